Context: an optimization exercise on an open-source flow, tuned for small area, a short achievable clock period and few clock cycles per item. The choices shown serve that exercise and are no tape-out recipe.
At most, simulation tests tie the RTL to the original design; equivalence was not proved.
Runs are listed by start time; runs that overlapped did not see each other's results, and the first one shown may already differ from the original design.
The series may have gaps, and a smaller design here may also do less where the tests do not look.
Function not checked in runs 1, 3 to 10, 13, 14, 17, 21, 24, 31 and 34: the RTL went through the layout flow alone.
No activity file was given, so power comes from the tool's default toggle rates.

==> flow/design.v <==
module Processor(clk , rst , imem_addr , imem_data , IR , Loaded , Stored , Out , valid) ;
	input clk ;  
	input rst ;  
	input [15:0] imem_data ;  
	output [15:0] imem_addr ;  
	output reg valid ;  
	output reg [15:0] Out , Stored , Loaded ;  
	output reg [15:0] IR ;  
	reg RegWr , MemRd , MemWr ;  
	reg [2:0] ALUOP ;  
	reg [3:0] source1 , source2 ;  
    reg [3:0] destination ;  
	reg [3:0] opcode ;  
   	reg [15:0] source1Content , source2Content ;  
	reg [15:0] destinationContent ;  
	reg [15:0] pc ;	 
	reg [2:0] state ;  
	reg [15:0] AluOut ;	 
    reg [15:0] registers [15:0] ;
	reg [15:0] DataMemory [15:0] ;
	assign imem_addr = pc ;
	always @ (posedge clk) 	begin
		valid = 0 ;
		if (rst) begin
		    registers[0]  = 16'h0010;
		    registers[1]  = 16'h0020;
		    registers[2]  = 16'h0030;
		    registers[3]  = 16'h00AA;
		    registers[4]  = 16'h1C3A;
		    registers[5]  = 16'h0001;
		    registers[6]  = 16'h22E0;
		    registers[7]  = 16'h1C86;
		    registers[8]  = 16'h22DA;
		    registers[9]  = 16'h0414;
		    registers[10] = 16'h1A32;
		    registers[11] = 16'h0102;
		    registers[12] = 16'h1CBA;
		    registers[13] = 16'h0CDE;
		    registers[14] = 16'h3994;
		    registers[15] = 16'h1984;
			pc = 0 ;
			state = 0 ;
			IR = 0 ;
			Out = 0 ;
			Loaded = 0 ;
			Stored = 0 ;
			DataMemory[0] = 16'h0001 ;
			DataMemory[1] = 16'h0020 ;
			DataMemory[2] = 16'h0000 ;
			DataMemory[3] = 16'h00AA ;
			DataMemory[4] = 16'h1C3A ;
			DataMemory[5] = 16'h0000 ;
			DataMemory[6] = 16'h0000 ; 
			DataMemory[7] = 16'h0000 ;
			DataMemory[8] = 16'h22DA ;
			DataMemory[9] = 16'h0000 ;
			DataMemory[10] = 16'h1A32 ;
			DataMemory[11] = 16'h0102 ;
			DataMemory[12] = 16'h000 ;
			DataMemory[13] = 16'h0CDE ;
			DataMemory[14] = 16'h0000 ;
			DataMemory[15] = 16'h1984 ;
		end
		else
		case (state)
			3'b000: begin   
				IR = imem_data ;
				pc = pc + 1 ;  
				state = 3'b001 ;  
			end
			3'b001: begin  
				{opcode , destination , source1 , source2} = IR ;
				case (opcode)  
					4'b0000: begin RegWr = 1 ; MemRd=0 ; MemWr=0 ; ALUOP=0 ; end
					4'b0001: begin RegWr=1 ; MemRd=0 ; MemWr=0 ; ALUOP=1 ;	end
					4'b0010: begin RegWr=1 ; MemRd=0 ; MemWr=0 ; ALUOP=2 ; end
					4'b0011: begin RegWr=1 ; MemRd=0 ; MemWr=0 ; ALUOP=3 ; end
					4'b0100: begin RegWr=1 ; MemRd=0 ; MemWr=0 ; ALUOP=4 ; end
					4'b0101: begin RegWr=1 ; MemRd=1 ; MemWr=0 ; ALUOP=0 ; end  
					4'b0110: begin RegWr=0 ; MemRd=0 ; MemWr=1 ; ALUOP=0 ; end  
					default: begin RegWr=1 ; MemRd=0 ; MemWr=0 ; ALUOP=0 ; end   
				endcase
				state = 3'b010 ;  
			end
			3'b010: begin  
				case ({RegWr , MemRd , MemWr , ALUOP}) 
					6'b100000: begin  
							 source1Content = registers[source1] ;
							 source2Content = registers[source2] ;
							 AluOut = source1Content + source2Content ;
							 state = 3'b011 ;  
					end
					6'b100001: begin   
							source1Content = registers[source1] ;
							source2Content = registers[source2] ;
							AluOut = source1Content - source2Content ;
							state = 3'b011 ;    
					end
					6'b100010: begin    
						source1Content = registers[source1] ;
						source2Content = registers[source2] ;
						AluOut = source1Content & source2Content ;
						state = 3'b011 ;		 
					end
					6'b100011: begin 	  
						source1Content = registers[source1] ;
						source2Content = registers[source2] ;
						AluOut = source1Content | source2Content ;
						state = 3'b011 ;  
					end	
					6'b100100: begin  
						source1Content = registers[source1] ;
						source2Content = registers[source2] ;
						AluOut = source1Content ^ source2Content ;
						state = 3'b011 ;  
					end	
					6'b110000: begin
						source1Content = registers[source1] ;
						state = 3'b100 ;  
					end	
					6'b001000: begin  
						source1Content = registers[source1] ;
						state = 3'b101 ;  
					end
					default: begin  
							 state = 3'b000 ;
					end
				endcase
			end
			3'b011: begin  
					registers[destination] = AluOut ;  
					Out = AluOut ;
					valid = 1 ;
					state = 3'b000 ;   
			end
			3'b100: begin  
						registers[destination] = DataMemory[source1Content[3:0]] ;  
						Loaded = DataMemory[source1Content[3:0]] ;  
						Out = DataMemory[source1Content[3:0]] ;
						valid = 1 ;
						state = 3'b000 ;  
			end
			3'b101: begin  
				DataMemory[source1Content[3:0]] = registers[destination] ;  
				Stored = registers[destination] ;  
				Out = registers[destination] ;
				valid = 1 ;
				state = 3'b000 ;  
			end
			default: begin  
				 state = 3'b000 ;
			end
		endcase
	end
endmodule
==> flow/run.sh <==
#!/bin/bash
# synth_recipe.tcl (not shown) runs the flow's synth.tcl, then flattens the netlist and writes it again
# the make line also repeats each setting of config.mk as NAME=value (left out here)
make -C /OpenROAD-flow-scripts/flow DESIGN_CONFIG=/design/flow/config.mk WORK_HOME=/design/flow/orfs CLKGATE_MAP_FILE= SYNTH_SCRIPT=/design/flow/synth_recipe.tcl finish
==> flow/config.mk <==
export PLATFORM = sky130hd
export DESIGN_NAME = Processor
export DESIGN_NICKNAME = Processor
export VERILOG_FILES = /design/flow/design.v
export SDC_FILE = /design/flow/constraint.sdc
export NUM_CORES = 4
export LEC_CHECK = 0
export CAP_MARGIN = 20
export CORE_MARGIN = 2
export CORE_UTILIZATION = 45
export SLEW_MARGIN = 20
==> flow/constraint.sdc <==
create_clock -name core_clock -period 6.0 [get_ports {clk}]
set_input_delay 1.2000 -clock core_clock [delete_from_list [all_inputs] [get_ports {clk}]]
set_output_delay 1.2000 -clock core_clock [all_outputs]
set_load 0.01 [all_outputs]
==> qor.txt, run 1 <==
Leak Pwr: 12.34 nW
Starting Density: 45.38%
Crit-path cells: buf_4 > buf_4 > nand2b_1 > o21ai_0 > a21oi_1 > a311oi_1 > a21oi_1 > buf_4 > inv_1 > ha_1 > nor2b_1 > a21oi_1 > xnor2_1 > ha_1 > a21boi_0 > o21ai_1 > a21oi_1 > o31a_1 > o311a_1 > o311a_1 > o21a_1 > o31ai_1
Floorplan row count: 96
HP Class: flop to flop
CP startpoint kind: flop
IO Port Bufs: 98
Wirelength, routed: 146000 µm
Post-synth ARST share: 0%
Vias in the first global route: 28630
CP most frequent cell: a21oi_1
Cell with the most instances after synthesis: nand2_1
CP max-delay cell: edfxtp_1
Clock sinks: 634
Setup Skew: 0.03389 ns
Layout cells sized above 1: 10.28%
Post-synth cell types: 87
Number of enable flip-flop cells after synthesis: 38
Area leader, netlist: dfxtp_1
Pre-CTS setup slack: 0.4220 ns
Final worst setup slack: 0.3231 ns
Core area: 68470 µm²
Post-DRT Antenna Nets: 0
Drt via density: 6.630
Total GRT Usage: 40.13%
Final hold vios: 0
Synth top area share: 38.40%
Cts hold-fix bufs: 0
CTS root buffer: clkbuf_16
HPWL Detailed: 100500 µm
CP Capture Type: flop
Clock Path Buffers: 3
Min Tclk post-route: 5.677 ns
Setup Crit Path Kind: flop to flop
Hold depth: 2
Worst R2R End: AluOut[14]$_DFFE_PP_
Ranking of synthesized cells by area: dfxtp_1 (38%), nand2_1 (8.3%), a22oi_1 (6.4%)
Die area: 71170 µm²
Hold EP: Stored[13]$_SDFFE_PP0P_
Max_cap viols: 0
Post-layout util: 52.45%
DIE WIDTH: 266.8 µm
Critical path arrival: 6.13 ns
Max VDD drop: 0.0002228 V
Hold Path Origin: Stored[13]$_SDFFE_PP0P_
Antenna violations before repair: 5
R2r setup slk: 0.32 ns
Synthesized area: 31070 µm²
Top FF cell, synth: dfxtp_1
Cts bufs inserted: 72
Clock latency on the worst-skew pair: 0.66 ns
Yosys warning count: 3
Fin. max-slew vios: 0
Sum of negative setup slack: 0 ns
Post-synth net total: 3899
CTS tree: done
GRT Residual Overflow: 0
Top post-synthesis cells by count: nand2_1 (683), dfxtp_1 (596), nor2_1 (412)
Setup bufs post-CTS: 0
Fin crit share: 94.62%
DR pass1 iterations: 9
Synthesis-to-finish area growth: 15.58%
Max-Slew Margin vs Limit: 12.57%
Critical path peak fanout: 19
Status: complete, no violations
Max stage delay on crit path: 0.74 ns
Seq/Total Area, Yosys: 42.07%
#FFs+latches synth: 634
I/O pin count: 99
First-pass GRT wire length: 208500 µm
Via count: 31700
Post-CTS resize count: 0
Unrepaired setup endpoints after global routing: false
DRT iter0 DRCs: 5055
CTS clk-pin slew, worst paths: 0.07 ns
Synth Instances: 3829
Top delay family on crit path: compound AO/OA/AOI/OAI gates
Wirelength per Cell: 30.53 µm
Worst Path Buf+Inv: 4
Pwr/cell area: 279.2 nW/µm²
Avg Inst Size Synth: 8.115 µm²
Fin nets: 3913
Worst EP required: 6.46 ns
Gp weighted congestion: 1.045
Die height: 266.8 µm
Worst slew pin tran: 1.307 ns
CTS HTree Levels: 3
Largest net degree at the start of global routing: 218
R2r worst-path depth: 22
DRC: 0
Final Setup Violations: 0
Worst r2r src: source2[2]$_DFFE_PP_
Fmax: 0.1762 GHz
Antenna Cells: 0
kinds of logic (layout without fill, tap and decap cells):
family	Yosys count	after routing	synth area share [%]
compound gates	1219	1219	27.41
xor+xnor	36	36	1.015
fa+ha+maj	52	52	2.118
buf+inv	389	459	5.178
flops	634	634	42.07
mux	61	61	2.219
simple gates	1438	1438	19.99
area by class of cell:
| cell class | count | area [µm²] |
|---|---|---|
| clock buffers | 102 | 2076 |
| well taps | 882 | 1104 |
| clock inverters | 28 | 434.2 |
| flip-flops and latches | 634 | 13070 |
| repair buffers | 273 | 2375 |
| multi-input cells | 2806 | 16640 |
| fillers | 6590 | 32550 |
| inverters | 56 | 210.2 |
per-stage QoR:
| stage | hold WS [ns] | cell area (µm²) | std cells | total power, mW |
|---|---|---|---|---|
| detailed placement | 0.4439 | 33380 | 4651 | 5.403 |
| CTS | 0.4517 | 35890 | 4781 | 10.02 |
| floorplan | 0.4332 | 31070 | 3829 | 5.009 |
| finish | 0.4514 | 35910 | 4781 | 10.03 |
| global placement | 0.4389 | 33380 | 4651 | 5.409 |
| global route | 0.4684 | 35910 | 4781 | 10.28 |
tightest hold or removal path, stage by stage (launching register included):
cell	delay [ns]
dfxtp_1	0.30
nand2_1	0.05
a21oi_1	0.05
per-layer routing:
| metal | vias to the layer above | wire length [µm] | track usage (%) |
|---|---|---|---|
| li1 | 13900 | - | - |
| met1 | 15110 | 60710 | 55.80 |
| met2 | 2166 | 59980 | 57.85 |
| met3 | 514 | 17360 | 11.00 |
| met4 | 8 | 7842 | 17.61 |
| met5 | - | 57 | 0 |
sequential cells by signal, summed over array words and instances (netlist names), 16 cells and up:
name,flops
DataMemory,256
pc,16
IR,16
Out,16
AluOut,16
Loaded,16
registers,256
Stored,16
placed cells by master (no fill, tap or decap), types with 37 or more instances in the layout:
| cell type | count |
|---|---|
| edfxtp_1 | 38 |
| o21ai_0 | 46 |
| nor2_1 | 404 |
| a22o_1 | 44 |
| a21oi_1 | 386 |
| nand2_1 | 683 |
| a211oi_1 | 195 |
| buf_4 | 169 |
| nand3b_1 | 40 |
| nand3_1 | 75 |
| clkbuf_16 | 73 |
| nand4_1 | 58 |
| mux2i_1 | 37 |
| a22oi_1 | 266 |
| clkdlybuf4s50_1 | 97 |
| inv_1 | 54 |
| a211o_1 | 75 |
| ha_1 | 51 |
| a221oi_1 | 48 |
| dfxtp_1 | 596 |
worst max-delay path by stage:
stage | to | from | depth (start not counted)
floorplan | AluOut[14]$_DFFE_PP_ | source2[1]$_DFFE_PP_ | 22
global placement | AluOut[14]$_DFFE_PP_ | source2[1]$_DFFE_PP_ | 20
detailed placement | AluOut[14]$_DFFE_PP_ | source2[1]$_DFFE_PP_ | 20
CTS | AluOut[14]$_DFFE_PP_ | source2[1]$_DFFE_PP_ | 20
global route | AluOut[14]$_DFFE_PP_ | source2[2]$_DFFE_PP_ | 22
finish | AluOut[14]$_DFFE_PP_ | source2[2]$_DFFE_PP_ | 22
power by group:
group / switching, mW / internal (mW) / total, mW
registers: 0.0486 / 4.30 / 4.35
clock network: 1.95 / 2.71 / 4.67
logic: 0.678 / 0.334 / 1.01
total: 2.68 / 7.35 / 10.0
==> run 2, diff against run 1 <==
==> flow/design.v (replaced) <==
module Processor(clk , rst , imem_addr , imem_data , IR , Loaded , Stored , Out , valid) ;
	input clk ;
	input rst ;
	input [15:0] imem_data ;
	output [15:0] imem_addr ;
	output reg valid ;
	output reg [15:0] Out , Stored , Loaded ;
	output reg [15:0] IR ;
	localparam [255:0] RINIT = {
		16'h1984, 16'h3994, 16'h0CDE, 16'h1CBA, 16'h0102, 16'h1A32, 16'h0414, 16'h22DA,
		16'h1C86, 16'h22E0, 16'h0001, 16'h1C3A, 16'h00AA, 16'h0030, 16'h0020, 16'h0010 } ;
	localparam [255:0] MINIT = {
		16'h1984, 16'h0000, 16'h0CDE, 16'h0000, 16'h0102, 16'h1A32, 16'h0000, 16'h22DA,
		16'h0000, 16'h0000, 16'h0000, 16'h1C3A, 16'h00AA, 16'h0000, 16'h0020, 16'h0001 } ;
	reg [15:0] pc ;
	assign imem_addr = pc ;
	reg [255:0] rf ;    
	reg [255:0] dm ;    
	reg [15:0] IRd ;
	reg vd ;
	always @(posedge clk) begin
		IRd <= imem_data ;
		if (rst) begin
			pc <= 16'd0 ;
			vd <= 1'b0 ;
		end else begin
			pc <= pc + 16'd1 ;
			vd <= 1'b1 ;
		end
	end
	wire [3:0] d_op  = IRd[15:12] ;
	wire [3:0] d_rd  = IRd[11:8] ;
	wire [3:0] d_rs1 = IRd[7:4] ;
	wire [3:0] d_rs2 = IRd[3:0] ;
	wire d_store = (d_op == 4'd6) ;
	wire [3:0] d_rb = d_store ? d_rd : d_rs2 ;
	reg [15:0] A , B ;
	reg [15:0] IRe ;
	reg ve ;
	reg fa , fb ;         
	wire e_wr ;           
	always @(posedge clk) begin
		A <= rf[{d_rs1, 4'b0} +: 16] ;
		B <= rf[{d_rb, 4'b0} +: 16] ;
		IRe <= IRd ;
		fa <= e_wr && (IRe[11:8] == d_rs1) ;
		fb <= e_wr && (IRe[11:8] == d_rb) ;
		ve <= vd && !rst ;
	end
	wire [3:0] e_op = IRe[15:12] ;
	wire [3:0] e_rd = IRe[11:8] ;
	wire e_sub   = (e_op == 4'd1) ;
	wire e_and   = (e_op == 4'd2) ;
	wire e_or    = (e_op == 4'd3) ;
	wire e_xor   = (e_op == 4'd4) ;
	wire e_load  = (e_op == 4'd5) ;
	wire e_store = (e_op == 4'd6) ;
	assign e_wr = ve && !e_store ;
	wire [15:0] a = fa ? Out : A ;
	wire [15:0] b = fb ? Out : B ;
	wire [15:0] sum = a + (e_sub ? ~b : b) + {15'd0, e_sub} ;
	wire [15:0] mrd = dm[{a[3:0], 4'b0} +: 16] ;
	reg [15:0] res ;
	always @* begin
		if (e_load) res = mrd ;
		else if (e_store) res = b ;
		else if (e_and) res = a & b ;
		else if (e_or) res = a | b ;
		else if (e_xor) res = a ^ b ;
		else res = sum ;
	end
	integer i ;
	always @(posedge clk) begin
		if (rst) begin
			rf <= RINIT ;
			dm <= MINIT ;
			valid <= 1'b0 ;
			Loaded <= 16'd0 ;
			Stored <= 16'd0 ;
		end else begin
			valid <= ve ;
			for (i = 0 ; i < 16 ; i = i + 1) begin
				if (e_wr && e_rd == i) rf[16*i +: 16] <= res ;
				if (ve && e_store && a[3:0] == i) dm[16*i +: 16] <= b ;
			end
			if (ve && e_load) Loaded <= res ;
			if (ve && e_store) Stored <= b ;
		end
		IR <= IRe ;
		Out <= res ;
	end
endmodule
==> run 2 against run 1 <==
Fmax grew 24%. Final area shrank 4.7%. Clock power fell by 2%. Sequential power grew 6.9%. Register-to-register slack better by 1.1 ns. Utilization down 0.58 points. Critical path type unchanged. Largest cell class unchanged. Largest power group is now registers.
==> qor.txt, run 2 <==
Critical path arrival: 5.04 ns
Dpl cells: 3843
Final hold vios: 0
Setup Crit Path Kind: flop to flop
DRC: 0
Avg Inst Size Synth: 9.713 µm²
Wirelength, routed: 96500 µm
Sequential Power Share: 43.0%
Seq/Total Area, Yosys: 44.05%
CP max-delay cell: dfxtp_1
Clock power frac: 42.2%
Antenna violations before repair: 2
Top delay family on crit path: compound AO/OA/AOI/OAI gates
Die height: 262.4 µm
CTS clk-pin slew, worst paths: 0.06 ns
Max stage delay on crit path: 0.79 ns
I/O pin count: 99
Worst EP required: 6.46 ns
Post-DRT Antenna Nets: 0
Most common cell after layout, fill and taps aside: dfxtp_1
DP Area: 31770 µm²
CTS tree: done
Clock latency on the worst-skew pair: 0.63 ns
Wirelength per Cell: 24.29 µm
Max_cap viols: 0
Clock Path Buffers: 3
Unrepaired setup endpoints after global routing: false
Layout cells sized above 1: 15.06%
CP startpoint kind: flop
R2r worst-path depth: 12
Cell with the most instances after synthesis: dfxtp_1
#FFs+latches synth: 661
Yosys warning count: 1
Cts hold-fix bufs: 0
Drt via density: 6.211
Antenna Cells: 0
Fin nets: 3121
CP Capture Type: flop
Sum of negative setup slack: 0 ns
Synthesized area: 30040 µm²
Register area: 13240 µm²
Area leader, netlist: dfxtp_1
Net Switching: 3.000 mW
Synthesis-to-finish area growth: 13.93%
GRT Residual Overflow: 0
R2r setup slk: 1.42 ns
Most frequent cells in the layout: dfxtp_1 (659), nor2_1 (388), a211oi_1 (323), nand2_1 (283), mux4_2 (186)
Starting Density: 45.53%
CTS root buffer: clkbuf_16
Comb pwr share: 14.8%
Via count: 24670
Fmax: 0.2183 GHz
Top post-synthesis cells by count: dfxtp_1 (661), nor2_1 (408), a211oi_1 (323)
Synth Instances: 3093
Max VDD drop: 0.0001824 V
Die area: 68840 µm²
CP most frequent cell: a21oi_1
Ranking of synthesized cells by area: dfxtp_1 (44%), mux4_2 (14%), a211oi_1 (8.1%)
Core area: 65980 µm²
Worst R2R End: rf[237]$_SDFFE_PP1P_
Fin crit share: 76.33%
Final instance area: 34230 µm²
Floorplan row count: 94
Fin. max-slew vios: 0
Post-synth cell types: 70
Top FF cell, synth: dfxtp_1
DR pass1 iterations: 5
First-pass GRT wire length: 147700 µm
Post-CTS resize count: 0
Worst slew pin tran: 1.051 ns
DIE WIDTH: 262.4 µm
Post-synth ARST share: 0%
Switching part of the total: 27.74%
Vias in the first global route: 24180
Number of enable flip-flop cells after synthesis: 0
Critical path peak fanout: 21
Leak Pwr: 12.02 nW
Gp weighted congestion: 0.9081
Setup Skew: 0.02639 ns
Max-Slew Margin vs Limit: 28.44%
Clock sinks: 661
Post-synth net total: 3161
Cts bufs inserted: 72
Largest net degree at the start of global routing: 158
Final Setup Violations: 0
Synth top area share: 44.05%
IO Port Bufs: 98
Total GRT Usage: 27.68%
Min Tclk post-route: 4.580 ns
Multi-input logic area: 15570 µm²
Worst Path Buf+Inv: 2
Hold depth: 0
Setup bufs post-CTS: 0
Worst r2r src: fb$_DFF_P_
Crit-path cells: buf_12 > mux2i_2 > buf_4 > xnor2_1 > ha_1 > a21oi_1 > nor2_1 > a2111oi_0 > o21ai_1 > or4_1 > a31oi_2 > a21oi_1
Status: complete, no violations
Pint: 7.814 mW
HP Class: flop to flop
Layout Cells excl Fill: 3972
CTS HTree Levels: 3
Hold Path Origin: IRe[3]$_DFF_P_
Hold_ws: 0.3243 ns
Hold EP: IR[3]$_DFF_P_
# fillers: 5852
HPWL Detailed: 61860 µm
Pwr/cell area: 316.0 nW/µm²
DRT iter0 DRCs: 2295
run 2: metal layers:
metal	vias to the layer above	global-route usage [%]	part of all wire [%]
li1	11200	-	-
met1	12130	34.85	40
met2	1051	44.59	46
met3	287	5.875	7.3
met4	2	15.08	5.8
met5	-	0	0.0093
run 2: worst max-delay path by stage:
stage | from | end | cells after the start
floorplan | fb$_DFF_P_ | Out[13]$_DFF_P_ | 15
global placement | fb$_DFF_P_ | rf[61]$_SDFFE_PP0P_ | 12
detailed placement | fb$_DFF_P_ | rf[189]$_SDFFE_PP0P_ | 12
CTS | fb$_DFF_P_ | rf[237]$_SDFFE_PP1P_ | 12
global route | fb$_DFF_P_ | rf[237]$_SDFFE_PP1P_ | 12
finish | fb$_DFF_P_ | rf[237]$_SDFFE_PP1P_ | 12
run 2: per-stage QoR:
stage	total power, mW	utilization [%]	worst slack [ns]
after floorplan	5.723	-	1.756
after global placement	6.302	48.15	1.568
after detailed placement	6.323	48.15	1.427
after CTS	10.87	51.87	1.413
after global routing	11.18	51.87	1.029
final	10.81	51.87	1.420
run 2: worst reg2reg max path, stage by stage (launching register included):
cell	delay, ns
dfxtp_1	0.79
buf_12	0.26
mux2i_2	0.22
buf_4	0.29
xnor2_1	0.14
ha_1	0.25
a21oi_1	0.27
nor2_1	0.08
a2111oi_0	0.47
o21ai_1	0.23
or4_1	0.53
a31oi_2	0.72
a21oi_1	0.17
run 2: area by class of cell:
cell class	instances	share of cell area, %
sequential	661	38.68
inverter	54	0.6068
multi-input combinational	2081	45.49
clock inverter	16	0.6032
clock buffer	113	6.576
tap	864	3.158
timing repair buffer	183	4.891
run 2: cells by family (layout without fill, tap and decap cells):
group                      count (synthesis)  after routing  share of synthesized area (%)
DFF                                      661            661                          44.05
buffers and inverters                    351            366                          4.869
muxes                                    284            284                          17.38
and+or+nand+nor                          884            884                          12.35
adders and majority gates                 50             50                          2.107
xor gates and xnor gates                  44             44                          1.283
AOI/OAI and AO/OA                        819            819                          17.96
run 2: power groups by stage:
stage                     clock [mW]  combinational, mW  sequential, mW
after floorplan                    0               1.05            4.67
after global placement             0               1.55            4.75
after detailed placement           0               1.57            4.75
after CTS                       4.64               1.58            4.65
after global routing            4.81               1.71            4.66
final                           4.56               1.60            4.65
Testbench counts for the RTL of run 2, summed over its fixed seeds: cycles 3,216, instrs 3,200.
==> run 3, diff against run 2 <==
--- a/flow/design.v
+++ b/flow/design.v
@@ -70,9 +70,23 @@
 		else res = sum ;
 	end
-	integer i ;
+	wire [15:0] rf_wd_0 = res & {16{~rst}} ;    
+	wire [15:0] rf_wd_1 = res | {16{rst}} ;     
+	wire [15:0] dm_wd_0 = b & {16{~rst}} ;
+	wire [15:0] dm_wd_1 = b | {16{rst}} ;
+	genvar gi , gj ;
+	generate
+		for (gi = 0 ; gi < 16 ; gi = gi + 1) begin : row
+			wire rf_en = rst | (e_wr && e_rd == gi) ;
+			wire dm_en = rst | (ve && e_store && a[3:0] == gi) ;
+			for (gj = 0 ; gj < 16 ; gj = gj + 1) begin : col
+				always @(posedge clk) begin
+					if (rf_en) rf[16*gi + gj] <= RINIT[16*gi + gj] ? rf_wd_1[gj] : rf_wd_0[gj] ;
+					if (dm_en) dm[16*gi + gj] <= MINIT[16*gi + gj] ? dm_wd_1[gj] : dm_wd_0[gj] ;
+				end
+			end
+		end
+	endgenerate
 	always @(posedge clk) begin
 		if (rst) begin
-			rf <= RINIT ;
-			dm <= MINIT ;
 			valid <= 1'b0 ;
 			Loaded <= 16'd0 ;
@@ -80,8 +94,4 @@
 		end else begin
 			valid <= ve ;
-			for (i = 0 ; i < 16 ; i = i + 1) begin
-				if (e_wr && e_rd == i) rf[16*i +: 16] <= res ;
-				if (ve && e_store && a[3:0] == i) dm[16*i +: 16] <= b ;
-			end
 			if (ve && e_load) Loaded <= res ;
 			if (ve && e_store) Stored <= b ;
--- a/flow/config.mk
+++ b/flow/config.mk
@@ -8,4 +8,5 @@
 export CAP_MARGIN = 20
 export CORE_MARGIN = 2
-export CORE_UTILIZATION = 45
+export CORE_UTILIZATION = 50
+export SETUP_SLACK_MARGIN = 3.2
 export SLEW_MARGIN = 20
==> run 3 against run 2 <==
Still clean. Synthesized cell count shrank 39%. Die area shrank 13%. Register-to-register slack gained 1.3 ns. Sequential share of layout area grew 11 points. Wire length shrank 6.4%. Critical path depth grew 2. Combinational power grew to 3.1 times the previous value. Clock-buffer cell count shrank 8. First-iteration DRC count shrank 5.1%. Setup slack gained 1.3 ns. Largest cell class is now registers. Highest routed layer is now met4.
==> qor.txt, run 3 <==
Status: complete, no violations
DR WL met2: 44760 µm
Clock latency on the worst-skew pair: 0.62 ns
DRT iter0 DRCs: 2178
Via count: 19140
Routed length on met1: 35600 µm
Synthesis-to-finish area growth: 27.48%
Top FF cell, synth: edfxtp_1
CTS HTree Levels: 3
Synthesized area: 28950 µm²
Vias in the first global route: 18640
Antenna violations before repair: 0
Cts hold-fix bufs: 0
Avg Inst Size Synth: 15.28 µm²
Antenna Cells: 0
Fmax: 0.3067 GHz
# fillers: 4109
#FFs+latches synth: 661
Sum of negative setup slack: 0 ns
Worst slew pin tran: 1.162 ns
Cts bufs inserted: 69
GRT Residual Overflow: 0
Final Setup Violations: 0
Most frequent cells in the layout: edfxtp_1 (512), mux4_2 (178), buf_4 (178), nand2_1 (176), dfxtp_1 (124)
Setup Crit Path Kind: flop to flop
Wirelength, routed: 90300 µm
IO Port Bufs: 98
Worst EP required: 6.37 ns
Multi-input logic area: 11490 µm²
Seq/Total Area, Yosys: 63.42%
Top routing layer in use: met4
Max-Slew Margin vs Limit: 22.26%
Yosys warning count: 1
Post-synth ARST share: 0%
Post-DRT Antenna Nets: 0
Post-synth net total: 1963
Clock Path Buffers: 3
Final hold vios: 0
Ranking of synthesized cells by area: edfxtp_1 (53%), mux4_2 (14%), dfxtp_1 (10%)
Number of enable flip-flop cells after synthesis: 512
Top post-synthesis cells by count: edfxtp_1 (512), nand2_1 (180), mux4_2 (178)
Fin nets: 2268
Most common cell after layout, fill and taps aside: edfxtp_1
Max VDD drop: 0.0002484 V
Critical path peak fanout: 7
Gp weighted congestion: 0.8726
Die height: 244.6 µm
Worst r2r src: IRe[14]$_DFF_P_
Die area: 59840 µm²
Critical path arrival: 3.63 ns
Setup Skew: 0.02494 ns
Synth top area share: 53.11%
DR pass1 iterations: 7
Cell with the most instances after synthesis: edfxtp_1
Wirelength per Cell: 29.88 µm
Core area: 57480 µm²
DRC: 0
Fin. max-slew vios: 0
CP Capture Type: flop
Starting Density: 50.37%
First-pass GRT wire length: 128500 µm
Unrepaired setup endpoints after global routing: true
Area leader, netlist: edfxtp_1
Post-layout util: 64.21%
I/O pin count: 99
CTS tree: done
HPWL Detailed: 52750 µm
Crit path launch: IRe[14]$_DFF_P_
Clock sinks: 661
Synth Instances: 1895
Max_cap viols: 0
CP startpoint kind: flop
Post-synth cell types: 77
Hold Path Origin: IRe[7]$_DFF_P_
Met3 WL: 7069 µm
CTS root buffer: clkbuf_16
CTS clk-pin slew, worst paths: 0.06 ns
Layout cells sized above 1: 33.10%
DIE WIDTH: 244.6 µm
Total GRT Usage: 29.70%
Leak Pwr: 13.39 nW
Largest net degree at the start of global routing: 46
Register area: 18410 µm²
Pwr/cell area: 426.4 nW/µm²
Min Tclk post-route: 3.260 ns
Fin crit share: 54.34%
HP Class: flop to flop
Floorplan row count: 88
Drt via density: 6.333
==> run 3: cell types whose count changed in the layout (fill, tap and decap cells not counted), moves of 35 or more <==
cell	previous run	this run
buf_4	81	178
nand3_1	57	12
o21ai_0	119	22
a211oi_1	323	32
edfxtp_1	0	512
nor3_1	44	9
a21oi_1	185	28
nand2_1	283	176
dfxtp_1	659	124
nor2_1	388	79
==> run 3: power breakdown <==
part	internal, mW	switching, mW	total, mW
sequential	6.05	0.487	6.54
combinational	2.34	2.61	4.96
clock	2.47	1.77	4.24
==> run 3: cell families (layout without fill, tap and decap cells) <==
group,count (synthesis),in the layout,synth area share (%)
multiplexers,300,301,18.16
AND/OR/NAND/NOR,409,411,6.531
AO/OA/AOI/OAI,272,275,6.259
adder cells (fa/ha/maj),50,50,2.187
XOR/XNOR,36,36,1.089
flip-flops,661,661,63.42
buffers and inverters,167,523,2.360
==> run 3: timing repair <==
item / 4_1_cts / 5_1_grt
pin swaps: 62 / 55
cloned: 9 / 9
setup endpoints to repair: 831 / 460
resized for setup: 195 / 71
setup buffers: 111 / 72
hold endpoints to repair: 0 / 0
==> run 3: area by class of cell <==
cell class	count	area share, %
Sequential cell	661	49.90
Multi-Input combinational cell	1073	31.14
Timing Repair Buffer	348	9.656
Clock buffer	105	5.489
Tap cell	765	2.594
Inverter	45	0.5967
Clock inverter	23	0.5662
Timing Repair inverter	2	0.06103
==> run 3: worst paths after layout <==
path	end	cells past startpoint	slack [ns]
setup / recovery	rf[168]$_DFFE_PP_	14	2.74
hold / removal	IR[7]$_DFF_P_	0	0.32
setup reg to reg	rf[168]$_DFFE_PP_	14	2.74
hold reg to reg	IR[7]$_DFF_P_	0	0.32
==> run 3: critical path, stage by stage, from the launching register on <==
cell and delay, ns:
dfxtp_4 0.36, nor4b_4 0.29, buf_4 0.17, buf_12 0.13
buf_4 0.12, xnor2_2 0.12, ha_4 0.25, nor2b_4 0.13
o31a_1 0.31, o211a_1 0.24, o211ai_1 0.25, a31o_2 0.27
a21oi_4 0.09, buf_4 0.17, buf_12 0.12
==> run 3: through the flow <==
step	setup WS (ns)	std cells	hold WS [ns]	instance area (µm²)	power [mW]
floorplan	2.796	1895	0.3096	29500	8.954
global placement	1.902	2692	0.3099	31490	10.16
detailed placement	1.694	2693	0.3121	31500	10.25
CTS	2.803	2941	0.3279	35750	15.28
global route	2.675	3022	0.3329	36900	16.30
finish	2.740	3022	0.3234	36900	15.73
==> run 3: per-layer routing <==
metal | up-vias | track usage, %
li1 | 8067 | -
met1 | 9894 | 40.40
met2 | 1005 | 49.50
met3 | 171 | 4.253
met4 | 0 | 9.918
met5 | - | 0
==> run 4, diff against run 3 <==
--- a/flow/config.mk
+++ b/flow/config.mk
@@ -6,7 +6,8 @@
 export NUM_CORES = 4
 export LEC_CHECK = 0
+export ABC_CLOCK_PERIOD_IN_PS = 2300
 export CAP_MARGIN = 20
 export CORE_MARGIN = 2
 export CORE_UTILIZATION = 50
-export SETUP_SLACK_MARGIN = 3.2
+export SETUP_SLACK_MARGIN = 3.7
 export SLEW_MARGIN = 20
==> run 4 against run 3 <==
Fmax about the same. Area after synthesis unchanged. Utilization rose by 2.6 points. Clock-buffer cell count down 5. Critical path depth shrank 2. Largest cell class unchanged. Largest power group unchanged.
==> qor.txt, run 4 <==
Status: complete, no violations
Pwr/cell area: 417.7 nW/µm²
Worst slew pin tran: 0.8726 ns
Synth Area in Compound Gates: 6.259%
Most frequent cells in the layout: edfxtp_1 (512), mux4_2 (178), buf_4 (174), nand2_1 (161), dfxtp_1 (79)
Seq/Total Area, Yosys: 63.42%
Min Tclk post-route: 3.263 ns
# fillers: 3995
Critical path arrival: 3.60 ns
CTS root buffer: clkbuf_16
Mux cell area share after synthesis: 18.16%
Antenna violations before repair: 0
Drt via density: 6.302
Unrepaired setup endpoints after global routing: true
Wirelength, routed: 91160 µm
Floorplan row count: 88
CTS tree: done
Cts bufs inserted: 69
Wirelength per Cell: 29.64 µm
Cell with the most instances after synthesis: edfxtp_1
#FFs+latches synth: 661
HPWL Detailed: 51040 µm
Fin. max-slew vios: 0
Worst EP required: 6.34 ns
Via count: 19390
GRT met3 Usage: 5.456%
Avg Inst Size Synth: 15.28 µm²
Largest net degree at the start of global routing: 51
CTS HTree Levels: 3
Critical path peak fanout: 5
Dpl cells: 2680
Yosys warning count: 1
Final Setup Violations: 0
Global Route met1 Usage: 40.93%
Gp weighted congestion: 0.8930
Cts hold-fix bufs: 0
Setup Crit Path Kind: flop to flop
Max-Slew Margin vs Limit: 41.70%
Fin crit share: 54.38%
Vias in the first global route: 19000
Post-synth ARST share: 0%
Area leader, netlist: edfxtp_1
Met2 GRT Util: 49.87%
Max VDD drop: 0.0002913 V
GRT Residual Overflow: 0
Sum of negative setup slack: 0 ns
I/O pin count: 99
Core area: 57480 µm²
Ranking of synthesized cells by area: edfxtp_1 (53%), mux4_2 (14%), dfxtp_1 (10%)
Largest family of logic cells by synthesized area: multiplexers
DRC: 0
Final instance area: 38400 µm²
Fin nets: 2323
DP Area: 31700 µm²
Final hold vios: 0
Leak Pwr: 14.04 nW
Post-DRT Antenna Nets: 0
Layout Cells excl Fill: 3076
Starting Density: 50.37%
DR pass1 iterations: 7
Die area: 59840 µm²
Total GRT Usage: 30.37%
Clock sinks: 661
Setup Skew: 0.03173 ns
Grt peak-use layer: met2
Register area: 18530 µm²
Synth Area in XOR/XNOR: 1.089%
Top FF cell, synth: edfxtp_1
Number of enable flip-flop cells after synthesis: 512
HP Class: flop to flop
Fmax: 0.3065 GHz
CP startpoint kind: flop
Clock latency on the worst-skew pair: 0.62 ns
Max_cap viols: 0
CTS clk-pin slew, worst paths: 0.06 ns
Synth top area share: 53.11%
Synth Instances: 1895
DRT iter0 DRCs: 1914
Layout cells sized above 1: 44.05%
Post-synthesis adder-cell area fraction: 2.187%
Post-synth cell types: 77
Multi-input logic area: 12010 µm²
CP Capture Type: flop
Post-synthesis simple-gate area fraction: 6.531%
Most common cell after layout, fill and taps aside: edfxtp_1
Synthesis-to-finish area growth: 32.65%
Top post-synthesis cells by count: edfxtp_1 (512), nand2_1 (180), mux4_2 (178)
DIE WIDTH: 244.6 µm
Clock Path Buffers: 3
Synthesized area: 28950 µm²
Post-synth net total: 1963
Die height: 244.6 µm
IO Port Bufs: 98
First-pass GRT wire length: 130800 µm
Antenna Cells: 0
Post-layout util: 66.81%
run 4: metal layers:
metal | up-vias | part of all wire (%) | routed length, µm
met3 | 195 | 8.3 | 7598
met5 | - | 0 | 0
li1 | 8177 | - | -
met4 | 0 | 3.5 | 3150
met2 | 1047 | 49 | 44350
met1 | 9966 | 40 | 36070
run 4: logic make-up (layout without fill, tap and decap cells):
family                     after synthesis  in the layout
buffers and inverters                  167            579
AOI/OAI and AO/OA                      272            275
adders and majority gates               50             50
xor gates and xnor gates                36             36
DFF                                    661            661
muxes                                  300            300
and+or+nand+nor                        409            410
run 4: worst paths after layout:
path,to,cells after the start,startpoint,slack (ns)
worst max-delay path,rf[214]$_DFFE_PP_,12,IRe[13]$_DFF_P_,2.74
worst max register to register,rf[214]$_DFFE_PP_,12,IRe[13]$_DFF_P_,2.74
worst min register to register,IR[3]$_DFF_P_,0,IRe[3]$_DFF_P_,0.32
worst min-delay path,IR[3]$_DFF_P_,0,IRe[3]$_DFF_P_,0.32
run 4: power by group:
group          internal, mW  leakage, nW  switching (mW)
clock                  2.38         1.06            1.75
combinational          2.62         6.65            2.79
sequential             6.06         6.33           0.432
run 4: repair_timing:
action	CTS	global route
endpoints found under the setup margin	995	719
pin swaps	92	51
gates resized for setup	703	97
cloned	17	4
buffers inserted	200	48
run 4: critical path, cell delays in order, from the launching register on:
cell       delay (ns)
dfxtp_4          0.36
nor4b_4          0.27
buf_4            0.19
clkbuf_16        0.17
xnor2_4          0.13
ha_4             0.24
nor2b_4          0.14
o31a_1           0.33
buf_4            0.17
or3_4            0.39
a31oi_4          0.21
o21ai_4          0.13
or2_1            0.27
run 4: area by class of cell:
type                            count  share of cell area (%)
Clock buffer                      100                   5.044
Clock inverter                     27                  0.5996
Inverter                           45                  0.6028
Multi-Input combinational cell   1071                   31.27
Sequential cell                   661                   48.26
Tap cell                          765                   2.493
Timing Repair Buffer              405                   11.70
Timing Repair inverter              2                 0.03910
run 4: per-stage QoR:
stage               hold WS, ns  power [mW]  setup slack [ns]
floorplan                0.3096       9.028             2.931
global placement         0.3105       10.18             1.960
detailed placement       0.3121       10.27             1.917
CTS                      0.3252       15.56             2.761
global route             0.3302       16.60             2.697
finish                   0.3235       16.04             2.737
==> run 5, diff against run 4 <==
==> flow/design.v (replaced) <==
module Processor(clk , rst , imem_addr , imem_data , IR , Loaded , Stored , Out , valid) ;
	input clk ;
	input rst ;
	input [15:0] imem_data ;
	output [15:0] imem_addr ;
	output reg valid ;
	output reg [15:0] Out , Stored , Loaded ;
	output reg [15:0] IR ;
	localparam [255:0] RINIT = {
		16'h1984, 16'h3994, 16'h0CDE, 16'h1CBA, 16'h0102, 16'h1A32, 16'h0414, 16'h22DA,
		16'h1C86, 16'h22E0, 16'h0001, 16'h1C3A, 16'h00AA, 16'h0030, 16'h0020, 16'h0010 } ;
	localparam [255:0] MINIT = {
		16'h1984, 16'h0000, 16'h0CDE, 16'h0000, 16'h0102, 16'h1A32, 16'h0000, 16'h22DA,
		16'h0000, 16'h0000, 16'h0000, 16'h1C3A, 16'h00AA, 16'h0000, 16'h0020, 16'h0001 } ;
	reg [15:0] pc ;
	assign imem_addr = pc ;
	reg [255:0] rf ;    
	reg [255:0] dm ;    
	reg rst_q ;
	reg [15:0] IRd ;
	reg vd ;
	always @(posedge clk) begin
		IRd <= imem_data ;
		rst_q <= rst ;
		if (rst) begin
			pc <= 16'd0 ;
			vd <= 1'b0 ;
		end else begin
			pc <= pc + 16'd1 ;
			vd <= 1'b1 ;
		end
	end
	wire [3:0] d_op  = IRd[15:12] ;
	wire [3:0] d_rd  = IRd[11:8] ;
	wire [3:0] d_rs1 = IRd[7:4] ;
	wire [3:0] d_rs2 = IRd[3:0] ;
	wire d_sub   = (d_op == 4'd1) ;
	wire d_and   = (d_op == 4'd2) ;
	wire d_or    = (d_op == 4'd3) ;
	wire d_xor   = (d_op == 4'd4) ;
	wire d_load  = (d_op == 4'd5) ;
	wire d_store = (d_op == 4'd6) ;
	wire d_sum   = !(d_and || d_or || d_xor || d_load || d_store) ;
	wire [3:0] d_rb = d_store ? d_rd : d_rs2 ;
	reg [15:0] A , Bx ;   
	reg [15:0] IRe ;
	reg ve ;
	reg c_sub , c_and , c_or , c_xor , c_ld , c_st , c_sum ;
	reg fa ;              
	reg fbp , fbn ;       
	reg ww ;              
	reg [3:0] wrd ;
	wire e_wr = ve && !c_st ;    
	wire [15:0] rfa = (ww && wrd == d_rs1) ? Out : rf[{d_rs1, 4'b0} +: 16] ;
	wire [15:0] rfb = (ww && wrd == d_rb) ? Out : rf[{d_rb, 4'b0} +: 16] ;
	wire fwa = e_wr && (IRe[11:8] == d_rs1) ;
	wire fwb = e_wr && (IRe[11:8] == d_rb) ;
	always @(posedge clk) begin
		A <= rfa ;
		Bx <= d_sub ? ~rfb : rfb ;
		IRe <= IRd ;
		fa <= fwa ;
		fbp <= fwb && !d_sub ;
		fbn <= fwb && d_sub ;
		c_sub <= d_sub ;
		c_and <= d_and ;
		c_or <= d_or ;
		c_xor <= d_xor ;
		c_sum <= d_sum ;
		c_ld <= d_load && vd && !rst ;
		c_st <= d_store && vd && !rst ;
		ve <= vd && !rst ;
	end
	wire [15:0] a = fa ? Out : A ;
	wire [15:0] b = fbp ? Out : (fbn ? ~Out : Bx) ;    
	wire [15:0] sum = a + b + {15'd0, c_sub} ;
	wire [15:0] mrd = dm[{a[3:0], 4'b0} +: 16] ;
	wire [15:0] res = ({16{c_sum}} & sum) | ({16{c_and}} & (a & b)) | ({16{c_or}} & (a | b)) |
	                  ({16{c_xor}} & (a ^ b)) | ({16{c_ld}} & mrd) | ({16{c_st}} & b) ;
	wire [15:0] rf_wd_0 = Out & {16{~rst_q}} ;    
	wire [15:0] rf_wd_1 = Out | {16{rst_q}} ;     
	wire [15:0] dm_wd_0 = b & {16{~rst_q}} ;
	wire [15:0] dm_wd_1 = b | {16{rst_q}} ;
	genvar gi , gj ;
	generate
		for (gi = 0 ; gi < 16 ; gi = gi + 1) begin : row
			wire rf_en = rst_q | (ww && wrd == gi) ;
			wire dm_en = rst_q | (c_st && a[3:0] == gi) ;
			for (gj = 0 ; gj < 16 ; gj = gj + 1) begin : col
				always @(posedge clk) begin
					if (rf_en) rf[16*gi + gj] <= RINIT[16*gi + gj] ? rf_wd_1[gj] : rf_wd_0[gj] ;
					if (dm_en) dm[16*gi + gj] <= MINIT[16*gi + gj] ? dm_wd_1[gj] : dm_wd_0[gj] ;
				end
			end
		end
	endgenerate
	always @(posedge clk) begin
		if (rst) begin
			valid <= 1'b0 ;
			ww <= 1'b0 ;
		end else begin
			valid <= ve ;
			ww <= e_wr ;
		end
		if (rst_q) begin
			Loaded <= 16'd0 ;
			Stored <= 16'd0 ;
		end else begin
			if (c_ld) Loaded <= res ;
			if (c_st) Stored <= b ;
		end
		wrd <= IRe[11:8] ;
		IR <= IRe ;
		Out <= res ;
	end
endmodule
--- a/flow/config.mk
+++ b/flow/config.mk
@@ -6,8 +6,8 @@
 export NUM_CORES = 4
 export LEC_CHECK = 0
-export ABC_CLOCK_PERIOD_IN_PS = 2300
+export ABC_CLOCK_PERIOD_IN_PS = 2000
 export CAP_MARGIN = 20
 export CORE_MARGIN = 2
 export CORE_UTILIZATION = 50
-export SETUP_SLACK_MARGIN = 3.7
+export SETUP_SLACK_MARGIN = 3.9
 export SLEW_MARGIN = 20
==> run 5 against run 4 <==
Cell count increased by 4.8%. Sequential power decreased by 3%. Critical path type unchanged. Fmax increased by 7.0%. Highest routed layer unchanged. Non-clock buffer count increased by 9. Clock skew decreased by 0.010 ns. Global-route usage increased by 2.4 points.
==> qor.txt, run 5 <==
Status: complete, no violations
Top post-synthesis cells by count: edfxtp_1 (512), nand2_1 (247), dfxtp_1 (159)
DR pass1 iterations: 9
DRT iter0 DRCs: 2893
Synthesis-to-finish area growth: 32.79%
Clock Path Buffers: 3
Post-DRT Antenna Nets: 0
Fin. max-slew vios: 0
CTS tree: done
CTS root buffer: clkbuf_16
CP most frequent cell: ha_4
# fillers: 4010
Gp weighted congestion: 0.8775
Critical path peak fanout: 6
HP Class: flop to flop
Final instance area: 38960 µm²
Pwr/cell area: 391.0 nW/µm²
CP Capture Type: flop
Via count: 20770
Starting Density: 50.76%
Antenna Cells: 0
Fin crit share: 50.84%
Antenna violations before repair: 1
Die area: 60630 µm²
Pre-CTS setup slack: 2.170 ns
Most frequent cells in the layout: edfxtp_1 (512), nand2_1 (238), buf_4 (175), mux4_2 (154), buf_6 (123)
Leak Pwr: 14.34 nW
Critical path arrival: 3.54 ns
Cell with the most instances after synthesis: edfxtp_1
Area leader, netlist: edfxtp_1
DIE WIDTH: 246.2 µm
Clock latency on the worst-skew pair: 0.62 ns
I/O pin count: 99
Top delay family on crit path: compound AO/OA/AOI/OAI gates
Final Setup Violations: 0
Min Tclk post-route: 3.050 ns
Setup Skew: 0.02141 ns
IO Port Bufs: 98
CTS HTree Levels: 3
Synthesized area: 29340 µm²
Final hold vios: 0
Final worst setup slack: 2.950 ns
Max-Slew Margin vs Limit: 26.24%
Fmax: 0.3278 GHz
PnR Total Power: 15.23 mW
Ranking of synthesized cells by area: edfxtp_1 (52%), mux4_2 (12%), dfxtp_1 (11%)
Max_cap viols: 0
Most common cell after layout, fill and taps aside: edfxtp_1
Post-synth cell types: 69
Top FF cell, synth: edfxtp_1
Hold_ws: 0.3219 ns
DP Area: 31710 µm²
Max VDD drop: 0.0002488 V
First-pass GRT wire length: 140500 µm
Unrepaired setup endpoints after global routing: true
Die height: 246.2 µm
Seq/Total Area, Yosys: 63.25%
Sum of negative setup slack: 0 ns
Worst EP required: 6.49 ns
Worst Path Buf+Inv: 2
Hold Path Origin: IRe[14]$_DFF_P_
Core area: 57810 µm²
Synth Instances: 2038
Largest net degree at the start of global routing: 65
Cts bufs inserted: 72
Drt via density: 6.442
Layout Cells excl Fill: 3224
CTS clk-pin slew, worst paths: 0.06 ns
Post-layout util: 67.40%
Max stage delay on crit path: 0.48 ns
Crit path launch: fbn$_DFF_P_
Vias in the first global route: 20210
Total GRT Usage: 32.73%
Avg Inst Size Synth: 14.40 µm²
Floorplan row count: 88
GRT Residual Overflow: 0
Post-synth ARST share: 0%
Post-synth net total: 2089
Yosys warning count: 1
Setup Crit Path Kind: flop to flop
Number of enable flip-flop cells after synthesis: 512
Wirelength, routed: 100200 µm
Worst r2r src: fbn$_DFF_P_
Worst slew pin tran: 1.091 ns
Layout cells sized above 1: 41.68%
CP startpoint kind: flop
Dpl cells: 2819
Wirelength per Cell: 31.08 µm
Crit-path cells: buf_12 > mux2i_4 > nor2b_4 > a21o_4 > ha_4 > ha_4 > inv_4 > a221o_2 > a211oi_2 > mux2i_1 > a311o_1 > o31a_1
#FFs+latches synth: 671
Clock sinks: 671
Fin nets: 2453
DRC: 0
CP max-delay cell: a221o_2
HPWL Detailed: 54460 µm
Synth top area share: 52.40%
[run 5: changes by cell type after synthesis, sizes merged, moves of 21 or more]
cell,change
a211oi,-28
and2,-21
inv,+30
mux2,+22
mux2i,-28
mux4,-24
nand2,+67
nand3,+37
nor2,+35
o21ai,-34
[run 5: repair_timing]
| action | in CTS | in global routing |
|---|---|---|
| endpoints found under the setup margin | 1025 | 435 |
| buffers inserted | 176 | 59 |
| endpoints found under the hold margin | 0 | 0 |
| hold buffers | 0 | 0 |
| cloned | 29 | 10 |
| resized for setup | 759 | 124 |
| pin swaps | 72 | 54 |
[run 5: path summary, 6_finish.rpt]
kind	end	slack [ns]	cells after the start
max reg2reg	Loaded[13]$_SDFFE_PP0P_	2.95	12
max	Loaded[13]$_SDFFE_PP0P_	2.95	12
min	IR[14]$_DFF_P_	0.32	0
min reg2reg	IR[14]$_DFF_P_	0.32	0
[run 5: logic make-up (layout without fill, tap and decap cells)]
| logic type | after synthesis | in the layout | synth area share [%] |
|---|---|---|---|
| flip-flops | 671 | 671 | 63.25 |
| AND/OR/NAND/NOR | 532 | 532 | 8.090 |
| AO/OA/AOI/OAI | 275 | 275 | 6.648 |
| multiplexers | 270 | 276 | 16.07 |
| buffers and inverters | 206 | 621 | 3.007 |
| XOR/XNOR | 51 | 51 | 1.522 |
| adder cells (fa/ha/maj) | 33 | 33 | 1.407 |
[run 5: cell type report]
cell class | instances | area (µm²) | share of cell area (%)
multi-input combinational | 1167 | 11640 | 29.89
clock inverter | 41 | 370.4 | 0.9506
tap | 765 | 957.2 | 2.457
clock buffer | 90 | 1973 | 5.065
sequential | 671 | 18740 | 48.11
inverter | 75 | 330.3 | 0.8479
timing repair buffer | 414 | 4936 | 12.67
timing repair inverter | 1 | 5.005 | 0.01285
[run 5: layer usage]
layer | wire, µm | GRT usage (%) | vias up
met5 | 0 | 0 | -
met4 | 4189 | 13.60 | 0
met2 | 45360 | 49.08 | 1286
met3 | 11390 | 7.582 | 244
li1 | - | - | 8577
met1 | 39260 | 46.18 | 10660
[run 5: worst reg2reg max path: stages, from the launching register on]
cell      delay (ns)
dfxtp_4         0.37
buf_12          0.14
mux2i_4         0.18
nor2b_4         0.14
a21o_4          0.21
ha_4            0.29
ha_4            0.18
inv_4           0.05
a221o_2         0.48
a211oi_2        0.26
mux2i_1         0.11
a311o_1         0.29
o31a_1          0.24
[run 5: where the power goes]
group / internal [mW] / leakage, nW / switching, mW
sequential: 5.90 / 6.43 / 0.415
combinational: 1.99 / 6.77 / 2.48
clock: 2.60 / 1.14 / 1.84
total: 10.5 / 14.3 / 4.74
==> run 6, diff against run 5 <==
--- a/flow/config.mk
+++ b/flow/config.mk
@@ -6,8 +6,8 @@
 export NUM_CORES = 4
 export LEC_CHECK = 0
-export ABC_CLOCK_PERIOD_IN_PS = 2000
+export ABC_CLOCK_PERIOD_IN_PS = 2500
 export CAP_MARGIN = 20
 export CORE_MARGIN = 2
 export CORE_UTILIZATION = 50
-export SETUP_SLACK_MARGIN = 3.9
+export SETUP_SLACK_MARGIN = 3.5
 export SLEW_MARGIN = 20
==> run 6 against run 5 <==
Fmax rose by 2.0%. Synthesized cell count unchanged. Area after synthesis unchanged. Critical path depth up 3. Combinational power is 6.0% lower. Die area unchanged. Setup slack better by 0.061 ns. Clock-buffer cell count rose by 19. Register-to-register slack improved by 0.06 ns. Via count shrank 4.4%. Clock power decreased by 4%. Largest power group unchanged.
==> qor.txt, run 6 <==
Status: complete, no violations
Switching part of the total: 30.97%
Clock Path Buffers: 3
Max-Slew Margin vs Limit: 18.00%
Avg Inst Size Synth: 14.40 µm²
Final worst setup slack: 3.010 ns
DRT iter0 DRCs: 2544
Cts bufs inserted: 73
Starting Density: 50.76%
DP Area: 31640 µm²
DR pass1 iterations: 8
Layout Cells excl Fill: 3120
Post-DRT Antenna Nets: 0
Cts hold-fix bufs: 0
Fmax: 0.3345 GHz
Drt via density: 6.363
Top post-synthesis cells by count: edfxtp_1 (512), nand2_1 (247), dfxtp_1 (159)
Comb pwr share: 28.5%
Grt peak-use layer: met2
GRT Residual Overflow: 0
Total GRT Usage: 30.76%
Most frequent cells in the layout: edfxtp_1 (512), nand2_1 (239), mux4_2 (152), buf_4 (141), dfxtp_1 (123)
Post-synth ARST share: 0%
Synth Instances: 2038
Min Tclk post-route: 2.990 ns
Net Switching: 4.565 mW
Final hold vios: 0
Die area: 60630 µm²
Fin. max-slew vios: 0
Post-synth cell types: 69
Global Route met1 Usage: 43.82%
Dpl cells: 2829
I/O pin count: 99
Floorplan row count: 88
Fin crit share: 49.83%
Pwr/cell area: 401.5 nW/µm²
GRT met3 Usage: 6.797%
Ranking of synthesized cells by area: edfxtp_1 (52%), mux4_2 (12%), dfxtp_1 (11%)
Clock latency on the worst-skew pair: 0.62 ns
Top FF cell, synth: edfxtp_1
Seq/Total Area, Yosys: 63.25%
CTS clk-pin slew, worst paths: 0.06 ns
Critical path arrival: 3.50 ns
Largest net degree at the start of global routing: 64
HPWL Detailed: 55350 µm
Pre-CTS setup slack: 2.060 ns
Gp weighted congestion: 0.8894
CP startpoint kind: flop
Most common cell after layout, fill and taps aside: edfxtp_1
Sequential Power Share: 42.7%
Number of enable flip-flop cells after synthesis: 512
HP Class: flop to flop
Yosys warning count: 1
Post-synth net total: 2089
IO Port Bufs: 98
Synthesis-to-finish area growth: 25.12%
Clock power frac: 28.8%
Met2 GRT Util: 46.93%
Cell with the most instances after synthesis: edfxtp_1
Final instance area: 36710 µm²
Synthesized area: 29340 µm²
Unrepaired setup endpoints after global routing: true
Pint: 10.18 mW
CTS HTree Levels: 3
Max_cap viols: 0
Via count: 19850
CP Capture Type: flop
Vias in the first global route: 19540
Max VDD drop: 0.0002076 V
Wirelength, routed: 93400 µm
Synth top area share: 52.40%
Layout cells sized above 1: 31.48%
CTS tree: done
Setup Crit Path Kind: flop to flop
#FFs+latches synth: 671
Setup Skew: 0.02400 ns
DRC: 0
Worst EP required: 6.51 ns
Die height: 246.2 µm
Sum of negative setup slack: 0 ns
Hold_ws: 0.3257 ns
Area leader, netlist: edfxtp_1
Wirelength per Cell: 29.94 µm
Worst slew pin tran: 1.228 ns
Antenna violations before repair: 0
CTS root buffer: clkbuf_16
Clock sinks: 671
Critical path peak fanout: 7
Leak Pwr: 13.42 nW
DIE WIDTH: 246.2 µm
Final Setup Violations: 0
Core area: 57810 µm²
First-pass GRT wire length: 133300 µm
Fin nets: 2345
-- run 6: cell counts after synthesis --
No cell type changed its count.
-- run 6: timing repair --
action / 4_1_cts / 5_1_grt
setup buffers: 99 / 42
pin swaps: 65 / 67
gates resized for setup: 347 / 103
setup endpoints to repair: 602 / 210
cloned: 10 / 3
-- run 6: power groups by stage --
stage | sequential [mW] | clock, mW | combinational, mW
after floorplan | 6.20 | 0 | 2.23
after global placement | 6.37 | 0 | 3.26
after detailed placement | 6.40 | 0 | 3.29
after CTS | 6.28 | 4.31 | 3.87
after global routing | 6.35 | 4.50 | 4.43
final | 6.30 | 4.25 | 4.20
-- run 6: cells by family after synthesis --
family | synth area share, %
DFF | 63.25
and+or+nand+nor | 8.090
AOI/OAI and AO/OA | 6.648
muxes | 16.07
buffers and inverters | 3.007
xor gates and xnor gates | 1.522
adders and majority gates | 1.407
-- run 6: through the flow --
step / total power [mW] / util, %
after global placement: 9.629 / 54.71
after global routing: 15.28 / 63.50
after floorplan: 8.432 / -
after detailed placement: 9.691 / 54.73
final: 14.74 / 63.51
after CTS: 14.46 / 61.93
-- run 6: final cells by class --
type	instances	area, µm²
timing repair buffer	310	3207
clock buffer	109	2098
antenna	1	2.502
fill	4222	21100
timing repair inverter	1	5.005
multi-input combinational	1162	11310
sequential	671	18660
inverter	75	317.8
clock inverter	26	148.9
tap	765	957.2
-- run 6: worst max-delay path, cell delays in order, from the launching register on --
cell and delay (ns):
dfxtp_4 0.39, buf_12 0.15, mux2i_4 0.23, nor2b_4 0.19, a21o_4 0.11, ha_4 0.20
ha_4 0.16, inv_2 0.06, buf_6 0.09, o21ai_4 0.05, ha_4 0.20, nor2_4 0.10
o221ai_4 0.12, a221oi_2 0.30, mux2_4 0.34, a211oi_2 0.18
-- run 6: final timing paths --
| path | startpoint | to | slack [ns] | cells past startpoint |
|---|---|---|---|---|
| worst max-delay path | fbn$_DFF_P_ | Loaded[12]$_SDFFE_PP0P_ | 3.01 | 15 |
| worst min-delay path | IRe[6]$_DFF_P_ | IR[6]$_DFF_P_ | 0.33 | 0 |
| worst max register to register | fbn$_DFF_P_ | Loaded[12]$_SDFFE_PP0P_ | 3.01 | 15 |
| worst min register to register | IRe[6]$_DFF_P_ | IR[6]$_DFF_P_ | 0.33 | 0 |
-- run 6: layer usage --
metal	wire length, µm	share of wire [%]
met2	42640	46
met1	37560	40
met5	0	0
met4	3100	3.3
met3	10110	11
==> run 7, diff against run 6 <==
--- a/flow/design.v
+++ b/flow/design.v
@@ -47,20 +47,19 @@
 	reg ve ;
 	reg c_sub , c_and , c_or , c_xor , c_ld , c_st , c_sum ;
-	reg fa ;              
-	reg fbp , fbn ;       
 	reg ww ;              
 	reg [3:0] wrd ;
+	wire [15:0] res ;     
+	reg [3:0] Am ;        
 	wire e_wr = ve && !c_st ;    
+	wire fwa = e_wr && (IRe[11:8] == d_rs1) ;
+	wire fwb = e_wr && (IRe[11:8] == d_rb) ;
 	wire [15:0] rfa = (ww && wrd == d_rs1) ? Out : rf[{d_rs1, 4'b0} +: 16] ;
 	wire [15:0] rfb = (ww && wrd == d_rb) ? Out : rf[{d_rb, 4'b0} +: 16] ;
-	wire fwa = e_wr && (IRe[11:8] == d_rs1) ;
-	wire fwb = e_wr && (IRe[11:8] == d_rb) ;
+	wire [15:0] opb = fwb ? res : rfb ;
 	always @(posedge clk) begin
-		A <= rfa ;
-		Bx <= d_sub ? ~rfb : rfb ;
+		A <= fwa ? res : rfa ;
+		if (d_load || d_store) Am <= fwa ? res[3:0] : rfa[3:0] ;
+		Bx <= d_sub ? ~opb : opb ;
 		IRe <= IRd ;
-		fa <= fwa ;
-		fbp <= fwb && !d_sub ;
-		fbn <= fwb && d_sub ;
 		c_sub <= d_sub ;
 		c_and <= d_and ;
@@ -72,19 +71,17 @@
 		ve <= vd && !rst ;
 	end
-	wire [15:0] a = fa ? Out : A ;
-	wire [15:0] b = fbp ? Out : (fbn ? ~Out : Bx) ;    
-	wire [15:0] sum = a + b + {15'd0, c_sub} ;
-	wire [15:0] mrd = dm[{a[3:0], 4'b0} +: 16] ;
-	wire [15:0] res = ({16{c_sum}} & sum) | ({16{c_and}} & (a & b)) | ({16{c_or}} & (a | b)) |
-	                  ({16{c_xor}} & (a ^ b)) | ({16{c_ld}} & mrd) | ({16{c_st}} & b) ;
+	wire [15:0] sum = A + Bx + {15'd0, c_sub} ;
+	wire [15:0] mrd = dm[{Am, 4'b0} +: 16] ;
+	assign res = ({16{c_sum}} & sum) | ({16{c_and}} & (A & Bx)) | ({16{c_or}} & (A | Bx)) |
+	             ({16{c_xor}} & (A ^ Bx)) | ({16{c_ld}} & mrd) | ({16{c_st}} & Bx) ;
 	wire [15:0] rf_wd_0 = Out & {16{~rst_q}} ;    
 	wire [15:0] rf_wd_1 = Out | {16{rst_q}} ;     
-	wire [15:0] dm_wd_0 = b & {16{~rst_q}} ;
-	wire [15:0] dm_wd_1 = b | {16{rst_q}} ;
+	wire [15:0] dm_wd_0 = Bx & {16{~rst_q}} ;
+	wire [15:0] dm_wd_1 = Bx | {16{rst_q}} ;
 	genvar gi , gj ;
 	generate
 		for (gi = 0 ; gi < 16 ; gi = gi + 1) begin : row
 			wire rf_en = rst_q | (ww && wrd == gi) ;
-			wire dm_en = rst_q | (c_st && a[3:0] == gi) ;
+			wire dm_en = rst_q | (c_st && Am == gi) ;
 			for (gj = 0 ; gj < 16 ; gj = gj + 1) begin : col
 				always @(posedge clk) begin
@@ -107,6 +104,6 @@
 			Stored <= 16'd0 ;
 		end else begin
-			if (c_ld) Loaded <= res ;
-			if (c_st) Stored <= b ;
+			if (c_ld) Loaded <= mrd ;
+			if (c_st) Stored <= Bx ;
 		end
 		wrd <= IRe[11:8] ;
--- a/flow/config.mk
+++ b/flow/config.mk
@@ -6,5 +6,4 @@
 export NUM_CORES = 4
 export LEC_CHECK = 0
-export ABC_CLOCK_PERIOD_IN_PS = 2500
 export CAP_MARGIN = 20
 export CORE_MARGIN = 2
==> run 7 against run 6 <==
Worst hold slack got worse by 0.012 ns. Largest cell class unchanged. Critical path depth fell by 5. Sequential power rose by 1%. Non-clock buffer count fell by 58. Largest power group unchanged. Clock-buffer cell count fell by 8. Fmax rose by 4.1%.
==> qor.txt, run 7 <==
Floorplan row count: 88
Cell with the most instances after synthesis: edfxtp_1
DR pass1 iterations: 6
Fmax: 0.3484 GHz
Synthesized area: 29090 µm²
Post-synth ARST share: 0%
Min Tclk post-route: 2.871 ns
Net Switching: 3.765 mW
Clock sinks: 672
Worst slew pin tran: 1.117 ns
Leak Pwr: 13.18 nW
Wirelength, routed: 86110 µm
Clock power frac: 32.6%
Area leader, netlist: edfxtp_1
Post-DRT Antenna Nets: 0
DIE WIDTH: 245.2 µm
DRC: 0
Top FF cell, synth: edfxtp_1
Synth Instances: 1913
Dpl cells: 2705
GRT Residual Overflow: 0
Number of enable flip-flop cells after synthesis: 516
Die height: 245.2 µm
Pint: 9.862 mW
Critical path arrival: 3.37 ns
Clock latency on the worst-skew pair: 0.62 ns
CP Capture Type: flop
Die area: 60120 µm²
Sum of negative setup slack: 0 ns
Fin. max-slew vios: 0
Fin nets: 2175
Antenna violations before repair: 3
Max_cap viols: 0
Gp weighted congestion: 0.8558
Critical path peak fanout: 13
Wirelength per Cell: 29.24 µm
Cts bufs inserted: 72
CP startpoint kind: flop
Final hold vios: 0
Switching part of the total: 27.63%
#FFs+latches synth: 672
Comb pwr share: 20.6%
HP Class: flop to flop
Layout cells sized above 1: 30.15%
Total GRT Usage: 29.00%
Vias in the first global route: 18430
Drt via density: 6.261
Unrepaired setup endpoints after global routing: true
Avg Inst Size Synth: 15.21 µm²
Sequential Power Share: 46.8%
Synth top area share: 53.27%
CTS HTree Levels: 3
Ranking of synthesized cells by area: edfxtp_1 (53%), mux4_2 (13%), dfxtp_1 (11%)
Pwr/cell area: 381.9 nW/µm²
Seq/Total Area, Yosys: 64.00%
Max-Slew Margin vs Limit: 25.25%
Setup Skew: 0.02331 ns
Fin crit share: 47.84%
Post-synth cell types: 80
Status: complete, no violations
Largest net degree at the start of global routing: 50
First-pass GRT wire length: 125000 µm
Layout Cells excl Fill: 2945
Core area: 57590 µm²
DRT iter0 DRCs: 2029
Yosys warning count: 1
Most common cell after layout, fill and taps aside: edfxtp_1
Clock Path Buffers: 3
Starting Density: 50.51%
Top post-synthesis cells by count: edfxtp_1 (516), nand2_1 (191), mux4_2 (168)
IO Port Bufs: 98
CTS root buffer: clkbuf_16
I/O pin count: 99
PnR Total Power: 13.63 mW
Final Setup Violations: 0
Setup Crit Path Kind: flop to flop
Post-synth net total: 1966
Max VDD drop: 0.0003536 V
Via count: 18440
Synthesis-to-finish area growth: 22.66%
Most frequent cells in the layout: edfxtp_1 (516), nand2_1 (176), mux4_2 (168), mux2i_1 (117), dfxtp_1 (107)
Worst EP required: 6.50 ns
HPWL Detailed: 50890 µm
CTS clk-pin slew, worst paths: 0.06 ns
CTS tree: done
==> run 7: final timing paths <==
| path | from | endpoint | slack [ns] | cells after the start |
|---|---|---|---|---|
| worst max-delay path | IRd[12]$_DFF_P_ | Bx[5]$_DFF_P_ | 3.13 | 10 |
| worst min-delay path | IRe[7]$_DFF_P_ | IR[7]$_DFF_P_ | 0.31 | 0 |
| worst max register to register | IRd[12]$_DFF_P_ | Bx[5]$_DFF_P_ | 3.13 | 10 |
| worst min register to register | IRe[7]$_DFF_P_ | IR[7]$_DFF_P_ | 0.31 | 0 |
==> run 7: layout make-up <==
cell class                      count  area (µm²)
Fill cell                        4319       21900
Sequential cell                   672       18750
Multi-Input combinational cell   1074       10710
Timing Repair Buffer              252        2699
Clock buffer                      101        2087
Tap cell                          765       957.2
Clock inverter                     30       276.5
Inverter                           50       200.2
Antenna cell                        1       2.502
==> run 7: critical path, stage by stage, from the launching register on <==
cell and delay (ns):
dfxtp_4 0.40, nand4bb_4 0.16, buf_12 0.17, mux2i_4 0.43
buf_4 0.37, nor2_1 0.16, a32oi_1 0.20, a31oi_1 0.15
a21o_1 0.20, a22o_1 0.17, a221o_1 0.34
==> run 7: cells by family after synthesis <==
group	count (synthesis)	share of synthesized area [%]
and+or+nand+nor	441	7.002
xor gates and xnor gates	49	1.475
DFF	672	64.00
AOI/OAI and AO/OA	250	5.979
buffers and inverters	168	2.387
adders and majority gates	35	1.557
muxes	298	17.60
==> run 7: through the flow <==
| step | hold slack, ns | instance area [µm²] | worst slack [ns] | util, % |
|---|---|---|---|---|
| after global routing | 0.3104 | 35680 | 3.049 | 61.96 |
| final | 0.3132 | 35680 | 3.129 | 61.96 |
| after floorplan | 0.3096 | 29290 | 3.300 | - |
| after CTS | 0.3084 | 35230 | 3.156 | 61.19 |
| after detailed placement | 0.3121 | 31210 | 2.309 | 54.20 |
| after global placement | 0.3120 | 31200 | 2.273 | 54.18 |
==> run 7: layer usage <==
layer	vias up	share of wire, %	track usage (%)	wire [µm]
li1	7826	-	-	-
met4	0	4.6	12.20	3977
met1	9494	38	36.80	32700
met5	-	0	0	0
met3	232	7.5	5.259	6440
met2	887	50	49.13	42990
==> run 7: power by group through the flow <==
| stage | logic, mW | registers [mW] | clock network, mW |
|---|---|---|---|
| 5_1_grt | 2.99 | 6.43 | 4.69 |
| 4_1_cts | 2.64 | 6.36 | 4.51 |
| 2_1_floorplan | 1.54 | 6.22 | 0 |
| 6_report | 2.81 | 6.37 | 4.44 |
| 3_3_place_gp | 2.22 | 6.41 | 0 |
| 3_5_place_dp | 2.26 | 6.44 | 0 |
==> run 7: timing repair <==
action                                  4_1_cts  5_1_grt
endpoints found under the setup margin      408      155
buffers inserted                             72       23
pin swaps                                    38       25
resized for setup                           316       88
hold buffers                                  0        0
cloned                                       13        0
==> run 8, diff against run 7 <==
--- a/flow/config.mk
+++ b/flow/config.mk
@@ -8,5 +8,6 @@
 export CAP_MARGIN = 20
 export CORE_MARGIN = 2
-export CORE_UTILIZATION = 50
-export SETUP_SLACK_MARGIN = 3.5
+export CORE_UTILIZATION = 55
+export SETUP_SLACK_MARGIN = 3.8
 export SLEW_MARGIN = 20
+export TNS_END_PERCENT = 100
==> run 8 against run 7 <==
Still clean. Setup slack improved by 0.015 ns. Die area decreased by 8.9%. Clock skew decreased by 0.0014 ns. Sequential power decreased by 0.6%. Combinational power increased by 9.3%. Via count increased by 3.9%. Cell count increased by 1.5%. Wire length increased by 3.5%. Clock power increased by 2%. Sequential cell count unchanged. Synthesized cell count unchanged. Area after synthesis unchanged. Critical path type unchanged. Largest power group unchanged. Highest routed layer is now met5.
==> qor.txt, run 8 <==
Status: complete, no violations
Worst EP required: 6.53 ns
Fin nets: 2297
Switching part of the total: 27.41%
Post-synth ARST share: 0%
Via count: 19160
Synth Area in XOR/XNOR: 1.475%
DRC: 0
IO Port Bufs: 98
Antenna Cells: 0
Setup Skew: 0.02192 ns
Cell with the most instances after synthesis: edfxtp_1
Most frequent cells in the layout: edfxtp_1 (516), nand2_1 (175), mux4_2 (168), buf_4 (161), mux2i_1 (115)
Worst slew pin tran: 1.087 ns
Drt via density: 6.408
Setup Crit Path Kind: flop to flop
Clock Path Buffers: 3
Pwr/cell area: 371.1 nW/µm²
Most common cell after layout, fill and taps aside: edfxtp_1
Core area: 52450 µm²
#FFs+latches synth: 672
Max VDD drop: 0.0002614 V
Ranking of synthesized cells by area: edfxtp_1 (53%), mux4_2 (13%), dfxtp_1 (11%)
Die area: 54740 µm²
Final hold vios: 0
Mux cell area share after synthesis: 17.60%
CP Capture Type: flop
Cts bufs inserted: 72
Seq/Total Area, Yosys: 64.00%
R2r worst-path depth: 11
Gp weighted congestion: 0.8249
HP Class: flop to flop
Floorplan row count: 84
Pint: 10.13 mW
DIE WIDTH: 234.0 µm
Comb pwr share: 22.0%
Wirelength, routed: 89140 µm
Fin. max-slew vios: 0
CTS root buffer: clkbuf_16
DR pass1 iterations: 5
Die height: 234.0 µm
Vias in the first global route: 18800
Post-synth net total: 1966
Layout cells sized above 1: 40.27%
PnR Total Power: 13.95 mW
Hold depth: 0
DP Area: 31250 µm²
Max-Slew Margin vs Limit: 27.38%
Fmax: 0.3502 GHz
Area leader, netlist: edfxtp_1
Post-synthesis adder-cell area fraction: 1.557%
CTS tree: done
Total GRT Usage: 32.74%
I/O pin count: 99
Antenna violations before repair: 1
HPWL Detailed: 48300 µm
Sequential Power Share: 45.4%
Yosys warning count: 1
Top post-synthesis cells by count: edfxtp_1 (516), nand2_1 (191), mux4_2 (168)
Min Tclk post-route: 2.855 ns
Top FF cell, synth: edfxtp_1
Wirelength per Cell: 29.81 µm
CP startpoint kind: flop
Synthesis-to-finish area growth: 29.29%
Critical path peak fanout: 3
Largest family of logic cells by synthesized area: multiplexers
Clock latency on the worst-skew pair: 0.61 ns
Unrepaired setup endpoints after global routing: true
Synth top area share: 53.27%
Avg Inst Size Synth: 15.21 µm²
Synthesized area: 29090 µm²
Max_cap viols: 0
Starting Density: 55.47%
DRT iter0 DRCs: 1983
Number of enable flip-flop cells after synthesis: 516
Synth Area in Compound Gates: 5.979%
Critical path arrival: 3.39 ns
CTS clk-pin slew, worst paths: 0.06 ns
First-pass GRT wire length: 127400 µm
GRT Residual Overflow: 0
Post-DRT Antenna Nets: 0
Leak Pwr: 14.08 nW
CTS HTree Levels: 3
Clock sinks: 672
Post-synth cell types: 80
Synth Instances: 1913
Largest net degree at the start of global routing: 54
Final Setup Violations: 0
Clock power frac: 32.6%
Net Switching: 3.825 mW
Sum of negative setup slack: 0 ns
Final instance area: 37610 µm²
Post-synthesis simple-gate area fraction: 7.002%
Fin crit share: 47.59%
## run 8: cell counts after synthesis
No cell type changed its count.
## run 8: layer usage
metal	track usage, %	part of all wire, %	vias to the layer above
met3	5.873	8.8	257
li1	-	-	8107
met4	14.16	4.7	2
met1	42.22	37	9746
met5	0	0.013	-
met2	54.84	50	1048
## run 8: logic make-up (layout without fill, tap and decap cells)
family,count (synthesis),after routing
flops,672,672
simple gates,441,445
mux,298,304
compound gates,250,250
buf+inv,168,547
xor+xnor,49,49
fa+ha+maj,35,35
## run 8: cell type report
type                    count  area (µm²)
clock inverters            34       381.6
fillers                  3367       14840
inverters                  50       197.7
repair buffers            365        4151
multi-input cells        1083       11120
clock buffers              98        2057
flip-flops and latches    672       18840
well taps                 688       860.8
## run 8: worst paths after layout
check,from,end,slack (ns)
max,Bx[0]$_DFF_P_,Bx[14]$_DFF_P_,3.14
min,IRe[3]$_DFF_P_,IR[3]$_DFF_P_,0.33
max reg2reg,Bx[0]$_DFF_P_,Bx[14]$_DFF_P_,3.14
min reg2reg,IRe[3]$_DFF_P_,IR[3]$_DFF_P_,0.33
## run 8: timing repair
item                       4_1_cts  5_1_grt
gates resized for setup        679       83
setup endpoints to repair      518      347
cloned                          24        2
pin swaps                       56       34
hold endpoints to repair         0        0
setup buffers                  147       62
hold buffers                     0        0
## run 8: stage by stage
step / std cells / hold WS (ns) / setup WS (ns) / utilization, %
floorplan: 1913 / 0.3096 / 3.300 / -
CTS: 2926 / 0.3244 / 3.136 / 69.90
global placement: 2621 / 0.3115 / 2.125 / 59.53
finish: 2990 / 0.3254 / 3.145 / 71.71
global route: 2990 / 0.3302 / 3.016 / 71.71
detailed placement: 2623 / 0.3121 / 2.059 / 59.58
## run 8: power by group through the flow
stage	Combinational, mW	Sequential [mW]	Clock, mW
floorplan	1.60	6.22	0
global placement	2.27	6.40	0
detailed placement	2.31	6.43	0
CTS	2.85	6.32	4.59
global route	3.25	6.39	4.80
finish	3.07	6.33	4.55
## run 8: critical path, cell delays in order (launching register included)
cell and delay, ns:
dfxtp_4 0.36, fa_2 0.41, inv_2 0.08, fa_2 0.21, nor2b_2 0.06, o2111ai_2 0.20
nand3_2 0.17, a311o_1 0.35, o31a_1 0.26, o311a_4 0.38, mux2i_1 0.16, xor2_1 0.15
==> run 9, diff against run 8 <==
--- a/flow/design.v
+++ b/flow/design.v
@@ -19,7 +19,11 @@
 	reg rst_q ;
 	reg [15:0] IRd ;
+	reg [3:0] d_rb ;      
+	reg d_sub ;
 	reg vd ;
 	always @(posedge clk) begin
 		IRd <= imem_data ;
+		d_rb <= (imem_data[15:12] == 4'd6) ? imem_data[11:8] : imem_data[3:0] ;
+		d_sub <= (imem_data[15:12] == 4'd1) ;
 		rst_q <= rst ;
 		if (rst) begin
@@ -32,8 +36,5 @@
 	end
 	wire [3:0] d_op  = IRd[15:12] ;
-	wire [3:0] d_rd  = IRd[11:8] ;
 	wire [3:0] d_rs1 = IRd[7:4] ;
-	wire [3:0] d_rs2 = IRd[3:0] ;
-	wire d_sub   = (d_op == 4'd1) ;
 	wire d_and   = (d_op == 4'd2) ;
 	wire d_or    = (d_op == 4'd3) ;
@@ -42,5 +43,4 @@
 	wire d_store = (d_op == 4'd6) ;
 	wire d_sum   = !(d_and || d_or || d_xor || d_load || d_store) ;
-	wire [3:0] d_rb = d_store ? d_rd : d_rs2 ;
 	reg [15:0] A , Bx ;   
 	reg [15:0] IRe ;
@@ -71,7 +71,7 @@
 		ve <= vd && !rst ;
 	end
-	wire [15:0] sum = A + Bx + {15'd0, c_sub} ;
+	wire [16:0] sum = {A, 1'b1} + {Bx, c_sub} ;    
 	wire [15:0] mrd = dm[{Am, 4'b0} +: 16] ;
-	assign res = ({16{c_sum}} & sum) | ({16{c_and}} & (A & Bx)) | ({16{c_or}} & (A | Bx)) |
+	assign res = ({16{c_sum}} & sum[16:1]) | ({16{c_and}} & (A & Bx)) | ({16{c_or}} & (A | Bx)) |
 	             ({16{c_xor}} & (A ^ Bx)) | ({16{c_ld}} & mrd) | ({16{c_st}} & Bx) ;
 	wire [15:0] rf_wd_0 = Out & {16{~rst_q}} ;    
--- a/flow/config.mk
+++ b/flow/config.mk
@@ -8,6 +8,7 @@
 export CAP_MARGIN = 20
 export CORE_MARGIN = 2
-export CORE_UTILIZATION = 55
-export SETUP_SLACK_MARGIN = 3.8
+export CORE_UTILIZATION = 50
+export CTS_CLUSTER_DIAMETER = 60
+export CTS_CLUSTER_SIZE = 30
+export SETUP_SLACK_MARGIN = 3.7
 export SLEW_MARGIN = 20
-export TNS_END_PERCENT = 100
==> run 9 against run 8 <==
Final area down 8.1%. Wire length down 12%. Worst hold slack better by 0.0026 ns. Largest power group unchanged. Setup slack better by 0.32 ns. Clock skew down 0.00079 ns. Register-to-register slack better by 0.32 ns.
==> qor.txt, run 9 <==
Yosys warning count: 1
Most common cell after layout, fill and taps aside: edfxtp_1
Switching part of the total: 28.94%
Max-Slew Margin vs Limit: 29.45%
Cts bufs inserted: 47
Clock latency on the worst-skew pair: 0.61 ns
Largest net degree at the start of global routing: 49
CTS clk-pin slew, worst paths: 0.08 ns
Layout cells sized above 1: 35.56%
Total GRT Usage: 26.54%
Fin nets: 2067
Pwr/cell area: 357.6 nW/µm²
Leak Pwr: 12.42 nW
Drt via density: 6.157
HPWL Detailed: 46180 µm
Fin crit share: 42.33%
Seq/Total Area, Yosys: 64.89%
Min Tclk post-route: 2.540 ns
Unrepaired setup endpoints after global routing: true
Antenna violations before repair: 0
Wirelength per Cell: 27.90 µm
Starting Density: 50.28%
Post-synth ARST share: 0%
Avg Inst Size Synth: 15.91 µm²
Critical path arrival: 3.02 ns
HP Class: flop to flop
First-pass GRT wire length: 115300 µm
Pint: 8.778 mW
Max VDD drop: 0.0003691 V
CP Capture Type: flop
Ranking of synthesized cells by area: edfxtp_1 (54%), mux4_2 (14%), dfxtp_1 (11%)
Sequential Power Share: 51.4%
Clock Path Buffers: 3
Post-synth net total: 1865
CTS tree: done
DR pass1 iterations: 6
Setup Crit Path Kind: flop to flop
CP startpoint kind: flop
Final Setup Violations: 0
Critical path peak fanout: 8
Gp weighted congestion: 0.9052
Fmax: 0.3937 GHz
Most frequent cells in the layout: edfxtp_1 (516), mux4_2 (180), buf_4 (116), nand2_1 (102), mux2i_1 (85)
Worst EP required: 6.48 ns
Synthesized area: 28840 µm²
Floorplan row count: 88
Via count: 17350
Vias in the first global route: 17260
Fin. max-slew vios: 0
I/O pin count: 99
Final instance area: 34550 µm²
Final hold vios: 0
#FFs+latches synth: 677
DRC: 0
Cell with the most instances after synthesis: edfxtp_1
GRT Residual Overflow: 0
Clock sinks: 677
Dpl cells: 2606
Comb pwr share: 21.2%
CTS HTree Levels: 2
Post-DRT Antenna Nets: 0
Area leader, netlist: edfxtp_1
DP Area: 30700 µm²
Net Switching: 3.575 mW
Status: complete, no violations
# fillers: 4301
Top FF cell, synth: edfxtp_1
DRT iter0 DRCs: 1720
Layout Cells excl Fill: 2818
Number of enable flip-flop cells after synthesis: 516
Synthesis-to-finish area growth: 19.78%
Wirelength, routed: 78630 µm
Setup Skew: 0.02113 ns
Sum of negative setup slack: 0 ns
Synth Instances: 1813
Die area: 59620 µm²
Max_cap viols: 0
IO Port Bufs: 98
Post-synth cell types: 69
CTS root buffer: clkbuf_16
Core area: 57370 µm²
Antenna Cells: 0
DIE WIDTH: 244.2 µm
Top post-synthesis cells by count: edfxtp_1 (516), mux4_2 (180), dfxtp_1 (161)
Worst slew pin tran: 1.056 ns
Cts hold-fix bufs: 0
Synth top area share: 53.72%
Die height: 244.2 µm
Clock power frac: 27.4%
==> run 9: metrics by stage <==
| step | setup WS [ns] | hold WS [ns] | total power, mW | utilization [%] |
|---|---|---|---|---|
| 3_3_place_gp | 2.639 | 0.3110 | 8.528 | 53.51 |
| 6_report | 3.460 | 0.3281 | 12.35 | 60.23 |
| 3_5_place_dp | 2.601 | 0.3121 | 8.591 | 53.51 |
| 2_1_floorplan | 3.715 | 0.3096 | 7.763 | - |
| 4_1_cts | 3.475 | 0.3279 | 12.30 | 59.45 |
| 5_1_grt | 3.347 | 0.3371 | 12.85 | 60.23 |
==> run 9: routing by layer <==
metal  global-route usage, %  wire length (µm)
met1                   35.71             31420
met4                   7.640              2227
met3                   4.104              5418
met2                   45.02             39560
met5                       0                 0
==> run 9: cell type report <==
cell class              count  area, µm²  share of cell area (%)
clock buffers              52       1247                   3.611
inverters                  55      212.7                  0.6157
clock inverters            35      365.4                   1.058
multi-input cells         966      10030                   29.04
well taps                 765      957.2                   2.771
repair buffers            268       2814                   8.145
flip-flops and latches    677      18920                   54.76
==> run 9: path summary, 6_finish.rpt <==
kind	from	endpoint	slack, ns	cells past startpoint
min	IRe[5]$_DFF_P_	IR[5]$_DFF_P_	0.33	0
min reg2reg	IRe[5]$_DFF_P_	IR[5]$_DFF_P_	0.33	0
max reg2reg	Am[0]$_DFFE_PP_	Bx[15]$_DFF_P_	3.46	10
max	Am[0]$_DFFE_PP_	Bx[15]$_DFF_P_	3.46	10
==> run 9: timing repair <==
item | in CTS | in global routing
pin swaps | 29 | 10
gates cloned | 7 | 0
buffers inserted | 95 | 23
endpoints found under the setup margin | 513 | 168
resized for setup | 610 | 60
==> run 9: power by group through the flow <==
stage	Clock, mW	Combinational [mW]	Sequential, mW
floorplan	0	1.51	6.26
global placement	0	2.09	6.44
detailed placement	0	2.13	6.46
CTS	3.45	2.51	6.35
global route	3.62	2.82	6.42
finish	3.39	2.62	6.35
==> run 9: logic make-up after synthesis <==
kind of cell               Yosys count  synth area share [%]
buffers and inverters              170                 2.681
and+or+nand+nor                    331                 5.579
AOI/OAI and AO/OA                  274                 6.372
xor gates and xnor gates            50                 1.518
muxes                              277                 17.46
adders and majority gates           34                 1.501
DFF                                677                 64.89
==> run 9: critical path, stage by stage (launching register included) <==
cell and delay [ns]:
edfxtp_1 0.42, buf_12 0.19, buf_12 0.12, buf_16 0.13
mux4_2 0.49, a22o_1 0.24, a31oi_4 0.22, o2111a_1 0.23
o211ai_2 0.13, a21oi_2 0.16, xnor2_1 0.07
==> run 10, diff against run 9 <==
--- a/flow/config.mk
+++ b/flow/config.mk
@@ -9,6 +9,4 @@
 export CORE_MARGIN = 2
 export CORE_UTILIZATION = 50
-export CTS_CLUSTER_DIAMETER = 60
-export CTS_CLUSTER_SIZE = 30
-export SETUP_SLACK_MARGIN = 3.7
+export SETUP_SLACK_MARGIN = 3.5
 export SLEW_MARGIN = 20
==> run 10 against run 9 <==
Worst hold slack got worse by 0.0055 ns. Non-clock buffer count down 74. Setup slack better by 0.026 ns. Global-route usage fell by 0.51 points. Still clean on timing, DRC and antenna. Sequential share of layout area up 0.43 points. Sequential power about the same. Critical path depth shrank 2.
==> qor.txt, run 10 <==
Status: complete, no violations
Min Tclk post-route: 2.514 ns
Pwr/cell area: 383.0 nW/µm²
GRT Residual Overflow: 0
Clock power frac: 33.0%
Dpl cells: 2604
HPWL Detailed: 46270 µm
Core area: 57370 µm²
Top FF cell, synth: edfxtp_1
Max stage delay on crit path: 0.59 ns
Most frequent cells in the layout: edfxtp_1 (516), mux4_2 (180), dfxtp_1 (109), nand2_1 (103), mux2i_1 (88)
Area leader, netlist: edfxtp_1
Synthesis-to-finish area growth: 18.38%
Floorplan row count: 88
Total GRT Usage: 26.03%
Sequential Power Share: 48.8%
Post-synthesis simple-gate area fraction: 5.578%
Comb pwr share: 18.2%
DP Area: 30690 µm²
Number of enable flip-flop cells after synthesis: 516
CTS clk-pin slew, worst paths: 0.06 ns
DR pass1 iterations: 5
Synth Area in XOR/XNOR: 1.518%
Starting Density: 50.28%
Max_cap viols: 0
Final hold vios: 0
First-pass GRT wire length: 113300 µm
Unrepaired setup endpoints after global routing: true
Largest net degree at the start of global routing: 57
Ranking of synthesized cells by area: edfxtp_1 (54%), mux4_2 (14%), dfxtp_1 (11%)
CP Capture Type: flop
Via count: 17070
Final Setup Violations: 0
DRC: 0
CP max-delay cell: edfxtp_1
CTS tree: done
Sum of negative setup slack: 0 ns
Post-synth cell types: 69
Fmax: 0.3978 GHz
Die area: 59620 µm²
Layout Cells excl Fill: 2787
Critical path peak fanout: 11
Synth top area share: 53.72%
Largest family of logic cells by synthesized area: multiplexers
Cts bufs inserted: 71
Clock Path Buffers: 3
Fin. max-slew vios: 0
Avg Inst Size Synth: 15.91 µm²
Max-Slew Margin vs Limit: 30.14%
Final instance area: 34150 µm²
Synthesized area: 28840 µm²
Most common cell after layout, fill and taps aside: edfxtp_1
Worst EP required: 6.47 ns
Antenna violations before repair: 0
Antenna Cells: 0
Leak Pwr: 12.25 nW
DRT iter0 DRCs: 1544
Clock latency on the worst-skew pair: 0.62 ns
Top post-synthesis cells by count: edfxtp_1 (516), mux4_2 (180), dfxtp_1 (161)
I/O pin count: 99
# fillers: 4318
Post-synth ARST share: 0%
#FFs+latches synth: 677
Synth Area in Compound Gates: 6.372%
Max VDD drop: 0.0002852 V
Pint: 9.587 mW
Post-DRT Antenna Nets: 0
HP Class: flop to flop
CTS root buffer: clkbuf_16
Clock sinks: 677
Seq/Total Area, Yosys: 64.89%
Worst slew pin tran: 1.044 ns
Net Switching: 3.491 mW
Switching part of the total: 26.69%
CP startpoint kind: flop
Fin nets: 2017
Crit-path cells: and3b_1 > a22o_1 > a31oi_4 > o2111ai_2 > a31o_1 > buf_4 > nor2_1 > a21oi_1
Wirelength per Cell: 27.63 µm
Die height: 244.2 µm
Mux cell area share after synthesis: 17.46%
Synth Instances: 1813
Yosys warning count: 1
Post-synth net total: 1865
Drt via density: 6.123
Vias in the first global route: 17440
IO Port Bufs: 98
Post-layout util: 59.52%
Wirelength, routed: 77010 µm
DIE WIDTH: 244.2 µm
Layout cells sized above 1: 27.15%
Gp weighted congestion: 0.9656
CTS HTree Levels: 3
Fin crit share: 41.90%
Cell with the most instances after synthesis: edfxtp_1
Post-synthesis adder-cell area fraction: 1.501%
Setup Skew: 0.02304 ns
Setup Crit Path Kind: flop to flop
Critical path arrival: 2.99 ns
## run 10: cell counts after synthesis
Identical to the previous run, type by type.
## run 10: layer usage
layer / up-vias / GRT usage (%) / share of wire (%)
met2: 764 / 44.28 / 50
met1: 8758 / 33.92 / 39
met3: 136 / 4.785 / 8.0
met5: - / 0 / 0
li1: 7407 / - / -
met4: 0 / 8.590 / 2.6
## run 10: worst paths after layout
| path | startpoint | end | slack, ns | cells after the start |
|---|---|---|---|---|
| setup reg to reg | Am[2]$_DFFE_PP_ | A[9]$_DFF_P_ | 3.49 | 8 |
| hold / removal | IRd[3]$_DFF_P_ | IRe[3]$_DFF_P_ | 0.32 | 0 |
| setup / recovery | Am[2]$_DFFE_PP_ | A[9]$_DFF_P_ | 3.49 | 8 |
| hold reg to reg | IRd[3]$_DFF_P_ | IRe[3]$_DFF_P_ | 0.32 | 0 |
## run 10: power by group through the flow
stage	Combinational (mW)	Sequential [mW]	Clock, mW
2_1_floorplan	1.50	6.26	0
3_3_place_gp	2.10	6.43	0
3_5_place_dp	2.14	6.46	0
4_1_cts	2.24	6.38	4.40
5_1_grt	2.55	6.46	4.58
6_report	2.37	6.38	4.32
## run 10: timing repair
action                     4_1_cts  5_1_grt
gates resized for setup        237       67
pin swaps                        7       15
cloned                           3        2
buffers inserted                24       24
setup endpoints to repair      341       67
hold buffers                     0        0
## run 10: critical path: cells and delay by family (launching register included)
family,cells,cell delay [ns]
simple gates,2,0.61
flops,1,0.59
compound gates,5,1.02
buf+inv,1,0.14
## run 10: logic make-up (layout without fill, tap and decap cells)
family	count (synthesis)	after routing
AOI/OAI and AO/OA	274	274
buffers and inverters	170	379
xor gates and xnor gates	50	50
muxes	277	277
DFF	677	677
adders and majority gates	34	34
and+or+nand+nor	331	331
## run 10: cell type report
cell class / instances / area, µm² / share of cell area [%]
clock buffer: 103 / 2039 / 5.973
clock inverter: 27 / 242.7 / 0.7109
inverter: 55 / 207.7 / 0.6083
multi-input combinational: 966 / 9869 / 28.90
sequential: 677 / 18850 / 55.19
tap: 765 / 957.2 / 2.803
timing repair buffer: 194 / 1983 / 5.808
## run 10: per-stage QoR
step | setup slack (ns) | power, mW | hold slack [ns]
after floorplan | 3.403 | 7.761 | 0.3096
after global routing | 3.399 | 13.59 | 0.3314
after CTS | 3.441 | 13.02 | 0.3201
after global placement | 2.693 | 8.530 | 0.3102
final | 3.486 | 13.08 | 0.3226
after detailed placement | 2.701 | 8.597 | 0.3121
==> run 11, diff against run 10 <==
--- a/flow/design.v
+++ b/flow/design.v
@@ -50,5 +50,6 @@
 	reg [3:0] wrd ;
 	wire [15:0] res ;     
-	reg [3:0] Am ;        
+	reg [15:0] Am ;       
+	reg [15:0] wen ;      
 	wire e_wr = ve && !c_st ;    
 	wire fwa = e_wr && (IRe[11:8] == d_rs1) ;
@@ -59,5 +60,6 @@
 	always @(posedge clk) begin
 		A <= fwa ? res : rfa ;
-		if (d_load || d_store) Am <= fwa ? res[3:0] : rfa[3:0] ;
+		Am <= 16'd1 << (fwa ? res[3:0] : rfa[3:0]) ;
+		wen <= {16{rst}} | ({16{e_wr}} & (16'd1 << IRe[11:8])) ;
 		Bx <= d_sub ? ~opb : opb ;
 		IRe <= IRd ;
@@ -72,5 +74,10 @@
 	end
 	wire [16:0] sum = {A, 1'b1} + {Bx, c_sub} ;    
-	wire [15:0] mrd = dm[{Am, 4'b0} +: 16] ;
+	reg [15:0] mrd ;
+	integer k ;
+	always @* begin
+		mrd = 16'd0 ;
+		for (k = 0 ; k < 16 ; k = k + 1) mrd = mrd | ({16{Am[k]}} & dm[16*k +: 16]) ;
+	end
 	assign res = ({16{c_sum}} & sum[16:1]) | ({16{c_and}} & (A & Bx)) | ({16{c_or}} & (A | Bx)) |
 	             ({16{c_xor}} & (A ^ Bx)) | ({16{c_ld}} & mrd) | ({16{c_st}} & Bx) ;
@@ -82,6 +89,6 @@
 	generate
 		for (gi = 0 ; gi < 16 ; gi = gi + 1) begin : row
-			wire rf_en = rst_q | (ww && wrd == gi) ;
-			wire dm_en = rst_q | (c_st && Am == gi) ;
+			wire rf_en = wen[gi] ;
+			wire dm_en = rst_q | (c_st && Am[gi]) ;
 			for (gj = 0 ; gj < 16 ; gj = gj + 1) begin : col
 				always @(posedge clk) begin
--- a/flow/config.mk
+++ b/flow/config.mk
@@ -9,4 +9,5 @@
 export CORE_MARGIN = 2
 export CORE_UTILIZATION = 50
-export SETUP_SLACK_MARGIN = 3.5
+export SETUP_SLACK_MARGIN = 3.8
 export SLEW_MARGIN = 20
+export TNS_END_PERCENT = 20
==> run 11 against run 10 <==
Still clean on timing, DRC and antenna. Final area increased by 2.9%. Global-route usage is 1.5 points higher. Power increased by 13%. Clock power up 6.3%. Sequential power increased by 4.9%. Critical path depth is 1 higher. Via count grew 2.9%. Clock skew shrank 0.0074 ns. Fmax rose by 0.69%. Register-to-register slack improved by 0.02 ns. Critical path type unchanged. Critical endpoint is now Bx[10]$_DFF_P_. Largest power group unchanged.
==> qor.txt, run 11 <==
Total GRT Usage: 27.49%
Max-Slew Margin vs Limit: 20.32%
#FFs+latches synth: 705
HPWL Detailed: 46380 µm
Largest net degree at the start of global routing: 52
Leak Pwr: 12.76 nW
# fillers: 4219
IO Port Bufs: 98
CTS root buffer: clkbuf_16
Pwr/cell area: 421.5 nW/µm²
CP Capture Type: flop
Worst r2r src: A[0]$_DFF_P_
Fin crit share: 41.61%
Starting Density: 50.24%
Clock latency on the worst-skew pair: 0.61 ns
Fin nets: 2068
Antenna violations before repair: 0
Antenna Cells: 0
Die area: 59580 µm²
Unrepaired setup endpoints after global routing: true
Cell with the most instances after synthesis: edfxtp_1
Most frequent cells in the layout: edfxtp_1 (512), mux4_2 (158), dfxtp_1 (140), buf_4 (107), nand2_1 (92)
Top FF cell, synth: edfxtp_1
Die height: 244.1 µm
Comb pwr share: 23.9%
DIE WIDTH: 244.1 µm
Hold Path Origin: IRe[12]$_DFF_P_
HP Class: flop to flop
Status: complete, no violations
Clock sinks: 705
Net Switching: 4.196 mW
Wirelength, routed: 81280 µm
Setup Skew: 0.01560 ns
Hold depth: 0
Synth Instances: 1811
Drt via density: 6.187
Final hold vios: 0
PnR Total Power: 14.82 mW
Most common cell after layout, fill and taps aside: edfxtp_1
Max stage delay on crit path: 0.36 ns
Yosys warning count: 1
Gp weighted congestion: 0.8670
Max VDD drop: 0.0002850 V
Clock Path Buffers: 3
Synth top area share: 53.34%
Max_cap viols: 0
Min Tclk post-route: 2.496 ns
Critical path arrival: 3.03 ns
GRT Residual Overflow: 0
Worst EP required: 6.54 ns
CTS clk-pin slew, worst paths: 0.06 ns
Switching part of the total: 28.32%
Area leader, netlist: edfxtp_1
Vias in the first global route: 17710
Hold EP: IR[12]$_DFF_P_
Worst Path Buf+Inv: 1
DR pass1 iterations: 5
R2r worst-path depth: 9
Top post-synthesis cells by count: edfxtp_1 (512), dfxtp_1 (193), mux4_2 (158)
DRC: 0
Via count: 17560
I/O pin count: 99
Ranking of synthesized cells by area: edfxtp_1 (53%), dfxtp_1 (13%), mux4_2 (12%)
Final Setup Violations: 0
Wirelength per Cell: 28.63 µm
Clock power frac: 31.0%
Crit-path cells: inv_2 > ha_4 > a211oi_4 > o211ai_1 > and2_4 > or3_1 > a311o_1 > o21ai_1 > xnor2_1
Synthesis-to-finish area growth: 21.96%
Multi-input logic area: 9495 µm²
Met3 WL: 5470 µm
Routed length on met1: 32180 µm
Seq/Total Area, Yosys: 66.75%
Cts bufs inserted: 73
Worst R2R End: Bx[10]$_DFF_P_
Sum of negative setup slack: 0 ns
Floorplan row count: 88
Number of enable flip-flop cells after synthesis: 512
Sequential Power Share: 45.2%
Setup Crit Path Kind: flop to flop
Core area: 57370 µm²
Fmax: 0.4006 GHz
Post-synth net total: 1863
Post-synth cell types: 72
Post-DRT Antenna Nets: 0
Critical path peak fanout: 3
Top delay family on crit path: compound AO/OA/AOI/OAI gates
Register area: 19390 µm²
Fin. max-slew vios: 0
Pint: 10.62 mW
CP max-delay cell: dfxtp_2
DRT iter0 DRCs: 1828
DR WL met2: 40960 µm
First-pass GRT wire length: 118400 µm
Synthesized area: 28820 µm²
Layout cells sized above 1: 30.52%
Avg Inst Size Synth: 15.91 µm²
Top routing layer in use: met4
Worst slew pin tran: 1.195 ns
CP startpoint kind: flop
CTS HTree Levels: 3
Post-synth ARST share: 0%
CTS tree: done
R2r setup slk: 3.50 ns
run 11: worst max path at each step:
stage	endpoint	slack [ns]	cells past startpoint	startpoint
finish	Bx[10]$_DFF_P_	3.50	9	A[0]$_DFF_P_
global route	Bx[13]$_DFF_P_	3.43	9	Bx[3]$_DFF_P_
CTS	Out[14]	3.46	1	Out[14]$_DFF_P_
detailed placement	Am[2]$_SDFF_PP0_	2.80	7	IRd[5]$_DFF_P_
global placement	Bx[1]$_DFF_P_	2.82	7	d_rb[0]$_DFF_P_
floorplan	Bx[13]$_DFF_P_	3.56	10	Bx[4]$_DFF_P_
run 11: cell type report:
cell class | instances | share of cell area [%]
inverter | 46 | 0.5304
tap | 765 | 2.723
multi-input combinational | 938 | 27.01
timing repair buffer | 252 | 7.628
sequential | 705 | 55.17
clock buffer | 106 | 6.161
clock inverter | 27 | 0.7760
run 11: kinds of logic (layout without fill, tap and decap cells):
group | after synthesis | after routing | share of synthesized area (%)
muxes | 202 | 202 | 13.90
xor gates and xnor gates | 53 | 53 | 1.611
AOI/OAI and AO/OA | 305 | 305 | 7.884
DFF | 705 | 705 | 66.75
buffers and inverters | 168 | 431 | 2.396
adders and majority gates | 34 | 34 | 1.502
and+or+nand+nor | 344 | 344 | 5.961
run 11: through the flow:
stage | area [µm²] | instances | util, % | hold slack [ns] | worst slack (ns)
final | 35150 | 2839 | 61.28 | 0.3251 | 3.504
after global routing | 35150 | 2839 | 61.28 | 0.3286 | 3.434
after CTS | 34710 | 2819 | 60.52 | 0.3251 | 3.463
after detailed placement | 30710 | 2600 | 53.54 | 0.3121 | 2.796
after global placement | 30710 | 2600 | 53.54 | 0.3098 | 2.822
after floorplan | 28950 | 1811 | - | 0.3096 | 3.562
run 11: repair_timing:
action | CTS | global route
endpoints found under the setup margin | 248 | 190
buffers inserted | 76 | 20
cloned | 10 | 0
resized for setup | 289 | 103
pin swaps | 55 | 19
hold buffers | 0 | 0
run 11: metal layers:
metal / vias to the layer above / global-route usage, %
met5: - / 0
met4: 0 / 9.415
met1: 9159 / 35.98
met2: 665 / 47.02
met3: 166 / 4.258
li1: 7574 / -
run 11: power by group through the flow:
stage	clock network, mW	logic [mW]	registers (mW)
after floorplan	0	1.79	6.56
after global placement	0	2.59	6.75
after detailed placement	0	2.62	6.78
after CTS	4.66	3.25	6.68
after global routing	4.85	3.75	6.77
final	4.59	3.53	6.69
Testbench counts for the RTL of run 11, summed over its fixed seeds: cycles 3,216, instrs 3,200.
==> run 12, diff against run 11 <==
--- a/flow/config.mk
+++ b/flow/config.mk
@@ -9,5 +9,4 @@
 export CORE_MARGIN = 2
 export CORE_UTILIZATION = 50
-export SETUP_SLACK_MARGIN = 3.8
+export SETUP_SLACK_MARGIN = 3.6
 export SLEW_MARGIN = 20
-export TNS_END_PERCENT = 20
==> run 12 against run 11 <==
Cell count is 0.85% lower. Area after synthesis stayed put. Fmax is 2.7% lower. Critical path type unchanged. Global-route usage is 0.14 points lower.
==> qor.txt, run 12 <==
Status: complete, no violations
Worst r2r src: Bx[6]$_DFF_P_
Unrepaired setup endpoints after global routing: true
Synthesis-to-finish area growth: 18.55%
Number of enable flip-flop cells after synthesis: 512
Setup Crit Path Kind: flop to flop
Clock Path Buffers: 3
First-pass GRT wire length: 118100 µm
R2r setup slk: 3.43 ns
Cell with the most instances after synthesis: edfxtp_1
Leak Pwr: 12.22 nW
CP max-delay cell: or4_4
Hold_ws: 0.3218 ns
Fin nets: 2045
Pwr/cell area: 418.2 nW/µm²
Layout Cells excl Fill: 2815
Post-synth net total: 1863
# fillers: 4377
Max-Slew Margin vs Limit: 19.61%
Seq/Total Area, Yosys: 66.75%
Fmax: 0.3898 GHz
HP Class: flop to flop
Hold depth: 0
Avg Inst Size Synth: 15.91 µm²
Critical path arrival: 3.06 ns
DR pass1 iterations: 5
Clock latency on the worst-skew pair: 0.62 ns
Most frequent cells in the layout: edfxtp_1 (512), mux4_2 (158), dfxtp_1 (117), buf_4 (106), nand2_1 (95)
Die area: 59580 µm²
Sum of negative setup slack: 0 ns
CTS HTree Levels: 3
Most common cell after layout, fill and taps aside: edfxtp_1
CP most frequent cell: or4_4
PnR Total Power: 14.29 mW
IO Port Bufs: 98
CTS root buffer: clkbuf_16
Total GRT Usage: 27.35%
GRT Residual Overflow: 0
Gp weighted congestion: 0.8605
Post-synth ARST share: 0%
Top post-synthesis cells by count: edfxtp_1 (512), dfxtp_1 (193), mux4_2 (158)
Pre-CTS setup slack: 2.593 ns
Crit-path cells: inv_1 > ha_4 > nand4_1 > or4_4 > and3_4 > or4_4 > buf_4 > nor2_4 > a21oi_1
Final worst setup slack: 3.435 ns
Final Setup Violations: 0
Clock sinks: 705
Hold EP: IR[13]$_DFF_P_
Post-synth cell types: 72
Fin crit share: 42.75%
Hold Path Origin: IRe[13]$_DFF_P_
CTS tree: done
Critical path peak fanout: 4
Synthesized area: 28820 µm²
Starting Density: 50.24%
DP Area: 30700 µm²
DRT iter0 DRCs: 1662
Max stage delay on crit path: 0.53 ns
Vias in the first global route: 17670
Final hold vios: 0
Register area: 19420 µm²
Max_cap viols: 0
Layout cells sized above 1: 31.87%
Post-layout util: 59.56%
Post-DRT Antenna Nets: 0
DIE WIDTH: 244.1 µm
Core area: 57370 µm²
I/O pin count: 99
CP startpoint kind: flop
Min Tclk post-route: 2.565 ns
R2r worst-path depth: 9
Fin. max-slew vios: 0
Wirelength, routed: 80820 µm
Ranking of synthesized cells by area: edfxtp_1 (53%), dfxtp_1 (13%), mux4_2 (12%)
Top FF cell, synth: edfxtp_1
Die height: 244.1 µm
Worst EP required: 6.49 ns
Worst slew pin tran: 1.206 ns
Area leader, netlist: edfxtp_1
CTS clk-pin slew, worst paths: 0.06 ns
#FFs+latches synth: 705
Final instance area: 34170 µm²
Drt via density: 6.135
Multi-input logic area: 9365 µm²
Synth Instances: 1811
Antenna violations before repair: 3
Cts bufs inserted: 73
Wirelength per Cell: 28.71 µm
Max VDD drop: 0.0002979 V
HPWL Detailed: 47300 µm
Worst R2R End: A[13]$_DFF_P_
Largest net degree at the start of global routing: 58
Yosys warning count: 1
Via count: 17270
DRC: 0
CP Capture Type: flop
Synth top area share: 53.34%
Setup Skew: 0.01908 ns
Dpl cells: 2601
Floorplan row count: 88
## run 12: cell counts after synthesis
Identical to the previous run, type by type.
## run 12: worst max path at each step
stage / from / to / slack (ns) / depth (start not counted)
floorplan: Bx[4]$_DFF_P_ / Bx[13]$_DFF_P_ / 3.56 / 10
global placement: IRd[5]$_DFF_P_ / Am[0]$_SDFF_PP0_ / 2.66 / 7
detailed placement: IRd[6]$_DFF_P_ / Am[2]$_SDFF_PP0_ / 2.59 / 8
CTS: Bx[3]$_DFF_P_ / Bx[13]$_DFF_P_ / 3.43 / 9
global route: Bx[3]$_DFF_P_ / Bx[10]$_DFF_P_ / 3.36 / 9
finish: Bx[6]$_DFF_P_ / A[13]$_DFF_P_ / 3.43 / 9
## run 12: repair_timing
action | 4_1_cts | 5_1_grt
setup endpoints to repair | 158 | 123
buffers inserted | 54 | 25
hold buffers | 0 | 0
gates cloned | 1 | 2
gates resized for setup | 428 | 74
pin swaps | 28 | 24
## run 12: layout make-up
type                    instances  share of cell area, %
diodes                          1               0.007324
clock inverters                35                 0.9082
multi-input cells             939                  27.41
flip-flops and latches        705                  56.84
clock buffers                  96                  5.790
well taps                     765                  2.801
repair buffers                228                  5.691
inverters                      46                 0.5493
## run 12: logic make-up after synthesis
kind of cell | count (synthesis) | share of synthesized area [%]
compound gates | 305 | 7.884
xor+xnor | 53 | 1.611
fa+ha+maj | 34 | 1.502
buf+inv | 168 | 2.396
flops | 705 | 66.75
mux | 202 | 13.90
simple gates | 344 | 5.961
## run 12: worst max-delay path: cells and delay by family (launching register included)
family / cells / cell delay, ns
AO/OA/AOI/OAI: 1 / 0.04
adder cells (fa/ha/maj): 1 / 0.31
buffers and inverters: 2 / 0.31
flip-flops: 1 / 0.40
AND/OR/NAND/NOR: 5 / 1.37
## run 12: routing by layer
metal	GRT usage, %	up-vias	part of all wire, %
met5	0	-	0
met4	7.676	0	2.4
met3	3.797	114	7.2
met2	47.64	729	51
met1	36.05	8895	39
li1	-	7532	-
## run 12: power by group
group | internal [mW] | total (mW) | switching, mW
Combinational | 1.45 | 3.25 | 1.80
Clock | 2.51 | 4.36 | 1.86
Sequential | 6.23 | 6.68 | 0.448
Total | 10.2 | 14.3 | 4.10
==> run 13, diff against run 12 <==
--- a/flow/design.v
+++ b/flow/design.v
@@ -57,10 +57,10 @@
 	wire [15:0] rfa = (ww && wrd == d_rs1) ? Out : rf[{d_rs1, 4'b0} +: 16] ;
 	wire [15:0] rfb = (ww && wrd == d_rb) ? Out : rf[{d_rb, 4'b0} +: 16] ;
-	wire [15:0] opb = fwb ? res : rfb ;
+	wire [15:0] nA , nBx , nAm ;
 	always @(posedge clk) begin
-		A <= fwa ? res : rfa ;
-		Am <= 16'd1 << (fwa ? res[3:0] : rfa[3:0]) ;
+		A <= nA ;
+		Am <= nAm ;
 		wen <= {16{rst}} | ({16{e_wr}} & (16'd1 << IRe[11:8])) ;
-		Bx <= d_sub ? ~opb : opb ;
+		Bx <= nBx ;
 		IRe <= IRd ;
 		c_sub <= d_sub ;
@@ -73,13 +73,8 @@
 		ve <= vd && !rst ;
 	end
-	wire [16:0] sum = {A, 1'b1} + {Bx, c_sub} ;    
-	reg [15:0] mrd ;
-	integer k ;
-	always @* begin
-		mrd = 16'd0 ;
-		for (k = 0 ; k < 16 ; k = k + 1) mrd = mrd | ({16{Am[k]}} & dm[16*k +: 16]) ;
-	end
-	assign res = ({16{c_sum}} & sum[16:1]) | ({16{c_and}} & (A & Bx)) | ({16{c_or}} & (A | Bx)) |
-	             ({16{c_xor}} & (A ^ Bx)) | ({16{c_ld}} & mrd) | ({16{c_st}} & Bx) ;
+	wire [15:0] mrd ;
+	Alu alu (.A(A), .Bx(Bx), .Am(Am), .dm(dm), .c_sub(c_sub), .c_sum(c_sum), .c_and(c_and), .c_or(c_or),
+	         .c_xor(c_xor), .c_ld(c_ld), .c_st(c_st), .rfa(rfa), .rfb(rfb), .fwa(fwa), .fwb(fwb), .d_sub(d_sub),
+	         .mrd(mrd), .res(res), .nA(nA), .nBx(nBx), .nAm(nAm)) ;
 	wire [15:0] rf_wd_0 = Out & {16{~rst_q}} ;    
 	wire [15:0] rf_wd_1 = Out | {16{rst_q}} ;     
@@ -119,2 +114,22 @@
 	end
 endmodule
+module Alu(A , Bx , Am , dm , c_sub , c_sum , c_and , c_or , c_xor , c_ld , c_st , rfa , rfb , fwa , fwb , d_sub ,
+           mrd , res , nA , nBx , nAm) ;
+	input [15:0] A , Bx , Am , rfa , rfb ;
+	input [255:0] dm ;
+	input c_sub , c_sum , c_and , c_or , c_xor , c_ld , c_st , fwa , fwb , d_sub ;
+	output reg [15:0] mrd ;
+	output [15:0] res , nA , nBx , nAm ;
+	integer k ;
+	always @* begin
+		mrd = 16'd0 ;
+		for (k = 0 ; k < 16 ; k = k + 1) mrd = mrd | ({16{Am[k]}} & dm[16*k +: 16]) ;
+	end
+	wire [16:0] sum = {A, 1'b1} + {Bx, c_sub} ;    
+	assign res = ({16{c_sum}} & sum[16:1]) | ({16{c_and}} & (A & Bx)) | ({16{c_or}} & (A | Bx)) |
+	             ({16{c_xor}} & (A ^ Bx)) | ({16{c_ld}} & mrd) | ({16{c_st}} & Bx) ;
+	assign nA = fwa ? res : rfa ;
+	assign nAm = 16'd1 << nA[3:0] ;
+	wire [15:0] opb = fwb ? res : rfb ;
+	assign nBx = d_sub ? ~opb : opb ;
+endmodule
--- a/flow/config.mk
+++ b/flow/config.mk
@@ -8,5 +8,9 @@
 export CAP_MARGIN = 20
 export CORE_MARGIN = 2
-export CORE_UTILIZATION = 50
-export SETUP_SLACK_MARGIN = 3.6
+export CORE_UTILIZATION = 65
+export CTS_CLUSTER_DIAMETER = 80
+export CTS_CLUSTER_SIZE = 25
+export SETUP_SLACK_MARGIN = 3.7
 export SLEW_MARGIN = 20
+export SYNTH_HIERARCHICAL = 1
+export SYNTH_MINIMUM_KEEP_SIZE = 0
==> run 13 against run 12 <==
Still clean. Power down 9.8%. Synthesized cell count up 2.2%. Die area down 21%. Sequential cell count unchanged. Register-to-register slack worse by 0.06 ns. Via count up 4.1%.
==> qor.txt, run 13 <==
Max-Slew Margin vs Limit: 25.66%
Pwr/cell area: 379.2 nW/µm²
Final worst setup slack: 3.374 ns
Top post-synthesis cells by count: edfxtp_1 (512), dfxtp_1 (193), mux2i_1 (135)
Synth Instances: 1850
Post-DRT Antenna Nets: 0
Cts bufs inserted: 36
Number of enable flip-flop cells after synthesis: 512
Avg Inst Size Synth: 15.91 µm²
GRT Residual Overflow: 0
PnR Total Power: 12.89 mW
Clock latency on the worst-skew pair: 0.59 ns
CP startpoint kind: flop
HP Class: flop to flop
Critical path peak fanout: 9
DR pass1 iterations: 5
Via count: 17980
I/O pin count: 99
DR WL met2: 39950 µm
Fin crit share: 43.77%
Setup Crit Path Kind: flop to flop
Post-synth cell types: 72
Cell with the most instances after synthesis: edfxtp_1
DIE WIDTH: 216.8 µm
Drt via density: 6.785
Largest net degree at the start of global routing: 60
Most frequent cells in the layout: edfxtp_1 (512), mux4_2 (128), buf_4 (124), mux2i_1 (121), dfxtp_1 (95)
Total GRT Usage: 32.97%
CTS root buffer: clkbuf_16
Most common cell after layout, fill and taps aside: edfxtp_1
Ranking of synthesized cells by area: edfxtp_1 (52%), dfxtp_1 (13%), mux4_2 (9.8%)
Antenna violations before repair: 1
Min Tclk post-route: 2.626 ns
Worst slew pin tran: 1.115 ns
Floorplan row count: 77
Post-synth net total: 1902
Fin nets: 2087
IO Port Bufs: 98
CTS tree: done
Vias in the first global route: 17790
Clock Path Buffers: 3
Max_cap viols: 0
Worst EP required: 6.48 ns
Status: complete, no violations
Critical path arrival: 3.11 ns
Post-synth ARST share: 0%
Final Setup Violations: 0
DRC: 0
Layout cells sized above 1: 34.22%
Post-layout util: 76.55%
Gp weighted congestion: 0.9217
Final hold vios: 0
Die height: 216.8 µm
Max VDD drop: 0.0002769 V
HPWL Detailed: 42680 µm
Top FF cell, synth: edfxtp_1
Met3 WL: 7013 µm
Wirelength per Cell: 29.34 µm
Yosys warning count: 8
Unrepaired setup endpoints after global routing: true
CTS clk-pin slew, worst paths: 0.10 ns
Sum of negative setup slack: 0 ns
Cts hold-fix bufs: 0
DRT iter0 DRCs: 1696
Seq/Total Area, Yosys: 65.37%
Top routing layer in use: met4
CP Capture Type: flop
Fmax: 0.3808 GHz
Core area: 44410 µm²
Pre-CTS setup slack: 2.769 ns
#FFs+latches synth: 705
Starting Density: 66.26%
Synth top area share: 52.24%
Synthesis-to-finish area growth: 15.53%
Clock sinks: 705
Routed length on met1: 27680 µm
Leak Pwr: 12.48 nW
CTS HTree Levels: 2
Area leader, netlist: edfxtp_1
Die area: 46990 µm²
Fin. max-slew vios: 0
First-pass GRT wire length: 112500 µm
Synthesized area: 29430 µm²
Setup Skew: 0.02797 ns
Wirelength, routed: 77750 µm
-- run 13: final cells by class --
type	count	area, µm²
Sequential cell	705	19470
Fill cell	2584	10420
Multi-Input combinational cell	970	9986
Timing Repair Buffer	265	2502
Clock buffer	51	991.0
Tap cell	592	740.7
Inverter	57	221.5
Clock inverter	9	88.84
Antenna cell	1	2.502
-- run 13: kinds of logic (layout without fill, tap and decap cells) --
logic type / count (synthesis) / in the layout / share of synthesized area (%)
fa+ha+maj: 34 / 34 / 1.471
mux: 308 / 308 / 16.16
xor+xnor: 45 / 45 / 1.339
buf+inv: 175 / 382 / 2.653
other cells: 0 / 1 / 0
compound gates: 283 / 283 / 7.551
flops: 705 / 705 / 65.37
simple gates: 300 / 300 / 5.455
-- run 13: worst max-delay path: stages, from the launching register on --
cell     delay [ns]
dfxtp_4        0.38
buf_12         0.15
mux4_2         0.51
mux2i_1        0.21
mux2i_2        0.16
mux2_2         0.29
mux2_4         0.35
buf_4          0.16
nor4_2         0.30
-- run 13: final timing paths --
kind              slack (ns)  cells after the start            from        endpoint
hold / removal          0.33                      0  IRd[1]$_DFF_P_  IRe[1]$_DFF_P_
setup / recovery        3.37                      8  IRd[4]$_DFF_P_   Am[4]$_DFF_P_
hold reg to reg         0.33                      0  IRd[1]$_DFF_P_  IRe[1]$_DFF_P_
setup reg to reg        3.37                      8  IRd[4]$_DFF_P_   Am[4]$_DFF_P_
-- run 13: what timing repair did --
item / 4_1_cts / 5_1_grt
setup endpoints to repair: 188 / 324
gates resized for setup: 554 / 65
hold endpoints to repair: 0 / 0
setup buffers: 87 / 22
cloned: 6 / 7
pin swaps: 32 / 18
-- run 13: power by group --
| group | leakage [nW] | switching [mW] | internal, mW |
|---|---|---|---|
| Combinational | 5.20 | 1.91 | 1.59 |
| Sequential | 6.75 | 0.456 | 6.23 |
| Clock | 0.528 | 1.52 | 1.19 |
-- run 13: metrics by stage --
stage / hold slack, ns / instance area [µm²] / instances
global route: 0.3338 / 34000 / 2650
CTS: 0.3295 / 33400 / 2620
finish: 0.3330 / 34000 / 2650
detailed placement: 0.3121 / 31070 / 2467
floorplan: 0.3096 / 29580 / 1850
global placement: 0.3113 / 31040 / 2466
-- run 13: Yosys stat by module, one instance, submodules excluded --
module     cell area (µm²)  cells  flip-flops and latches  times used
Alu                   3814    546                       0           1
Processor            25620   1304                     705           1
-- run 13: metal layers --
layer	track usage [%]	up-vias
li1	-	7645
met1	42.08	9110
met2	57.43	1015
met3	5.507	209
met4	12.01	0
met5	0	-
==> run 14, diff against run 13 <==
--- a/flow/config.mk
+++ b/flow/config.mk
@@ -9,6 +9,4 @@
 export CORE_MARGIN = 2
 export CORE_UTILIZATION = 65
-export CTS_CLUSTER_DIAMETER = 80
-export CTS_CLUSTER_SIZE = 25
 export SETUP_SLACK_MARGIN = 3.7
 export SLEW_MARGIN = 20
==> run 14 against run 13 <==
Cell count up 3.3%. Critical path depth increased by 4. Via count grew 3.4%. Critical endpoint is now Bx[12]$_DFF_P_. Highest routed layer unchanged.
==> qor.txt, run 14 <==
Fmax: 0.3878 GHz
IO Port Bufs: 98
Pwr/cell area: 413.2 nW/µm²
Most common cell after layout, fill and taps aside: edfxtp_1
Worst slew pin tran: 1.167 ns
Worst Path Buf+Inv: 4
CTS HTree Levels: 3
Largest family of logic cells by synthesized area: multiplexers
Antenna violations before repair: 1
Avg Inst Size Synth: 15.91 µm²
Post-synth net total: 1902
Total GRT Usage: 34.05%
Fin crit share: 42.97%
Layout Cells excl Fill: 2737
Synth top area share: 52.24%
Clock latency on the worst-skew pair: 0.62 ns
Ranking of synthesized cells by area: edfxtp_1 (52%), dfxtp_1 (13%), mux4_2 (9.8%)
Seq/Total Area, Yosys: 65.37%
Top post-synthesis cells by count: edfxtp_1 (512), dfxtp_1 (193), mux2i_1 (135)
Dpl cells: 2467
Die height: 216.8 µm
Via count: 18600
Yosys warning count: 8
Synthesis-to-finish area growth: 21.22%
CP max-delay cell: o211ai_1
Top delay family on crit path: compound AO/OA/AOI/OAI gates
Unrepaired setup endpoints after global routing: true
Vias in the first global route: 18420
DRC: 0
HP Class: flop to flop
First-pass GRT wire length: 115700 µm
CTS tree: done
I/O pin count: 99
Fin nets: 2141
GRT Residual Overflow: 0
DR pass1 iterations: 6
Setup Skew: 0.02512 ns
Crit-path cells: buf_6 > buf_6 > ha_4 > a21oi_4 > o211ai_1 > buf_4 > o211ai_1 > buf_4 > a31oi_2 > o211ai_1 > mux2i_1 > xnor2_1
Post-synth cell types: 72
Max VDD drop: 0.0004979 V
Status: complete, no violations
Leak Pwr: 13.25 nW
Min Tclk post-route: 2.578 ns
CP most frequent cell: o211ai_1
Synth Area in Compound Gates: 7.551%
Cts bufs inserted: 69
Final hold vios: 0
HPWL Detailed: 42680 µm
DRT iter0 DRCs: 2020
Critical path peak fanout: 4
Die area: 46990 µm²
CP startpoint kind: flop
CTS clk-pin slew, worst paths: 0.06 ns
CTS root buffer: clkbuf_16
Antenna Cells: 0
Layout cells sized above 1: 36.32%
Wirelength, routed: 82570 µm
Largest net degree at the start of global routing: 60
Final Setup Violations: 0
DIE WIDTH: 216.8 µm
Synth Area in XOR/XNOR: 1.339%
Post-synthesis simple-gate area fraction: 5.455%
Critical path arrival: 3.07 ns
Floorplan row count: 77
Worst EP required: 6.49 ns
Max stage delay on crit path: 0.38 ns
Synth Instances: 1850
Top FF cell, synth: edfxtp_1
Cts hold-fix bufs: 0
Wirelength per Cell: 30.17 µm
Drt via density: 6.795
Starting Density: 66.26%
Max-Slew Margin vs Limit: 22.21%
Synthesized area: 29430 µm²
CP Capture Type: flop
Post-synth ARST share: 0%
Max_cap viols: 0
Gp weighted congestion: 0.9217
Most frequent cells in the layout: edfxtp_1 (512), buf_4 (130), mux4_2 (128), mux2i_1 (117), dfxtp_1 (105)
Clock sinks: 705
Area leader, netlist: edfxtp_1
Post-DRT Antenna Nets: 0
Fin. max-slew vios: 0
Post-synthesis adder-cell area fraction: 1.471%
Setup Crit Path Kind: flop to flop
Core area: 44410 µm²
#FFs+latches synth: 705
Mux cell area share after synthesis: 16.16%
Cell with the most instances after synthesis: edfxtp_1
Clock Path Buffers: 3
DP Area: 31070 µm²
Sum of negative setup slack: 0 ns
Final instance area: 35670 µm²
Number of enable flip-flop cells after synthesis: 512
## run 14: changes by cell type in the layout (fill, tap and decap cells not counted), sizes merged
cell / previous run / this run
clkinv: 6 / 28
clkbuf: 57 / 95
mux2i: 136 / 137
buf: 240 / 258
clkinvlp: 0 / 2
clkdlybuf4s15: 0 / 1
diode: 1 / 0
bufinv: 0 / 3
inv: 60 / 63
## run 14: layout make-up
class                   count  area, µm²
clock inverters            39      287.8
clock buffers              88       1966
fillers                  2319       8740
inverters                  57      221.5
multi-input cells         971      10140
well taps                 592      740.7
repair buffers            285       2863
flip-flops and latches    705      19450
## run 14: where the power goes
| group | internal (mW) | leakage [nW] | switching, mW |
|---|---|---|---|
| Sequential | 6.24 | 6.74 | 0.471 |
| Clock | 2.46 | 1.12 | 1.84 |
| Combinational | 1.70 | 5.38 | 2.03 |
## run 14: final timing paths
kind	cells past startpoint	start	slack [ns]	endpoint
worst max-delay path	12	Bx[0]$_DFF_P_	3.42	Bx[12]$_DFF_P_
worst min-delay path	0	IRd[1]$_DFF_P_	0.33	IRe[1]$_DFF_P_
worst max register to register	12	Bx[0]$_DFF_P_	3.42	Bx[12]$_DFF_P_
worst min register to register	0	IRd[1]$_DFF_P_	0.33	IRe[1]$_DFF_P_
## run 14: what timing repair did
item,4_1_cts,5_1_grt
buffers inserted,88,39
gates resized for setup,551,110
endpoints found under the setup margin,193,335
gates cloned,8,8
hold endpoints to repair,0,0
pin swaps,41,38
## run 14: routing by layer
layer / track usage [%] / vias to the layer above / part of all wire [%]
met4: 13.81 / 0 / 4.5
met1: 43.08 / 9399 / 35
li1: - / 7776 / -
met3: 5.926 / 254 / 9.3
met2: 58.86 / 1169 / 51
met5: 0 / - / 0
## run 14: per-module statistics from Yosys (local to each module, per instance)
| module | area [µm²] | flops+latches | cells |
|---|---|---|---|
| Processor | 25620 | 705 | 1304 |
| Alu | 3814 | 0 | 546 |
## run 14: cell families (layout without fill, tap and decap cells)
| group | count (synthesis) | after routing |
|---|---|---|
| muxes | 308 | 309 |
| AOI/OAI and AO/OA | 283 | 283 |
| xor gates and xnor gates | 45 | 45 |
| DFF | 705 | 705 |
| buffers and inverters | 175 | 469 |
| and+or+nand+nor | 300 | 300 |
| adders and majority gates | 34 | 34 |
## run 14: metrics by stage
step / utilization [%] / worst slack (ns) / hold WS (ns) / total power, mW
floorplan: - / 3.701 / 0.3096 / 8.441
global placement: 69.90 / 2.833 / 0.3113 / 9.384
detailed placement: 69.96 / 2.769 / 0.3121 / 9.492
CTS: 78.15 / 3.547 / 0.3261 / 14.30
global route: 80.32 / 3.358 / 0.3310 / 15.21
finish: 80.32 / 3.422 / 0.3268 / 14.74
==> run 15, diff against run 14 <==
--- a/flow/design.v
+++ b/flow/design.v
@@ -57,10 +57,10 @@
 	wire [15:0] rfa = (ww && wrd == d_rs1) ? Out : rf[{d_rs1, 4'b0} +: 16] ;
 	wire [15:0] rfb = (ww && wrd == d_rb) ? Out : rf[{d_rb, 4'b0} +: 16] ;
-	wire [15:0] nA , nBx , nAm ;
+	wire [15:0] opb = fwb ? res : rfb ;
 	always @(posedge clk) begin
-		A <= nA ;
-		Am <= nAm ;
+		A <= fwa ? res : rfa ;
+		Am <= 16'd1 << (fwa ? res[3:0] : rfa[3:0]) ;
 		wen <= {16{rst}} | ({16{e_wr}} & (16'd1 << IRe[11:8])) ;
-		Bx <= nBx ;
+		Bx <= d_sub ? ~opb : opb ;
 		IRe <= IRd ;
 		c_sub <= d_sub ;
@@ -73,8 +73,13 @@
 		ve <= vd && !rst ;
 	end
-	wire [15:0] mrd ;
-	Alu alu (.A(A), .Bx(Bx), .Am(Am), .dm(dm), .c_sub(c_sub), .c_sum(c_sum), .c_and(c_and), .c_or(c_or),
-	         .c_xor(c_xor), .c_ld(c_ld), .c_st(c_st), .rfa(rfa), .rfb(rfb), .fwa(fwa), .fwb(fwb), .d_sub(d_sub),
-	         .mrd(mrd), .res(res), .nA(nA), .nBx(nBx), .nAm(nAm)) ;
+	wire [16:0] sum = {A, 1'b1} + {Bx, c_sub} ;    
+	reg [15:0] mrd ;
+	integer k ;
+	always @* begin
+		mrd = 16'd0 ;
+		for (k = 0 ; k < 16 ; k = k + 1) mrd = mrd | ({16{Am[k]}} & dm[16*k +: 16]) ;
+	end
+	assign res = ({16{c_sum}} & sum[16:1]) | ({16{c_and}} & (A & Bx)) | ({16{c_or}} & (A | Bx)) |
+	             ({16{c_xor}} & (A ^ Bx)) | ({16{c_ld}} & mrd) | ({16{c_st}} & Bx) ;
 	wire [15:0] rf_wd_0 = Out & {16{~rst_q}} ;    
 	wire [15:0] rf_wd_1 = Out | {16{rst_q}} ;     
@@ -114,22 +119,2 @@
 	end
 endmodule
-module Alu(A , Bx , Am , dm , c_sub , c_sum , c_and , c_or , c_xor , c_ld , c_st , rfa , rfb , fwa , fwb , d_sub ,
-           mrd , res , nA , nBx , nAm) ;
-	input [15:0] A , Bx , Am , rfa , rfb ;
-	input [255:0] dm ;
-	input c_sub , c_sum , c_and , c_or , c_xor , c_ld , c_st , fwa , fwb , d_sub ;
-	output reg [15:0] mrd ;
-	output [15:0] res , nA , nBx , nAm ;
-	integer k ;
-	always @* begin
-		mrd = 16'd0 ;
-		for (k = 0 ; k < 16 ; k = k + 1) mrd = mrd | ({16{Am[k]}} & dm[16*k +: 16]) ;
-	end
-	wire [16:0] sum = {A, 1'b1} + {Bx, c_sub} ;    
-	assign res = ({16{c_sum}} & sum[16:1]) | ({16{c_and}} & (A & Bx)) | ({16{c_or}} & (A | Bx)) |
-	             ({16{c_xor}} & (A ^ Bx)) | ({16{c_ld}} & mrd) | ({16{c_st}} & Bx) ;
-	assign nA = fwa ? res : rfa ;
-	assign nAm = 16'd1 << nA[3:0] ;
-	wire [15:0] opb = fwb ? res : rfb ;
-	assign nBx = d_sub ? ~opb : opb ;
-endmodule
--- a/flow/config.mk
+++ b/flow/config.mk
@@ -11,4 +11,2 @@
 export SETUP_SLACK_MARGIN = 3.7
 export SLEW_MARGIN = 20
-export SYNTH_HIERARCHICAL = 1
-export SYNTH_MINIMUM_KEEP_SIZE = 0
==> run 15 against run 14 <==
Sequential share of layout area up 2.1 points. Final area down 3.7%. Critical path depth down 4. Highest routed layer unchanged. Cell count down 3.2%. Fmax up 0.47%. Non-clock buffer count down 41. Setup slack better by 0.012 ns. Clock power down 2%. Sequential cell count unchanged. First-iteration DRC count up 1.3%.
==> qor.txt, run 15 <==
Min Tclk post-route: 2.566 ns
Via count: 17910
Yosys warning count: 1
HP Class: flop to flop
Layout cells sized above 1: 34.99%
Number of enable flip-flop cells after synthesis: 512
Max VDD drop: 0.0003232 V
# fillers: 2543
CP startpoint kind: flop
Seq/Total Area, Yosys: 66.75%
Pwr/cell area: 418.2 nW/µm²
Net Switching: 4.149 mW
Synth top area share: 53.34%
Max-Slew Margin vs Limit: 20.14%
Ranking of synthesized cells by area: edfxtp_1 (53%), dfxtp_1 (13%), mux4_2 (12%)
Unrepaired setup endpoints after global routing: true
Comb pwr share: 23.7%
Most common cell after layout, fill and taps aside: edfxtp_1
CTS tree: done
Clock sinks: 705
Synthesis-to-finish area growth: 19.15%
Drt via density: 6.757
Area leader, netlist: edfxtp_1
Hold_ws: 0.3235 ns
CTS HTree Levels: 3
Final hold vios: 0
DR pass1 iterations: 5
Fin nets: 2057
Wirelength per Cell: 29.88 µm
Setup Skew: 0.01974 ns
Antenna Cells: 0
DP Area: 30410 µm²
DRT iter0 DRCs: 2047
Fin crit share: 42.77%
Multi-input logic area: 9532 µm²
Wirelength, routed: 79180 µm
Switching part of the total: 28.89%
Fmax: 0.3896 GHz
CTS root buffer: clkbuf_16
Register area: 19450 µm²
Sequential Power Share: 47.1%
Post-synth net total: 1863
Sum of negative setup slack: 0 ns
Die height: 214.6 µm
Floorplan row count: 77
Pre-CTS setup slack: 2.736 ns
Cts bufs inserted: 69
Max_cap viols: 0
Post-DRT Antenna Nets: 0
Clock Path Buffers: 3
Synthesized area: 28820 µm²
Clock latency on the worst-skew pair: 0.62 ns
Most frequent cells in the layout: edfxtp_1 (512), mux4_2 (158), buf_4 (109), dfxtp_1 (100), nand2_1 (92)
Leak Pwr: 12.41 nW
Top FF cell, synth: edfxtp_1
Worst r2r src: Bx[5]$_DFF_P_
Status: complete, no violations
Fin. max-slew vios: 0
GRT Residual Overflow: 0
#FFs+latches synth: 705
Cell with the most instances after synthesis: edfxtp_1
Vias in the first global route: 17940
Critical path peak fanout: 8
Pint: 10.21 mW
Antenna violations before repair: 0
Final Setup Violations: 0
Starting Density: 65.46%
Dpl cells: 2415
CP Capture Type: flop
Worst EP required: 6.46 ns
Total GRT Usage: 34.61%
Synth Instances: 1811
Final worst setup slack: 3.434 ns
Post-synth cell types: 72
Clock power frac: 29.2%
Final instance area: 34340 µm²
Core area: 44030 µm²
Critical path arrival: 3.02 ns
Gp weighted congestion: 0.9102
DIE WIDTH: 214.6 µm
Post-synth ARST share: 0%
Worst slew pin tran: 1.198 ns
First-pass GRT wire length: 115900 µm
IO Port Bufs: 98
Top post-synthesis cells by count: edfxtp_1 (512), dfxtp_1 (193), mux4_2 (158)
CTS clk-pin slew, worst paths: 0.07 ns
Largest net degree at the start of global routing: 67
Setup Crit Path Kind: flop to flop
Avg Inst Size Synth: 15.91 µm²
Layout Cells excl Fill: 2650
HPWL Detailed: 43870 µm
I/O pin count: 99
DRC: 0
Crit path launch: Bx[5]$_DFF_P_
Die area: 46040 µm²
Hold Path Origin: IRe[2]$_DFF_P_
==> run 15: final cells by class <==
type	instances	area share (%)
clock buffers	94	5.669
clock inverters	30	0.6704
inverters	46	0.5429
multi-input cells	939	27.76
flip-flops and latches	705	56.64
well taps	592	2.157
repair buffers	244	6.562
==> run 15: layer usage <==
metal	GRT usage, %	part of all wire (%)
met1	43.74	35
met2	58.38	50
met3	6.879	10
met4	16.09	4.7
met5	0	0
==> run 15: power by group through the flow <==
| stage | clock network [mW] | registers [mW] | logic (mW) |
|---|---|---|---|
| 2_1_floorplan | 0 | 6.56 | 1.79 |
| 3_3_place_gp | 0 | 6.77 | 2.48 |
| 3_5_place_dp | 0 | 6.82 | 2.52 |
| 4_1_cts | 4.22 | 6.73 | 3.07 |
| 5_1_grt | 4.40 | 6.83 | 3.59 |
| 6_report | 4.20 | 6.77 | 3.40 |
==> run 15: timing repair <==
item,CTS,global route
setup endpoints to repair,161,154
gates resized for setup,544,72
pin swaps,41,25
buffers inserted,79,22
hold buffers,0,0
cloned,9,1
==> run 15: critical path: stages, from the launching register on <==
cell        delay, ns
dfxtp_2          0.37
inv_1            0.09
ha_4             0.33
clkinvlp_4       0.12
or4_4            0.56
and3_4           0.16
or4_4            0.52
o22ai_4          0.17
xnor2_1          0.08
==> run 15: kinds of logic after synthesis <==
logic type	count (synthesis)	synth area share [%]
mux	202	13.90
simple gates	344	5.961
xor+xnor	53	1.611
buf+inv	168	2.396
flops	705	66.75
compound gates	305	7.884
fa+ha+maj	34	1.502
==> run 15: worst paths after layout <==
kind	end	slack, ns	cells after the start
max	Bx[13]$_DFF_P_	3.43	8
min	IR[2]$_DFF_P_	0.32	0
max reg2reg	Bx[13]$_DFF_P_	3.43	8
min reg2reg	IR[2]$_DFF_P_	0.32	0
==> run 15: through the flow <==
stage / util [%] / power (mW)
final: 78.00 / 14.36
after CTS: 76.85 / 14.02
after floorplan: - / 8.348
after global placement: 69.07 / 9.244
after global routing: 78.00 / 14.82
after detailed placement: 69.08 / 9.342
Testbench counts for the RTL of run 15, summed over its fixed seeds: cycles 3,216, instrs 3,200.
==> run 16, diff against run 15 <==
--- a/flow/config.mk
+++ b/flow/config.mk
@@ -9,4 +9,6 @@
 export CORE_MARGIN = 2
 export CORE_UTILIZATION = 65
+export CTS_CLUSTER_DIAMETER = 70
+export CTS_CLUSTER_SIZE = 20
 export SETUP_SLACK_MARGIN = 3.7
 export SLEW_MARGIN = 20
==> run 16 against run 15 <==
Clock skew up 0.010 ns. Clock power decreased by about 30%. Wire length down 3.6%. Critical path depth is 1 higher. Die area unchanged. Final area is 2.4% lower. Worst hold slack worse by 0.013 ns. Area after synthesis stayed put. Global-route usage down 1.7 points. Clock-buffer cell count fell by 24. Combinational power down 3%. Largest power group unchanged.
==> qor.txt, run 16 <==
Status: complete, no violations
Max VDD drop: 0.0003108 V
Pint: 9.189 mW
Cell with the most instances after synthesis: edfxtp_1
Synthesized area: 28820 µm²
I/O pin count: 99
Crit-path cells: inv_2 > ha_4 > and3_4 > a221oi_4 > or4_4 > and3_4 > or4_4 > o22ai_2 > xnor2_1
Gp weighted congestion: 0.9102
HP Class: flop to flop
Layout Cells excl Fill: 2616
Setup Skew: 0.02973 ns
Wirelength per Cell: 29.18 µm
Post-synth net total: 1863
Top post-synthesis cells by count: edfxtp_1 (512), dfxtp_1 (193), mux4_2 (158)
First-pass GRT wire length: 111100 µm
Critical path peak fanout: 5
Avg Inst Size Synth: 15.91 µm²
CP startpoint kind: flop
Final Setup Violations: 0
Leak Pwr: 12.02 nW
Max_cap viols: 0
Comb pwr share: 25.4%
Yosys warning count: 1
DIE WIDTH: 214.6 µm
Min Tclk post-route: 2.549 ns
Most frequent cells in the layout: edfxtp_1 (512), mux4_2 (158), buf_4 (114), dfxtp_1 (95), nand2_1 (92)
Fin. max-slew vios: 0
Fmax: 0.3924 GHz
Top FF cell, synth: edfxtp_1
Sequential Power Share: 51.9%
Fin crit share: 42.48%
Starting Density: 65.46%
Layout cells sized above 1: 33.42%
Area leader, netlist: edfxtp_1
Worst slew pin tran: 1.183 ns
Post-synth cell types: 72
Ranking of synthesized cells by area: edfxtp_1 (53%), dfxtp_1 (13%), mux4_2 (12%)
Critical path arrival: 3.00 ns
Largest net degree at the start of global routing: 67
Worst EP required: 6.45 ns
Floorplan row count: 77
Seq/Total Area, Yosys: 66.75%
Switching part of the total: 29.21%
Vias in the first global route: 17350
CP max-delay cell: or4_4
Fin nets: 2041
Setup Crit Path Kind: flop to flop
Max stage delay on crit path: 0.52 ns
PnR Total Power: 12.98 mW
Core area: 44030 µm²
Sum of negative setup slack: 0 ns
Dpl cells: 2415
Post-DRT Antenna Nets: 0
Number of enable flip-flop cells after synthesis: 512
CTS tree: done
Clock latency on the worst-skew pair: 0.61 ns
CTS HTree Levels: 2
Via count: 17620
Clock sinks: 705
CTS root buffer: clkbuf_16
Pwr/cell area: 387.2 nW/µm²
DRT iter0 DRCs: 2083
Total GRT Usage: 32.89%
Net Switching: 3.791 mW
Die height: 214.6 µm
Final hold vios: 0
GRT Residual Overflow: 0
IO Port Bufs: 98
Die area: 46040 µm²
Clock Path Buffers: 3
Post-synth ARST share: 0%
Clock power frac: 22.7%
Cts hold-fix bufs: 0
DR pass1 iterations: 6
Synth top area share: 53.34%
Hold_ws: 0.3106 ns
Antenna violations before repair: 0
HPWL Detailed: 43870 µm
Synth Instances: 1811
Final worst setup slack: 3.451 ns
Unrepaired setup endpoints after global routing: true
Max-Slew Margin vs Limit: 21.10%
Cts bufs inserted: 42
Drt via density: 6.737
#FFs+latches synth: 705
Pre-CTS setup slack: 2.736 ns
Synthesis-to-finish area growth: 16.30%
DRC: 0
Most common cell after layout, fill and taps aside: edfxtp_1
CP Capture Type: flop
# fillers: 2669
Wirelength, routed: 76340 µm
CTS clk-pin slew, worst paths: 0.08 ns
[run 16: worst max-delay path: cells and delay by family, from the launching register on]
| family | cells | cell delay, ns |
|---|---|---|
| simple gates | 4 | 1.32 |
| buf+inv | 1 | 0.07 |
| compound gates | 2 | 0.25 |
| xor+xnor | 1 | 0.08 |
| flops | 1 | 0.41 |
| fa+ha+maj | 1 | 0.27 |
[run 16: timing repair]
| item | 4_1_cts | 5_1_grt |
|---|---|---|
| gates cloned | 5 | 6 |
| pin swaps | 32 | 25 |
| resized for setup | 531 | 74 |
| buffers inserted | 76 | 35 |
| endpoints found under the setup margin | 164 | 143 |
[run 16: final timing paths]
kind | end | cells past startpoint | slack [ns] | start
worst max-delay path | Bx[13]$_DFF_P_ | 9 | 3.45 | Bx[4]$_DFF_P_
worst min-delay path | IRe[3]$_DFF_P_ | 0 | 0.31 | IRd[3]$_DFF_P_
worst max register to register | Bx[13]$_DFF_P_ | 9 | 3.45 | Bx[4]$_DFF_P_
worst min register to register | IRe[3]$_DFF_P_ | 0 | 0.31 | IRd[3]$_DFF_P_
[run 16: kinds of logic (layout without fill, tap and decap cells)]
group	count (synthesis)	in the layout	synth area share (%)
compound gates	305	305	7.884
mux	202	202	13.90
simple gates	344	345	5.961
other cells	0	1	0
flops	705	705	66.75
xor+xnor	53	53	1.611
buf+inv	168	379	2.396
fa+ha+maj	34	34	1.502
[run 16: per-stage QoR]
step,area [µm²],utilization [%]
final,33520,76.13
after global routing,33520,76.13
after CTS,32750,74.38
after detailed placement,30410,69.08
after global placement,30410,69.07
after floorplan,28930,-
[run 16: per-layer routing]
layer	wire length, µm	share of wire, %	track usage (%)
met3	7754	10	5.475
met5	0	0	0
met4	3002	3.9	11.81
met2	38500	50	55.95
met1	27090	35	43.40
[run 16: final cells by class]
type / instances / area [µm²] / area share [%]
Sequential cell: 705 / 19450 / 58.04
Multi-Input combinational cell: 939 / 9435 / 28.15
Timing Repair Buffer: 255 / 2432 / 7.256
Clock buffer: 70 / 1199 / 3.576
Tap cell: 592 / 740.7 / 2.210
Inverter: 46 / 185.2 / 0.5524
Clock inverter: 8 / 71.32 / 0.2128
Antenna cell: 1 / 2.502 / 0.007465
[run 16: power groups by stage]
stage | Combinational, mW | Clock, mW | Sequential [mW]
after global routing | 3.49 | 3.15 | 6.80
after global placement | 2.48 | 0 | 6.77
after floorplan | 1.79 | 0 | 6.56
after detailed placement | 2.52 | 0 | 6.82
after CTS | 2.96 | 2.98 | 6.71
final | 3.30 | 2.94 | 6.74
==> run 17, diff against run 16 <==
--- a/flow/design.v
+++ b/flow/design.v
@@ -57,10 +57,10 @@
 	wire [15:0] rfa = (ww && wrd == d_rs1) ? Out : rf[{d_rs1, 4'b0} +: 16] ;
 	wire [15:0] rfb = (ww && wrd == d_rb) ? Out : rf[{d_rb, 4'b0} +: 16] ;
-	wire [15:0] opb = fwb ? res : rfb ;
+	wire [15:0] nA , nBx ;
 	always @(posedge clk) begin
-		A <= fwa ? res : rfa ;
-		Am <= 16'd1 << (fwa ? res[3:0] : rfa[3:0]) ;
+		A <= nA ;
+		Am <= 16'd1 << nA[3:0] ;
 		wen <= {16{rst}} | ({16{e_wr}} & (16'd1 << IRe[11:8])) ;
-		Bx <= d_sub ? ~opb : opb ;
+		Bx <= nBx ;
 		IRe <= IRd ;
 		c_sub <= d_sub ;
@@ -73,5 +73,4 @@
 		ve <= vd && !rst ;
 	end
-	wire [16:0] sum = {A, 1'b1} + {Bx, c_sub} ;    
 	reg [15:0] mrd ;
 	integer k ;
@@ -80,6 +79,7 @@
 		for (k = 0 ; k < 16 ; k = k + 1) mrd = mrd | ({16{Am[k]}} & dm[16*k +: 16]) ;
 	end
-	assign res = ({16{c_sum}} & sum[16:1]) | ({16{c_and}} & (A & Bx)) | ({16{c_or}} & (A | Bx)) |
-	             ({16{c_xor}} & (A ^ Bx)) | ({16{c_ld}} & mrd) | ({16{c_st}} & Bx) ;
+	Alu alu (.A(A), .Bx(Bx), .c_sub(c_sub), .c_sum(c_sum), .c_and(c_and), .c_or(c_or), .c_xor(c_xor),
+	         .c_ld(c_ld), .c_st(c_st), .mrd(mrd), .rfa(rfa), .rfb(rfb), .fwa(fwa), .fwb(fwb), .d_sub(d_sub),
+	         .res(res), .nA(nA), .nBx(nBx)) ;
 	wire [15:0] rf_wd_0 = Out & {16{~rst_q}} ;    
 	wire [15:0] rf_wd_1 = Out | {16{rst_q}} ;     
@@ -119,2 +119,14 @@
 	end
 endmodule
+module Alu(A , Bx , c_sub , c_sum , c_and , c_or , c_xor , c_ld , c_st , mrd , rfa , rfb , fwa , fwb , d_sub ,
+           res , nA , nBx) ;
+	input [15:0] A , Bx , mrd , rfa , rfb ;
+	input c_sub , c_sum , c_and , c_or , c_xor , c_ld , c_st , fwa , fwb , d_sub ;
+	output [15:0] res , nA , nBx ;
+	wire [16:0] sum = {A, 1'b1} + {Bx, c_sub} ;    
+	assign res = ({16{c_sum}} & sum[16:1]) | ({16{c_and}} & (A & Bx)) | ({16{c_or}} & (A | Bx)) |
+	             ({16{c_xor}} & (A ^ Bx)) | ({16{c_ld}} & mrd) | ({16{c_st}} & Bx) ;
+	assign nA = fwa ? res : rfa ;
+	wire [15:0] opb = fwb ? res : rfb ;
+	assign nBx = d_sub ? ~opb : opb ;
+endmodule
--- a/flow/config.mk
+++ b/flow/config.mk
@@ -13,2 +13,4 @@
 export SETUP_SLACK_MARGIN = 3.7
 export SLEW_MARGIN = 20
+export SYNTH_HIERARCHICAL = 1
+export SYNTH_MINIMUM_KEEP_SIZE = 0
==> run 17 against run 16 <==
Area after synthesis rose by 2.2%. Synthesized cell count rose by 6.7%. Clock power rose by 4%. Sequential power rose by 0.9%. Cell count rose by 6.9%. Global-route usage rose by 2.4 points. Critical endpoint is now Am[8]$_SDFF_PN0_. Worst hold slack improved by 0.015 ns. Register-to-register slack got worse by 0.14 ns. Setup slack got worse by 0.14 ns. Die area rose by 2.2%. Still clean on timing, DRC and antenna.
==> qor.txt, run 17 <==
Leak Pwr: 13.38 nW
Setup Crit Path Kind: flop to flop
Fin. max-slew vios: 0
DRT iter0 DRCs: 2439
Die area: 47060 µm²
Fin nets: 2221
I/O pin count: 99
Min Tclk post-route: 2.692 ns
#FFs+latches synth: 705
Clock Path Buffers: 3
Post-synth ARST share: 0%
Clock sinks: 705
Post-synth net total: 1984
CTS root buffer: clkbuf_16
Post-synth cell types: 65
Area leader, netlist: edfxtp_1
Max VDD drop: 0.0002401 V
Top post-synthesis cells by count: edfxtp_1 (512), dfxtp_1 (193), a22oi_1 (137)
Unrepaired setup endpoints after global routing: true
Antenna Cells: 0
Drt via density: 6.710
Sum of negative setup slack: 0 ns
Synthesis-to-finish area growth: 21.20%
Gp weighted congestion: 0.8767
IO Port Bufs: 98
Multi-input logic area: 10630 µm²
Floorplan row count: 78
Antenna violations before repair: 4
Post-DRT Antenna Nets: 0
Crit-path cells: buf_4 > clkbuf_16 > a22oi_1 > nand2_1 > nor4_4 > buf_4 > inv_2 > a221oi_2 > o311a_1 > buf_6 > a21oi_4 > buf_6 > nor3_1
DR pass1 iterations: 5
First-pass GRT wire length: 120400 µm
Most common cell after layout, fill and taps aside: edfxtp_1
Register area: 19480 µm²
CP startpoint kind: flop
Top FF cell, synth: edfxtp_1
PnR Total Power: 14.08 mW
Clock latency on the worst-skew pair: 0.62 ns
Worst slew pin tran: 1.239 ns
Worst EP required: 6.52 ns
Fin crit share: 44.87%
HPWL Detailed: 46990 µm
# fillers: 2470
Final hold vios: 0
Die height: 216.9 µm
Synth top area share: 52.17%
Vias in the first global route: 18600
GRT met3 Usage: 5.437%
Number of enable flip-flop cells after synthesis: 512
Critical path arrival: 3.21 ns
Cell with the most instances after synthesis: edfxtp_1
Max stage delay on crit path: 0.36 ns
HP Class: flop to flop
Wirelength per Cell: 30.32 µm
Layout cells sized above 1: 40.03%
Largest net degree at the start of global routing: 61
Synthesized area: 29470 µm²
Starting Density: 65.36%
DRC: 0
Seq/Total Area, Yosys: 65.28%
CP Capture Type: flop
GRT Residual Overflow: 0
CTS tree: done
Wirelength, routed: 84770 µm
CTS clk-pin slew, worst paths: 0.08 ns
Critical path peak fanout: 6
Grt peak-use layer: met2
Pwr/cell area: 394.2 nW/µm²
Yosys warning count: 7
Cts bufs inserted: 43
CP max-delay cell: dfxtp_4
Fmax: 0.3714 GHz
Global Route met1 Usage: 46.85%
Avg Inst Size Synth: 15.25 µm²
Most frequent cells in the layout: edfxtp_1 (512), buf_4 (131), mux4_2 (128), mux2i_1 (107), nand2_1 (100)
Max_cap viols: 0
Setup Skew: 0.02874 ns
Final Setup Violations: 0
Met2 GRT Util: 57.28%
DIE WIDTH: 216.9 µm
Core area: 45090 µm²
Total GRT Usage: 35.33%
Max-Slew Margin vs Limit: 17.42%
Synth Instances: 1932
Via count: 18760
CTS HTree Levels: 2
Ranking of synthesized cells by area: edfxtp_1 (52%), dfxtp_1 (13%), mux4_2 (9.8%)
Status: complete, no violations
Cts hold-fix bufs: 0
## run 17: cell count changes after synthesis, moves of 16 or more
cell      previous run  this run
a221oi_1            51         3
a22o_1              43         1
a22oi_1             50       137
inv_1               45        64
mux2_2               5        42
mux2i_1             39       118
mux4_2             158       128
nand2_1             95       122
nor2b_1             26        42
nor4_1               2        23
## run 17: area by class of cell
cell class                 instances  area share, %
sequential                       705          54.55
clock inverter                    11         0.3328
inverter                          65         0.6831
multi-input combinational       1037          29.76
tap                              600          2.102
timing repair buffer             317          9.248
clock buffer                      61          3.321
## run 17: worst paths after layout
path / start / to / slack [ns] / cells after the start
worst max register to register: Am[14]$_SDFF_PN0_ / Am[8]$_SDFF_PN0_ / 3.31 / 13
worst min-delay path: IRe[7]$_DFF_P_ / IR[7]$_DFF_P_ / 0.33 / 0
worst max-delay path: Am[14]$_SDFF_PN0_ / Am[8]$_SDFF_PN0_ / 3.31 / 13
worst min register to register: IRe[7]$_DFF_P_ / IR[7]$_DFF_P_ / 0.33 / 0
## run 17: logic make-up after synthesis
family	after synthesis	synth area share, %
buffers and inverters	190	2.815
XOR/XNOR	53	1.575
adder cells (fa/ha/maj)	34	1.469
flip-flops	705	65.28
AND/OR/NAND/NOR	357	5.825
AO/OA/AOI/OAI	304	7.587
multiplexers	289	15.45
## run 17: per-layer routing
metal | vias up | routed length [µm] | part of all wire (%)
met1 | 9452 | 30800 | 36
met5 | - | 34 | 0.040
li1 | 7899 | - | -
met3 | 251 | 8056 | 9.5
met2 | 1152 | 41030 | 48
met4 | 6 | 4836 | 5.7
## run 17: repair_timing
item	in CTS	in global routing
pin swaps	75	52
endpoints found under the setup margin	145	160
buffers inserted	122	30
resized for setup	702	124
gates cloned	9	4
## run 17: critical path, delay by kind of cell, from the launching register on
kind	cells	cell delay, ns
compound gates	4	0.82
simple gates	3	0.57
buf+inv	6	0.85
flops	1	0.36
## run 17: Yosys stat by module, one instance, submodules excluded
module / flops+latches / times used / cell area, µm²
Alu: 0 / 1 / 2315
Processor: 705 / 1 / 27150
## run 17: report_power, final
part	internal [mW]	switching [mW]
sequential	6.25	0.547
clock	1.45	1.61
combinational	1.96	2.26
total	9.66	4.42
## run 17: per-stage QoR
stage | std cells | hold WS, ns | setup slack [ns] | cell area (µm²) | utilization [%]
after floorplan | 1932 | 0.3096 | 3.677 | 29700 | -
after global placement | 2559 | 0.3101 | 2.637 | 31130 | 69.05
after detailed placement | 2559 | 0.3121 | 2.647 | 31140 | 69.08
after CTS | 2762 | 0.3247 | 3.438 | 34810 | 77.21
after global routing | 2796 | 0.3316 | 3.256 | 35720 | 79.22
final | 2796 | 0.3261 | 3.308 | 35720 | 79.22
==> run 18, diff against run 17 <==
--- a/flow/design.v
+++ b/flow/design.v
@@ -21,4 +21,5 @@
 	reg [3:0] d_rb ;      
 	reg d_sub ;
+	reg [15:0] ra_oh , rb_oh ;    
 	reg vd ;
 	always @(posedge clk) begin
@@ -26,4 +27,6 @@
 		d_rb <= (imem_data[15:12] == 4'd6) ? imem_data[11:8] : imem_data[3:0] ;
 		d_sub <= (imem_data[15:12] == 4'd1) ;
+		ra_oh <= 16'd1 << imem_data[7:4] ;
+		rb_oh <= 16'd1 << ((imem_data[15:12] == 4'd6) ? imem_data[11:8] : imem_data[3:0]) ;
 		rst_q <= rst ;
 		if (rst) begin
@@ -55,12 +58,22 @@
 	wire fwa = e_wr && (IRe[11:8] == d_rs1) ;
 	wire fwb = e_wr && (IRe[11:8] == d_rb) ;
-	wire [15:0] rfa = (ww && wrd == d_rs1) ? Out : rf[{d_rs1, 4'b0} +: 16] ;
-	wire [15:0] rfb = (ww && wrd == d_rb) ? Out : rf[{d_rb, 4'b0} +: 16] ;
-	wire [15:0] nA , nBx ;
+	reg [15:0] rda , rdb ;
+	integer k ;
+	always @* begin
+		rda = 16'd0 ;
+		rdb = 16'd0 ;
+		for (k = 0 ; k < 16 ; k = k + 1) begin
+			rda = rda | ({16{ra_oh[k]}} & rf[16*k +: 16]) ;
+			rdb = rdb | ({16{rb_oh[k]}} & rf[16*k +: 16]) ;
+		end
+	end
+	wire [15:0] rfa = (ww && wrd == d_rs1) ? Out : rda ;
+	wire [15:0] rfb = (ww && wrd == d_rb) ? Out : rdb ;
+	wire [15:0] opb = fwb ? res : rfb ;
 	always @(posedge clk) begin
-		A <= nA ;
-		Am <= 16'd1 << nA[3:0] ;
+		A <= fwa ? res : rfa ;
+		Am <= 16'd1 << (fwa ? res[3:0] : rfa[3:0]) ;
 		wen <= {16{rst}} | ({16{e_wr}} & (16'd1 << IRe[11:8])) ;
-		Bx <= nBx ;
+		Bx <= d_sub ? ~opb : opb ;
 		IRe <= IRd ;
 		c_sub <= d_sub ;
@@ -73,13 +86,13 @@
 		ve <= vd && !rst ;
 	end
+	wire [16:0] sum = {A, 1'b1} + {Bx, c_sub} ;    
 	reg [15:0] mrd ;
-	integer k ;
+	integer m ;
 	always @* begin
 		mrd = 16'd0 ;
-		for (k = 0 ; k < 16 ; k = k + 1) mrd = mrd | ({16{Am[k]}} & dm[16*k +: 16]) ;
+		for (m = 0 ; m < 16 ; m = m + 1) mrd = mrd | ({16{Am[m]}} & dm[16*m +: 16]) ;
 	end
-	Alu alu (.A(A), .Bx(Bx), .c_sub(c_sub), .c_sum(c_sum), .c_and(c_and), .c_or(c_or), .c_xor(c_xor),
-	         .c_ld(c_ld), .c_st(c_st), .mrd(mrd), .rfa(rfa), .rfb(rfb), .fwa(fwa), .fwb(fwb), .d_sub(d_sub),
-	         .res(res), .nA(nA), .nBx(nBx)) ;
+	assign res = ({16{c_sum}} & sum[16:1]) | ({16{c_and}} & (A & Bx)) | ({16{c_or}} & (A | Bx)) |
+	             ({16{c_xor}} & (A ^ Bx)) | ({16{c_ld}} & mrd) | ({16{c_st}} & Bx) ;
 	wire [15:0] rf_wd_0 = Out & {16{~rst_q}} ;    
 	wire [15:0] rf_wd_1 = Out | {16{rst_q}} ;     
@@ -119,14 +132,2 @@
 	end
 endmodule
-module Alu(A , Bx , c_sub , c_sum , c_and , c_or , c_xor , c_ld , c_st , mrd , rfa , rfb , fwa , fwb , d_sub ,
-           res , nA , nBx) ;
-	input [15:0] A , Bx , mrd , rfa , rfb ;
-	input c_sub , c_sum , c_and , c_or , c_xor , c_ld , c_st , fwa , fwb , d_sub ;
-	output [15:0] res , nA , nBx ;
-	wire [16:0] sum = {A, 1'b1} + {Bx, c_sub} ;    
-	assign res = ({16{c_sum}} & sum[16:1]) | ({16{c_and}} & (A & Bx)) | ({16{c_or}} & (A | Bx)) |
-	             ({16{c_xor}} & (A ^ Bx)) | ({16{c_ld}} & mrd) | ({16{c_st}} & Bx) ;
-	assign nA = fwa ? res : rfa ;
-	wire [15:0] opb = fwb ? res : rfb ;
-	assign nBx = d_sub ? ~opb : opb ;
-endmodule
--- a/flow/config.mk
+++ b/flow/config.mk
@@ -11,6 +11,5 @@
 export CTS_CLUSTER_DIAMETER = 70
 export CTS_CLUSTER_SIZE = 20
-export SETUP_SLACK_MARGIN = 3.7
+export SETUP_SLACK_MARGIN = 3.85
 export SLEW_MARGIN = 20
-export SYNTH_HIERARCHICAL = 1
-export SYNTH_MINIMUM_KEEP_SIZE = 0
+export TNS_END_PERCENT = 30
==> run 18 against run 17 <==
Still clean. Cell count is 3.3% higher. Critical path depth fell by 4. Setup slack better by 0.24 ns. Non-clock buffer count shrank 69. Wire length rose by 6.3%. Largest cell class unchanged.
==> qor.txt, run 18 <==
Min Tclk post-route: 2.451 ns
CP startpoint kind: flop
Yosys warning count: 1
Leak Pwr: 12.09 nW
Fin crit share: 40.85%
Clock power frac: 23.5%
HPWL Detailed: 51210 µm
Critical path arrival: 2.98 ns
IO Port Bufs: 98
Drt via density: 7.075
Post-synthesis adder-cell area fraction: 1.500%
Sum of negative setup slack: 0 ns
DRT iter0 DRCs: 2954
Synth Area in XOR/XNOR: 1.548%
Fmax: 0.4080 GHz
Area leader, netlist: edfxtp_1
Worst Path Buf+Inv: 1
Clock sinks: 737
PnR Total Power: 12.79 mW
DR pass1 iterations: 9
Synth Instances: 2131
GRT Residual Overflow: 0
Pint: 9.010 mW
Max_cap viols: 0
Hold_ws: 0.3225 ns
Net Switching: 3.778 mW
Worst R2R End: Bx[15]$_DFF_P_
Final worst setup slack: 3.549 ns
Hold depth: 0
Gp weighted congestion: 0.9326
Antenna Cells: 0
Worst EP required: 6.52 ns
HP Class: flop to flop
Top delay family on crit path: compound AO/OA/AOI/OAI gates
CP most frequent cell: o211ai_1
Total GRT Usage: 39.02%
Top FF cell, synth: edfxtp_1
Vias in the first global route: 20210
Wirelength per Cell: 31.20 µm
I/O pin count: 99
Cts bufs inserted: 43
Most common cell after layout, fill and taps aside: edfxtp_1
Hold Path Origin: IRe[4]$_DFF_P_
Die area: 46090 µm²
Synth Area in Compound Gates: 15.71%
Max VDD drop: 0.0003130 V
Seq/Total Area, Yosys: 68.90%
DRC: 0
Max stage delay on crit path: 0.41 ns
Post-synth ARST share: 0%
Comb pwr share: 22.5%
CTS clk-pin slew, worst paths: 0.08 ns
Clock Path Buffers: 3
Synthesized area: 28850 µm²
Fin nets: 2321
Ranking of synthesized cells by area: edfxtp_1 (53%), dfxtp_1 (16%), a22oi_1 (5.2%)
Floorplan row count: 77
Largest family of logic cells by synthesized area: compound AO/OA/AOI/OAI gates
Crit-path cells: fa_2 > a21oi_2 > o211ai_1 > buf_4 > a221oi_4 > nand4b_1 > o211ai_1 > o21ai_1 > xnor2_1
Cts hold-fix bufs: 0
CP Capture Type: flop
Starting Density: 65.53%
Max-Slew Margin vs Limit: 18.18%
Die height: 214.7 µm
Wirelength, routed: 90110 µm
CP max-delay cell: fa_2
R2r setup slk: 3.55 ns
Setup Crit Path Kind: flop to flop
Number of enable flip-flop cells after synthesis: 512
Avg Inst Size Synth: 13.54 µm²
#FFs+latches synth: 737
Worst r2r src: Bx[0]$_DFF_P_
Sequential Power Share: 54.1%
Critical path peak fanout: 4
CTS tree: done
Layout cells sized above 1: 25.09%
Status: complete, no violations
Fin. max-slew vios: 0
Hold EP: IR[4]$_DFF_P_
DIE WIDTH: 214.7 µm
Worst slew pin tran: 1.226 ns
Synth top area share: 53.29%
Cell with the most instances after synthesis: edfxtp_1
CTS root buffer: clkbuf_16
Via count: 20430
Pre-CTS setup slack: 3.075 ns
Post-synth cell types: 69
Mux cell area share after synthesis: 1.167%
DR WL met2: 42500 µm
Routed length on met1: 30460 µm
Final Setup Violations: 0
CTS HTree Levels: 2
Core area: 44030 µm²
Clock latency on the worst-skew pair: 0.60 ns
Switching part of the total: 29.54%
Top routing layer in use: met4
Most frequent cells in the layout: edfxtp_1 (512), a22oi_1 (201), nor2_1 (135), buf_4 (128), dfxtp_1 (112)
Setup Skew: 0.02172 ns
Unrepaired setup endpoints after global routing: true
Post-DRT Antenna Nets: 0
Post-synth net total: 2183
Top post-synthesis cells by count: edfxtp_1 (512), dfxtp_1 (225), a22oi_1 (201)
Pwr/cell area: 381.6 nW/µm²
Antenna violations before repair: 0
First-pass GRT wire length: 131400 µm
Met3 WL: 11470 µm
Largest net degree at the start of global routing: 72
Post-synthesis simple-gate area fraction: 8.313%
R2r worst-path depth: 9
Synthesis-to-finish area growth: 16.16%
Final hold vios: 0
-- run 18: cell types whose count changed after synthesis, sizes merged, moves of 33 or more --
cell | before | now
mux4 | 128 | 0
a221oi | 3 | 105
mux2i | 118 | 22
a22o | 1 | 96
a22oi | 137 | 201
nor2 | 86 | 142
clkbuf | 74 | 120
nand3 | 12 | 58
mux2 | 43 | 10
-- run 18: layer usage --
| metal | GRT usage, % | vias up |
|---|---|---|
| met2 | 63.41 | 1610 |
| met4 | 21.27 | 0 |
| li1 | - | 8510 |
| met1 | 48.34 | 9906 |
| met3 | 9.816 | 406 |
| met5 | 0 | - |
-- run 18: worst max path at each step --
stage | from | end | depth (start not counted)
after floorplan | Bx[13]$_DFF_P_ | A[14]$_DFF_P_ | 10
after global placement | rst | vd$_DFF_P_ | 2
after detailed placement | imem_data[15] | rb_oh[1]$_SDFF_PP0_ | 5
after CTS | Out[3]$_DFF_P_ | Out[3] | 1
after global routing | Bx[0]$_DFF_P_ | Bx[11]$_DFF_P_ | 9
final | Bx[0]$_DFF_P_ | Bx[15]$_DFF_P_ | 9
-- run 18: repair_timing --
item	in CTS	in global routing
gates resized for setup	700	43
endpoints found under the setup margin	410	524
gates cloned	2	0
buffers inserted	90	13
hold endpoints to repair	0	0
pin swaps	43	23
-- run 18: final cells by class --
type	instances	area, µm²
Fill cell	2772	10510
Clock inverter	3	23.77
Sequential cell	737	20120
Inverter	52	207.7
Multi-Input combinational cell	1187	8901
Clock buffer	69	1226
Tap cell	592	740.7
Timing Repair Buffer	248	2292
-- run 18: power by group through the flow --
stage	combinational [mW]	sequential (mW)	clock [mW]
floorplan	1.33	6.77	0
global placement	2.02	6.96	0
detailed placement	2.07	6.98	0
CTS	2.65	6.88	3.01
global route	3.04	6.97	3.19
finish	2.87	6.92	3.00
-- run 18: logic make-up after synthesis --
group           count (synthesis)
compound gates                587
xor+xnor                       51
fa+ha+maj                      34
buf+inv                       209
flops                         737
mux                            32
simple gates                  481
-- run 18: stage by stage --
stage	instances	util, %	area [µm²]
final	2888	76.12	33510
after global routing	2888	76.12	33510
after CTS	2874	75.53	33260
after detailed placement	2710	68.83	30310
after global placement	2710	68.83	30310
after floorplan	2131	-	28860
Testbench counts for the RTL of run 18, summed over its fixed seeds: cycles 3,216, instrs 3,200.
==> run 19, diff against run 18 <==
--- a/flow/config.mk
+++ b/flow/config.mk
@@ -11,5 +11,4 @@
 export CTS_CLUSTER_DIAMETER = 70
 export CTS_CLUSTER_SIZE = 20
-export SETUP_SLACK_MARGIN = 3.85
+export SETUP_SLACK_MARGIN = 3.7
 export SLEW_MARGIN = 20
-export TNS_END_PERCENT = 30
==> run 19 against run 18 <==
Highest routed layer unchanged. Die area did not move. Critical endpoint unchanged. Sequential share of layout area rose by 1.5 points. Area after synthesis did not move. Largest power group unchanged. Still clean.
==> qor.txt, run 19 <==
Crit-path cells: fa_2 > a21oi_2 > o211ai_1 > buf_4 > a2111oi_2 > nor3_1 > o211ai_1 > buf_4 > o21ai_2 > xnor2_1
Cell with the most instances after synthesis: edfxtp_1
Worst Path Buf+Inv: 2
Worst R2R End: Bx[15]$_DFF_P_
Synthesized area: 28850 µm²
Synthesis-to-finish area growth: 13.40%
Worst r2r src: Bx[0]$_DFF_P_
Worst slew pin tran: 1.238 ns
CP startpoint kind: flop
Max stage delay on crit path: 0.42 ns
Most frequent cells in the layout: edfxtp_1 (512), a22oi_1 (201), nor2_1 (135), dfxtp_1 (110), a22o_1 (96)
CP max-delay cell: fa_2
Register area: 20130 µm²
Starting Density: 65.53%
Gp weighted congestion: 0.9394
Setup Crit Path Kind: flop to flop
Clock Path Buffers: 3
HPWL Detailed: 50430 µm
Wirelength, routed: 87190 µm
Top delay family on crit path: compound AO/OA/AOI/OAI gates
I/O pin count: 99
Cts hold-fix bufs: 0
IO Port Bufs: 98
DR pass1 iterations: 6
Max_cap viols: 0
GRT Residual Overflow: 0
Hold EP: IR[13]$_DFF_P_
Area leader, netlist: edfxtp_1
Grt peak-use layer: met2
#FFs+latches synth: 737
Critical path peak fanout: 4
Core area: 44030 µm²
Pwr/cell area: 385.6 nW/µm²
Hold depth: 0
Max VDD drop: 0.0003341 V
Comb pwr share: 21.0%
HP Class: flop to flop
Vias in the first global route: 19660
Post-synth ARST share: 0%
Die area: 46090 µm²
Fin nets: 2271
Critical path arrival: 2.88 ns
Ranking of synthesized cells by area: edfxtp_1 (53%), dfxtp_1 (16%), a22oi_1 (5.2%)
CTS tree: done
Most common cell after layout, fill and taps aside: edfxtp_1
Clock latency on the worst-skew pair: 0.61 ns
Layout Cells excl Fill: 2845
Number of enable flip-flop cells after synthesis: 512
Floorplan row count: 77
Avg Inst Size Synth: 13.54 µm²
Post-DRT Antenna Nets: 0
Global Route met1 Usage: 47.61%
Fmax: 0.4184 GHz
Pint: 8.903 mW
Antenna violations before repair: 1
DRT iter0 DRCs: 2987
Worst EP required: 6.49 ns
Post-synth cell types: 69
CTS root buffer: clkbuf_16
Status: complete, no violations
Top FF cell, synth: edfxtp_1
# fillers: 2868
DRC: 0
Synth Instances: 2131
Met2 GRT Util: 60.84%
CTS clk-pin slew, worst paths: 0.08 ns
Wirelength per Cell: 30.65 µm
Yosys warning count: 1
Hold Path Origin: IRe[13]$_DFF_P_
Post-synth net total: 2183
Total GRT Usage: 37.34%
Final Setup Violations: 0
Top post-synthesis cells by count: edfxtp_1 (512), dfxtp_1 (225), a22oi_1 (201)
R2r worst-path depth: 10
Seq/Total Area, Yosys: 68.90%
Dpl cells: 2701
Final hold vios: 0
Net Switching: 3.713 mW
Max-Slew Margin vs Limit: 17.37%
First-pass GRT wire length: 126200 µm
Largest net degree at the start of global routing: 67
Cts bufs inserted: 43
Multi-input logic area: 8788 µm²
Antenna Cells: 0
Clock sinks: 737
Via count: 19990
Die height: 214.7 µm
Setup Skew: 0.02046 ns
Synth top area share: 53.29%
R2r setup slk: 3.61 ns
Min Tclk post-route: 2.390 ns
Leak Pwr: 11.72 nW
CTS HTree Levels: 2
Switching part of the total: 29.43%
Fin crit share: 39.83%
DIE WIDTH: 214.7 µm
Clock power frac: 24.0%
CP Capture Type: flop
Fin. max-slew vios: 0
Unrepaired setup endpoints after global routing: true
Layout cells sized above 1: 22.50%
Sequential Power Share: 54.9%
Drt via density: 7.028
GRT met3 Usage: 8.270%
Sum of negative setup slack: 0 ns
-- run 19: cell counts after synthesis --
Identical to the previous run, type by type.
-- run 19: layout make-up --
type,instances,share of cell area [%]
clock buffers,74,3.775
clock inverters,5,0.09561
inverters,52,0.6272
multi-input cells,1187,26.86
flip-flops and latches,737,61.54
well taps,592,2.264
repair buffers,198,4.841
-- run 19: metrics by stage --
step / hold slack (ns) / instance area (µm²) / setup WS (ns) / utilization (%) / power (mW)
after floorplan: 0.3096 / 28860 / 3.710 / - / 8.100
after global placement: 0.3107 / 30240 / 3.135 / 68.68 / 8.972
after detailed placement: 0.3128 / 30240 / 3.079 / 68.68 / 9.030
after CTS: 0.3258 / 32160 / 3.610 / 73.05 / 12.29
after global routing: 0.3311 / 32720 / 3.561 / 74.31 / 13.03
final: 0.3263 / 32720 / 3.610 / 74.31 / 12.62
-- run 19: timing repair --
item	CTS	global route
resized for setup	563	97
pin swaps	22	23
setup buffers	45	18
endpoints found under the setup margin	137	126
gates cloned	1	1
-- run 19: power groups by stage --
| stage | Sequential, mW | Combinational (mW) | Clock (mW) |
|---|---|---|---|
| finish | 6.93 | 2.66 | 3.03 |
| global route | 6.98 | 2.81 | 3.23 |
| CTS | 6.89 | 2.36 | 3.04 |
| detailed placement | 6.99 | 2.04 | 0 |
| global placement | 6.97 | 2.00 | 0 |
| floorplan | 6.77 | 1.33 | 0 |
-- run 19: worst max path at each step --
stage,endpoint,start,cells past startpoint
after global placement,vd$_DFF_P_,rst,2
after floorplan,A[14]$_DFF_P_,Bx[13]$_DFF_P_,10
final,Bx[15]$_DFF_P_,Bx[0]$_DFF_P_,10
after CTS,Out[14],Out[14]$_DFF_P_,1
after global routing,A[14]$_DFF_P_,Bx[1]$_DFF_P_,9
after detailed placement,wen[11]$_DFF_P_,rst,3
-- run 19: logic make-up after synthesis --
kind of cell | count (synthesis) | share of synthesized area (%)
xor+xnor | 51 | 1.548
simple gates | 481 | 8.313
flops | 737 | 68.90
compound gates | 587 | 15.71
mux | 32 | 1.167
fa+ha+maj | 34 | 1.500
buf+inv | 209 | 2.866
-- run 19: layer usage --
| metal | share of wire (%) | vias to the layer above | wire length (µm) |
|---|---|---|---|
| met5 | 0 | - | 0 |
| met4 | 6.3 | 0 | 5450 |
| met3 | 12 | 389 | 10550 |
| met2 | 46 | 1502 | 40540 |
| met1 | 35 | 9688 | 30650 |
| li1 | - | 8415 | - |
==> run 20, diff against run 19 <==
--- a/flow/config.mk
+++ b/flow/config.mk
@@ -8,5 +8,5 @@
 export CAP_MARGIN = 20
 export CORE_MARGIN = 2
-export CORE_UTILIZATION = 65
+export CORE_UTILIZATION = 72
 export CTS_CLUSTER_DIAMETER = 70
 export CTS_CLUSTER_SIZE = 20
==> run 20 against run 19 <==
Now fails the layout checks on capacitance limit, slew limit. Synthesized cell count unchanged. Clock power up 3%. Cell count shrank 2.5%. Via count increased by 3.8%. Area after synthesis unchanged. Fmax shrank 0.73%. Global-route usage grew 5.4 points. Die area fell by 9.5%. First-iteration DRC count grew 29%. Critical path type unchanged.
==> qor.txt, run 20 <==
First-pass GRT wire length: 128400 µm
Fin. max-slew vios: 16
Floorplan row count: 73
CP Capture Type: flop
Wirelength per Cell: 32.62 µm
Vias in the first global route: 20410
Max_cap viols: 1
Final Setup Violations: 0
Leak Pwr: 11.75 nW
Final hold vios: 0
SO Faults: capacitance limit, slew limit
Post-synth net total: 2183
Synth top area share: 53.29%
Min Tclk post-route: 2.407 ns
Layout cells sized above 1: 22.91%
# fillers: 2059
Cts hold-fix bufs: 0
Most frequent cells in the layout: edfxtp_1 (512), a22oi_1 (201), nor2_1 (136), dfxtp_1 (99), a22o_1 (96)
Worst EP required: 6.50 ns
CTS HTree Levels: 2
Status: finished with violations
Die height: 204.2 µm
HPWL Detailed: 50970 µm
Gp weighted congestion: 0.9422
Max-Slew Margin vs Limit: -14.55%
Top post-synthesis cells by count: edfxtp_1 (512), dfxtp_1 (225), a22oi_1 (201)
Worst slew pin tran: 1.712 ns
Yosys warning count: 1
Post-synth ARST share: 0%
Starting Density: 72.79%
R2r setup slk: 3.59 ns
Synthesis-to-finish area growth: 13.45%
Fin nets: 2272
Clock latency on the worst-skew pair: 0.64 ns
Critical path arrival: 2.91 ns
Die area: 41690 µm²
Number of enable flip-flop cells after synthesis: 512
Via count: 20750
Unrepaired setup endpoints after global routing: true
Clock Path Buffers: 3
#FFs+latches synth: 737
DIE WIDTH: 204.2 µm
Register area: 20170 µm²
DR pass1 iterations: 9
Core area: 39640 µm²
Cts bufs inserted: 44
CTS clk-pin slew, worst paths: 0.09 ns
Fin crit share: 40.12%
Drt via density: 7.481
Multi-input logic area: 8768 µm²
Cell with the most instances after synthesis: edfxtp_1
Antenna violations before repair: 3
HP Class: flop to flop
Pwr/cell area: 388.6 nW/µm²
CTS root buffer: clkbuf_16
Setup Skew: 0.04282 ns
Synth Instances: 2131
Post-synth cell types: 69
Ranking of synthesized cells by area: edfxtp_1 (53%), dfxtp_1 (16%), a22oi_1 (5.2%)
I/O pin count: 99
DRC: 0
Fmax: 0.4154 GHz
Area leader, netlist: edfxtp_1
Setup Crit Path Kind: flop to flop
Clock sinks: 737
Max VDD drop: 0.0003082 V
CTS tree: done
IO Port Bufs: 98
Largest net degree at the start of global routing: 52
Synthesized area: 28850 µm²
Wirelength, routed: 90480 µm
Total GRT Usage: 42.73%
Post-layout util: 82.58%
Sum of negative setup slack: 0 ns
DRT iter0 DRCs: 3859
Most common cell after layout, fill and taps aside: edfxtp_1
Critical path peak fanout: 4
GRT Residual Overflow: 0
Post-DRT Antenna Nets: 0
Top FF cell, synth: edfxtp_1
Seq/Total Area, Yosys: 68.90%
Avg Inst Size Synth: 13.54 µm²
CP startpoint kind: flop
[run 20: cell families after synthesis]
group | after synthesis | share of synthesized area (%)
and+or+nand+nor | 481 | 8.313
muxes | 32 | 1.167
DFF | 737 | 68.90
buffers and inverters | 209 | 2.866
xor gates and xnor gates | 51 | 1.548
AOI/OAI and AO/OA | 587 | 15.71
adders and majority gates | 34 | 1.500
[run 20: power by group]
group | internal [mW] | switching (mW) | total, mW
Sequential | 6.40 | 0.600 | 7.00
Combinational | 1.07 | 1.54 | 2.61
Clock | 1.43 | 1.67 | 3.11
Total | 8.90 | 3.82 | 12.7
[run 20: critical path, stage by stage (launching register included)]
cell and delay [ns]:
dfxtp_4 0.37, fa_2 0.38, a21oi_2 0.18, o211ai_1 0.26, a2111oi_2 0.45, nor3_1 0.09, o211ai_1 0.31, o21ai_1 0.14
xnor2_1 0.13
[run 20: area by class of cell]
class / count / area share, %
clock inverters: 9 / 0.3325
clock buffers: 65 / 3.604
diodes: 1 / 0.007645
inverters: 52 / 0.6230
multi-input cells: 1187 / 26.79
repair buffers: 198 / 5.030
flip-flops and latches: 737 / 61.61
well taps: 525 / 2.007
[run 20: per-stage QoR]
step	std cells	cell area, µm²	power [mW]	setup WS (ns)	hold WS [ns]
2_1_floorplan	2131	28860	8.100	3.710	0.3096
3_3_place_gp	2628	30110	8.925	3.152	0.3098
3_5_place_dp	2628	30110	9.021	3.085	0.3128
4_1_cts	2752	32100	12.32	3.634	0.3253
5_1_grt	2773	32730	13.05	3.522	0.3356
6_report	2774	32730	12.72	3.593	0.3226
[run 20: layer usage]
layer  global-route usage (%)  routed length (µm)
met1                    52.42               28490
met2                    68.17               40980
met3                    12.85               13760
met4                    23.96                7107
met5                        0                 139
[run 20: timing repair]
action / CTS / global route
resized for setup: 573 / 102
gates cloned: 1 / 1
pin swaps: 20 / 29
setup buffers: 49 / 20
endpoints found under the setup margin: 231 / 100
endpoints found under the hold margin: 0 / 0
[run 20: final timing paths]
check            startpoint        endpoint  depth (start not counted)
max           Bx[0]$_DFF_P_  Bx[15]$_DFF_P_                          8
max reg2reg   Bx[0]$_DFF_P_  Bx[15]$_DFF_P_                          8
min          IRd[9]$_DFF_P_  IRe[9]$_DFF_P_                          0
min reg2reg  IRd[9]$_DFF_P_  IRe[9]$_DFF_P_                          0
==> run 21, diff against run 20 <==
--- a/flow/design.v
+++ b/flow/design.v
@@ -19,5 +19,5 @@
 	reg rst_q ;
 	reg [15:0] IRd ;
-	reg [3:0] d_rb ;      
+	reg [3:0] d_rb ;              
 	reg d_sub ;
 	reg [15:0] ra_oh , rb_oh ;    
@@ -50,12 +50,11 @@
 	reg ve ;
 	reg c_sub , c_and , c_or , c_xor , c_ld , c_st , c_sum ;
-	reg ww ;              
-	reg [3:0] wrd ;
-	wire [15:0] res ;     
-	reg [15:0] Am ;       
+	reg fa , fb ;         
+	reg [15:0] sumR , othR ;
+	reg sW , wW , ldW , stW , vW ;
+	reg [3:0] rdW ;
+	reg [15:0] IRw ;
 	reg [15:0] wen ;      
-	wire e_wr = ve && !c_st ;    
-	wire fwa = e_wr && (IRe[11:8] == d_rs1) ;
-	wire fwb = e_wr && (IRe[11:8] == d_rb) ;
+	wire [15:0] wv = sW ? sumR : othR ;    
 	reg [15:0] rda , rdb ;
 	integer k ;
@@ -68,12 +67,12 @@
 		end
 	end
-	wire [15:0] rfa = (ww && wrd == d_rs1) ? Out : rda ;
-	wire [15:0] rfb = (ww && wrd == d_rb) ? Out : rdb ;
-	wire [15:0] opb = fwb ? res : rfb ;
+	wire [15:0] rfa = (wW && rdW == d_rs1) ? wv : rda ;
+	wire [15:0] rfb = (wW && rdW == d_rb) ? wv : rdb ;
+	wire e_wr = ve && !c_st ;    
 	always @(posedge clk) begin
-		A <= fwa ? res : rfa ;
-		Am <= 16'd1 << (fwa ? res[3:0] : rfa[3:0]) ;
-		wen <= {16{rst}} | ({16{e_wr}} & (16'd1 << IRe[11:8])) ;
-		Bx <= d_sub ? ~opb : opb ;
+		A <= rfa ;
+		Bx <= d_sub ? ~rfb : rfb ;
+		fa <= e_wr && (IRe[11:8] == d_rs1) ;
+		fb <= e_wr && (IRe[11:8] == d_rb) ;
 		IRe <= IRd ;
 		c_sub <= d_sub ;
@@ -86,22 +85,44 @@
 		ve <= vd && !rst ;
 	end
-	wire [16:0] sum = {A, 1'b1} + {Bx, c_sub} ;    
+	wire [15:0] a = fa ? wv : A ;
+	wire [15:0] b = fb ? (wv ^ {16{c_sub}}) : Bx ;    
+	wire [16:0] sum = {a, 1'b1} + {b, c_sub} ;        
+	wire [15:0] am = 16'd1 << a[3:0] ;                
 	reg [15:0] mrd ;
 	integer m ;
 	always @* begin
 		mrd = 16'd0 ;
-		for (m = 0 ; m < 16 ; m = m + 1) mrd = mrd | ({16{Am[m]}} & dm[16*m +: 16]) ;
+		for (m = 0 ; m < 16 ; m = m + 1) mrd = mrd | ({16{am[m]}} & dm[16*m +: 16]) ;
 	end
-	assign res = ({16{c_sum}} & sum[16:1]) | ({16{c_and}} & (A & Bx)) | ({16{c_or}} & (A | Bx)) |
-	             ({16{c_xor}} & (A ^ Bx)) | ({16{c_ld}} & mrd) | ({16{c_st}} & Bx) ;
-	wire [15:0] rf_wd_0 = Out & {16{~rst_q}} ;    
-	wire [15:0] rf_wd_1 = Out | {16{rst_q}} ;     
-	wire [15:0] dm_wd_0 = Bx & {16{~rst_q}} ;
-	wire [15:0] dm_wd_1 = Bx | {16{rst_q}} ;
+	wire [15:0] oth = ({16{c_and}} & (a & b)) | ({16{c_or}} & (a | b)) | ({16{c_xor}} & (a ^ b)) |
+	                  ({16{c_ld}} & mrd) | ({16{c_st}} & b) ;
+	always @(posedge clk) begin
+		sumR <= sum[16:1] ;
+		othR <= oth ;
+		sW <= c_sum ;
+		rdW <= IRe[11:8] ;
+		IRw <= IRe ;
+		wen <= {16{rst}} | ({16{e_wr}} & (16'd1 << IRe[11:8])) ;
+		if (rst) begin
+			wW <= 1'b0 ;
+			ldW <= 1'b0 ;
+			stW <= 1'b0 ;
+			vW <= 1'b0 ;
+		end else begin
+			wW <= e_wr ;
+			ldW <= c_ld ;
+			stW <= c_st ;
+			vW <= ve ;
+		end
+	end
+	wire [15:0] rf_wd_0 = wv & {16{~rst_q}} ;    
+	wire [15:0] rf_wd_1 = wv | {16{rst_q}} ;     
+	wire [15:0] dm_wd_0 = b & {16{~rst_q}} ;
+	wire [15:0] dm_wd_1 = b | {16{rst_q}} ;
 	genvar gi , gj ;
 	generate
 		for (gi = 0 ; gi < 16 ; gi = gi + 1) begin : row
 			wire rf_en = wen[gi] ;
-			wire dm_en = rst_q | (c_st && Am[gi]) ;
+			wire dm_en = rst_q | (c_st && am[gi]) ;
 			for (gj = 0 ; gj < 16 ; gj = gj + 1) begin : col
 				always @(posedge clk) begin
@@ -113,21 +134,17 @@
 	endgenerate
 	always @(posedge clk) begin
-		if (rst) begin
+		if (rst)
 			valid <= 1'b0 ;
-			ww <= 1'b0 ;
-		end else begin
-			valid <= ve ;
-			ww <= e_wr ;
-		end
+		else
+			valid <= vW ;
 		if (rst_q) begin
 			Loaded <= 16'd0 ;
 			Stored <= 16'd0 ;
 		end else begin
-			if (c_ld) Loaded <= mrd ;
-			if (c_st) Stored <= Bx ;
+			if (ldW) Loaded <= othR ;
+			if (stW) Stored <= othR ;
 		end
-		wrd <= IRe[11:8] ;
-		IR <= IRe ;
-		Out <= res ;
+		IR <= IRw ;
+		Out <= wv ;
 	end
 endmodule
--- a/flow/config.mk
+++ b/flow/config.mk
@@ -8,5 +8,5 @@
 export CAP_MARGIN = 20
 export CORE_MARGIN = 2
-export CORE_UTILIZATION = 72
+export CORE_UTILIZATION = 65
 export CTS_CLUSTER_DIAMETER = 70
 export CTS_CLUSTER_SIZE = 20
==> run 21 against run 20 <==
Now clean on timing, DRC and antenna. Setup slack got worse by 0.85 ns. Cell count rose by 16%. Power grew 16%. Worst hold slack improved by 0.00076 ns. Wire length is 32% higher. Area after synthesis up 5.6%. Largest cell class unchanged.
==> qor.txt, run 21 <==
Status: complete, no violations
Switching part of the total: 33.40%
Met3 WL: 20450 µm
Final Setup Violations: 0
Antenna violations before repair: 7
Post-synth net total: 2330
Gp weighted congestion: 1.006
Sequential Power Share: 48.4%
Layout cells sized above 1: 29.91%
DR pass1 iterations: 11
Clock sinks: 775
Starting Density: 65.60%
PnR Total Power: 14.71 mW
CTS HTree Levels: 2
Core area: 46460 µm²
Leak Pwr: 14.12 nW
Top post-synthesis cells by count: edfxtp_1 (512), dfxtp_1 (263), a22oi_1 (185)
Routed length on met1: 37280 µm
Cell with the most instances after synthesis: edfxtp_1
Post-synth cell types: 78
CP startpoint kind: flop
Clock Path Buffers: 3
DRT iter0 DRCs: 5171
Most frequent cells in the layout: edfxtp_1 (512), dfxtp_1 (181), a22oi_1 (173), buf_4 (171), nor2_1 (122)
Wirelength, routed: 119800 µm
CTS clk-pin slew, worst paths: 0.08 ns
Pint: 9.796 mW
Post-synthesis simple-gate area fraction: 7.924%
DIE WIDTH: 220.5 µm
Cts hold-fix bufs: 0
Setup Crit Path Kind: flop to flop
Die area: 48630 µm²
Area leader, netlist: edfxtp_1
Synth Area in Compound Gates: 13.80%
HPWL Detailed: 61820 µm
Yosys warning count: 1
Total GRT Usage: 46.51%
Pwr/cell area: 386.8 nW/µm²
Die height: 220.5 µm
Vias in the first global route: 22680
Synth top area share: 50.45%
Multi-input logic area: 10650 µm²
Clock power frac: 22.6%
Fin. max-slew vios: 0
Layout Cells excl Fill: 3211
CTS tree: done
Worst slew pin tran: 1.317 ns
Post-synthesis adder-cell area fraction: 1.421%
Sum of negative setup slack: 0 ns
Dpl cells: 2870
Floorplan row count: 79
Wirelength per Cell: 37.29 µm
CP Capture Type: flop
Setup Skew: 0.06296 ns
R2r worst-path depth: 10
Clock latency on the worst-skew pair: 0.69 ns
GRT Residual Overflow: 0
Cts bufs inserted: 46
Most common cell after layout, fill and taps aside: edfxtp_1
I/O pin count: 99
Final worst setup slack: 2.738 ns
Max VDD drop: 0.0003524 V
Synth Instances: 2278
Final hold vios: 0
Largest net degree at the start of global routing: 81
Post-layout util: 81.87%
DP Area: 32100 µm²
Unrepaired setup endpoints after global routing: true
Via count: 24370
Mux cell area share after synthesis: 3.917%
Synthesized area: 30470 µm²
Ranking of synthesized cells by area: edfxtp_1 (50%), dfxtp_1 (17%), a22oi_1 (4.6%)
Fmax: 0.3065 GHz
Synthesis-to-finish area growth: 24.80%
Largest family of logic cells by synthesized area: compound AO/OA/AOI/OAI gates
Post-synth ARST share: 0%
Critical path peak fanout: 26
Hold_ws: 0.3233 ns
DRC: 0
Comb pwr share: 29.0%
Fin crit share: 54.37%
Hold depth: 0
Worst EP required: 6.47 ns
Pre-CTS setup slack: 1.768 ns
Post-DRT Antenna Nets: 0
#FFs+latches synth: 775
IO Port Bufs: 98
HP Class: flop to flop
Net Switching: 4.913 mW
Avg Inst Size Synth: 13.38 µm²
First-pass GRT wire length: 158200 µm
Fin nets: 2616
Top FF cell, synth: edfxtp_1
Seq/Total Area, Yosys: 67.73%
Drt via density: 7.589
# fillers: 2336
Min Tclk post-route: 3.262 ns
Critical path arrival: 3.74 ns
Final instance area: 38030 µm²
DR WL met2: 49930 µm
Register area: 20760 µm²
Max-Slew Margin vs Limit: 12.07%
Top routing layer in use: met5
Number of enable flip-flop cells after synthesis: 512
Synth Area in XOR/XNOR: 2.098%
Max_cap viols: 0
CTS root buffer: clkbuf_16
[run 21: changes by cell type after synthesis, moves of 19 or more]
cell      previous run  this run
nand2_1             90       112
nand4_1             39        17
dfxtp_1            225       263
nor2b_1             27         8
or2_2               34         3
xor2_1              17        43
nor3_1              27        59
o22ai_1              0        19
a22o_1              96        69
nand3_1             57        89
a21oi_1             47        66
mux2i_1             22        90
a221oi_1            96        63
[run 21: final cells by class]
type | count | share of cell area (%)
clock inverter | 8 | 0.2204
antenna | 6 | 0.03948
timing repair inverter | 7 | 0.2763
multi-input combinational | 1292 | 28.00
timing repair buffer | 378 | 10.61
tap | 607 | 1.997
inverter | 64 | 0.8192
clock buffer | 74 | 3.441
sequential | 775 | 54.60
[run 21: logic make-up (layout without fill, tap and decap cells)]
| family | after synthesis | after routing |
|---|---|---|
| compound gates | 555 | 558 |
| xor+xnor | 73 | 73 |
| fa+ha+maj | 34 | 34 |
| buf+inv | 214 | 531 |
| flops | 775 | 775 |
| mux | 110 | 110 |
| other cells | 0 | 6 |
| simple gates | 517 | 517 |
[run 21: power groups by stage]
| stage | clock, mW | combinational (mW) | sequential (mW) |
|---|---|---|---|
| after floorplan | 0 | 1.66 | 6.96 |
| after global placement | 0 | 2.48 | 7.12 |
| after detailed placement | 0 | 2.54 | 7.14 |
| after CTS | 3.26 | 3.38 | 7.03 |
| after global routing | 3.48 | 4.31 | 7.14 |
| final | 3.33 | 4.26 | 7.12 |
[run 21: final timing paths]
path,start,endpoint,slack [ns]
worst max register to register,fa$_DFF_P_,othR[15]$_DFF_P_,2.74
worst max-delay path,fa$_DFF_P_,othR[15]$_DFF_P_,2.74
worst min register to register,IRw[6]$_DFF_P_,IR[6]$_DFF_P_,0.32
worst min-delay path,IRw[6]$_DFF_P_,IR[6]$_DFF_P_,0.32
[run 21: metal layers]
layer,track usage (%),up-vias
met5,1.111,-
met4,30.40,12
met3,20.30,947
met2,67.59,2769
met1,56.64,11350
li1,-,9292
[run 21: what timing repair did]
action                     in CTS  in global routing
resized for setup             682                195
setup endpoints to repair     729                433
gates cloned                   15                  0
pin swaps                      67                 65
hold endpoints to repair        0                  0
buffers inserted              163                 74
[run 21: worst max-delay path: stages (launching register included)]
cell and delay [ns]:
dfxtp_4 0.44, buf_8 0.21, nor2_2 0.33, a21o_4 0.22, buf_6 0.13, buf_4 0.23
inv_12 0.13, nand2_1 0.19, o21ai_1 0.16, nor4_4 0.79, o221ai_1 0.25
==> run 22, diff against run 21 <==
==> flow/design.v: back to that of run 18 <==
--- a/flow/config.mk
+++ b/flow/config.mk
@@ -9,6 +9,6 @@
 export CORE_MARGIN = 2
 export CORE_UTILIZATION = 65
-export CTS_CLUSTER_DIAMETER = 70
-export CTS_CLUSTER_SIZE = 20
+export CTS_CLUSTER_DIAMETER = 60
+export CTS_CLUSTER_SIZE = 16
 export SETUP_SLACK_MARGIN = 3.7
 export SLEW_MARGIN = 20
==> run 22 against run 21 <==
Sequential power fell by 3%. Cell count down 11%. Synthesized cell count shrank 6.5%. Critical path type is now flop to primary output. Utilization down 6.4 points. Wire length decreased by 27%. Worst hold slack worse by 0.0050 ns. Still clean on timing, DRC and antenna.
==> qor.txt, run 22 <==
Max_cap viols: 0
DRC: 0
Setup Crit Path Kind: flop to primary output
Synth top area share: 53.29%
Antenna violations before repair: 1
Most common cell after layout, fill and taps aside: edfxtp_1
Largest net degree at the start of global routing: 67
Ranking of synthesized cells by area: edfxtp_1 (53%), dfxtp_1 (16%), a22oi_1 (5.2%)
R2r setup slk: 3.63 ns
Hold EP: IR[7]$_DFF_P_
CTS HTree Levels: 2
Yosys warning count: 1
Clock Path Buffers: 3
Floorplan row count: 77
GRT Residual Overflow: 0
I/O pin count: 99
Core area: 44030 µm²
Min Tclk post-route: 2.381 ns
Worst EP required: 4.80 ns
Status: complete, no violations
Post-synth ARST share: 0%
CTS clk-pin slew, worst paths: 0.08 ns
Total GRT Usage: 37.47%
Unrepaired setup endpoints after global routing: true
Fmax: 0.4200 GHz
Fin. max-slew vios: 0
Post-synth net total: 2183
Starting Density: 65.53%
Die height: 214.7 µm
Worst Path Buf+Inv: 1
Setup Skew: 0.02615 ns
Pwr/cell area: 393.6 nW/µm²
Worst slew pin tran: 1.227 ns
Top post-synthesis cells by count: edfxtp_1 (512), dfxtp_1 (225), a22oi_1 (201)
Drt via density: 6.999
CP Capture Type: primary output
Most frequent cells in the layout: edfxtp_1 (512), a22oi_1 (201), nor2_1 (135), dfxtp_1 (106), a22o_1 (96)
Crit path launch: Out[14]$_DFF_P_
Number of enable flip-flop cells after synthesis: 512
Top FF cell, synth: edfxtp_1
Synthesized area: 28850 µm²
Top delay family on crit path: flip-flops
Crit-path cells: buf_6
IO Port Bufs: 98
Gp weighted congestion: 0.9394
DR pass1 iterations: 8
Critical path peak fanout: 4
Cts hold-fix bufs: 0
CTS tree: done
Fin nets: 2282
Cell with the most instances after synthesis: edfxtp_1
DIE WIDTH: 214.7 µm
Seq/Total Area, Yosys: 68.90%
Synthesis-to-finish area growth: 15.15%
Wirelength, routed: 87260 µm
Clock latency on the worst-skew pair: 0.63 ns
Cts bufs inserted: 53
HPWL Detailed: 50430 µm
Leak Pwr: 11.89 nW
CP startpoint kind: flop
Max VDD drop: 0.0003276 V
Post-synth cell types: 69
Clock sinks: 737
Avg Inst Size Synth: 13.54 µm²
Synth Instances: 2131
Hold depth: 0
Max-Slew Margin vs Limit: 18.08%
Hold Path Origin: IRe[7]$_DFF_P_
Die area: 46090 µm²
Critical Path Stages: 1
Dpl cells: 2701
Sum of negative setup slack: 0 ns
Critical path arrival: 1.18 ns
Hold_ws: 0.3184 ns
HP Class: flop to flop
Final hold vios: 0
# fillers: 2801
CP max-delay cell: dfxtp_4
Layout cells sized above 1: 23.30%
First-pass GRT wire length: 126600 µm
Post-DRT Antenna Nets: 0
Antenna Cells: 0
Worst R2R End: A[14]$_DFF_P_
Max stage delay on crit path: 0.42 ns
Area leader, netlist: edfxtp_1
#FFs+latches synth: 737
DRT iter0 DRCs: 2839
Vias in the first global route: 19800
Wirelength per Cell: 30.44 µm
Fin crit share: 39.69%
R2r worst-path depth: 10
Layout Cells excl Fill: 2867
Worst r2r src: Bx[1]$_DFF_P_
CTS root buffer: clkbuf_16
Final Setup Violations: 0
Via count: 20070
[run 22: changes by cell type in the layout (fill, tap and decap cells not counted), sizes merged, moves of 19 or more]
cell and change:
dfxtp -38, nand3 -30, or2 +33, nor2b +19
a22o +27, nor3 -32, o22ai -19, nand2 -22
mux2i -72, a221oi +40, buf -178, nand4 +22
xor2 -26
[run 22: what timing repair did]
action                     4_1_cts  5_1_grt
setup endpoints to repair      138      120
resized for setup              578      112
buffers inserted                44       20
pin swaps                       25       27
cloned                           2        0
[run 22: per-layer routing]
metal	up-vias	GRT usage (%)	part of all wire, %
li1	8459	-	-
met1	9761	47.13	35
met2	1493	60.82	47
met3	352	9.106	12
met4	0	19.38	5.7
met5	-	0	0
[run 22: kinds of logic after synthesis]
| group | count (synthesis) | share of synthesized area [%] |
|---|---|---|
| AO/OA/AOI/OAI | 587 | 15.71 |
| XOR/XNOR | 51 | 1.548 |
| adder cells (fa/ha/maj) | 34 | 1.500 |
| buffers and inverters | 209 | 2.866 |
| flip-flops | 737 | 68.90 |
| multiplexers | 32 | 1.167 |
| AND/OR/NAND/NOR | 481 | 8.313 |
[run 22: worst max path at each step]
stage | to
finish | Out[14]
global route | A[14]$_DFF_P_
CTS | Out[14]
detailed placement | wen[11]$_DFF_P_
global placement | vd$_DFF_P_
floorplan | A[14]$_DFF_P_
[run 22: power breakdown]
part | internal (mW) | total [mW] | leakage [nW] | switching [mW]
clock | 1.79 | 3.49 | 0.780 | 1.70
sequential | 6.41 | 6.94 | 7.03 | 0.534
combinational | 1.08 | 2.65 | 4.08 | 1.57
[run 22: area by class of cell]
class	count	area [µm²]	share of cell area [%]
flip-flops and latches	737	20150	60.64
clock buffers	92	1514	4.557
multi-input cells	1187	8770	26.40
well taps	592	740.7	2.230
inverters	52	203.9	0.6139
repair buffers	199	1739	5.235
clock inverters	8	107.6	0.3239
[run 22: per-stage QoR]
stage	util, %	total power, mW	area, µm²	setup WS (ns)
after floorplan	-	8.100	28860	3.710
after global placement	68.68	8.972	30240	3.135
after detailed placement	68.68	9.030	30240	3.079
after CTS	74.12	12.75	32640	3.608
after global routing	75.46	13.50	33220	3.571
final	75.46	13.08	33220	3.619
Testbench counts for the RTL of run 22, summed over its fixed seeds: cycles 3,216, instrs 3,200.
==> run 23, diff against run 22 <==
--- a/flow/config.mk
+++ b/flow/config.mk
@@ -9,6 +9,6 @@
 export CORE_MARGIN = 2
 export CORE_UTILIZATION = 65
-export CTS_CLUSTER_DIAMETER = 60
-export CTS_CLUSTER_SIZE = 16
-export SETUP_SLACK_MARGIN = 3.7
+export CTS_CLUSTER_DIAMETER = 70
+export CTS_CLUSTER_SIZE = 20
+export SETUP_SLACK_MARGIN = 3.6
 export SLEW_MARGIN = 20
==> run 23 against run 22 <==
Still clean. Power down 5.4%. Utilization down 2.0 points. Fmax down 1.5%. Synthesized cell count unchanged. Clock power down 12%. Sequential share of layout area up 1.4 points. Critical path type is now flop to flop. Largest cell class unchanged.
==> qor.txt, run 23 <==
Synthesis-to-finish area growth: 12.03%
Avg Inst Size Synth: 13.54 µm²
Number of enable flip-flop cells after synthesis: 512
First-pass GRT wire length: 126800 µm
Min Tclk post-route: 2.416 ns
Max_cap viols: 0
Drt via density: 7.100
CTS HTree Levels: 2
Worst slew pin tran: 1.215 ns
Post-layout util: 73.42%
Post-DRT Antenna Nets: 0
Wirelength, routed: 88000 µm
CTS tree: done
R2r setup slk: 3.58 ns
Setup Skew: 0.03064 ns
Most common cell after layout, fill and taps aside: edfxtp_1
Total GRT Usage: 37.71%
Clock Path Buffers: 3
HP Class: flop to flop
Gp weighted congestion: 0.9202
Die area: 46090 µm²
I/O pin count: 99
Post-synth net total: 2183
Clock sinks: 737
Largest net degree at the start of global routing: 80
PnR Total Power: 12.37 mW
#FFs+latches synth: 737
Worst EP required: 6.53 ns
IO Port Bufs: 98
CP Capture Type: flop
Post-synth cell types: 69
Critical path arrival: 2.95 ns
Core area: 44030 µm²
Sum of negative setup slack: 0 ns
Cell with the most instances after synthesis: edfxtp_1
DIE WIDTH: 214.7 µm
DR pass1 iterations: 7
Layout cells sized above 1: 19.68%
Pwr/cell area: 382.8 nW/µm²
Fmax: 0.4138 GHz
Synth top area share: 53.29%
Post-synth ARST share: 0%
Top FF cell, synth: edfxtp_1
Fin crit share: 40.27%
Final hold vios: 0
Starting Density: 65.53%
Max-Slew Margin vs Limit: 18.87%
Synthesized area: 28850 µm²
HPWL Detailed: 51020 µm
Max VDD drop: 0.0003374 V
Ranking of synthesized cells by area: edfxtp_1 (53%), dfxtp_1 (16%), a22oi_1 (5.2%)
Vias in the first global route: 19540
Fin nets: 2255
Floorplan row count: 77
Wirelength per Cell: 31.16 µm
Cts bufs inserted: 44
Area leader, netlist: edfxtp_1
Yosys warning count: 1
Hold depth: 0
Setup Crit Path Kind: flop to flop
Hold_ws: 0.3219 ns
GRT Residual Overflow: 0
Final Setup Violations: 0
Leak Pwr: 11.47 nW
R2r worst-path depth: 9
CTS root buffer: clkbuf_16
Synth Instances: 2131
Top post-synthesis cells by count: edfxtp_1 (512), dfxtp_1 (225), a22oi_1 (201)
DRC: 0
Status: complete, no violations
DP Area: 30300 µm²
Unrepaired setup endpoints after global routing: true
CTS clk-pin slew, worst paths: 0.09 ns
Die height: 214.7 µm
Most frequent cells in the layout: edfxtp_1 (512), a22oi_1 (201), nor2_1 (136), dfxtp_1 (131), a22o_1 (96)
Fin. max-slew vios: 0
Antenna violations before repair: 2
CP startpoint kind: flop
DRT iter0 DRCs: 2864
Via count: 20050
Seq/Total Area, Yosys: 68.90%
Clock latency on the worst-skew pair: 0.61 ns
Final instance area: 32320 µm²
Critical path peak fanout: 5
[run 23: path summary, 6_finish.rpt]
check,startpoint,endpoint
worst max-delay path,Bx[3]$_DFF_P_,Bx[9]$_DFF_P_
worst min-delay path,IRe[6]$_DFF_P_,IR[6]$_DFF_P_
worst max register to register,Bx[3]$_DFF_P_,Bx[9]$_DFF_P_
worst min register to register,IRe[6]$_DFF_P_,IR[6]$_DFF_P_
[run 23: metrics by stage]
step | cells | worst slack [ns]
after detailed placement | 2711 | 2.993
after global routing | 2824 | 3.521
after CTS | 2809 | 3.473
after global placement | 2711 | 3.030
final | 2824 | 3.584
after floorplan | 2131 | 3.615
[run 23: timing repair]
item	CTS	global route
buffers inserted	23	13
pin swaps	13	19
hold buffers	0	0
endpoints found under the setup margin	127	71
resized for setup	367	97
gates cloned	1	0
[run 23: layout make-up]
class                           count  area (µm²)
Fill cell                        2851       11700
Clock inverter                      9       98.84
Multi-Input combinational cell   1186        8534
Antenna cell                        1       2.502
Timing Repair Buffer              182        1481
Sequential cell                   737       20060
Tap cell                          592       740.7
Clock buffer                       65        1201
Inverter                           52       201.4
[run 23: cell families (layout without fill, tap and decap cells)]
| kind of cell | Yosys count | in the layout | share of synthesized area, % |
|---|---|---|---|
| compound gates | 587 | 587 | 15.71 |
| flops | 737 | 737 | 68.90 |
| simple gates | 481 | 482 | 8.313 |
| mux | 32 | 32 | 1.167 |
| buf+inv | 209 | 308 | 2.866 |
| other cells | 0 | 1 | 0 |
| xor+xnor | 51 | 51 | 1.548 |
| fa+ha+maj | 34 | 34 | 1.500 |
[run 23: per-layer routing]
layer	share of wire [%]	up-vias	track usage, %
met3	13	378	7.972
met5	0	-	0
li1	-	8379	-
met4	6.1	0	19.72
met2	47	1612	61.28
met1	35	9680	48.14
[run 23: worst max-delay path, stage by stage, from the launching register on]
cell	delay, ns
dfxtp_4	0.39
inv_2	0.06
ha_4	0.31
nand2_1	0.08
o211ai_1	0.49
a21oi_2	0.21
xnor2_1	0.18
a211o_1	0.33
o21ai_2	0.16
xnor2_1	0.12
[run 23: power by group]
part | switching [mW] | internal (mW) | leakage (nW)
Combinational | 1.47 | 0.904 | 3.82
Clock | 1.61 | 1.45 | 0.629
Sequential | 0.534 | 6.41 | 7.02
==> run 24, diff against run 23 <==
--- a/flow/design.v
+++ b/flow/design.v
@@ -47,4 +47,6 @@
 	wire d_sum   = !(d_and || d_or || d_xor || d_load || d_store) ;
 	reg [15:0] A , Bx ;   
+	reg [15:0] As , Bs ;  
+	reg sa , sb ;         
 	reg [15:0] IRe ;
 	reg ve ;
@@ -53,4 +55,7 @@
 	reg [3:0] wrd ;
 	wire [15:0] res ;     
+	wire [15:0] rest ;    
+	wire [15:0] a , b ;   
+	wire [16:0] sum ;
 	reg [15:0] Am ;       
 	reg [15:0] wen ;      
@@ -70,10 +75,14 @@
 	wire [15:0] rfa = (ww && wrd == d_rs1) ? Out : rda ;
 	wire [15:0] rfb = (ww && wrd == d_rb) ? Out : rdb ;
-	wire [15:0] opb = fwb ? res : rfb ;
+	wire [15:0] opb = fwb ? rest : rfb ;
 	always @(posedge clk) begin
-		A <= fwa ? res : rfa ;
+		A <= fwa ? rest : rfa ;
+		As <= sum[16:1] ;
+		sa <= fwa && c_sum ;
+		Bs <= sum[16:1] ^ {16{d_sub}} ;
+		sb <= fwb && c_sum ;
 		Am <= 16'd1 << (fwa ? res[3:0] : rfa[3:0]) ;
 		wen <= {16{rst}} | ({16{e_wr}} & (16'd1 << IRe[11:8])) ;
-		Bx <= d_sub ? ~opb : opb ;
+		Bx <= opb ^ {16{d_sub}} ;
 		IRe <= IRd ;
 		c_sub <= d_sub ;
@@ -86,5 +95,7 @@
 		ve <= vd && !rst ;
 	end
-	wire [16:0] sum = {A, 1'b1} + {Bx, c_sub} ;    
+	assign a = sa ? As : A ;
+	assign b = sb ? Bs : Bx ;
+	assign sum = {a, 1'b1} + {b, c_sub} ;    
 	reg [15:0] mrd ;
 	integer m ;
@@ -93,10 +104,11 @@
 		for (m = 0 ; m < 16 ; m = m + 1) mrd = mrd | ({16{Am[m]}} & dm[16*m +: 16]) ;
 	end
-	assign res = ({16{c_sum}} & sum[16:1]) | ({16{c_and}} & (A & Bx)) | ({16{c_or}} & (A | Bx)) |
-	             ({16{c_xor}} & (A ^ Bx)) | ({16{c_ld}} & mrd) | ({16{c_st}} & Bx) ;
+	assign rest = ({16{c_and}} & (a & b)) | ({16{c_or}} & (a | b)) |
+	              ({16{c_xor}} & (a ^ b)) | ({16{c_ld}} & mrd) | ({16{c_st}} & b) ;
+	assign res = c_sum ? sum[16:1] : rest ;
 	wire [15:0] rf_wd_0 = Out & {16{~rst_q}} ;    
 	wire [15:0] rf_wd_1 = Out | {16{rst_q}} ;     
-	wire [15:0] dm_wd_0 = Bx & {16{~rst_q}} ;
-	wire [15:0] dm_wd_1 = Bx | {16{rst_q}} ;
+	wire [15:0] dm_wd_0 = b & {16{~rst_q}} ;
+	wire [15:0] dm_wd_1 = b | {16{rst_q}} ;
 	genvar gi , gj ;
 	generate
@@ -125,5 +137,5 @@
 		end else begin
 			if (c_ld) Loaded <= mrd ;
-			if (c_st) Stored <= Bx ;
+			if (c_st) Stored <= b ;
 		end
 		wrd <= IRe[11:8] ;
--- a/flow/config.mk
+++ b/flow/config.mk
@@ -11,4 +11,4 @@
 export CTS_CLUSTER_DIAMETER = 70
 export CTS_CLUSTER_SIZE = 20
-export SETUP_SLACK_MARGIN = 3.6
+export SETUP_SLACK_MARGIN = 3.7
 export SLEW_MARGIN = 20
==> run 24 against run 23 <==
Die area increased by 4.3%. Power grew 12%. First-iteration DRC count up 19%. Sequential power grew 5.5%. Non-clock buffer count is 90 higher. Wire length is 9.9% higher.
==> qor.txt, run 24 <==
Status: complete, no violations
Clock latency on the worst-skew pair: 0.61 ns
Top post-synthesis cells by count: edfxtp_1 (512), dfxtp_1 (259), a221oi_1 (161)
Number of enable flip-flop cells after synthesis: 512
Wirelength, routed: 96740 µm
Post-synth ARST share: 0%
Hold depth: 0
Drt via density: 7.159
HPWL Detailed: 57110 µm
DR WL met2: 45540 µm
CP startpoint kind: flop
Gp weighted congestion: 0.9235
Worst R2R End: Am[4]$_SDFF_PP0_
CP Capture Type: flop
Die area: 48060 µm²
IO Port Bufs: 98
CTS HTree Levels: 2
Cts bufs inserted: 46
Avg Inst Size Synth: 14.19 µm²
DRC: 0
Worst r2r src: sb$_DFF_P_
Critical Path Stages: 11
Post-DRT Antenna Nets: 0
#FFs+latches synth: 771
Ranking of synthesized cells by area: edfxtp_1 (51%), dfxtp_1 (17%), a221oi_1 (4.7%)
Core area: 45580 µm²
Starting Density: 66.06%
Top delay family on crit path: compound AO/OA/AOI/OAI gates
Crit-path cells: buf_4 > buf_4 > mux2i_4 > ha_4 > nand2_1 > o21ai_0 > a221oi_2 > o211ai_1 > a31o_4 > buf_12 > nor4_4
CTS clk-pin slew, worst paths: 0.09 ns
Setup Skew: 0.02388 ns
Floorplan row count: 78
DR pass1 iterations: 13
CP max-delay cell: dfxtp_4
Routed length on met1: 33320 µm
Min Tclk post-route: 2.799 ns
Final worst setup slack: 3.201 ns
CTS tree: done
Pre-CTS setup slack: 2.391 ns
Synthesis-to-finish area growth: 17.44%
Antenna violations before repair: 1
Final hold vios: 0
Leak Pwr: 12.95 nW
Worst EP required: 6.51 ns
Fmax: 0.3573 GHz
Fin. max-slew vios: 0
Critical path peak fanout: 6
Cts hold-fix bufs: 0
Top routing layer in use: met4
Area leader, netlist: edfxtp_1
Pwr/cell area: 391.6 nW/µm²
Setup Crit Path Kind: flop to flop
R2r worst-path depth: 11
GRT Residual Overflow: 0
Worst slew pin tran: 1.282 ns
Max-Slew Margin vs Limit: 14.40%
Post-synth cell types: 69
Via count: 20910
Sum of negative setup slack: 0 ns
Synth top area share: 51.07%
Most frequent cells in the layout: edfxtp_1 (512), dfxtp_1 (163), a22o_1 (160), a221oi_1 (160), buf_4 (148)
Layout cells sized above 1: 27.51%
Synthesized area: 30110 µm²
Critical Path End: Am[4]$_SDFF_PP0_
R2r setup slk: 3.20 ns
Crit path launch: sb$_DFF_P_
Synth Instances: 2121
DRT iter0 DRCs: 3399
Clock sinks: 771
Die height: 219.2 µm
Largest net degree at the start of global routing: 65
Top FF cell, synth: edfxtp_1
Worst Path Buf+Inv: 3
Hold_ws: 0.3239 ns
Yosys warning count: 1
Unrepaired setup endpoints after global routing: true
Critical path arrival: 3.31 ns
Total GRT Usage: 39.84%
Wirelength per Cell: 33.12 µm
Final Setup Violations: 0
First-pass GRT wire length: 135800 µm
Max stage delay on crit path: 0.42 ns
Max_cap viols: 0
Fin crit share: 46.65%
CTS root buffer: clkbuf_16
CP most frequent cell: buf_4
Clock Path Buffers: 3
Vias in the first global route: 20250
Seq/Total Area, Yosys: 68.29%
Max VDD drop: 0.0002913 V
HP Class: flop to flop
Fin nets: 2337
I/O pin count: 99
Met3 WL: 11540 µm
Post-synth net total: 2173
Cell with the most instances after synthesis: edfxtp_1
DIE WIDTH: 219.2 µm
Most common cell after layout, fill and taps aside: edfxtp_1
[run 24: worst min path at each step]
stage	end	from	slack [ns]
after floorplan	IR[0]$_DFF_P_	IRe[0]$_DFF_P_	0.31
after global placement	IR[13]$_DFF_P_	IRe[13]$_DFF_P_	0.31
after detailed placement	IR[12]$_DFF_P_	IRe[12]$_DFF_P_	0.31
after CTS	IR[3]$_DFF_P_	IRe[3]$_DFF_P_	0.33
after global routing	IRe[9]$_DFF_P_	IRd[9]$_DFF_P_	0.34
final	IR[0]$_DFF_P_	IRe[0]$_DFF_P_	0.32
[run 24: cell families after synthesis]
logic type      count (synthesis)  synth area share (%)
xor+xnor                       73                 2.174
compound gates                559                 15.53
simple gates                  384                 6.467
mux                            91                 3.296
buf+inv                       209                 2.809
fa+ha+maj                      34                 1.438
flops                         771                 68.29
[run 24: through the flow]
stage	instances	cell area, µm²	total power, mW	util (%)
2_1_floorplan	2121	30330	8.687	-
3_3_place_gp	2717	31770	9.650	69.71
3_5_place_dp	2717	31770	9.746	69.71
4_1_cts	2886	34480	13.40	75.64
5_1_grt	2919	35350	14.23	77.57
6_report	2921	35360	13.85	77.58
[run 24: final cells by class]
| type | instances | area (µm²) |
|---|---|---|
| Clock buffer | 76 | 1338 |
| Sequential cell | 771 | 20760 |
| Inverter | 53 | 202.7 |
| Timing Repair Buffer | 272 | 2354 |
| Fill cell | 2598 | 10220 |
| Antenna cell | 2 | 5.005 |
| Clock inverter | 6 | 66.31 |
| Multi-Input combinational cell | 1141 | 9882 |
| Tap cell | 600 | 750.7 |
[run 24: per-layer routing]
layer,global-route usage (%),up-vias
li1,-,8628
met1,50.99,10280
met2,64.63,1624
met3,8.371,385
met4,20.63,0
met5,0,-
[run 24: timing repair]
action                                  4_1_cts  5_1_grt
pin swaps                                    25       35
setup buffers                                87       33
endpoints found under the setup margin      422      161
resized for setup                           605      132
[run 24: power by group]
part | internal, mW | leakage (nW) | switching (mW)
Combinational | 1.38 | 4.96 | 1.88
Sequential | 6.73 | 7.31 | 0.599
Clock | 1.55 | 0.674 | 1.72
==> run 25, diff against run 24 <==
--- a/flow/design.v
+++ b/flow/design.v
@@ -47,6 +47,4 @@
 	wire d_sum   = !(d_and || d_or || d_xor || d_load || d_store) ;
 	reg [15:0] A , Bx ;   
-	reg [15:0] As , Bs ;  
-	reg sa , sb ;         
 	reg [15:0] IRe ;
 	reg ve ;
@@ -55,7 +53,4 @@
 	reg [3:0] wrd ;
 	wire [15:0] res ;     
-	wire [15:0] rest ;    
-	wire [15:0] a , b ;   
-	wire [16:0] sum ;
 	reg [15:0] Am ;       
 	reg [15:0] wen ;      
@@ -75,14 +70,10 @@
 	wire [15:0] rfa = (ww && wrd == d_rs1) ? Out : rda ;
 	wire [15:0] rfb = (ww && wrd == d_rb) ? Out : rdb ;
-	wire [15:0] opb = fwb ? rest : rfb ;
+	wire [15:0] opb = fwb ? res : rfb ;
 	always @(posedge clk) begin
-		A <= fwa ? rest : rfa ;
-		As <= sum[16:1] ;
-		sa <= fwa && c_sum ;
-		Bs <= sum[16:1] ^ {16{d_sub}} ;
-		sb <= fwb && c_sum ;
+		A <= fwa ? res : rfa ;
 		Am <= 16'd1 << (fwa ? res[3:0] : rfa[3:0]) ;
 		wen <= {16{rst}} | ({16{e_wr}} & (16'd1 << IRe[11:8])) ;
-		Bx <= opb ^ {16{d_sub}} ;
+		Bx <= d_sub ? ~opb : opb ;
 		IRe <= IRd ;
 		c_sub <= d_sub ;
@@ -95,7 +86,5 @@
 		ve <= vd && !rst ;
 	end
-	assign a = sa ? As : A ;
-	assign b = sb ? Bs : Bx ;
-	assign sum = {a, 1'b1} + {b, c_sub} ;    
+	wire [16:0] sum = {A, 1'b1} + {Bx, c_sub} ;    
 	reg [15:0] mrd ;
 	integer m ;
@@ -104,11 +93,10 @@
 		for (m = 0 ; m < 16 ; m = m + 1) mrd = mrd | ({16{Am[m]}} & dm[16*m +: 16]) ;
 	end
-	assign rest = ({16{c_and}} & (a & b)) | ({16{c_or}} & (a | b)) |
-	              ({16{c_xor}} & (a ^ b)) | ({16{c_ld}} & mrd) | ({16{c_st}} & b) ;
-	assign res = c_sum ? sum[16:1] : rest ;
+	assign res = ({16{c_sum}} & sum[16:1]) | ({16{c_and}} & (A & Bx)) | ({16{c_or}} & (A | Bx)) |
+	             ({16{c_xor}} & (A ^ Bx)) | ({16{c_ld}} & mrd) | ({16{c_st}} & Bx) ;
 	wire [15:0] rf_wd_0 = Out & {16{~rst_q}} ;    
 	wire [15:0] rf_wd_1 = Out | {16{rst_q}} ;     
-	wire [15:0] dm_wd_0 = b & {16{~rst_q}} ;
-	wire [15:0] dm_wd_1 = b | {16{rst_q}} ;
+	wire [15:0] dm_wd_0 = Bx & {16{~rst_q}} ;
+	wire [15:0] dm_wd_1 = Bx | {16{rst_q}} ;
 	genvar gi , gj ;
 	generate
@@ -137,5 +125,5 @@
 		end else begin
 			if (c_ld) Loaded <= mrd ;
-			if (c_st) Stored <= b ;
+			if (c_st) Stored <= Bx ;
 		end
 		wrd <= IRe[11:8] ;
--- a/flow/config.mk
+++ b/flow/config.mk
@@ -13,2 +13,3 @@
 export SETUP_SLACK_MARGIN = 3.7
 export SLEW_MARGIN = 20
+export TNS_END_PERCENT = 5
==> run 25 against run 24 <==
Highest routed layer unchanged. Largest power group unchanged. Sequential share of layout area rose by 3.3 points. Still clean on timing, DRC and antenna. Worst hold slack improved by 0.0031 ns. Power decreased by 10%. Clock power shrank 7.1%. Area after synthesis down 4.2%. Critical endpoint is now A[14]$_DFF_P_. Final area decreased by 8.5%. Setup slack better by 0.37 ns.
==> qor.txt, run 25 <==
CP most frequent cell: o211ai_1
Drt via density: 7.049
DRT iter0 DRCs: 3122
Clock latency on the worst-skew pair: 0.61 ns
Min Tclk post-route: 2.425 ns
Net Switching: 3.650 mW
I/O pin count: 99
Post-synth cell types: 69
Synthesized area: 28850 µm²
Most frequent cells in the layout: edfxtp_1 (512), a22oi_1 (201), dfxtp_1 (139), nor2_1 (137), a22o_1 (96)
Synth Instances: 2131
First-pass GRT wire length: 125500 µm
Setup Skew: 0.01687 ns
DIE WIDTH: 214.7 µm
Comb pwr share: 19.9%
DR pass1 iterations: 8
Floorplan row count: 77
Global Route met1 Usage: 47.68%
Total GRT Usage: 37.15%
Avg Inst Size Synth: 13.54 µm²
Top FF cell, synth: edfxtp_1
DRC: 0
Antenna violations before repair: 1
Worst Path Buf+Inv: 1
PnR Total Power: 12.42 mW
Setup Crit Path Kind: flop to flop
Fin crit share: 40.42%
Unrepaired setup endpoints after global routing: true
Wirelength per Cell: 30.58 µm
Post-synth ARST share: 0%
Sequential Power Share: 55.7%
Post-DRT Antenna Nets: 0
HPWL Detailed: 50430 µm
GRT met3 Usage: 7.943%
Fmax: 0.4124 GHz
Met2 GRT Util: 60.61%
CTS tree: done
HP Class: flop to flop
Hold Path Origin: IRe[13]$_DFF_P_
CTS root buffer: clkbuf_16
Grt peak-use layer: met2
Fin nets: 2248
Top post-synthesis cells by count: edfxtp_1 (512), dfxtp_1 (225), a22oi_1 (201)
Largest net degree at the start of global routing: 67
Post-synth net total: 2183
Layout cells sized above 1: 18.12%
Switching part of the total: 29.38%
Leak Pwr: 11.43 nW
Clock Path Buffers: 3
Synthesis-to-finish area growth: 12.09%
CP Capture Type: flop
Antenna Cells: 0
Top delay family on crit path: compound AO/OA/AOI/OAI gates
Worst r2r src: Bx[1]$_DFF_P_
Synth top area share: 53.29%
Max-Slew Margin vs Limit: 14.73%
Most common cell after layout, fill and taps aside: edfxtp_1
CTS HTree Levels: 2
Number of enable flip-flop cells after synthesis: 512
IO Port Bufs: 98
Yosys warning count: 1
Core area: 44030 µm²
Fin. max-slew vios: 0
Cts bufs inserted: 43
Critical path arrival: 2.94 ns
Worst EP required: 6.51 ns
Clock power frac: 24.4%
Cell with the most instances after synthesis: edfxtp_1
CP startpoint kind: flop
Wirelength, routed: 86290 µm
GRT Residual Overflow: 0
CP max-delay cell: o211ai_1
Area leader, netlist: edfxtp_1
Starting Density: 65.53%
Die height: 214.7 µm
Clock sinks: 737
Pwr/cell area: 384.2 nW/µm²
CTS clk-pin slew, worst paths: 0.09 ns
Critical path peak fanout: 5
Pint: 8.774 mW
Gp weighted congestion: 0.9394
Seq/Total Area, Yosys: 68.90%
Via count: 19890
Sum of negative setup slack: 0 ns
Max stage delay on crit path: 0.40 ns
Vias in the first global route: 19570
Crit path launch: Bx[1]$_DFF_P_
Status: complete, no violations
Die area: 46090 µm²
Final hold vios: 0
Ranking of synthesized cells by area: edfxtp_1 (53%), dfxtp_1 (16%), a22oi_1 (5.2%)
Worst slew pin tran: 1.277 ns
Crit-path cells: inv_2 > ha_4 > o211ai_1 > o21ai_4 > o211ai_1 > nand2_1 > or3_1 > a31o_1 > a21o_1
#FFs+latches synth: 737
Max_cap viols: 0
Final Setup Violations: 0
Max VDD drop: 0.0003311 V
==> run 25: path summary, 6_finish.rpt <==
| path | slack [ns] | end | cells past startpoint |
|---|---|---|---|
| min reg2reg | 0.33 | IR[13]$_DFF_P_ | 0 |
| max | 3.57 | A[14]$_DFF_P_ | 9 |
| max reg2reg | 3.57 | A[14]$_DFF_P_ | 9 |
| min | 0.33 | IR[13]$_DFF_P_ | 0 |
==> run 25: power groups by stage <==
stage / Clock [mW] / Sequential, mW / Combinational, mW
2_1_floorplan: 0 / 6.77 / 1.33
3_3_place_gp: 0 / 6.97 / 2.00
3_5_place_dp: 0 / 6.99 / 2.04
4_1_cts: 3.04 / 6.89 / 2.26
5_1_grt: 3.24 / 6.98 / 2.63
6_report: 3.03 / 6.92 / 2.47
==> run 25: cells by family after synthesis <==
family / synth area share [%]
buf+inv: 2.866
mux: 1.167
xor+xnor: 1.548
flops: 68.90
compound gates: 15.71
simple gates: 8.313
fa+ha+maj: 1.500
==> run 25: routing by layer <==
layer  vias to the layer above  wire (µm)
met5                         -          0
met4                         0       5162
met3                       385      10820
met2                      1532      40160
met1                      9600      30150
li1                       8375          -
==> run 25: layout make-up <==
cell class                 instances  area [µm²]
multi-input combinational       1186        8569
sequential                       737       20050
fill                            2961       11690
timing repair buffer             176        1515
clock buffer                      74        1235
clock inverter                     5       31.28
inverter                          52       197.7
tap                              592       740.7
==> run 25: through the flow <==
stage	instance area [µm²]	hold WS [ns]	utilization [%]	cells	setup slack (ns)
global route	32340	0.3314	73.45	2822	3.487
CTS	32050	0.3258	72.80	2817	3.607
detailed placement	30240	0.3128	68.68	2701	3.079
finish	32340	0.3270	73.45	2822	3.575
global placement	30240	0.3107	68.68	2701	3.135
floorplan	28860	0.3096	-	2131	3.710
==> run 25: repair_timing <==
item / in CTS / in global routing
setup endpoints to repair: 137 / 179
pin swaps: 16 / 19
gates cloned: 1 / 0
hold buffers: 0 / 0
resized for setup: 399 / 51
buffers inserted: 36 / 4
Testbench counts for the RTL of run 25, summed over its fixed seeds: cycles 3,216, instrs 3,200.
==> run 26, diff against run 25 <==
--- a/flow/config.mk
+++ b/flow/config.mk
@@ -11,5 +11,5 @@
 export CTS_CLUSTER_DIAMETER = 70
 export CTS_CLUSTER_SIZE = 20
-export SETUP_SLACK_MARGIN = 3.7
+export SETUP_SLACK_MARGIN = 3.75
 export SLEW_MARGIN = 20
-export TNS_END_PERCENT = 5
+export TNS_END_PERCENT = 10
==> run 26 against run 25 <==
Sequential share of layout area shrank 1.9 points. Still clean on timing, DRC and antenna. Utilization up 2.5 points. Combinational power grew 18%. Register-to-register slack worse by 0.05 ns. Global-route usage up 0.97 points. Clock-buffer cell count fell by 5.
==> qor.txt, run 26 <==
Hold_ws: 0.3247 ns
Number of enable flip-flop cells after synthesis: 512
Top post-synthesis cells by count: edfxtp_1 (512), dfxtp_1 (225), a22oi_1 (201)
Cts bufs inserted: 43
Via count: 20290
Largest net degree at the start of global routing: 72
# fillers: 2770
DR pass1 iterations: 6
Starting Density: 65.53%
Antenna violations before repair: 2
Synthesis-to-finish area growth: 15.91%
Most common cell after layout, fill and taps aside: edfxtp_1
Ranking of synthesized cells by area: edfxtp_1 (53%), dfxtp_1 (16%), a22oi_1 (5.2%)
Fmax: 0.4044 GHz
Status: complete, no violations
Crit-path cells: a21o_1
Unrepaired setup endpoints after global routing: true
R2r worst-path depth: 1
CTS root buffer: clkbuf_16
Post-synth net total: 2183
Worst R2R End: dm[232]$_DFFE_PP_
Leak Pwr: 11.89 nW
IO Port Bufs: 98
Drt via density: 7.073
Worst slew pin tran: 1.296 ns
CP startpoint kind: flop
Die height: 214.7 µm
Dpl cells: 2710
Fin nets: 2302
Max_cap viols: 0
Cell with the most instances after synthesis: edfxtp_1
Hold Path Origin: IRe[4]$_DFF_P_
Total GRT Usage: 38.12%
Min Tclk post-route: 2.473 ns
HPWL Detailed: 51210 µm
Pwr/cell area: 383.4 nW/µm²
Post-synth ARST share: 0%
Seq/Total Area, Yosys: 68.90%
Synthesized area: 28850 µm²
Clock latency on the worst-skew pair: 0.60 ns
Critical path peak fanout: 71
Area leader, netlist: edfxtp_1
CP Capture Type: flop
Vias in the first global route: 19730
Max VDD drop: 0.0003079 V
Max-Slew Margin vs Limit: 13.57%
Most frequent cells in the layout: edfxtp_1 (512), a22oi_1 (200), nor2_1 (135), dfxtp_1 (132), buf_4 (109)
DP Area: 30310 µm²
Gp weighted congestion: 0.9326
Core area: 44030 µm²
Synth Instances: 2131
CTS HTree Levels: 2
Setup Crit Path Kind: flop to flop
Synth top area share: 53.29%
CTS clk-pin slew, worst paths: 0.08 ns
Post-DRT Antenna Nets: 0
Wirelength, routed: 89670 µm
Clock Path Buffers: 3
R2r setup slk: 3.53 ns
DIE WIDTH: 214.7 µm
DRT iter0 DRCs: 2924
Setup Skew: 0.01742 ns
CTS tree: done
I/O pin count: 99
Top FF cell, synth: edfxtp_1
Die area: 46090 µm²
DRC: 0
CP max-delay cell: a21o_1
Sum of negative setup slack: 0 ns
Final Setup Violations: 0
Hold EP: IR[4]$_DFF_P_
Layout Cells excl Fill: 2869
GRT Residual Overflow: 0
Critical path arrival: 2.68 ns
First-pass GRT wire length: 128400 µm
Post-layout util: 75.96%
Worst r2r src: rst_q$_DFF_P_
Worst Path Buf+Inv: 0
Antenna Cells: 0
Yosys warning count: 1
Max stage delay on crit path: 1.03 ns
Layout cells sized above 1: 22.79%
Hold depth: 0
Worst EP required: 6.20 ns
Cts hold-fix bufs: 0
Wirelength per Cell: 31.26 µm
#FFs+latches synth: 737
Fin crit share: 41.22%
Fin. max-slew vios: 0
Clock sinks: 737
Top delay family on crit path: compound AO/OA/AOI/OAI gates
Final instance area: 33440 µm²
HP Class: flop to flop
Final hold vios: 0
Floorplan row count: 77
Post-synth cell types: 69
Avg Inst Size Synth: 13.54 µm²
[run 26: cell counts after synthesis]
Identical to the previous run, type by type.
[run 26: cell type report]
class                           count  area, µm²  area share [%]
Sequential cell                   737      20100           60.09
Inverter                           52      207.7          0.6211
Clock buffer                       69       1226           3.667
Clock inverter                      3      23.77         0.07109
Timing Repair Buffer              229       2123           6.349
Tap cell                          592      740.7           2.215
Multi-Input combinational cell   1187       9025           26.99
[run 26: worst max-delay path by stage]
stage	from	endpoint	cells past startpoint
6_report	rst_q$_DFF_P_	dm[232]$_DFFE_PP_	1
5_1_grt	Bx[0]$_DFF_P_	Bx[15]$_DFF_P_	9
4_1_cts	pc[12]$_SDFF_PP0_	imem_addr[12]	1
3_5_place_dp	imem_data[15]	rb_oh[1]$_SDFF_PP0_	5
3_3_place_gp	rst	vd$_DFF_P_	2
2_1_floorplan	Bx[13]$_DFF_P_	A[14]$_DFF_P_	10
[run 26: kinds of logic (layout without fill, tap and decap cells)]
logic type / count (synthesis) / after routing / share of synthesized area (%)
flip-flops: 737 / 737 / 68.90
AO/OA/AOI/OAI: 587 / 587 / 15.71
AND/OR/NAND/NOR: 481 / 483 / 8.313
buffers and inverters: 209 / 353 / 2.866
XOR/XNOR: 51 / 51 / 1.548
adder cells (fa/ha/maj): 34 / 34 / 1.500
multiplexers: 32 / 32 / 1.167
[run 26: through the flow]
step / power (mW) / setup WS [ns]
after floorplan: 8.100 / 3.710
after global placement: 8.983 / 3.131
after detailed placement: 9.048 / 3.075
after CTS: 12.20 / 3.610
after global routing: 13.24 / 3.505
final: 12.82 / 3.527
[run 26: routing by layer]
layer	share of wire, %	GRT usage (%)
met3	12	8.752
met2	47	61.74
met1	35	48.05
met4	6.7	20.63
met5	0	0
[run 26: timing repair]
action / CTS / global route
buffers inserted: 35 / 50
setup endpoints to repair: 228 / 391
pin swaps: 12 / 62
cloned: 1 / 1
gates resized for setup: 397 / 197
[run 26: where the power goes]
| part | internal (mW) | switching [mW] |
|---|---|---|
| Clock | 1.41 | 1.58 |
| Combinational | 1.21 | 1.70 |
| Sequential | 6.41 | 0.512 |
==> run 27, diff against run 26 <==
--- a/flow/config.mk
+++ b/flow/config.mk
@@ -9,7 +9,7 @@
 export CORE_MARGIN = 2
 export CORE_UTILIZATION = 65
-export CTS_CLUSTER_DIAMETER = 70
-export CTS_CLUSTER_SIZE = 20
-export SETUP_SLACK_MARGIN = 3.75
+export CTS_BUF_LIST = sky130_fd_sc_hd__clkbuf_8 sky130_fd_sc_hd__clkbuf_16
+export CTS_CLUSTER_DIAMETER = 60
+export CTS_CLUSTER_SIZE = 16
+export SETUP_SLACK_MARGIN = 3.7
 export SLEW_MARGIN = 20
-export TNS_END_PERCENT = 10
==> run 27 against run 26 <==
Still clean. Power rose by 1.9%. Sequential share of layout area rose by 0.37 points. Setup slack improved by 0.096 ns. Critical path depth did not move. Utilization fell by 0.27 points. Register-to-register slack improved by 0.10 ns. Sequential cell count did not move. Global-route usage fell by 0.65 points. Largest cell class unchanged. Largest power group unchanged. Highest routed layer is now met5.
==> qor.txt, run 27 <==
Status: complete, no violations
Top post-synthesis cells by count: edfxtp_1 (512), dfxtp_1 (225), a22oi_1 (201)
Cell with the most instances after synthesis: edfxtp_1
Layout cells sized above 1: 23.66%
Largest net degree at the start of global routing: 67
Clock sinks: 737
Cts hold-fix bufs: 0
Cts bufs inserted: 53
Seq/Total Area, Yosys: 68.90%
Setup Skew: 0.02178 ns
Gp weighted congestion: 0.9394
Top delay family on crit path: flip-flops
DR pass1 iterations: 9
Core area: 44030 µm²
CP Capture Type: primary output
Critical path arrival: 1.18 ns
HP Class: flop to flop
Post-synth net total: 2183
Post-synth ARST share: 0%
Wirelength, routed: 87890 µm
Vias in the first global route: 19800
Die height: 214.7 µm
DRT iter0 DRCs: 2787
Max_cap viols: 0
Antenna Cells: 0
Post-synth cell types: 69
CTS root buffer: clkbuf_16
Post-layout util: 75.69%
CTS clk-pin slew, worst paths: 0.08 ns
CP startpoint kind: flop
Pwr/cell area: 391.9 nW/µm²
GRT Residual Overflow: 0
GRT met3 Usage: 8.950%
DP Area: 30240 µm²
CP max-delay cell: dfxtp_4
Post-DRT Antenna Nets: 0
Clock power frac: 26.3%
Area leader, netlist: edfxtp_1
#FFs+latches synth: 737
Yosys warning count: 1
First-pass GRT wire length: 126600 µm
Synth Instances: 2131
Worst Path Buf+Inv: 1
CTS tree: done
Wirelength per Cell: 30.66 µm
Antenna violations before repair: 1
Most common cell after layout, fill and taps aside: edfxtp_1
Final instance area: 33320 µm²
I/O pin count: 99
Synthesized area: 28850 µm²
Comb pwr share: 20.5%
DIE WIDTH: 214.7 µm
Via count: 20200
Global Route met1 Usage: 47.23%
Fin nets: 2281
Met2 GRT Util: 60.83%
Final hold vios: 0
Ranking of synthesized cells by area: edfxtp_1 (53%), dfxtp_1 (16%), a22oi_1 (5.2%)
PnR Total Power: 13.06 mW
Max stage delay on crit path: 0.42 ns
Synthesis-to-finish area growth: 15.50%
Fmax: 0.4207 GHz
Sum of negative setup slack: 0 ns
Final Setup Violations: 0
Clock Path Buffers: 3
Unrepaired setup endpoints after global routing: true
Avg Inst Size Synth: 13.54 µm²
Max-Slew Margin vs Limit: 16.72%
Leak Pwr: 12.07 nW
Fin crit share: 39.62%
Crit-path cells: buf_6
Floorplan row count: 77
Max VDD drop: 0.0003287 V
IO Port Bufs: 98
DRC: 0
Pint: 9.233 mW
Critical path peak fanout: 4
Die area: 46090 µm²
Number of enable flip-flop cells after synthesis: 512
Grt peak-use layer: met2
Fin. max-slew vios: 0
# fillers: 2797
Sequential Power Share: 53.2%
Most frequent cells in the layout: edfxtp_1 (512), a22oi_1 (201), nor2_1 (134), dfxtp_1 (106), a22o_1 (96)
Top FF cell, synth: edfxtp_1
Total GRT Usage: 37.47%
Synth top area share: 53.29%
Net Switching: 3.826 mW
Starting Density: 65.53%
CTS HTree Levels: 2
Worst slew pin tran: 1.248 ns
Min Tclk post-route: 2.377 ns
Setup Crit Path Kind: flop to primary output
HPWL Detailed: 50430 µm
Drt via density: 7.050
Worst EP required: 4.80 ns
Clock latency on the worst-skew pair: 0.63 ns
Switching part of the total: 29.30%
## run 27: cells by family after synthesis
| family | Yosys count | share of synthesized area (%) |
|---|---|---|
| XOR/XNOR | 51 | 1.548 |
| buffers and inverters | 209 | 2.866 |
| AO/OA/AOI/OAI | 587 | 15.71 |
| adder cells (fa/ha/maj) | 34 | 1.500 |
| multiplexers | 32 | 1.167 |
| flip-flops | 737 | 68.90 |
| AND/OR/NAND/NOR | 481 | 8.313 |
## run 27: worst paths after layout
path,from,to,slack [ns],cells after the start
hold / removal,IRd[0]$_DFF_P_,IRe[0]$_DFF_P_,0.32,0
hold reg to reg,IRd[0]$_DFF_P_,IRe[0]$_DFF_P_,0.32,0
setup / recovery,Out[14]$_DFF_P_,Out[14],3.62,1
setup reg to reg,Bx[1]$_DFF_P_,A[14]$_DFF_P_,3.63,10
## run 27: power groups by stage
| stage | clock network, mW | logic [mW] | registers [mW] |
|---|---|---|---|
| finish | 3.43 | 2.68 | 6.95 |
| global route | 3.65 | 2.83 | 7.00 |
| global placement | 0 | 2.00 | 6.97 |
| floorplan | 0 | 1.33 | 6.77 |
| detailed placement | 0 | 2.04 | 6.99 |
| CTS | 3.44 | 2.35 | 6.90 |
## run 27: layout make-up
| type | count | area (µm²) | share of cell area, % |
|---|---|---|---|
| flip-flops and latches | 737 | 20150 | 60.46 |
| clock inverters | 44 | 242.7 | 0.7284 |
| repair buffers | 198 | 1779 | 5.339 |
| clock buffers | 56 | 1379 | 4.138 |
| well taps | 592 | 740.7 | 2.223 |
| inverters | 52 | 203.9 | 0.6120 |
| multi-input cells | 1187 | 8831 | 26.50 |
## run 27: routing by layer
metal	wire length, µm	vias to the layer above
met5	32	-
met4	5268	2
met3	10980	387
met2	40870	1541
met1	30730	9812
li1	-	8462
## run 27: what timing repair did
action | 4_1_cts | 5_1_grt
endpoints found under the setup margin | 138 | 122
setup buffers | 44 | 18
cloned | 2 | 0
pin swaps | 25 | 36
gates resized for setup | 578 | 129
## run 27: stage by stage
step / hold slack, ns / cells / setup WS [ns]
3_5_place_dp: 0.3128 / 2701 / 3.079
5_1_grt: 0.3218 / 2866 / 3.570
4_1_cts: 0.3137 / 2847 / 3.608
2_1_floorplan: 0.3096 / 2131 / 3.710
3_3_place_gp: 0.3107 / 2701 / 3.135
6_report: 0.3237 / 2866 / 3.623
==> run 28, diff against run 27 <==
--- a/flow/config.mk
+++ b/flow/config.mk
@@ -9,7 +9,7 @@
 export CORE_MARGIN = 2
 export CORE_UTILIZATION = 65
-export CTS_BUF_LIST = sky130_fd_sc_hd__clkbuf_8 sky130_fd_sc_hd__clkbuf_16
-export CTS_CLUSTER_DIAMETER = 60
-export CTS_CLUSTER_SIZE = 16
+export CTS_BUF_LIST = sky130_fd_sc_hd__clkbuf_8
+export CTS_CLUSTER_DIAMETER = 50
+export CTS_CLUSTER_SIZE = 12
 export SETUP_SLACK_MARGIN = 3.7
 export SLEW_MARGIN = 20
==> run 28 against run 27 <==
Critical path type unchanged. Sequential cell count unchanged. Setup slack worse by 0.068 ns. Sequential share of layout area up 0.29 points. Worst hold slack worse by 0.011 ns. Synthesized cell count unchanged. Still clean on timing, DRC and antenna. Clock-buffer cell count up 23. Utilization down 0.41 points. Clock skew up 0.023 ns. Largest power group unchanged. Area after synthesis unchanged. Clock power down 14%. Fmax down 2.8%.
==> qor.txt, run 28 <==
Status: complete, no violations
Worst Path Buf+Inv: 1
Sum of negative setup slack: 0 ns
CTS clk-pin slew, worst paths: 0.09 ns
Synth Instances: 2131
Starting Density: 65.53%
Clock latency on the worst-skew pair: 0.69 ns
Routed length on met1: 30580 µm
Met3 WL: 11170 µm
Cell with the most instances after synthesis: edfxtp_1
Unrepaired setup endpoints after global routing: true
Ranking of synthesized cells by area: edfxtp_1 (53%), dfxtp_1 (16%), a22oi_1 (5.2%)
I/O pin count: 99
Number of enable flip-flop cells after synthesis: 512
Gp weighted congestion: 0.9394
Critical path peak fanout: 4
Synthesized area: 28850 µm²
DP Area: 30240 µm²
# fillers: 2825
Synthesis-to-finish area growth: 14.87%
First-pass GRT wire length: 126300 µm
Pwr/cell area: 379.0 nW/µm²
Antenna violations before repair: 1
DIE WIDTH: 214.7 µm
Pre-CTS setup slack: 3.079 ns
Drt via density: 6.971
GRT Residual Overflow: 0
CTS root buffer: clkbuf_8
Wirelength, routed: 87880 µm
DRT iter0 DRCs: 2919
Seq/Total Area, Yosys: 68.90%
Die area: 46090 µm²
Top FF cell, synth: edfxtp_1
Vias in the first global route: 19830
Clock Path Buffers: 3
Via count: 20280
DR pass1 iterations: 7
Wirelength per Cell: 30.21 µm
Most common cell after layout, fill and taps aside: edfxtp_1
Fmax: 0.4089 GHz
Max-Slew Margin vs Limit: 17.77%
Final worst setup slack: 3.555 ns
Crit-path cells: buf_6
Worst EP required: 4.80 ns
CTS tree: done
CTS HTree Levels: 3
Final Setup Violations: 0
Final hold vios: 0
Post-synth ARST share: 0%
Synth top area share: 53.29%
Leak Pwr: 12.06 nW
Fin. max-slew vios: 0
Fin nets: 2314
CP startpoint kind: flop
#FFs+latches synth: 737
Critical path arrival: 1.25 ns
Top routing layer in use: met4
Post-layout util: 75.27%
Post-synth cell types: 69
CP Capture Type: primary output
Layout cells sized above 1: 24.21%
Area leader, netlist: edfxtp_1
Fin crit share: 40.76%
Core area: 44030 µm²
Floorplan row count: 77
Post-synth net total: 2183
DR WL met2: 41050 µm
Max_cap viols: 0
Post-DRT Antenna Nets: 0
Worst slew pin tran: 1.232 ns
Final instance area: 33140 µm²
Max stage delay on crit path: 0.42 ns
HP Class: flop to flop
Multi-input logic area: 8786 µm²
Largest net degree at the start of global routing: 67
Antenna Cells: 0
Top delay family on crit path: flip-flops
Register area: 20130 µm²
CP max-delay cell: dfxtp_4
PnR Total Power: 12.56 mW
DRC: 0
HPWL Detailed: 50430 µm
Yosys warning count: 1
Total GRT Usage: 37.46%
IO Port Bufs: 98
Clock sinks: 737
Max VDD drop: 0.0003544 V
Top post-synthesis cells by count: edfxtp_1 (512), dfxtp_1 (225), a22oi_1 (201)
Setup Skew: 0.04493 ns
Most frequent cells in the layout: edfxtp_1 (512), a22oi_1 (201), nor2_1 (136), dfxtp_1 (106), buf_4 (98)
Die height: 214.7 µm
Cts bufs inserted: 72
Min Tclk post-route: 2.445 ns
Avg Inst Size Synth: 13.54 µm²
Setup Crit Path Kind: flop to primary output
==> run 28: timing repair <==
action                     in CTS  in global routing
setup buffers                  43                 34
pin swaps                      22                 39
hold buffers                    0                  0
gates cloned                    1                  1
setup endpoints to repair     138                157
gates resized for setup       597                110
==> run 28: area by class of cell <==
cell class	count	share of cell area, %
Sequential cell	737	60.75
Multi-Input combinational cell	1187	26.51
Timing Repair Buffer	212	5.923
Clock buffer	79	3.281
Tap cell	592	2.235
Clock inverter	50	0.6871
Inverter	52	0.6154
==> run 28: power breakdown <==
group / internal, mW / total, mW / switching [mW] / leakage, nW
sequential: 6.40 / 6.93 / 0.531 / 7.03
clock: 1.26 / 2.94 / 1.68 / 0.830
combinational: 1.11 / 2.69 / 1.58 / 4.19
==> run 28: worst paths after layout <==
| check | startpoint | to | slack, ns | depth (start not counted) |
|---|---|---|---|---|
| worst max-delay path | Out[14]$_DFF_P_ | Out[14] | 3.55 | 1 |
| worst min-delay path | IRe[7]$_DFF_P_ | IR[7]$_DFF_P_ | 0.31 | 0 |
| worst max register to register | Bx[1]$_DFF_P_ | A[14]$_DFF_P_ | 3.61 | 9 |
| worst min register to register | IRe[7]$_DFF_P_ | IR[7]$_DFF_P_ | 0.31 | 0 |
==> run 28: logic make-up after synthesis <==
kind of cell,after synthesis,share of synthesized area [%]
flops,737,68.90
fa+ha+maj,34,1.500
simple gates,481,8.313
xor+xnor,51,1.548
buf+inv,209,2.866
compound gates,587,15.71
mux,32,1.167
==> run 28: per-stage QoR <==
stage                     cells  hold slack (ns)
after floorplan            2131           0.3096
after detailed placement   2701           0.3128
final                      2909           0.3128
after CTS                  2874           0.3177
after global placement     2701           0.3107
after global routing       2909           0.3310
==> run 28: layer usage <==
layer | GRT usage, % | vias to the layer above
li1 | - | 8505
met3 | 8.071 | 356
met4 | 19.70 | 0
met2 | 60.66 | 1633
met1 | 47.84 | 9786
met5 | 0 | -
==> run 29, diff against run 28 <==
--- a/flow/config.mk
+++ b/flow/config.mk
@@ -9,7 +9,6 @@
 export CORE_MARGIN = 2
 export CORE_UTILIZATION = 65
-export CTS_BUF_LIST = sky130_fd_sc_hd__clkbuf_8
-export CTS_CLUSTER_DIAMETER = 50
-export CTS_CLUSTER_SIZE = 12
+export CTS_CLUSTER_DIAMETER = 70
+export CTS_CLUSTER_SIZE = 30
 export SETUP_SLACK_MARGIN = 3.7
 export SLEW_MARGIN = 20
==> run 29 against run 28 <==
Critical path type is now flop to flop. Clock-buffer cell count fell by 37. Setup slack gained 0.018 ns. Utilization down 0.50 points. Register-to-register slack got worse by 0.04 ns. Largest cell class unchanged. Clock skew down 0.024 ns. Fmax is 0.75% higher. Non-clock buffer count decreased by 2. Largest power group unchanged. Sequential cell count unchanged. Highest routed layer unchanged.
==> qor.txt, run 29 <==
Post-synthesis simple-gate area fraction: 8.313%
Clock latency on the worst-skew pair: 0.60 ns
Vias in the first global route: 19620
Synthesized area: 28850 µm²
DRT iter0 DRCs: 2720
DRC: 0
Most common cell after layout, fill and taps aside: edfxtp_1
Unrepaired setup endpoints after global routing: true
Top FF cell, synth: edfxtp_1
I/O pin count: 99
Die height: 214.7 µm
Fmax: 0.4120 GHz
First-pass GRT wire length: 126300 µm
Post-synth cell types: 69
Post-synth net total: 2183
DIE WIDTH: 214.7 µm
CTS root buffer: clkbuf_16
Largest family of logic cells by synthesized area: compound AO/OA/AOI/OAI gates
CTS clk-pin slew, worst paths: 0.10 ns
Largest net degree at the start of global routing: 67
Area leader, netlist: edfxtp_1
Post-DRT Antenna Nets: 0
Cts bufs inserted: 37
Die area: 46090 µm²
Post-synth ARST share: 0%
CP max-delay cell: fa_2
Top delay family on crit path: compound AO/OA/AOI/OAI gates
Number of enable flip-flop cells after synthesis: 512
CTS tree: done
Fin crit share: 40.45%
Critical path peak fanout: 4
Synth Area in XOR/XNOR: 1.548%
Most frequent cells in the layout: edfxtp_1 (512), a22oi_1 (199), nor2_1 (132), dfxtp_1 (107), buf_4 (100)
Worst slew pin tran: 1.214 ns
Clock Path Buffers: 3
Clock sinks: 737
Leak Pwr: 11.82 nW
Synthesis-to-finish area growth: 14.10%
Synth top area share: 53.29%
Floorplan row count: 77
Pwr/cell area: 385.3 nW/µm²
Wirelength, routed: 87610 µm
Fin. max-slew vios: 0
Sum of negative setup slack: 0 ns
Total GRT Usage: 37.37%
Avg Inst Size Synth: 13.54 µm²
Ranking of synthesized cells by area: edfxtp_1 (53%), dfxtp_1 (16%), a22oi_1 (5.2%)
Layout cells sized above 1: 23.81%
Post-synthesis adder-cell area fraction: 1.500%
Drt via density: 7.040
Status: complete, no violations
Wirelength per Cell: 30.82 µm
Seq/Total Area, Yosys: 68.90%
GRT Residual Overflow: 0
Synth Area in Compound Gates: 15.71%
Max_cap viols: 0
CP startpoint kind: flop
Max VDD drop: 0.0003868 V
Max stage delay on crit path: 0.37 ns
Antenna violations before repair: 1
Antenna Cells: 0
Mux cell area share after synthesis: 1.167%
Starting Density: 65.53%
Cell with the most instances after synthesis: edfxtp_1
Max-Slew Margin vs Limit: 18.97%
Via count: 20020
Crit-path cells: buf_4 > fa_2 > a21oi_2 > o211ai_1 > buf_4 > a2111oi_4 > nor3_1 > o211ai_1 > buf_4 > o21ai_2 > xnor2_1
Cts hold-fix bufs: 0
Min Tclk post-route: 2.427 ns
#FFs+latches synth: 737
Final hold vios: 0
Setup Crit Path Kind: flop to flop
Gp weighted congestion: 0.9394
Top post-synthesis cells by count: edfxtp_1 (512), dfxtp_1 (225), a22oi_1 (201)
IO Port Bufs: 98
DR pass1 iterations: 6
HPWL Detailed: 50430 µm
Fin nets: 2277
Post-layout util: 74.77%
CP Capture Type: flop
HP Class: flop to flop
Worst Path Buf+Inv: 3
Critical path arrival: 2.90 ns
CP most frequent cell: buf_4
Setup Skew: 0.02124 ns
CTS HTree Levels: 2
Worst EP required: 6.47 ns
Core area: 44030 µm²
Final Setup Violations: 0
Yosys warning count: 1
Synth Instances: 2131
run 29: area by class of cell:
| type | instances | area, µm² |
|---|---|---|
| multi-input cells | 1187 | 8792 |
| clock inverters | 23 | 324.1 |
| clock buffers | 42 | 965.9 |
| flip-flops and latches | 737 | 20140 |
| repair buffers | 210 | 1753 |
| fillers | 2815 | 11110 |
| well taps | 592 | 740.7 |
| inverters | 52 | 202.7 |
run 29: where the power goes:
| part | switching [mW] | internal [mW] | total [mW] | leakage [nW] |
|---|---|---|---|---|
| logic | 1.58 | 1.10 | 2.69 | 4.16 |
| clock network | 1.72 | 1.34 | 3.06 | 0.623 |
| registers | 0.528 | 6.40 | 6.93 | 7.03 |
run 29: per-stage QoR:
| stage | setup slack, ns | hold WS, ns | instance area, µm² | std cells | power [mW] |
|---|---|---|---|---|---|
| after global routing | 3.515 | 0.3420 | 32920 | 2843 | 13.09 |
| after global placement | 3.135 | 0.3107 | 30240 | 2701 | 8.972 |
| after floorplan | 3.710 | 0.3096 | 28860 | 2131 | 8.100 |
| after detailed placement | 3.079 | 0.3128 | 30240 | 2701 | 9.030 |
| after CTS | 3.620 | 0.3372 | 32210 | 2816 | 12.32 |
| final | 3.573 | 0.3332 | 32920 | 2843 | 12.68 |
run 29: cells by family after synthesis:
logic type               after synthesis
flip-flops                           737
AO/OA/AOI/OAI                        587
AND/OR/NAND/NOR                      481
buffers and inverters                209
XOR/XNOR                              51
adder cells (fa/ha/maj)               34
multiplexers                          32
run 29: routing by layer:
metal / up-vias / GRT usage [%] / routed length, µm
met2: 1501 / 61.34 / 41040
li1: 8425 / - / -
met1: 9728 / 47.48 / 30710
met5: - / 0 / 0
met3: 362 / 8.199 / 10770
met4: 0 / 18.22 / 5090
run 29: path summary, 6_finish.rpt:
check / from / end / slack [ns] / cells past startpoint
worst min register to register: IRd[3]$_DFF_P_ / IRe[3]$_DFF_P_ / 0.33 / 0
worst max-delay path: A[0]$_DFF_P_ / Bx[15]$_DFF_P_ / 3.57 / 11
worst min-delay path: IRd[3]$_DFF_P_ / IRe[3]$_DFF_P_ / 0.33 / 0
worst max register to register: A[0]$_DFF_P_ / Bx[15]$_DFF_P_ / 3.57 / 11
run 29: worst register-to-register path: cells and delay by family (launching register included):
| family | cells | cell delay, ns |
|---|---|---|
| AO/OA/AOI/OAI | 5 | 0.89 |
| buffers and inverters | 3 | 0.49 |
| adder cells (fa/ha/maj) | 1 | 0.37 |
| flip-flops | 1 | 0.35 |
| XOR/XNOR | 1 | 0.12 |
| AND/OR/NAND/NOR | 1 | 0.08 |
run 29: timing repair:
action | CTS | global route
pin swaps | 24 | 34
setup buffers | 48 | 26
cloned | 2 | 0
endpoints found under the setup margin | 137 | 93
resized for setup | 563 | 114
==> run 30, diff against run 29 <==
--- a/flow/config.mk
+++ b/flow/config.mk
@@ -9,6 +9,6 @@
 export CORE_MARGIN = 2
 export CORE_UTILIZATION = 65
-export CTS_CLUSTER_DIAMETER = 70
-export CTS_CLUSTER_SIZE = 30
+export CTS_CLUSTER_DIAMETER = 80
+export CTS_CLUSTER_SIZE = 25
 export SETUP_SLACK_MARGIN = 3.7
 export SLEW_MARGIN = 20
==> run 30 against run 29 <==
Cell count down 0.46%. Setup slack improved by 0.024 ns. Die area did not move. Largest cell class unchanged. Global-route usage barely moved. Synthesized cell count stayed put. Wire length decreased by 0.70%. Via count down 0.36%. Worst hold slack got worse by 0.017 ns. Critical path depth decreased by 2. Sequential share of layout area grew 0.80 points.
==> qor.txt, run 30 <==
Yosys warning count: 1
Fin crit share: 40.06%
Synth Area in Compound Gates: 15.71%
Final hold vios: 0
I/O pin count: 99
Clock power frac: 22.2%
CTS tree: done
Unrepaired setup endpoints after global routing: true
Setup Skew: 0.02457 ns
Die area: 46090 µm²
Most frequent cells in the layout: edfxtp_1 (512), a22oi_1 (201), nor2_1 (133), dfxtp_1 (111), a22o_1 (96)
HP Class: flop to flop
CP Capture Type: flop
Cts hold-fix bufs: 0
Synthesized area: 28850 µm²
Top post-synthesis cells by count: edfxtp_1 (512), dfxtp_1 (225), a22oi_1 (201)
Most common cell after layout, fill and taps aside: edfxtp_1
Synthesis-to-finish area growth: 12.57%
Final Setup Violations: 0
Leak Pwr: 11.63 nW
Post-synthesis adder-cell area fraction: 1.500%
GRT Residual Overflow: 0
Critical path peak fanout: 5
Hold Path Origin: IRd[2]$_DFF_P_
Pint: 8.655 mW
CTS clk-pin slew, worst paths: 0.10 ns
Synth Instances: 2131
IO Port Bufs: 98
Post-synthesis simple-gate area fraction: 8.313%
DR pass1 iterations: 7
Via count: 19940
Mux cell area share after synthesis: 1.167%
Area leader, netlist: edfxtp_1
Seq/Total Area, Yosys: 68.90%
Starting Density: 65.53%
Ranking of synthesized cells by area: edfxtp_1 (53%), dfxtp_1 (16%), a22oi_1 (5.2%)
# fillers: 2890
Comb pwr share: 21.4%
Drt via density: 7.047
Synth top area share: 53.29%
Largest net degree at the start of global routing: 67
Crit path launch: Bx[1]$_DFF_P_
CP most frequent cell: o211ai_1
Worst EP required: 6.49 ns
Max_cap viols: 0
#FFs+latches synth: 737
Fin. max-slew vios: 0
Worst Path Buf+Inv: 1
Sequential Power Share: 56.4%
Sum of negative setup slack: 0 ns
Top delay family on crit path: compound AO/OA/AOI/OAI gates
First-pass GRT wire length: 126100 µm
Critical path arrival: 2.90 ns
Post-synth ARST share: 0%
CP max-delay cell: dfxtp_4
Floorplan row count: 77
Pwr/cell area: 378.4 nW/µm²
Dpl cells: 2701
Antenna violations before repair: 1
PnR Total Power: 12.29 mW
Min Tclk post-route: 2.403 ns
CTS root buffer: clkbuf_16
Synth Area in XOR/XNOR: 1.548%
Net Switching: 3.634 mW
HPWL Detailed: 50430 µm
DRC: 0
Wirelength, routed: 87000 µm
Cell with the most instances after synthesis: edfxtp_1
Clock Path Buffers: 3
Fin nets: 2269
Clock latency on the worst-skew pair: 0.59 ns
Max-Slew Margin vs Limit: 17.20%
Gp weighted congestion: 0.9394
Cts bufs inserted: 36
Worst slew pin tran: 1.240 ns
Crit-path cells: inv_4 > ha_4 > o211ai_1 > o21ai_4 > o211ai_1 > nand2_1 > or3_1 > a31o_1 > a21o_1
Core area: 44030 µm²
Layout Cells excl Fill: 2830
Vias in the first global route: 19430
Die height: 214.7 µm
Top FF cell, synth: edfxtp_1
Post-synth cell types: 69
Layout cells sized above 1: 22.65%
DIE WIDTH: 214.7 µm
Clock sinks: 737
DRT iter0 DRCs: 2821
Worst r2r src: Bx[1]$_DFF_P_
Status: complete, no violations
Post-DRT Antenna Nets: 0
Fmax: 0.4161 GHz
Antenna Cells: 0
Total GRT Usage: 37.36%
Setup Crit Path Kind: flop to flop
Max stage delay on crit path: 0.39 ns
Wirelength per Cell: 30.74 µm
Switching part of the total: 29.57%
Max VDD drop: 0.0003906 V
Largest family of logic cells by synthesized area: compound AO/OA/AOI/OAI gates
Number of enable flip-flop cells after synthesis: 512
CP startpoint kind: flop
Avg Inst Size Synth: 13.54 µm²
CTS HTree Levels: 2
Post-synth net total: 2183
run 30: changes by cell type in the layout (fill, tap and decap cells not counted), sizes merged:
| cell | previous run | this run |
|---|---|---|
| inv | 59 | 52 |
| clkinvlp | 2 | 1 |
| bufinv | 2 | 0 |
| clkdlybuf4s50 | 15 | 14 |
| clkbuf | 42 | 55 |
| dlymetal6s2s | 1 | 2 |
| buf | 193 | 186 |
| clkinv | 12 | 3 |
run 30: final timing paths:
path	to	slack [ns]	depth (start not counted)
max reg2reg	A[14]$_DFF_P_	3.60	9
min reg2reg	IRe[2]$_DFF_P_	0.32	0
min	IRe[2]$_DFF_P_	0.32	0
max	A[14]$_DFF_P_	3.60	9
run 30: routing by layer:
metal  routed length [µm]  track usage [%]  part of all wire [%]
met2                40360            60.95                    46
met4                 5288            17.69                   6.1
met1                30690            48.59                    35
met5                    0                0                     0
met3                10660            7.376                    12
run 30: cell type report:
cell class / count / area (µm²) / area share (%)
Timing Repair Buffer: 203 / 1603 / 4.935
Inverter: 52 / 205.2 / 0.6318
Tap cell: 592 / 740.7 / 2.281
Multi-Input combinational cell: 1187 / 8752 / 26.95
Clock inverter: 4 / 42.54 / 0.1310
Sequential cell: 737 / 20130 / 61.98
Clock buffer: 55 / 1003 / 3.090
run 30: kinds of logic after synthesis:
family	count (synthesis)
flip-flops	737
AO/OA/AOI/OAI	587
AND/OR/NAND/NOR	481
buffers and inverters	209
XOR/XNOR	51
adder cells (fa/ha/maj)	34
multiplexers	32
run 30: timing repair:
| item | in CTS | in global routing |
|---|---|---|
| resized for setup | 553 | 104 |
| setup buffers | 45 | 23 |
| gates cloned | 2 | 0 |
| setup endpoints to repair | 138 | 108 |
| pin swaps | 20 | 27 |
run 30: worst reg2reg max path, cell delays in order, from the launching register on:
cell and delay [ns]:
dfxtp_4 0.39, inv_4 0.04, ha_4 0.22, o211ai_1 0.37
o21ai_4 0.12, o211ai_1 0.30, nand2_1 0.14, or3_1 0.33
a31o_1 0.24, a21o_1 0.16
run 30: metrics by stage:
step	area, µm²	utilization [%]	setup WS [ns]	hold slack (ns)
detailed placement	30240	68.68	3.079	0.3128
finish	32480	73.77	3.597	0.3161
floorplan	28860	-	3.710	0.3096
CTS	31900	72.45	3.627	0.3208
global placement	30240	68.68	3.135	0.3107
global route	32480	73.77	3.539	0.3193
run 30: power groups by stage:
stage / Sequential [mW] / Combinational [mW] / Clock (mW)
after CTS: 6.89 / 2.33 / 2.74
after global routing: 6.98 / 2.79 / 2.93
after global placement: 6.97 / 2.00 / 0
after floorplan: 6.77 / 1.33 / 0
after detailed placement: 6.99 / 2.04 / 0
final: 6.93 / 2.63 / 2.73
==> run 31, diff against run 30 <==
--- a/flow/design.v
+++ b/flow/design.v
@@ -53,4 +53,6 @@
 	reg [3:0] wrd ;
 	wire [15:0] res ;     
+	wire [15:0] rest ;
+	wire [16:0] sum = {A, 1'b1} + {Bx, c_sub} ;    
 	reg [15:0] Am ;       
 	reg [15:0] wen ;      
@@ -70,10 +72,13 @@
 	wire [15:0] rfa = (ww && wrd == d_rs1) ? Out : rda ;
 	wire [15:0] rfb = (ww && wrd == d_rb) ? Out : rdb ;
-	wire [15:0] opb = fwb ? res : rfb ;
+	wire fsa = fwa && c_sum ;
+	wire fsb = fwb && c_sum ;
+	wire [15:0] nA = fsa ? sum[16:1] : (fwa ? rest : rfa) ;
+	wire [15:0] opb = fwb ? rest : rfb ;
 	always @(posedge clk) begin
-		A <= fwa ? res : rfa ;
-		Am <= 16'd1 << (fwa ? res[3:0] : rfa[3:0]) ;
+		A <= nA ;
+		Am <= 16'd1 << nA[3:0] ;
 		wen <= {16{rst}} | ({16{e_wr}} & (16'd1 << IRe[11:8])) ;
-		Bx <= d_sub ? ~opb : opb ;
+		Bx <= fsb ? (sum[16:1] ^ {16{d_sub}}) : (opb ^ {16{d_sub}}) ;
 		IRe <= IRd ;
 		c_sub <= d_sub ;
@@ -86,5 +91,4 @@
 		ve <= vd && !rst ;
 	end
-	wire [16:0] sum = {A, 1'b1} + {Bx, c_sub} ;    
 	reg [15:0] mrd ;
 	integer m ;
@@ -93,6 +97,7 @@
 		for (m = 0 ; m < 16 ; m = m + 1) mrd = mrd | ({16{Am[m]}} & dm[16*m +: 16]) ;
 	end
-	assign res = ({16{c_sum}} & sum[16:1]) | ({16{c_and}} & (A & Bx)) | ({16{c_or}} & (A | Bx)) |
-	             ({16{c_xor}} & (A ^ Bx)) | ({16{c_ld}} & mrd) | ({16{c_st}} & Bx) ;
+	assign rest = ({16{c_and}} & (A & Bx)) | ({16{c_or}} & (A | Bx)) |
+	              ({16{c_xor}} & (A ^ Bx)) | ({16{c_ld}} & mrd) | ({16{c_st}} & Bx) ;
+	assign res = c_sum ? sum[16:1] : rest ;
 	wire [15:0] rf_wd_0 = Out & {16{~rst_q}} ;    
 	wire [15:0] rf_wd_1 = Out | {16{rst_q}} ;     
--- a/flow/config.mk
+++ b/flow/config.mk
@@ -9,6 +9,6 @@
 export CORE_MARGIN = 2
 export CORE_UTILIZATION = 65
-export CTS_CLUSTER_DIAMETER = 80
-export CTS_CLUSTER_SIZE = 25
+export CTS_CLUSTER_DIAMETER = 70
+export CTS_CLUSTER_SIZE = 20
 export SETUP_SLACK_MARGIN = 3.7
 export SLEW_MARGIN = 20
==> run 31 against run 30 <==
Wire length up 4.1%. Highest routed layer unchanged. Combinational power is essentially flat. Sequential share of layout area down 1.3 points. Clock-buffer cell count increased by 11. Clock skew down 0.0018 ns.
==> qor.txt, run 31 <==
Status: complete, no violations
CTS tree: done
Starting Density: 65.41%
Via count: 20550
Leak Pwr: 12.06 nW
Synthesized area: 28740 µm²
Top FF cell, synth: edfxtp_1
Final hold vios: 0
DR pass1 iterations: 6
CTS HTree Levels: 2
Post-DRT Antenna Nets: 0
Worst r2r src: Am[14]$_SDFF_PN0_
Comb pwr share: 20.5%
Setup Skew: 0.02273 ns
Switching part of the total: 28.93%
Post-layout util: 75.42%
R2r worst-path depth: 10
Layout cells sized above 1: 24.08%
Seq/Total Area, Yosys: 69.18%
Yosys warning count: 1
Crit-path cells: buf_2 > a22o_1 > a221oi_1 > nand3_1 > o21ai_2 > a32oi_1 > nand2_2 > o21ai_4 > buf_4 > nor4b_4
Max VDD drop: 0.0003430 V
Hold depth: 0
Worst slew pin tran: 1.162 ns
Synthesis-to-finish area growth: 15.31%
Cts bufs inserted: 44
HPWL Detailed: 51440 µm
Critical path arrival: 3.02 ns
CTS clk-pin slew, worst paths: 0.09 ns
Floorplan row count: 77
Min Tclk post-route: 2.532 ns
Number of enable flip-flop cells after synthesis: 512
Hold Path Origin: IRd[0]$_DFF_P_
Max stage delay on crit path: 0.38 ns
Hold EP: IRe[0]$_DFF_P_
Dpl cells: 2701
GRT Residual Overflow: 0
Clock latency on the worst-skew pair: 0.60 ns
Fin nets: 2329
IO Port Bufs: 98
Fmax: 0.3949 GHz
Core area: 43930 µm²
Fin. max-slew vios: 0
Largest net degree at the start of global routing: 67
Clock Path Buffers: 3
Most frequent cells in the layout: edfxtp_1 (512), a22oi_1 (187), buf_4 (155), nor2_1 (134), dfxtp_1 (122)
#FFs+latches synth: 737
Drt via density: 7.091
CTS root buffer: clkbuf_16
Max_cap viols: 0
Die height: 214.3 µm
DRC: 0
Critical path peak fanout: 8
Pwr/cell area: 383.0 nW/µm²
Net Switching: 3.671 mW
Sum of negative setup slack: 0 ns
# fillers: 2821
CP startpoint kind: flop
Post-synth ARST share: 0%
Synth top area share: 53.51%
Gp weighted congestion: 0.9047
Synth Instances: 2111
Fin crit share: 42.20%
DIE WIDTH: 214.3 µm
CP Capture Type: flop
Antenna violations before repair: 1
Wirelength per Cell: 31.24 µm
Layout Cells excl Fill: 2898
Post-synth cell types: 69
R2r setup slk: 3.47 ns
Unrepaired setup endpoints after global routing: true
Final Setup Violations: 0
DRT iter0 DRCs: 3159
Area leader, netlist: edfxtp_1
Pint: 9.020 mW
Vias in the first global route: 19960
Ranking of synthesized cells by area: edfxtp_1 (54%), dfxtp_1 (16%), a22oi_1 (4.9%)
Post-synth net total: 2163
Cell with the most instances after synthesis: edfxtp_1
Max-Slew Margin vs Limit: 22.57%
Setup Crit Path Kind: flop to flop
Clock power frac: 25.0%
Sequential Power Share: 54.5%
Wirelength, routed: 90540 µm
CP max-delay cell: dfxtp_4
I/O pin count: 99
HP Class: flop to flop
Clock sinks: 737
Worst R2R End: Am[13]$_SDFF_PN0_
Avg Inst Size Synth: 13.61 µm²
Most common cell after layout, fill and taps aside: edfxtp_1
Worst EP required: 6.49 ns
Die area: 45910 µm²
Total GRT Usage: 38.50%
First-pass GRT wire length: 129200 µm
Top post-synthesis cells by count: edfxtp_1 (512), dfxtp_1 (225), a22oi_1 (188)
[run 31: metal layers]
| metal | track usage, % | vias up | share of wire (%) |
|---|---|---|---|
| met1 | 48.47 | 9957 | 34 |
| met4 | 18.75 | 0 | 6.5 |
| met5 | 0 | - | 0 |
| met2 | 63.39 | 1622 | 47 |
| li1 | - | 8532 | - |
| met3 | 9.050 | 438 | 13 |
[run 31: layout make-up]
cell class              count  area, µm²  area share (%)
flip-flops and latches    737      20100           60.67
multi-input cells        1172       8600           25.95
repair buffers            272       2135           6.442
clock buffers              66       1236           3.731
well taps                 592      740.7           2.236
inverters                  50      201.4          0.6080
clock inverters             8      117.6          0.3550
diodes                      1      2.502        0.007553
[run 31: metrics by stage]
| stage | area [µm²] | hold WS [ns] | total power, mW | worst slack, ns |
|---|---|---|---|---|
| 2_1_floorplan | 28800 | 0.3096 | 7.978 | 3.650 |
| 3_3_place_gp | 30330 | 0.3101 | 8.799 | 3.003 |
| 3_5_place_dp | 30330 | 0.3138 | 8.864 | 2.910 |
| 4_1_cts | 32580 | 0.3277 | 12.35 | 3.532 |
| 6_report | 33130 | 0.3268 | 12.69 | 3.468 |
| 5_1_grt | 33130 | 0.3347 | 13.09 | 3.379 |
[run 31: cells by family after synthesis]
kind of cell / Yosys count / synth area share, %
xor gates and xnor gates: 51 / 1.554
and+or+nand+nor: 453 / 8.112
AOI/OAI and AO/OA: 610 / 15.96
adders and majority gates: 34 / 1.507
DFF: 737 / 69.18
muxes: 23 / 0.9100
buffers and inverters: 203 / 2.778
[run 31: what timing repair did]
item	4_1_cts	5_1_grt
endpoints found under the setup margin	295	87
resized for setup	560	70
pin swaps	40	40
hold buffers	0	0
cloned	0	3
hold endpoints to repair	0	0
setup buffers	86	33
[run 31: worst max-delay path by stage]
stage,to,slack [ns],from
2_1_floorplan,rb_oh[8]$_SDFF_PN0_,3.65,imem_data[15]
3_3_place_gp,Am[6]$_SDFF_PP0_,3.00,Am[7]$_SDFF_PP0_
3_5_place_dp,rb_oh[15]$_SDFF_PN0_,2.91,imem_data[15]
4_1_cts,Bx[12]$_DFF_P_,3.53,Bx[0]$_DFF_P_
5_1_grt,Bx[9]$_DFF_P_,3.38,Bx[0]$_DFF_P_
6_report,Am[13]$_SDFF_PN0_,3.47,Am[14]$_SDFF_PN0_
[run 31: worst max-delay path, delay by kind of cell (launching register included)]
family / cells / cell delay, ns
simple gates: 3 / 0.57
compound gates: 5 / 1.12
flops: 1 / 0.38
buf+inv: 2 / 0.36
[run 31: power by group through the flow]
stage / clock (mW) / combinational (mW) / sequential [mW]
2_1_floorplan: 0 / 1.23 / 6.74
6_report: 3.17 / 2.60 / 6.92
5_1_grt: 3.37 / 2.75 / 6.97
3_5_place_dp: 0 / 1.85 / 7.01
3_3_place_gp: 0 / 1.80 / 6.99
4_1_cts: 3.18 / 2.28 / 6.89
==> run 32, diff against run 31 <==
--- a/flow/design.v
+++ b/flow/design.v
@@ -53,6 +53,4 @@
 	reg [3:0] wrd ;
 	wire [15:0] res ;     
-	wire [15:0] rest ;
-	wire [16:0] sum = {A, 1'b1} + {Bx, c_sub} ;    
 	reg [15:0] Am ;       
 	reg [15:0] wen ;      
@@ -72,13 +70,10 @@
 	wire [15:0] rfa = (ww && wrd == d_rs1) ? Out : rda ;
 	wire [15:0] rfb = (ww && wrd == d_rb) ? Out : rdb ;
-	wire fsa = fwa && c_sum ;
-	wire fsb = fwb && c_sum ;
-	wire [15:0] nA = fsa ? sum[16:1] : (fwa ? rest : rfa) ;
-	wire [15:0] opb = fwb ? rest : rfb ;
+	wire [15:0] opb = fwb ? res : rfb ;
 	always @(posedge clk) begin
-		A <= nA ;
-		Am <= 16'd1 << nA[3:0] ;
+		A <= fwa ? res : rfa ;
+		Am <= 16'd1 << (fwa ? res[3:0] : rfa[3:0]) ;
 		wen <= {16{rst}} | ({16{e_wr}} & (16'd1 << IRe[11:8])) ;
-		Bx <= fsb ? (sum[16:1] ^ {16{d_sub}}) : (opb ^ {16{d_sub}}) ;
+		Bx <= d_sub ? ~opb : opb ;
 		IRe <= IRd ;
 		c_sub <= d_sub ;
@@ -91,4 +86,5 @@
 		ve <= vd && !rst ;
 	end
+	wire [16:0] sum = {A, 1'b1} + {Bx, c_sub} ;    
 	reg [15:0] mrd ;
 	integer m ;
@@ -97,7 +93,6 @@
 		for (m = 0 ; m < 16 ; m = m + 1) mrd = mrd | ({16{Am[m]}} & dm[16*m +: 16]) ;
 	end
-	assign rest = ({16{c_and}} & (A & Bx)) | ({16{c_or}} & (A | Bx)) |
-	              ({16{c_xor}} & (A ^ Bx)) | ({16{c_ld}} & mrd) | ({16{c_st}} & Bx) ;
-	assign res = c_sum ? sum[16:1] : rest ;
+	assign res = ({16{c_sum}} & sum[16:1]) | ({16{c_and}} & (A & Bx)) | ({16{c_or}} & (A | Bx)) |
+	             ({16{c_xor}} & (A ^ Bx)) | ({16{c_ld}} & mrd) | ({16{c_st}} & Bx) ;
 	wire [15:0] rf_wd_0 = Out & {16{~rst_q}} ;    
 	wire [15:0] rf_wd_1 = Out | {16{rst_q}} ;     
--- a/flow/config.mk
+++ b/flow/config.mk
@@ -11,4 +11,5 @@
 export CTS_CLUSTER_DIAMETER = 70
 export CTS_CLUSTER_SIZE = 20
+export GPL_ROUTABILITY_DRIVEN = 0
 export SETUP_SLACK_MARGIN = 3.7
 export SLEW_MARGIN = 20
==> run 32 against run 31 <==
First-iteration DRC count is 4.2% lower. Power is 1.2% lower. Die area is 0.40% higher. Register-to-register slack better by 0.19 ns. Clock power is 3% lower. Sequential cell count stayed put. Area after synthesis is 0.41% higher. Wire length is 2.8% lower. Largest power group unchanged. Highest routed layer unchanged.
==> qor.txt, run 32 <==
Top FF cell, synth: edfxtp_1
Max_cap viols: 0
Largest net degree at the start of global routing: 72
I/O pin count: 99
Die area: 46090 µm²
CTS tree: done
Ranking of synthesized cells by area: edfxtp_1 (53%), dfxtp_1 (16%), a22oi_1 (5.2%)
PnR Total Power: 12.54 mW
Clock latency on the worst-skew pair: 0.61 ns
Layout cells sized above 1: 22.39%
CTS root buffer: clkbuf_16
Total GRT Usage: 37.76%
CTS HTree Levels: 2
Hold depth: 0
CP Capture Type: flop
Fin crit share: 38.95%
Layout Cells excl Fill: 2847
IO Port Bufs: 98
Floorplan row count: 77
R2r worst-path depth: 8
Cts bufs inserted: 44
CP startpoint kind: flop
DRT iter0 DRCs: 3027
Synth Instances: 2131
Cell with the most instances after synthesis: edfxtp_1
HPWL Detailed: 50710 µm
Post-synth ARST share: 0%
Die height: 214.7 µm
Area leader, netlist: edfxtp_1
#FFs+latches synth: 737
Max VDD drop: 0.0002571 V
Number of enable flip-flop cells after synthesis: 512
Wirelength, routed: 87990 µm
Critical path peak fanout: 17
DR pass1 iterations: 6
Min Tclk post-route: 2.337 ns
Most frequent cells in the layout: edfxtp_1 (512), a22oi_1 (201), nor2_1 (135), dfxtp_1 (117), a22o_1 (96)
Unrepaired setup endpoints after global routing: true
Antenna Cells: 0
Synthesis-to-finish area growth: 13.30%
Drt via density: 7.068
Antenna violations before repair: 3
Top post-synthesis cells by count: edfxtp_1 (512), dfxtp_1 (225), a22oi_1 (201)
Sum of negative setup slack: 0 ns
Dpl cells: 2707
DIE WIDTH: 214.7 µm
Fin. max-slew vios: 0
DRC: 0
Final instance area: 32690 µm²
Via count: 20120
Setup Skew: 0.02346 ns
Synthesized area: 28850 µm²
Avg Inst Size Synth: 13.54 µm²
HP Class: flop to flop
Pre-CTS setup slack: 3.067 ns
Fin nets: 2274
Cts hold-fix bufs: 0
Worst EP required: 6.51 ns
Fmax: 0.4279 GHz
Post-DRT Antenna Nets: 0
DP Area: 30290 µm²
Worst slew pin tran: 1.209 ns
Most common cell after layout, fill and taps aside: edfxtp_1
CTS clk-pin slew, worst paths: 0.08 ns
Vias in the first global route: 19700
Leak Pwr: 11.73 nW
Clock sinks: 737
Critical path arrival: 2.85 ns
Yosys warning count: 1
Core area: 44030 µm²
GRT Residual Overflow: 0
Final hold vios: 0
Seq/Total Area, Yosys: 68.90%
Starting Density: 65.53%
Wirelength per Cell: 30.90 µm
Final worst setup slack: 3.663 ns
Post-synth cell types: 69
Synth top area share: 53.29%
Final Setup Violations: 0
Pwr/cell area: 383.7 nW/µm²
Clock Path Buffers: 3
Status: complete, no violations
Setup Crit Path Kind: flop to flop
Max-Slew Margin vs Limit: 19.32%
First-pass GRT wire length: 127500 µm
Post-synth net total: 2183
[run 32: cell count changes after synthesis, sizes merged, moves of 11 or more]
cell / delta
a21oi: -30
and3: -14
a22oi: +13
buf: +13
nor3: +12
a22o: -11
o211ai: +11
[run 32: worst max-delay path, cell delays in order (launching register included)]
cell and delay [ns]:
dfxtp_1 0.31, buf_4 0.25, a22o_1 0.27, a221oi_1 0.35, nand4_1 0.30, a211oi_2 0.34
nand3_2 0.13, a21oi_1 0.17, xnor2_1 0.13
[run 32: stage by stage]
stage          hold WS (ns)  util (%)
3_5_place_dp         0.3121     68.79
5_1_grt              0.3183     74.24
3_3_place_gp         0.3104     68.78
6_report             0.3192     74.24
2_1_floorplan        0.3096         -
4_1_cts              0.3191     73.10
[run 32: final timing paths]
check / start / to / slack (ns)
worst max register to register: Am[8]$_SDFF_PN0_ / Bx[13]$_DFF_P_ / 3.66
worst max-delay path: Am[8]$_SDFF_PN0_ / Bx[13]$_DFF_P_ / 3.66
worst min-delay path: IRd[0]$_DFF_P_ / IRe[0]$_DFF_P_ / 0.32
worst min register to register: IRd[0]$_DFF_P_ / IRe[0]$_DFF_P_ / 0.32
[run 32: area by class of cell]
class | instances | area (µm²)
multi-input combinational | 1187 | 8717
tap | 592 | 740.7
inverter | 52 | 203.9
sequential | 737 | 20120
timing repair buffer | 200 | 1609
clock buffer | 71 | 1234
clock inverter | 8 | 60.06
fill | 2876 | 11340
[run 32: repair_timing]
item / in CTS / in global routing
pin swaps: 23 / 27
gates cloned: 1 / 1
gates resized for setup: 552 / 94
setup endpoints to repair: 138 / 141
setup buffers: 42 / 16
[run 32: logic make-up after synthesis]
family,count (synthesis),synth area share (%)
AOI/OAI and AO/OA,587,15.71
xor gates and xnor gates,51,1.548
adders and majority gates,34,1.500
buffers and inverters,209,2.866
DFF,737,68.90
muxes,32,1.167
and+or+nand+nor,481,8.313
[run 32: where the power goes]
group / leakage [nW] / internal (mW) / switching, mW
registers: 7.03 / 6.40 / 0.533
clock network: 0.626 / 1.43 / 1.63
logic: 4.08 / 1.02 / 1.53
[run 32: routing by layer]
layer / track usage [%] / wire length (µm) / vias to the layer above
met1: 47.73 / 30220 / 9704
met4: 18.68 / 5344 / 0
li1: - / - / 8412
met3: 9.121 / 11210 / 401
met5: 0 / 0 / -
met2: 61.51 / 41210 / 1605
Testbench counts for the RTL of run 32, summed over its fixed seeds: cycles 3,216, instrs 3,200.
==> run 33, diff against run 32 <==
--- a/flow/config.mk
+++ b/flow/config.mk
@@ -8,8 +8,7 @@
 export CAP_MARGIN = 20
 export CORE_MARGIN = 2
-export CORE_UTILIZATION = 65
+export CORE_UTILIZATION = 68
 export CTS_CLUSTER_DIAMETER = 70
 export CTS_CLUSTER_SIZE = 20
-export GPL_ROUTABILITY_DRIVEN = 0
 export SETUP_SLACK_MARGIN = 3.7
 export SLEW_MARGIN = 20
==> run 33 against run 32 <==
Cell count shrank 2.0%. Largest cell class unchanged. Setup slack got worse by 0.033 ns. Critical path depth is the same. Clock power down 3%. Still clean. Register-to-register slack got worse by 0.03 ns. Die area down 4.3%. Largest power group unchanged. Fmax fell by 1.4%.
==> qor.txt, run 33 <==
Antenna violations before repair: 0
Post-DRT Antenna Nets: 0
Synthesized area: 28850 µm²
Fin nets: 2271
Largest net degree at the start of global routing: 73
Pwr/cell area: 384.7 nW/µm²
Top delay family on crit path: compound AO/OA/AOI/OAI gates
# fillers: 2566
Final Setup Violations: 0
Fin crit share: 39.50%
Cts hold-fix bufs: 0
Min Tclk post-route: 2.370 ns
Switching part of the total: 29.29%
Setup Crit Path Kind: flop to flop
Fin. max-slew vios: 0
Worst EP required: 6.47 ns
Max VDD drop: 0.0003042 V
Synthesis-to-finish area growth: 12.32%
Wirelength per Cell: 31.26 µm
Crit path launch: Bx[0]$_DFF_P_
Die height: 210.0 µm
HPWL Detailed: 49970 µm
Max-Slew Margin vs Limit: 16.04%
Comb pwr share: 20.3%
Final instance area: 32410 µm²
Ranking of synthesized cells by area: edfxtp_1 (53%), dfxtp_1 (16%), a22oi_1 (5.2%)
Clock latency on the worst-skew pair: 0.60 ns
CP Capture Type: flop
DRT iter0 DRCs: 3089
Unrepaired setup endpoints after global routing: true
Number of enable flip-flop cells after synthesis: 512
Gp weighted congestion: 0.9339
GRT Residual Overflow: 0
Pint: 8.816 mW
Critical path peak fanout: 4
Final hold vios: 0
CTS HTree Levels: 2
DP Area: 30190 µm²
Sequential Power Share: 55.9%
Fmax: 0.4219 GHz
Net Switching: 3.651 mW
CTS root buffer: clkbuf_16
CP most frequent cell: o211ai_1
Top post-synthesis cells by count: edfxtp_1 (512), dfxtp_1 (225), a22oi_1 (201)
Worst Path Buf+Inv: 0
Total GRT Usage: 39.39%
Worst r2r src: Bx[0]$_DFF_P_
Max_cap viols: 0
Starting Density: 68.78%
Die area: 44090 µm²
Cts bufs inserted: 43
CTS clk-pin slew, worst paths: 0.08 ns
Sum of negative setup slack: 0 ns
Post-synth ARST share: 0%
DIE WIDTH: 210.0 µm
Synth Instances: 2131
Crit-path cells: fa_2 > a21oi_4 > o211ai_1 > a2111oi_1 > nor3_1 > o211ai_1 > o21ai_1 > xnor2_1
Post-synth cell types: 69
Leak Pwr: 11.66 nW
Avg Inst Size Synth: 13.54 µm²
CP max-delay cell: fa_2
Yosys warning count: 1
Worst slew pin tran: 1.258 ns
Cell with the most instances after synthesis: edfxtp_1
Post-synth net total: 2183
IO Port Bufs: 98
Most frequent cells in the layout: edfxtp_1 (512), a22oi_1 (201), nor2_1 (135), dfxtp_1 (110), buf_4 (98)
Via count: 20340
Core area: 41950 µm²
Area leader, netlist: edfxtp_1
CP startpoint kind: flop
First-pass GRT wire length: 126000 µm
#FFs+latches synth: 737
Status: complete, no violations
Clock Path Buffers: 3
Vias in the first global route: 19770
Clock sinks: 737
Layout cells sized above 1: 21.95%
CTS tree: done
Most common cell after layout, fill and taps aside: edfxtp_1
Post-layout util: 77.26%
DRC: 0
Critical path arrival: 2.84 ns
Drt via density: 7.290
Floorplan row count: 75
Top FF cell, synth: edfxtp_1
Hold Path Origin: IRd[11]$_DFF_P_
Antenna Cells: 0
Seq/Total Area, Yosys: 68.90%
Wirelength, routed: 87230 µm
I/O pin count: 99
Synth top area share: 53.29%
Max stage delay on crit path: 0.43 ns
Setup Skew: 0.01450 ns
R2r setup slk: 3.63 ns
HP Class: flop to flop
DR pass1 iterations: 7
Clock power frac: 23.8%
==> run 33: repair_timing <==
action	CTS	global route
setup endpoints to repair	201	148
buffers inserted	44	18
resized for setup	539	86
hold endpoints to repair	0	0
gates cloned	1	0
pin swaps	19	31
==> run 33: per-layer routing <==
layer | GRT usage, % | vias up | routed length [µm]
met4 | 19.59 | 0 | 5172
met5 | 0 | - | 0
met3 | 9.639 | 410 | 12170
met2 | 62.74 | 1756 | 40150
li1 | - | 8410 | -
met1 | 51.22 | 9764 | 29740
==> run 33: logic make-up after synthesis <==
kind of cell | share of synthesized area [%]
DFF | 68.90
AOI/OAI and AO/OA | 15.71
and+or+nand+nor | 8.313
buffers and inverters | 2.866
xor gates and xnor gates | 1.548
adders and majority gates | 1.500
muxes | 1.167
==> run 33: final timing paths <==
kind / endpoint / cells after the start
hold / removal: IRe[11]$_DFF_P_ / 0
setup reg to reg: Bx[15]$_DFF_P_ / 8
hold reg to reg: IRe[11]$_DFF_P_ / 0
setup / recovery: Bx[15]$_DFF_P_ / 8
==> run 33: worst reg2reg max path: cells and delay by family, from the launching register on <==
family,cells,cell delay (ns)
xor+xnor,1,0.14
flops,1,0.37
compound gates,5,1.23
simple gates,1,0.08
fa+ha+maj,1,0.43
==> run 33: area by class of cell <==
| cell class | count | area, µm² | area share, % |
|---|---|---|---|
| Clock inverter | 5 | 36.28 | 0.1120 |
| Multi-Input combinational cell | 1186 | 8623 | 26.61 |
| Inverter | 52 | 198.9 | 0.6139 |
| Timing Repair Buffer | 199 | 1546 | 4.772 |
| Tap cell | 539 | 674.4 | 2.081 |
| Sequential cell | 737 | 20130 | 62.13 |
| Clock buffer | 72 | 1195 | 3.687 |
==> run 33: power groups by stage <==
stage | sequential [mW] | combinational, mW | clock (mW)
finish | 6.97 | 2.53 | 2.97
CTS | 6.94 | 2.27 | 2.97
global placement | 7.00 | 1.94 | 0
floorplan | 6.77 | 1.33 | 0
global route | 7.02 | 2.67 | 3.14
detailed placement | 7.03 | 1.98 | 0
==> run 33: through the flow <==
| step | worst slack [ns] | total power [mW] | std cells | hold WS, ns |
|---|---|---|---|---|
| after floorplan | 3.710 | 8.100 | 2131 | 0.3096 |
| after global placement | 3.144 | 8.940 | 2650 | 0.3097 |
| after detailed placement | 3.105 | 9.010 | 2650 | 0.3121 |
| after CTS | 3.624 | 12.19 | 2772 | 0.3293 |
| after global routing | 3.557 | 12.83 | 2790 | 0.3329 |
| final | 3.630 | 12.47 | 2790 | 0.3265 |
==> run 34, diff against run 33 <==
--- a/flow/design.v
+++ b/flow/design.v
@@ -50,9 +50,6 @@
 	reg ve ;
 	reg c_sub , c_and , c_or , c_xor , c_ld , c_st , c_sum ;
-	reg ww ;              
-	reg [3:0] wrd ;
 	wire [15:0] res ;     
 	reg [15:0] Am ;       
-	reg [15:0] wen ;      
 	wire e_wr = ve && !c_st ;    
 	wire fwa = e_wr && (IRe[11:8] == d_rs1) ;
@@ -68,11 +65,10 @@
 		end
 	end
-	wire [15:0] rfa = (ww && wrd == d_rs1) ? Out : rda ;
-	wire [15:0] rfb = (ww && wrd == d_rb) ? Out : rdb ;
+	wire [15:0] rfa = rda ;
+	wire [15:0] rfb = rdb ;
 	wire [15:0] opb = fwb ? res : rfb ;
 	always @(posedge clk) begin
 		A <= fwa ? res : rfa ;
 		Am <= 16'd1 << (fwa ? res[3:0] : rfa[3:0]) ;
-		wen <= {16{rst}} | ({16{e_wr}} & (16'd1 << IRe[11:8])) ;
 		Bx <= d_sub ? ~opb : opb ;
 		IRe <= IRd ;
@@ -95,6 +91,6 @@
 	assign res = ({16{c_sum}} & sum[16:1]) | ({16{c_and}} & (A & Bx)) | ({16{c_or}} & (A | Bx)) |
 	             ({16{c_xor}} & (A ^ Bx)) | ({16{c_ld}} & mrd) | ({16{c_st}} & Bx) ;
-	wire [15:0] rf_wd_0 = Out & {16{~rst_q}} ;    
-	wire [15:0] rf_wd_1 = Out | {16{rst_q}} ;     
+	wire [15:0] rf_wd_0 = res & {16{~rst_q}} ;    
+	wire [15:0] rf_wd_1 = res | {16{rst_q}} ;     
 	wire [15:0] dm_wd_0 = Bx & {16{~rst_q}} ;
 	wire [15:0] dm_wd_1 = Bx | {16{rst_q}} ;
@@ -102,5 +98,5 @@
 	generate
 		for (gi = 0 ; gi < 16 ; gi = gi + 1) begin : row
-			wire rf_en = wen[gi] ;
+			wire rf_en = rst_q | (e_wr && IRe[11:8] == gi) ;
 			wire dm_en = rst_q | (c_st && Am[gi]) ;
 			for (gj = 0 ; gj < 16 ; gj = gj + 1) begin : col
@@ -113,11 +109,8 @@
 	endgenerate
 	always @(posedge clk) begin
-		if (rst) begin
+		if (rst)
 			valid <= 1'b0 ;
-			ww <= 1'b0 ;
-		end else begin
+		else
 			valid <= ve ;
-			ww <= e_wr ;
-		end
 		if (rst_q) begin
 			Loaded <= 16'd0 ;
@@ -127,5 +120,4 @@
 			if (c_st) Stored <= Bx ;
 		end
-		wrd <= IRe[11:8] ;
 		IR <= IRe ;
 		Out <= res ;
--- a/flow/config.mk
+++ b/flow/config.mk
@@ -8,5 +8,5 @@
 export CAP_MARGIN = 20
 export CORE_MARGIN = 2
-export CORE_UTILIZATION = 68
+export CORE_UTILIZATION = 65
 export CTS_CLUSTER_DIAMETER = 70
 export CTS_CLUSTER_SIZE = 20
==> run 34 against run 33 <==
Still clean on timing, DRC and antenna. Utilization shrank 0.71 points. Wire length shrank 0.62%. Fmax shrank 8.7%. Largest power group unchanged. Register-to-register slack lost 0.22 ns. Highest routed layer is now met5. Area after synthesis shrank 2.7%.
==> qor.txt, run 34 <==
Max stage delay on crit path: 0.39 ns
R2r setup slk: 3.41 ns
Top post-synthesis cells by count: edfxtp_1 (512), dfxtp_1 (208), a22oi_1 (181)
CTS root buffer: clkbuf_16
Setup Crit Path Kind: flop to flop
Hold Path Origin: IRd[11]$_DFF_P_
Most common cell after layout, fill and taps aside: edfxtp_1
Die area: 44860 µm²
Post-synth cell types: 76
GRT Residual Overflow: 0
Post-synth ARST share: 0%
Max-Slew Margin vs Limit: 9.910%
Largest net degree at the start of global routing: 52
Most frequent cells in the layout: edfxtp_1 (512), a22oi_1 (181), dfxtp_1 (128), a22o_1 (105), a221oi_1 (105)
Drt via density: 7.144
Worst slew pin tran: 1.350 ns
DR pass1 iterations: 8
Clock latency on the worst-skew pair: 0.61 ns
Die height: 211.8 µm
Post-synth net total: 2064
CTS HTree Levels: 2
Fmax: 0.3854 GHz
Dpl cells: 2582
Clock sinks: 720
Pre-CTS setup slack: 2.817 ns
Max VDD drop: 0.0002739 V
Synth top area share: 54.77%
Final Setup Violations: 0
Final hold vios: 0
Seq/Total Area, Yosys: 69.61%
Worst Path Buf+Inv: 2
CTS clk-pin slew, worst paths: 0.08 ns
Area leader, netlist: edfxtp_1
PnR Total Power: 14.03 mW
DRT iter0 DRCs: 3014
DIE WIDTH: 211.8 µm
First-pass GRT wire length: 122700 µm
Fin. max-slew vios: 0
Wirelength, routed: 86690 µm
CP startpoint kind: flop
Min Tclk post-route: 2.595 ns
Setup Skew: 0.01766 ns
Layout cells sized above 1: 26.82%
Cts hold-fix bufs: 0
Antenna violations before repair: 2
Vias in the first global route: 19130
Worst r2r src: Bx[0]$_DFF_P_
Fin nets: 2211
Max_cap viols: 0
Gp weighted congestion: 0.9789
Total GRT Usage: 38.04%
Status: complete, no violations
Starting Density: 65.45%
Clock Path Buffers: 3
Layout Cells excl Fill: 2778
CTS tree: done
Leak Pwr: 11.90 nW
Crit-path cells: fa_2 > a21o_1 > a22o_1 > o211ai_1 > a311o_1 > o211ai_4 > nor2b_4 > buf_4 > buf_12
Unrepaired setup endpoints after global routing: true
Pwr/cell area: 427.3 nW/µm²
Number of enable flip-flop cells after synthesis: 512
Cts bufs inserted: 42
Cell with the most instances after synthesis: edfxtp_1
Fin crit share: 43.25%
Ranking of synthesized cells by area: edfxtp_1 (55%), dfxtp_1 (15%), a22oi_1 (4.8%)
Synth Instances: 2012
Critical path peak fanout: 8
Synthesis-to-finish area growth: 16.95%
Worst EP required: 6.36 ns
Via count: 19850
DRC: 0
I/O pin count: 99
Avg Inst Size Synth: 13.95 µm²
Top delay family on crit path: compound AO/OA/AOI/OAI gates
Critical path arrival: 2.96 ns
# fillers: 2633
IO Port Bufs: 98
Crit path launch: Bx[0]$_DFF_P_
Sum of negative setup slack: 0 ns
Floorplan row count: 76
Synthesized area: 28070 µm²
HP Class: flop to flop
#FFs+latches synth: 720
Final worst setup slack: 3.405 ns
CP Capture Type: flop
Post-DRT Antenna Nets: 0
CP max-delay cell: fa_2
Yosys warning count: 1
Wirelength per Cell: 31.21 µm
Top FF cell, synth: edfxtp_1
Core area: 42890 µm²
HPWL Detailed: 48940 µm
-- run 34: power breakdown --
group,internal (mW),switching (mW)
clock,1.41,1.54
sequential,6.58,0.545
combinational,1.72,2.24
-- run 34: metrics by stage --
| step | hold WS (ns) | utilization, % | cell area (µm²) |
|---|---|---|---|
| after floorplan | 0.3096 | - | 28230 |
| final | 0.3128 | 76.55 | 32830 |
| after global routing | 0.3309 | 76.54 | 32830 |
| after detailed placement | 0.3121 | 68.92 | 29560 |
| after global placement | 0.3103 | 68.88 | 29540 |
| after CTS | 0.3175 | 74.82 | 32090 |
-- run 34: cell type report --
cell class                      instances  area, µm²  area share (%)
Multi-Input combinational cell       1091       8837           26.92
Clock inverter                          5      31.28         0.09528
Tap cell                              585      732.0           2.230
Sequential cell                       720      19690           59.97
Antenna cell                            1      2.502        0.007623
Clock buffer                           72       1227           3.739
Timing Repair Buffer                  242       2041           6.216
Inverter                               62      269.0          0.8194
-- run 34: path summary, 6_finish.rpt --
path | endpoint | cells past startpoint
worst max-delay path | rf[79]$_DFFE_PP_ | 9
worst min-delay path | IRe[11]$_DFF_P_ | 0
worst max register to register | rf[79]$_DFFE_PP_ | 9
worst min register to register | IRe[11]$_DFF_P_ | 0
-- run 34: kinds of logic after synthesis --
group / count (synthesis) / synth area share [%]
buf+inv: 209 / 3.138
flops: 720 / 69.61
xor+xnor: 40 / 1.248
mux: 24 / 0.9182
compound gates: 570 / 16.04
simple gates: 415 / 7.511
fa+ha+maj: 34 / 1.542
-- run 34: repair_timing --
item	in CTS	in global routing
resized for setup	588	115
setup endpoints to repair	932	407
pin swaps	42	45
gates cloned	7	3
buffers inserted	82	26
-- run 34: metal layers --
metal / up-vias / GRT usage (%) / share of wire (%)
met5: - / 0 / 0.015
met4: 2 / 18.43 / 5.7
met3: 418 / 9.687 / 13
met2: 1648 / 62.66 / 47
met1: 9621 / 47.24 / 34
li1: 8157 / - / -
==> run 35, diff against run 34 <==
--- a/flow/design.v
+++ b/flow/design.v
@@ -50,6 +50,9 @@
 	reg ve ;
 	reg c_sub , c_and , c_or , c_xor , c_ld , c_st , c_sum ;
+	reg ww ;              
+	reg [3:0] wrd ;
 	wire [15:0] res ;     
 	reg [15:0] Am ;       
+	reg [15:0] wen ;      
 	wire e_wr = ve && !c_st ;    
 	wire fwa = e_wr && (IRe[11:8] == d_rs1) ;
@@ -65,10 +68,11 @@
 		end
 	end
-	wire [15:0] rfa = rda ;
-	wire [15:0] rfb = rdb ;
+	wire [15:0] rfa = (ww && wrd == d_rs1) ? Out : rda ;
+	wire [15:0] rfb = (ww && wrd == d_rb) ? Out : rdb ;
 	wire [15:0] opb = fwb ? res : rfb ;
 	always @(posedge clk) begin
 		A <= fwa ? res : rfa ;
 		Am <= 16'd1 << (fwa ? res[3:0] : rfa[3:0]) ;
+		wen <= {16{rst}} | ({16{e_wr}} & (16'd1 << IRe[11:8])) ;
 		Bx <= d_sub ? ~opb : opb ;
 		IRe <= IRd ;
@@ -91,6 +95,6 @@
 	assign res = ({16{c_sum}} & sum[16:1]) | ({16{c_and}} & (A & Bx)) | ({16{c_or}} & (A | Bx)) |
 	             ({16{c_xor}} & (A ^ Bx)) | ({16{c_ld}} & mrd) | ({16{c_st}} & Bx) ;
-	wire [15:0] rf_wd_0 = res & {16{~rst_q}} ;    
-	wire [15:0] rf_wd_1 = res | {16{rst_q}} ;     
+	wire [15:0] rf_wd_0 = Out & {16{~rst_q}} ;    
+	wire [15:0] rf_wd_1 = Out | {16{rst_q}} ;     
 	wire [15:0] dm_wd_0 = Bx & {16{~rst_q}} ;
 	wire [15:0] dm_wd_1 = Bx | {16{rst_q}} ;
@@ -98,5 +102,5 @@
 	generate
 		for (gi = 0 ; gi < 16 ; gi = gi + 1) begin : row
-			wire rf_en = rst_q | (e_wr && IRe[11:8] == gi) ;
+			wire rf_en = wen[gi] ;
 			wire dm_en = rst_q | (c_st && Am[gi]) ;
 			for (gj = 0 ; gj < 16 ; gj = gj + 1) begin : col
@@ -109,8 +113,11 @@
 	endgenerate
 	always @(posedge clk) begin
-		if (rst)
+		if (rst) begin
 			valid <= 1'b0 ;
-		else
+			ww <= 1'b0 ;
+		end else begin
 			valid <= ve ;
+			ww <= e_wr ;
+		end
 		if (rst_q) begin
 			Loaded <= 16'd0 ;
@@ -120,4 +127,5 @@
 			if (c_st) Stored <= Bx ;
 		end
+		wrd <= IRe[11:8] ;
 		IR <= IRe ;
 		Out <= res ;
--- a/flow/config.mk
+++ b/flow/config.mk
@@ -8,7 +8,8 @@
 export CAP_MARGIN = 20
 export CORE_MARGIN = 2
-export CORE_UTILIZATION = 65
+export CORE_UTILIZATION = 68
 export CTS_CLUSTER_DIAMETER = 70
 export CTS_CLUSTER_SIZE = 20
+export GPL_ROUTABILITY_DRIVEN = 0
 export SETUP_SLACK_MARGIN = 3.7
 export SLEW_MARGIN = 20
==> run 35 against run 34 <==
Highest routed layer is now met4. Setup slack better by 0.19 ns. Still clean. Critical endpoint is now Bx[9]$_DFF_P_. Wire length is 0.76% higher. Critical path type unchanged. Worst hold slack better by 0.015 ns.
==> qor.txt, run 35 <==
Max_cap viols: 0
Top post-synthesis cells by count: edfxtp_1 (512), dfxtp_1 (225), a22oi_1 (201)
Number of enable flip-flop cells after synthesis: 512
Total GRT Usage: 39.45%
Synth Area in XOR/XNOR: 1.548%
Min Tclk post-route: 2.400 ns
Critical path peak fanout: 4
Largest family of logic cells by synthesized area: compound AO/OA/AOI/OAI gates
Net Switching: 3.683 mW
Die height: 210.0 µm
Sum of negative setup slack: 0 ns
Drt via density: 7.248
Most common cell after layout, fill and taps aside: edfxtp_1
DRC: 0
Hold_ws: 0.3281 ns
Worst slew pin tran: 1.265 ns
GRT Residual Overflow: 0
Pwr/cell area: 384.8 nW/µm²
Fin crit share: 40.01%
Setup Crit Path Kind: flop to flop
HPWL Detailed: 49750 µm
Layout Cells excl Fill: 2807
R2r worst-path depth: 9
Cts bufs inserted: 43
Max VDD drop: 0.0004480 V
CP max-delay cell: fa_2
Max-Slew Margin vs Limit: 15.54%
Fin. max-slew vios: 0
Starting Density: 68.78%
Yosys warning count: 1
Clock Path Buffers: 3
Status: complete, no violations
Sequential Power Share: 55.6%
Core area: 41950 µm²
Switching part of the total: 29.29%
Post-synth net total: 2183
Comb pwr share: 20.4%
HP Class: flop to flop
Final Setup Violations: 0
#FFs+latches synth: 737
Unrepaired setup endpoints after global routing: true
Pint: 8.890 mW
Setup Skew: 0.02457 ns
CTS clk-pin slew, worst paths: 0.08 ns
Top FF cell, synth: edfxtp_1
Leak Pwr: 11.80 nW
# fillers: 2480
CP Capture Type: flop
Clock power frac: 24.0%
Post-synthesis simple-gate area fraction: 8.313%
Layout cells sized above 1: 23.33%
DIE WIDTH: 210.0 µm
Floorplan row count: 75
Multi-input logic area: 8731 µm²
DRT iter0 DRCs: 3612
Synth Instances: 2131
Largest net degree at the start of global routing: 65
Critical path arrival: 2.86 ns
Synth Area in Compound Gates: 15.71%
Avg Inst Size Synth: 13.54 µm²
Post-synthesis adder-cell area fraction: 1.500%
Area leader, netlist: edfxtp_1
Post-synth ARST share: 0%
First-pass GRT wire length: 126600 µm
Final worst setup slack: 3.600 ns
Via count: 20340
Fmax: 0.4166 GHz
Fin nets: 2287
Synthesis-to-finish area growth: 13.24%
DR pass1 iterations: 8
Clock sinks: 737
Synthesized area: 28850 µm²
I/O pin count: 99
Vias in the first global route: 19710
Clock latency on the worst-skew pair: 0.61 ns
Most frequent cells in the layout: edfxtp_1 (512), a22oi_1 (201), nor2_1 (135), buf_4 (113), dfxtp_1 (101)
Antenna violations before repair: 0
R2r setup slk: 3.60 ns
Mux cell area share after synthesis: 1.167%
Cell with the most instances after synthesis: edfxtp_1
Final hold vios: 0
Seq/Total Area, Yosys: 68.90%
CTS HTree Levels: 2
Wirelength, routed: 87350 µm
Post-DRT Antenna Nets: 0
Max stage delay on crit path: 0.42 ns
Ranking of synthesized cells by area: edfxtp_1 (53%), dfxtp_1 (16%), a22oi_1 (5.2%)
IO Port Bufs: 98
Synth top area share: 53.29%
Dpl cells: 2639
Hold depth: 0
Post-synth cell types: 69
Crit-path cells: fa_2 > a21oi_4 > o211ai_1 > buf_4 > a21oi_4 > xnor2_1 > a211o_1 > o21ai_1 > xnor2_1
CP startpoint kind: flop
Wirelength per Cell: 31.12 µm
CTS root buffer: clkbuf_16
CTS tree: done
Register area: 20150 µm²
Die area: 44090 µm²
Worst EP required: 6.46 ns
Pre-CTS setup slack: 3.094 ns
[run 35: path summary, 6_finish.rpt]
path,start,endpoint
setup / recovery,A[0]$_DFF_P_,Bx[9]$_DFF_P_
hold / removal,IRd[10]$_DFF_P_,IRe[10]$_DFF_P_
setup reg to reg,A[0]$_DFF_P_,Bx[9]$_DFF_P_
hold reg to reg,IRd[10]$_DFF_P_,IRe[10]$_DFF_P_
[run 35: final cells by class]
type                    instances  area share, %
flip-flops and latches        737          61.67
inverters                      52         0.6319
clock buffers                  73          3.799
clock inverters                 4        0.08808
diodes                          1       0.007659
repair buffers                214          5.017
multi-input cells            1187          26.72
well taps                     539          2.064
[run 35: through the flow]
step           total power, mW  instance area [µm²]  util, %
4_1_cts                  12.24                31990    76.27
3_5_place_dp             9.006                30100    71.77
5_1_grt                  12.96                32670    77.89
2_1_floorplan            8.100                28860        -
3_3_place_gp             8.933                30100    71.77
6_report                 12.57                32670    77.89
[run 35: power groups by stage]
stage	logic (mW)	clock network (mW)	registers [mW]
6_report	2.57	3.02	6.98
5_1_grt	2.73	3.20	7.03
4_1_cts	2.27	3.02	6.95
3_5_place_dp	1.95	0	7.05
3_3_place_gp	1.91	0	7.02
2_1_floorplan	1.33	0	6.77
[run 35: what timing repair did]
item                       in CTS  in global routing
gates cloned                    2                  0
pin swaps                      20                 35
gates resized for setup       544                106
setup endpoints to repair     206                107
buffers inserted               48                 40
hold buffers                    0                  0
[run 35: kinds of logic (layout without fill, tap and decap cells)]
| kind of cell | count (synthesis) | count (layout) |
|---|---|---|
| simple gates | 481 | 483 |
| other cells | 0 | 1 |
| fa+ha+maj | 34 | 34 |
| compound gates | 587 | 587 |
| buf+inv | 209 | 343 |
| flops | 737 | 737 |
| mux | 32 | 32 |
| xor+xnor | 51 | 51 |
[run 35: critical path, delay by kind of cell, from the launching register on]
family,cells,cell delay [ns]
xor+xnor,2,0.17
flops,1,0.35
buf+inv,1,0.22
fa+ha+maj,1,0.42
compound gates,5,1.10
[run 35: metal layers]
metal | global-route usage, % | routed length, µm | share of wire, % | vias to the layer above
met5 | 0 | 0 | 0 | -
met4 | 20.54 | 5335 | 6.1 | 0
met3 | 10.82 | 11990 | 14 | 400
met2 | 63.44 | 40510 | 46 | 1844
met1 | 49.54 | 29530 | 34 | 9639
li1 | - | - | - | 8461
Testbench counts for the RTL of run 35, summed over its fixed seeds: cycles 3,216, instrs 3,200.
==> run 36, diff against run 35 <==
--- a/flow/config.mk
+++ b/flow/config.mk
@@ -8,7 +8,7 @@
 export CAP_MARGIN = 20
 export CORE_MARGIN = 2
-export CORE_UTILIZATION = 68
-export CTS_CLUSTER_DIAMETER = 70
-export CTS_CLUSTER_SIZE = 20
+export CORE_UTILIZATION = 65
+export CTS_CLUSTER_DIAMETER = 80
+export CTS_CLUSTER_SIZE = 25
 export GPL_ROUTABILITY_DRIVEN = 0
 export SETUP_SLACK_MARGIN = 3.7
==> run 36 against run 35 <==
Still clean on timing, DRC and antenna. Via count is 0.92% lower. Synthesized cell count stayed put. Fmax is 2.7% higher. Sequential share of layout area is 0.096 points higher. First-iteration DRC count is 16% lower. Non-clock buffer count is 10 lower. Worst hold slack worse by 0.0069 ns. Utilization is 3.9 points lower. Power is 1.6% lower. Clock-buffer cell count is 20 lower. Register-to-register slack better by 0.08 ns. Critical path type is now flop to primary output. Largest power group unchanged.
==> qor.txt, run 36 <==
CTS root buffer: clkbuf_16
DR pass1 iterations: 10
Top post-synthesis cells by count: edfxtp_1 (512), dfxtp_1 (225), a22oi_1 (201)
DIE WIDTH: 214.7 µm
GRT Residual Overflow: 0
Vias in the first global route: 19580
Hold Path Origin: IRd[0]$_DFF_P_
Sum of negative setup slack: 0 ns
Die height: 214.7 µm
Crit-path cells: buf_6
Status: complete, no violations
Pwr/cell area: 379.8 nW/µm²
Post-synth net total: 2183
Fin nets: 2271
Hold EP: IRe[0]$_DFF_P_
#FFs+latches synth: 737
Synth Instances: 2131
Total GRT Usage: 37.49%
Fin. max-slew vios: 0
Final hold vios: 0
Leak Pwr: 11.68 nW
Post-synth ARST share: 0%
CTS tree: done
R2r setup slk: 3.68 ns
Starting Density: 65.53%
Area leader, netlist: edfxtp_1
Post-synth cell types: 69
Post-synthesis simple-gate area fraction: 8.313%
Setup Crit Path Kind: flop to primary output
Setup Skew: 0.01632 ns
Multi-input logic area: 8840 µm²
Clock latency on the worst-skew pair: 0.59 ns
Max-Slew Margin vs Limit: 19.02%
Critical path arrival: 1.14 ns
Core area: 44030 µm²
Avg Inst Size Synth: 13.54 µm²
Via count: 20160
CP Capture Type: primary output
Number of enable flip-flop cells after synthesis: 512
IO Port Bufs: 98
Largest net degree at the start of global routing: 72
DRC: 0
Wirelength per Cell: 31.01 µm
CP max-delay cell: dfxtp_4
Fin crit share: 38.96%
Largest family of logic cells by synthesized area: compound AO/OA/AOI/OAI gates
Top FF cell, synth: edfxtp_1
Wirelength, routed: 87880 µm
DRT iter0 DRCs: 3036
Synth Area in XOR/XNOR: 1.548%
HP Class: flop to flop
Worst r2r src: Bx[0]$_DFF_P_
CP startpoint kind: flop
Cts bufs inserted: 37
Mux cell area share after synthesis: 1.167%
Final Setup Violations: 0
Register area: 20120 µm²
I/O pin count: 99
Layout cells sized above 1: 22.94%
Ranking of synthesized cells by area: edfxtp_1 (53%), dfxtp_1 (16%), a22oi_1 (5.2%)
Synth top area share: 53.29%
Post-synthesis adder-cell area fraction: 1.500%
Seq/Total Area, Yosys: 68.90%
# fillers: 2882
Die area: 46090 µm²
Fmax: 0.4278 GHz
Most frequent cells in the layout: edfxtp_1 (512), a22oi_1 (201), nor2_1 (134), dfxtp_1 (114), buf_4 (97)
CTS clk-pin slew, worst paths: 0.10 ns
Worst R2R End: A[14]$_DFF_P_
Yosys warning count: 1
Clock sinks: 737
Clock Path Buffers: 3
Post-layout util: 73.98%
Floorplan row count: 77
R2r worst-path depth: 9
Synth Area in Compound Gates: 15.71%
Max_cap viols: 0
Synthesis-to-finish area growth: 12.89%
Antenna violations before repair: 4
Min Tclk post-route: 2.338 ns
HPWL Detailed: 50710 µm
Drt via density: 7.112
CTS HTree Levels: 2
Worst EP required: 4.80 ns
Max VDD drop: 0.0003614 V
Synthesized area: 28850 µm²
Critical path peak fanout: 5
Worst Path Buf+Inv: 1
First-pass GRT wire length: 126500 µm
Post-DRT Antenna Nets: 0
Cell with the most instances after synthesis: edfxtp_1
Most common cell after layout, fill and taps aside: edfxtp_1
Unrepaired setup endpoints after global routing: true
Hold depth: 0
Max stage delay on crit path: 0.43 ns
Top delay family on crit path: flip-flops
Worst slew pin tran: 1.213 ns
==> run 36: changes by cell type in the layout (fill, tap and decap cells not counted), moves of 5 or more <==
cell | previous run | this run
dfxtp_4 | 46 | 40
a21o_1 | 19 | 14
clkbuf_1 | 27 | 16
a221oi_1 | 85 | 76
dfxtp_2 | 78 | 71
clkbuf_16 | 45 | 37
dfxtp_1 | 101 | 114
buf_4 | 113 | 97
a21o_2 | 0 | 5
a221oi_2 | 19 | 28
==> run 36: area by class of cell <==
type                            instances  area share [%]
Antenna cell                            1        0.007683
Clock buffer                           53           3.027
Clock inverter                          8          0.3150
Inverter                               52          0.6300
Multi-Input combinational cell       1187           27.14
Sequential cell                       737           61.77
Tap cell                              592           2.274
Timing Repair Buffer                  204           4.840
==> run 36: cells by family (layout without fill, tap and decap cells) <==
kind of cell    Yosys count  after routing
fa+ha+maj                34             34
xor+xnor                 51             51
other cells               0              1
compound gates          587            587
simple gates            481            483
mux                      32             32
buf+inv                 209            317
flops                   737            737
==> run 36: what timing repair did <==
item | CTS | global route
setup endpoints to repair | 140 | 148
pin swaps | 23 | 27
cloned | 1 | 1
setup buffers | 44 | 19
gates resized for setup | 547 | 106
hold buffers | 0 | 0
==> run 36: per-layer routing <==
metal	vias up	GRT usage, %	routed length, µm
li1	8404	-	-
met1	9696	47.02	30110
met2	1619	60.92	41300
met3	437	9.858	11090
met4	0	18.43	5383
met5	-	0	0
==> run 36: metrics by stage <==
step	power (mW)	setup slack, ns	hold WS, ns	instance area [µm²]	std cells
final	12.37	3.662	0.3212	32570	2834
after CTS	12.05	3.628	0.3217	31930	2813
after floorplan	8.100	3.710	0.3096	28860	2131
after global routing	12.77	3.585	0.3244	32570	2833
after detailed placement	9.032	3.067	0.3121	30290	2707
after global placement	8.965	3.135	0.3104	30280	2707
==> run 36: power breakdown <==
group	internal (mW)	total (mW)	switching, mW
Combinational	1.07	2.65	1.58
Clock	1.22	2.79	1.56
Sequential	6.41	6.94	0.533
==> run 36: how the worst max path moves through the flow <==
stage                         from  cells after the start  slack (ns)             endpoint
CTS                 Out[5]$_DFF_P_                      1        3.63               Out[5]
floorplan           Bx[13]$_DFF_P_                     10        3.71        A[14]$_DFF_P_
finish              Out[5]$_DFF_P_                      1        3.66               Out[5]
global route         Bx[0]$_DFF_P_                     10        3.58       Bx[15]$_DFF_P_
global placement               rst                      2        3.13           vd$_DFF_P_
detailed placement   imem_data[12]                      5        3.07  rb_oh[8]$_SDFF_PN0_
==> run 37, diff against run 36 <==
--- a/flow/config.mk
+++ b/flow/config.mk
@@ -12,4 +12,4 @@
 export CTS_CLUSTER_SIZE = 25
 export GPL_ROUTABILITY_DRIVEN = 0
-export SETUP_SLACK_MARGIN = 3.7
+export SETUP_SLACK_MARGIN = 3.8
 export SLEW_MARGIN = 20
==> run 37 against run 36 <==
Worst hold slack better by 0.0077 ns. Setup slack worse by 0.057 ns. Final area up 2.8%. Die area is the same. Clock skew grew 0.0044 ns. Global-route usage is 1.4 points higher. Critical path type is now flop to flop. Sequential cell count unchanged. First-iteration DRC count rose by 1.8%. Still clean on timing, DRC and antenna.
==> qor.txt, run 37 <==
Seq/Total Area, Yosys: 68.90%
Die height: 214.7 µm
Worst r2r src: A[1]$_DFF_P_
Worst slew pin tran: 1.209 ns
Largest net degree at the start of global routing: 66
Unrepaired setup endpoints after global routing: true
Fin nets: 2310
HPWL Detailed: 51570 µm
Critical path arrival: 2.89 ns
Die area: 46090 µm²
Synthesis-to-finish area growth: 16.07%
DR pass1 iterations: 6
Layout cells sized above 1: 26.21%
Vias in the first global route: 20180
Top routing layer in use: met5
Antenna violations before repair: 1
Final worst setup slack: 3.605 ns
CTS root buffer: clkbuf_16
R2r worst-path depth: 11
Worst R2R End: A[14]$_DFF_P_
Max-Slew Margin vs Limit: 19.29%
Leak Pwr: 11.98 nW
Wirelength per Cell: 31.65 µm
GRT Residual Overflow: 0
Critical path peak fanout: 4
Avg Inst Size Synth: 13.54 µm²
Via count: 20480
Sum of negative setup slack: 0 ns
Status: complete, no violations
CTS HTree Levels: 2
DRT iter0 DRCs: 3090
Post-synth cell types: 69
Routed length on met1: 30640 µm
Max_cap viols: 0
Post-synth net total: 2183
Synthesized area: 28850 µm²
Crit path launch: A[1]$_DFF_P_
Post-synth ARST share: 0%
Top post-synthesis cells by count: edfxtp_1 (512), dfxtp_1 (225), a22oi_1 (201)
Final hold vios: 0
CP max-delay cell: dfxtp_2
PnR Total Power: 12.62 mW
Clock latency on the worst-skew pair: 0.60 ns
Post-DRT Antenna Nets: 0
Clock sinks: 737
Max VDD drop: 0.0004269 V
Synth Instances: 2131
Most frequent cells in the layout: edfxtp_1 (512), a22oi_1 (201), nor2_1 (130), buf_4 (123), dfxtp_1 (109)
DRC: 0
DR WL met2: 42040 µm
Fin. max-slew vios: 0
Fin crit share: 39.92%
DIE WIDTH: 214.7 µm
Max stage delay on crit path: 0.36 ns
R2r setup slk: 3.60 ns
Min Tclk post-route: 2.395 ns
HP Class: flop to flop
Top FF cell, synth: edfxtp_1
Setup Skew: 0.02067 ns
Pwr/cell area: 376.7 nW/µm²
Cell with the most instances after synthesis: edfxtp_1
Crit-path cells: inv_2 > ha_4 > o211ai_1 > buf_4 > o21ai_4 > o211ai_1 > buf_4 > nand2_2 > or3_1 > a31o_1 > a21o_1
IO Port Bufs: 98
Total GRT Usage: 38.93%
Antenna Cells: 0
Final Setup Violations: 0
Pre-CTS setup slack: 3.063 ns
CTS clk-pin slew, worst paths: 0.09 ns
Ranking of synthesized cells by area: edfxtp_1 (53%), dfxtp_1 (16%), a22oi_1 (5.2%)
Drt via density: 7.124
I/O pin count: 99
Worst EP required: 6.49 ns
Post-layout util: 76.06%
CTS tree: done
Setup Crit Path Kind: flop to flop
Cts bufs inserted: 36
Met3 WL: 11990 µm
Floorplan row count: 77
#FFs+latches synth: 737
Wirelength, routed: 90960 µm
Synth top area share: 53.29%
Yosys warning count: 1
Cts hold-fix bufs: 0
CP startpoint kind: flop
First-pass GRT wire length: 130800 µm
Most common cell after layout, fill and taps aside: edfxtp_1
Clock Path Buffers: 3
CP Capture Type: flop
Critical Path End: A[14]$_DFF_P_
Starting Density: 65.53%
Area leader, netlist: edfxtp_1
Number of enable flip-flop cells after synthesis: 512
Core area: 44030 µm²
Fmax: 0.4175 GHz
==> run 37: cell counts after synthesis <==
No cell type changed its count.
==> run 37: logic make-up (layout without fill, tap and decap cells) <==
family / Yosys count / in the layout / synth area share [%]
adders and majority gates: 34 / 34 / 1.500
and+or+nand+nor: 481 / 483 / 8.313
AOI/OAI and AO/OA: 587 / 587 / 15.71
xor gates and xnor gates: 51 / 51 / 1.548
muxes: 32 / 32 / 1.167
DFF: 737 / 737 / 68.90
buffers and inverters: 209 / 358 / 2.866
==> run 37: metrics by stage <==
step,instance area (µm²),instances,hold WS (ns)
after global placement,30350,2714,0.3102
after CTS,32920,2854,0.3305
after floorplan,28900,2131,0.3096
after detailed placement,30350,2714,0.3121
final,33490,2874,0.3289
after global routing,33490,2874,0.3321
==> run 37: power breakdown <==
group	switching [mW]	internal (mW)	leakage, nW	total (mW)
logic	1.72	1.18	4.43	2.90
clock network	1.55	1.24	0.521	2.79
registers	0.518	6.41	7.03	6.93
==> run 37: area by class of cell <==
cell class,instances,area [µm²]
inverter,52,214.0
multi-input combinational,1187,9045
clock inverter,6,68.82
clock buffer,56,1018
tap,592,740.7
fill,2658,10540
timing repair buffer,244,2263
sequential,737,20140
==> run 37: critical path: cells and delay by family, from the launching register on <==
family,cells,cell delay (ns)
adders and majority gates,1,0.26
AOI/OAI and AO/OA,5,0.89
and+or+nand+nor,2,0.36
buffers and inverters,3,0.40
DFF,1,0.36
==> run 37: worst min-delay path by stage <==
stage / startpoint / end / cells after the start / slack, ns
2_1_floorplan: IRe[0]$_DFF_P_ / IR[0]$_DFF_P_ / 0 / 0.31
3_3_place_gp: IRd[9]$_DFF_P_ / IRe[9]$_DFF_P_ / 0 / 0.31
5_1_grt: IRe[2]$_DFF_P_ / IR[2]$_DFF_P_ / 0 / 0.33
4_1_cts: IRe[2]$_DFF_P_ / IR[2]$_DFF_P_ / 0 / 0.33
6_report: IRe[2]$_DFF_P_ / IR[2]$_DFF_P_ / 0 / 0.33
3_5_place_dp: IRd[2]$_DFF_P_ / IRe[2]$_DFF_P_ / 0 / 0.31
==> run 37: repair_timing <==
| item | 4_1_cts | 5_1_grt |
|---|---|---|
| buffers inserted | 76 | 20 |
| gates cloned | 2 | 0 |
| gates resized for setup | 684 | 102 |
| endpoints found under the setup margin | 241 | 279 |
| hold endpoints to repair | 0 | 0 |
| pin swaps | 44 | 43 |
==> run 37: per-layer routing <==
| layer | vias up | GRT usage, % |
|---|---|---|
| met3 | 455 | 10.96 |
| met4 | 2 | 22.13 |
| li1 | 8482 | - |
| met2 | 1653 | 62.33 |
| met1 | 9883 | 47.88 |
| met5 | - | 0 |
==> run 38, diff against run 37 <==
--- a/flow/config.mk
+++ b/flow/config.mk
@@ -9,7 +9,7 @@
 export CORE_MARGIN = 2
 export CORE_UTILIZATION = 65
-export CTS_CLUSTER_DIAMETER = 80
-export CTS_CLUSTER_SIZE = 25
+export CTS_CLUSTER_DIAMETER = 90
+export CTS_CLUSTER_SIZE = 28
 export GPL_ROUTABILITY_DRIVEN = 0
-export SETUP_SLACK_MARGIN = 3.8
+export SETUP_SLACK_MARGIN = 3.7
 export SLEW_MARGIN = 20
==> run 38 against run 37 <==
Still clean on timing, DRC and antenna. Area after synthesis stayed put. Sequential cell count unchanged. Setup slack better by 0.010 ns. Cell count down 0.97%. Die area unchanged. Critical path depth shrank 10. Clock skew barely moved. Clock power is 5% lower. Fmax grew 0.43%. Critical endpoint is now Out[5].
==> qor.txt, run 38 <==
Synth Instances: 2131
Critical path arrival: 1.18 ns
Fin crit share: 39.75%
#FFs+latches synth: 737
Max_cap viols: 0
Critical path peak fanout: 5
Vias in the first global route: 19440
Synthesized area: 28850 µm²
Final Setup Violations: 0
PnR Total Power: 12.26 mW
DIE WIDTH: 214.7 µm
Antenna violations before repair: 2
Cts bufs inserted: 31
Pwr/cell area: 372.0 nW/µm²
GRT Residual Overflow: 0
DR WL met2: 41050 µm
First-pass GRT wire length: 125800 µm
Top FF cell, synth: edfxtp_1
Post-synth cell types: 69
Floorplan row count: 77
R2r setup slk: 3.66 ns
Layout Cells excl Fill: 2846
CP Capture Type: primary output
Wirelength, routed: 87620 µm
Post-synth ARST share: 0%
Cell with the most instances after synthesis: edfxtp_1
HPWL Detailed: 50710 µm
Setup Skew: 0.02103 ns
Clock sinks: 737
CTS tree: done
DRC: 0
Top routing layer in use: met5
Min Tclk post-route: 2.385 ns
Sum of negative setup slack: 0 ns
Worst r2r src: Bx[1]$_DFF_P_
CP startpoint kind: flop
Post-DRT Antenna Nets: 0
Top post-synthesis cells by count: edfxtp_1 (512), dfxtp_1 (225), a22oi_1 (201)
Max VDD drop: 0.0003508 V
Setup Crit Path Kind: flop to primary output
Core area: 44030 µm²
R2r worst-path depth: 9
Hold depth: 0
DR pass1 iterations: 7
Fin. max-slew vios: 0
Hold Path Origin: IRd[0]$_DFF_P_
Die height: 214.7 µm
Synthesis-to-finish area growth: 14.22%
HP Class: flop to flop
I/O pin count: 99
Largest net degree at the start of global routing: 72
Most common cell after layout, fill and taps aside: edfxtp_1
Met3 WL: 10670 µm
Clock latency on the worst-skew pair: 0.63 ns
Yosys warning count: 1
Die area: 46090 µm²
Via count: 20120
Worst slew pin tran: 1.214 ns
Total GRT Usage: 37.12%
Seq/Total Area, Yosys: 68.90%
DRT iter0 DRCs: 2888
IO Port Bufs: 98
Dpl cells: 2707
Max-Slew Margin vs Limit: 18.96%
Avg Inst Size Synth: 13.54 µm²
Fin nets: 2282
Leak Pwr: 11.76 nW
Drt via density: 7.069
Hold EP: IRe[0]$_DFF_P_
Synth top area share: 53.29%
Routed length on met1: 30290 µm
CTS clk-pin slew, worst paths: 0.11 ns
Crit-path cells: buf_6
CTS HTree Levels: 1
CP max-delay cell: dfxtp_4
Fmax: 0.4193 GHz
Post-synth net total: 2183
Antenna Cells: 0
Number of enable flip-flop cells after synthesis: 512
CTS root buffer: clkbuf_16
Max stage delay on crit path: 0.43 ns
Area leader, netlist: edfxtp_1
Cts hold-fix bufs: 0
# fillers: 2803
Status: complete, no violations
Worst Path Buf+Inv: 1
Clock Path Buffers: 3
Ranking of synthesized cells by area: edfxtp_1 (53%), dfxtp_1 (16%), a22oi_1 (5.2%)
Worst R2R End: A[14]$_DFF_P_
Layout cells sized above 1: 23.65%
Wirelength per Cell: 30.79 µm
Top delay family on crit path: flip-flops
Worst EP required: 4.80 ns
Starting Density: 65.53%
Final hold vios: 0
Most frequent cells in the layout: edfxtp_1 (512), a22oi_1 (201), nor2_1 (134), buf_4 (110), dfxtp_1 (107)
Unrepaired setup endpoints after global routing: true
-- run 38: cell count changes in the layout (fill, tap and decap cells not counted), moves of 5 or more --
cell / previous run / this run
clkbuf_16: 38 / 33
buf_6: 96 / 82
buf_4: 123 / 110
a21o_1: 11 / 19
nand2_1: 85 / 90
nand2_2: 5 / 0
a21o_2: 8 / 0
inv_1: 37 / 43
o21ai_1: 15 / 10
-- run 38: cell families after synthesis --
family	synth area share [%]
AOI/OAI and AO/OA	15.71
xor gates and xnor gates	1.548
adders and majority gates	1.500
buffers and inverters	2.866
DFF	68.90
muxes	1.167
and+or+nand+nor	8.313
-- run 38: timing repair --
item / in CTS / in global routing
gates cloned: 1 / 1
resized for setup: 599 / 117
buffers inserted: 44 / 35
endpoints found under the setup margin: 134 / 135
pin swaps: 21 / 31
-- run 38: cell type report --
type / count / area [µm²] / area share [%]
clock buffer: 49 / 885.9 / 2.688
clock inverter: 8 / 120.1 / 0.3645
inverter: 52 / 205.2 / 0.6226
multi-input combinational: 1187 / 8827 / 26.78
sequential: 737 / 20140 / 61.12
tap: 592 / 740.7 / 2.248
timing repair buffer: 221 / 2036 / 6.177
-- run 38: worst max path at each step --
stage / from / end / cells past startpoint
6_report: Out[5]$_DFF_P_ / Out[5] / 1
5_1_grt: Bx[1]$_DFF_P_ / A[14]$_DFF_P_ / 9
4_1_cts: Out[5]$_DFF_P_ / Out[5] / 1
3_5_place_dp: imem_data[12] / rb_oh[8]$_SDFF_PN0_ / 5
3_3_place_gp: rst / vd$_DFF_P_ / 2
2_1_floorplan: Bx[13]$_DFF_P_ / A[14]$_DFF_P_ / 10
-- run 38: stage by stage --
step                      hold WS [ns]  worst slack (ns)  utilization, %  instance area (µm²)
final                           0.3256             3.615           74.85                32960
after global routing            0.3312             3.583           74.85                32960
after CTS                       0.3238             3.606           72.95                32120
after detailed placement        0.3121             3.067           68.79                30290
after global placement          0.3104             3.135           68.78                30280
after floorplan                 0.3096             3.710               -                28860
-- run 38: where the power goes --
group	internal (mW)	switching, mW
Clock	1.14	1.51
Combinational	1.10	1.57
Sequential	6.40	0.528
-- run 38: per-layer routing --
metal / vias up / track usage [%]
li1: 8430 / -
met1: 9732 / 47.41
met2: 1561 / 61.21
met3: 394 / 7.730
met4: 2 / 17.36
met5: - / 1.146
==> run 39, diff against run 38 <==
--- a/flow/config.mk
+++ b/flow/config.mk
@@ -9,7 +9,7 @@
 export CORE_MARGIN = 2
 export CORE_UTILIZATION = 65
-export CTS_CLUSTER_DIAMETER = 90
-export CTS_CLUSTER_SIZE = 28
+export CTS_CLUSTER_DIAMETER = 80
+export CTS_CLUSTER_SIZE = 25
 export GPL_ROUTABILITY_DRIVEN = 0
-export SETUP_SLACK_MARGIN = 3.7
+export SETUP_SLACK_MARGIN = 3.65
 export SLEW_MARGIN = 20
==> run 39 against run 38 <==
Combinational power fell by 5%. Clock power rose by 5%. Setup slack improved by 0.0086 ns. Non-clock buffer count fell by 28. Cell count fell by 0.88%. Utilization fell by 1.7 points. Synthesized cell count did not move. Sequential power barely moved. Fmax rose by 0.36%. Clock-buffer cell count rose by 4. Register-to-register slack got worse by 0.04 ns. Clock skew fell by 0.0063 ns. Largest cell class unchanged.
==> qor.txt, run 39 <==
Fin. max-slew vios: 0
Total GRT Usage: 37.50%
GRT met3 Usage: 9.461%
First-pass GRT wire length: 126500 µm
CTS HTree Levels: 2
Clock sinks: 737
CTS root buffer: clkbuf_16
Core area: 44030 µm²
Top post-synthesis cells by count: edfxtp_1 (512), dfxtp_1 (225), a22oi_1 (201)
CTS clk-pin slew, worst paths: 0.09 ns
Grt peak-use layer: met2
DRC: 0
Avg Inst Size Synth: 13.54 µm²
Multi-input logic area: 8720 µm²
Critical path arrival: 2.83 ns
Synth Instances: 2131
Setup Crit Path Kind: flop to flop
Cts bufs inserted: 37
Fmax: 0.4208 GHz
CP Capture Type: flop
Post-synth net total: 2183
Post-synth ARST share: 0%
Worst R2R End: Bx[14]$_DFF_P_
Synthesized area: 28850 µm²
Via count: 20010
DR pass1 iterations: 6
#FFs+latches synth: 737
Worst slew pin tran: 1.290 ns
Dpl cells: 2707
Most frequent cells in the layout: edfxtp_1 (512), a22oi_1 (201), nor2_1 (136), dfxtp_1 (114), a22o_1 (96)
Crit path launch: rb_oh[5]$_SDFF_PP0_
Fin crit share: 39.60%
DIE WIDTH: 214.7 µm
PnR Total Power: 12.24 mW
Floorplan row count: 77
CP startpoint kind: flop
Worst r2r src: rb_oh[5]$_SDFF_PP0_
Layout Cells excl Fill: 2821
Clock latency on the worst-skew pair: 0.58 ns
Wirelength, routed: 87130 µm
Layout cells sized above 1: 21.71%
Worst EP required: 6.45 ns
Global Route met1 Usage: 47.21%
Starting Density: 65.53%
Antenna Cells: 0
R2r setup slk: 3.62 ns
# fillers: 2924
Wirelength per Cell: 30.89 µm
Final worst setup slack: 3.624 ns
Ranking of synthesized cells by area: edfxtp_1 (53%), dfxtp_1 (16%), a22oi_1 (5.2%)
Antenna violations before repair: 4
Number of enable flip-flop cells after synthesis: 512
Max-Slew Margin vs Limit: 13.90%
Hold depth: 0
Most common cell after layout, fill and taps aside: edfxtp_1
Fin nets: 2259
Cell with the most instances after synthesis: edfxtp_1
Synth top area share: 53.29%
Synthesis-to-finish area growth: 11.65%
Status: complete, no violations
Area leader, netlist: edfxtp_1
Post-synth cell types: 69
Cts hold-fix bufs: 0
CTS tree: done
Pwr/cell area: 379.8 nW/µm²
Clock Path Buffers: 3
IO Port Bufs: 98
Top FF cell, synth: edfxtp_1
Register area: 20100 µm²
Unrepaired setup endpoints after global routing: true
Met2 GRT Util: 61.11%
Max_cap viols: 0
Drt via density: 7.093
Post-DRT Antenna Nets: 0
Final hold vios: 0
HPWL Detailed: 50710 µm
Largest net degree at the start of global routing: 72
Critical path peak fanout: 16
Die height: 214.7 µm
Critical Path End: Bx[14]$_DFF_P_
HP Class: flop to flop
Die area: 46090 µm²
Final Setup Violations: 0
I/O pin count: 99
R2r worst-path depth: 7
Pre-CTS setup slack: 3.067 ns
Leak Pwr: 11.55 nW
Vias in the first global route: 19490
Setup Skew: 0.01471 ns
Min Tclk post-route: 2.376 ns
DRT iter0 DRCs: 3025
Max VDD drop: 0.0003457 V
GRT Residual Overflow: 0
Yosys warning count: 1
Seq/Total Area, Yosys: 68.90%
Sum of negative setup slack: 0 ns
## run 39: critical path, stage by stage, from the launching register on
cell	delay [ns]
dfxtp_1	1.18
a22oi_1	0.23
nand2_1	0.13
nor3_2	0.08
a211oi_1	0.33
a211oi_1	0.09
o21ai_1	0.11
xnor2_1	0.08
## run 39: logic make-up after synthesis
kind of cell | synth area share [%]
xor+xnor | 1.548
fa+ha+maj | 1.500
simple gates | 8.313
buf+inv | 2.866
flops | 68.90
mux | 1.167
compound gates | 15.71
## run 39: worst min path at each step
stage,slack (ns),start,to
finish,0.32,IRd[0]$_DFF_P_,IRe[0]$_DFF_P_
floorplan,0.31,IRe[0]$_DFF_P_,IR[0]$_DFF_P_
global placement,0.31,IRe[2]$_DFF_P_,IR[2]$_DFF_P_
global route,0.33,IRd[0]$_DFF_P_,IRe[0]$_DFF_P_
CTS,0.32,IRd[0]$_DFF_P_,IRe[0]$_DFF_P_
detailed placement,0.31,IRe[3]$_DFF_P_,IR[3]$_DFF_P_
## run 39: what timing repair did
item,4_1_cts,5_1_grt
gates cloned,1,0
endpoints found under the setup margin,130,93
pin swaps,15,22
buffers inserted,38,14
resized for setup,458,122
## run 39: report_power, final
group	switching (mW)	total (mW)	internal [mW]
Clock	1.56	2.79	1.22
Combinational	1.55	2.53	0.973
Sequential	0.517	6.92	6.41
## run 39: metrics by stage
step                      hold slack [ns]  area, µm²  utilization, %
after floorplan                    0.3096      28860               -
after global placement             0.3104      30280           68.78
after detailed placement           0.3121      30290           68.79
after CTS                          0.3217      31790           72.20
after global routing               0.3304      32210           73.17
final                              0.3247      32210           73.17
## run 39: area by class of cell
cell class,count,area share [%]
inverter,52,0.6137
clock inverter,8,0.3185
tap,592,2.299
multi-input combinational,1186,27.07
sequential,737,62.40
clock buffer,53,3.061
timing repair buffer,193,4.237
## run 39: routing by layer
layer	vias up	wire, µm	part of all wire (%)
met5	-	0	0
met4	0	5013	5.8
met3	411	10790	12
met2	1577	40890	47
met1	9639	30440	35
li1	8382	-	-
==> run 40, diff against run 39 <==
--- a/flow/config.mk
+++ b/flow/config.mk
@@ -8,8 +8,8 @@
 export CAP_MARGIN = 20
 export CORE_MARGIN = 2
-export CORE_UTILIZATION = 65
+export CORE_UTILIZATION = 62
 export CTS_CLUSTER_DIAMETER = 80
 export CTS_CLUSTER_SIZE = 25
 export GPL_ROUTABILITY_DRIVEN = 0
-export SETUP_SLACK_MARGIN = 3.65
+export SETUP_SLACK_MARGIN = 3.7
 export SLEW_MARGIN = 20
==> run 40 against run 39 <==
Critical endpoint unchanged. Combinational power rose by 6%. Largest cell class unchanged. Worst hold slack gained 0.0060 ns. Clock skew shrank 0.0011 ns.
==> qor.txt, run 40 <==
Most frequent cells in the layout: edfxtp_1 (512), a22oi_1 (201), nor2_1 (132), dfxtp_1 (113), buf_4 (109)
Max-Slew Margin vs Limit: 18.06%
Hold EP: IR[0]$_DFF_P_
Final hold vios: 0
CTS root buffer: clkbuf_16
Synth Instances: 2131
Post-DRT Antenna Nets: 0
Crit-path cells: inv_1 > ha_4 > o211ai_1 > buf_4 > o21ai_4 > o211ai_1 > buf_4 > buf_4 > and2_1 > a41oi_2 > o21ai_1 > xnor2_1
DP Area: 30320 µm²
Ranking of synthesized cells by area: edfxtp_1 (53%), dfxtp_1 (16%), a22oi_1 (5.2%)
Area leader, netlist: edfxtp_1
Max VDD drop: 0.0003649 V
Top FF cell, synth: edfxtp_1
Hold_ws: 0.3307 ns
Setup Crit Path Kind: flop to flop
Wirelength per Cell: 30.91 µm
Worst Path Buf+Inv: 4
Sum of negative setup slack: 0 ns
Max_cap viols: 0
Min Tclk post-route: 2.459 ns
DIE WIDTH: 219.7 µm
Post-synth ARST share: 0%
Most common cell after layout, fill and taps aside: edfxtp_1
CP startpoint kind: flop
Core area: 46260 µm²
Worst R2R End: Bx[14]$_DFF_P_
Number of enable flip-flop cells after synthesis: 512
Clock power frac: 22.6%
Fin crit share: 40.98%
Pwr/cell area: 380.0 nW/µm²
Die height: 219.7 µm
HP Class: flop to flop
Cell with the most instances after synthesis: edfxtp_1
Fin nets: 2281
Unrepaired setup endpoints after global routing: true
Yosys warning count: 1
R2r worst-path depth: 12
Post-layout util: 70.62%
Top post-synthesis cells by count: edfxtp_1 (512), dfxtp_1 (225), a22oi_1 (201)
Net Switching: 3.673 mW
Hold Path Origin: IRe[0]$_DFF_P_
Comb pwr share: 21.5%
Synthesized area: 28850 µm²
Drt via density: 6.966
Wirelength, routed: 88430 µm
Synthesis-to-finish area growth: 13.22%
Cts bufs inserted: 36
Avg Inst Size Synth: 13.54 µm²
Starting Density: 62.37%
I/O pin count: 99
CP most frequent cell: buf_4
DRT iter0 DRCs: 2857
Floorplan row count: 79
Layout cells sized above 1: 23.03%
Worst slew pin tran: 1.227 ns
Fin. max-slew vios: 0
Hold depth: 0
CP max-delay cell: dfxtp_4
Fmax: 0.4067 GHz
Final Setup Violations: 0
Die area: 48280 µm²
Max stage delay on crit path: 0.38 ns
Pint: 8.742 mW
DR pass1 iterations: 9
Switching part of the total: 29.59%
Synth top area share: 53.29%
Leak Pwr: 11.73 nW
Antenna violations before repair: 0
Clock Path Buffers: 3
Antenna Cells: 0
Vias in the first global route: 19380
Seq/Total Area, Yosys: 68.90%
Post-synth cell types: 69
Critical path peak fanout: 5
GRT Residual Overflow: 0
Sequential Power Share: 55.9%
Top delay family on crit path: compound AO/OA/AOI/OAI gates
CTS HTree Levels: 2
HPWL Detailed: 50710 µm
R2r setup slk: 3.54 ns
Critical path arrival: 2.91 ns
Via count: 19930
Worst r2r src: Bx[3]$_DFF_P_
CTS tree: done
Cts hold-fix bufs: 0
CTS clk-pin slew, worst paths: 0.09 ns
Total GRT Usage: 36.52%
Post-synth net total: 2183
Status: complete, no violations
CP Capture Type: flop
Final instance area: 32670 µm²
Setup Skew: 0.01362 ns
First-pass GRT wire length: 126600 µm
Largest net degree at the start of global routing: 60
Worst EP required: 6.45 ns
DRC: 0
IO Port Bufs: 98
Clock latency on the worst-skew pair: 0.59 ns
Clock sinks: 737
#FFs+latches synth: 737
[run 40: cell counts after synthesis]
Identical to the previous run, type by type.
[run 40: layer usage]
| metal | part of all wire [%] | wire, µm | GRT usage, % |
|---|---|---|---|
| met1 | 35 | 30960 | 45.33 |
| met2 | 48 | 42350 | 60.59 |
| met3 | 13 | 11110 | 9.827 |
| met4 | 4.5 | 4010 | 15.57 |
| met5 | 0 | 0 | 0 |
[run 40: final cells by class]
type	instances	area [µm²]
clock buffers	57	1032
clock inverters	6	67.56
fillers	3165	13590
inverters	52	205.2
multi-input cells	1187	8818
flip-flops and latches	737	20110
well taps	607	759.5
repair buffers	215	1673
[run 40: what timing repair did]
action / in CTS / in global routing
pin swaps: 20 / 32
setup buffers: 53 / 19
endpoints found under the setup margin: 151 / 115
gates cloned: 2 / 0
gates resized for setup: 540 / 98
[run 40: logic make-up (layout without fill, tap and decap cells)]
| group | after synthesis | after routing | share of synthesized area (%) |
|---|---|---|---|
| DFF | 737 | 737 | 68.90 |
| muxes | 32 | 32 | 1.167 |
| xor gates and xnor gates | 51 | 51 | 1.548 |
| adders and majority gates | 34 | 34 | 1.500 |
| and+or+nand+nor | 481 | 483 | 8.313 |
| buffers and inverters | 209 | 330 | 2.866 |
| AOI/OAI and AO/OA | 587 | 587 | 15.71 |
[run 40: power by group through the flow]
stage | logic, mW | registers (mW) | clock network [mW]
floorplan | 1.33 | 6.77 | 0
global placement | 1.99 | 6.98 | 0
detailed placement | 2.03 | 7.00 | 0
CTS | 2.34 | 6.91 | 2.83
global route | 2.84 | 7.00 | 3.00
finish | 2.67 | 6.94 | 2.80
[run 40: worst reg2reg max path: stages, from the launching register on]
cell	delay (ns)
dfxtp_4	0.38
inv_1	0.08
ha_4	0.33
o211ai_1	0.13
buf_4	0.18
o21ai_4	0.21
o211ai_1	0.16
buf_4	0.17
buf_4	0.12
and2_1	0.14
a41oi_2	0.21
o21ai_1	0.09
xnor2_1	0.13
[run 40: metrics by stage]
step                cells  total power, mW  setup slack, ns
CTS                  2842            12.08            3.635
floorplan            2131            8.100            3.710
global placement     2724            8.976            3.147
global route         2861            12.84            3.461
detailed placement   2724            9.028            3.087
finish               2861            12.41            3.541
[run 40: worst max-delay path by stage]
stage,startpoint,end,slack (ns),depth (start not counted)
final,Bx[3]$_DFF_P_,Bx[14]$_DFF_P_,3.54,12
after global routing,Bx[1]$_DFF_P_,A[14]$_DFF_P_,3.46,10
after CTS,Out[3]$_DFF_P_,Out[3],3.63,1
after detailed placement,imem_data[13],rb_oh[0]$_SDFF_PP0_,3.09,5
after global placement,imem_data[15],rb_oh[1]$_SDFF_PP0_,3.15,5
after floorplan,Bx[13]$_DFF_P_,A[14]$_DFF_P_,3.71,10

-- afterwards: timing with drivers on the ports --
The results above use ideal ports. As a check the final layouts listed here were re-extracted and re-timed, cells and wires unchanged.
Step 1 (the two cells are an assumption about what drives the block):
set clk [get_ports {clk}]
set_driving_cell -lib_cell sky130_fd_sc_hd__clkbuf_16 $clk
set_driving_cell -lib_cell sky130_fd_sc_hd__buf_2 [delete_from_list [all_inputs] $clk]
Step 2 adds t to the input delays and takes it off the output delays; t is the mean of the earliest and latest rising clock arrival at the registers after step 1. Input paths then give back, and output paths get back, about the clock's delay inside the block.
Three values: no drivers, after step 1, after step 2; two values: the first two.
| run | t, ns | slack for setup (ns) | worst setup path after step 2 | worst slew at a driven data input, ns |
|---|---|---|---|---|
| run 1 | 0.721 | 0.323 / 0.323 / 0.323 | register to register | 0.05 |
| run 2 | 0.678 | 1.420 / 1.420 / 1.420 | register to register | 0.05 |
| run 3 | 0.667 | 2.740 / 2.740 / 2.528 | input to register | 0.07 |
| run 4 | 0.663 | 2.737 / 2.737 / 2.737 | register to register | 0.05 |
| run 5 | 0.673 | 2.950 / 2.950 / 2.950 | register to register | 0.04 |
| run 6 | 0.667 | 3.010 / 3.010 / 3.010 | register to register | 0.04 |
| run 7 | 0.672 | 3.129 / 3.129 / 3.129 | register to register | 0.06 |
| run 8 | 0.663 | 3.145 / 3.145 / 3.145 | register to register | 0.03 |
| run 9 | 0.659 | 3.460 / 3.460 / 3.205 | input to register | 0.04 |
| run 10 | 0.664 | 3.486 / 3.471 / 3.030 | input to register | 0.04 |
| run 11 | 0.663 | 3.504 / 3.449 / 3.070 | input to register | 0.04 |
| run 12 | 0.669 | 3.435 / 3.435 / 3.140 | input to register | 0.05 |
| run 13 | 0.645 | 3.374 / 3.374 / 3.328 | input to register | 0.04 |
| run 14 | 0.672 | 3.422 / 3.422 / 3.294 | input to register | 0.04 |
| run 15 | 0.665 | 3.434 / 3.423 / 3.266 | input to register | 0.04 |
| run 16 | 0.659 | 3.451 / 3.414 / 3.148 | input to register | 0.04 |
| run 17 | 0.661 | 3.308 / 3.308 / 3.226 | input to register | 0.04 |
| run 18 | 0.653 | 3.549 / 3.549 / 3.363 | input to register | 0.05 |
| run 19 | 0.658 | 3.610 / 3.587 / 3.137 | input to register | 0.05 |
| run 20 | 0.671 | 3.593 / 3.593 / 3.084 | input to register | 0.04 |
| run 21 | 0.709 | 2.738 / 2.738 / 2.738 | register to register | 0.05 |
| run 22 | 0.682 | 3.619 / 3.560 / 3.130 | input to register | 0.04 |
| run 23 | 0.652 | 3.584 / 3.560 / 3.059 | input to register | 0.05 |
| run 24 | 0.660 | 3.201 / 3.201 / 3.061 | input to register | 0.06 |
| run 25 | 0.659 | 3.575 / 3.552 / 3.080 | input to register | 0.04 |
| run 26 | 0.656 | 3.527 / 3.527 / 3.109 | input to register | 0.05 |
| run 27 | 0.682 | 3.623 / 3.563 / 3.079 | input to register | 0.04 |
| run 28 | 0.728 | 3.555 / 3.497 / 3.056 | input to register | 0.05 |
| run 29 | 0.647 | 3.573 / 3.573 / 3.139 | input to register | 0.04 |
| run 30 | 0.645 | 3.597 / 3.589 / 3.129 | input to register | 0.04 |
| run 31 | 0.655 | 3.468 / 3.468 / 3.144 | input to register | 0.04 |
| run 32 | 0.651 | 3.663 / 3.630 / 3.135 | input to register | 0.04 |
| run 33 | 0.655 | 3.630 / 3.618 / 3.123 | input to register | 0.04 |
| run 34 | 0.657 | 3.405 / 3.405 / 3.238 | input to register | 0.04 |
| run 35 | 0.655 | 3.600 / 3.600 / 3.158 | input to register | 0.04 |
| run 36 | 0.641 | 3.662 / 3.601 / 3.245 | input to register | 0.04 |
| run 37 | 0.651 | 3.605 / 3.592 / 3.326 | input to register | 0.04 |
| run 38 | 0.680 | 3.615 / 3.559 / 3.118 | input to register | 0.05 |
| run 39 | 0.637 | 3.624 / 3.608 / 3.124 | input to register | 0.04 |
| run 40 | 0.641 | 3.541 / 3.541 / 3.099 | input to register | 0.04 |
The setup slack of run 27, which loses most, moves by -0.060 ns with the drivers and by -0.544 ns with both steps.
